Background: an optimization exercise with open tools, aiming at small area, a short achievable clock period and few clock cycles per item. Do not read the settings as production practice.
RTL that was checked went through simulation tests only; none was proved equivalent to the original.
Runs are listed by start time; runs that overlapped did not see each other's results, and the first one shown may already differ from the original design.
Not every run is shown, and edits may drop behaviour that the tests do not exercise.
Only the layout flow was run in runs 2 to 15, 20 to 24, 26, 30, 34 and 38; the RTL was not checked for function there.
Power is estimated from default activity; no workload was simulated.

## design/flow/run.sh

```bash
#!/bin/bash
# synth_recipe.tcl (not shown) runs the flow's synth.tcl, then flattens the netlist and writes it again
# the make line also repeats each setting of config.mk as NAME=value (left out here)
make -C /OpenROAD-flow-scripts/flow DESIGN_CONFIG=/design/flow/config.mk WORK_HOME=/design/flow/orfs CLKGATE_MAP_FILE= SYNTH_SCRIPT=/design/flow/synth_recipe.tcl finish
```

## design/flow/config.mk

```make
export PLATFORM = sky130hd
export DESIGN_NAME = aes_top
export DESIGN_NICKNAME = aes_top
export VERILOG_FILES = /design/flow/design.v
export SDC_FILE = /design/flow/constraint.sdc
export NUM_CORES = 8
export LEC_CHECK = 0
export ABC_AREA = 1
export CAP_MARGIN = 20
export CORE_MARGIN = 2
export CORE_UTILIZATION = 40
export SLEW_MARGIN = 20
```

## design/flow/constraint.sdc

```tcl
create_clock -name core_clock -period 7.0 [get_ports {clk}]
set_input_delay 1.4000 -clock core_clock [delete_from_list [all_inputs] [get_ports {clk}]]
set_output_delay 1.4000 -clock core_clock [all_outputs]
set_load 0.01 [all_outputs]
```

## design/flow/design.v

```verilog
module aes_sbox(
    input [7:0]in_byte,
    output reg [7:0]out_byte
);
always@(*) begin
  case(in_byte)
          8'h00: out_byte = 8'h63;  8'h01: out_byte = 8'h7c;
        8'h02: out_byte = 8'h77;  8'h03: out_byte = 8'h7b;
        8'h04: out_byte = 8'hf2;  8'h05: out_byte = 8'h6b;
        8'h06: out_byte = 8'h6f;  8'h07: out_byte = 8'hc5;
        8'h08: out_byte = 8'h30;  8'h09: out_byte = 8'h01;
        8'h0a: out_byte = 8'h67;  8'h0b: out_byte = 8'h2b;
        8'h0c: out_byte = 8'hfe;  8'h0d: out_byte = 8'hd7;
        8'h0e: out_byte = 8'hab;  8'h0f: out_byte = 8'h76;
        8'h10: out_byte = 8'hca;  8'h11: out_byte = 8'h82;
        8'h12: out_byte = 8'hc9;  8'h13: out_byte = 8'h7d;
        8'h14: out_byte = 8'hfa;  8'h15: out_byte = 8'h59;
        8'h16: out_byte = 8'h47;  8'h17: out_byte = 8'hf0;
        8'h18: out_byte = 8'had;  8'h19: out_byte = 8'hd4;
        8'h1a: out_byte = 8'ha2;  8'h1b: out_byte = 8'haf;
        8'h1c: out_byte = 8'h9c;  8'h1d: out_byte = 8'ha4;
        8'h1e: out_byte = 8'h72;  8'h1f: out_byte = 8'hc0;
        8'h20: out_byte = 8'hb7;  8'h21: out_byte = 8'hfd;
        8'h22: out_byte = 8'h93;  8'h23: out_byte = 8'h26;
        8'h24: out_byte = 8'h36;  8'h25: out_byte = 8'h3f;
        8'h26: out_byte = 8'hf7;  8'h27: out_byte = 8'hcc;
        8'h28: out_byte = 8'h34;  8'h29: out_byte = 8'ha5;
        8'h2a: out_byte = 8'he5;  8'h2b: out_byte = 8'hf1;
        8'h2c: out_byte = 8'h71;  8'h2d: out_byte = 8'hd8;
        8'h2e: out_byte = 8'h31;  8'h2f: out_byte = 8'h15;
        8'h30: out_byte = 8'h04;  8'h31: out_byte = 8'hc7;
        8'h32: out_byte = 8'h23;  8'h33: out_byte = 8'hc3;
        8'h34: out_byte = 8'h18;  8'h35: out_byte = 8'h96;
        8'h36: out_byte = 8'h05;  8'h37: out_byte = 8'h9a;
        8'h38: out_byte = 8'h07;  8'h39: out_byte = 8'h12;
        8'h3a: out_byte = 8'h80;  8'h3b: out_byte = 8'he2;
        8'h3c: out_byte = 8'heb;  8'h3d: out_byte = 8'h27;
        8'h3e: out_byte = 8'hb2;  8'h3f: out_byte = 8'h75;
        8'h40: out_byte = 8'h09;  8'h41: out_byte = 8'h83;
        8'h42: out_byte = 8'h2c;  8'h43: out_byte = 8'h1a;
        8'h44: out_byte = 8'h1b;  8'h45: out_byte = 8'h6e;
        8'h46: out_byte = 8'h5a;  8'h47: out_byte = 8'ha0;
        8'h48: out_byte = 8'h52;  8'h49: out_byte = 8'h3b;
        8'h4a: out_byte = 8'hd6;  8'h4b: out_byte = 8'hb3;
        8'h4c: out_byte = 8'h29;  8'h4d: out_byte = 8'he3;
        8'h4e: out_byte = 8'h2f;  8'h4f: out_byte = 8'h84;
        8'h50: out_byte = 8'h53;  8'h51: out_byte = 8'hd1;
        8'h52: out_byte = 8'h00;  8'h53: out_byte = 8'hed;
        8'h54: out_byte = 8'h20;  8'h55: out_byte = 8'hfc;
        8'h56: out_byte = 8'hb1;  8'h57: out_byte = 8'h5b;
        8'h58: out_byte = 8'h6a;  8'h59: out_byte = 8'hcb;
        8'h5a: out_byte = 8'hbe;  8'h5b: out_byte = 8'h39;
        8'h5c: out_byte = 8'h4a;  8'h5d: out_byte = 8'h4c;
        8'h5e: out_byte = 8'h58;  8'h5f: out_byte = 8'hcf;
        8'h60: out_byte = 8'hd0;  8'h61: out_byte = 8'hef;
        8'h62: out_byte = 8'haa;  8'h63: out_byte = 8'hfb;
        8'h64: out_byte = 8'h43;  8'h65: out_byte = 8'h4d;
        8'h66: out_byte = 8'h33;  8'h67: out_byte = 8'h85;
        8'h68: out_byte = 8'h45;  8'h69: out_byte = 8'hf9;
        8'h6a: out_byte = 8'h02;  8'h6b: out_byte = 8'h7f;
        8'h6c: out_byte = 8'h50;  8'h6d: out_byte = 8'h3c;
        8'h6e: out_byte = 8'h9f;  8'h6f: out_byte = 8'ha8;
        8'h70: out_byte = 8'h51;  8'h71: out_byte = 8'ha3;
        8'h72: out_byte = 8'h40;  8'h73: out_byte = 8'h8f;
        8'h74: out_byte = 8'h92;  8'h75: out_byte = 8'h9d;
        8'h76: out_byte = 8'h38;  8'h77: out_byte = 8'hf5;
        8'h78: out_byte = 8'hbc;  8'h79: out_byte = 8'hb6;
        8'h7a: out_byte = 8'hda;  8'h7b: out_byte = 8'h21;
        8'h7c: out_byte = 8'h10;  8'h7d: out_byte = 8'hff;
        8'h7e: out_byte = 8'hf3;  8'h7f: out_byte = 8'hd2;
        8'h80: out_byte = 8'hcd;  8'h81: out_byte = 8'h0c;
        8'h82: out_byte = 8'h13;  8'h83: out_byte = 8'hec;
        8'h84: out_byte = 8'h5f;  8'h85: out_byte = 8'h97;
        8'h86: out_byte = 8'h44;  8'h87: out_byte = 8'h17;
        8'h88: out_byte = 8'hc4;  8'h89: out_byte = 8'ha7;
        8'h8a: out_byte = 8'h7e;  8'h8b: out_byte = 8'h3d;
        8'h8c: out_byte = 8'h64;  8'h8d: out_byte = 8'h5d;
        8'h8e: out_byte = 8'h19;  8'h8f: out_byte = 8'h73;
        8'h90: out_byte = 8'h60;  8'h91: out_byte = 8'h81;
        8'h92: out_byte = 8'h4f;  8'h93: out_byte = 8'hdc;
        8'h94: out_byte = 8'h22;  8'h95: out_byte = 8'h2a;
        8'h96: out_byte = 8'h90;  8'h97: out_byte = 8'h88;
        8'h98: out_byte = 8'h46;  8'h99: out_byte = 8'hee;
        8'h9a: out_byte = 8'hb8;  8'h9b: out_byte = 8'h14;
        8'h9c: out_byte = 8'hde;  8'h9d: out_byte = 8'h5e;
        8'h9e: out_byte = 8'h0b;  8'h9f: out_byte = 8'hdb;
        8'ha0: out_byte = 8'he0;  8'ha1: out_byte = 8'h32;
        8'ha2: out_byte = 8'h3a;  8'ha3: out_byte = 8'h0a;
        8'ha4: out_byte = 8'h49;  8'ha5: out_byte = 8'h06;
        8'ha6: out_byte = 8'h24;  8'ha7: out_byte = 8'h5c;
        8'ha8: out_byte = 8'hc2;  8'ha9: out_byte = 8'hd3;
        8'haa: out_byte = 8'hac;  8'hab: out_byte = 8'h62;
        8'hac: out_byte = 8'h91;  8'had: out_byte = 8'h95;
        8'hae: out_byte = 8'he4;  8'haf: out_byte = 8'h79;
        8'hb0: out_byte = 8'he7;  8'hb1: out_byte = 8'hc8;
        8'hb2: out_byte = 8'h37;  8'hb3: out_byte = 8'h6d;
        8'hb4: out_byte = 8'h8d;  8'hb5: out_byte = 8'hd5;
        8'hb6: out_byte = 8'h4e;  8'hb7: out_byte = 8'ha9;
        8'hb8: out_byte = 8'h6c;  8'hb9: out_byte = 8'h56;
        8'hba: out_byte = 8'hf4;  8'hbb: out_byte = 8'hea;
        8'hbc: out_byte = 8'h65;  8'hbd: out_byte = 8'h7a;
        8'hbe: out_byte = 8'hae;  8'hbf: out_byte = 8'h08;
        8'hc0: out_byte = 8'hba;  8'hc1: out_byte = 8'h78;
        8'hc2: out_byte = 8'h25;  8'hc3: out_byte = 8'h2e;
        8'hc4: out_byte = 8'h1c;  8'hc5: out_byte = 8'ha6;
        8'hc6: out_byte = 8'hb4;  8'hc7: out_byte = 8'hc6;
        8'hc8: out_byte = 8'he8;  8'hc9: out_byte = 8'hdd;
        8'hca: out_byte = 8'h74;  8'hcb: out_byte = 8'h1f;
        8'hcc: out_byte = 8'h4b;  8'hcd: out_byte = 8'hbd;
        8'hce: out_byte = 8'h8b;  8'hcf: out_byte = 8'h8a;
        8'hd0: out_byte = 8'h70;  8'hd1: out_byte = 8'h3e;
        8'hd2: out_byte = 8'hb5;  8'hd3: out_byte = 8'h66;
        8'hd4: out_byte = 8'h48;  8'hd5: out_byte = 8'h03;
        8'hd6: out_byte = 8'hf6;  8'hd7: out_byte = 8'h0e;
        8'hd8: out_byte = 8'h61;  8'hd9: out_byte = 8'h35;
        8'hda: out_byte = 8'h57;  8'hdb: out_byte = 8'hb9;
        8'hdc: out_byte = 8'h86;  8'hdd: out_byte = 8'hc1;
        8'hde: out_byte = 8'h1d;  8'hdf: out_byte = 8'h9e;
        8'he0: out_byte = 8'he1;  8'he1: out_byte = 8'hf8;
        8'he2: out_byte = 8'h98;  8'he3: out_byte = 8'h11;
        8'he4: out_byte = 8'h69;  8'he5: out_byte = 8'hd9;
        8'he6: out_byte = 8'h8e;  8'he7: out_byte = 8'h94;
        8'he8: out_byte = 8'h9b;  8'he9: out_byte = 8'h1e;
        8'hea: out_byte = 8'h87;  8'heb: out_byte = 8'he9;
        8'hec: out_byte = 8'hce;  8'hed: out_byte = 8'h55;
        8'hee: out_byte = 8'h28;  8'hef: out_byte = 8'hdf;
        8'hf0: out_byte = 8'h8c;  8'hf1: out_byte = 8'ha1;
        8'hf2: out_byte = 8'h89;  8'hf3: out_byte = 8'h0d;
        8'hf4: out_byte = 8'hbf;  8'hf5: out_byte = 8'he6;
        8'hf6: out_byte = 8'h42;  8'hf7: out_byte = 8'h68;
        8'hf8: out_byte = 8'h41;  8'hf9: out_byte = 8'h99;
        8'hfa: out_byte = 8'h2d;  8'hfb: out_byte = 8'h0f;
        8'hfc: out_byte = 8'hb0;  8'hfd: out_byte = 8'h54;
        8'hfe: out_byte = 8'hbb;  8'hff: out_byte = 8'h16;
        default: out_byte = 8'h00;
    endcase
end
endmodule
module subbytes(
    input [127:0]in_state,
    output [127:0]out_state
);
aes_sbox sbox0 (.in_byte(in_state[127:120]), .out_byte(out_state[127:120]));
aes_sbox sbox1 (.in_byte(in_state[119:112]), .out_byte(out_state[119:112]));
aes_sbox sbox2 (.in_byte(in_state[111:104]), .out_byte(out_state[111:104]));
aes_sbox sbox3 (.in_byte(in_state[103:96]), .out_byte(out_state[103:96]));
aes_sbox sbox4 (.in_byte(in_state[95:88]), .out_byte(out_state[95:88]));
aes_sbox sbox5 (.in_byte(in_state[87:80]), .out_byte(out_state[87:80]));
aes_sbox sbox6 (.in_byte(in_state[79:72]), .out_byte(out_state[79:72]));
aes_sbox sbox7 (.in_byte(in_state[71:64]), .out_byte(out_state[71:64]));
aes_sbox sbox8 (.in_byte(in_state[63:56]), .out_byte(out_state[63:56]));
aes_sbox sbox9 (.in_byte(in_state[55:48]), .out_byte(out_state[55:48]));
aes_sbox sbox10 (.in_byte(in_state[47:40]), .out_byte(out_state[47:40]));
aes_sbox sbox11 (.in_byte(in_state[39:32]), .out_byte(out_state[39:32]));
aes_sbox sbox12 (.in_byte(in_state[31:24]), .out_byte(out_state[31:24]));
aes_sbox sbox13 (.in_byte(in_state[23:16]), .out_byte(out_state[23:16]));
aes_sbox sbox14 (.in_byte(in_state[15:8]), .out_byte(out_state[15:8]));
aes_sbox sbox15 (.in_byte(in_state[7:0]), .out_byte(out_state[7:0]));
endmodule
module shiftrows(
    input [127:0]in_state,
    output [127:0]out_state
);
assign out_state[127:120] = in_state[127:120];
assign out_state[95:88]   = in_state[95:88];
assign out_state[63:56]   = in_state[63:56];
assign out_state[31:24]   = in_state[31:24];
assign out_state[119:112] = in_state[87:80];
assign out_state[87:80]   = in_state[55:48];   
assign out_state[55:48]   = in_state[23:16];  
assign out_state[23:16]   = in_state[119:112];
assign out_state[111:104] = in_state[47:40];
assign out_state[79:72]   = in_state[15:8];
assign out_state[47:40]   = in_state[111:104];
assign out_state[15:8]    = in_state[79:72];
assign out_state[103:96] = in_state[7:0];
assign out_state[71:64]   = in_state[103:96];
assign out_state[39:32]   = in_state[71:64];
assign out_state[7:0]     = in_state[39:32];
endmodule
module mixcolumns(
    input [127:0]in_state,
    output [127:0]out_state
);
function [7:0]xtime;
input [7:0]b;
begin
    xtime = (b[7] == 1'b0)? (b<<1) : ((b<<1)^8'h1b);
end
endfunction
genvar i;
generate
    for(i=0; i<4; i=i+1) begin : MC 
    wire [7:0]s0 = in_state[127 - i*32 -: 8];
    wire [7:0]s1 = in_state[119 - i*32 -: 8];
    wire [7:0]s2 = in_state[111 - i*32 -: 8];
    wire [7:0]s3 = in_state[103 - i*32 -: 8];
    wire [7:0]m0 = xtime(s0) ^ (xtime(s1)^s1) ^ s2 ^ s3;
    wire [7:0]m1 = s0 ^ xtime(s1) ^ (xtime(s2) ^ s2) ^ s3;
    wire [7:0]m2 = s0 ^ s1 ^ xtime(s2) ^ (xtime(s3) ^ s3);
    wire [7:0]m3 = (xtime(s0) ^ s0) ^ s1 ^ s2 ^ xtime(s3);
    assign out_state[127 - i*32 -: 8] = m0;
    assign out_state[119 - i*32 -: 8] = m1;
    assign out_state[111 - i*32 -: 8] = m2;
    assign out_state[103 - i*32 -: 8] = m3;
    end
endgenerate
endmodule
module addroundkey(
    input [127:0]in_state,
    input [127:0]round_key,
    output [127:0]out_state
);
assign out_state = in_state ^ round_key;
endmodule
module aes_datapath(
    input [127:0]state_in,
    input [127:0]round_key,
    input final_round,
    output [127:0]state_out
);
wire [127:0]subbytes_out;
wire [127:0]shiftrows_out;
wire [127:0]mixcolumns_out;
wire [127:0]addroundkey_in;
subbytes u_subbytes(
    .in_state(state_in),
    .out_state(subbytes_out)
);
shiftrows u_shiftrows(
    .in_state(subbytes_out),
    .out_state(shiftrows_out)
);
mixcolumns u_mixcolumns(
    .in_state(shiftrows_out),
    .out_state(mixcolumns_out)
);
assign addroundkey_in = final_round ? shiftrows_out : mixcolumns_out;
addroundkey u_addroundkey(
    .in_state(addroundkey_in),
    .round_key(round_key),
    .out_state(state_out)
);
endmodule
module key_expansion (
    input         clk,
    input         rst_n,
    input         en,
    input  [3:0]  round,
    input  [127:0] cipher_key,
    output [127:0] round_key
);
    reg [127:0] key_reg;
    wire [127:0] prev_key;
    assign prev_key = (round == 0) ? cipher_key : key_reg;
    wire [31:0] w0, w1, w2, w3;
    assign w0 = prev_key[127:96];
    assign w1 = prev_key[95:64];
    assign w2 = prev_key[63:32];
    assign w3 = prev_key[31:0];
    wire [31:0] rotword;
    assign rotword = {w3[23:0], w3[31:24]};
    wire [31:0] subword;
    wire [7:0] sb0, sb1, sb2, sb3;
    aes_sbox u_s0(.in_byte(rotword[31:24]), .out_byte(sb0));
    aes_sbox u_s1(.in_byte(rotword[23:16]), .out_byte(sb1));
    aes_sbox u_s2(.in_byte(rotword[15:8 ]), .out_byte(sb2));
    aes_sbox u_s3(.in_byte(rotword[7 :0 ]), .out_byte(sb3));
    assign subword = {sb0, sb1, sb2, sb3};
    function [7:0] get_rcon;
        input [3:0] r;
        case(r)
            0: get_rcon = 8'h01; 1: get_rcon = 8'h02; 2: get_rcon = 8'h04;
            3: get_rcon = 8'h08; 4: get_rcon = 8'h10; 5: get_rcon = 8'h20;
            6: get_rcon = 8'h40; 7: get_rcon = 8'h80; 8: get_rcon = 8'h1b;
            9: get_rcon = 8'h36; default: get_rcon = 8'h00;
        endcase
    endfunction
    wire [31:0] rcon_word;
    assign rcon_word = {get_rcon(round), 24'h0};
    wire [31:0] g_out;
    assign g_out = subword ^ rcon_word;
    wire [31:0] w4, w5, w6, w7;
    assign w4 = w0 ^ g_out;
    assign w5 = w1 ^ w4;
    assign w6 = w2 ^ w5;
    assign w7 = w3 ^ w6;
    wire [127:0] next_key;
    assign next_key = {w4, w5, w6, w7};
    assign round_key = key_reg; 
    always @(posedge clk or negedge rst_n) begin
        if (!rst_n) 
            key_reg <= 128'b0;
        else if (en) 
            key_reg <= next_key;
    end
endmodule
module state_reg (
    input         clk,         
    input         rst_n,       
    input         en,          
    input  [127:0] d,          
    output reg [127:0] q       
);
    always @(posedge clk or negedge rst_n) begin
        if (!rst_n)
            q <= 128'b0;       
        else if (en)
            q <= d;            
    end
endmodule
module aes_controller (
    input        clk,
    input        rst_n,
    input        start,
    output reg [3:0] round,
    output reg   state_en,
    output reg   final_round,
    output reg   done
);
    localparam IDLE   = 2'b00;
    localparam INIT   = 2'b01;
    localparam ROUND  = 2'b10;
    localparam FINISH = 2'b11;
    reg [1:0] state, next_state;
    always @(posedge clk or negedge rst_n) begin
        if (!rst_n) state <= IDLE;
        else        state <= next_state;
    end
    always @(posedge clk or negedge rst_n) begin
        if (!rst_n)
            round <= 4'd0;
        else begin
            if (state == INIT)
                round <= 4'd1;           
            else if (state == ROUND && round < 4'd10)
                round <= round + 1'b1;   
            else if (state == IDLE)
                round <= 4'd0;
        end
    end
    always @(*) begin
        next_state  = state;
        state_en    = 1'b0;
        final_round = 1'b0;
        done        = 1'b0;
        case (state)
            IDLE: begin
                if (start) next_state = INIT;
            end
            INIT: begin
                state_en   = 1'b1;
                next_state = ROUND;
            end
            ROUND: begin
                state_en = 1'b1;
                if (round == 4'd10) begin
                    final_round = 1'b1;    
                    next_state  = FINISH;  
                end
            end
            FINISH: begin
                done = 1'b1;
                next_state = IDLE;
            end
        endcase
    end
endmodule
module aes_top (
    input         clk,
    input         rst_n,
    input         start,
    input  [127:0] plaintext,
    input  [127:0] cipher_key,
    output [127:0] ciphertext,
    output        done
);
    wire [127:0] state_q;         
    wire [127:0] next_state;      
    wire [127:0] round_key;       
    wire [127:0] initial_state;   
    wire [3:0]   round;           
    wire         state_en;        
    wire         final_round;     
    assign initial_state = plaintext ^ cipher_key;
    state_reg u_state_reg (
        .clk   (clk),
        .rst_n (rst_n),
        .en    (state_en),
        .d     ( (round == 4'd0) ? initial_state : next_state ),
        .q     (state_q)
    );
    aes_datapath u_datapath (
        .state_in   (state_q),
        .round_key  (round_key),
        .final_round(final_round),
        .state_out  (next_state)
    );
    key_expansion u_key_expansion (
        .clk        (clk),
        .rst_n      (rst_n),
        .en         (state_en),      
        .round      (round),
        .cipher_key (cipher_key),
        .round_key  (round_key)
    );
    aes_controller u_controller (
        .clk        (clk),
        .rst_n      (rst_n),
        .start      (start),
        .round      (round),
        .state_en   (state_en),
        .final_round(final_round),
        .done       (done)
    );
    assign ciphertext = state_q;
endmodule
```

==> results.toml, run 1 <==
[sta]
setup_viol = 0
final-max-slew-violation-count = 0
max_freq_ghz = 0.179
layout_worst_path_cycle_share_pct = 79.7
hold_violations = 0
relSlewSlack_pct = 15.3
final.setup.tns_ns = 0
pin_slew_with_the_least_headroom_to_its_limit_ns = 1.27
layout_min_cycle_time_ns = 5.58
setup_repair_after_global_routing_missed_its_margin = "false"
timing.clock.skew_ns = 0.0394

[routing]
post_drt_wl_per_cell_um = 28.0
vias = 138000
drt-pass1-iter-count = 12
via_per_inst = 6.43
antenna_left = 0
finalWirelength_um = 603000
drt_iter0_drc = 26500
route.detailed.drc = 0

[yosys]
ys_seq_elements = 262
yosys-top-cells-area = "sky130_fd_sc_hd__nand2_1, sky130_fd_sc_hd__nand3_1, sky130_fd_sc_hd__dfrtp_1"
ys_async_sr_fraction_pct = 100
synthDistinctLibCells = 50
syn_area_per_cell_um2 = 4.81
synth_top_cell_by_area = "sky130_fd_sc_hd__nand2_1"
netlist_area_mm2 = 0.0908
number_of_enable_flip_flop_cells_after_synthesis = 0
synthCells = 18900
synthesis.yosys.warnings = 5
postSynth.topFlopCell = "sky130_fd_sc_hd__dfrtp_1"
synth_sequential_area_ratio_pct = 7.22
synth_top_area_share_pct = 32.1

[job]
drv.max_cap_violation_count = 0

[critical_path]
reg2reg_from = "u_state_reg.q[104]"
critPathLaunchType = "flop"
critPathArrivalTime_ns = 6.15
worst-setup-path-type = "reg -> reg"
setup.reg_to_reg.worst_slack_ns = 1.42
path_max_fanout = 11
rr_worst_depth = 21
worst_setup_path_startpoint = "u_state_reg.q[104]"
cp-end-kind = "flop"
critical_path_required_ns = 7.57

[clock_tree]
max-clock-path-buffers = 3
worst_skew_pair.late_latency_ns = 0.72
tritoncts.num_buffers = 45
cts_repair_resize_count = 0
clkTransAtPathRegs_ns = 0.06
tritoncts = "yes"
clock_sinks = 262
cts_hold_repair.buffers = 0
cts_root_buf = "sky130_fd_sc_hd__clkbuf_16"
htree_num_levels = 2
post-cts-setup-buffer-count = 0

[die]
start_util_pct = 40.3
die_height_um = 480
chipWidth_um = 480
number_of_top_level_pins = 388
floorplan.die_area_mm2 = 0.231
placement_rows = 174
design.core.area_mm2 = 0.225

[finish]
seq_area_mm2 = 0.00660
multi_input_comb_area_mm2 = 0.0747
total_of_fill_cells_in_the_finished_design = 26300
layout-drive-gt1-share_pct = 3.39
final_nets = 19000
signed_area_change_from_the_synthesized_netlist_to_the_final_layout_pct = 7.37
fin_util_pct = 43.3

[grt]
grt_first_pass_wirelength_um = 865000
antenna_found_initial = 40
gr-usage-all-layers_pct = 49.7
grt_max_degree = 131
overflow = 0
vias_in_the_first_global_route = 123000

[worst_hold_path]
holdCritStartpoint = "u_key_expansion.key_reg[70]"
worst_hold_path_type = "reg -> reg"
hold-path-cell-count = 2

[placement]
finalWeightedCongestion = 1.10
place_hpwl_um = 455000
numPortBuffers = 387

[outcome]
outcome = "timing/DRC/antenna clean"
area by class of cell:
cell class / count / area share [%]
clock inverter: 27 / 0.332
multi-input combinational: 16300 / 76.6
tap: 2992 / 3.84
antenna: 23 / 0.0591
inverter: 1168 / 4.51
sequential: 262 / 6.77
timing repair buffer: 708 / 6.62
clock buffer: 56 / 1.24
cells in the mapped netlist, drive strengths merged, types with 12 or more instances:
cell type / count
o21ai: 522
nand3: 5403
inv: 1132
o211ai: 186
clkbuf: 469
a31oi: 59
clkinv: 36
buf: 687
dfrtp: 262
nand3b: 40
xnor2: 16
or2: 17
nand4: 59
xor2: 151
nor3: 14
nand2: 7852
a21oi: 679
ha: 290
o22ai: 12
nor2: 986
metal layers:
| layer | global-route usage [%] | wire (um) | vias up |
|---|---|---|---|
| met5 | 0 | 279 | - |
| met1 | 61.9 | 220000 | 62800 |
| met3 | 14.6 | 84100 | 2816 |
| li1 | - | - | 61400 |
| met2 | 71.2 | 239000 | 11400 |
| met4 | 38.5 | 59300 | 40 |
path summary, 6_finish.rpt:
| path | to |
|---|---|
| max | u_state_reg.q[46] |
| min | u_key_expansion.key_reg[70] |
| max reg2reg | u_state_reg.q[46] |
| min reg2reg | u_key_expansion.key_reg[70] |
| max in group asynchronous | u_state_reg.q[92] |
| min in group asynchronous | u_state_reg.q[17] |
worst max-delay path, cell delays in order (launching register included):
cell	delay, ns
sky130_fd_sc_hd__dfrtp_1	0.79
sky130_fd_sc_hd__inv_1	0.37
sky130_fd_sc_hd__ha_1	0.44
sky130_fd_sc_hd__inv_1	0.08
sky130_fd_sc_hd__nand2_1	0.32
sky130_fd_sc_hd__nand2_1	0.33
sky130_fd_sc_hd__inv_1	0.25
sky130_fd_sc_hd__a21oi_1	0.09
sky130_fd_sc_hd__o21ai_0	0.15
sky130_fd_sc_hd__nand3_1	0.24
sky130_fd_sc_hd__inv_1	0.13
sky130_fd_sc_hd__nor2_1	0.05
sky130_fd_sc_hd__nor2_1	0.64
sky130_fd_sc_hd__nand2_1	0.16
sky130_fd_sc_hd__nand2_1	0.14
sky130_fd_sc_hd__nand3_1	0.11
sky130_fd_sc_hd__nand2_1	0.08
sky130_fd_sc_hd__nand2_1	0.05
sky130_fd_sc_hd__nand3_1	0.10
sky130_fd_sc_hd__nand3_1	0.65
sky130_fd_sc_hd__nand2_1	0.23
sky130_fd_sc_hd__inv_1	0.05
cell families after synthesis:
logic type               synth area share, %
flip-flops                              7.22
XOR/XNOR                                1.61
AND/OR/NAND/NOR                         67.8
adder cells (fa/ha/maj)                 4.00
buffers and inverters                   10.6
AO/OA/AOI/OAI                           8.80
cell usage in the layout, fill, tap and decap left out, types with 5 or more instances in the layout:
master,n
sky130_fd_sc_hd__clkinvlp_4,9
sky130_fd_sc_hd__diode_2,23
sky130_fd_sc_hd__nand2_4,13
sky130_fd_sc_hd__nor2_1,978
sky130_fd_sc_hd__inv_2,43
sky130_fd_sc_hd__clkinv_1,37
sky130_fd_sc_hd__o21ai_4,6
sky130_fd_sc_hd__nand4_1,59
sky130_fd_sc_hd__nand3_1,5379
sky130_fd_sc_hd__ha_1,288
sky130_fd_sc_hd__buf_4,306
sky130_fd_sc_hd__nor3_1,14
sky130_fd_sc_hd__clkbuf_1,8
sky130_fd_sc_hd__o211ai_1,186
sky130_fd_sc_hd__nand3b_1,39
sky130_fd_sc_hd__o21ai_1,47
sky130_fd_sc_hd__nand3_2,23
sky130_fd_sc_hd__o22ai_1,12
sky130_fd_sc_hd__xor2_1,151
sky130_fd_sc_hd__nor2_2,6
sky130_fd_sc_hd__nand2_1,7761
sky130_fd_sc_hd__clkinv_4,5
sky130_fd_sc_hd__clkdlybuf4s50_1,386
sky130_fd_sc_hd__clkbuf_16,46
sky130_fd_sc_hd__a21oi_1,676
sky130_fd_sc_hd__or2_2,17
sky130_fd_sc_hd__buf_12,13
sky130_fd_sc_hd__a31oi_1,59
sky130_fd_sc_hd__inv_1,1086
sky130_fd_sc_hd__nand2_2,77
sky130_fd_sc_hd__dfrtp_1,230
sky130_fd_sc_hd__xnor2_1,16
sky130_fd_sc_hd__dfrtp_2,31
sky130_fd_sc_hd__o21ai_0,468
sky130_fd_sc_hd__bufinv_16,5
metrics by stage:
step / setup slack [ns] / std cells / cell area [um2] / hold WS, ns
finish: 1.42 / 21500 / 97500 / 0.489
global route: 1.22 / 21500 / 97400 / 0.521
CTS: 1.82 / 21500 / 97400 / 0.495
detailed placement: 1.55 / 21400 / 95900 / 0.479
global placement: 1.51 / 21400 / 95900 / 0.473
floorplan: 3.52 / 18900 / 90800 / 0.449
Testbench counts, summed over its fixed seeds: cycles 6,656, blocks 512.
Power of run 1 is left out: the tool's default activity adds up to more than one toggle a clock period on the data nets, which glitch-free logic cannot reach.
--- run 2: outline of the changes from run 1 ---
design/flow/design.v: 417 -> 1663 lines; modules unchanged: 0
  aes_sbox: edited, 138 -> 141 lines, not shown
  aes_sbox_n: new, 141 lines, not shown
  subbytes: edited, 21 -> 18 lines, not shown
  shiftrows_addkey: new, 134 lines, not shown
  mixcolumns: edited, 28 -> 456 lines, not shown
  g_xor2: new, 1 line, not shown
  g_xnor2: new, 1 line, not shown
  g_nand2: new, 1 line, not shown
  g_nor2: new, 1 line, not shown
  g_nand2b: new, 1 line, not shown
  g_mux2i: new, 1 line, not shown
  mux128_n: new, 135 lines, not shown
  and 6 more new or edited modules, 0 of them shown
  removed: shiftrows, addroundkey, state_reg
--- a/design/flow/config.mk
+++ b/design/flow/config.mk
@@ -5,8 +5,10 @@
 export SDC_FILE = /design/flow/constraint.sdc
 export NUM_CORES = 8
 export LEC_CHECK = 0
-export ABC_AREA = 1
+export ABC_AREA = 0
 export CAP_MARGIN = 20
 export CORE_MARGIN = 2
 export CORE_UTILIZATION = 40
 export SLEW_MARGIN = 20
+export SYNTH_HIERARCHICAL = 1
+export SYNTH_MINIMUM_KEEP_SIZE = 0
==> run 2 against run 1 <==
  * Final area fell by 52%
  * Via count fell by 79%
  * Wire length fell by 78%
  * Hold slack improved by 0.14 ns
  * Area after synthesis fell by 60%
  * Clock skew fell by 0.010 ns
  * Critical path depth rose by 3
  * Non-clock buffer count fell by 36
  * Register-to-register slack got worse by 1.0 ns
  * Largest cell class unchanged
==> results.toml, run 2 <==
[outcome]
outcome = "timing/DRC/antenna clean"

[sta]
timing.clock.skew_ns = 0.0294
layout_worst_path_cycle_share_pct = 94.0
hold_violations = 0
hold_ws_ns = 0.625
setup_repair_after_global_routing_missed_its_margin = "true"
layout_min_cycle_time_ns = 6.58
max_freq_ghz = 0.152
layout_setup_ws_ns = 0.422
final-max-slew-violation-count = 0
relSlewSlack_pct = 34.2
pin_slew_with_the_least_headroom_to_its_limit_ns = 0.983
setup_viol = 0

[critical_path]
critPathLaunchType = "flop"
crit_top_cell = "sky130_fd_sc_hd__xor2_1"
path_max_fanout = 52
critical_path.slowest_cell = "sky130_fd_sc_hd__xor2_1"
critical_path_required_ns = 7.50
cp-end-kind = "flop"
setup.reg_to_reg.worst_slack_ns = 0.42
critPathArrivalTime_ns = 7.08
regToRegEndpoint = "r_q[116]"
reg2reg_from = "cnt[0]"
rr_worst_depth = 24
critical_path_cell_by_cell = "inv_2 > ha_4 > nand2b_4 > nor2_4 > buf_12 > mux2i_1 > xor2_1 > xor2_2 > xor2_2 > xor2_1 > nand2_1 > xor2_2 > xor2_1 > xor2_2 > xor2_1 > nand2b_1 > xnor2_2 > xor2_1 > nand2_1 > xor2_2 > xnor2_2 > xor2_1 > xor2_1 > buf_4"
worst_path_largest_cell_delay_ns = 0.45
worst-setup-path-type = "reg -> reg"
worst_setup_path_startpoint = "cnt[0]"

[yosys]
synthesis.yosys.warnings = 8
netlist_area_mm2 = 0.0362
synthCells = 4099
synthDistinctLibCells = 27
ys_seq_elements = 292
synth_top_area_share_pct = 54.0
syn_area_per_cell_um2 = 8.83
postSynth.topFlopCell = "sky130_fd_sc_hd__dfxtp_1"
ys_async_sr_fraction_pct = 1.37
yosys-top-cells-area = "sky130_fd_sc_hd__xor2_1, sky130_fd_sc_hd__dfxtp_1, sky130_fd_sc_hd__xnor2_1"
post_synth_most_frequent_cells = "sky130_fd_sc_hd__xor2_1, sky130_fd_sc_hd__nand2_1, sky130_fd_sc_hd__xnor2_1"
synth_most_common_cell = "sky130_fd_sc_hd__xor2_1"
synth_top_cell_by_area = "sky130_fd_sc_hd__xor2_1"
number_of_enable_flip_flop_cells_after_synthesis = 0
synth_sequential_area_ratio_pct = 16.2

[finish]
final_nets = 5077
antennaDiodeCount = 0
signed_area_change_from_the_synthesized_netlist_to_the_final_layout_pct = 29.9
mostFrequentLayoutCells = "sky130_fd_sc_hd__xor2_1, sky130_fd_sc_hd__nand2_1, sky130_fd_sc_hd__xnor2_1"
layoutNonFillerInstCount = 6018
layout-drive-gt1-share_pct = 12.7
total_of_fill_cells_in_the_finished_design = 8475
mostFrequentLayoutCell = "sky130_fd_sc_hd__xor2_1"

[routing]
drt_iter0_drc = 1754
route.detailed.drc = 0
vias = 28500
via_per_inst = 4.73
drt-pass1-iter-count = 6
finalWirelength_um = 135000
antenna_left = 0
post_drt_wl_per_cell_um = 22.5

[clock_tree]
worst_skew_pair.late_latency_ns = 0.59
clock_sinks = 292
max-clock-path-buffers = 3
cts_root_buf = "sky130_fd_sc_hd__clkbuf_16"
post-cts-setup-buffer-count = 0
cts_hold_repair.buffers = 0
htree_num_levels = 2
tritoncts.num_buffers = 41
cts_repair_resize_count = 0
clkTransAtPathRegs_ns = 0.06
tritoncts = "yes"

[grt]
vias_in_the_first_global_route = 29100
grt_max_degree = 53
overflow = 0
gr-usage-all-layers_pct = 28.5
antenna_found_initial = 3
grt_first_pass_wirelength_um = 195000

[die]
design.core.area_mm2 = 0.0899
start_util_pct = 40.3
floorplan.die_area_mm2 = 0.0929
number_of_top_level_pins = 388
placement_rows = 110
die_height_um = 305
chipWidth_um = 305

[placement]
placedCellCount = 5945
place_ws_ns = 0.209
finalWeightedCongestion = 0.982
numPortBuffers = 387
place_hpwl_um = 118000

[worst_hold_path]
holdPathEnd = "cnt[0]"
worst_hold_path_type = "reg -> reg"
holdCritStartpoint = "cnt[0]"
hold-path-cell-count = 1

[job]
drv.max_cap_violation_count = 0
==> run 2: cell count changes in the layout (fill, tap and decap cells not counted), sizes merged, moves of 677 or more <==
cell,before,now
nor2,986,8
nand3,5403,1
xor2,151,2232
inv,1134,5
a21oi,679,2
nand2,7852,633
==> run 2: area by class of cell <==
type	instances	area, um2	area share [%]
clock buffer	56	1180	2.52
multi-input combinational	3800	32200	68.4
tap	1176	1470	3.13
sequential	292	5870	12.5
inverter	5	21.3	0.0452
clock inverter	17	201	0.428
timing repair buffer	672	6110	13.0
==> run 2: routing by layer <==
metal | track usage [%] | share of wire [%] | up-vias
met3 | 3.05 | 4.6 | 160
met2 | 46.9 | 46 | 805
met1 | 38.9 | 46 | 13500
met5 | 0 | 0.0081 | -
li1 | - | - | 14000
met4 | 9.11 | 3.6 | 2
==> run 2: worst max-delay path: cells and delay by family, from the launching register on <==
family / cells / cell delay, ns
fa+ha+maj: 1 / 0.16
simple gates: 5 / 0.81
mux: 1 / 0.38
flops: 1 / 0.44
buf+inv: 3 / 0.66
xor+xnor: 14 / 4.01
==> run 2: metrics by stage <==
step | instance area, um2 | setup TNS, ns | util [%]
2_1_floorplan | 37900 | -645.36 | -
3_3_place_gp | 45500 | 0 | 50.6
3_5_place_dp | 45500 | 0 | 50.6
4_1_cts | 46900 | 0 | 52.2
5_1_grt | 47000 | -0.131 | 52.3
6_report | 47000 | 0 | 52.3
==> run 2: logic make-up after synthesis <==
family,Yosys count,share of synthesized area [%]
AO/OA/AOI/OAI,10,0.218
adder cells (fa/ha/maj),6,0.207
flip-flops,292,16.2
multiplexers,257,7.11
AND/OR/NAND/NOR,695,7.62
buffers and inverters,7,0.121
XOR/XNOR,2832,68.5
==> run 2: per-module statistics from Yosys, one instance, submodules excluded, excerpt <==
module	times used	flops+latches	cells	area [um2]
aes_top	1	292	292	5870
aes_controller	1	0	39	295
g_mux2i	256	0	1	10.0
g_xnor2	600	0	1	8.76
g_xor2	2232	0	1	8.76
g_nand2b	48	0	1	6.26
g_nand2	632	0	1	3.75
==> run 2: how the worst max path moves through the flow <==
stage / end / cells past startpoint
6_report: r_q[116] / 24
5_1_grt: r_q[27] / 25
4_1_cts: r_q[27] / 28
3_5_place_dp: r_q[50] / 19
3_3_place_gp: r_q[116] / 20
2_1_floorplan: r_q[10] / 22
Power of run 2 is left out for the same reason.
==> inputs of run 3 (changes only) <==
--- a/design/flow/design.v
+++ b/design/flow/design.v
@@ -1600,15 +1600,17 @@
 endmodule
 module aes_controller(
     input      [3:0] cnt,
+    input            idle,
+    input            done,
     input            start,
     output     [3:0] cnt_next,
-    output           idle,
-    output           done,
+    output           idle_next,
+    output           done_next,
     output reg [7:0] rc
 );
-    assign idle = (cnt == 4'd0);
-    assign done = (cnt == 4'd10);
-    assign cnt_next = idle ? {3'b000, start} : (done ? 4'd0 : cnt + 4'd1);
+    assign cnt_next  = idle ? {3'b000, start} : (done ? 4'd0 : cnt + 4'd1);
+    assign idle_next = (cnt_next == 4'd0);
+    assign done_next = (cnt_next == 4'd10);
     always @(*) begin
         case (cnt)
             4'd1:    rc = 8'h01;
@@ -1635,16 +1637,20 @@
     output         done
 );
     reg  [3:0]   cnt;
+    reg          idle;      
+    reg          done_q;    
     reg  [127:0] r_q;       
     reg  [127:0] kn_q;      
     reg  [31:0]  s_q;       
     wire [3:0]   cnt_next;
-    wire         idle;
+    wire         idle_next, done_next;
     wire [7:0]   rc;
     wire [127:0] k_next, kp_n, x, sb;
     wire [31:0]  s_d;
-    aes_controller u_ctrl (.cnt(cnt), .start(start), .cnt_next(cnt_next),
-                           .idle(idle), .done(done), .rc(rc));
+    aes_controller u_ctrl (.cnt(cnt), .idle(idle), .done(done_q), .start(start),
+                           .cnt_next(cnt_next), .idle_next(idle_next),
+                           .done_next(done_next), .rc(rc));
+    assign done = done_q;
     key_expansion u_kx (.k_n(kn_q), .s(s_q), .rc(rc), .k_next(k_next));
     mux128_n      u_km (.s(idle), .a(k_next), .b(cipher_key), .y_n(kp_n));
     key_sbox      u_ks (.w_n(kp_n[31:0]), .s(s_d));
@@ -1657,7 +1663,14 @@
         s_q  <= s_d;
     end
     always @(posedge clk or negedge rst_n) begin
-        if (!rst_n) cnt <= 4'd0;
-        else        cnt <= cnt_next;
+        if (!rst_n) begin
+            cnt    <= 4'd0;
+            idle   <= 1'b1;
+            done_q <= 1'b0;
+        end else begin
+            cnt    <= cnt_next;
+            idle   <= idle_next;
+            done_q <= done_next;
+        end
     end
 endmodule
--- a/design/flow/config.mk
+++ b/design/flow/config.mk
@@ -9,6 +9,7 @@
 export CAP_MARGIN = 20
 export CORE_MARGIN = 2
 export CORE_UTILIZATION = 40
+export SETUP_SLACK_MARGIN = 2.0
 export SLEW_MARGIN = 20
 export SYNTH_HIERARCHICAL = 1
 export SYNTH_MINIMUM_KEEP_SIZE = 0
==> run 3 against run 2 <==
  * Wire length grew 52%
  * Hold slack worse by 0.022 ns
  * Global-route usage up 7.3 points
  * Clock skew fell by 0.0048 ns
==> results.toml, run 3 <==
[clock_tree]
tritoncts.num_buffers = 41
tritoncts = "yes"
cts_hold_repair.buffers = 0
cts_root_buf = "sky130_fd_sc_hd__clkbuf_16"
clock_sinks = 294
htree_num_levels = 2
worst_skew_pair.late_latency_ns = 0.61
max-clock-path-buffers = 3
clkTransAtPathRegs_ns = 0.06

[finish]
mostFrequentLayoutCell = "sky130_fd_sc_hd__xor2_1"
fin_util_pct = 83.2
signed_area_change_from_the_synthesized_netlist_to_the_final_layout_pct = 107
total_of_fill_cells_in_the_finished_design = 4146
layout-drive-gt1-share_pct = 57.1
multi_input_comb_area_mm2 = 0.0491
mostFrequentLayoutCells = "sky130_fd_sc_hd__xor2_1, sky130_fd_sc_hd__buf_4, sky130_fd_sc_hd__xor2_2"
seq_area_mm2 = 0.00608
final_nets = 6196
layoutNonFillerInstCount = 7141

[die]
floorplan.die_area_mm2 = 0.0930
design.core.area_mm2 = 0.0899
placement_rows = 110
chipWidth_um = 305
start_util_pct = 40.3
number_of_top_level_pins = 388
die_height_um = 305

[sta]
layout_setup_ws_ns = 0.680
layout_worst_path_cycle_share_pct = 90.3
final-max-slew-violation-count = 0
timing.clock.skew_ns = 0.0245
setup_repair_after_global_routing_missed_its_margin = "true"
final.setup.tns_ns = 0
relSlewSlack_pct = 39.2
setup_viol = 0
layout_min_cycle_time_ns = 6.32
max_freq_ghz = 0.158
pin_slew_with_the_least_headroom_to_its_limit_ns = 0.906
hold_violations = 0

[grt]
grt_first_pass_wirelength_um = 244000
gr-usage-all-layers_pct = 35.8
grt_max_degree = 19
vias_in_the_first_global_route = 37300
overflow = 0
antenna_found_initial = 3

[yosys]
post_synth_most_frequent_cells = "sky130_fd_sc_hd__xor2_1, sky130_fd_sc_hd__nand2_1, sky130_fd_sc_hd__xnor2_1"
synthesis.yosys.warnings = 8
synth_most_common_cell = "sky130_fd_sc_hd__xor2_1"
synth_sequential_area_ratio_pct = 16.3
yosys-top-cells-area = "sky130_fd_sc_hd__xor2_1, sky130_fd_sc_hd__dfxtp_1, sky130_fd_sc_hd__xnor2_1"
synth_top_cell_by_area = "sky130_fd_sc_hd__xor2_1"
number_of_enable_flip_flop_cells_after_synthesis = 0
synthDistinctLibCells = 24
synth_top_area_share_pct = 54.0
ys_seq_elements = 294
synthCells = 4094
netlist_area_mm2 = 0.0362
postSynth.topFlopCell = "sky130_fd_sc_hd__dfxtp_1"
syn_area_per_cell_um2 = 8.85
ys_async_sr_fraction_pct = 2.04

[critical_path]
worst-setup-path-type = "reg -> reg"
critPathLaunchType = "flop"
cp-end-kind = "flop"
critical_path_required_ns = 7.55
critPathArrivalTime_ns = 6.87
path_max_fanout = 4

[placement]
placedCellCount = 5942
finalWeightedCongestion = 0.966
place_hpwl_um = 120000
numPortBuffers = 387
place_ws_ns = 0.224

[routing]
antenna_left = 0
post_drt_wl_per_cell_um = 28.8
drt-pass1-iter-count = 5
finalWirelength_um = 206000
vias = 37900
route.detailed.drc = 0
via_per_inst = 5.31
drt_iter0_drc = 3271

[outcome]
outcome = "timing/DRC/antenna clean"

[worst_hold_path]
worst_hold_path_type = "reg -> reg"

[job]
drv.max_cap_violation_count = 0
run 3: cell types whose count changed in the layout (fill, tap and decap cells not counted), sizes merged, moves of 3 or more:
cell	change
diode	+3
nor2	-6
bufinv	+3
clkdlybuf4s50	-100
dlygate4sd2	+100
clkbuf	-5
buf	+1120
run 3: path summary, 6_finish.rpt:
kind | startpoint | endpoint | slack [ns] | cells past startpoint
worst max-delay path | r_q[37] | r_q[1] | 0.68 | 23
worst min-delay path | done_q | cnt[2] | 0.60 | 1
worst max register to register | r_q[37] | r_q[1] | 0.68 | 23
worst min register to register | done_q | cnt[2] | 0.60 | 1
max in group asynchronous | rst_n | idle | 5.68 | 1
min in group asynchronous | rst_n | done_q | 1.05 | 1
run 3: critical path: stages, from the launching register on:
cell                      delay, ns
sky130_fd_sc_hd__dfxtp_1       0.63
sky130_fd_sc_hd__xor2_1        0.34
sky130_fd_sc_hd__xor2_1        0.45
sky130_fd_sc_hd__mux2i_1       0.25
sky130_fd_sc_hd__xor2_2        0.36
sky130_fd_sc_hd__xor2_2        0.28
sky130_fd_sc_hd__buf_6         0.18
sky130_fd_sc_hd__xor2_2        0.19
sky130_fd_sc_hd__xor2_1        0.24
sky130_fd_sc_hd__nand2_1       0.11
sky130_fd_sc_hd__xor2_1        0.27
sky130_fd_sc_hd__xor2_1        0.32
sky130_fd_sc_hd__xor2_2        0.25
sky130_fd_sc_hd__xor2_2        0.26
sky130_fd_sc_hd__xnor2_2       0.12
sky130_fd_sc_hd__xnor2_2       0.26
sky130_fd_sc_hd__xor2_2        0.22
sky130_fd_sc_hd__xor2_1        0.36
sky130_fd_sc_hd__nand2_2       0.19
sky130_fd_sc_hd__xor2_4        0.20
sky130_fd_sc_hd__buf_6         0.14
sky130_fd_sc_hd__xnor2_1       0.22
sky130_fd_sc_hd__xnor2_1       0.21
sky130_fd_sc_hd__buf_4         0.21
run 3: cells by family after synthesis:
| family | Yosys count | share of synthesized area, % |
|---|---|---|
| buf+inv | 4 | 0.0415 |
| fa+ha+maj | 6 | 0.207 |
| compound gates | 5 | 0.104 |
| flops | 294 | 16.3 |
| simple gates | 695 | 7.67 |
| mux | 258 | 7.15 |
| xor+xnor | 2832 | 68.5 |
run 3: per-layer routing:
layer	global-route usage [%]	vias to the layer above	wire length [um]
met3	5.53	921	16700
met1	44.0	19100	71500
met5	0	-	13
met2	58.6	2310	95700
li1	-	15600	-
met4	23.5	2	21900
run 3: what timing repair did:
action / CTS / global route
pin swaps: 722 / 654
setup endpoints to repair: 165 / 163
setup buffers: 827 / 284
gates cloned: 10 / 1
gates resized for setup: 1906 / 808
run 3: Yosys stat by module, one instance, submodules excluded, a selection:
module | flip-flops and latches | times used | area (um2)
g_nand2b | 0 | 48 | 6.26
aes_controller | 0 | 1 | 256
g_nand2 | 0 | 632 | 3.75
g_mux2i | 0 | 256 | 10.0
g_xnor2 | 0 | 600 | 8.76
g_xor2 | 0 | 2232 | 8.76
aes_top | 294 | 1 | 5920
run 3: layout make-up:
cell class	count	share of cell area, %
Antenna cell	3	0.0100
Clock buffer	50	1.50
Clock inverter	24	0.425
Inverter	4	0.0201
Multi-Input combinational cell	3796	65.7
Sequential cell	294	8.12
Tap cell	1176	1.97
Timing Repair Buffer	1794	22.3
run 3: through the flow:
| step | hold slack [ns] | area, um2 |
|---|---|---|
| finish | 0.603 | 74800 |
| global placement | 0.611 | 46400 |
| floorplan | 0.560 | 38800 |
| detailed placement | 0.603 | 46400 |
| CTS | 0.610 | 66700 |
| global route | 0.645 | 74800 |
Power of run 3 is left out for the same reason.
==> inputs of run 4 (changes only) <==
--- a/design/flow/config.mk
+++ b/design/flow/config.mk
@@ -9,7 +9,6 @@
 export CAP_MARGIN = 20
 export CORE_MARGIN = 2
 export CORE_UTILIZATION = 40
-export SETUP_SLACK_MARGIN = 2.0
 export SLEW_MARGIN = 20
 export SYNTH_HIERARCHICAL = 1
 export SYNTH_MINIMUM_KEEP_SIZE = 0
==> run 4 against run 3 <==
  * Wire length decreased by 34%
  * Critical endpoint is now s_q[2]
  * Via count shrank 24%
  * Area after synthesis is the same
  * Clock skew is 0.012 ns higher
  * First-iteration DRC count down 43%
==> results.toml, run 4 <==
[outcome]
outcome = "timing/DRC/antenna clean"

[critical_path]
worst_path_largest_cell_delay_ns = 0.43
critPathTopFamily = "XOR/XNOR gates"
critical_path_required_ns = 7.52
setup.reg_to_reg.worst_slack_ns = 0.42
path_max_fanout = 5
cp-end-kind = "flop"
critical_path.slowest_cell = "sky130_fd_sc_hd__dfrtp_1"
worst-path-buf-inv = 2
worst-setup-path-type = "reg -> reg"
critPathLaunchType = "flop"
crit_top_cell = "sky130_fd_sc_hd__xor2_1"
critical_path_cell_by_cell = "inv_1 > ha_1 > a22o_1 > xnor2_1 > xnor2_2 > xor2_1 > mux2i_1 > buf_4 > xor2_2 > xor2_2 > xor2_1 > nand2_1 > xor2_2 > xor2_1 > xor2_2 > xor2_1 > nand2b_1 > xnor2_2 > xor2_1 > xor2_1 > nand2_2 > xnor2_4 > xor2_1 > xor2_1"
critPathArrivalTime_ns = 7.10

[die]
chipWidth_um = 305
start_util_pct = 40.3
design.core.area_mm2 = 0.0899
floorplan.die_area_mm2 = 0.0930
die_height_um = 305
placement_rows = 110
number_of_top_level_pins = 388

[clock_tree]
htree_num_levels = 2
worst_skew_pair.late_latency_ns = 0.61
cts_repair_resize_count = 0
max-clock-path-buffers = 3
tritoncts = "yes"
cts_root_buf = "sky130_fd_sc_hd__clkbuf_16"
post-cts-setup-buffer-count = 0
clkTransAtPathRegs_ns = 0.07
clock_sinks = 294
cts_hold_repair.buffers = 0
tritoncts.num_buffers = 42

[yosys]
synthesis.yosys.warnings = 8
postSynth.topFlopCell = "sky130_fd_sc_hd__dfxtp_1"
syn_area_per_cell_um2 = 8.85
number_of_enable_flip_flop_cells_after_synthesis = 0
ys_seq_elements = 294
synthDistinctLibCells = 24
synth_sequential_area_ratio_pct = 16.3
post_synth_most_frequent_cells = "sky130_fd_sc_hd__xor2_1, sky130_fd_sc_hd__nand2_1, sky130_fd_sc_hd__xnor2_1"
yosys-top-cells-area = "sky130_fd_sc_hd__xor2_1, sky130_fd_sc_hd__dfxtp_1, sky130_fd_sc_hd__xnor2_1"
synth_most_common_cell = "sky130_fd_sc_hd__xor2_1"
synth_top_cell_by_area = "sky130_fd_sc_hd__xor2_1"
synth_top_area_share_pct = 54.0
ys_async_sr_fraction_pct = 2.04
netlist_area_mm2 = 0.0362
synthCells = 4094

[grt]
gr-usage-all-layers_pct = 28.7
antenna_found_initial = 1
grt_first_pass_wirelength_um = 196000
overflow = 0
grt_max_degree = 53
vias_in_the_first_global_route = 29500

[routing]
drt_iter0_drc = 1870
drt-pass1-iter-count = 5
antenna_left = 0
post_drt_wl_per_cell_um = 22.6
via_per_inst = 4.75
route.detailed.drc = 0
vias = 28600
finalWirelength_um = 136000

[sta]
relSlewSlack_pct = 36.6
setup_viol = 0
max_freq_ghz = 0.152
layout_min_cycle_time_ns = 6.58
hold_violations = 0
timing.clock.skew_ns = 0.0367
setup_repair_after_global_routing_missed_its_margin = "false"
layout_worst_path_cycle_share_pct = 94.0
pin_slew_with_the_least_headroom_to_its_limit_ns = 0.948
final-max-slew-violation-count = 0

[finish]
signed_area_change_from_the_synthesized_netlist_to_the_final_layout_pct = 31.5
final_nets = 5079
mostFrequentLayoutCells = "sky130_fd_sc_hd__xor2_1, sky130_fd_sc_hd__nand2_1, sky130_fd_sc_hd__xnor2_1"
total_of_fill_cells_in_the_finished_design = 8409
layout.cell_area.non_filler_mm2 = 0.0476
layout-drive-gt1-share_pct = 13.9
mostFrequentLayoutCell = "sky130_fd_sc_hd__xor2_1"

[placement]
numPortBuffers = 387
place_hpwl_um = 119000
place_area_mm2 = 0.0460
finalWeightedCongestion = 0.982

[worst_hold_path]
worst_hold_path_type = "reg -> reg"

[job]
drv.max_cap_violation_count = 0
## run 4: cell counts after synthesis
No cell type changed its count.
## run 4: per-module statistics from Yosys, one instance, submodules excluded, a selection
module,times used,area [um2],flip-flops and latches
g_nand2b,48,6.26,0
g_mux2i,256,10.0,0
g_xnor2,600,8.76,0
g_xor2,2232,8.76,0
g_nand2,632,3.75,0
aes_top,1,5920,294
aes_controller,1,256,0
## run 4: logic make-up (layout without fill, tap and decap cells)
group / count (synthesis) / after routing / synth area share (%)
mux: 258 / 258 / 7.15
other cells: 0 / 1 / 0
flops: 294 / 294 / 16.3
simple gates: 695 / 695 / 7.67
buf+inv: 4 / 757 / 0.0415
fa+ha+maj: 6 / 6 / 0.207
compound gates: 5 / 5 / 0.104
xor+xnor: 2832 / 2832 / 68.5
## run 4: path summary, 6_finish.rpt
kind	startpoint	end	cells after the start
setup / recovery	cnt[0]	s_q[2]	24
hold / removal	done_q	cnt[2]	1
setup reg to reg	cnt[0]	s_q[2]	24
hold reg to reg	done_q	cnt[2]	1
max in group asynchronous	rst_n	idle	1
min in group asynchronous	rst_n	cnt[2]	1
## run 4: layout make-up
type,count,area (um2),share of cell area (%)
Antenna cell,1,2.50,0.00526
Clock buffer,51,1130,2.38
Tap cell,1176,1470,3.09
Timing Repair Buffer,676,6120,12.9
Clock inverter,26,392,0.823
Sequential cell,294,5920,12.4
Inverter,4,15.0,0.0315
Multi-Input combinational cell,3796,32600,68.4
## run 4: metrics by stage
stage | cells | setup slack [ns] | hold slack (ns) | setup TNS, ns | utilization [%]
detailed placement | 5946 | 0.241 | 0.584 | 0 | 51.2
floorplan | 4094 | -0.439 | 0.560 | -18.66 | -
finish | 6024 | 0.422 | 0.598 | 0 | 53.0
global placement | 5946 | 0.160 | 0.599 | 0 | 51.2
global route | 6023 | 0.00160 | 0.618 | 0 | 53.0
CTS | 6023 | 0.308 | 0.596 | 0 | 52.9
## run 4: metal layers
layer  up-vias  GRT usage [%]  routed length (um)
met2       812           45.0               59700
met4         0           14.3                7690
li1      14000              -                   -
met5         -              0                   0
met3       189           2.79                5930
met1     13700           39.1               63000
## run 4: worst register-to-register path: stages, from the launching register on
cell	delay [ns]
sky130_fd_sc_hd__dfrtp_1	0.43
sky130_fd_sc_hd__inv_1	0.09
sky130_fd_sc_hd__ha_1	0.33
sky130_fd_sc_hd__a22o_1	0.23
sky130_fd_sc_hd__xnor2_1	0.40
sky130_fd_sc_hd__xnor2_2	0.24
sky130_fd_sc_hd__xor2_1	0.22
sky130_fd_sc_hd__mux2i_1	0.29
sky130_fd_sc_hd__buf_4	0.22
sky130_fd_sc_hd__xor2_2	0.37
sky130_fd_sc_hd__xor2_2	0.33
sky130_fd_sc_hd__xor2_1	0.35
sky130_fd_sc_hd__nand2_1	0.16
sky130_fd_sc_hd__xor2_2	0.22
sky130_fd_sc_hd__xor2_1	0.26
sky130_fd_sc_hd__xor2_2	0.35
sky130_fd_sc_hd__xor2_1	0.29
sky130_fd_sc_hd__nand2b_1	0.14
sky130_fd_sc_hd__xnor2_2	0.27
sky130_fd_sc_hd__xor2_1	0.29
sky130_fd_sc_hd__xor2_1	0.25
sky130_fd_sc_hd__nand2_2	0.16
sky130_fd_sc_hd__xnor2_4	0.28
sky130_fd_sc_hd__xor2_1	0.19
sky130_fd_sc_hd__xor2_1	0.15
Power of run 4 is left out for the same reason.
==> inputs of run 5 (changes only) <==
--- a/design/flow/design.v
+++ b/design/flow/design.v
@@ -1,3 +1,26 @@
+module gf16_inv(input [3:0] a, output reg [8:0] y);
+  always @(*) begin
+    case (a)
+      4'h0: y = 9'h000;
+      4'h1: y = 9'h03c;
+      4'h2: y = 9'h198;
+      4'h3: y = 9'h1a4;
+      4'h4: y = 9'h033;
+      4'h5: y = 9'h0ca;
+      4'h6: y = 9'h197;
+      4'h7: y = 9'h0f6;
+      4'h8: y = 9'h152;
+      4'h9: y = 9'h15d;
+      4'ha: y = 9'h0c5;
+      4'hb: y = 9'h16e;
+      4'hc: y = 9'h161;
+      4'hd: y = 9'h0f9;
+      4'he: y = 9'h1ab;
+      4'hf: y = 9'h00f;
+      default: y = 9'h000;
+    endcase
+  end
+endmodule
 module aes_sbox(
     input [7:0] a,
     output [7:0] y
@@ -8,8 +31,7 @@
   wire n49, n50, n51, n52, n53, n54, n55, n56, n57, n58, n59, n60, n61, n62, n63, n64;
   wire n65, n66, n67, n68, n69, n70, n71, n72, n73, n74, n75, n76, n77, n78, n79, n80;
   wire n81, n82, n83, n84, n85, n86, n87, n88, n89, n90, n91, n92, n93, n94, n95, n96;
-  wire n97, n98, n99, n100, n101, n102, n103, n104, n105, n106, n107, n108, n109, n110, n111, n112;
-  wire n113, n114, n115, n116, n117, n118, n119, n120;
+  wire n97, n98, n99, n100, n101, n102, n103, n104, n105, n106, n107;
   g_xor2 un1 (.a(a[7]), .b(a[4]), .y(n1));
   g_xor2 un2 (.a(a[7]), .b(a[2]), .y(n2));
   g_xor2 un3 (.a(a[7]), .b(a[1]), .y(n3));
@@ -60,84 +82,63 @@
   g_xor2 un48 (.a(n44), .b(n42), .y(n48));
   g_xor2 un49 (.a(n45), .b(n40), .y(n49));
   g_xor2 un50 (.a(n46), .b(n25), .y(n50));
-  g_xor2 un51 (.a(n49), .b(n50), .y(n51));
-  g_nand2 un52 (.a(n49), .b(n47), .y(n52));
-  g_xnor2 un53 (.a(n48), .b(n52), .y(n53));
-  g_xor2 un54 (.a(n47), .b(n48), .y(n54));
-  g_xnor2 un55 (.a(n50), .b(n52), .y(n55));
-  g_nand2 un56 (.a(n55), .b(n54), .y(n56));
-  g_nand2 un57 (.a(n53), .b(n51), .y(n57));
-  g_nand2 un58 (.a(n47), .b(n50), .y(n58));
-  g_nand2b un59 (.a(n54), .b(n58), .y(n59));
-  g_xnor2 un60 (.a(n54), .b(n52), .y(n60));
-  g_nand2 un61 (.a(n48), .b(n49), .y(n61));
-  g_nand2b un62 (.a(n51), .b(n61), .y(n62));
-  g_xnor2 un63 (.a(n51), .b(n52), .y(n63));
-  g_xnor2 un64 (.a(n48), .b(n56), .y(n64));
-  g_xnor2 un65 (.a(n59), .b(n60), .y(n65));
-  g_xnor2 un66 (.a(n50), .b(n57), .y(n66));
-  g_xnor2 un67 (.a(n62), .b(n63), .y(n67));
-  g_xor2 un68 (.a(n65), .b(n67), .y(n68));
-  g_xor2 un69 (.a(n64), .b(n66), .y(n69));
-  g_xor2 un70 (.a(n64), .b(n65), .y(n70));
-  g_xor2 un71 (.a(n66), .b(n67), .y(n71));
-  g_xor2 un72 (.a(n69), .b(n68), .y(n72));
-  g_nand2 un73 (.a(n71), .b(n6), .y(n73));
-  g_nand2 un74 (.a(n67), .b(n8), .y(n74));
-  g_nand2 un75 (.a(n66), .b(a[0]), .y(n75));
-  g_nand2 un76 (.a(n70), .b(n16), .y(n76));
-  g_nand2 un77 (.a(n65), .b(n9), .y(n77));
-  g_nand2 un78 (.a(n64), .b(n17), .y(n78));
-  g_nand2 un79 (.a(n69), .b(n15), .y(n79));
-  g_nand2 un80 (.a(n72), .b(n27), .y(n80));
-  g_nand2 un81 (.a(n68), .b(n10), .y(n81));
-  g_nand2 un82 (.a(n71), .b(n13), .y(n82));
-  g_nand2 un83 (.a(n67), .b(n23), .y(n83));
-  g_nand2 un84 (.a(n66), .b(n19), .y(n84));
-  g_nand2 un85 (.a(n70), .b(n3), .y(n85));
-  g_nand2 un86 (.a(n65), .b(n22), .y(n86));
-  g_nand2 un87 (.a(n64), .b(n20), .y(n87));
-  g_nand2 un88 (.a(n69), .b(n1), .y(n88));
-  g_nand2 un89 (.a(n72), .b(n4), .y(n89));
-  g_nand2 un90 (.a(n68), .b(n2), .y(n90));
-  g_xor2 un91 (.a(n88), .b(n89), .y(n91));
-  g_xor2 un92 (.a(n77), .b(n83), .y(n92));
-  g_xor2 un93 (.a(n73), .b(n75), .y(n93));
-  g_xor2 un94 (.a(n74), .b(n82), .y(n94));
-  g_xor2 un95 (.a(n81), .b(n85), .y(n95));
-  g_xor2 un96 (.a(n76), .b(n88), .y(n96));
-  g_xnor2 un97 (.a(n89), .b(n96), .y(n97));
-  g_xnor2 un98 (.a(n73), .b(n94), .y(n98));
-  g_xor2 un99 (.a(n78), .b(n86), .y(n99));
-  g_xor2 un100 (.a(n79), .b(n80), .y(n100));
-  g_xnor2 un101 (.a(n80), .b(n95), .y(n101));
-  g_xnor2 un102 (.a(n87), .b(n93), .y(n102));
-  g_xor2 un103 (.a(n75), .b(n78), .y(n103));
-  g_xnor2 un104 (.a(n77), .b(n91), .y(n104));
-  g_xor2 un105 (.a(n79), .b(n88), .y(n105));
-  g_xnor2 un106 (.a(n82), .b(n92), .y(n106));
-  g_xnor2 un107 (.a(n83), .b(n91), .y(n107));
-  g_xnor2 un108 (.a(n84), .b(n92), .y(n108));
-  g_xnor2 un109 (.a(n85), .b(n99), .y(n109));
-  g_xnor2 un110 (.a(n90), .b(n95), .y(n110));
-  g_xor2 un111 (.a(n91), .b(n92), .y(n111));
-  g_xor2 un112 (.a(n92), .b(n98), .y(n112));
-  g_xor2 un113 (.a(n94), .b(n103), .y(n113));
-  g_xor2 un114 (.a(n109), .b(n93), .y(n114));
-  g_xor2 un115 (.a(n106), .b(n100), .y(n115));
-  g_xor2 un116 (.a(n97), .b(n101), .y(n116));
-  g_xor2 un117 (.a(n98), .b(n100), .y(n117));
-  g_xor2 un118 (.a(n99), .b(n101), .y(n118));
-  g_xor2 un119 (.a(n102), .b(n105), .y(n119));
-  g_xor2 un120 (.a(n102), .b(n108), .y(n120));
-  g_xor2 un121 (.a(n97), .b(n115), .y(y[7]));
-  g_xnor2 un122 (.a(n107), .b(n117), .y(y[6]));
-  g_xnor2 un123 (.a(n110), .b(n119), .y(y[5]));
-  g_xor2 un124 (.a(n97), .b(n112), .y(y[4]));
-  g_xor2 un125 (.a(n111), .b(n113), .y(y[3]));
-  g_xor2 un126 (.a(n116), .b(n120), .y(y[2]));
-  g_xnor2 un127 (.a(n104), .b(n118), .y(y[1]));
-  g_xnor2 un128 (.a(n97), .b(n114), .y(y[0]));
+  gf16_inv un51 (.a({n47, n48, n49, n50}), .y({n59, n58, n57, n56, n55, n54, n53, n52, n51}));
+  g_nand2 un60 (.a(n58), .b(n6), .y(n60));
+  g_nand2 un61 (.a(n54), .b(n8), .y(n61));
+  g_nand2 un62 (.a(n53), .b(a[0]), .y(n62));
+  g_nand2 un63 (.a(n57), .b(n16), .y(n63));
+  g_nand2 un64 (.a(n52), .b(n9), .y(n64));
+  g_nand2 un65 (.a(n51), .b(n17), .y(n65));
+  g_nand2 un66 (.a(n56), .b(n15), .y(n66));
+  g_nand2 un67 (.a(n59), .b(n27), .y(n67));
+  g_nand2 un68 (.a(n55), .b(n10), .y(n68));
+  g_nand2 un69 (.a(n58), .b(n13), .y(n69));
+  g_nand2 un70 (.a(n54), .b(n23), .y(n70));
+  g_nand2 un71 (.a(n53), .b(n19), .y(n71));
+  g_nand2 un72 (.a(n57), .b(n3), .y(n72));
+  g_nand2 un73 (.a(n52), .b(n22), .y(n73));
+  g_nand2 un74 (.a(n51), .b(n20), .y(n74));
+  g_nand2 un75 (.a(n56), .b(n1), .y(n75));
+  g_nand2 un76 (.a(n59), .b(n4), .y(n76));
+  g_nand2 un77 (.a(n55), .b(n2), .y(n77));
+  g_xor2 un78 (.a(n75), .b(n76), .y(n78));
+  g_xor2 un79 (.a(n64), .b(n70), .y(n79));
+  g_xor2 un80 (.a(n60), .b(n62), .y(n80));
+  g_xor2 un81 (.a(n61), .b(n69), .y(n81));
+  g_xor2 un82 (.a(n68), .b(n72), .y(n82));
+  g_xor2 un83 (.a(n63), .b(n75), .y(n83));
+  g_xnor2 un84 (.a(n76), .b(n83), .y(n84));
+  g_xnor2 un85 (.a(n60), .b(n81), .y(n85));
+  g_xor2 un86 (.a(n65), .b(n73), .y(n86));
+  g_xor2 un87 (.a(n66), .b(n67), .y(n87));
+  g_xnor2 un88 (.a(n67), .b(n82), .y(n88));
+  g_xnor2 un89 (.a(n74), .b(n80), .y(n89));
+  g_xor2 un90 (.a(n62), .b(n65), .y(n90));
+  g_xnor2 un91 (.a(n64), .b(n78), .y(n91));
+  g_xor2 un92 (.a(n66), .b(n75), .y(n92));
+  g_xnor2 un93 (.a(n69), .b(n79), .y(n93));
+  g_xnor2 un94 (.a(n70), .b(n78), .y(n94));
+  g_xnor2 un95 (.a(n71), .b(n79), .y(n95));
+  g_xnor2 un96 (.a(n72), .b(n86), .y(n96));
+  g_xnor2 un97 (.a(n77), .b(n82), .y(n97));
+  g_xor2 un98 (.a(n78), .b(n79), .y(n98));
+  g_xor2 un99 (.a(n79), .b(n85), .y(n99));
+  g_xor2 un100 (.a(n81), .b(n90), .y(n100));
+  g_xor2 un101 (.a(n96), .b(n80), .y(n101));
+  g_xor2 un102 (.a(n93), .b(n87), .y(n102));
+  g_xor2 un103 (.a(n84), .b(n88), .y(n103));
+  g_xor2 un104 (.a(n85), .b(n87), .y(n104));
+  g_xor2 un105 (.a(n86), .b(n88), .y(n105));
+  g_xor2 un106 (.a(n89), .b(n92), .y(n106));
+  g_xor2 un107 (.a(n89), .b(n95), .y(n107));
+  g_xor2 un108 (.a(n84), .b(n102), .y(y[7]));
+  g_xnor2 un109 (.a(n94), .b(n104), .y(y[6]));
+  g_xnor2 un110 (.a(n97), .b(n106), .y(y[5]));
+  g_xor2 un111 (.a(n84), .b(n99), .y(y[4]));
+  g_xor2 un112 (.a(n98), .b(n100), .y(y[3]));
+  g_xor2 un113 (.a(n103), .b(n107), .y(y[2]));
+  g_xnor2 un114 (.a(n91), .b(n105), .y(y[1]));
+  g_xnor2 un115 (.a(n84), .b(n101), .y(y[0]));
 endmodule
 module aes_sbox_n(
     input [7:0] a,
@@ -149,8 +150,7 @@
   wire n49, n50, n51, n52, n53, n54, n55, n56, n57, n58, n59, n60, n61, n62, n63, n64;
   wire n65, n66, n67, n68, n69, n70, n71, n72, n73, n74, n75, n76, n77, n78, n79, n80;
   wire n81, n82, n83, n84, n85, n86, n87, n88, n89, n90, n91, n92, n93, n94, n95, n96;
-  wire n97, n98, n99, n100, n101, n102, n103, n104, n105, n106, n107, n108, n109, n110, n111, n112;
-  wire n113, n114, n115, n116, n117, n118, n119, n120;
+  wire n97, n98, n99, n100, n101, n102, n103, n104, n105, n106, n107;
   g_xor2 un1 (.a(a[7]), .b(a[4]), .y(n1));
   g_xor2 un2 (.a(a[7]), .b(a[2]), .y(n2));
   g_xor2 un3 (.a(a[7]), .b(a[1]), .y(n3));
@@ -201,84 +201,63 @@
   g_xor2 un48 (.a(n44), .b(n42), .y(n48));
   g_xor2 un49 (.a(n45), .b(n40), .y(n49));
   g_xor2 un50 (.a(n46), .b(n25), .y(n50));
-  g_xor2 un51 (.a(n49), .b(n50), .y(n51));
-  g_nand2 un52 (.a(n49), .b(n47), .y(n52));
-  g_xnor2 un53 (.a(n48), .b(n52), .y(n53));
-  g_xor2 un54 (.a(n47), .b(n48), .y(n54));
-  g_xnor2 un55 (.a(n50), .b(n52), .y(n55));
-  g_nand2 un56 (.a(n55), .b(n54), .y(n56));
-  g_nand2 un57 (.a(n53), .b(n51), .y(n57));
-  g_nand2 un58 (.a(n47), .b(n50), .y(n58));
-  g_nand2b un59 (.a(n54), .b(n58), .y(n59));
-  g_xnor2 un60 (.a(n54), .b(n52), .y(n60));
-  g_nand2 un61 (.a(n48), .b(n49), .y(n61));
-  g_nand2b un62 (.a(n51), .b(n61), .y(n62));
-  g_xnor2 un63 (.a(n51), .b(n52), .y(n63));
-  g_xnor2 un64 (.a(n48), .b(n56), .y(n64));
-  g_xnor2 un65 (.a(n59), .b(n60), .y(n65));
-  g_xnor2 un66 (.a(n50), .b(n57), .y(n66));
-  g_xnor2 un67 (.a(n62), .b(n63), .y(n67));
-  g_xor2 un68 (.a(n65), .b(n67), .y(n68));
-  g_xor2 un69 (.a(n64), .b(n66), .y(n69));
-  g_xor2 un70 (.a(n64), .b(n65), .y(n70));
-  g_xor2 un71 (.a(n66), .b(n67), .y(n71));
-  g_xor2 un72 (.a(n69), .b(n68), .y(n72));
-  g_nand2 un73 (.a(n71), .b(n6), .y(n73));
-  g_nand2 un74 (.a(n67), .b(n8), .y(n74));
-  g_nand2b un75 (.a(n66), .b(a[0]), .y(n75));
-  g_nand2 un76 (.a(n70), .b(n16), .y(n76));
-  g_nand2 un77 (.a(n65), .b(n9), .y(n77));
-  g_nand2 un78 (.a(n64), .b(n17), .y(n78));
-  g_nand2 un79 (.a(n69), .b(n15), .y(n79));
-  g_nand2 un80 (.a(n72), .b(n27), .y(n80));
-  g_nand2 un81 (.a(n68), .b(n10), .y(n81));
-  g_nand2 un82 (.a(n71), .b(n13), .y(n82));
-  g_nand2 un83 (.a(n67), .b(n23), .y(n83));
-  g_nand2 un84 (.a(n66), .b(n19), .y(n84));
-  g_nand2 un85 (.a(n70), .b(n3), .y(n85));
-  g_nand2 un86 (.a(n65), .b(n22), .y(n86));
-  g_nand2 un87 (.a(n64), .b(n20), .y(n87));
-  g_nand2 un88 (.a(n69), .b(n1), .y(n88));
-  g_nand2 un89 (.a(n72), .b(n4), .y(n89));
-  g_nand2 un90 (.a(n68), .b(n2), .y(n90));
-  g_xor2 un91 (.a(n88), .b(n89), .y(n91));
-  g_xor2 un92 (.a(n77), .b(n83), .y(n92));
-  g_xor2 un93 (.a(n73), .b(n75), .y(n93));
-  g_xor2 un94 (.a(n74), .b(n82), .y(n94));
-  g_xor2 un95 (.a(n81), .b(n85), .y(n95));
-  g_xor2 un96 (.a(n76), .b(n88), .y(n96));
-  g_xnor2 un97 (.a(n89), .b(n96), .y(n97));
-  g_xnor2 un98 (.a(n73), .b(n94), .y(n98));
-  g_xor2 un99 (.a(n78), .b(n86), .y(n99));
-  g_xor2 un100 (.a(n79), .b(n80), .y(n100));
-  g_xnor2 un101 (.a(n80), .b(n95), .y(n101));
-  g_xnor2 un102 (.a(n87), .b(n93), .y(n102));
-  g_xor2 un103 (.a(n75), .b(n78), .y(n103));
-  g_xnor2 un104 (.a(n77), .b(n91), .y(n104));
-  g_xor2 un105 (.a(n79), .b(n88), .y(n105));
-  g_xnor2 un106 (.a(n82), .b(n92), .y(n106));
-  g_xnor2 un107 (.a(n83), .b(n91), .y(n107));
-  g_xnor2 un108 (.a(n84), .b(n92), .y(n108));
-  g_xnor2 un109 (.a(n85), .b(n99), .y(n109));
-  g_xnor2 un110 (.a(n90), .b(n95), .y(n110));
-  g_xor2 un111 (.a(n91), .b(n92), .y(n111));
-  g_xor2 un112 (.a(n92), .b(n98), .y(n112));
-  g_xor2 un113 (.a(n94), .b(n103), .y(n113));
-  g_xor2 un114 (.a(n109), .b(n93), .y(n114));
-  g_xor2 un115 (.a(n106), .b(n100), .y(n115));
-  g_xor2 un116 (.a(n97), .b(n101), .y(n116));
-  g_xor2 un117 (.a(n98), .b(n100), .y(n117));
-  g_xor2 un118 (.a(n99), .b(n101), .y(n118));
-  g_xor2 un119 (.a(n102), .b(n105), .y(n119));
-  g_xor2 un120 (.a(n102), .b(n108), .y(n120));
-  g_xor2 un121 (.a(n97), .b(n115), .y(y[7]));
-  g_xnor2 un122 (.a(n107), .b(n117), .y(y[6]));
-  g_xnor2 un123 (.a(n110), .b(n119), .y(y[5]));
-  g_xor2 un124 (.a(n97), .b(n112), .y(y[4]));
-  g_xor2 un125 (.a(n111), .b(n113), .y(y[3]));
-  g_xor2 un126 (.a(n116), .b(n120), .y(y[2]));
-  g_xnor2 un127 (.a(n104), .b(n118), .y(y[1]));
-  g_xnor2 un128 (.a(n97), .b(n114), .y(y[0]));
+  gf16_inv un51 (.a({n47, n48, n49, n50}), .y({n59, n58, n57, n56, n55, n54, n53, n52, n51}));
+  g_nand2 un60 (.a(n58), .b(n6), .y(n60));
+  g_nand2 un61 (.a(n54), .b(n8), .y(n61));
+  g_nand2b un62 (.a(n53), .b(a[0]), .y(n62));
+  g_nand2 un63 (.a(n57), .b(n16), .y(n63));
+  g_nand2 un64 (.a(n52), .b(n9), .y(n64));
+  g_nand2 un65 (.a(n51), .b(n17), .y(n65));
+  g_nand2 un66 (.a(n56), .b(n15), .y(n66));
+  g_nand2 un67 (.a(n59), .b(n27), .y(n67));
+  g_nand2 un68 (.a(n55), .b(n10), .y(n68));
+  g_nand2 un69 (.a(n58), .b(n13), .y(n69));
+  g_nand2 un70 (.a(n54), .b(n23), .y(n70));
+  g_nand2 un71 (.a(n53), .b(n19), .y(n71));
+  g_nand2 un72 (.a(n57), .b(n3), .y(n72));
+  g_nand2 un73 (.a(n52), .b(n22), .y(n73));
+  g_nand2 un74 (.a(n51), .b(n20), .y(n74));
+  g_nand2 un75 (.a(n56), .b(n1), .y(n75));
+  g_nand2 un76 (.a(n59), .b(n4), .y(n76));
+  g_nand2 un77 (.a(n55), .b(n2), .y(n77));
+  g_xor2 un78 (.a(n75), .b(n76), .y(n78));
+  g_xor2 un79 (.a(n64), .b(n70), .y(n79));
+  g_xor2 un80 (.a(n60), .b(n62), .y(n80));
+  g_xor2 un81 (.a(n61), .b(n69), .y(n81));
+  g_xor2 un82 (.a(n68), .b(n72), .y(n82));
+  g_xor2 un83 (.a(n63), .b(n75), .y(n83));
+  g_xnor2 un84 (.a(n76), .b(n83), .y(n84));
+  g_xnor2 un85 (.a(n60), .b(n81), .y(n85));
+  g_xor2 un86 (.a(n65), .b(n73), .y(n86));
+  g_xor2 un87 (.a(n66), .b(n67), .y(n87));
+  g_xnor2 un88 (.a(n67), .b(n82), .y(n88));
+  g_xnor2 un89 (.a(n74), .b(n80), .y(n89));
+  g_xor2 un90 (.a(n62), .b(n65), .y(n90));
+  g_xnor2 un91 (.a(n64), .b(n78), .y(n91));
+  g_xor2 un92 (.a(n66), .b(n75), .y(n92));
+  g_xnor2 un93 (.a(n69), .b(n79), .y(n93));
+  g_xnor2 un94 (.a(n70), .b(n78), .y(n94));
+  g_xnor2 un95 (.a(n71), .b(n79), .y(n95));
+  g_xnor2 un96 (.a(n72), .b(n86), .y(n96));
+  g_xnor2 un97 (.a(n77), .b(n82), .y(n97));
+  g_xor2 un98 (.a(n78), .b(n79), .y(n98));
+  g_xor2 un99 (.a(n79), .b(n85), .y(n99));
+  g_xor2 un100 (.a(n81), .b(n90), .y(n100));
+  g_xor2 un101 (.a(n96), .b(n80), .y(n101));
+  g_xor2 un102 (.a(n93), .b(n87), .y(n102));
+  g_xor2 un103 (.a(n84), .b(n88), .y(n103));
+  g_xor2 un104 (.a(n85), .b(n87), .y(n104));
+  g_xor2 un105 (.a(n86), .b(n88), .y(n105));
+  g_xor2 un106 (.a(n89), .b(n92), .y(n106));
+  g_xor2 un107 (.a(n89), .b(n95), .y(n107));
+  g_xor2 un108 (.a(n84), .b(n102), .y(y[7]));
+  g_xnor2 un109 (.a(n94), .b(n104), .y(y[6]));
+  g_xnor2 un110 (.a(n97), .b(n106), .y(y[5]));
+  g_xor2 un111 (.a(n84), .b(n99), .y(y[4]));
+  g_xor2 un112 (.a(n98), .b(n100), .y(y[3]));
+  g_xor2 un113 (.a(n103), .b(n107), .y(y[2]));
+  g_xnor2 un114 (.a(n91), .b(n105), .y(y[1]));
+  g_xnor2 un115 (.a(n84), .b(n101), .y(y[0]));
 endmodule
 module subbytes(input [127:0] in_state, output [127:0] out_state);
   aes_sbox s0 (.a(in_state[127:120]), .y(out_state[127:120]));
@@ -1599,33 +1578,17 @@
     aes_sbox_n u3 (.a(w_n[31:24]), .y(s[7:0]));
 endmodule
 module aes_controller(
-    input      [3:0] cnt,
-    input            idle,
-    input            done,
-    input            start,
-    output     [3:0] cnt_next,
-    output           idle_next,
-    output           done_next,
-    output reg [7:0] rc
+    input        idle,
+    input        done,
+    input        start,
+    input  [7:0] rc,
+    output       idle_next,
+    output       done_next,
+    output [7:0] rc_next
 );
-    assign cnt_next  = idle ? {3'b000, start} : (done ? 4'd0 : cnt + 4'd1);
-    assign idle_next = (cnt_next == 4'd0);
-    assign done_next = (cnt_next == 4'd10);
-    always @(*) begin
-        case (cnt)
-            4'd1:    rc = 8'h01;
-            4'd2:    rc = 8'h02;
-            4'd3:    rc = 8'h04;
-            4'd4:    rc = 8'h08;
-            4'd5:    rc = 8'h10;
-            4'd6:    rc = 8'h20;
-            4'd7:    rc = 8'h40;
-            4'd8:    rc = 8'h80;
-            4'd9:    rc = 8'h1b;
-            4'd10:   rc = 8'h36;
-            default: rc = 8'h00;
-        endcase
-    end
+    assign idle_next = idle ? ~start : done;
+    assign done_next = ~idle & (rc == 8'h1b);
+    assign rc_next   = idle ? 8'h01 : {rc[6:0], 1'b0} ^ (rc[7] ? 8'h1b : 8'h00);
 endmodule
 module aes_top (
     input          clk,
@@ -1636,20 +1599,19 @@
     output [127:0] ciphertext,
     output         done
 );
-    reg  [3:0]   cnt;
     reg          idle;      
     reg          done_q;    
+    reg  [7:0]   rc;        
     reg  [127:0] r_q;       
     reg  [127:0] kn_q;      
     reg  [31:0]  s_q;       
-    wire [3:0]   cnt_next;
     wire         idle_next, done_next;
-    wire [7:0]   rc;
+    wire [7:0]   rc_next;
     wire [127:0] k_next, kp_n, x, sb;
     wire [31:0]  s_d;
-    aes_controller u_ctrl (.cnt(cnt), .idle(idle), .done(done_q), .start(start),
-                           .cnt_next(cnt_next), .idle_next(idle_next),
-                           .done_next(done_next), .rc(rc));
+    aes_controller u_ctrl (.idle(idle), .done(done_q), .start(start), .rc(rc),
+                           .idle_next(idle_next), .done_next(done_next),
+                           .rc_next(rc_next));
     assign done = done_q;
     key_expansion u_kx (.k_n(kn_q), .s(s_q), .rc(rc), .k_next(k_next));
     mux128_n      u_km (.s(idle), .a(k_next), .b(cipher_key), .y_n(kp_n));
@@ -1661,14 +1623,13 @@
         r_q  <= sb;
         kn_q <= kp_n;
         s_q  <= s_d;
+        rc   <= rc_next;
     end
     always @(posedge clk or negedge rst_n) begin
         if (!rst_n) begin
-            cnt    <= 4'd0;
             idle   <= 1'b1;
             done_q <= 1'b0;
         end else begin
-            cnt    <= cnt_next;
             idle   <= idle_next;
             done_q <= done_next;
         end
==> run 5 against run 4 <==
  * Clock skew is 0.0076 ns lower
  * Final area is 6.2% higher
  * Synthesized cell count is 3.6% higher
  * Utilization is 1.4 points lower
  * Area after synthesis is 8.7% higher
  * Worst setup slack better by 0.24 ns
  * First-iteration DRC count is 22% higher
  * Register-to-register slack better by 0.24 ns
  * Final cell count is 2.9% higher
  * Sequential share of layout area is 0.61 points lower
  * Still clean on timing, DRC and antenna
  * Global-route usage is 0.052 points higher
==> results.toml, run 5 <==
[sta]
timing.clock.skew_ns = 0.0291
relSlewSlack_pct = 31.0
layout_min_cycle_time_ns = 6.34
setup_viol = 0
setup_repair_after_global_routing_missed_its_margin = "false"
pin_slew_with_the_least_headroom_to_its_limit_ns = 1.03
final-max-slew-violation-count = 0
hold_violations = 0
max_freq_ghz = 0.158
layout_worst_path_cycle_share_pct = 90.5
final.setup.tns_ns = 0

[die]
number_of_top_level_pins = 388
placement_rows = 115
floorplan.die_area_mm2 = 0.101
die_height_um = 318
chipWidth_um = 318
start_util_pct = 40.2
design.core.area_mm2 = 0.0980

[yosys]
ys_async_sr_fraction_pct = 0.671
netlist_area_mm2 = 0.0394
synthDistinctLibCells = 24
post_synth_most_frequent_cells = "sky130_fd_sc_hd__xor2_1, sky130_fd_sc_hd__nand2_1, sky130_fd_sc_hd__xnor2_1"
postSynth.topFlopCell = "sky130_fd_sc_hd__dfxtp_1"
synthCells = 4243
syn_area_per_cell_um2 = 9.28
ys_seq_elements = 298
synth_top_area_share_pct = 46.5
number_of_enable_flip_flop_cells_after_synthesis = 0
synth_top_cell_by_area = "sky130_fd_sc_hd__xor2_1"
synth_sequential_area_ratio_pct = 15.2
synth_most_common_cell = "sky130_fd_sc_hd__xor2_1"
yosys-top-cells-area = "sky130_fd_sc_hd__xor2_1, sky130_fd_sc_hd__dfxtp_1, sky130_fd_sc_hd__xnor2_1"
synthesis.yosys.warnings = 8

[critical_path]
cp-end-kind = "flop"
reg2reg_from = "r_q[103]"
path_max_fanout = 6
rr_worst_depth = 21
critical_path_required_ns = 7.50
critPathArrivalTime_ns = 6.84
setup.reg_to_reg.worst_slack_ns = 0.66
worst-setup-path-type = "reg -> reg"
regToRegEndpoint = "r_q[68]"
critPathLaunchType = "flop"

[routing]
vias = 30300
route.detailed.drc = 0
finalWirelength_um = 148000
post_drt_wl_per_cell_um = 23.9
via_per_inst = 4.89
antenna_left = 0
drt_iter0_drc = 2288
drt-pass1-iter-count = 5

[grt]
gr-usage-all-layers_pct = 28.7
overflow = 0
antenna_found_initial = 4
grt_first_pass_wirelength_um = 212000
vias_in_the_first_global_route = 31000
grt_max_degree = 56

[finish]
mostFrequentLayoutCells = "sky130_fd_sc_hd__xor2_1, sky130_fd_sc_hd__nand2_1, sky130_fd_sc_hd__xnor2_1, sky130_fd_sc_hd__clkdlybuf4s50_1, sky130_fd_sc_hd__dfxtp_1"
antennaDiodeCount = 0
signed_area_change_from_the_synthesized_netlist_to_the_final_layout_pct = 28.4
layout-drive-gt1-share_pct = 17.5
layoutNonFillerInstCount = 6197
final_nets = 5276
multi_input_comb_area_mm2 = 0.0352
mostFrequentLayoutCell = "sky130_fd_sc_hd__xor2_1"
seq_area_mm2 = 0.00598
total_of_fill_cells_in_the_finished_design = 9161

[clock_tree]
post-cts-setup-buffer-count = 0
cts_root_buf = "sky130_fd_sc_hd__clkbuf_16"
clock_sinks = 298
tritoncts.num_buffers = 41
clkTransAtPathRegs_ns = 0.06
max-clock-path-buffers = 3
cts_hold_repair.buffers = 0
htree_num_levels = 2
tritoncts = "yes"
cts_repair_resize_count = 0
worst_skew_pair.late_latency_ns = 0.60

[worst_hold_path]
holdPathEnd = "idle"
hold-path-cell-count = 2
holdCritStartpoint = "done_q"
worst_hold_path_type = "reg -> reg"

[placement]
numPortBuffers = 387
placedCellCount = 6121
place_hpwl_um = 128000
finalWeightedCongestion = 0.984

[job]
drv.max_cap_violation_count = 0

[outcome]
outcome = "timing/DRC/antenna clean"
-- run 5: cell types whose count changed in the layout (fill, tap and decap cells not counted), moves of 32 or more --
cell	before	now
sky130_fd_sc_hd__xor2_1	2045	1864
sky130_fd_sc_hd__nand2_1	614	456
sky130_fd_sc_hd__inv_1	4	121
sky130_fd_sc_hd__xnor2_1	504	387
sky130_fd_sc_hd__ha_1	6	120
sky130_fd_sc_hd__mux4_2	0	100
sky130_fd_sc_hd__nand2_2	20	84
sky130_fd_sc_hd__a21oi_1	0	60
sky130_fd_sc_hd__buf_4	283	241
sky130_fd_sc_hd__nand2b_1	48	8
sky130_fd_sc_hd__xnor2_2	88	56
-- run 5: worst max-delay path by stage --
| stage | endpoint | depth (start not counted) | from | slack, ns |
|---|---|---|---|---|
| global route | r_q[34] | 20 | r_q[71] | 0.26 |
| global placement | r_q[68] | 18 | plaintext[66] | 0.40 |
| finish | r_q[68] | 21 | r_q[103] | 0.66 |
| detailed placement | r_q[68] | 18 | plaintext[66] | 0.41 |
| floorplan | r_q[10] | 18 | idle | -0.39 |
| CTS | r_q[68] | 21 | r_q[103] | 0.67 |
-- run 5: cells by family (layout without fill, tap and decap cells) --
kind of cell	after synthesis	count (layout)	synth area share, %
simple gates	591	591	5.87
fa+ha+maj	140	140	4.45
buf+inv	202	869	2.82
mux	377	377	13.8
xor+xnor	2535	2535	56.4
flops	298	298	15.2
compound gates	100	100	1.53
-- run 5: per-stage QoR --
stage | hold WS [ns] | area (um2) | setup slack, ns | util [%]
floorplan | 0.469 | 42300 | -0.391 | -
global placement | 0.471 | 49200 | 0.403 | 50.2
detailed placement | 0.475 | 49200 | 0.412 | 50.2
CTS | 0.484 | 50600 | 0.675 | 51.6
global route | 0.505 | 50600 | 0.258 | 51.6
finish | 0.479 | 50600 | 0.663 | 51.6
-- run 5: modules after synthesis (local to each module, per instance), a selection --
| module | flops+latches | copies in the design | cell area (um2) |
|---|---|---|---|
| aes_top | 298 | 1 | 5980 |
| gf16_inv | 0 | 20 | 325 |
| aes_controller | 0 | 1 | 111 |
| g_mux2i | 0 | 256 | 10.0 |
| g_xnor2 | 0 | 440 | 8.76 |
| g_xor2 | 0 | 2092 | 8.76 |
| g_nand2b | 0 | 8 | 6.26 |
| g_nand2 | 0 | 532 | 3.75 |
-- run 5: per-layer routing --
| layer | vias up | track usage [%] | routed length, um |
|---|---|---|---|
| met2 | 884 | 45.3 | 65600 |
| met1 | 14700 | 39.5 | 67600 |
| li1 | 14500 | - | - |
| met5 | - | 0 | 9 |
| met3 | 182 | 3.34 | 7200 |
| met4 | 2 | 12.5 | 7420 |
-- run 5: final cells by class --
class | instances | area share [%]
multi-input combinational | 3743 | 69.5
sequential | 298 | 11.8
timing repair buffer | 632 | 11.4
tap | 1287 | 3.18
clock buffer | 49 | 2.21
inverter | 161 | 1.29
clock inverter | 27 | 0.566
-- run 5: critical path: stages (launching register included) --
cell	delay [ns]
sky130_fd_sc_hd__dfxtp_1	0.65
sky130_fd_sc_hd__xor2_1	0.18
sky130_fd_sc_hd__buf_4	0.18
sky130_fd_sc_hd__xor2_1	0.17
sky130_fd_sc_hd__xor2_1	0.55
sky130_fd_sc_hd__mux2i_1	0.18
sky130_fd_sc_hd__xor2_1	0.45
sky130_fd_sc_hd__xor2_2	0.31
sky130_fd_sc_hd__xor2_1	0.41
sky130_fd_sc_hd__xor2_1	0.32
sky130_fd_sc_hd__nand2_1	0.11
sky130_fd_sc_hd__xor2_1	0.18
sky130_fd_sc_hd__xor2_1	0.24
sky130_fd_sc_hd__xor2_2	0.33
sky130_fd_sc_hd__inv_2	0.12
sky130_fd_sc_hd__ha_4	0.28
sky130_fd_sc_hd__mux4_2	0.52
sky130_fd_sc_hd__nand2_2	0.14
sky130_fd_sc_hd__xor2_2	0.21
sky130_fd_sc_hd__xnor2_1	0.22
sky130_fd_sc_hd__xor2_1	0.23
sky130_fd_sc_hd__xor2_1	0.25
Power of run 5 is left out for the same reason.
==> inputs of run 6 (changes only) <==
--- a/design/flow/design.v
+++ b/design/flow/design.v
@@ -1,26 +1,3 @@
-module gf16_inv(input [3:0] a, output reg [8:0] y);
-  always @(*) begin
-    case (a)
-      4'h0: y = 9'h000;
-      4'h1: y = 9'h03c;
-      4'h2: y = 9'h198;
-      4'h3: y = 9'h1a4;
-      4'h4: y = 9'h033;
-      4'h5: y = 9'h0ca;
-      4'h6: y = 9'h197;
-      4'h7: y = 9'h0f6;
-      4'h8: y = 9'h152;
-      4'h9: y = 9'h15d;
-      4'ha: y = 9'h0c5;
-      4'hb: y = 9'h16e;
-      4'hc: y = 9'h161;
-      4'hd: y = 9'h0f9;
-      4'he: y = 9'h1ab;
-      4'hf: y = 9'h00f;
-      default: y = 9'h000;
-    endcase
-  end
-endmodule
 module aes_sbox(
     input [7:0] a,
     output [7:0] y
@@ -31,7 +8,8 @@
   wire n49, n50, n51, n52, n53, n54, n55, n56, n57, n58, n59, n60, n61, n62, n63, n64;
   wire n65, n66, n67, n68, n69, n70, n71, n72, n73, n74, n75, n76, n77, n78, n79, n80;
   wire n81, n82, n83, n84, n85, n86, n87, n88, n89, n90, n91, n92, n93, n94, n95, n96;
-  wire n97, n98, n99, n100, n101, n102, n103, n104, n105, n106, n107;
+  wire n97, n98, n99, n100, n101, n102, n103, n104, n105, n106, n107, n108, n109, n110, n111, n112;
+  wire n113, n114, n115, n116, n117, n118, n119, n120;
   g_xor2 un1 (.a(a[7]), .b(a[4]), .y(n1));
   g_xor2 un2 (.a(a[7]), .b(a[2]), .y(n2));
   g_xor2 un3 (.a(a[7]), .b(a[1]), .y(n3));
@@ -82,63 +60,84 @@
   g_xor2 un48 (.a(n44), .b(n42), .y(n48));
   g_xor2 un49 (.a(n45), .b(n40), .y(n49));
   g_xor2 un50 (.a(n46), .b(n25), .y(n50));
-  gf16_inv un51 (.a({n47, n48, n49, n50}), .y({n59, n58, n57, n56, n55, n54, n53, n52, n51}));
-  g_nand2 un60 (.a(n58), .b(n6), .y(n60));
-  g_nand2 un61 (.a(n54), .b(n8), .y(n61));
-  g_nand2 un62 (.a(n53), .b(a[0]), .y(n62));
-  g_nand2 un63 (.a(n57), .b(n16), .y(n63));
-  g_nand2 un64 (.a(n52), .b(n9), .y(n64));
-  g_nand2 un65 (.a(n51), .b(n17), .y(n65));
-  g_nand2 un66 (.a(n56), .b(n15), .y(n66));
-  g_nand2 un67 (.a(n59), .b(n27), .y(n67));
-  g_nand2 un68 (.a(n55), .b(n10), .y(n68));
-  g_nand2 un69 (.a(n58), .b(n13), .y(n69));
-  g_nand2 un70 (.a(n54), .b(n23), .y(n70));
-  g_nand2 un71 (.a(n53), .b(n19), .y(n71));
-  g_nand2 un72 (.a(n57), .b(n3), .y(n72));
-  g_nand2 un73 (.a(n52), .b(n22), .y(n73));
-  g_nand2 un74 (.a(n51), .b(n20), .y(n74));
-  g_nand2 un75 (.a(n56), .b(n1), .y(n75));
-  g_nand2 un76 (.a(n59), .b(n4), .y(n76));
-  g_nand2 un77 (.a(n55), .b(n2), .y(n77));
-  g_xor2 un78 (.a(n75), .b(n76), .y(n78));
-  g_xor2 un79 (.a(n64), .b(n70), .y(n79));
-  g_xor2 un80 (.a(n60), .b(n62), .y(n80));
-  g_xor2 un81 (.a(n61), .b(n69), .y(n81));
-  g_xor2 un82 (.a(n68), .b(n72), .y(n82));
-  g_xor2 un83 (.a(n63), .b(n75), .y(n83));
-  g_xnor2 un84 (.a(n76), .b(n83), .y(n84));
-  g_xnor2 un85 (.a(n60), .b(n81), .y(n85));
-  g_xor2 un86 (.a(n65), .b(n73), .y(n86));
-  g_xor2 un87 (.a(n66), .b(n67), .y(n87));
-  g_xnor2 un88 (.a(n67), .b(n82), .y(n88));
-  g_xnor2 un89 (.a(n74), .b(n80), .y(n89));
-  g_xor2 un90 (.a(n62), .b(n65), .y(n90));
-  g_xnor2 un91 (.a(n64), .b(n78), .y(n91));
-  g_xor2 un92 (.a(n66), .b(n75), .y(n92));
-  g_xnor2 un93 (.a(n69), .b(n79), .y(n93));
-  g_xnor2 un94 (.a(n70), .b(n78), .y(n94));
-  g_xnor2 un95 (.a(n71), .b(n79), .y(n95));
-  g_xnor2 un96 (.a(n72), .b(n86), .y(n96));
-  g_xnor2 un97 (.a(n77), .b(n82), .y(n97));
-  g_xor2 un98 (.a(n78), .b(n79), .y(n98));
-  g_xor2 un99 (.a(n79), .b(n85), .y(n99));
-  g_xor2 un100 (.a(n81), .b(n90), .y(n100));
-  g_xor2 un101 (.a(n96), .b(n80), .y(n101));
-  g_xor2 un102 (.a(n93), .b(n87), .y(n102));
-  g_xor2 un103 (.a(n84), .b(n88), .y(n103));
-  g_xor2 un104 (.a(n85), .b(n87), .y(n104));
-  g_xor2 un105 (.a(n86), .b(n88), .y(n105));
-  g_xor2 un106 (.a(n89), .b(n92), .y(n106));
-  g_xor2 un107 (.a(n89), .b(n95), .y(n107));
-  g_xor2 un108 (.a(n84), .b(n102), .y(y[7]));
-  g_xnor2 un109 (.a(n94), .b(n104), .y(y[6]));
-  g_xnor2 un110 (.a(n97), .b(n106), .y(y[5]));
-  g_xor2 un111 (.a(n84), .b(n99), .y(y[4]));
-  g_xor2 un112 (.a(n98), .b(n100), .y(y[3]));
-  g_xor2 un113 (.a(n103), .b(n107), .y(y[2]));
-  g_xnor2 un114 (.a(n91), .b(n105), .y(y[1]));
-  g_xnor2 un115 (.a(n84), .b(n101), .y(y[0]));
+  g_xor2 un51 (.a(n49), .b(n50), .y(n51));
+  g_nand2 un52 (.a(n49), .b(n47), .y(n52));
+  g_xnor2 un53 (.a(n48), .b(n52), .y(n53));
+  g_xor2 un54 (.a(n47), .b(n48), .y(n54));
+  g_xnor2 un55 (.a(n50), .b(n52), .y(n55));
+  g_nand2 un56 (.a(n55), .b(n54), .y(n56));
+  g_nand2 un57 (.a(n53), .b(n51), .y(n57));
+  g_nand2 un58 (.a(n47), .b(n50), .y(n58));
+  g_nand2b un59 (.a(n54), .b(n58), .y(n59));
+  g_xnor2 un60 (.a(n54), .b(n52), .y(n60));
+  g_nand2 un61 (.a(n48), .b(n49), .y(n61));
+  g_nand2b un62 (.a(n51), .b(n61), .y(n62));
+  g_xnor2 un63 (.a(n51), .b(n52), .y(n63));
+  g_xnor2 un64 (.a(n48), .b(n56), .y(n64));
+  g_xnor2 un65 (.a(n59), .b(n60), .y(n65));
+  g_xnor2 un66 (.a(n50), .b(n57), .y(n66));
+  g_xnor2 un67 (.a(n62), .b(n63), .y(n67));
+  g_xor2 un68 (.a(n65), .b(n67), .y(n68));
+  g_xor2 un69 (.a(n64), .b(n66), .y(n69));
+  g_xor2 un70 (.a(n64), .b(n65), .y(n70));
+  g_xor2 un71 (.a(n66), .b(n67), .y(n71));
+  g_xor2 un72 (.a(n69), .b(n68), .y(n72));
+  g_nand2 un73 (.a(n71), .b(n6), .y(n73));
+  g_nand2 un74 (.a(n67), .b(n8), .y(n74));
+  g_nand2 un75 (.a(n66), .b(a[0]), .y(n75));
+  g_nand2 un76 (.a(n70), .b(n16), .y(n76));
+  g_nand2 un77 (.a(n65), .b(n9), .y(n77));
+  g_nand2 un78 (.a(n64), .b(n17), .y(n78));
+  g_nand2 un79 (.a(n69), .b(n15), .y(n79));
+  g_nand2 un80 (.a(n72), .b(n27), .y(n80));
+  g_nand2 un81 (.a(n68), .b(n10), .y(n81));
+  g_nand2 un82 (.a(n71), .b(n13), .y(n82));
+  g_nand2 un83 (.a(n67), .b(n23), .y(n83));
+  g_nand2 un84 (.a(n66), .b(n19), .y(n84));
+  g_nand2 un85 (.a(n70), .b(n3), .y(n85));
+  g_nand2 un86 (.a(n65), .b(n22), .y(n86));
+  g_nand2 un87 (.a(n64), .b(n20), .y(n87));
+  g_nand2 un88 (.a(n69), .b(n1), .y(n88));
+  g_nand2 un89 (.a(n72), .b(n4), .y(n89));
+  g_nand2 un90 (.a(n68), .b(n2), .y(n90));
+  g_xor2 un91 (.a(n88), .b(n89), .y(n91));
+  g_xor2 un92 (.a(n77), .b(n83), .y(n92));
+  g_xor2 un93 (.a(n73), .b(n75), .y(n93));
+  g_xor2 un94 (.a(n74), .b(n82), .y(n94));
+  g_xor2 un95 (.a(n81), .b(n85), .y(n95));
+  g_xor2 un96 (.a(n76), .b(n88), .y(n96));
+  g_xnor2 un97 (.a(n89), .b(n96), .y(n97));
+  g_xnor2 un98 (.a(n73), .b(n94), .y(n98));
+  g_xor2 un99 (.a(n78), .b(n86), .y(n99));
+  g_xor2 un100 (.a(n79), .b(n80), .y(n100));
+  g_xnor2 un101 (.a(n80), .b(n95), .y(n101));
+  g_xnor2 un102 (.a(n87), .b(n93), .y(n102));
+  g_xor2 un103 (.a(n75), .b(n78), .y(n103));
+  g_xnor2 un104 (.a(n77), .b(n91), .y(n104));
+  g_xor2 un105 (.a(n79), .b(n88), .y(n105));
+  g_xnor2 un106 (.a(n82), .b(n92), .y(n106));
+  g_xnor2 un107 (.a(n83), .b(n91), .y(n107));
+  g_xnor2 un108 (.a(n84), .b(n92), .y(n108));
+  g_xnor2 un109 (.a(n85), .b(n99), .y(n109));
+  g_xnor2 un110 (.a(n90), .b(n95), .y(n110));
+  g_xor2 un111 (.a(n91), .b(n92), .y(n111));
+  g_xor2 un112 (.a(n92), .b(n98), .y(n112));
+  g_xor2 un113 (.a(n94), .b(n103), .y(n113));
+  g_xor2 un114 (.a(n109), .b(n93), .y(n114));
+  g_xor2 un115 (.a(n106), .b(n100), .y(n115));
+  g_xor2 un116 (.a(n97), .b(n101), .y(n116));
+  g_xor2 un117 (.a(n98), .b(n100), .y(n117));
+  g_xor2 un118 (.a(n99), .b(n101), .y(n118));
+  g_xor2 un119 (.a(n102), .b(n105), .y(n119));
+  g_xor2 un120 (.a(n102), .b(n108), .y(n120));
+  g_xor2 un121 (.a(n97), .b(n115), .y(y[7]));
+  g_xnor2 un122 (.a(n107), .b(n117), .y(y[6]));
+  g_xnor2 un123 (.a(n110), .b(n119), .y(y[5]));
+  g_xor2 un124 (.a(n97), .b(n112), .y(y[4]));
+  g_xor2 un125 (.a(n111), .b(n113), .y(y[3]));
+  g_xor2 un126 (.a(n116), .b(n120), .y(y[2]));
+  g_xnor2 un127 (.a(n104), .b(n118), .y(y[1]));
+  g_xnor2 un128 (.a(n97), .b(n114), .y(y[0]));
 endmodule
 module aes_sbox_n(
     input [7:0] a,
@@ -150,7 +149,8 @@
   wire n49, n50, n51, n52, n53, n54, n55, n56, n57, n58, n59, n60, n61, n62, n63, n64;
   wire n65, n66, n67, n68, n69, n70, n71, n72, n73, n74, n75, n76, n77, n78, n79, n80;
   wire n81, n82, n83, n84, n85, n86, n87, n88, n89, n90, n91, n92, n93, n94, n95, n96;
-  wire n97, n98, n99, n100, n101, n102, n103, n104, n105, n106, n107;
+  wire n97, n98, n99, n100, n101, n102, n103, n104, n105, n106, n107, n108, n109, n110, n111, n112;
+  wire n113, n114, n115, n116, n117, n118, n119, n120;
   g_xor2 un1 (.a(a[7]), .b(a[4]), .y(n1));
   g_xor2 un2 (.a(a[7]), .b(a[2]), .y(n2));
   g_xor2 un3 (.a(a[7]), .b(a[1]), .y(n3));
@@ -201,63 +201,84 @@
   g_xor2 un48 (.a(n44), .b(n42), .y(n48));
   g_xor2 un49 (.a(n45), .b(n40), .y(n49));
   g_xor2 un50 (.a(n46), .b(n25), .y(n50));
-  gf16_inv un51 (.a({n47, n48, n49, n50}), .y({n59, n58, n57, n56, n55, n54, n53, n52, n51}));
-  g_nand2 un60 (.a(n58), .b(n6), .y(n60));
-  g_nand2 un61 (.a(n54), .b(n8), .y(n61));
-  g_nand2b un62 (.a(n53), .b(a[0]), .y(n62));
-  g_nand2 un63 (.a(n57), .b(n16), .y(n63));
-  g_nand2 un64 (.a(n52), .b(n9), .y(n64));
-  g_nand2 un65 (.a(n51), .b(n17), .y(n65));
-  g_nand2 un66 (.a(n56), .b(n15), .y(n66));
-  g_nand2 un67 (.a(n59), .b(n27), .y(n67));
-  g_nand2 un68 (.a(n55), .b(n10), .y(n68));
-  g_nand2 un69 (.a(n58), .b(n13), .y(n69));
-  g_nand2 un70 (.a(n54), .b(n23), .y(n70));
-  g_nand2 un71 (.a(n53), .b(n19), .y(n71));
-  g_nand2 un72 (.a(n57), .b(n3), .y(n72));
-  g_nand2 un73 (.a(n52), .b(n22), .y(n73));
-  g_nand2 un74 (.a(n51), .b(n20), .y(n74));
-  g_nand2 un75 (.a(n56), .b(n1), .y(n75));
-  g_nand2 un76 (.a(n59), .b(n4), .y(n76));
-  g_nand2 un77 (.a(n55), .b(n2), .y(n77));
-  g_xor2 un78 (.a(n75), .b(n76), .y(n78));
-  g_xor2 un79 (.a(n64), .b(n70), .y(n79));
-  g_xor2 un80 (.a(n60), .b(n62), .y(n80));
-  g_xor2 un81 (.a(n61), .b(n69), .y(n81));
-  g_xor2 un82 (.a(n68), .b(n72), .y(n82));
-  g_xor2 un83 (.a(n63), .b(n75), .y(n83));
-  g_xnor2 un84 (.a(n76), .b(n83), .y(n84));
-  g_xnor2 un85 (.a(n60), .b(n81), .y(n85));
-  g_xor2 un86 (.a(n65), .b(n73), .y(n86));
-  g_xor2 un87 (.a(n66), .b(n67), .y(n87));
-  g_xnor2 un88 (.a(n67), .b(n82), .y(n88));
-  g_xnor2 un89 (.a(n74), .b(n80), .y(n89));
-  g_xor2 un90 (.a(n62), .b(n65), .y(n90));
-  g_xnor2 un91 (.a(n64), .b(n78), .y(n91));
-  g_xor2 un92 (.a(n66), .b(n75), .y(n92));
-  g_xnor2 un93 (.a(n69), .b(n79), .y(n93));
-  g_xnor2 un94 (.a(n70), .b(n78), .y(n94));
-  g_xnor2 un95 (.a(n71), .b(n79), .y(n95));
-  g_xnor2 un96 (.a(n72), .b(n86), .y(n96));
-  g_xnor2 un97 (.a(n77), .b(n82), .y(n97));
-  g_xor2 un98 (.a(n78), .b(n79), .y(n98));
-  g_xor2 un99 (.a(n79), .b(n85), .y(n99));
-  g_xor2 un100 (.a(n81), .b(n90), .y(n100));
-  g_xor2 un101 (.a(n96), .b(n80), .y(n101));
-  g_xor2 un102 (.a(n93), .b(n87), .y(n102));
-  g_xor2 un103 (.a(n84), .b(n88), .y(n103));
-  g_xor2 un104 (.a(n85), .b(n87), .y(n104));
-  g_xor2 un105 (.a(n86), .b(n88), .y(n105));
-  g_xor2 un106 (.a(n89), .b(n92), .y(n106));
-  g_xor2 un107 (.a(n89), .b(n95), .y(n107));
-  g_xor2 un108 (.a(n84), .b(n102), .y(y[7]));
-  g_xnor2 un109 (.a(n94), .b(n104), .y(y[6]));
-  g_xnor2 un110 (.a(n97), .b(n106), .y(y[5]));
-  g_xor2 un111 (.a(n84), .b(n99), .y(y[4]));
-  g_xor2 un112 (.a(n98), .b(n100), .y(y[3]));
-  g_xor2 un113 (.a(n103), .b(n107), .y(y[2]));
-  g_xnor2 un114 (.a(n91), .b(n105), .y(y[1]));
-  g_xnor2 un115 (.a(n84), .b(n101), .y(y[0]));
+  g_xor2 un51 (.a(n49), .b(n50), .y(n51));
+  g_nand2 un52 (.a(n49), .b(n47), .y(n52));
+  g_xnor2 un53 (.a(n48), .b(n52), .y(n53));
+  g_xor2 un54 (.a(n47), .b(n48), .y(n54));
+  g_xnor2 un55 (.a(n50), .b(n52), .y(n55));
+  g_nand2 un56 (.a(n55), .b(n54), .y(n56));
+  g_nand2 un57 (.a(n53), .b(n51), .y(n57));
+  g_nand2 un58 (.a(n47), .b(n50), .y(n58));
+  g_nand2b un59 (.a(n54), .b(n58), .y(n59));
+  g_xnor2 un60 (.a(n54), .b(n52), .y(n60));
+  g_nand2 un61 (.a(n48), .b(n49), .y(n61));
+  g_nand2b un62 (.a(n51), .b(n61), .y(n62));
+  g_xnor2 un63 (.a(n51), .b(n52), .y(n63));
+  g_xnor2 un64 (.a(n48), .b(n56), .y(n64));
+  g_xnor2 un65 (.a(n59), .b(n60), .y(n65));
+  g_xnor2 un66 (.a(n50), .b(n57), .y(n66));
+  g_xnor2 un67 (.a(n62), .b(n63), .y(n67));
+  g_xor2 un68 (.a(n65), .b(n67), .y(n68));
+  g_xor2 un69 (.a(n64), .b(n66), .y(n69));
+  g_xor2 un70 (.a(n64), .b(n65), .y(n70));
+  g_xor2 un71 (.a(n66), .b(n67), .y(n71));
+  g_xor2 un72 (.a(n69), .b(n68), .y(n72));
+  g_nand2 un73 (.a(n71), .b(n6), .y(n73));
+  g_nand2 un74 (.a(n67), .b(n8), .y(n74));
+  g_nand2b un75 (.a(n66), .b(a[0]), .y(n75));
+  g_nand2 un76 (.a(n70), .b(n16), .y(n76));
+  g_nand2 un77 (.a(n65), .b(n9), .y(n77));
+  g_nand2 un78 (.a(n64), .b(n17), .y(n78));
+  g_nand2 un79 (.a(n69), .b(n15), .y(n79));
+  g_nand2 un80 (.a(n72), .b(n27), .y(n80));
+  g_nand2 un81 (.a(n68), .b(n10), .y(n81));
+  g_nand2 un82 (.a(n71), .b(n13), .y(n82));
+  g_nand2 un83 (.a(n67), .b(n23), .y(n83));
+  g_nand2 un84 (.a(n66), .b(n19), .y(n84));
+  g_nand2 un85 (.a(n70), .b(n3), .y(n85));
+  g_nand2 un86 (.a(n65), .b(n22), .y(n86));
+  g_nand2 un87 (.a(n64), .b(n20), .y(n87));
+  g_nand2 un88 (.a(n69), .b(n1), .y(n88));
+  g_nand2 un89 (.a(n72), .b(n4), .y(n89));
+  g_nand2 un90 (.a(n68), .b(n2), .y(n90));
+  g_xor2 un91 (.a(n88), .b(n89), .y(n91));
+  g_xor2 un92 (.a(n77), .b(n83), .y(n92));
+  g_xor2 un93 (.a(n73), .b(n75), .y(n93));
+  g_xor2 un94 (.a(n74), .b(n82), .y(n94));
+  g_xor2 un95 (.a(n81), .b(n85), .y(n95));
+  g_xor2 un96 (.a(n76), .b(n88), .y(n96));
+  g_xnor2 un97 (.a(n89), .b(n96), .y(n97));
+  g_xnor2 un98 (.a(n73), .b(n94), .y(n98));
+  g_xor2 un99 (.a(n78), .b(n86), .y(n99));
+  g_xor2 un100 (.a(n79), .b(n80), .y(n100));
+  g_xnor2 un101 (.a(n80), .b(n95), .y(n101));
+  g_xnor2 un102 (.a(n87), .b(n93), .y(n102));
+  g_xor2 un103 (.a(n75), .b(n78), .y(n103));
+  g_xnor2 un104 (.a(n77), .b(n91), .y(n104));
+  g_xor2 un105 (.a(n79), .b(n88), .y(n105));
+  g_xnor2 un106 (.a(n82), .b(n92), .y(n106));
+  g_xnor2 un107 (.a(n83), .b(n91), .y(n107));
+  g_xnor2 un108 (.a(n84), .b(n92), .y(n108));
+  g_xnor2 un109 (.a(n85), .b(n99), .y(n109));
+  g_xnor2 un110 (.a(n90), .b(n95), .y(n110));
+  g_xor2 un111 (.a(n91), .b(n92), .y(n111));
+  g_xor2 un112 (.a(n92), .b(n98), .y(n112));
+  g_xor2 un113 (.a(n94), .b(n103), .y(n113));
+  g_xor2 un114 (.a(n109), .b(n93), .y(n114));
+  g_xor2 un115 (.a(n106), .b(n100), .y(n115));
+  g_xor2 un116 (.a(n97), .b(n101), .y(n116));
+  g_xor2 un117 (.a(n98), .b(n100), .y(n117));
+  g_xor2 un118 (.a(n99), .b(n101), .y(n118));
+  g_xor2 un119 (.a(n102), .b(n105), .y(n119));
+  g_xor2 un120 (.a(n102), .b(n108), .y(n120));
+  g_xor2 un121 (.a(n97), .b(n115), .y(y[7]));
+  g_xnor2 un122 (.a(n107), .b(n117), .y(y[6]));
+  g_xnor2 un123 (.a(n110), .b(n119), .y(y[5]));
+  g_xor2 un124 (.a(n97), .b(n112), .y(y[4]));
+  g_xor2 un125 (.a(n111), .b(n113), .y(y[3]));
+  g_xor2 un126 (.a(n116), .b(n120), .y(y[2]));
+  g_xnor2 un127 (.a(n104), .b(n118), .y(y[1]));
+  g_xnor2 un128 (.a(n97), .b(n114), .y(y[0]));
 endmodule
 module subbytes(input [127:0] in_state, output [127:0] out_state);
   aes_sbox s0 (.a(in_state[127:120]), .y(out_state[127:120]));
==> run 6 against run 5 <==
  * Global-route usage shrank 0.69 points
  * Critical path type unchanged
  * Non-clock buffer count grew 45
  * First-iteration DRC count shrank 27%
  * Highest routed layer unchanged
  * Still clean
==> results.toml, run 6 <==
[sta]
setup_repair_after_global_routing_missed_its_margin = "false"
layout_setup_ws_ns = 0.412
max_freq_ghz = 0.152
final-max-slew-violation-count = 0
final.setup.tns_ns = 0
hold_violations = 0
pin_slew_with_the_least_headroom_to_its_limit_ns = 1.16
relSlewSlack_pct = 22.5
setup_viol = 0
timing.clock.skew_ns = 0.0231
layout_worst_path_cycle_share_pct = 94.1
layout_min_cycle_time_ns = 6.59

[critical_path]
setup.reg_to_reg.worst_slack_ns = 0.41
endpoint = "r_q[90]"
path_max_fanout = 5
critPathArrivalTime_ns = 7.07
cp-end-kind = "flop"
critPathLaunchType = "flop"
worst_setup_path_startpoint = "r_q[103]"
rr_worst_depth = 21
regToRegEndpoint = "r_q[90]"
reg2reg_from = "r_q[103]"
worst-setup-path-type = "reg -> reg"
critical_path_required_ns = 7.48

[clock_tree]
clock_sinks = 298
max-clock-path-buffers = 3
worst_skew_pair.late_latency_ns = 0.57
cts_root_buf = "sky130_fd_sc_hd__clkbuf_16"
tritoncts = "yes"
htree_num_levels = 2
clkTransAtPathRegs_ns = 0.06
post-cts-setup-buffer-count = 0
tritoncts.num_buffers = 39

[routing]
drt-pass1-iter-count = 7
drt_iter0_drc = 1670
via_per_inst = 4.71
post_drt_wl_per_cell_um = 22.2
route.detailed.drc = 0
antenna_left = 0
vias = 28300
finalWirelength_um = 133000

[yosys]
synth_most_common_cell = "sky130_fd_sc_hd__xor2_1"
ys_async_sr_fraction_pct = 0.671
synth_sequential_area_ratio_pct = 16.5
synth_top_cell_by_area = "sky130_fd_sc_hd__xor2_1"
netlist_area_mm2 = 0.0361
synthDistinctLibCells = 16
syn_area_per_cell_um2 = 8.85
postSynth.topFlopCell = "sky130_fd_sc_hd__dfxtp_1"
yosys-top-cells-area = "sky130_fd_sc_hd__xor2_1, sky130_fd_sc_hd__dfxtp_1, sky130_fd_sc_hd__xnor2_1"
synth_top_area_share_pct = 54.1
synthCells = 4083
number_of_enable_flip_flop_cells_after_synthesis = 0
post_synth_most_frequent_cells = "sky130_fd_sc_hd__xor2_1, sky130_fd_sc_hd__nand2_1, sky130_fd_sc_hd__xnor2_1"
synthesis.yosys.warnings = 7
ys_seq_elements = 298

[placement]
numPortBuffers = 387
finalWeightedCongestion = 0.975
place_area_mm2 = 0.0454
place_ws_ns = 0.218
place_hpwl_um = 116000

[die]
start_util_pct = 40.3
number_of_top_level_pins = 388
die_height_um = 305
chipWidth_um = 305
placement_rows = 110
floorplan.die_area_mm2 = 0.0927
design.core.area_mm2 = 0.0897

[finish]
layout.cell_area.non_filler_mm2 = 0.0467
mostFrequentLayoutCells = "sky130_fd_sc_hd__xor2_1, sky130_fd_sc_hd__nand2_1, sky130_fd_sc_hd__xnor2_1"
antennaDiodeCount = 0
layout-drive-gt1-share_pct = 12.2
final_nets = 5059
mostFrequentLayoutCell = "sky130_fd_sc_hd__xor2_1"
signed_area_change_from_the_synthesized_netlist_to_the_final_layout_pct = 29.4

[job]
drv.max_cap_violation_count = 0

[grt]
grt_first_pass_wirelength_um = 191000
gr-usage-all-layers_pct = 28.0
antenna_found_initial = 6
vias_in_the_first_global_route = 29100
overflow = 0
grt_max_degree = 38

[outcome]
outcome = "timing/DRC/antenna clean"

[worst_hold_path]
worst_hold_path_type = "reg -> reg"
-- run 6: cell types whose count changed after synthesis, moves of 40 or more --
cell and delta:
sky130_fd_sc_hd__ha_1 -140, sky130_fd_sc_hd__a21oi_1 -60, sky130_fd_sc_hd__inv_1 -140, sky130_fd_sc_hd__mux4_2 -80
sky130_fd_sc_hd__xnor2_1 +160, sky130_fd_sc_hd__buf_6 -40, sky130_fd_sc_hd__nand2_1 +80, sky130_fd_sc_hd__mux4_1 -40
sky130_fd_sc_hd__nand2b_1 +40, sky130_fd_sc_hd__xor2_1 +140
-- run 6: Yosys stat by module (local to each module, per instance), a selection --
module	cell area, um2	cells	flops+latches
aes_top	5980	298	298
aes_controller	111	17	0
g_mux2i	10.0	1	0
g_xnor2	8.76	1	0
g_xor2	8.76	1	0
g_nand2b	6.26	1	0
g_nand2	3.75	1	0
-- run 6: layout make-up --
type / count / area [um2]
timing repair buffer: 677 / 6100
fill: 8606 / 43000
clock inverter: 14 / 161
tap: 1176 / 1470
multi-input combinational: 3783 / 31800
inverter: 1 / 3.75
clock buffer: 56 / 1200
sequential: 298 / 5980
-- run 6: timing repair --
action / CTS / global route
hold buffers: 0 / 0
gates resized for setup: 0 / 1
endpoints found under the setup margin: 0 / 1
-- run 6: kinds of logic (layout without fill, tap and decap cells) --
family                 after synthesis  count (layout)  share of synthesized area (%)
AND/OR/NAND/NOR                    691             691                           7.58
XOR/XNOR                          2835            2835                           68.7
multiplexers                       257             257                           7.12
flip-flops                         298             298                           16.5
buffers and inverters                2             748                         0.0242
-- run 6: how the worst min path moves through the flow --
stage | endpoint | startpoint | slack [ns] | cells after the start
2_1_floorplan | rc[5] | rc[4] | 0.47 | 1
3_3_place_gp | idle | done_q | 0.48 | 2
3_5_place_dp | idle | done_q | 0.48 | 2
6_report | idle | done_q | 0.49 | 2
5_1_grt | rc[2] | rc[1] | 0.51 | 1
4_1_cts | idle | done_q | 0.49 | 2
-- run 6: worst max-delay path, cell delays in order (launching register included) --
cell and delay, ns:
sky130_fd_sc_hd__dfxtp_1 0.69, sky130_fd_sc_hd__xor2_1 0.58, sky130_fd_sc_hd__xor2_1 0.24, sky130_fd_sc_hd__xor2_1 0.32, sky130_fd_sc_hd__mux2i_1 0.18, sky130_fd_sc_hd__xor2_2 0.32
sky130_fd_sc_hd__xor2_2 0.40, sky130_fd_sc_hd__xor2_2 0.33, sky130_fd_sc_hd__xor2_1 0.35, sky130_fd_sc_hd__nand2_1 0.14, sky130_fd_sc_hd__xor2_2 0.21, sky130_fd_sc_hd__xor2_1 0.25
sky130_fd_sc_hd__xor2_2 0.32, sky130_fd_sc_hd__xor2_1 0.28, sky130_fd_sc_hd__nand2_1 0.13, sky130_fd_sc_hd__xnor2_2 0.28, sky130_fd_sc_hd__xor2_1 0.34, sky130_fd_sc_hd__nand2_1 0.22
sky130_fd_sc_hd__xor2_1 0.24, sky130_fd_sc_hd__xnor2_2 0.30, sky130_fd_sc_hd__xor2_1 0.21, sky130_fd_sc_hd__xor2_1 0.16
-- run 6: metal layers --
metal / routed length (um) / share of wire [%] / vias to the layer above / global-route usage [%]
li1: - / - / 13900 / -
met1: 61700 / 46 / 13400 / 38.0
met2: 58700 / 44 / 790 / 44.3
met3: 6340 / 4.8 / 173 / 3.91
met4: 6500 / 4.9 / 10 / 12.1
met5: 64 / 0.048 / - / 0
-- run 6: stage by stage --
step	hold WS [ns]	utilization, %	cells
5_1_grt	0.508	52.1	6005
4_1_cts	0.487	52.1	6005
3_3_place_gp	0.476	50.6	5935
3_5_place_dp	0.478	50.6	5935
2_1_floorplan	0.469	-	4083
6_report	0.489	52.1	6005
Power of run 6 is left out for the same reason.
==> inputs of run 7 (changes only) <==
--- a/design/flow/config.mk
+++ b/design/flow/config.mk
@@ -8,7 +8,7 @@
 export ABC_AREA = 0
 export CAP_MARGIN = 20
 export CORE_MARGIN = 2
-export CORE_UTILIZATION = 40
+export CORE_UTILIZATION = 65
 export SLEW_MARGIN = 20
 export SYNTH_HIERARCHICAL = 1
 export SYNTH_MINIMUM_KEEP_SIZE = 0
==> run 7 against run 6 <==
  * Synthesized cell count stayed put
  * Final cell count is 9.2% lower
  * Flip-flop and latch count stayed put
  * Die area is 38% lower
  * Largest cell class unchanged
  * Highest routed layer unchanged
  * Critical path depth stayed put
==> results.toml, run 7 <==
[finish]
layout-drive-gt1-share_pct = 9.82
antennaDiodeCount = 0
mostFrequentLayoutCells = "sky130_fd_sc_hd__xor2_1, sky130_fd_sc_hd__nand2_1, sky130_fd_sc_hd__xnor2_1"
final_nets = 4935
fin_util_pct = 82.3
mostFrequentLayoutCell = "sky130_fd_sc_hd__xor2_1"
signed_area_change_from_the_synthesized_netlist_to_the_final_layout_pct = 25.2

[clock_tree]
cts_hold_repair.buffers = 0
worst_skew_pair.late_latency_ns = 0.57
max-clock-path-buffers = 3
cts_root_buf = "sky130_fd_sc_hd__clkbuf_16"
tritoncts = "yes"
htree_num_levels = 2
tritoncts.num_buffers = 38
post-cts-setup-buffer-count = 0
cts_repair_resize_count = 0
clkTransAtPathRegs_ns = 0.06
clock_sinks = 298

[critical_path]
critPathLaunchType = "flop"
rr_worst_depth = 21
crit_top_cell = "sky130_fd_sc_hd__xor2_1"
worst-path-buf-inv = 0
worst_path_largest_cell_delay_ns = 0.66
path_max_fanout = 5
regToRegEndpoint = "r_q[106]"
critical_path_cell_by_cell = "xor2_1 > xor2_1 > xor2_1 > mux2i_1 > xor2_1 > xor2_2 > xor2_2 > xor2_1 > nand2_1 > xor2_2 > xor2_1 > xor2_2 > xor2_1 > nand2_1 > xnor2_2 > xor2_1 > nand2_1 > xor2_1 > xnor2_2 > xor2_1 > xor2_1"
critical_path_required_ns = 7.48
worst-setup-path-type = "reg -> reg"
reg2reg_from = "r_q[7]"
setup.reg_to_reg.worst_slack_ns = 0.25
critPathArrivalTime_ns = 7.23
critPathTopFamily = "XOR/XNOR gates"
critical_path.slowest_cell = "sky130_fd_sc_hd__xor2_1"
cp-end-kind = "flop"

[placement]
place_hpwl_um = 105000
numPortBuffers = 387
finalWeightedCongestion = 1.06

[yosys]
synth-compound-area-share_pct = 0
synthAdderAreaFrac_pct = 0
number_of_enable_flip_flop_cells_after_synthesis = 0
netlist_area_mm2 = 0.0361
postSynth.topFlopCell = "sky130_fd_sc_hd__dfxtp_1"
synth_top_area_share_pct = 54.1
ys_async_sr_fraction_pct = 0.671
synthCells = 4083
yosys.area_share.xor_xnor_pct = 68.7
syn_area_per_cell_um2 = 8.85
synth_sequential_area_ratio_pct = 16.5
yosys-top-cells-area = "sky130_fd_sc_hd__xor2_1, sky130_fd_sc_hd__dfxtp_1, sky130_fd_sc_hd__xnor2_1"
synth_most_common_cell = "sky130_fd_sc_hd__xor2_1"
synth_top_cell_by_area = "sky130_fd_sc_hd__xor2_1"
synthDistinctLibCells = 16
synth.mux.area_fraction_pct = 7.12
largest_family_of_logic_cells_by_synthesized_area = "XOR/XNOR gates"
synthesis.yosys.warnings = 7
post_synth_and_or_nand_nor_area_fraction_pct = 7.58
post_synth_most_frequent_cells = "sky130_fd_sc_hd__xor2_1, sky130_fd_sc_hd__nand2_1, sky130_fd_sc_hd__xnor2_1"
ys_seq_elements = 298

[grt]
antenna_found_initial = 3
grt_first_pass_wirelength_um = 182000
overflow = 0
gr-usage-all-layers_pct = 42.7
grt_max_degree = 51
vias_in_the_first_global_route = 30000

[routing]
post_drt_wl_per_cell_um = 23.0
vias = 29700
antenna_left = 0
drt_iter0_drc = 2718
drt-pass1-iter-count = 5
route.detailed.drc = 0
finalWirelength_um = 126000
via_per_inst = 5.44

[outcome]
outcome = "timing/DRC/antenna clean"

[sta]
setup_viol = 0
final-max-slew-violation-count = 0
layout_min_cycle_time_ns = 6.75
max_freq_ghz = 0.148
pin_slew_with_the_least_headroom_to_its_limit_ns = 1.08
timing.clock.skew_ns = 0.0228
layout_worst_path_cycle_share_pct = 96.5
hold_violations = 0
setup_repair_after_global_routing_missed_its_margin = "false"
relSlewSlack_pct = 27.7

[die]
floorplan.die_area_mm2 = 0.0575
number_of_top_level_pins = 388
start_util_pct = 65.7
die_height_um = 240
design.core.area_mm2 = 0.0550
placement_rows = 86
chipWidth_um = 240

[worst_hold_path]
hold-path-cell-count = 1
worst_hold_path_type = "reg -> reg"
holdCritStartpoint = "rc[1]"
holdPathEnd = "rc[2]"

[job]
drv.max_cap_violation_count = 0
-- run 7: cell counts after synthesis --
No cell type changed its count.
-- run 7: stage by stage --
step	hold slack, ns	area [um2]	std cells	setup slack (ns)	TNS [ns]
4_1_cts	0.505	45200	5452	0.472	0
6_report	0.509	45200	5452	0.246	0
3_3_place_gp	0.480	43900	5384	0.271	0
5_1_grt	0.518	45200	5452	0.0354	0
3_5_place_dp	0.489	43900	5384	0.260	0
2_1_floorplan	0.469	37800	4083	-0.436	-20.93
-- run 7: how the worst max path moves through the flow --
stage,endpoint,cells past startpoint,start
global route,r_q[31],21,rc[5]
floorplan,s_q[10],17,idle
finish,r_q[106],21,r_q[7]
global placement,r_q[65],20,plaintext[66]
detailed placement,r_q[27],19,cipher_key[30]
CTS,r_q[106],21,r_q[7]
-- run 7: layout make-up --
cell class,count,area (um2)
flip-flops and latches,298,5980
inverters,1,3.75
well taps,748,936
multi-input cells,3783,31800
fillers,3523,9740
clock inverters,18,254
repair buffers,554,5180
clock buffers,50,1080
-- run 7: routing by layer --
metal,wire (um),track usage (%),vias to the layer above
met4,9030,27.1,6
li1,-,-,13700
met3,10800,7.47,341
met1,51300,55.1,14200
met2,54400,66.0,1468
met5,39,0,-
-- run 7: worst register-to-register path: cells and delay by family, from the launching register on --
kind             cells  cell delay (ns)
XOR/XNOR            17             5.30
AND/OR/NAND/NOR      3             0.50
flip-flops           1             0.64
multiplexers         1             0.21
-- run 7: kinds of logic (layout without fill, tap and decap cells) --
family                    after synthesis  after routing
buffers and inverters                   2            623
xor gates and xnor gates             2835           2835
and+or+nand+nor                       691            691
muxes                                 257            257
DFF                                   298            298
-- run 7: per-module statistics from Yosys (local to each module, per instance), a selection --
module          cell area, um2  flops+latches
g_xor2                    8.76              0
g_nand2b                  6.26              0
g_mux2i                   10.0              0
g_xnor2                   8.76              0
aes_top                   5980            298
g_nand2                   3.75              0
aes_controller             111              0
Power of run 7 is left out for the same reason.
==> inputs of run 8 (changes only) <==
--- a/design/flow/config.mk
+++ b/design/flow/config.mk
@@ -6,9 +6,9 @@
 export NUM_CORES = 8
 export LEC_CHECK = 0
 export ABC_AREA = 0
-export CAP_MARGIN = 20
+export CAP_MARGIN = 5
 export CORE_MARGIN = 2
-export CORE_UTILIZATION = 65
-export SLEW_MARGIN = 20
+export CORE_UTILIZATION = 40
+export SLEW_MARGIN = 5
 export SYNTH_HIERARCHICAL = 1
 export SYNTH_MINIMUM_KEEP_SIZE = 0
==> run 8 against run 7 <==
  * Still clean
  * Critical path depth stayed put
  * Critical path type unchanged
  * Register-to-register slack improved by 0.17 ns
  * Non-clock buffer count grew 123
  * Final cell count grew 10%
  * Die area up 61%
  * Global-route usage decreased by 15 points
  * Highest routed layer unchanged
  * Fmax rose by 2.5%
  * Worst setup slack improved by 0.17 ns
==> results.toml, run 8 <==
[finish]
mostFrequentLayoutCells = "sky130_fd_sc_hd__xor2_1, sky130_fd_sc_hd__nand2_1, sky130_fd_sc_hd__xnor2_1"
mostFrequentLayoutCell = "sky130_fd_sc_hd__xor2_1"
layout-drive-gt1-share_pct = 12.2
antennaDiodeCount = 0
signed_area_change_from_the_synthesized_netlist_to_the_final_layout_pct = 29.4
final_nets = 5059

[clock_tree]
clkTransAtPathRegs_ns = 0.06
cts_root_buf = "sky130_fd_sc_hd__clkbuf_16"
tritoncts = "yes"
clock_sinks = 298
worst_skew_pair.late_latency_ns = 0.57
cts_hold_repair.buffers = 0
htree_num_levels = 2
tritoncts.num_buffers = 39
max-clock-path-buffers = 3

[critical_path]
endpoint = "r_q[90]"
critical_path.slowest_cell = "sky130_fd_sc_hd__dfxtp_1"
reg2reg_from = "r_q[103]"
critPathTopFamily = "XOR/XNOR gates"
path_max_fanout = 5
worst-setup-path-type = "reg -> reg"
setup.reg_to_reg.worst_slack_ns = 0.41
critical_path_cell_by_cell = "xor2_1 > xor2_1 > xor2_1 > mux2i_1 > xor2_2 > xor2_2 > xor2_2 > xor2_1 > nand2_1 > xor2_2 > xor2_1 > xor2_2 > xor2_1 > nand2_1 > xnor2_2 > xor2_1 > nand2_1 > xor2_1 > xnor2_2 > xor2_1 > xor2_1"
worst_setup_path_startpoint = "r_q[103]"
rr_worst_depth = 21
worst-path-buf-inv = 0
worst_path_largest_cell_delay_ns = 0.69
crit_top_cell = "sky130_fd_sc_hd__xor2_1"
regToRegEndpoint = "r_q[90]"
critPathArrivalTime_ns = 7.07
critical_path_required_ns = 7.48
critical_path_cell_count = 21
cp-end-kind = "flop"
critPathLaunchType = "flop"

[routing]
via_per_inst = 4.71
finalWirelength_um = 133000
vias = 28300
post_drt_wl_per_cell_um = 22.2
drt-pass1-iter-count = 7
antenna_left = 0
drt_iter0_drc = 1670
route.detailed.drc = 0

[sta]
final-max-slew-violation-count = 0
max_freq_ghz = 0.152
layout_setup_ws_ns = 0.412
pin_slew_with_the_least_headroom_to_its_limit_ns = 1.16
layout_min_cycle_time_ns = 6.59
layout_worst_path_cycle_share_pct = 94.1
timing.clock.skew_ns = 0.0231
relSlewSlack_pct = 22.5
setup_repair_after_global_routing_missed_its_margin = "false"
setup_viol = 0
hold_violations = 0

[die]
die_height_um = 305
number_of_top_level_pins = 388
placement_rows = 110
design.core.area_mm2 = 0.0897
chipWidth_um = 305
start_util_pct = 40.3
floorplan.die_area_mm2 = 0.0927

[worst_hold_path]
holdCritStartpoint = "done_q"
worst_hold_path_type = "reg -> reg"

[grt]
gr-usage-all-layers_pct = 28.0
globalRoute.busiestLayer = "met2"
grt_max_degree = 38
global_route.usage.met2_pct = 44.3
grt_util_met1_pct = 38.0
antenna_found_initial = 6
overflow = 0
gr-usage-met3_pct = 3.91
vias_in_the_first_global_route = 29100
grt_first_pass_wirelength_um = 191000

[placement]
place_hpwl_um = 116000
finalWeightedCongestion = 0.975
numPortBuffers = 387
place_ws_ns = 0.218

[yosys]
postSynth.topFlopCell = "sky130_fd_sc_hd__dfxtp_1"
synth_top_cell_by_area = "sky130_fd_sc_hd__xor2_1"
post_synth_most_frequent_cells = "sky130_fd_sc_hd__xor2_1, sky130_fd_sc_hd__nand2_1, sky130_fd_sc_hd__xnor2_1"
ys_seq_elements = 298
netlist_area_mm2 = 0.0361
synth_most_common_cell = "sky130_fd_sc_hd__xor2_1"
ys_async_sr_fraction_pct = 0.671
synthesis.yosys.warnings = 7
synth_top_area_share_pct = 54.1
synth_sequential_area_ratio_pct = 16.5
syn_area_per_cell_um2 = 8.85
synthCells = 4083
synthDistinctLibCells = 16
yosys-top-cells-area = "sky130_fd_sc_hd__xor2_1, sky130_fd_sc_hd__dfxtp_1, sky130_fd_sc_hd__xnor2_1"
number_of_enable_flip_flop_cells_after_synthesis = 0

[job]
drv.max_cap_violation_count = 0

[outcome]
outcome = "timing/DRC/antenna clean"
[run 8: worst min-delay path by stage]
stage	slack, ns	depth (start not counted)	end
3_3_place_gp	0.48	2	idle
6_report	0.49	2	idle
2_1_floorplan	0.47	1	rc[5]
3_5_place_dp	0.48	2	idle
5_1_grt	0.51	1	rc[2]
4_1_cts	0.49	2	idle
[run 8: modules after synthesis, one instance, submodules excluded, a selection]
module          copies in the design  area (um2)
aes_controller                     1         111
aes_top                            1        5980
g_xnor2                          600        8.76
g_nand2b                          48        6.26
g_xor2                          2232        8.76
g_mux2i                          256        10.0
g_nand2                          632        3.75
[run 8: layer usage]
metal  vias up  wire length (um)
met5         -                64
met4        10              6500
met3       173              6340
met2       790             58700
met1     13400             61700
li1      13900                 -
[run 8: cells by family after synthesis]
logic type,Yosys count,synth area share [%]
flops,298,16.5
xor+xnor,2835,68.7
buf+inv,2,0.0242
mux,257,7.12
simple gates,691,7.58
[run 8: timing repair]
item | 4_1_cts | 5_1_grt
endpoints found under the setup margin | 0 | 1
buffers inserted | 0 | 0
gates resized for setup | 0 | 1
[run 8: stage by stage]
stage | TNS [ns] | utilization (%) | instance area, um2 | hold WS [ns] | std cells
4_1_cts | 0 | 52.1 | 46700 | 0.487 | 6005
6_report | 0 | 52.1 | 46700 | 0.489 | 6005
3_5_place_dp | 0 | 50.6 | 45400 | 0.478 | 5935
2_1_floorplan | -20.93 | - | 37800 | 0.469 | 4083
5_1_grt | 0 | 52.1 | 46700 | 0.508 | 6005
3_3_place_gp | 0 | 50.6 | 45400 | 0.476 | 5935
[run 8: final cells by class]
cell class	instances	area, um2
clock buffer	56	1200
clock inverter	14	161
fill	8606	43000
inverter	1	3.75
multi-input combinational	3783	31800
sequential	298	5980
tap	1176	1470
timing repair buffer	677	6100
[run 8: worst reg2reg max path: stages (launching register included)]
cell and delay (ns):
sky130_fd_sc_hd__dfxtp_1 0.69, sky130_fd_sc_hd__xor2_1 0.58, sky130_fd_sc_hd__xor2_1 0.24, sky130_fd_sc_hd__xor2_1 0.32, sky130_fd_sc_hd__mux2i_1 0.18, sky130_fd_sc_hd__xor2_2 0.32
sky130_fd_sc_hd__xor2_2 0.40, sky130_fd_sc_hd__xor2_2 0.34, sky130_fd_sc_hd__xor2_1 0.35, sky130_fd_sc_hd__nand2_1 0.15, sky130_fd_sc_hd__xor2_2 0.21, sky130_fd_sc_hd__xor2_1 0.25
sky130_fd_sc_hd__xor2_2 0.32, sky130_fd_sc_hd__xor2_1 0.28, sky130_fd_sc_hd__nand2_1 0.13, sky130_fd_sc_hd__xnor2_2 0.28, sky130_fd_sc_hd__xor2_1 0.34, sky130_fd_sc_hd__nand2_1 0.22
sky130_fd_sc_hd__xor2_1 0.24, sky130_fd_sc_hd__xnor2_2 0.30, sky130_fd_sc_hd__xor2_1 0.21, sky130_fd_sc_hd__xor2_1 0.16
Power of run 8 is left out for the same reason.
==> inputs of run 9 (changes only) <==
--- a/design/flow/config.mk
+++ b/design/flow/config.mk
@@ -6,9 +6,10 @@
 export NUM_CORES = 8
 export LEC_CHECK = 0
 export ABC_AREA = 0
-export CAP_MARGIN = 5
+export CAP_MARGIN = 20
 export CORE_MARGIN = 2
 export CORE_UTILIZATION = 40
-export SLEW_MARGIN = 5
+export CTS_BUF_LIST = sky130_fd_sc_hd__clkbuf_4 sky130_fd_sc_hd__clkbuf_8
+export SLEW_MARGIN = 20
 export SYNTH_HIERARCHICAL = 1
 export SYNTH_MINIMUM_KEEP_SIZE = 0
==> run 9 against run 8 <==
  * Hold slack barely moved
  * Sequential share of layout area barely moved
  * Final area is 0.19% higher
  * Clock-buffer cell count is 32 higher
  * Wire length hardly changed
  * Utilization grew 0.098 points
  * First-iteration DRC count shrank 0.42%
  * Fmax fell by 0.25%
  * Clock skew rose by 0.019 ns
  * Critical path type unchanged
==> results.toml, run 9 <==
[critical_path]
critPathArrivalTime_ns = 7.18
critical_path_cell_by_cell = "xor2_1 > xor2_1 > xor2_1 > mux2i_1 > xor2_1 > xor2_2 > xor2_1 > xor2_1 > nand2_1 > xor2_1 > xor2_1 > xor2_2 > xor2_1 > nand2_1 > xnor2_2 > xor2_1 > nand2_1 > xor2_1 > xnor2_2 > xor2_1 > xor2_1"
worst_setup_path_startpoint = "r_q[103]"
critical_path_required_ns = 7.58
reg2reg_from = "r_q[103]"
regToRegEndpoint = "r_q[66]"
crit_top_cell = "sky130_fd_sc_hd__xor2_1"
worst-setup-path-type = "reg -> reg"
worst-path-buf-inv = 0
critical_path.slowest_cell = "sky130_fd_sc_hd__dfxtp_1"
setup.reg_to_reg.worst_slack_ns = 0.40
rr_worst_depth = 21
worst_path_largest_cell_delay_ns = 0.70
critPathTopFamily = "XOR/XNOR gates"
critPathLaunchType = "flop"
path_max_fanout = 5
cp-end-kind = "flop"

[yosys]
syn_area_per_cell_um2 = 8.85
synth_most_common_cell = "sky130_fd_sc_hd__xor2_1"
ys_async_sr_fraction_pct = 0.671
synth_top_cell_by_area = "sky130_fd_sc_hd__xor2_1"
postSynth.topFlopCell = "sky130_fd_sc_hd__dfxtp_1"
synthDistinctLibCells = 16
synthCells = 4083
ys_seq_elements = 298
post_synth_most_frequent_cells = "sky130_fd_sc_hd__xor2_1, sky130_fd_sc_hd__nand2_1, sky130_fd_sc_hd__xnor2_1"
number_of_enable_flip_flop_cells_after_synthesis = 0
synthesis.yosys.warnings = 7
synth_sequential_area_ratio_pct = 16.5
synth_top_area_share_pct = 54.1
yosys-top-cells-area = "sky130_fd_sc_hd__xor2_1, sky130_fd_sc_hd__dfxtp_1, sky130_fd_sc_hd__xnor2_1"
netlist_area_mm2 = 0.0361

[clock_tree]
clock_sinks = 298
tritoncts = "yes"
tritoncts.num_buffers = 58
worst_skew_pair.late_latency_ns = 0.68
htree_num_levels = 2
cts_repair_resize_count = 0
max-clock-path-buffers = 3
clkTransAtPathRegs_ns = 0.06
cts_root_buf = "sky130_fd_sc_hd__clkbuf_8"
cts_hold_repair.buffers = 0
post-cts-setup-buffer-count = 0

[sta]
setup_viol = 0
layout_setup_ws_ns = 0.396
layout_worst_path_cycle_share_pct = 94.3
max_freq_ghz = 0.151
pin_slew_with_the_least_headroom_to_its_limit_ns = 1.15
setup_repair_after_global_routing_missed_its_margin = "false"
relSlewSlack_pct = 22.8
hold_violations = 0
final-max-slew-violation-count = 0
timing.clock.skew_ns = 0.0426
layout_min_cycle_time_ns = 6.60

[grt]
antenna_found_initial = 7
vias_in_the_first_global_route = 29400
overflow = 0
grt_max_degree = 38
grt_first_pass_wirelength_um = 192000
gr-usage-all-layers_pct = 28.1

[finish]
signed_area_change_from_the_synthesized_netlist_to_the_final_layout_pct = 29.6
final_nets = 5078
mostFrequentLayoutCell = "sky130_fd_sc_hd__xor2_1"
total_of_fill_cells_in_the_finished_design = 8599
layout-drive-gt1-share_pct = 13.0
layoutNonFillerInstCount = 6044
mostFrequentLayoutCells = "sky130_fd_sc_hd__xor2_1, sky130_fd_sc_hd__nand2_1, sky130_fd_sc_hd__xnor2_1"

[placement]
place_ws_ns = 0.218
numPortBuffers = 387
placedCellCount = 5935
finalWeightedCongestion = 0.975
place_hpwl_um = 116000

[routing]
vias = 28200
drt_iter0_drc = 1663
via_per_inst = 4.67
drt-pass1-iter-count = 5
route.detailed.drc = 0
antenna_left = 0
post_drt_wl_per_cell_um = 22.0
finalWirelength_um = 133000

[die]
design.core.area_mm2 = 0.0897
placement_rows = 110
start_util_pct = 40.3
floorplan.die_area_mm2 = 0.0927
chipWidth_um = 305
number_of_top_level_pins = 388
die_height_um = 305

[worst_hold_path]
hold-path-cell-count = 2
holdPathEnd = "idle"
holdCritStartpoint = "done_q"
worst_hold_path_type = "reg -> reg"

[job]
drv.max_cap_violation_count = 0

[outcome]
outcome = "timing/DRC/antenna clean"
[run 9: cell count changes in the layout (fill, tap and decap cells not counted), sizes merged]
cell	before	now
clkinv	6	10
diode	0	1
clkinvlp	5	3
clkbuf	56	88
bufinv	3	7
[run 9: stage by stage]
step           area (um2)  hold slack, ns  utilization, %  setup TNS (ns)
2_1_floorplan       37800           0.469               -          -20.93
3_3_place_gp        45400           0.476            50.6               0
3_5_place_dp        45400           0.478            50.6               0
4_1_cts             46800           0.487            52.2               0
5_1_grt             46800           0.508            52.2               0
6_report            46800           0.489            52.2               0
[run 9: cells by family after synthesis]
family | after synthesis | share of synthesized area [%]
flops | 298 | 16.5
xor+xnor | 2835 | 68.7
buf+inv | 2 | 0.0242
mux | 257 | 7.12
simple gates | 691 | 7.58
[run 9: Yosys stat by module (local to each module, per instance), excerpt]
module	area [um2]	flops+latches	copies in the design	cells
aes_controller	111	0	1	17
aes_top	5980	298	1	298
g_mux2i	10.0	0	256	1
g_nand2	3.75	0	632	1
g_nand2b	6.26	0	48	1
g_xnor2	8.76	0	600	1
g_xor2	8.76	0	2232	1
[run 9: layout make-up]
class                      count  area (um2)  share of cell area (%)
antenna                        1        2.50                 0.00534
inverter                       1        3.75                 0.00801
clock buffer                  88        1150                    2.47
multi-input combinational   3783       31800                    68.0
clock inverter                20         294                   0.628
tap                         1176        1470                    3.14
sequential                   298        5980                    12.8
timing repair buffer         677        6100                    13.0
[run 9: worst max path at each step]
| stage | to | slack [ns] | cells after the start |
|---|---|---|---|
| 2_1_floorplan | s_q[10] | -0.44 | 17 |
| 3_3_place_gp | r_q[106] | 0.18 | 18 |
| 3_5_place_dp | r_q[42] | 0.22 | 19 |
| 4_1_cts | r_q[66] | 0.47 | 21 |
| 5_1_grt | r_q[118] | 0.04 | 20 |
| 6_report | r_q[66] | 0.40 | 21 |
[run 9: worst reg2reg max path: cells and delay by family (launching register included)]
family / cells / cell delay [ns]
XOR/XNOR: 17 / 4.97
flip-flops: 1 / 0.70
AND/OR/NAND/NOR: 3 / 0.47
multiplexers: 1 / 0.39
[run 9: layer usage]
layer / up-vias / global-route usage (%) / wire [um]
li1: 14000 / - / -
met1: 13300 / 37.8 / 61600
met2: 739 / 44.4 / 58600
met3: 191 / 4.23 / 6360
met4: 10 / 12.5 / 6550
met5: - / 0 / 64
Power of run 9 is left out for the same reason.
==> run 10: too many edits to list; what changed since run 9 <==
design/flow/design.v: 1658 -> 1657 lines; modules unchanged: 9
  gf16_inv: new, 23 lines, not shown
  aes_sbox_n: edited, 141 -> 119 lines, not shown
  subbytes: edited, 18 -> 18 lines, not shown
  mixcolumns_addkey: new, 593 lines, shown in part
  aes_inmux: new, 272 lines, not shown
  aes_datapath: edited, 11 -> 12 lines, not shown
  key_expansion: edited, 280 -> 280 lines, not shown
  aes_controller: edited, 13 -> 14 lines, not shown
  aes_top: edited, 45 -> 45 lines, not shown
  removed: aes_sbox, mixcolumns, aes_addkey
==> module mixcolumns_addkey as of run 10, first 6 of 593 lines <==
module mixcolumns_addkey(
    input [127:0] r,
    input [127:0] k,
    output [127:0] y
);
  wire m1, m2, m3, m4, m5, m6, m7, m8, m9, m10, m11, m12, m13, m14, m15, m16;
--- a/design/flow/config.mk
+++ b/design/flow/config.mk
@@ -9,7 +9,6 @@
 export CAP_MARGIN = 20
 export CORE_MARGIN = 2
 export CORE_UTILIZATION = 40
-export CTS_BUF_LIST = sky130_fd_sc_hd__clkbuf_4 sky130_fd_sc_hd__clkbuf_8
 export SLEW_MARGIN = 20
 export SYNTH_HIERARCHICAL = 1
 export SYNTH_MINIMUM_KEEP_SIZE = 0
==> run 10 against run 9 <==
  * Final area rose by 9.4%
  * First-iteration DRC count grew 38%
  * Still clean
  * Non-clock buffer count up 2
  * Clock skew down 0.016 ns
  * Final cell count increased by 4.8%
  * Critical endpoint is now r_q[107]
  * Clock-buffer cell count fell by 36
  * Global-route usage rose by 0.41 points
  * Utilization decreased by 0.26 points
==> results.toml, run 10 <==
[placement]
place_hpwl_um = 130000
finalWeightedCongestion = 0.975
placedCellCount = 6265
place_area_mm2 = 0.0498
numPortBuffers = 387
place_ws_ns = 0.236

[sta]
layout_min_cycle_time_ns = 6.41
setup_viol = 0
layout_worst_path_cycle_share_pct = 91.5
setup_repair_after_global_routing_missed_its_margin = "false"
hold_violations = 0
final-max-slew-violation-count = 0
relSlewSlack_pct = 18.4
timing.clock.skew_ns = 0.0271
final.setup.tns_ns = 0
max_freq_ghz = 0.156
pin_slew_with_the_least_headroom_to_its_limit_ns = 1.22
layout_setup_ws_ns = 0.592

[clock_tree]
clkTransAtPathRegs_ns = 0.06
cts_root_buf = "sky130_fd_sc_hd__clkbuf_16"
clock_sinks = 266
cts_hold_repair.buffers = 0
worst_skew_pair.late_latency_ns = 0.58
tritoncts.num_buffers = 38
tritoncts = "yes"
cts_repair_resize_count = 0
post-cts-setup-buffer-count = 0
htree_num_levels = 2
max-clock-path-buffers = 3

[critical_path]
regToRegEndpoint = "r_q[107]"
path_max_fanout = 32
worst_path_largest_cell_delay_ns = 1.04
worst-setup-path-type = "reg -> reg"
crit_top_cell = "sky130_fd_sc_hd__xor2_1"
worst-path-buf-inv = 4
critical_path.slowest_cell = "sky130_fd_sc_hd__dfstp_4"
rr_worst_depth = 18
setup.reg_to_reg.worst_slack_ns = 0.59
critPathTopFamily = "XOR/XNOR gates"
critPathArrivalTime_ns = 6.90
worst_setup_path_startpoint = "idle"
cp-end-kind = "flop"
reg2reg_from = "idle"
critical_path_required_ns = 7.49
critical_path_cell_count = 18
critPathLaunchType = "flop"
critical_path_cell_by_cell = "buf_12 > buf_4 > mux2i_1 > xor2_1 > xor2_1 > xor2_1 > nand2_1 > xor2_1 > xor2_1 > xor2_2 > inv_2 > ha_4 > inv_1 > mux4_2 > nand2_2 > xor2_1 > xor2_1 > xor2_1"

[routing]
via_per_inst = 4.94
post_drt_wl_per_cell_um = 23.6
route.detailed.drc = 0
drt_iter0_drc = 2298
antenna_left = 0
finalWirelength_um = 150000
drt-pass1-iter-count = 5
vias = 31300

[grt]
antenna_found_initial = 1
gr-usage-all-layers_pct = 28.5
grt_first_pass_wirelength_um = 215000
grt_max_degree = 37
vias_in_the_first_global_route = 32000
overflow = 0

[finish]
final_nets = 5417
antennaDiodeCount = 0
layout-drive-gt1-share_pct = 15.6
layout.cell_area.non_filler_mm2 = 0.0513
mostFrequentLayoutCells = "sky130_fd_sc_hd__xor2_1, sky130_fd_sc_hd__nand2_1, sky130_fd_sc_hd__xnor2_1"
layoutNonFillerInstCount = 6335
mostFrequentLayoutCell = "sky130_fd_sc_hd__xor2_1"
seq_area_mm2 = 0.00538
multi_input_comb_area_mm2 = 0.0361
signed_area_change_from_the_synthesized_netlist_to_the_final_layout_pct = 28.2
total_of_fill_cells_in_the_finished_design = 9230

[yosys]
ys_seq_elements = 266
ys_async_sr_fraction_pct = 3.76
number_of_enable_flip_flop_cells_after_synthesis = 0
synthDistinctLibCells = 27
synth_most_common_cell = "sky130_fd_sc_hd__xor2_1"
netlist_area_mm2 = 0.0400
postSynth.topFlopCell = "sky130_fd_sc_hd__dfxtp_1"
synth_top_cell_by_area = "sky130_fd_sc_hd__xor2_1"
synthCells = 4341
syn_area_per_cell_um2 = 9.21
synthesis.yosys.warnings = 8
synth_top_area_share_pct = 47.9
synth_sequential_area_ratio_pct = 13.5
post_synth_most_frequent_cells = "sky130_fd_sc_hd__xor2_1, sky130_fd_sc_hd__nand2_1, sky130_fd_sc_hd__xnor2_1"
yosys-top-cells-area = "sky130_fd_sc_hd__xor2_1, sky130_fd_sc_hd__dfxtp_1, sky130_fd_sc_hd__xnor2_1"

[worst_hold_path]
hold-path-cell-count = 1
worst_hold_path_type = "reg -> reg"
holdPathEnd = "rc[5]"
holdCritStartpoint = "rc[4]"

[die]
chipWidth_um = 320
design.core.area_mm2 = 0.0987
number_of_top_level_pins = 388
die_height_um = 320
floorplan.die_area_mm2 = 0.102
placement_rows = 115
start_util_pct = 40.5

[outcome]
outcome = "timing/DRC/antenna clean"

[job]
drv.max_cap_violation_count = 0
[run 10: logic make-up (layout without fill, tap and decap cells)]
| kind of cell | Yosys count | in the layout | synth area share (%) |
|---|---|---|---|
| AO/OA/AOI/OAI | 101 | 101 | 1.52 |
| XOR/XNOR | 2663 | 2663 | 58.4 |
| adder cells (fa/ha/maj) | 140 | 140 | 4.38 |
| buffers and inverters | 203 | 910 | 2.49 |
| flip-flops | 266 | 266 | 13.5 |
| multiplexers | 376 | 376 | 13.7 |
| AND/OR/NAND/NOR | 592 | 592 | 6.05 |
[run 10: Yosys stat by module, one instance, submodules excluded, excerpt]
module          cells  cell area (um2)  flops+latches
aes_controller     19              145              0
aes_top           266             5380            266
g_mux2i             1             10.0              0
g_nand2             1             3.75              0
g_nand2b            1             6.26              0
g_xnor2             1             8.76              0
g_xor2              1             8.76              0
gf16_inv           30              323              0
[run 10: worst reg2reg max path, cell delays in order (launching register included)]
cell                      delay (ns)
sky130_fd_sc_hd__dfstp_4        1.04
sky130_fd_sc_hd__buf_12         0.29
sky130_fd_sc_hd__buf_4          0.22
sky130_fd_sc_hd__mux2i_1        0.53
sky130_fd_sc_hd__xor2_1         0.49
sky130_fd_sc_hd__xor2_1         0.46
sky130_fd_sc_hd__xor2_1         0.37
sky130_fd_sc_hd__nand2_1        0.11
sky130_fd_sc_hd__xor2_1         0.18
sky130_fd_sc_hd__xor2_1         0.25
sky130_fd_sc_hd__xor2_2         0.43
sky130_fd_sc_hd__inv_2          0.14
sky130_fd_sc_hd__ha_4           0.32
sky130_fd_sc_hd__inv_1          0.04
sky130_fd_sc_hd__mux4_2         0.48
sky130_fd_sc_hd__nand2_2        0.15
sky130_fd_sc_hd__xor2_1         0.41
sky130_fd_sc_hd__xor2_1         0.23
sky130_fd_sc_hd__xor2_1         0.20
[run 10: layout make-up]
type                    instances  area share [%]
repair buffers                679            11.9
inverters                     161            1.28
clock buffers                  52            2.18
clock inverters                18           0.649
multi-input cells            3872            70.3
well taps                    1287            3.14
flip-flops and latches        266            10.5
[run 10: worst max path at each step]
| stage | slack, ns | to |
|---|---|---|
| after floorplan | -0.63 | k_q[34] |
| after global placement | 0.25 | r_q[108] |
| after detailed placement | 0.24 | k_q[101] |
| after CTS | 0.63 | r_q[107] |
| after global routing | 0.27 | r_q[106] |
| final | 0.59 | r_q[107] |
[run 10: layer usage]
layer / GRT usage, % / part of all wire, %
met1: 38.3 / 45
met2: 46.7 / 46
met3: 3.60 / 5.3
met4: 10.3 / 3.9
met5: 0 / 0.012
[run 10: through the flow]
step                hold slack [ns]  util [%]
finish                        0.582      51.9
global route                  0.606      51.9
CTS                           0.580      51.9
detailed placement            0.571      50.5
global placement              0.564      50.5
floorplan                     0.543         -
Power of run 10 is not shown: the default activity estimate is doubtful for this run.
==> inputs of run 11 (changes only) <==
--- a/design/flow/design.v
+++ b/design/flow/design.v
@@ -1,26 +1,3 @@
-module gf16_inv(input [3:0] a, output reg [8:0] y);
-  always @(*) begin
-    case (a)
-      4'h0: y = 9'h000;
-      4'h1: y = 9'h03c;
-      4'h2: y = 9'h198;
-      4'h3: y = 9'h1a4;
-      4'h4: y = 9'h033;
-      4'h5: y = 9'h0ca;
-      4'h6: y = 9'h197;
-      4'h7: y = 9'h0f6;
-      4'h8: y = 9'h152;
-      4'h9: y = 9'h15d;
-      4'ha: y = 9'h0c5;
-      4'hb: y = 9'h16e;
-      4'hc: y = 9'h161;
-      4'hd: y = 9'h0f9;
-      4'he: y = 9'h1ab;
-      4'hf: y = 9'h00f;
-      default: y = 9'h000;
-    endcase
-  end
-endmodule
 module aes_sbox_n(
     input [7:0] a,
     output [7:0] y
@@ -31,7 +8,8 @@
   wire n49, n50, n51, n52, n53, n54, n55, n56, n57, n58, n59, n60, n61, n62, n63, n64;
   wire n65, n66, n67, n68, n69, n70, n71, n72, n73, n74, n75, n76, n77, n78, n79, n80;
   wire n81, n82, n83, n84, n85, n86, n87, n88, n89, n90, n91, n92, n93, n94, n95, n96;
-  wire n97, n98, n99, n100, n101, n102, n103, n104, n105, n106, n107;
+  wire n97, n98, n99, n100, n101, n102, n103, n104, n105, n106, n107, n108, n109, n110, n111, n112;
+  wire n113, n114, n115, n116, n117, n118, n119, n120;
   g_xor2 un1 (.a(a[7]), .b(a[4]), .y(n1));
   g_xor2 un2 (.a(a[7]), .b(a[2]), .y(n2));
   g_xor2 un3 (.a(a[7]), .b(a[1]), .y(n3));
@@ -82,63 +60,84 @@
   g_xor2 un48 (.a(n44), .b(n42), .y(n48));
   g_xor2 un49 (.a(n45), .b(n40), .y(n49));
   g_xor2 un50 (.a(n46), .b(n25), .y(n50));
-  gf16_inv un51 (.a({n47, n48, n49, n50}), .y({n59, n58, n57, n56, n55, n54, n53, n52, n51}));
-  g_nand2 un60 (.a(n58), .b(n6), .y(n60));
-  g_nand2 un61 (.a(n54), .b(n8), .y(n61));
-  g_nand2b un62 (.a(n53), .b(a[0]), .y(n62));
-  g_nand2 un63 (.a(n57), .b(n16), .y(n63));
-  g_nand2 un64 (.a(n52), .b(n9), .y(n64));
-  g_nand2 un65 (.a(n51), .b(n17), .y(n65));
-  g_nand2 un66 (.a(n56), .b(n15), .y(n66));
-  g_nand2 un67 (.a(n59), .b(n27), .y(n67));
-  g_nand2 un68 (.a(n55), .b(n10), .y(n68));
-  g_nand2 un69 (.a(n58), .b(n13), .y(n69));
-  g_nand2 un70 (.a(n54), .b(n23), .y(n70));
-  g_nand2 un71 (.a(n53), .b(n19), .y(n71));
-  g_nand2 un72 (.a(n57), .b(n3), .y(n72));
-  g_nand2 un73 (.a(n52), .b(n22), .y(n73));
-  g_nand2 un74 (.a(n51), .b(n20), .y(n74));
-  g_nand2 un75 (.a(n56), .b(n1), .y(n75));
-  g_nand2 un76 (.a(n59), .b(n4), .y(n76));
-  g_nand2 un77 (.a(n55), .b(n2), .y(n77));
-  g_xor2 un78 (.a(n75), .b(n76), .y(n78));
-  g_xor2 un79 (.a(n64), .b(n70), .y(n79));
-  g_xor2 un80 (.a(n60), .b(n62), .y(n80));
-  g_xor2 un81 (.a(n61), .b(n69), .y(n81));
-  g_xor2 un82 (.a(n68), .b(n72), .y(n82));
-  g_xor2 un83 (.a(n63), .b(n75), .y(n83));
-  g_xnor2 un84 (.a(n76), .b(n83), .y(n84));
-  g_xnor2 un85 (.a(n60), .b(n81), .y(n85));
-  g_xor2 un86 (.a(n65), .b(n73), .y(n86));
-  g_xor2 un87 (.a(n66), .b(n67), .y(n87));
-  g_xnor2 un88 (.a(n67), .b(n82), .y(n88));
-  g_xnor2 un89 (.a(n74), .b(n80), .y(n89));
-  g_xor2 un90 (.a(n62), .b(n65), .y(n90));
-  g_xnor2 un91 (.a(n64), .b(n78), .y(n91));
-  g_xor2 un92 (.a(n66), .b(n75), .y(n92));
-  g_xnor2 un93 (.a(n69), .b(n79), .y(n93));
-  g_xnor2 un94 (.a(n70), .b(n78), .y(n94));
-  g_xnor2 un95 (.a(n71), .b(n79), .y(n95));
-  g_xnor2 un96 (.a(n72), .b(n86), .y(n96));
-  g_xnor2 un97 (.a(n77), .b(n82), .y(n97));
-  g_xor2 un98 (.a(n78), .b(n79), .y(n98));
-  g_xor2 un99 (.a(n79), .b(n85), .y(n99));
-  g_xor2 un100 (.a(n81), .b(n90), .y(n100));
-  g_xor2 un101 (.a(n96), .b(n80), .y(n101));
-  g_xor2 un102 (.a(n93), .b(n87), .y(n102));
-  g_xor2 un103 (.a(n84), .b(n88), .y(n103));
-  g_xor2 un104 (.a(n85), .b(n87), .y(n104));
-  g_xor2 un105 (.a(n86), .b(n88), .y(n105));
-  g_xor2 un106 (.a(n89), .b(n92), .y(n106));
-  g_xor2 un107 (.a(n89), .b(n95), .y(n107));
-  g_xor2 un108 (.a(n84), .b(n102), .y(y[7]));
-  g_xnor2 un109 (.a(n94), .b(n104), .y(y[6]));
-  g_xnor2 un110 (.a(n97), .b(n106), .y(y[5]));
-  g_xor2 un111 (.a(n84), .b(n99), .y(y[4]));
-  g_xor2 un112 (.a(n98), .b(n100), .y(y[3]));
-  g_xor2 un113 (.a(n103), .b(n107), .y(y[2]));
-  g_xnor2 un114 (.a(n91), .b(n105), .y(y[1]));
-  g_xnor2 un115 (.a(n84), .b(n101), .y(y[0]));
+  g_xor2 un51 (.a(n49), .b(n50), .y(n51));
+  g_nand2 un52 (.a(n49), .b(n47), .y(n52));
+  g_xnor2 un53 (.a(n48), .b(n52), .y(n53));
+  g_xor2 un54 (.a(n47), .b(n48), .y(n54));
+  g_xnor2 un55 (.a(n50), .b(n52), .y(n55));
+  g_nand2 un56 (.a(n55), .b(n54), .y(n56));
+  g_nand2 un57 (.a(n53), .b(n51), .y(n57));
+  g_nand2 un58 (.a(n47), .b(n50), .y(n58));
+  g_nand2b un59 (.a(n54), .b(n58), .y(n59));
+  g_xnor2 un60 (.a(n54), .b(n52), .y(n60));
+  g_nand2 un61 (.a(n48), .b(n49), .y(n61));
+  g_nand2b un62 (.a(n51), .b(n61), .y(n62));
+  g_xnor2 un63 (.a(n51), .b(n52), .y(n63));
+  g_xnor2 un64 (.a(n48), .b(n56), .y(n64));
+  g_xnor2 un65 (.a(n59), .b(n60), .y(n65));
+  g_xnor2 un66 (.a(n50), .b(n57), .y(n66));
+  g_xnor2 un67 (.a(n62), .b(n63), .y(n67));
+  g_xor2 un68 (.a(n65), .b(n67), .y(n68));
+  g_xor2 un69 (.a(n64), .b(n66), .y(n69));
+  g_xor2 un70 (.a(n64), .b(n65), .y(n70));
+  g_xor2 un71 (.a(n66), .b(n67), .y(n71));
+  g_xor2 un72 (.a(n69), .b(n68), .y(n72));
+  g_nand2 un73 (.a(n71), .b(n6), .y(n73));
+  g_nand2 un74 (.a(n67), .b(n8), .y(n74));
+  g_nand2b un75 (.a(n66), .b(a[0]), .y(n75));
+  g_nand2 un76 (.a(n70), .b(n16), .y(n76));
+  g_nand2 un77 (.a(n65), .b(n9), .y(n77));
+  g_nand2 un78 (.a(n64), .b(n17), .y(n78));
+  g_nand2 un79 (.a(n69), .b(n15), .y(n79));
+  g_nand2 un80 (.a(n72), .b(n27), .y(n80));
+  g_nand2 un81 (.a(n68), .b(n10), .y(n81));
+  g_nand2 un82 (.a(n71), .b(n13), .y(n82));
+  g_nand2 un83 (.a(n67), .b(n23), .y(n83));
+  g_nand2 un84 (.a(n66), .b(n19), .y(n84));
+  g_nand2 un85 (.a(n70), .b(n3), .y(n85));
+  g_nand2 un86 (.a(n65), .b(n22), .y(n86));
+  g_nand2 un87 (.a(n64), .b(n20), .y(n87));
+  g_nand2 un88 (.a(n69), .b(n1), .y(n88));
+  g_nand2 un89 (.a(n72), .b(n4), .y(n89));
+  g_nand2 un90 (.a(n68), .b(n2), .y(n90));
+  g_xor2 un91 (.a(n88), .b(n89), .y(n91));
+  g_xor2 un92 (.a(n77), .b(n83), .y(n92));
+  g_xor2 un93 (.a(n73), .b(n75), .y(n93));
+  g_xor2 un94 (.a(n74), .b(n82), .y(n94));
+  g_xor2 un95 (.a(n81), .b(n85), .y(n95));
+  g_xor2 un96 (.a(n76), .b(n88), .y(n96));
+  g_xnor2 un97 (.a(n89), .b(n96), .y(n97));
+  g_xnor2 un98 (.a(n73), .b(n94), .y(n98));
+  g_xor2 un99 (.a(n78), .b(n86), .y(n99));
+  g_xor2 un100 (.a(n79), .b(n80), .y(n100));
+  g_xnor2 un101 (.a(n80), .b(n95), .y(n101));
+  g_xnor2 un102 (.a(n87), .b(n93), .y(n102));
+  g_xor2 un103 (.a(n75), .b(n78), .y(n103));
+  g_xnor2 un104 (.a(n77), .b(n91), .y(n104));
+  g_xor2 un105 (.a(n79), .b(n88), .y(n105));
+  g_xnor2 un106 (.a(n82), .b(n92), .y(n106));
+  g_xnor2 un107 (.a(n83), .b(n91), .y(n107));
+  g_xnor2 un108 (.a(n84), .b(n92), .y(n108));
+  g_xnor2 un109 (.a(n85), .b(n99), .y(n109));
+  g_xnor2 un110 (.a(n90), .b(n95), .y(n110));
+  g_xor2 un111 (.a(n91), .b(n92), .y(n111));
+  g_xor2 un112 (.a(n92), .b(n98), .y(n112));
+  g_xor2 un113 (.a(n94), .b(n103), .y(n113));
+  g_xor2 un114 (.a(n109), .b(n93), .y(n114));
+  g_xor2 un115 (.a(n106), .b(n100), .y(n115));
+  g_xor2 un116 (.a(n97), .b(n101), .y(n116));
+  g_xor2 un117 (.a(n98), .b(n100), .y(n117));
+  g_xor2 un118 (.a(n99), .b(n101), .y(n118));
+  g_xor2 un119 (.a(n102), .b(n105), .y(n119));
+  g_xor2 un120 (.a(n102), .b(n108), .y(n120));
+  g_xor2 un121 (.a(n97), .b(n115), .y(y[7]));
+  g_xnor2 un122 (.a(n107), .b(n117), .y(y[6]));
+  g_xnor2 un123 (.a(n110), .b(n119), .y(y[5]));
+  g_xor2 un124 (.a(n97), .b(n112), .y(y[4]));
+  g_xor2 un125 (.a(n111), .b(n113), .y(y[3]));
+  g_xor2 un126 (.a(n116), .b(n120), .y(y[2]));
+  g_xnor2 un127 (.a(n104), .b(n118), .y(y[1]));
+  g_xnor2 un128 (.a(n97), .b(n114), .y(y[0]));
 endmodule
 module subbytes(input [127:0] x_n, output [127:0] y);
   aes_sbox_n s0 (.a(x_n[127:120]), .y(y[127:120]));
==> run 11 against run 10 <==
  * Still clean
  * Via count fell by 7.1%
  * Global-route usage decreased by 0.24 points
  * Wire length shrank 9.3%
  * Final area is 7.7% lower
  * Clock skew decreased by 0.0085 ns
  * Critical path type unchanged
  * Critical endpoint is now r_q[114]
  * Largest cell class unchanged
==> results.toml, run 11 <==
[outcome]
outcome = "timing/DRC/antenna clean"

[yosys]
postSynth.topFlopCell = "sky130_fd_sc_hd__dfxtp_1"
synthDistinctLibCells = 18
synth_top_cell_by_area = "sky130_fd_sc_hd__xor2_1"
ys_seq_elements = 266
post_synth_most_frequent_cells = "sky130_fd_sc_hd__xor2_1, sky130_fd_sc_hd__xnor2_1, sky130_fd_sc_hd__nand2_1"
ys_async_sr_fraction_pct = 3.76
number_of_enable_flip_flop_cells_after_synthesis = 0
synth_most_common_cell = "sky130_fd_sc_hd__xor2_1"
netlist_area_mm2 = 0.0368
synth_top_area_share_pct = 55.5
synthesis.yosys.warnings = 7
synth_sequential_area_ratio_pct = 14.6
syn_area_per_cell_um2 = 8.79
synthCells = 4181
yosys-top-cells-area = "sky130_fd_sc_hd__xor2_1, sky130_fd_sc_hd__xnor2_1, sky130_fd_sc_hd__dfxtp_1"

[critical_path]
endpoint = "r_q[114]"
rr_worst_depth = 21
worst-setup-path-type = "reg -> reg"
critical_path_required_ns = 7.49
regToRegEndpoint = "r_q[114]"
critPathLaunchType = "flop"
reg2reg_from = "r_q[47]"
critPathArrivalTime_ns = 6.97
path_max_fanout = 5
worst_setup_path_startpoint = "r_q[47]"
setup.reg_to_reg.worst_slack_ns = 0.52
cp-end-kind = "flop"

[routing]
route.detailed.drc = 0
antenna_left = 0
finalWirelength_um = 136000
drt-pass1-iter-count = 5
vias = 29100
drt_iter0_drc = 1743
post_drt_wl_per_cell_um = 22.2
via_per_inst = 4.75

[sta]
pin_slew_with_the_least_headroom_to_its_limit_ns = 1.08
max_freq_ghz = 0.154
timing.clock.skew_ns = 0.0186
setup_repair_after_global_routing_missed_its_margin = "false"
setup_viol = 0
layout_worst_path_cycle_share_pct = 92.6
hold_violations = 0
relSlewSlack_pct = 26.0
layout_min_cycle_time_ns = 6.48
final-max-slew-violation-count = 0

[finish]
seq_area_mm2 = 0.00538
signed_area_change_from_the_synthesized_netlist_to_the_final_layout_pct = 28.7
antennaDiodeCount = 0
multi_input_comb_area_mm2 = 0.0330
final_nets = 5164
total_of_fill_cells_in_the_finished_design = 8707
layoutNonFillerInstCount = 6116
layout-drive-gt1-share_pct = 11.7
mostFrequentLayoutCell = "sky130_fd_sc_hd__xor2_1"
mostFrequentLayoutCells = "sky130_fd_sc_hd__xor2_1, sky130_fd_sc_hd__nand2_1, sky130_fd_sc_hd__xnor2_1"

[grt]
overflow = 0
vias_in_the_first_global_route = 29900
grt_max_degree = 45
antenna_found_initial = 2
grt_first_pass_wirelength_um = 196000
gr-usage-all-layers_pct = 28.2

[placement]
finalWeightedCongestion = 1.01
place_hpwl_um = 119000
placedCellCount = 6053
numPortBuffers = 387

[clock_tree]
clock_sinks = 266
clkTransAtPathRegs_ns = 0.06
max-clock-path-buffers = 3
cts_root_buf = "sky130_fd_sc_hd__clkbuf_16"
worst_skew_pair.late_latency_ns = 0.57
tritoncts = "yes"
cts_repair_resize_count = 0
post-cts-setup-buffer-count = 0
tritoncts.num_buffers = 36
htree_num_levels = 2
cts_hold_repair.buffers = 0

[die]
floorplan.die_area_mm2 = 0.0943
chipWidth_um = 307
number_of_top_level_pins = 388
design.core.area_mm2 = 0.0914
placement_rows = 111
die_height_um = 307
start_util_pct = 40.2

[worst_hold_path]
hold-path-cell-count = 1
worst_hold_path_type = "reg -> reg"

[job]
drv.max_cap_violation_count = 0
## run 11: cell count changes after synthesis, moves of 80 or more
cell	delta
sky130_fd_sc_hd__xnor2_1	+160
sky130_fd_sc_hd__nand2_1	+80
sky130_fd_sc_hd__xor2_1	+140
sky130_fd_sc_hd__inv_1	-140
sky130_fd_sc_hd__ha_1	-140
## run 11: final cells by class
class	instances	area share, %
timing repair buffer	688	13.1
tap	1186	3.14
multi-input combinational	3912	69.8
clock inverter	15	0.381
clock buffer	48	2.20
inverter	1	0.00794
sequential	266	11.4
## run 11: worst max-delay path: stages, from the launching register on
cell and delay (ns):
sky130_fd_sc_hd__dfxtp_1 0.49, sky130_fd_sc_hd__xor2_1 0.57, sky130_fd_sc_hd__xor2_1 0.23, sky130_fd_sc_hd__xor2_1 0.41, sky130_fd_sc_hd__mux2i_1 0.14, sky130_fd_sc_hd__buf_4 0.19
sky130_fd_sc_hd__xor2_1 0.45, sky130_fd_sc_hd__xor2_1 0.47, sky130_fd_sc_hd__xor2_1 0.34, sky130_fd_sc_hd__nand2_1 0.11, sky130_fd_sc_hd__xor2_1 0.17, sky130_fd_sc_hd__xor2_1 0.26
sky130_fd_sc_hd__xor2_2 0.34, sky130_fd_sc_hd__xor2_1 0.30, sky130_fd_sc_hd__nand2b_1 0.14, sky130_fd_sc_hd__xnor2_2 0.29, sky130_fd_sc_hd__xor2_1 0.33, sky130_fd_sc_hd__xor2_1 0.22
sky130_fd_sc_hd__nand2_1 0.18, sky130_fd_sc_hd__xnor2_2 0.37, sky130_fd_sc_hd__xor2_1 0.21, sky130_fd_sc_hd__xor2_1 0.18
## run 11: cell families after synthesis
kind of cell / after synthesis / share of synthesized area, %
AND/OR/NAND/NOR: 692 / 7.74
XOR/XNOR: 2963 / 70.6
multiplexers: 256 / 6.97
buffers and inverters: 3 / 0.0510
AO/OA/AOI/OAI: 1 / 0.0204
flip-flops: 266 / 14.6
## run 11: per-module statistics from Yosys, one instance, submodules excluded, a selection
module / flops+latches / times used / cells inside
g_mux2i: 0 / 256 / 1
g_nand2: 0 / 600 / 1
g_nand2b: 0 / 80 / 1
aes_controller: 0 / 1 / 19
g_xnor2: 0 / 632 / 1
g_xor2: 0 / 2328 / 1
aes_top: 266 / 1 / 266
## run 11: worst min-delay path by stage
stage	from	endpoint	slack, ns
detailed placement	rc[4]	rc[5]	0.57
CTS	rc[4]	rc[5]	0.57
global route	rc[4]	rc[5]	0.58
global placement	rc[4]	rc[5]	0.57
finish	rc[4]	rc[5]	0.57
floorplan	rc[4]	rc[5]	0.54
## run 11: stage by stage
stage | cell area, um2 | utilization (%) | hold WS (ns) | TNS [ns] | setup slack, ns
detailed placement | 46100 | 50.4 | 0.573 | 0 | 0.0860
global route | 47300 | 51.8 | 0.582 | 0 | 0.0607
floorplan | 38400 | - | 0.543 | -55.08 | -0.601
CTS | 47300 | 51.8 | 0.573 | 0 | 0.586
global placement | 46100 | 50.4 | 0.574 | 0 | 0.170
finish | 47300 | 51.8 | 0.572 | 0 | 0.520
## run 11: metal layers
layer | vias to the layer above | share of wire [%] | track usage (%)
li1 | 14300 | - | -
met1 | 13900 | 45 | 37.5
met2 | 798 | 47 | 47.6
met3 | 149 | 5.0 | 3.32
met4 | 2 | 3.5 | 8.97
met5 | - | 0.0096 | 0
Power of run 11 is not shown: the default activity estimate is doubtful for this run.
==> inputs of run 12 (changes only) <==
--- a/design/flow/config.mk
+++ b/design/flow/config.mk
@@ -9,6 +9,7 @@
 export CAP_MARGIN = 20
 export CORE_MARGIN = 2
 export CORE_UTILIZATION = 40
+export SETUP_SLACK_MARGIN = 1.0
 export SLEW_MARGIN = 20
 export SYNTH_HIERARCHICAL = 1
 export SYNTH_MINIMUM_KEEP_SIZE = 0
==> run 12 against run 11 <==
  * Still clean
  * Sequential share of layout area decreased by 1.2 points
  * Global-route usage about the same
  * Wire length increased by 3.3%
  * Final cell count increased by 2.5%
  * Flip-flop and latch count unchanged
  * Clock skew about the same
  * Worst setup slack improved by 0.52 ns
  * Non-clock buffer count increased by 150
  * Critical path depth increased by 3
  * First-iteration DRC count increased by 5.4%
  * Synthesized cell count unchanged
  * Die area unchanged
  * Critical path type is now in -> reg
  * Highest routed layer is now met4
==> results.toml, run 12 <==
[outcome]
outcome = "timing/DRC/antenna clean"

[sta]
relSlewSlack_pct = 27.5
layout_min_cycle_time_ns = 5.96
pin_slew_with_the_least_headroom_to_its_limit_ns = 1.08
hold_ws_ns = 0.575
hold_violations = 0
max_freq_ghz = 0.168
layout_worst_path_cycle_share_pct = 85.1
timing.clock.skew_ns = 0.0185
final-max-slew-violation-count = 0
final.setup.tns_ns = 0
setup_repair_after_global_routing_missed_its_margin = "true"
setup_viol = 0

[critical_path]
path_max_fanout = 4
critPathTopFamily = "XOR/XNOR gates"
critical_path_required_ns = 7.43
reg2reg_from = "idle"
rr_worst_depth = 24
critPathArrivalTime_ns = 6.38
critical_path_cell_by_cell = "clkdlybuf4s50_1 > mux2i_2 > xor2_1 > buf_4 > xor2_1 > buf_4 > xor2_1 > xnor2_1 > xnor2_1 > xor2_1 > buf_4 > nand2_2 > buf_4 > xnor2_1 > xnor2_1 > buf_4 > xor2_4 > xor2_4 > nand2_2 > xor2_4 > xor2_2 > xnor2_2 > xor2_1 > xor2_1"
cp-end-kind = "flop"
worst_path_largest_cell_delay_ns = 0.50
worst-setup-path-type = "in -> reg"
critPathLaunchType = "primary input"
critical_path.slowest_cell = "sky130_fd_sc_hd__clkdlybuf4s50_1"
worst-path-buf-inv = 6
setup.reg_to_reg.worst_slack_ns = 1.22
regToRegEndpoint = "k_q[22]"
crit_top_cell = "sky130_fd_sc_hd__xor2_1"

[clock_tree]
clkTransAtPathRegs_ns = 0.06
cts_root_buf = "sky130_fd_sc_hd__clkbuf_16"
htree_num_levels = 2
max-clock-path-buffers = 3
cts_hold_repair.buffers = 0
clock_sinks = 266
worst_skew_pair.late_latency_ns = 0.57
tritoncts = "yes"
tritoncts.num_buffers = 36

[yosys]
synth_most_common_cell = "sky130_fd_sc_hd__xor2_1"
netlist_area_mm2 = 0.0368
synthAdderAreaFrac_pct = 0
synth_top_area_share_pct = 55.5
yosys.area_share.xor_xnor_pct = 70.6
largest_family_of_logic_cells_by_synthesized_area = "XOR/XNOR gates"
synth_top_cell_by_area = "sky130_fd_sc_hd__xor2_1"
post_synth_most_frequent_cells = "sky130_fd_sc_hd__xor2_1, sky130_fd_sc_hd__xnor2_1, sky130_fd_sc_hd__nand2_1"
ys_async_sr_fraction_pct = 3.76
yosys-top-cells-area = "sky130_fd_sc_hd__xor2_1, sky130_fd_sc_hd__xnor2_1, sky130_fd_sc_hd__dfxtp_1"
synthCells = 4181
number_of_enable_flip_flop_cells_after_synthesis = 0
post_synth_and_or_nand_nor_area_fraction_pct = 7.74
syn_area_per_cell_um2 = 8.79
synthesis.yosys.warnings = 7
synth_sequential_area_ratio_pct = 14.6
synthDistinctLibCells = 18
synth.mux.area_fraction_pct = 6.97
synth-compound-area-share_pct = 0.0204
ys_seq_elements = 266
postSynth.topFlopCell = "sky130_fd_sc_hd__dfxtp_1"

[placement]
place_hpwl_um = 119000
finalWeightedCongestion = 1.01
numPortBuffers = 387

[grt]
overflow = 0
antenna_found_initial = 1
vias_in_the_first_global_route = 30200
grt_max_degree = 51
gr-usage-all-layers_pct = 28.2
grt_first_pass_wirelength_um = 196000

[finish]
mostFrequentLayoutCell = "sky130_fd_sc_hd__xor2_1"
mostFrequentLayoutCells = "sky130_fd_sc_hd__xor2_1, sky130_fd_sc_hd__nand2_1, sky130_fd_sc_hd__xnor2_1"
signed_area_change_from_the_synthesized_netlist_to_the_final_layout_pct = 44.1
layout-drive-gt1-share_pct = 24.0
final_nets = 5314
fin_util_pct = 58.0

[worst_hold_path]
holdPathEnd = "rc[7]"
holdCritStartpoint = "rc[6]"
hold-path-cell-count = 1
worst_hold_path_type = "reg -> reg"

[die]
start_util_pct = 40.2
chipWidth_um = 307
design.core.area_mm2 = 0.0914
floorplan.die_area_mm2 = 0.0943
placement_rows = 111
number_of_top_level_pins = 388
die_height_um = 307

[routing]
finalWirelength_um = 140000
via_per_inst = 4.79
post_drt_wl_per_cell_um = 22.4
antenna_left = 0
route.detailed.drc = 0
drt-pass1-iter-count = 5
drt_iter0_drc = 1837
vias = 30100

[job]
drv.max_cap_violation_count = 0
==> run 12: changes by cell type in the layout (fill, tap and decap cells not counted), moves of 18 or more <==
cell,previous run,this run
sky130_fd_sc_hd__mux2i_1,256,167
sky130_fd_sc_hd__nand2_2,4,36
sky130_fd_sc_hd__mux2i_4,0,47
sky130_fd_sc_hd__dlymetal6s2s_1,0,18
sky130_fd_sc_hd__buf_4,295,434
sky130_fd_sc_hd__xor2_4,0,52
sky130_fd_sc_hd__mux2i_2,0,42
sky130_fd_sc_hd__xnor2_2,78,132
sky130_fd_sc_hd__xor2_1,2199,1915
sky130_fd_sc_hd__nand2_1,596,560
sky130_fd_sc_hd__clkdlybuf4s50_1,387,368
sky130_fd_sc_hd__xnor2_1,553,482
sky130_fd_sc_hd__xor2_2,129,361
==> run 12: worst max-delay path by stage <==
| stage | startpoint | to | cells after the start |
|---|---|---|---|
| finish | cipher_key[11] | k_q[22] | 24 |
| global route | cipher_key[1] | k_q[42] | 23 |
| CTS | idle | r_q[106] | 19 |
| detailed placement | cipher_key[2] | k_q[11] | 20 |
| global placement | cipher_key[105] | r_q[106] | 19 |
| floorplan | idle | k_q[31] | 19 |
==> run 12: per-module statistics from Yosys, one instance, submodules excluded, excerpt <==
| module | area [um2] | flops+latches | times used |
|---|---|---|---|
| g_nand2 | 3.75 | 0 | 600 |
| g_nand2b | 6.26 | 0 | 80 |
| aes_top | 5380 | 266 | 1 |
| g_xor2 | 8.76 | 0 | 2328 |
| aes_controller | 145 | 0 | 1 |
| g_mux2i | 10.0 | 0 | 256 |
| g_xnor2 | 8.76 | 0 | 632 |
==> run 12: timing repair <==
item,in CTS,in global routing
cloned,0,1
buffers inserted,13,133
setup endpoints to repair,127,252
resized for setup,79,504
pin swaps,10,144
==> run 12: per-layer routing <==
layer | part of all wire (%) | track usage (%)
met1 | 44 | 38.5
met2 | 47 | 46.8
met3 | 5.9 | 3.14
met4 | 3.2 | 7.95
met5 | 0 | 0
==> run 12: worst reg2reg max path, delay by kind of cell (launching register included) <==
kind	cells	cell delay (ns)
buffers and inverters	6	1.17
XOR/XNOR	15	3.18
flip-flops	1	0.69
multiplexers	1	0.39
AND/OR/NAND/NOR	2	0.22
==> run 12: layout make-up <==
class,count,area (um2)
diodes,1,2.50
clock buffers,42,985
clock inverters,24,322
fillers,8102,38400
inverters,1,3.75
multi-input cells,3912,37300
flip-flops and latches,266,5390
well taps,1186,1480
repair buffers,838,7470
==> run 12: kinds of logic (layout without fill, tap and decap cells) <==
kind of cell,count (synthesis),after routing
AND/OR/NAND/NOR,692,692
buffers and inverters,3,905
AO/OA/AOI/OAI,1,1
flip-flops,266,266
multiplexers,256,256
other,0,1
XOR/XNOR,2963,2963
==> run 12: stage by stage <==
stage	worst slack, ns	instance area [um2]	cells
3_5_place_dp	0.167	46400	6056
5_1_grt	0.811	53000	6269
4_1_cts	0.942	48300	6135
2_1_floorplan	-0.601	38700	4181
6_report	1.04	53000	6270
3_3_place_gp	0.268	46400	6056
Power of run 12 is not shown: the default activity estimate is doubtful for this run.
==> inputs of run 13 (changes only) <==
--- a/design/flow/config.mk
+++ b/design/flow/config.mk
@@ -9,7 +9,7 @@
 export CAP_MARGIN = 20
 export CORE_MARGIN = 2
 export CORE_UTILIZATION = 40
-export SETUP_SLACK_MARGIN = 1.0
+export SETUP_SLACK_MARGIN = 0.5
 export SLEW_MARGIN = 20
 export SYNTH_HIERARCHICAL = 1
 export SYNTH_MINIMUM_KEEP_SIZE = 0
==> run 13 against run 12 <==
  * Still clean
  * Wire length down 3.0%
  * Hold slack worse by 0.00079 ns
  * Utilization down 5.5 points
  * Largest cell class unchanged
  * Highest routed layer unchanged
==> results.toml, run 13 <==
[placement]
numPortBuffers = 387
finalWeightedCongestion = 1.01
place_hpwl_um = 119000
placedCellCount = 6056
place_area_mm2 = 0.0464

[worst_hold_path]
worst_hold_path_type = "reg -> reg"

[sta]
hold_violations = 0
layout_worst_path_cycle_share_pct = 89.6
pin_slew_with_the_least_headroom_to_its_limit_ns = 1.12
timing.clock.skew_ns = 0.0163
final-max-slew-violation-count = 0
hold_ws_ns = 0.575
setup_viol = 0
setup_repair_after_global_routing_missed_its_margin = "true"
max_freq_ghz = 0.159
relSlewSlack_pct = 24.8
layout_min_cycle_time_ns = 6.27

[yosys]
yosys-top-cells-area = "sky130_fd_sc_hd__xor2_1, sky130_fd_sc_hd__xnor2_1, sky130_fd_sc_hd__dfxtp_1"
postSynth.topFlopCell = "sky130_fd_sc_hd__dfxtp_1"
ys_async_sr_fraction_pct = 3.76
synth_top_cell_by_area = "sky130_fd_sc_hd__xor2_1"
synth_top_area_share_pct = 55.5
netlist_area_mm2 = 0.0368
post_synth_most_frequent_cells = "sky130_fd_sc_hd__xor2_1, sky130_fd_sc_hd__xnor2_1, sky130_fd_sc_hd__nand2_1"
synth_most_common_cell = "sky130_fd_sc_hd__xor2_1"
synthDistinctLibCells = 18
number_of_enable_flip_flop_cells_after_synthesis = 0
synthCells = 4181
synthesis.yosys.warnings = 7
synth_sequential_area_ratio_pct = 14.6
syn_area_per_cell_um2 = 8.79
ys_seq_elements = 266

[finish]
layout-drive-gt1-share_pct = 13.6
layoutNonFillerInstCount = 6125
mostFrequentLayoutCells = "sky130_fd_sc_hd__xor2_1, sky130_fd_sc_hd__nand2_1, sky130_fd_sc_hd__xnor2_1"
signed_area_change_from_the_synthesized_netlist_to_the_final_layout_pct = 30.5
fin_util_pct = 52.5
seq_area_mm2 = 0.00538
multi_input_comb_area_mm2 = 0.0335
layout.cell_area.non_filler_mm2 = 0.0480
final_nets = 5168
total_of_fill_cells_in_the_finished_design = 8667
mostFrequentLayoutCell = "sky130_fd_sc_hd__xor2_1"

[critical_path]
cp-end-kind = "flop"
critical_path_required_ns = 7.45
endpoint = "k_q[27]"
path_max_fanout = 4
rr_worst_depth = 21
worst_setup_path_startpoint = "cipher_key[21]"
regToRegEndpoint = "k_q[103]"
critPathArrivalTime_ns = 6.72
reg2reg_from = "idle"
worst-setup-path-type = "in -> reg"
setup.reg_to_reg.worst_slack_ns = 0.80
critPathLaunchType = "primary input"

[die]
design.core.area_mm2 = 0.0914
number_of_top_level_pins = 388
die_height_um = 307
chipWidth_um = 307
floorplan.die_area_mm2 = 0.0943
placement_rows = 111
start_util_pct = 40.2

[routing]
drt-pass1-iter-count = 5
antenna_left = 0
route.detailed.drc = 0
drt_iter0_drc = 1944
finalWirelength_um = 136000
post_drt_wl_per_cell_um = 22.2
vias = 29200
via_per_inst = 4.77

[grt]
grt_max_degree = 51
overflow = 0
antenna_found_initial = 2
vias_in_the_first_global_route = 30100
grt_first_pass_wirelength_um = 195000
gr-usage-all-layers_pct = 28.1

[clock_tree]
htree_num_levels = 2
max-clock-path-buffers = 3
cts_root_buf = "sky130_fd_sc_hd__clkbuf_16"
tritoncts = "yes"
clock_sinks = 266
clkTransAtPathRegs_ns = 0.06
tritoncts.num_buffers = 36
cts_hold_repair.buffers = 0
worst_skew_pair.late_latency_ns = 0.57

[outcome]
outcome = "timing/DRC/antenna clean"

[job]
drv.max_cap_violation_count = 0
[run 13: worst min path at each step]
stage           from     to  slack (ns)  depth (start not counted)
6_report       rc[1]  rc[2]        0.57                          1
5_1_grt        rc[6]  rc[7]        0.59                          1
4_1_cts        rc[6]  rc[7]        0.57                          1
3_5_place_dp   rc[6]  rc[7]        0.57                          1
3_3_place_gp   rc[6]  rc[7]        0.56                          1
2_1_floorplan  rc[4]  rc[5]        0.54                          1
[run 13: layout make-up]
class                           count  area share (%)
Antenna cell                        2          0.0104
Clock buffer                       42            2.05
Clock inverter                     24           0.670
Inverter                            1         0.00782
Multi-Input combinational cell   3912            69.9
Sequential cell                   266            11.2
Tap cell                         1186            3.09
Timing Repair Buffer              692            13.0
[run 13: logic make-up (layout without fill, tap and decap cells)]
family / Yosys count / after routing / share of synthesized area [%]
AOI/OAI and AO/OA: 1 / 1 / 0.0204
xor gates and xnor gates: 2963 / 2963 / 70.6
buffers and inverters: 3 / 759 / 0.0510
DFF: 266 / 266 / 14.6
muxes: 256 / 256 / 6.97
other: 0 / 2 / 0
and+or+nand+nor: 692 / 692 / 7.74
[run 13: through the flow]
step / setup slack, ns / TNS (ns)
finish: 0.730 / 0
global route: 0.445 / 0
CTS: 0.649 / 0
detailed placement: 0.167 / 0
global placement: 0.268 / 0
floorplan: -0.601 / -54.81
[run 13: per-layer routing]
metal | part of all wire [%] | up-vias | GRT usage, %
li1 | - | 14200 | -
met1 | 46 | 14100 | 38.5
met2 | 46 | 772 | 46.7
met3 | 5.0 | 150 | 3.11
met4 | 2.8 | 0 | 7.61
met5 | 0 | - | 0
[run 13: worst max-delay path: stages]
cell and delay [ns]:
sky130_fd_sc_hd__clkdlybuf4s50_1 0.55, sky130_fd_sc_hd__mux2i_1 0.22, sky130_fd_sc_hd__buf_4 0.18, sky130_fd_sc_hd__xor2_1 0.18
sky130_fd_sc_hd__buf_4 0.15, sky130_fd_sc_hd__xor2_1 0.21, sky130_fd_sc_hd__xor2_1 0.31, sky130_fd_sc_hd__nand2_1 0.12
sky130_fd_sc_hd__xnor2_1 0.25, sky130_fd_sc_hd__xor2_1 0.28, sky130_fd_sc_hd__nand2_1 0.22, sky130_fd_sc_hd__xnor2_1 0.22
sky130_fd_sc_hd__nand2_1 0.09, sky130_fd_sc_hd__xnor2_1 0.26, sky130_fd_sc_hd__xor2_1 0.35, sky130_fd_sc_hd__xor2_1 0.25
sky130_fd_sc_hd__nand2_2 0.15, sky130_fd_sc_hd__xor2_2 0.27, sky130_fd_sc_hd__xor2_1 0.26, sky130_fd_sc_hd__xor2_2 0.14
sky130_fd_sc_hd__buf_4 0.17, sky130_fd_sc_hd__xor2_1 0.18, sky130_fd_sc_hd__xor2_1 0.29
[run 13: per-module statistics from Yosys (local to each module, per instance), excerpt]
module / cells / flip-flops and latches
g_xnor2: 1 / 0
aes_controller: 19 / 0
g_nand2b: 1 / 0
g_mux2i: 1 / 0
g_xor2: 1 / 0
g_nand2: 1 / 0
aes_top: 266 / 266
[run 13: repair_timing]
action | 4_1_cts | 5_1_grt
endpoints found under the setup margin | 0 | 62
setup buffers | 0 | 1
gates resized for setup | 0 | 39
Power of run 13 is not shown: the default activity estimate is doubtful for this run.
==> inputs of run 14 (changes only) <==
--- a/design/flow/config.mk
+++ b/design/flow/config.mk
@@ -9,7 +9,7 @@
 export CAP_MARGIN = 20
 export CORE_MARGIN = 2
 export CORE_UTILIZATION = 40
-export SETUP_SLACK_MARGIN = 0.5
+export GPL_TIMING_DRIVEN = 0
 export SLEW_MARGIN = 20
 export SYNTH_HIERARCHICAL = 1
 export SYNTH_MINIMUM_KEEP_SIZE = 0
==> run 14 against run 13 <==
  * Wire length decreased by 2.3%
  * Sequential share of layout area up 0.34 points
  * Die area did not move
  * Global-route usage is 0.76 points lower
  * Still clean
  * Hold slack improved by 0.025 ns
  * Area after synthesis is the same
  * Flip-flop and latch count stayed put
  * Register-to-register slack worse by 0.63 ns
  * Largest cell class unchanged
==> results.toml, run 14 <==
[die]
floorplan.die_area_mm2 = 0.0943
die_height_um = 307
design.core.area_mm2 = 0.0914
start_util_pct = 40.2
placement_rows = 111
chipWidth_um = 307
number_of_top_level_pins = 388

[sta]
timing.clock.skew_ns = 0.0305
relSlewSlack_pct = 24.1
setup_viol = 0
pin_slew_with_the_least_headroom_to_its_limit_ns = 1.13
layout_min_cycle_time_ns = 6.83
max_freq_ghz = 0.146
setup_repair_after_global_routing_missed_its_margin = "true"
layout_worst_path_cycle_share_pct = 97.6
final-max-slew-violation-count = 0
hold_violations = 0
layout_setup_ws_ns = 0.169

[clock_tree]
max-clock-path-buffers = 3
worst_skew_pair.late_latency_ns = 0.56
tritoncts.num_buffers = 34
tritoncts = "yes"
clock_sinks = 266
clkTransAtPathRegs_ns = 0.07
cts_root_buf = "sky130_fd_sc_hd__clkbuf_16"
htree_num_levels = 2

[yosys]
post_synth_most_frequent_cells = "sky130_fd_sc_hd__xor2_1, sky130_fd_sc_hd__xnor2_1, sky130_fd_sc_hd__nand2_1"
synthDistinctLibCells = 18
synth_top_area_share_pct = 55.5
ys_async_sr_fraction_pct = 3.76
postSynth.topFlopCell = "sky130_fd_sc_hd__dfxtp_1"
ys_seq_elements = 266
synthCells = 4181
synth_top_cell_by_area = "sky130_fd_sc_hd__xor2_1"
synth_sequential_area_ratio_pct = 14.6
number_of_enable_flip_flop_cells_after_synthesis = 0
syn_area_per_cell_um2 = 8.79
netlist_area_mm2 = 0.0368
synth_most_common_cell = "sky130_fd_sc_hd__xor2_1"
yosys-top-cells-area = "sky130_fd_sc_hd__xor2_1, sky130_fd_sc_hd__xnor2_1, sky130_fd_sc_hd__dfxtp_1"
synthesis.yosys.warnings = 7

[grt]
grt_max_degree = 49
grt_first_pass_wirelength_um = 189000
overflow = 0
vias_in_the_first_global_route = 28600
antenna_found_initial = 1
gr-usage-all-layers_pct = 27.3

[placement]
place_ws_ns = -1.47
finalWeightedCongestion = 0.983
place_area_mm2 = 0.0439
place_hpwl_um = 114000
numPortBuffers = 387

[critical_path]
cp-end-kind = "flop"
regToRegEndpoint = "k_q[41]"
worst_setup_path_startpoint = "idle"
rr_worst_depth = 22
path_max_fanout = 25
critPathArrivalTime_ns = 7.22
critical_path_required_ns = 7.38
critPathLaunchType = "flop"
setup.reg_to_reg.worst_slack_ns = 0.17
reg2reg_from = "idle"
worst-setup-path-type = "reg -> reg"

[worst_hold_path]
holdPathEnd = "rc[2]"
worst_hold_path_type = "reg -> reg"
hold-path-cell-count = 1
holdCritStartpoint = "rc[1]"

[routing]
antenna_left = 0
drt_iter0_drc = 1690
route.detailed.drc = 0
vias = 28100
drt-pass1-iter-count = 5
finalWirelength_um = 133000
post_drt_wl_per_cell_um = 22.7
via_per_inst = 4.79

[finish]
signed_area_change_from_the_synthesized_netlist_to_the_final_layout_pct = 26.7
mostFrequentLayoutCells = "sky130_fd_sc_hd__xor2_1, sky130_fd_sc_hd__nand2_1, sky130_fd_sc_hd__xnor2_1"
final_nets = 4914
mostFrequentLayoutCell = "sky130_fd_sc_hd__xor2_1"
layout-drive-gt1-share_pct = 9.04
total_of_fill_cells_in_the_finished_design = 8638
layout.cell_area.non_filler_mm2 = 0.0466

[job]
drv.max_cap_violation_count = 0

[outcome]
outcome = "timing/DRC/antenna clean"
-- run 14: cell counts after synthesis --
Identical to the previous run, type by type.
-- run 14: timing repair --
item	4_1_cts	5_1_grt
endpoints found under the setup margin	129	95
buffers inserted	16	26
resized for setup	61	80
pin swaps	10	16
gates cloned	3	1
hold buffers	0	0
-- run 14: worst max-delay path by stage --
stage	cells past startpoint	end	slack, ns
after floorplan	19	k_q[31]	-0.60
after global placement	19	k_q[58]	-3.42
after detailed placement	21	k_q[56]	-1.47
after CTS	20	k_q[58]	0.02
after global routing	21	k_q[22]	-0.04
final	22	k_q[41]	0.17
-- run 14: layout make-up --
cell class / count / area (um2) / area share [%]
multi-input cells: 3912 / 34100 / 73.2
flip-flops and latches: 266 / 5380 / 11.6
repair buffers: 438 / 4480 / 9.62
well taps: 1186 / 1480 / 3.19
clock buffers: 45 / 996 / 2.14
clock inverters: 15 / 128 / 0.274
plain buffers: 2 / 15.0 / 0.0322
inverters: 1 / 3.75 / 0.00806
diodes: 1 / 2.50 / 0.00537
-- run 14: per-module statistics from Yosys (local to each module, per instance), excerpt --
module          cell area [um2]  flops+latches  copies in the design  cells
g_mux2i                    10.0              0                   256      1
g_nand2b                   6.26              0                    80      1
g_xor2                     8.76              0                  2328      1
g_nand2                    3.75              0                   600      1
aes_top                    5380            266                     1    266
aes_controller              145              0                     1     19
g_xnor2                    8.76              0                   632      1
-- run 14: cells by family (layout without fill, tap and decap cells) --
family	count (synthesis)	after routing	synth area share (%)
flops	266	266	14.6
simple gates	692	692	7.74
other cells	0	1	0
buf+inv	3	501	0.0510
xor+xnor	2963	2963	70.6
compound gates	1	1	0.0204
mux	256	256	6.97
-- run 14: per-layer routing --
layer	GRT usage (%)	wire (um)	up-vias	part of all wire, %
li1	-	-	13700	-
met3	3.25	6790	133	5.1
met5	0	0	-	0
met2	45.9	62200	796	47
met4	9.29	4750	0	3.6
met1	36.3	59100	13400	44
-- run 14: worst max-delay path: stages, from the launching register on --
cell	delay, ns
sky130_fd_sc_hd__dfstp_4	0.64
sky130_fd_sc_hd__buf_16	0.20
sky130_fd_sc_hd__buf_16	0.28
sky130_fd_sc_hd__buf_16	0.25
sky130_fd_sc_hd__mux2i_4	0.42
sky130_fd_sc_hd__xor2_4	0.33
sky130_fd_sc_hd__xor2_4	0.29
sky130_fd_sc_hd__xor2_2	0.27
sky130_fd_sc_hd__nand2_1	0.13
sky130_fd_sc_hd__xor2_2	0.26
sky130_fd_sc_hd__xor2_1	0.26
sky130_fd_sc_hd__xor2_2	0.32
sky130_fd_sc_hd__xor2_1	0.30
sky130_fd_sc_hd__nand2b_1	0.15
sky130_fd_sc_hd__xnor2_2	0.29
sky130_fd_sc_hd__xor2_1	0.31
sky130_fd_sc_hd__xor2_1	0.24
sky130_fd_sc_hd__nand2_1	0.18
sky130_fd_sc_hd__xnor2_2	0.30
sky130_fd_sc_hd__xor2_2	0.28
sky130_fd_sc_hd__xnor2_4	0.15
sky130_fd_sc_hd__xnor2_1	0.27
sky130_fd_sc_hd__xor2_2	0.42
-- run 14: metrics by stage --
stage	TNS, ns	std cells	hold WS [ns]	util (%)
floorplan	-55.08	4181	0.543	-
global placement	-565.00	5754	0.586	47.9
detailed placement	-85.38	5759	0.590	48.0
CTS	0	5838	0.598	50.0
global route	-0.0625	5865	0.617	51.0
finish	0	5866	0.599	51.0
Power of run 14 is not shown: the default activity estimate is doubtful for this run.
==> inputs of run 15 (changes only) <==
==> design/flow/flow/run.sh (new file) <==
#!/bin/bash
# The standard layout (standard.sh), with smaller port buffers: every input
# and output port still gets its own buffer, but a buf_1 instead of the
# default clkdlybuf4s50_1.
set -euo pipefail
bash standard.sh "BUFFER_PORTS_ARGS=-buffer_cell sky130_fd_sc_hd__buf_1" finish > layout.log 2>&1
==> design/flow/standard.sh (new file) <==
#!/bin/bash
# synth_recipe.tcl (not shown) runs the flow's synth.tcl, then flattens the netlist and writes it again
# the make line also repeats each setting of config.mk as NAME=value (left out here)
make -C /OpenROAD-flow-scripts/flow DESIGN_CONFIG=/design/flow/config.mk WORK_HOME=/design/flow/orfs CLKGATE_MAP_FILE= SYNTH_SCRIPT=/design/flow/synth_recipe.tcl "${@:-finish}"
--- a/design/flow/config.mk
+++ b/design/flow/config.mk
@@ -9,7 +9,7 @@
 export CAP_MARGIN = 20
 export CORE_MARGIN = 2
 export CORE_UTILIZATION = 40
-export GPL_TIMING_DRIVEN = 0
+export SETUP_SLACK_MARGIN = 0.5
 export SLEW_MARGIN = 20
 export SYNTH_HIERARCHICAL = 1
 export SYNTH_MINIMUM_KEEP_SIZE = 0
removed: design/flow/run.sh
==> run 15 against run 14 <==
  * Still clean on timing, DRC and antenna
  * Final cell count up 2.2%
  * Area after synthesis unchanged
  * First-iteration DRC count is 21% higher
  * Clock-buffer cell count fell by 3
  * Wire length up 2.2%
  * Sequential share of layout area increased by 0.47 points
  * Non-clock buffer count increased by 129
  * Critical path depth increased by 3
  * Die area unchanged
  * Fmax increased by 9.4%
  * Flip-flop and latch count unchanged
  * Utilization is 1.9 points lower
  * Critical endpoint is now k_q[121]
==> results.toml, run 15 <==
[outcome]
outcome = "timing/DRC/antenna clean"

[yosys]
synthesis.yosys.warnings = 7
synth_top_cell_by_area = "sky130_fd_sc_hd__xor2_1"
synthDistinctLibCells = 18
ys_async_sr_fraction_pct = 3.76
netlist_area_mm2 = 0.0368
synth_sequential_area_ratio_pct = 14.6
syn_area_per_cell_um2 = 8.79
post_synth_most_frequent_cells = "sky130_fd_sc_hd__xor2_1, sky130_fd_sc_hd__xnor2_1, sky130_fd_sc_hd__nand2_1"
synth_most_common_cell = "sky130_fd_sc_hd__xor2_1"
yosys-top-cells-area = "sky130_fd_sc_hd__xor2_1, sky130_fd_sc_hd__xnor2_1, sky130_fd_sc_hd__dfxtp_1"
synth_top_area_share_pct = 55.5
synthCells = 4181
number_of_enable_flip_flop_cells_after_synthesis = 0
ys_seq_elements = 266
postSynth.topFlopCell = "sky130_fd_sc_hd__dfxtp_1"

[die]
number_of_top_level_pins = 388
die_height_um = 307
floorplan.die_area_mm2 = 0.0943
start_util_pct = 40.2
design.core.area_mm2 = 0.0914
placement_rows = 111
chipWidth_um = 307

[finish]
final_nets = 5044
total_of_fill_cells_in_the_finished_design = 8959
fin_util_pct = 49.0
antennaDiodeCount = 0
layout-drive-gt1-share_pct = 12.1
mostFrequentLayoutCells = "sky130_fd_sc_hd__xor2_1, sky130_fd_sc_hd__nand2_1, sky130_fd_sc_hd__xnor2_1"
mostFrequentLayoutCell = "sky130_fd_sc_hd__xor2_1"
layoutNonFillerInstCount = 5996
layout.cell_area.non_filler_mm2 = 0.0448
signed_area_change_from_the_synthesized_netlist_to_the_final_layout_pct = 21.8

[sta]
final.setup.tns_ns = 0
relSlewSlack_pct = 26.7
max_freq_ghz = 0.160
final-max-slew-violation-count = 0
layout_min_cycle_time_ns = 6.24
layout_worst_path_cycle_share_pct = 89.2
hold_violations = 0
timing.clock.skew_ns = 0.0147
setup_repair_after_global_routing_missed_its_margin = "true"
setup_viol = 0
pin_slew_with_the_least_headroom_to_its_limit_ns = 1.09

[grt]
gr-usage-all-layers_pct = 28.2
vias_in_the_first_global_route = 29300
overflow = 0
antenna_found_initial = 1
grt_max_degree = 46
grt_first_pass_wirelength_um = 195000

[placement]
placedCellCount = 5925
finalWeightedCongestion = 1.02
place_hpwl_um = 119000
numPortBuffers = 387
place_area_mm2 = 0.0430

[clock_tree]
worst_skew_pair.late_latency_ns = 0.57
max-clock-path-buffers = 3
tritoncts = "yes"
clock_sinks = 266
tritoncts.num_buffers = 35
cts_hold_repair.buffers = 0
htree_num_levels = 2
clkTransAtPathRegs_ns = 0.07
cts_root_buf = "sky130_fd_sc_hd__clkbuf_16"

[routing]
antenna_left = 0
via_per_inst = 4.80
finalWirelength_um = 136000
vias = 28800
post_drt_wl_per_cell_um = 22.7
drt_iter0_drc = 2049
route.detailed.drc = 0
drt-pass1-iter-count = 5

[critical_path]
worst_setup_path_startpoint = "idle"
cp-end-kind = "flop"
critPathArrivalTime_ns = 6.68
regToRegEndpoint = "k_q[121]"
reg2reg_from = "idle"
critPathLaunchType = "flop"
endpoint = "k_q[121]"
rr_worst_depth = 25
critical_path.slowest_cell = "sky130_fd_sc_hd__dfstp_4"
critical_path_required_ns = 7.44
path_max_fanout = 45
crit_top_cell = "sky130_fd_sc_hd__xor2_1"
worst-setup-path-type = "reg -> reg"
worst_path_largest_cell_delay_ns = 0.81
setup.reg_to_reg.worst_slack_ns = 0.76

[worst_hold_path]
worst_hold_path_type = "reg -> reg"

[job]
drv.max_cap_violation_count = 0
==> run 15: worst min path at each step <==
stage                from     to  slack [ns]  depth (start not counted)
floorplan           rc[4]  rc[5]        0.54                          1
global placement    rc[1]  rc[2]        0.57                          1
detailed placement  rc[1]  rc[2]        0.58                          1
CTS                 rc[4]  rc[5]        0.59                          1
global route        rc[6]  rc[7]        0.60                          1
finish              rc[5]  rc[6]        0.59                          1
==> run 15: kinds of logic (layout without fill, tap and decap cells) <==
kind of cell | Yosys count | after routing | share of synthesized area [%]
AOI/OAI and AO/OA | 1 | 1 | 0.0204
buffers and inverters | 3 | 632 | 0.0510
muxes | 256 | 256 | 6.97
DFF | 266 | 266 | 14.6
xor gates and xnor gates | 2963 | 2963 | 70.6
and+or+nand+nor | 692 | 692 | 7.74
==> run 15: per-module statistics from Yosys (local to each module, per instance), excerpt <==
module,copies in the design,cells,flops+latches,cell area (um2)
g_nand2,600,1,0,3.75
g_nand2b,80,1,0,6.26
aes_top,1,266,266,5380
aes_controller,1,19,0,145
g_xor2,2328,1,0,8.76
g_mux2i,256,1,0,10.0
g_xnor2,632,1,0,8.76
==> run 15: critical path: cells and delay by family (launching register included) <==
family / cells / cell delay, ns
xor+xnor: 14 / 3.03
buf+inv: 7 / 1.36
flops: 1 / 0.81
simple gates: 3 / 0.44
mux: 1 / 0.38
==> run 15: layout make-up <==
cell class / count / area, um2 / share of cell area (%)
clock inverter: 20 / 282 / 0.628
clock buffer: 42 / 985 / 2.20
sequential: 266 / 5390 / 12.0
multi-input combinational: 3912 / 33800 / 75.4
timing repair buffer: 569 / 2890 / 6.46
tap: 1186 / 1480 / 3.31
inverter: 1 / 3.75 / 0.00838
==> run 15: stage by stage <==
| stage | worst slack [ns] | hold slack [ns] |
|---|---|---|
| floorplan | -0.601 | 0.543 |
| CTS | 0.564 | 0.594 |
| global route | 0.405 | 0.604 |
| global placement | 0.157 | 0.566 |
| finish | 0.759 | 0.591 |
| detailed placement | 0.0439 | 0.579 |
==> run 15: repair_timing <==
item,in CTS,in global routing
pin swaps,0,1
buffers inserted,0,9
resized for setup,2,77
endpoints found under the setup margin,17,162
==> run 15: per-layer routing <==
metal	part of all wire [%]	vias up	global-route usage, %	routed length, um
met3	6.1	166	3.94	8240
met1	45	13700	38.8	61600
met2	45	914	45.6	61300
met5	0	-	0	0
met4	3.4	0	8.41	4660
li1	-	14000	-	-
Power of run 15 is not shown: the default activity estimate is doubtful for this run.
==> run 16: too many edits to list; what changed since run 15 <==
design/flow/design.v: 1656 -> 1622 lines; modules unchanged: 16
  key_expansion: edited, 280 -> 246 lines, shown in part
==> module key_expansion as of run 16, first 15 of 246 lines <==
module key_expansion(
    input [127:0] kin_n,
    input [31:0] s,
    input [7:0] rc,
    output [127:0] k_next
);
  wire k1, k2, k3, k4, k5, k6, k7, k8, k9, k10, k11, k12, k13, k14, k15, k16;
  wire k17, k18, k19, k20, k21, k22, k23, k24, k25, k26, k27, k28, k29, k30, k31, k32;
  wire k33, k34, k35, k36, k37, k38, k39, k40, k41, k42, k43, k44, k45, k46, k47, k48;
  wire k49, k50, k51, k52, k53, k54, k55, k56, k57, k58, k59, k60, k61, k62, k63, k64;
  wire k65, k66, k67, k68, k69, k70, k71, k72, k73, k74, k75, k76, k77, k78, k79, k80;
  wire k81, k82, k83, k84, k85, k86, k87, k88, k89, k90, k91, k92, k93, k94, k95, k96;
  wire k97, k98, k99, k100, k101, k102, k103, k104;
  g_xnor2 uk1 (.a(kin_n[120]), .b(rc[0]), .y(k1));
  g_xnor2 uk2 (.a(kin_n[121]), .b(rc[1]), .y(k2));
==> run 16 against run 15 <==
  * Still clean
  * Critical path depth is 7 lower
  * First-iteration DRC count is 8.0% higher
  * Die area is 0.75% lower
  * Worst setup slack worse by 0.013 ns
  * Via count is 1.1% higher
  * Flip-flop and latch count stayed put
  * Highest routed layer unchanged
==> results.toml, run 16 <==
[routing]
drt-pass1-iter-count = 5
drt_iter0_drc = 2212
route.detailed.drc = 0
via_per_inst = 4.85
post_drt_wl_per_cell_um = 23.1
finalWirelength_um = 139000
vias = 29100
antenna_left = 0

[grt]
grt_first_pass_wirelength_um = 197000
overflow = 0
grt_max_degree = 40
antenna_found_initial = 3
gr-usage-all-layers_pct = 28.7
vias_in_the_first_global_route = 29400

[finish]
fin_util_pct = 49.6
signed_area_change_from_the_synthesized_netlist_to_the_final_layout_pct = 22.6
layout-drive-gt1-share_pct = 12.4
mostFrequentLayoutCells = "sky130_fd_sc_hd__xor2_1, sky130_fd_sc_hd__nand2_1, sky130_fd_sc_hd__xnor2_1"
total_of_fill_cells_in_the_finished_design = 8727
final_nets = 5054
layoutNonFillerInstCount = 6004
mostFrequentLayoutCell = "sky130_fd_sc_hd__xor2_1"
layout.cell_area.non_filler_mm2 = 0.0447

[clock_tree]
clock_sinks = 266
worst_skew_pair.late_latency_ns = 0.58
cts_hold_repair.buffers = 0
tritoncts.num_buffers = 36
cts_root_buf = "sky130_fd_sc_hd__clkbuf_16"
clkTransAtPathRegs_ns = 0.06
htree_num_levels = 2
tritoncts = "yes"
max-clock-path-buffers = 3

[yosys]
yosys.area_share.xor_xnor_pct = 70.4
number_of_enable_flip_flop_cells_after_synthesis = 0
synth_sequential_area_ratio_pct = 14.7
ys_async_sr_fraction_pct = 3.76
largest_family_of_logic_cells_by_synthesized_area = "XOR/XNOR gates"
post_synth_most_frequent_cells = "sky130_fd_sc_hd__xor2_1, sky130_fd_sc_hd__xnor2_1, sky130_fd_sc_hd__nand2_1"
netlist_area_mm2 = 0.0365
synth.mux.area_fraction_pct = 7.02
synth_top_area_share_pct = 54.4
synth_most_common_cell = "sky130_fd_sc_hd__xor2_1"
yosys-top-cells-area = "sky130_fd_sc_hd__xor2_1, sky130_fd_sc_hd__xnor2_1, sky130_fd_sc_hd__dfxtp_1"
postSynth.topFlopCell = "sky130_fd_sc_hd__dfxtp_1"
synthCells = 4149
synthDistinctLibCells = 18
synth-compound-area-share_pct = 0.0206
ys_seq_elements = 266
synthesis.yosys.warnings = 7
post_synth_and_or_nand_nor_area_fraction_pct = 7.80
synth_top_cell_by_area = "sky130_fd_sc_hd__xor2_1"
syn_area_per_cell_um2 = 8.79
synthAdderAreaFrac_pct = 0

[critical_path]
regToRegEndpoint = "r_q[76]"
critical_path_required_ns = 7.51
worst_path_largest_cell_delay_ns = 0.82
setup.reg_to_reg.worst_slack_ns = 0.75
reg2reg_from = "idle"
rr_worst_depth = 18
cp-end-kind = "flop"
critPathTopFamily = "XOR/XNOR gates"
worst_setup_path_startpoint = "idle"
critical_path_cell_by_cell = "buf_4 > buf_12 > mux2i_4 > xor2_4 > xor2_2 > xor2_1 > xor2_1 > xor2_1 > xor2_1 > xor2_1 > xnor2_1 > xnor2_1 > xor2_1 > xor2_1 > nand2_2 > xnor2_2 > xor2_1 > buf_4"
path_max_fanout = 39
worst-path-buf-inv = 3
worst-setup-path-type = "reg -> reg"
critical_path.slowest_cell = "sky130_fd_sc_hd__dfstp_4"
critPathArrivalTime_ns = 6.76
crit_top_cell = "sky130_fd_sc_hd__xor2_1"
critPathLaunchType = "flop"

[placement]
place_area_mm2 = 0.0429
place_hpwl_um = 120000
placedCellCount = 5923
numPortBuffers = 387
finalWeightedCongestion = 1.01

[die]
number_of_top_level_pins = 388
floorplan.die_area_mm2 = 0.0936
chipWidth_um = 306
start_util_pct = 40.5
design.core.area_mm2 = 0.0901
die_height_um = 306
placement_rows = 110

[power_and_ir_drop]
total_power_uw = 3750
powerDensity_mw_per_mm2 = 83.9
ir_worst_vdd_uv = 133
power.leakage_uw = 0.0184

[worst_hold_path]
hold-path-cell-count = 1
worst_hold_path_type = "reg -> reg"
holdCritStartpoint = "rc[4]"
holdPathEnd = "rc[5]"

[sta]
setup_viol = 0
hold_violations = 0
layout_min_cycle_time_ns = 6.25
hold_ws_ns = 0.579
relSlewSlack_pct = 31.6
final-max-slew-violation-count = 0
layout_worst_path_cycle_share_pct = 89.3
timing.clock.skew_ns = 0.0329
setup_repair_after_global_routing_missed_its_margin = "true"
max_freq_ghz = 0.160
pin_slew_with_the_least_headroom_to_its_limit_ns = 0.998

[job]
drv.max_cap_violation_count = 0

[outcome]
outcome = "timing/DRC/antenna clean"
[run 16: what timing repair did]
action | 4_1_cts | 5_1_grt
pin swaps | 0 | 6
buffers inserted | 0 | 10
cloned | 0 | 0
gates resized for setup | 6 | 65
endpoints found under the setup margin | 37 | 197
[run 16: report_power, final]
part | switching (uW) | total (uW) | internal [uW]
sequential | 0 | 1510 | 1510
combinational | 146 | 216 | 69.1
clock | 816 | 2020 | 1210
total | 963 | 3750 | 2790
[run 16: how the worst max path moves through the flow]
stage / to / slack [ns] / depth (start not counted)
floorplan: k_q[106] / -0.42 / 18
global placement: k_q[123] / 0.1 / 19
detailed placement: k_q[78] / 0.10 / 19
CTS: k_q[42] / 0.54 / 20
global route: r_q[122] / 0.47 / 21
finish: r_q[76] / 0.75 / 18
[run 16: cell type report]
class	instances	area (um2)	area share [%]
flip-flops and latches	266	5380	12.0
diodes	8	20.0	0.0448
multi-input cells	3880	33400	74.7
inverters	1	3.75	0.00839
well taps	1176	1470	3.29
clock inverters	15	235	0.526
clock buffers	48	1010	2.25
repair buffers	610	3190	7.13
[run 16: cells by family after synthesis]
family                 count (synthesis)
AND/OR/NAND/NOR                      692
AO/OA/AOI/OAI                          1
buffers and inverters                  3
multiplexers                         256
flip-flops                           266
XOR/XNOR                            2931
[run 16: Yosys stat by module, one instance, submodules excluded, a selection]
module	flip-flops and latches	cells inside	times used	cell area [um2]
g_nand2	0	1	600	3.75
aes_controller	0	19	1	145
g_xor2	0	1	2264	8.76
aes_top	266	266	1	5380
g_xnor2	0	1	664	8.76
g_mux2i	0	1	256	10.0
g_nand2b	0	1	80	6.26
[run 16: per-layer routing]
| layer | part of all wire [%] | GRT usage (%) | vias up |
|---|---|---|---|
| met5 | 0 | 0 | - |
| met4 | 3.6 | 9.21 | 0 |
| met3 | 6.7 | 3.70 | 162 |
| met2 | 44 | 45.8 | 1001 |
| met1 | 46 | 40.0 | 14000 |
| li1 | - | - | 14000 |
[run 16: metrics by stage]
step | setup slack [ns] | TNS (ns)
after floorplan | -0.422 | -44.62
after global placement | 0.0960 | 0
after detailed placement | 0.103 | 0
after CTS | 0.537 | 0
after global routing | 0.472 | 0
final | 0.746 | 0
Testbench counts for the RTL of run 16, summed over its fixed seeds: cycles 5,632, blocks 512.
==> inputs of run 17 (changes only) <==
==> design/flow/flow/run.sh (replaced) <==
#!/bin/bash
# The standard layout (standard.sh) with two changes:
#  - every input and output port gets a buf_1 as its port buffer instead of
#    the default clkdlybuf4s50_1;
#  - no timing repair at floorplan (REMOVE_ABC_BUFFERS=1): its wire-load
#    estimates are pessimistic; timing is repaired after placement instead.
set -euo pipefail
bash standard.sh "BUFFER_PORTS_ARGS=-buffer_cell sky130_fd_sc_hd__buf_1" \
  REMOVE_ABC_BUFFERS=1 finish > layout.log 2>&1
--- a/design/flow/config.mk
+++ b/design/flow/config.mk
@@ -9,7 +9,7 @@
 export CAP_MARGIN = 20
 export CORE_MARGIN = 2
 export CORE_UTILIZATION = 40
-export SETUP_SLACK_MARGIN = 0.5
+export SETUP_SLACK_MARGIN = 1.0
 export SLEW_MARGIN = 20
 export SYNTH_HIERARCHICAL = 1
 export SYNTH_MINIMUM_KEEP_SIZE = 0
==> run 17 against run 16 <==
  * Synthesized cell count did not move
  * Hold slack improved by 0.0073 ns
  * Via count rose by 2.2%
  * Critical path depth rose by 5
  * Die area did not move
  * Final area rose by 2.8%
  * Clock skew rose by 0.0010 ns
  * Still clean on timing, DRC and antenna
  * Critical path type unchanged
  * Global-route usage fell by 0.83 points
  * Fmax rose by 7.2%
  * Power fell by 2.8%
  * Sequential share of layout area fell by 0.26 points
  * Register-to-register slack improved by 0.42 ns
==> results.toml, run 17 <==
[power_and_ir_drop]
total_switching_power_uw = 947
p_comb_share_pct = 6.0
ir_worst_vdd_uv = 122
total_power_uw = 3650
p_seq_share_pct = 41.5
power.leakage_uw = 0.0188
share_of_total_power_in_the_clock_network_pct = 52.4
cellInternalPower_uw = 2700
switching_share_pct = 26.0
powerDensity_mw_per_mm2 = 79.4

[sta]
timing.clock.skew_ns = 0.0339
relSlewSlack_pct = 29.5
layout_worst_path_cycle_share_pct = 83.3
final-max-slew-violation-count = 0
setup_viol = 0
pin_slew_with_the_least_headroom_to_its_limit_ns = 1.05
layout_min_cycle_time_ns = 5.83
hold_violations = 0
setup_repair_after_global_routing_missed_its_margin = "true"
final.setup.tns_ns = 0
max_freq_ghz = 0.171

[grt]
overflow = 0
grt_first_pass_wirelength_um = 192000
gr-usage-all-layers_pct = 27.9
antenna_found_initial = 1
grt_max_degree = 53
vias_in_the_first_global_route = 29400

[clock_tree]
clkTransAtPathRegs_ns = 0.06
worst_skew_pair.late_latency_ns = 0.58
tritoncts.num_buffers = 36
clock_sinks = 266
max-clock-path-buffers = 3
cts_hold_repair.buffers = 0
tritoncts = "yes"
cts_root_buf = "sky130_fd_sc_hd__clkbuf_16"
htree_num_levels = 2

[critical_path]
reg2reg_from = "idle"
critical_path.slowest_cell = "sky130_fd_sc_hd__dfstp_4"
path_max_fanout = 12
cp-end-kind = "flop"
critPathLaunchType = "flop"
worst_path_largest_cell_delay_ns = 0.64
crit_top_cell = "sky130_fd_sc_hd__xor2_1"
critical_path_cell_by_cell = "buf_16 > clkbuf_16 > mux2i_4 > buf_4 > xor2_1 > xor2_1 > nand2_1 > xnor2_1 > xnor2_1 > xor2_1 > nand2_1 > xnor2_1 > nand2_1 > xnor2_1 > buf_4 > xor2_1 > nand2_1 > xor2_1 > xnor2_1 > xor2_1 > xnor2_2 > buf_4 > xor2_1"
regToRegEndpoint = "k_q[70]"
rr_worst_depth = 23
critical_path_required_ns = 7.41
worst-setup-path-type = "reg -> reg"
setup.reg_to_reg.worst_slack_ns = 1.17
critPathArrivalTime_ns = 6.24

[worst_hold_path]
worst_hold_path_type = "reg -> reg"
hold-path-cell-count = 1
holdPathEnd = "rc[2]"
holdCritStartpoint = "rc[1]"

[yosys]
postSynth.topFlopCell = "sky130_fd_sc_hd__dfxtp_1"
number_of_enable_flip_flop_cells_after_synthesis = 0
netlist_area_mm2 = 0.0365
synth_top_area_share_pct = 54.4
post_synth_most_frequent_cells = "sky130_fd_sc_hd__xor2_1, sky130_fd_sc_hd__xnor2_1, sky130_fd_sc_hd__nand2_1"
synth_most_common_cell = "sky130_fd_sc_hd__xor2_1"
ys_seq_elements = 266
synth_sequential_area_ratio_pct = 14.7
syn_area_per_cell_um2 = 8.79
synthDistinctLibCells = 18
ys_async_sr_fraction_pct = 3.76
yosys-top-cells-area = "sky130_fd_sc_hd__xor2_1, sky130_fd_sc_hd__xnor2_1, sky130_fd_sc_hd__dfxtp_1"
synthesis.yosys.warnings = 7
synthCells = 4149
synth_top_cell_by_area = "sky130_fd_sc_hd__xor2_1"

[finish]
layoutNonFillerInstCount = 6058
final_nets = 5112
layout.cell_area.non_filler_mm2 = 0.0460
mostFrequentLayoutCell = "sky130_fd_sc_hd__xor2_1"
layout-drive-gt1-share_pct = 15.0
fin_util_pct = 51.0
mostFrequentLayoutCells = "sky130_fd_sc_hd__xor2_1, sky130_fd_sc_hd__nand2_1, sky130_fd_sc_hd__xnor2_1"
signed_area_change_from_the_synthesized_netlist_to_the_final_layout_pct = 26.0

[die]
floorplan.die_area_mm2 = 0.0936
design.core.area_mm2 = 0.0901
start_util_pct = 40.5
placement_rows = 110
die_height_um = 306
chipWidth_um = 306
number_of_top_level_pins = 388

[routing]
post_drt_wl_per_cell_um = 22.8
vias = 29800
drt-pass1-iter-count = 7
drt_iter0_drc = 2226
antenna_left = 0
via_per_inst = 4.91
finalWirelength_um = 138000
route.detailed.drc = 0

[job]
drv.max_cap_violation_count = 0

[placement]
place_hpwl_um = 117000
finalWeightedCongestion = 1.00
numPortBuffers = 387
placedCellCount = 5931
place_area_mm2 = 0.0411

[outcome]
outcome = "timing/DRC/antenna clean"
run 17: cell types whose count changed in the layout (fill, tap and decap cells not counted), sizes merged:
cell	previous run	this run
buf	610	664
bufinv	5	2
clkbuf	48	50
clkinv	4	8
clkinvlp	2	6
diode	8	1
run 17: per-module statistics from Yosys, one instance, submodules excluded, excerpt:
module / flops+latches / times used / area [um2] / cells
g_nand2: 0 / 600 / 3.75 / 1
g_mux2i: 0 / 256 / 10.0 / 1
g_xnor2: 0 / 664 / 8.76 / 1
g_xor2: 0 / 2264 / 8.76 / 1
aes_top: 266 / 1 / 5380 / 266
aes_controller: 0 / 1 / 145 / 19
g_nand2b: 0 / 80 / 6.26 / 1
run 17: cells by family (layout without fill, tap and decap cells):
group	after synthesis	in the layout	synth area share, %
flip-flops	266	266	14.7
multiplexers	256	256	7.02
buffers and inverters	3	735	0.0514
XOR/XNOR	2931	2931	70.4
AND/OR/NAND/NOR	692	692	7.80
other	0	1	0
AO/OA/AOI/OAI	1	1	0.0206
run 17: worst max path at each step:
stage | end | from | slack [ns] | cells past startpoint
floorplan | k_q[106] | idle | -3.27 | 18
global placement | r_q[90] | cipher_key[92] | 0.23 | 20
detailed placement | r_q[90] | cipher_key[92] | 0.21 | 20
CTS | r_q[106] | r_q[7] | 1.0 | 20
global route | k_q[83] | idle | 0.89 | 23
finish | k_q[70] | idle | 1.17 | 23
run 17: layout make-up:
| cell class | instances | area, um2 |
|---|---|---|
| clock inverters | 20 | 184 |
| repair buffers | 668 | 3760 |
| flip-flops and latches | 266 | 5410 |
| clock buffers | 46 | 1020 |
| well taps | 1176 | 1470 |
| fillers | 8563 | 44200 |
| inverters | 1 | 3.75 |
| diodes | 1 | 2.50 |
| multi-input cells | 3880 | 34100 |
run 17: worst max-delay path, delay by kind of cell (launching register included):
kind	cells	cell delay (ns)
mux	1	0.35
flops	1	0.64
xor+xnor	13	3.05
buf+inv	5	1.00
simple gates	4	0.57
run 17: repair_timing:
| action | in CTS | in global routing |
|---|---|---|
| cloned | 0 | 4 |
| gates resized for setup | 87 | 375 |
| setup endpoints to repair | 159 | 251 |
| pin swaps | 4 | 55 |
| buffers inserted | 5 | 51 |
run 17: per-stage QoR:
step                      hold WS (ns)  setup slack (ns)
after floorplan                  0.546             -3.27
after global placement           0.574             0.231
after detailed placement         0.581             0.207
after CTS                        0.587             0.998
after global routing             0.599             0.890
final                            0.587              1.17
run 17: power groups by stage:
stage	Clock (uW)	Sequential (uW)	Combinational (uW)
final	1910	1510	220
after global routing	1990	1510	227
after CTS	1940	1510	204
after detailed placement	0	1550	200
after global placement	0	1550	202
after floorplan	0	1550	49.6
run 17: layer usage:
metal | vias up | part of all wire [%] | track usage, %
met2 | 1120 | 46 | 45.6
li1 | 14100 | - | -
met1 | 14400 | 43 | 37.4
met4 | 0 | 4.4 | 10.9
met3 | 204 | 6.8 | 3.11
met5 | - | 0 | 0
==> inputs of run 18 (changes only) <==
--- a/design/flow/config.mk
+++ b/design/flow/config.mk
@@ -9,7 +9,7 @@
 export CAP_MARGIN = 20
 export CORE_MARGIN = 2
 export CORE_UTILIZATION = 40
-export SETUP_SLACK_MARGIN = 1.0
+export SETUP_SLACK_MARGIN = 0.75
 export SLEW_MARGIN = 20
 export SYNTH_HIERARCHICAL = 1
 export SYNTH_MINIMUM_KEEP_SIZE = 0
==> run 18 against run 17 <==
  * Final area fell by 4.6%
  * Global-route usage is 0.088 points lower
  * Highest routed layer unchanged
  * Still clean
  * Non-clock buffer count shrank 47
==> results.toml, run 18 <==
[grt]
vias_in_the_first_global_route = 29300
grt_max_degree = 53
overflow = 0
antenna_found_initial = 1
gr-usage-all-layers_pct = 27.8
grt_first_pass_wirelength_um = 191000

[die]
chipWidth_um = 306
number_of_top_level_pins = 388
start_util_pct = 40.5
floorplan.die_area_mm2 = 0.0936
design.core.area_mm2 = 0.0901
die_height_um = 306
placement_rows = 110

[finish]
final_nets = 5065
total_of_fill_cells_in_the_finished_design = 8831
seq_area_mm2 = 0.00540
mostFrequentLayoutCell = "sky130_fd_sc_hd__xor2_1"
signed_area_change_from_the_synthesized_netlist_to_the_final_layout_pct = 20.2
layout-drive-gt1-share_pct = 10.2
multi_input_comb_area_mm2 = 0.0324
mostFrequentLayoutCells = "sky130_fd_sc_hd__xor2_1, sky130_fd_sc_hd__xnor2_1, sky130_fd_sc_hd__nand2_1"
layoutNonFillerInstCount = 6011

[placement]
numPortBuffers = 387
place_hpwl_um = 117000
placedCellCount = 5931
finalWeightedCongestion = 1.00

[sta]
pin_slew_with_the_least_headroom_to_its_limit_ns = 1.02
final-max-slew-violation-count = 0
max_freq_ghz = 0.166
timing.clock.skew_ns = 0.0326
hold_ws_ns = 0.591
relSlewSlack_pct = 30.3
setup_repair_after_global_routing_missed_its_margin = "true"
setup_viol = 0
layout_worst_path_cycle_share_pct = 86.0
layout_min_cycle_time_ns = 6.02
hold_violations = 0

[clock_tree]
clkTransAtPathRegs_ns = 0.06
htree_num_levels = 2
tritoncts = "yes"
max-clock-path-buffers = 3
clock_sinks = 266
tritoncts.num_buffers = 36
cts_root_buf = "sky130_fd_sc_hd__clkbuf_16"
worst_skew_pair.late_latency_ns = 0.57
cts_hold_repair.buffers = 0

[routing]
drt_iter0_drc = 2296
drt-pass1-iter-count = 6
antenna_left = 0
route.detailed.drc = 0
post_drt_wl_per_cell_um = 22.6
vias = 29400
finalWirelength_um = 136000
via_per_inst = 4.89

[yosys]
synth_most_common_cell = "sky130_fd_sc_hd__xor2_1"
post_synth_most_frequent_cells = "sky130_fd_sc_hd__xor2_1, sky130_fd_sc_hd__xnor2_1, sky130_fd_sc_hd__nand2_1"
syn_area_per_cell_um2 = 8.79
number_of_enable_flip_flop_cells_after_synthesis = 0
ys_seq_elements = 266
netlist_area_mm2 = 0.0365
synthCells = 4149
synth_top_cell_by_area = "sky130_fd_sc_hd__xor2_1"
postSynth.topFlopCell = "sky130_fd_sc_hd__dfxtp_1"
synthDistinctLibCells = 18
synth_top_area_share_pct = 54.4
yosys-top-cells-area = "sky130_fd_sc_hd__xor2_1, sky130_fd_sc_hd__xnor2_1, sky130_fd_sc_hd__dfxtp_1"
synthesis.yosys.warnings = 7
synth_sequential_area_ratio_pct = 14.7
ys_async_sr_fraction_pct = 3.76

[job]
drv.max_cap_violation_count = 0

[critical_path]
cp-end-kind = "flop"
critPathTopFamily = "XOR/XNOR gates"
worst-setup-path-type = "reg -> reg"
crit_top_cell = "sky130_fd_sc_hd__xor2_1"
critical_path_required_ns = 7.42
critical_path_cell_by_cell = "buf_12 > buf_6 > mux2i_2 > xor2_2 > xor2_1 > xor2_1 > nand2_1 > xor2_1 > xor2_1 > xor2_1 > buf_4 > xnor2_1 > nand2_1 > xnor2_1 > buf_4 > xor2_1 > nand2_1 > xor2_2 > xnor2_2 > xor2_1 > xnor2_1 > buf_4 > xnor2_1"
worst_path_largest_cell_delay_ns = 0.63
critPathArrivalTime_ns = 6.44
worst-path-buf-inv = 5
path_max_fanout = 16
critPathLaunchType = "flop"
critical_path.slowest_cell = "sky130_fd_sc_hd__dfstp_4"

[worst_hold_path]
worst_hold_path_type = "reg -> reg"

[outcome]
outcome = "timing/DRC/antenna clean"
## run 18: cell counts after synthesis
Identical to the previous run, type by type.
## run 18: per-module statistics from Yosys (local to each module, per instance), a selection
module	cells	copies in the design
g_nand2b	1	80
aes_controller	19	1
aes_top	266	1
g_xor2	1	2264
g_nand2	1	600
g_mux2i	1	256
g_xnor2	1	664
## run 18: metrics by stage
stage                     setup slack, ns  cell area, um2  TNS, ns  util [%]
after detailed placement            0.207           41100        0      45.6
final                               0.979           43900        0      48.7
after CTS                           0.711           42400        0      47.1
after global placement              0.231           41100        0      45.6
after global routing                0.655           43900        0      48.7
after floorplan                     -3.27           36500  -724.29         -
## run 18: metal layers
metal  routed length [um]  GRT usage (%)  vias up  part of all wire (%)
met4                 5770           10.9        0                   4.3
met5                    0              0        -                     0
li1                     -              -    14100                     -
met3                 8770           2.83      197                   6.5
met1                59300           37.4    14100                    44
met2                61800           45.4     1091                    46
## run 18: what timing repair did
action	4_1_cts	5_1_grt
cloned	0	2
pin swaps	0	8
gates resized for setup	20	198
buffers inserted	0	11
endpoints found under the setup margin	33	232
## run 18: kinds of logic after synthesis
logic type	Yosys count	synth area share (%)
buffers and inverters	3	0.0514
AO/OA/AOI/OAI	1	0.0206
XOR/XNOR	2931	70.4
flip-flops	266	14.7
AND/OR/NAND/NOR	692	7.80
multiplexers	256	7.02
## run 18: worst register-to-register path, cell delays in order, from the launching register on
cell and delay, ns:
sky130_fd_sc_hd__dfstp_4 0.63, sky130_fd_sc_hd__buf_12 0.20, sky130_fd_sc_hd__buf_6 0.32, sky130_fd_sc_hd__mux2i_2 0.40, sky130_fd_sc_hd__xor2_2 0.30, sky130_fd_sc_hd__xor2_1 0.27, sky130_fd_sc_hd__xor2_1 0.29, sky130_fd_sc_hd__nand2_1 0.11
sky130_fd_sc_hd__xor2_1 0.29, sky130_fd_sc_hd__xor2_1 0.21, sky130_fd_sc_hd__xor2_1 0.24, sky130_fd_sc_hd__buf_4 0.17, sky130_fd_sc_hd__xnor2_1 0.11, sky130_fd_sc_hd__nand2_1 0.09, sky130_fd_sc_hd__xnor2_1 0.26, sky130_fd_sc_hd__buf_4 0.17
sky130_fd_sc_hd__xor2_1 0.25, sky130_fd_sc_hd__nand2_1 0.18, sky130_fd_sc_hd__xor2_2 0.25, sky130_fd_sc_hd__xnor2_2 0.22, sky130_fd_sc_hd__xor2_1 0.26, sky130_fd_sc_hd__xnor2_1 0.13, sky130_fd_sc_hd__buf_4 0.19, sky130_fd_sc_hd__xnor2_1 0.34
## run 18: layout make-up
type / instances / share of cell area [%]
clock inverters: 20 / 0.419
well taps: 1176 / 3.35
multi-input cells: 3880 / 74.0
clock buffers: 46 / 2.33
flip-flops and latches: 266 / 12.3
inverters: 1 / 0.00856
diodes: 1 / 0.00571
repair buffers: 621 / 7.59
## run 18: path summary, 6_finish.rpt
kind | slack (ns) | endpoint | cells past startpoint | startpoint
max | 0.98 | k_q[105] | 23 | idle
min | 0.59 | rc[6] | 1 | rc[5]
max reg2reg | 0.98 | k_q[105] | 23 | idle
min reg2reg | 0.59 | rc[6] | 1 | rc[5]
max in group asynchronous | 5.80 | rc[5] | 1 | rst_n
min in group asynchronous | 0.82 | rc[1] | 1 | rst_n
Power of run 18 is not shown: the default activity estimate is doubtful for this run.
==> inputs of run 19 (changes only) <==
--- a/design/flow/config.mk
+++ b/design/flow/config.mk
@@ -9,7 +9,7 @@
 export CAP_MARGIN = 20
 export CORE_MARGIN = 2
 export CORE_UTILIZATION = 40
-export SETUP_SLACK_MARGIN = 0.75
+export SETUP_SLACK_MARGIN = 0.5
 export SLEW_MARGIN = 20
 export SYNTH_HIERARCHICAL = 1
 export SYNTH_MINIMUM_KEEP_SIZE = 0
==> run 19 against run 18 <==
  * Wire length fell by 0.93%
  * Non-clock buffer count down 10
  * Highest routed layer unchanged
  * Flip-flop and latch count is the same
  * Clock skew rose by 0.0029 ns
  * Utilization fell by 0.99 points
  * Largest cell class unchanged
  * Still clean
  * Global-route usage hardly changed
  * Final cell count fell by 0.17%
  * Sequential share of layout area increased by 0.22 points
  * Hold slack worse by 0.0027 ns
  * Fmax is 2.9% lower
==> results.toml, run 19 <==
[outcome]
outcome = "timing/DRC/antenna clean"

[yosys]
number_of_enable_flip_flop_cells_after_synthesis = 0
yosys-top-cells-area = "sky130_fd_sc_hd__xor2_1, sky130_fd_sc_hd__xnor2_1, sky130_fd_sc_hd__dfxtp_1"
synthCells = 4149
synthDistinctLibCells = 18
netlist_area_mm2 = 0.0365
post_synth_most_frequent_cells = "sky130_fd_sc_hd__xor2_1, sky130_fd_sc_hd__xnor2_1, sky130_fd_sc_hd__nand2_1"
synth_most_common_cell = "sky130_fd_sc_hd__xor2_1"
postSynth.topFlopCell = "sky130_fd_sc_hd__dfxtp_1"
ys_seq_elements = 266
synth_top_area_share_pct = 54.4
synthesis.yosys.warnings = 7
ys_async_sr_fraction_pct = 3.76
synth_sequential_area_ratio_pct = 14.7
synth_top_cell_by_area = "sky130_fd_sc_hd__xor2_1"
syn_area_per_cell_um2 = 8.79

[finish]
layoutNonFillerInstCount = 6001
mostFrequentLayoutCells = "sky130_fd_sc_hd__xor2_1, sky130_fd_sc_hd__xnor2_1, sky130_fd_sc_hd__nand2_1"
signed_area_change_from_the_synthesized_netlist_to_the_final_layout_pct = 17.8
final_nets = 5055
mostFrequentLayoutCell = "sky130_fd_sc_hd__xor2_1"
layout-drive-gt1-share_pct = 7.92
layout.cell_area.non_filler_mm2 = 0.0430
total_of_fill_cells_in_the_finished_design = 8949

[sta]
max_freq_ghz = 0.161
timing.clock.skew_ns = 0.0356
layout_min_cycle_time_ns = 6.20
setup_viol = 0
final-max-slew-violation-count = 0
hold_violations = 0
setup_repair_after_global_routing_missed_its_margin = "true"
relSlewSlack_pct = 31.1
final.setup.tns_ns = 0
pin_slew_with_the_least_headroom_to_its_limit_ns = 1.01
layout_worst_path_cycle_share_pct = 88.6

[worst_hold_path]
worst_hold_path_type = "reg -> reg"
holdCritStartpoint = "rc[1]"

[clock_tree]
worst_skew_pair.late_latency_ns = 0.58
tritoncts = "yes"
max-clock-path-buffers = 3
clock_sinks = 266
tritoncts.num_buffers = 36
htree_num_levels = 2
clkTransAtPathRegs_ns = 0.06
cts_hold_repair.buffers = 0
cts_root_buf = "sky130_fd_sc_hd__clkbuf_16"

[routing]
drt_iter0_drc = 2219
finalWirelength_um = 134000
antenna_left = 0
via_per_inst = 4.85
route.detailed.drc = 0
drt-pass1-iter-count = 7
vias = 29100
post_drt_wl_per_cell_um = 22.4

[critical_path]
worst_setup_path_startpoint = "idle"
reg2reg_from = "idle"
critPathLaunchType = "flop"
worst-setup-path-type = "reg -> reg"
path_max_fanout = 39
critical_path_cell_by_cell = "buf_12 > buf_16 > buf_4 > mux2i_1 > buf_4 > xor2_1 > xor2_1 > xor2_1 > nand2_1 > xor2_1 > xor2_1 > xor2_1 > buf_4 > nand2_1 > nand2b_1 > xnor2_1 > xor2_1 > xor2_1 > nand2_1 > xor2_1 > xor2_1 > xor2_1 > buf_4 > xor2_1"
worst_path_largest_cell_delay_ns = 0.63
crit_top_cell = "sky130_fd_sc_hd__xor2_1"
cp-end-kind = "flop"
critPathArrivalTime_ns = 6.64
critical_path.slowest_cell = "sky130_fd_sc_hd__dfstp_4"
critical_path_required_ns = 7.44

[placement]
place_area_mm2 = 0.0411
placedCellCount = 5931
place_hpwl_um = 117000
numPortBuffers = 387
finalWeightedCongestion = 1.00

[grt]
grt_max_degree = 53
overflow = 0
antenna_found_initial = 1
gr-usage-all-layers_pct = 27.8
vias_in_the_first_global_route = 29300
grt_first_pass_wirelength_um = 191000

[job]
drv.max_cap_violation_count = 0

[die]
die_height_um = 306
design.core.area_mm2 = 0.0901
start_util_pct = 40.5
placement_rows = 110
number_of_top_level_pins = 388
chipWidth_um = 306
floorplan.die_area_mm2 = 0.0936
run 19: cell counts after synthesis:
No cell type changed its count.
run 19: modules after synthesis, one instance, submodules excluded, excerpt:
module / cells / area, um2
g_xor2: 1 / 8.76
g_nand2b: 1 / 6.26
g_mux2i: 1 / 10.0
aes_controller: 19 / 145
aes_top: 266 / 5380
g_nand2: 1 / 3.75
g_xnor2: 1 / 8.76
run 19: layout make-up:
| type | instances | area [um2] | share of cell area (%) |
|---|---|---|---|
| antenna | 1 | 2.50 | 0.00582 |
| timing repair buffer | 611 | 3220 | 7.48 |
| multi-input combinational | 3880 | 31700 | 73.7 |
| inverter | 1 | 3.75 | 0.00874 |
| clock inverter | 20 | 184 | 0.428 |
| clock buffer | 46 | 1020 | 2.37 |
| tap | 1176 | 1470 | 3.42 |
| sequential | 266 | 5390 | 12.5 |
run 19: worst paths after layout:
kind | endpoint | cells after the start | slack (ns)
min in group asynchronous | rc[6] | 1 | 0.83
max reg2reg | k_q[95] | 24 | 0.80
min | rc[2] | 1 | 0.59
max in group asynchronous | rc[1] | 1 | 5.79
max | k_q[95] | 24 | 0.80
min reg2reg | rc[2] | 1 | 0.59
run 19: repair_timing:
item,4_1_cts,5_1_grt
hold endpoints to repair,0,0
setup endpoints to repair,0,149
buffers inserted,0,3
gates resized for setup,0,98
run 19: worst max-delay path, delay by kind of cell, from the launching register on:
| family | cells | cell delay, ns |
|---|---|---|
| XOR/XNOR | 13 | 3.42 |
| buffers and inverters | 6 | 1.36 |
| flip-flops | 1 | 0.63 |
| multiplexers | 1 | 0.20 |
| AND/OR/NAND/NOR | 4 | 0.42 |
run 19: cells by family after synthesis:
logic type                share of synthesized area, %
xor gates and xnor gates                          70.4
and+or+nand+nor                                   7.80
DFF                                               14.7
muxes                                             7.02
buffers and inverters                           0.0514
AOI/OAI and AO/OA                               0.0206
run 19: routing by layer:
metal / vias to the layer above / GRT usage (%) / wire [um]
met3: 182 / 2.81 / 8080
met1: 13800 / 37.4 / 59700
met4: 0 / 10.9 / 5570
met2: 997 / 45.4 / 61000
li1: 14100 / - / -
met5: - / 0 / 0
run 19: metrics by stage:
step	utilization (%)	hold WS, ns	setup WS (ns)
floorplan	-	0.546	-3.27
global placement	45.6	0.574	0.231
detailed placement	45.6	0.581	0.207
CTS	46.9	0.587	0.508
global route	47.7	0.599	0.396
finish	47.7	0.588	0.800
Power of run 19 is not shown: the default activity estimate is doubtful for this run.
==> inputs of run 20 (changes only) <==
--- a/design/flow/design.v
+++ b/design/flow/design.v
@@ -9,7 +9,8 @@
   wire n65, n66, n67, n68, n69, n70, n71, n72, n73, n74, n75, n76, n77, n78, n79, n80;
   wire n81, n82, n83, n84, n85, n86, n87, n88, n89, n90, n91, n92, n93, n94, n95, n96;
   wire n97, n98, n99, n100, n101, n102, n103, n104, n105, n106, n107, n108, n109, n110, n111, n112;
-  wire n113, n114, n115, n116, n117, n118, n119, n120;
+  wire n113, n114, n115, n116, n117, n118, n119, n120, n121, n122, n123, n124, n125, n126, n127, n128;
+  wire n129, n130, n131, n132, n133, n134, n135, n136, n137, n138, n139;
   g_xor2 un1 (.a(a[7]), .b(a[4]), .y(n1));
   g_xor2 un2 (.a(a[7]), .b(a[2]), .y(n2));
   g_xor2 un3 (.a(a[7]), .b(a[1]), .y(n3));
@@ -60,84 +61,103 @@
   g_xor2 un48 (.a(n44), .b(n42), .y(n48));
   g_xor2 un49 (.a(n45), .b(n40), .y(n49));
   g_xor2 un50 (.a(n46), .b(n25), .y(n50));
-  g_xor2 un51 (.a(n49), .b(n50), .y(n51));
-  g_nand2 un52 (.a(n49), .b(n47), .y(n52));
-  g_xnor2 un53 (.a(n48), .b(n52), .y(n53));
-  g_xor2 un54 (.a(n47), .b(n48), .y(n54));
-  g_xnor2 un55 (.a(n50), .b(n52), .y(n55));
-  g_nand2 un56 (.a(n55), .b(n54), .y(n56));
-  g_nand2 un57 (.a(n53), .b(n51), .y(n57));
-  g_nand2 un58 (.a(n47), .b(n50), .y(n58));
-  g_nand2b un59 (.a(n54), .b(n58), .y(n59));
-  g_xnor2 un60 (.a(n54), .b(n52), .y(n60));
-  g_nand2 un61 (.a(n48), .b(n49), .y(n61));
-  g_nand2b un62 (.a(n51), .b(n61), .y(n62));
-  g_xnor2 un63 (.a(n51), .b(n52), .y(n63));
-  g_xnor2 un64 (.a(n48), .b(n56), .y(n64));
-  g_xnor2 un65 (.a(n59), .b(n60), .y(n65));
-  g_xnor2 un66 (.a(n50), .b(n57), .y(n66));
-  g_xnor2 un67 (.a(n62), .b(n63), .y(n67));
-  g_xor2 un68 (.a(n65), .b(n67), .y(n68));
-  g_xor2 un69 (.a(n64), .b(n66), .y(n69));
-  g_xor2 un70 (.a(n64), .b(n65), .y(n70));
-  g_xor2 un71 (.a(n66), .b(n67), .y(n71));
-  g_xor2 un72 (.a(n69), .b(n68), .y(n72));
-  g_nand2 un73 (.a(n71), .b(n6), .y(n73));
-  g_nand2 un74 (.a(n67), .b(n8), .y(n74));
-  g_nand2b un75 (.a(n66), .b(a[0]), .y(n75));
-  g_nand2 un76 (.a(n70), .b(n16), .y(n76));
-  g_nand2 un77 (.a(n65), .b(n9), .y(n77));
-  g_nand2 un78 (.a(n64), .b(n17), .y(n78));
-  g_nand2 un79 (.a(n69), .b(n15), .y(n79));
-  g_nand2 un80 (.a(n72), .b(n27), .y(n80));
-  g_nand2 un81 (.a(n68), .b(n10), .y(n81));
-  g_nand2 un82 (.a(n71), .b(n13), .y(n82));
-  g_nand2 un83 (.a(n67), .b(n23), .y(n83));
-  g_nand2 un84 (.a(n66), .b(n19), .y(n84));
-  g_nand2 un85 (.a(n70), .b(n3), .y(n85));
-  g_nand2 un86 (.a(n65), .b(n22), .y(n86));
-  g_nand2 un87 (.a(n64), .b(n20), .y(n87));
-  g_nand2 un88 (.a(n69), .b(n1), .y(n88));
-  g_nand2 un89 (.a(n72), .b(n4), .y(n89));
-  g_nand2 un90 (.a(n68), .b(n2), .y(n90));
-  g_xor2 un91 (.a(n88), .b(n89), .y(n91));
-  g_xor2 un92 (.a(n77), .b(n83), .y(n92));
-  g_xor2 un93 (.a(n73), .b(n75), .y(n93));
-  g_xor2 un94 (.a(n74), .b(n82), .y(n94));
-  g_xor2 un95 (.a(n81), .b(n85), .y(n95));
-  g_xor2 un96 (.a(n76), .b(n88), .y(n96));
-  g_xnor2 un97 (.a(n89), .b(n96), .y(n97));
-  g_xnor2 un98 (.a(n73), .b(n94), .y(n98));
-  g_xor2 un99 (.a(n78), .b(n86), .y(n99));
-  g_xor2 un100 (.a(n79), .b(n80), .y(n100));
-  g_xnor2 un101 (.a(n80), .b(n95), .y(n101));
-  g_xnor2 un102 (.a(n87), .b(n93), .y(n102));
-  g_xor2 un103 (.a(n75), .b(n78), .y(n103));
-  g_xnor2 un104 (.a(n77), .b(n91), .y(n104));
-  g_xor2 un105 (.a(n79), .b(n88), .y(n105));
-  g_xnor2 un106 (.a(n82), .b(n92), .y(n106));
-  g_xnor2 un107 (.a(n83), .b(n91), .y(n107));
-  g_xnor2 un108 (.a(n84), .b(n92), .y(n108));
-  g_xnor2 un109 (.a(n85), .b(n99), .y(n109));
-  g_xnor2 un110 (.a(n90), .b(n95), .y(n110));
-  g_xor2 un111 (.a(n91), .b(n92), .y(n111));
-  g_xor2 un112 (.a(n92), .b(n98), .y(n112));
-  g_xor2 un113 (.a(n94), .b(n103), .y(n113));
-  g_xor2 un114 (.a(n109), .b(n93), .y(n114));
-  g_xor2 un115 (.a(n106), .b(n100), .y(n115));
-  g_xor2 un116 (.a(n97), .b(n101), .y(n116));
-  g_xor2 un117 (.a(n98), .b(n100), .y(n117));
-  g_xor2 un118 (.a(n99), .b(n101), .y(n118));
-  g_xor2 un119 (.a(n102), .b(n105), .y(n119));
-  g_xor2 un120 (.a(n102), .b(n108), .y(n120));
-  g_xor2 un121 (.a(n97), .b(n115), .y(y[7]));
-  g_xnor2 un122 (.a(n107), .b(n117), .y(y[6]));
-  g_xnor2 un123 (.a(n110), .b(n119), .y(y[5]));
-  g_xor2 un124 (.a(n97), .b(n112), .y(y[4]));
-  g_xor2 un125 (.a(n111), .b(n113), .y(y[3]));
-  g_xor2 un126 (.a(n116), .b(n120), .y(y[2]));
-  g_xnor2 un127 (.a(n104), .b(n118), .y(y[1]));
-  g_xnor2 un128 (.a(n97), .b(n114), .y(y[0]));
+  g_inv un51 (.a(n47), .y(n51));
+  g_inv un52 (.a(n48), .y(n52));
+  g_inv un53 (.a(n49), .y(n53));
+  g_inv un54 (.a(n50), .y(n54));
+  g_nand3 un55 (.a(n52), .b(n53), .c(n54), .y(n55));
+  g_nand3 un56 (.a(n52), .b(n49), .c(n50), .y(n56));
+  g_nand2 un57 (.a(n51), .b(n50), .y(n57));
+  g_nand2 un58 (.a(n51), .b(n52), .y(n58));
+  g_nand4 un59 (.a(n55), .b(n56), .c(n57), .d(n58), .y(n59));
+  g_nand3 un60 (.a(n52), .b(n49), .c(n54), .y(n60));
+  g_nand3 un61 (.a(n47), .b(n53), .c(n50), .y(n61));
+  g_nand3 un62 (.a(n47), .b(n48), .c(n53), .y(n62));
+  g_nand4 un63 (.a(n60), .b(n61), .c(n58), .d(n62), .y(n63));
+  g_nand2 un64 (.a(n53), .b(n54), .y(n64));
+  g_nand2 un65 (.a(n48), .b(n53), .y(n65));
+  g_nand3 un66 (.a(n51), .b(n52), .c(n54), .y(n66));
+  g_nand3 un67 (.a(n47), .b(n48), .c(n54), .y(n67));
+  g_nand4 un68 (.a(n64), .b(n65), .c(n66), .d(n67), .y(n68));
+  g_nand3 un69 (.a(n51), .b(n49), .c(n50), .y(n69));
+  g_nand3 un70 (.a(n47), .b(n52), .c(n54), .y(n70));
+  g_nand3 un71 (.a(n51), .b(n48), .c(n49), .y(n71));
+  g_nand4 un72 (.a(n64), .b(n69), .c(n70), .d(n71), .y(n72));
+  g_nand3 un73 (.a(n52), .b(n53), .c(n50), .y(n73));
+  g_nand3 un74 (.a(n51), .b(n49), .c(n54), .y(n74));
+  g_nand3 un75 (.a(n51), .b(n48), .c(n54), .y(n75));
+  g_nand3 un76 (.a(n47), .b(n52), .c(n53), .y(n76));
+  g_nand3 un77 (.a(n73), .b(n74), .c(n61), .y(n77));
+  g_nand3 un78 (.a(n75), .b(n71), .c(n76), .y(n78));
+  g_nor2 un79 (.a(n77), .b(n78), .y(n79));
+  g_nand3 un80 (.a(n48), .b(n53), .c(n54), .y(n80));
+  g_nand3 un81 (.a(n51), .b(n52), .c(n50), .y(n81));
+  g_nand3 un82 (.a(n56), .b(n80), .c(n69), .y(n82));
+  g_nand3 un83 (.a(n81), .b(n67), .c(n62), .y(n83));
+  g_nor2 un84 (.a(n82), .b(n83), .y(n84));
+  g_nand2 un85 (.a(n51), .b(n54), .y(n85));
+  g_nand3 un86 (.a(n47), .b(n48), .c(n49), .y(n86));
+  g_nand3 un87 (.a(n85), .b(n58), .c(n86), .y(n87));
+  g_nand2 un88 (.a(n52), .b(n53), .y(n88));
+  g_nand3 un89 (.a(n47), .b(n49), .c(n50), .y(n89));
+  g_nand3 un90 (.a(n64), .b(n88), .c(n89), .y(n90));
+  g_nand4 un91 (.a(n56), .b(n74), .c(n67), .d(n76), .y(n91));
+  g_nand2b un92 (.a(n6), .b(n90), .y(n92));
+  g_nand2b un93 (.a(n8), .b(n72), .y(n93));
+  g_nor2 un94 (.a(n68), .b(a[0]), .y(n94));
+  g_nand2b un95 (.a(n16), .b(n87), .y(n95));
+  g_nand2b un96 (.a(n9), .b(n63), .y(n96));
+  g_nand2b un97 (.a(n17), .b(n59), .y(n97));
+  g_nand2b un98 (.a(n15), .b(n84), .y(n98));
+  g_nand2 un99 (.a(n91), .b(n27), .y(n99));
+  g_nand2b un100 (.a(n10), .b(n79), .y(n100));
+  g_nand2b un101 (.a(n13), .b(n90), .y(n101));
+  g_nand2b un102 (.a(n23), .b(n72), .y(n102));
+  g_nand2b un103 (.a(n19), .b(n68), .y(n103));
+  g_nand2b un104 (.a(n3), .b(n87), .y(n104));
+  g_nand2b un105 (.a(n22), .b(n63), .y(n105));
+  g_nand2b un106 (.a(n20), .b(n59), .y(n106));
+  g_nand2b un107 (.a(n1), .b(n84), .y(n107));
+  g_nand2 un108 (.a(n91), .b(n4), .y(n108));
+  g_nand2b un109 (.a(n2), .b(n79), .y(n109));
+  g_xor2 un110 (.a(n107), .b(n108), .y(n110));
+  g_xor2 un111 (.a(n96), .b(n102), .y(n111));
+  g_xnor2 un112 (.a(n92), .b(n94), .y(n112));
+  g_xor2 un113 (.a(n93), .b(n101), .y(n113));
+  g_xor2 un114 (.a(n100), .b(n104), .y(n114));
+  g_xor2 un115 (.a(n95), .b(n107), .y(n115));
+  g_xnor2 un116 (.a(n108), .b(n115), .y(n116));
+  g_xnor2 un117 (.a(n92), .b(n113), .y(n117));
+  g_xor2 un118 (.a(n97), .b(n105), .y(n118));
+  g_xor2 un119 (.a(n98), .b(n99), .y(n119));
+  g_xnor2 un120 (.a(n99), .b(n114), .y(n120));
+  g_xnor2 un121 (.a(n106), .b(n112), .y(n121));
+  g_xnor2 un122 (.a(n94), .b(n97), .y(n122));
+  g_xnor2 un123 (.a(n96), .b(n110), .y(n123));
+  g_xor2 un124 (.a(n98), .b(n107), .y(n124));
+  g_xnor2 un125 (.a(n101), .b(n111), .y(n125));
+  g_xnor2 un126 (.a(n102), .b(n110), .y(n126));
+  g_xnor2 un127 (.a(n103), .b(n111), .y(n127));
+  g_xnor2 un128 (.a(n104), .b(n118), .y(n128));
+  g_xnor2 un129 (.a(n109), .b(n114), .y(n129));
+  g_xor2 un130 (.a(n110), .b(n111), .y(n130));
+  g_xor2 un131 (.a(n111), .b(n117), .y(n131));
+  g_xor2 un132 (.a(n113), .b(n122), .y(n132));
+  g_xor2 un133 (.a(n128), .b(n112), .y(n133));
+  g_xor2 un134 (.a(n125), .b(n119), .y(n134));
+  g_xor2 un135 (.a(n116), .b(n120), .y(n135));
+  g_xor2 un136 (.a(n117), .b(n119), .y(n136));
+  g_xor2 un137 (.a(n118), .b(n120), .y(n137));
+  g_xor2 un138 (.a(n121), .b(n124), .y(n138));
+  g_xor2 un139 (.a(n121), .b(n127), .y(n139));
+  g_xor2 un140 (.a(n116), .b(n134), .y(y[7]));
+  g_xnor2 un141 (.a(n126), .b(n136), .y(y[6]));
+  g_xnor2 un142 (.a(n129), .b(n138), .y(y[5]));
+  g_xor2 un143 (.a(n116), .b(n131), .y(y[4]));
+  g_xor2 un144 (.a(n130), .b(n132), .y(y[3]));
+  g_xor2 un145 (.a(n135), .b(n139), .y(y[2]));
+  g_xnor2 un146 (.a(n123), .b(n137), .y(y[1]));
+  g_xnor2 un147 (.a(n116), .b(n133), .y(y[0]));
 endmodule
 module subbytes(input [127:0] x_n, output [127:0] y);
   aes_sbox_n s0 (.a(x_n[127:120]), .y(y[127:120]));
@@ -890,6 +910,9 @@
 module g_nor2  (input a, input b, output y); assign y = ~(a | b);  endmodule
 module g_nand2b(input a, input b, output y); assign y = ~(a & ~b); endmodule
 module g_mux2i (input a, input b, input s, output y); assign y = ~(s ? b : a); endmodule
+module g_inv   (input a, output y);                   assign y = ~a;           endmodule
+module g_nand3 (input a, input b, input c, output y); assign y = ~(a & b & c); endmodule
+module g_nand4 (input a, input b, input c, input d, output y); assign y = ~(a & b & c & d); endmodule
 module mux128_n(
     input s,
     input [127:0] a,
--- a/design/flow/config.mk
+++ b/design/flow/config.mk
@@ -9,7 +9,7 @@
 export CAP_MARGIN = 20
 export CORE_MARGIN = 2
 export CORE_UTILIZATION = 40
-export SETUP_SLACK_MARGIN = 0.5
+export SETUP_SLACK_MARGIN = 0.75
 export SLEW_MARGIN = 20
 export SYNTH_HIERARCHICAL = 1
 export SYNTH_MINIMUM_KEEP_SIZE = 0
==> run 20 against run 19 <==
  * Still clean on timing, DRC and antenna
  * Final area increased by 1.7%
  * Wire length increased by 5.9%
  * Critical path depth decreased by 4
  * Sequential share of layout area decreased by 0.21 points
  * First-iteration DRC count increased by 41%
  * Final cell count increased by 6.6%
  * Fmax increased by 3.6%
  * Largest cell class unchanged
==> results.toml, run 20 <==
[outcome]
outcome = "timing/DRC/antenna clean"

[clock_tree]
cts_root_buf = "sky130_fd_sc_hd__clkbuf_16"
htree_num_levels = 2
worst_skew_pair.late_latency_ns = 0.58
max-clock-path-buffers = 3
tritoncts.num_buffers = 35
clock_sinks = 266
clkTransAtPathRegs_ns = 0.06
tritoncts = "yes"

[grt]
overflow = 0
grt_max_degree = 50
gr-usage-all-layers_pct = 28.0
antenna_found_initial = 5
grt_first_pass_wirelength_um = 205000
vias_in_the_first_global_route = 32200

[yosys]
yosys.area_share.xor_xnor_pct = 60.9
post_synth_and_or_nand_nor_area_fraction_pct = 17.3
synth-compound-area-share_pct = 0.0198
synth_sequential_area_ratio_pct = 14.2
synth_top_area_share_pct = 48.2
synthesis.yosys.warnings = 7
synth_most_common_cell = "sky130_fd_sc_hd__xor2_1"
ys_async_sr_fraction_pct = 3.76
post_synth_most_frequent_cells = "sky130_fd_sc_hd__xor2_1, sky130_fd_sc_hd__xnor2_1, sky130_fd_sc_hd__nand3_1"
netlist_area_mm2 = 0.0379
synth_top_cell_by_area = "sky130_fd_sc_hd__xor2_1"
synth.mux.area_fraction_pct = 6.77
ys_seq_elements = 266
number_of_enable_flip_flop_cells_after_synthesis = 0
yosys-top-cells-area = "sky130_fd_sc_hd__xor2_1, sky130_fd_sc_hd__dfxtp_1, sky130_fd_sc_hd__xnor2_1"
synthCells = 4529
postSynth.topFlopCell = "sky130_fd_sc_hd__dfxtp_1"
syn_area_per_cell_um2 = 8.36
synthDistinctLibCells = 21
synthAdderAreaFrac_pct = 0
largest_family_of_logic_cells_by_synthesized_area = "XOR/XNOR gates"

[routing]
vias = 33100
finalWirelength_um = 142000
drt-pass1-iter-count = 9
drt_iter0_drc = 3132
via_per_inst = 5.18
post_drt_wl_per_cell_um = 22.3
route.detailed.drc = 0
antenna_left = 0

[finish]
mostFrequentLayoutCells = "sky130_fd_sc_hd__xor2_1, sky130_fd_sc_hd__xnor2_1, sky130_fd_sc_hd__nand3_1"
fin_util_pct = 46.7
signed_area_change_from_the_synthesized_netlist_to_the_final_layout_pct = 15.4
layout.cell_area.non_filler_mm2 = 0.0437
final_nets = 5371
total_of_fill_cells_in_the_finished_design = 9441
mostFrequentLayoutCell = "sky130_fd_sc_hd__xor2_1"
layout-drive-gt1-share_pct = 5.16

[die]
floorplan.die_area_mm2 = 0.0971
chipWidth_um = 312
start_util_pct = 40.4
design.core.area_mm2 = 0.0936
die_height_um = 312
placement_rows = 112
number_of_top_level_pins = 388

[sta]
setup_viol = 0
timing.clock.skew_ns = 0.0386
layout_worst_path_cycle_share_pct = 85.5
setup_repair_after_global_routing_missed_its_margin = "false"
relSlewSlack_pct = 34.0
pin_slew_with_the_least_headroom_to_its_limit_ns = 0.962
max_freq_ghz = 0.167
final.setup.tns_ns = 0
final-max-slew-violation-count = 0
layout_min_cycle_time_ns = 5.98
hold_violations = 0

[worst_hold_path]
hold-path-cell-count = 1
worst_hold_path_type = "reg -> reg"

[placement]
place_area_mm2 = 0.0421
place_hpwl_um = 122000
numPortBuffers = 387
finalWeightedCongestion = 1.03

[critical_path]
cp-end-kind = "flop"
critPathLaunchType = "flop"
rr_worst_depth = 20
critical_path_required_ns = 7.49
critPathArrivalTime_ns = 6.47
path_max_fanout = 32
worst-setup-path-type = "reg -> reg"

[job]
drv.max_cap_violation_count = 0
==> run 20: changes by cell type after synthesis, moves of 80 or more <==
cell	delta
sky130_fd_sc_hd__inv_1	+80
sky130_fd_sc_hd__nand2_1	-280
sky130_fd_sc_hd__nand2b_1	+240
sky130_fd_sc_hd__nand3_1	+480
sky130_fd_sc_hd__nand4_1	+100
sky130_fd_sc_hd__xnor2_1	-120
sky130_fd_sc_hd__xor2_1	-180
==> run 20: per-module statistics from Yosys (local to each module, per instance), excerpt <==
module          times used  cell area (um2)  flops+latches
g_nand2b               320             6.26              0
g_nand3                480             5.00              0
g_inv                   80             3.75              0
aes_controller           1              145              0
g_xnor2                544             8.76              0
g_mux2i                256             10.0              0
g_nand4                100             6.26              0
g_nor2                  60             3.75              0
g_xor2                2084             8.76              0
==> run 20: worst max-delay path, cell delays in order, from the launching register on <==
cell                       delay, ns
sky130_fd_sc_hd__dfstp_4        0.90
sky130_fd_sc_hd__buf_12         0.31
sky130_fd_sc_hd__buf_4          0.25
sky130_fd_sc_hd__mux2i_1        0.63
sky130_fd_sc_hd__xor2_1         0.31
sky130_fd_sc_hd__xor2_1         0.44
sky130_fd_sc_hd__xor2_1         0.32
sky130_fd_sc_hd__nand2_1        0.11
sky130_fd_sc_hd__xor2_1         0.16
sky130_fd_sc_hd__xor2_1         0.15
sky130_fd_sc_hd__xor2_1         0.15
sky130_fd_sc_hd__buf_4          0.17
sky130_fd_sc_hd__inv_1          0.23
sky130_fd_sc_hd__nand3_1        0.20
sky130_fd_sc_hd__nand3_1        0.12
sky130_fd_sc_hd__nor2_1         0.07
sky130_fd_sc_hd__nand2b_1       0.21
sky130_fd_sc_hd__xor2_1         0.21
sky130_fd_sc_hd__xnor2_1        0.47
sky130_fd_sc_hd__xor2_1         0.22
sky130_fd_sc_hd__xor2_1         0.21
==> run 20: repair_timing <==
item | in CTS | in global routing
resized for setup | 2 | 35
hold buffers | 0 | 0
endpoints found under the setup margin | 3 | 97
buffers inserted | 0 | 1
endpoints found under the hold margin | 0 | 0
==> run 20: cell type report <==
type | instances | area [um2] | area share (%)
well taps | 1254 | 1570 | 3.59
flip-flops and latches | 266 | 5380 | 12.3
multi-input cells | 4180 | 32400 | 74.2
clock inverters | 24 | 332 | 0.759
clock buffers | 40 | 956 | 2.19
repair buffers | 548 | 2720 | 6.23
inverters | 81 | 304 | 0.696
diodes | 2 | 5.00 | 0.0115
==> run 20: final timing paths <==
check,startpoint,end,slack (ns)
setup / recovery,idle,r_q[66],1.02
hold / removal,rc[4],rc[5],0.57
setup reg to reg,idle,r_q[66],1.02
hold reg to reg,rc[4],rc[5],0.57
max in group asynchronous,rst_n,idle,5.85
min in group asynchronous,rst_n,rc[6],0.77
==> run 20: per-stage QoR <==
| stage | worst slack [ns] | hold WS [ns] | std cells |
|---|---|---|---|
| after CTS | 0.800 | 0.573 | 6392 |
| after global placement | 0.585 | 0.562 | 6328 |
| after global routing | 0.727 | 0.590 | 6395 |
| after floorplan | -2.84 | 0.546 | 4527 |
| final | 1.02 | 0.571 | 6395 |
| after detailed placement | 0.510 | 0.566 | 6328 |
==> run 20: kinds of logic (layout without fill, tap and decap cells) <==
kind of cell / Yosys count / after routing
AO/OA/AOI/OAI: 1 / 1
XOR/XNOR: 2631 / 2631
buffers and inverters: 83 / 693
flip-flops: 266 / 266
multiplexers: 256 / 256
other: 0 / 2
AND/OR/NAND/NOR: 1292 / 1292
==> run 20: routing by layer <==
| layer | GRT usage, % | vias up | wire length [um] |
|---|---|---|---|
| met5 | 0 | - | 30 |
| met4 | 12.6 | 4 | 7340 |
| met3 | 4.29 | 261 | 10400 |
| met2 | 45.1 | 1439 | 63500 |
| met1 | 36.9 | 15600 | 61100 |
| li1 | - | 15800 | - |
Power of run 20 is not shown: the default activity estimate is doubtful for this run.
--- run 21: outline of the changes from run 20 ---
design/flow/design.v: 1645 -> 1651 lines; modules unchanged: 15
  mux128_n: edited, 135 -> 135 lines, not shown
  aes_inmux: edited, 272 -> 272 lines, shown in part
  aes_datapath: edited, 12 -> 12 lines
  aes_controller: edited, 14 -> 19 lines, not shown
  aes_top: edited, 45 -> 46 lines, not shown
==> module aes_inmux, changes in run 21, first 12 of 395 lines <==
@@ -1,5 +1,5 @@
 module aes_inmux(
-    input idle,
+    input [15:0] idle,
     input [127:0] mck,
     input [127:0] plaintext,
     input [127:0] cipher_key,
@@ -14,259 +14,259 @@
   wire d193, d195, d197, d199, d201, d203, d205, d207, d209, d211, d213, d215, d217, d219, d221, d223;
   wire d225, d227, d229, d231, d233, d235, d237, d239, d241, d243, d245, d247, d249, d251, d253, d255;
   g_xor2 ud1 (.a(plaintext[0]), .b(cipher_key[0]), .y(d1));
-  g_mux2i ud2 (.a(mck[0]), .b(d1), .s(idle), .y(x_n[0]));
==> module aes_datapath, changes in run 21 <==
@@ -1,5 +1,5 @@
 module aes_datapath(
-    input          idle,
+    input  [15:0]  idle,
     input  [127:0] r,
     input  [127:0] k,
     input  [127:0] plaintext,
==> run 21 against run 20 <==
  * First-iteration DRC count rose by 9.6%
  * Die area rose by 1.4%
  * Area after synthesis rose by 1.4%
  * Worst setup slack improved by 0.012 ns
  * Register-to-register slack barely moved
  * Clock skew fell by 0.022 ns
  * Synthesized cell count rose by 0.71%
  * Wire length rose by 2.8%
  * Hold slack improved by 0.0041 ns
==> results.toml, run 21 <==
[sta]
final-max-slew-violation-count = 0
max_freq_ghz = 0.167
pin_slew_with_the_least_headroom_to_its_limit_ns = 1.00
setup_viol = 0
relSlewSlack_pct = 31.4
hold_violations = 0
timing.clock.skew_ns = 0.0169
setup_repair_after_global_routing_missed_its_margin = "false"
layout_min_cycle_time_ns = 5.97
layout_worst_path_cycle_share_pct = 85.3
layout_setup_ws_ns = 1.03
final.setup.tns_ns = 0

[die]
start_util_pct = 40.4
placement_rows = 113
die_height_um = 314
chipWidth_um = 314
floorplan.die_area_mm2 = 0.0985
design.core.area_mm2 = 0.0950
number_of_top_level_pins = 388

[critical_path]
worst_path_largest_cell_delay_ns = 0.58
critical_path_cell_by_cell = "xor2_2 > xor2_1 > xor2_1 > mux2i_1 > xor2_1 > xor2_2 > xor2_1 > nand2_1 > xor2_1 > xor2_1 > xor2_2 > inv_1 > nand3_1 > nand3_1 > nor2_1 > nand2b_1 > xor2_1 > xnor2_1 > xor2_1"
critical_path.slowest_cell = "sky130_fd_sc_hd__dfxtp_1"
critPathTopFamily = "XOR/XNOR gates"
critical_path_required_ns = 7.43
worst-path-buf-inv = 1
critPathArrivalTime_ns = 6.40
critPathLaunchType = "flop"
crit_top_cell = "sky130_fd_sc_hd__xor2_1"
cp-end-kind = "flop"
worst-setup-path-type = "reg -> reg"
path_max_fanout = 10

[grt]
overflow = 0
gr-usage-all-layers_pct = 28.3
grt_max_degree = 26
vias_in_the_first_global_route = 32000
antenna_found_initial = 6
grt_first_pass_wirelength_um = 208000

[yosys]
ys_async_sr_fraction_pct = 8.90
yosys-top-cells-area = "sky130_fd_sc_hd__xor2_1, sky130_fd_sc_hd__dfxtp_1, sky130_fd_sc_hd__xnor2_1"
synth.mux.area_fraction_pct = 7.06
post_synth_most_frequent_cells = "sky130_fd_sc_hd__xor2_1, sky130_fd_sc_hd__xnor2_1, sky130_fd_sc_hd__nand3_1"
ys_seq_elements = 281
number_of_enable_flip_flop_cells_after_synthesis = 0
synth-compound-area-share_pct = 0.0195
yosys.area_share.xor_xnor_pct = 60.0
postSynth.topFlopCell = "sky130_fd_sc_hd__dfxtp_1"
synthDistinctLibCells = 20
synthAdderAreaFrac_pct = 0
syn_area_per_cell_um2 = 8.42
synth_most_common_cell = "sky130_fd_sc_hd__xor2_1"
netlist_area_mm2 = 0.0384
synth_top_area_share_pct = 47.5
synth_top_cell_by_area = "sky130_fd_sc_hd__xor2_1"
synthesis.yosys.warnings = 7
post_synth_and_or_nand_nor_area_fraction_pct = 17.0
largest_family_of_logic_cells_by_synthesized_area = "XOR/XNOR gates"
synth_sequential_area_ratio_pct = 15.0
synthCells = 4561

[clock_tree]
cts_hold_repair.buffers = 0
clkTransAtPathRegs_ns = 0.06
post-cts-setup-buffer-count = 0
htree_num_levels = 2
worst_skew_pair.late_latency_ns = 0.56
clock_sinks = 281
tritoncts = "yes"
tritoncts.num_buffers = 36
max-clock-path-buffers = 3
cts_repair_resize_count = 0
cts_root_buf = "sky130_fd_sc_hd__clkbuf_16"

[routing]
finalWirelength_um = 146000
drt_iter0_drc = 3433
vias = 33300
drt-pass1-iter-count = 8
route.detailed.drc = 0
antenna_left = 0
via_per_inst = 5.18
post_drt_wl_per_cell_um = 22.8

[placement]
finalWeightedCongestion = 1.03
place_ws_ns = 0.494
place_hpwl_um = 125000
numPortBuffers = 387

[finish]
final_nets = 5393
mostFrequentLayoutCells = "sky130_fd_sc_hd__xor2_1, sky130_fd_sc_hd__xnor2_1, sky130_fd_sc_hd__nand3_1"
signed_area_change_from_the_synthesized_netlist_to_the_final_layout_pct = 14.7
layout-drive-gt1-share_pct = 5.10
total_of_fill_cells_in_the_finished_design = 9495
mostFrequentLayoutCell = "sky130_fd_sc_hd__xor2_1"

[job]
drv.max_cap_violation_count = 0

[outcome]
outcome = "timing/DRC/antenna clean"

[worst_hold_path]
worst_hold_path_type = "reg -> reg"
-- run 21: layer usage --
layer  vias up  wire length [um]  share of wire [%]  track usage [%]
li1      15800                 -                  -                -
met1     15800             64700                 44             39.1
met2      1464             64300                 44             45.1
met3       240             11500                7.9             4.16
met4         6              5790                4.0             9.47
met5         -                38              0.026                0
-- run 21: worst paths after layout --
check | from | endpoint | slack (ns) | depth (start not counted)
worst min register to register | rc[6] | rc[7] | 0.57 | 1
max in group asynchronous | rst_n | rc[5] | 5.39 | 1
worst max-delay path | r_q[103] | r_q[76] | 1.03 | 19
min in group asynchronous | rst_n | rc[3] | 1.00 | 1
worst min-delay path | rc[6] | rc[7] | 0.57 | 1
worst max register to register | r_q[103] | r_q[76] | 1.03 | 19
-- run 21: cells by family (layout without fill, tap and decap cells) --
family	after synthesis	in the layout
AO/OA/AOI/OAI	1	1
XOR/XNOR	2631	2631
buffers and inverters	85	684
flip-flops	281	281
multiplexers	271	271
other	0	4
AND/OR/NAND/NOR	1292	1292
-- run 21: final cells by class --
class / instances / area, um2 / share of cell area [%]
Antenna cell: 4 / 10.0 / 0.0227
Clock buffer: 46 / 1020 / 2.32
Clock inverter: 18 / 215 / 0.489
Inverter: 81 / 304 / 0.690
Multi-Input combinational cell: 4195 / 32500 / 73.9
Sequential cell: 281 / 5780 / 13.1
Tap cell: 1265 / 1580 / 3.59
Timing Repair Buffer: 539 / 2590 / 5.89
-- run 21: worst reg2reg max path: cells and delay by family (launching register included) --
kind,cells,cell delay [ns]
XOR/XNOR,12,3.80
AND/OR/NAND/NOR,5,0.81
flip-flops,1,0.58
multiplexers,1,0.41
buffers and inverters,1,0.25
-- run 21: stage by stage --
| step | instance area, um2 | util (%) | hold WS, ns | cells |
|---|---|---|---|---|
| 2_1_floorplan | 38400 | - | 0.546 | 4557 |
| 3_3_place_gp | 42600 | 44.8 | 0.561 | 6361 |
| 3_5_place_dp | 42600 | 44.8 | 0.565 | 6361 |
| 4_1_cts | 43800 | 46.1 | 0.569 | 6425 |
| 5_1_grt | 44000 | 46.3 | 0.587 | 6426 |
| 6_report | 44000 | 46.3 | 0.575 | 6429 |
-- run 21: Yosys stat by module, one instance, submodules excluded, excerpt --
module	times used	area, um2	flops+latches	cells inside
g_nand2b	320	6.26	0	1
g_mux2i	256	10.0	0	1
g_xnor2	544	8.76	0	1
g_nand3	480	5.00	0	1
aes_top	1	5770	281	281
g_nand4	100	6.26	0	1
Power of run 21 is not shown: default switching activity piles up to over one toggle a cycle in this logic, so the estimate is an artifact.
==> inputs of run 22 (changes only) <==
--- a/design/flow/config.mk
+++ b/design/flow/config.mk
@@ -9,7 +9,7 @@
 export CAP_MARGIN = 20
 export CORE_MARGIN = 2
 export CORE_UTILIZATION = 40
-export SETUP_SLACK_MARGIN = 0.75
+export SETUP_SLACK_MARGIN = 1.25
 export SLEW_MARGIN = 20
 export SYNTH_HIERARCHICAL = 1
 export SYNTH_MINIMUM_KEEP_SIZE = 0
==> run 22 against run 21 <==
  * Global-route usage is 0.063 points higher
  * Final cell count is 0.34% higher
  * Hold slack worse by 0.0020 ns
  * Still clean on timing, DRC and antenna
  * Critical path depth is 2 lower
  * Non-clock buffer count is 22 higher
  * Largest cell class unchanged
  * Utilization is 1.3 points higher
  * First-iteration DRC count is 1.9% lower
  * Clock skew is 0.0043 ns higher
  * Flip-flop and latch count stayed put
==> results.toml, run 22 <==
[outcome]
outcome = "timing/DRC/antenna clean"

[clock_tree]
cts_root_buf = "sky130_fd_sc_hd__clkbuf_16"
clkTransAtPathRegs_ns = 0.06
tritoncts.num_buffers = 36
clock_sinks = 281
htree_num_levels = 2
tritoncts = "yes"
worst_skew_pair.late_latency_ns = 0.57
max-clock-path-buffers = 3

[worst_hold_path]
worst_hold_path_type = "reg -> reg"
hold-path-cell-count = 1

[die]
number_of_top_level_pins = 388
floorplan.die_area_mm2 = 0.0985
die_height_um = 314
placement_rows = 113
start_util_pct = 40.4
chipWidth_um = 314
design.core.area_mm2 = 0.0950

[critical_path]
critical_path.slowest_cell = "sky130_fd_sc_hd__xor2_1"
worst-setup-path-type = "in -> reg"
critical_path_cell_by_cell = "buf_1 > xor2_1 > mux2i_2 > xor2_2 > xor2_1 > nand2_1 > xnor2_1 > xnor2_1 > xor2_1 > inv_1 > nand2_1 > nand3_1 > nand2b_1 > xor2_1 > xnor2_1 > xor2_1 > xor2_1"
worst_path_largest_cell_delay_ns = 0.54
crit_top_cell = "sky130_fd_sc_hd__xor2_1"
critPathArrivalTime_ns = 6.02
critPathLaunchType = "primary input"
rr_worst_depth = 18
cp-end-kind = "flop"
path_max_fanout = 9
critical_path_required_ns = 7.42

[yosys]
netlist_area_mm2 = 0.0384
post_synth_most_frequent_cells = "sky130_fd_sc_hd__xor2_1, sky130_fd_sc_hd__xnor2_1, sky130_fd_sc_hd__nand3_1"
syn_area_per_cell_um2 = 8.42
ys_async_sr_fraction_pct = 8.90
synth_top_cell_by_area = "sky130_fd_sc_hd__xor2_1"
synthCells = 4561
synthesis.yosys.warnings = 7
synth_sequential_area_ratio_pct = 15.0
postSynth.topFlopCell = "sky130_fd_sc_hd__dfxtp_1"
ys_seq_elements = 281
number_of_enable_flip_flop_cells_after_synthesis = 0
synthDistinctLibCells = 20
yosys-top-cells-area = "sky130_fd_sc_hd__xor2_1, sky130_fd_sc_hd__dfxtp_1, sky130_fd_sc_hd__xnor2_1"
synth_top_area_share_pct = 47.5
synth_most_common_cell = "sky130_fd_sc_hd__xor2_1"

[sta]
layout_min_cycle_time_ns = 5.60
relSlewSlack_pct = 30.4
setup_repair_after_global_routing_missed_its_margin = "true"
final.setup.tns_ns = 0
layout_setup_ws_ns = 1.40
setup_viol = 0
timing.clock.skew_ns = 0.0212
pin_slew_with_the_least_headroom_to_its_limit_ns = 1.01
hold_violations = 0
final-max-slew-violation-count = 0
layout_worst_path_cycle_share_pct = 80.0
max_freq_ghz = 0.179

[routing]
antenna_left = 0
drt-pass1-iter-count = 6
vias = 33600
route.detailed.drc = 0
via_per_inst = 5.20
post_drt_wl_per_cell_um = 22.9
drt_iter0_drc = 3367
finalWirelength_um = 148000

[placement]
place_ws_ns = 0.494
numPortBuffers = 387
place_hpwl_um = 125000
finalWeightedCongestion = 1.03

[grt]
gr-usage-all-layers_pct = 28.4
grt_first_pass_wirelength_um = 208000
overflow = 0
vias_in_the_first_global_route = 32000
antenna_found_initial = 10
grt_max_degree = 26

[finish]
final_nets = 5415
mostFrequentLayoutCell = "sky130_fd_sc_hd__xor2_1"
layout-drive-gt1-share_pct = 8.63
mostFrequentLayoutCells = "sky130_fd_sc_hd__xor2_1, sky130_fd_sc_hd__xnor2_1, sky130_fd_sc_hd__nand3_1"
signed_area_change_from_the_synthesized_netlist_to_the_final_layout_pct = 17.8

[job]
drv.max_cap_violation_count = 0
## run 22: cell types whose count changed in the layout (fill, tap and decap cells not counted), sizes merged
cell    delta
buf       +21
clkbuf     +1
## run 22: path summary, 6_finish.rpt
kind / start / slack, ns / to
worst max-delay path: cipher_key[73] / 1.40 / r_q[76]
worst min-delay path: rc[5] / 0.57 / rc[6]
worst max register to register: r_q[8] / 1.45 / r_q[76]
worst min register to register: rc[5] / 0.57 / rc[6]
max in group asynchronous: rst_n / 5.38 / rc[5]
min in group asynchronous: rst_n / 1.01 / rc[3]
## run 22: repair_timing
item                       in CTS  in global routing
setup buffers                   0                 22
hold buffers                    0                  0
resized for setup              33                178
pin swaps                       0                 10
setup endpoints to repair      72                234
## run 22: kinds of logic after synthesis
group,count (synthesis),share of synthesized area [%]
AO/OA/AOI/OAI,1,0.0196
multiplexers,271,7.06
AND/OR/NAND/NOR,1292,17.0
buffers and inverters,85,0.844
XOR/XNOR,2631,60.0
flip-flops,281,15.0
## run 22: per-layer routing
| layer | global-route usage (%) | routed length (um) |
|---|---|---|
| met2 | 45.2 | 65600 |
| met4 | 9.29 | 5560 |
| met1 | 39.1 | 64700 |
| met5 | 0 | 52 |
| met3 | 4.31 | 11800 |
## run 22: area by class of cell
cell class / count / area (um2)
Clock buffer: 46 / 1020
Inverter: 81 / 304
Sequential cell: 281 / 5810
Timing Repair Buffer: 561 / 2770
Clock inverter: 18 / 215
Fill cell: 9387 / 49800
Antenna cell: 4 / 10.0
Tap cell: 1265 / 1580
Multi-Input combinational cell: 4195 / 33500
## run 22: critical path, delay by kind of cell
family                 cells  cell delay, ns
XOR/XNOR                  10            3.01
buffers and inverters      2            0.52
AND/OR/NAND/NOR            4            0.71
multiplexers               1            0.39
## run 22: Yosys stat by module, one instance, submodules excluded, a selection
module          copies in the design  cell area (um2)  cells inside
g_nand4                          100             6.26             1
g_xor2                          2084             8.76             1
g_inv                             80             3.75             1
g_nand2b                         320             6.26             1
g_mux2i                          256             10.0             1
aes_controller                     1              293            36
## run 22: per-stage QoR
stage	hold WS, ns	cell area (um2)	utilization, %	cells
finish	0.573	45300	47.6	6451
global route	0.587	45200	47.6	6448
CTS	0.569	44000	46.3	6425
detailed placement	0.565	42600	44.8	6361
global placement	0.561	42600	44.8	6361
floorplan	0.546	38400	-	4557
Power of run 22 is left out for the same reason.
==> inputs of run 23 (changes only) <==
--- a/design/flow/config.mk
+++ b/design/flow/config.mk
@@ -9,7 +9,7 @@
 export CAP_MARGIN = 20
 export CORE_MARGIN = 2
 export CORE_UTILIZATION = 40
-export SETUP_SLACK_MARGIN = 1.25
+export SETUP_SLACK_MARGIN = 1.5
 export SLEW_MARGIN = 20
 export SYNTH_HIERARCHICAL = 1
 export SYNTH_MINIMUM_KEEP_SIZE = 0
==> run 23 against run 22 <==
  * Largest cell class unchanged
  * Still clean on timing, DRC and antenna
  * Highest routed layer unchanged
  * Final cell count rose by 1.0%
  * Clock skew is 0.0054 ns lower
  * Worst setup slack improved by 0.20 ns
  * Area after synthesis did not move
==> results.toml, run 23 <==
[die]
chipWidth_um = 314
start_util_pct = 40.4
design.core.area_mm2 = 0.0950
floorplan.die_area_mm2 = 0.0985
placement_rows = 113
die_height_um = 314
number_of_top_level_pins = 388

[yosys]
ys_seq_elements = 281
post_synth_most_frequent_cells = "sky130_fd_sc_hd__xor2_1, sky130_fd_sc_hd__xnor2_1, sky130_fd_sc_hd__nand3_1"
synth_most_common_cell = "sky130_fd_sc_hd__xor2_1"
yosys-top-cells-area = "sky130_fd_sc_hd__xor2_1, sky130_fd_sc_hd__dfxtp_1, sky130_fd_sc_hd__xnor2_1"
syn_area_per_cell_um2 = 8.42
ys_async_sr_fraction_pct = 8.90
synth_top_cell_by_area = "sky130_fd_sc_hd__xor2_1"
synth_sequential_area_ratio_pct = 15.0
synthDistinctLibCells = 20
netlist_area_mm2 = 0.0384
synth_top_area_share_pct = 47.5
synthesis.yosys.warnings = 7
postSynth.topFlopCell = "sky130_fd_sc_hd__dfxtp_1"
synthCells = 4561
number_of_enable_flip_flop_cells_after_synthesis = 0

[job]
drv.max_cap_violation_count = 0

[worst_hold_path]
holdPathEnd = "rc[6]"
hold-path-cell-count = 1
worst_hold_path_type = "reg -> reg"
holdCritStartpoint = "rc[5]"

[sta]
setup_repair_after_global_routing_missed_its_margin = "true"
max_freq_ghz = 0.185
hold_ws_ns = 0.571
hold_violations = 0
layout_worst_path_cycle_share_pct = 77.1
setup_viol = 0
final.setup.tns_ns = 0
timing.clock.skew_ns = 0.0158
relSlewSlack_pct = 32.4
pin_slew_with_the_least_headroom_to_its_limit_ns = 1.01
final-max-slew-violation-count = 0
layout_min_cycle_time_ns = 5.40

[placement]
numPortBuffers = 387
finalWeightedCongestion = 1.03
place_hpwl_um = 125000

[clock_tree]
clkTransAtPathRegs_ns = 0.06
cts_root_buf = "sky130_fd_sc_hd__clkbuf_16"
max-clock-path-buffers = 3
tritoncts.num_buffers = 36
worst_skew_pair.late_latency_ns = 0.56
tritoncts = "yes"
clock_sinks = 281
htree_num_levels = 2
cts_hold_repair.buffers = 0

[routing]
antenna_left = 0
drt_iter0_drc = 3487
finalWirelength_um = 150000
vias = 33900
drt-pass1-iter-count = 8
route.detailed.drc = 0
via_per_inst = 5.20
post_drt_wl_per_cell_um = 23.0

[finish]
fin_util_pct = 49.8
signed_area_change_from_the_synthesized_netlist_to_the_final_layout_pct = 23.3
mostFrequentLayoutCells = "sky130_fd_sc_hd__xor2_1, sky130_fd_sc_hd__xnor2_1, sky130_fd_sc_hd__nand3_1"
final_nets = 5480
layout-drive-gt1-share_pct = 13.1
mostFrequentLayoutCell = "sky130_fd_sc_hd__xor2_1"

[critical_path]
critPathLaunchType = "primary input"
critical_path_required_ns = 7.39
reg2reg_from = "k_q[73]"
cp-end-kind = "flop"
path_max_fanout = 10
regToRegEndpoint = "r_q[76]"
rr_worst_depth = 19
worst-setup-path-type = "in -> reg"
critPathArrivalTime_ns = 5.79
setup.reg_to_reg.worst_slack_ns = 1.65

[grt]
overflow = 0
grt_first_pass_wirelength_um = 209000
antenna_found_initial = 10
vias_in_the_first_global_route = 32200
grt_max_degree = 26
gr-usage-all-layers_pct = 28.5

[outcome]
outcome = "timing/DRC/antenna clean"
-- run 23: cell counts after synthesis --
No cell type changed its count.
-- run 23: critical path, cell delays in order --
cell and delay, ns:
sky130_fd_sc_hd__buf_1 0.28, sky130_fd_sc_hd__xor2_1 0.34, sky130_fd_sc_hd__mux2i_1 0.22, sky130_fd_sc_hd__xor2_2 0.32, sky130_fd_sc_hd__xor2_1 0.38, sky130_fd_sc_hd__xor2_1 0.32
sky130_fd_sc_hd__nand2_1 0.11, sky130_fd_sc_hd__xor2_1 0.16, sky130_fd_sc_hd__xor2_1 0.19, sky130_fd_sc_hd__xor2_1 0.20, sky130_fd_sc_hd__inv_1 0.18, sky130_fd_sc_hd__nand3_1 0.18
sky130_fd_sc_hd__nand4_1 0.15, sky130_fd_sc_hd__nor2_1 0.25, sky130_fd_sc_hd__xnor2_1 0.17, sky130_fd_sc_hd__xnor2_1 0.32, sky130_fd_sc_hd__xor2_1 0.13, sky130_fd_sc_hd__xnor2_1 0.48
-- run 23: how the worst max path moves through the flow --
stage | from | to | slack (ns) | cells past startpoint
6_report | cipher_key[70] | r_q[69] | 1.60 | 18
3_5_place_dp | cipher_key[119] | r_q[114] | 0.49 | 20
4_1_cts | r_q[31] | r_q[2] | 1.47 | 21
5_1_grt | r_q[97] | r_q[90] | 1.43 | 21
2_1_floorplan | cipher_key[4] | k_q[106] | 1.30 | 18
3_3_place_gp | cipher_key[76] | r_q[75] | 0.44 | 18
-- run 23: logic make-up (layout without fill, tap and decap cells) --
group / after synthesis / after routing / synth area share [%]
AOI/OAI and AO/OA: 1 / 1 / 0.0196
buffers and inverters: 85 / 771 / 0.844
DFF: 281 / 281 / 15.0
muxes: 271 / 271 / 7.06
other: 0 / 6 / 0
and+or+nand+nor: 1292 / 1292 / 17.0
xor gates and xnor gates: 2631 / 2631 / 60.0
-- run 23: layout make-up --
class / instances / area (um2)
fillers: 9073 / 47700
flip-flops and latches: 281 / 5840
repair buffers: 626 / 3260
clock buffers: 46 / 1020
inverters: 81 / 304
multi-input cells: 4195 / 35100
clock inverters: 18 / 215
well taps: 1265 / 1580
diodes: 6 / 15.0
-- run 23: repair_timing --
item / 4_1_cts / 5_1_grt
gates cloned: 0 / 0
setup buffers: 0 / 87
pin swaps: 2 / 52
endpoints found under the setup margin: 187 / 254
gates resized for setup: 107 / 341
hold endpoints to repair: 0 / 0
-- run 23: per-stage QoR --
| step | setup WS [ns] | instances | area, um2 |
|---|---|---|---|
| floorplan | 1.30 | 4557 | 38400 |
| global placement | 0.442 | 6361 | 42600 |
| detailed placement | 0.494 | 6361 | 42600 |
| CTS | 1.47 | 6425 | 44500 |
| global route | 1.43 | 6513 | 47300 |
| finish | 1.60 | 6518 | 47300 |
-- run 23: Yosys stat by module, one instance, submodules excluded, a selection --
| module | area [um2] | times used |
|---|---|---|
| g_xor2 | 8.76 | 2084 |
| g_nand3 | 5.00 | 480 |
| g_nand2 | 3.75 | 320 |
| g_nand4 | 6.26 | 100 |
| aes_top | 5770 | 1 |
| g_xnor2 | 8.76 | 544 |
| aes_controller | 293 | 1 |
| g_inv | 3.75 | 80 |
| g_mux2i | 10.0 | 256 |
| g_nand2b | 6.26 | 320 |
| g_nor2 | 3.75 | 60 |
-- run 23: layer usage --
| layer | vias up | wire [um] | part of all wire (%) | track usage (%) |
|---|---|---|---|---|
| li1 | 15900 | - | - | - |
| met1 | 16200 | 64100 | 43 | 39.0 |
| met2 | 1557 | 67100 | 45 | 45.6 |
| met3 | 259 | 12900 | 8.6 | 4.55 |
| met4 | 10 | 5750 | 3.8 | 9.25 |
| met5 | - | 68 | 0.045 | 0 |
Power of run 23 is left out for the same reason.
==> inputs of run 24 (changes only) <==
--- a/design/flow/config.mk
+++ b/design/flow/config.mk
@@ -9,7 +9,7 @@
 export CAP_MARGIN = 20
 export CORE_MARGIN = 2
 export CORE_UTILIZATION = 40
-export SETUP_SLACK_MARGIN = 1.5
+export SETUP_SLACK_MARGIN = 1.75
 export SLEW_MARGIN = 20
 export SYNTH_HIERARCHICAL = 1
 export SYNTH_MINIMUM_KEEP_SIZE = 0
==> run 24 against run 23 <==
  * First-iteration DRC count is 2.7% higher
  * Worst setup slack improved by 0.22 ns
  * Synthesized cell count is the same
  * Clock skew up 0.0075 ns
  * Hold slack lost 0.0013 ns
  * Flip-flop and latch count stayed put
  * Critical endpoint is now r_q[58]
==> results.toml, run 24 <==
[yosys]
ys_async_sr_fraction_pct = 8.90
post_synth_most_frequent_cells = "sky130_fd_sc_hd__xor2_1, sky130_fd_sc_hd__xnor2_1, sky130_fd_sc_hd__nand3_1"
synth_top_cell_by_area = "sky130_fd_sc_hd__xor2_1"
synth_sequential_area_ratio_pct = 15.0
synthCells = 4561
synthesis.yosys.warnings = 7
synth_most_common_cell = "sky130_fd_sc_hd__xor2_1"
syn_area_per_cell_um2 = 8.42
yosys-top-cells-area = "sky130_fd_sc_hd__xor2_1, sky130_fd_sc_hd__dfxtp_1, sky130_fd_sc_hd__xnor2_1"
ys_seq_elements = 281
netlist_area_mm2 = 0.0384
synthDistinctLibCells = 20
number_of_enable_flip_flop_cells_after_synthesis = 0
synth_top_area_share_pct = 47.5
postSynth.topFlopCell = "sky130_fd_sc_hd__dfxtp_1"

[sta]
relSlewSlack_pct = 31.7
final-max-slew-violation-count = 0
hold_ws_ns = 0.570
layout_worst_path_cycle_share_pct = 74.0
max_freq_ghz = 0.193
timing.clock.skew_ns = 0.0233
pin_slew_with_the_least_headroom_to_its_limit_ns = 1.02
layout_min_cycle_time_ns = 5.18
hold_violations = 0
setup_repair_after_global_routing_missed_its_margin = "true"
layout_setup_ws_ns = 1.82
final.setup.tns_ns = 0
setup_viol = 0

[job]
drv.max_cap_violation_count = 0

[finish]
multi_input_comb_area_mm2 = 0.0373
signed_area_change_from_the_synthesized_netlist_to_the_final_layout_pct = 30.5
mostFrequentLayoutCells = "sky130_fd_sc_hd__xor2_1, sky130_fd_sc_hd__xnor2_1, sky130_fd_sc_hd__nand3_1"
layout-drive-gt1-share_pct = 19.2
mostFrequentLayoutCell = "sky130_fd_sc_hd__xor2_1"
seq_area_mm2 = 0.00591
final_nets = 5550
total_of_fill_cells_in_the_finished_design = 8701
fin_util_pct = 52.7

[grt]
overflow = 0
grt_first_pass_wirelength_um = 211000
antenna_found_initial = 8
vias_in_the_first_global_route = 32500
grt_max_degree = 26
gr-usage-all-layers_pct = 28.7

[die]
number_of_top_level_pins = 388
floorplan.die_area_mm2 = 0.0985
placement_rows = 113
start_util_pct = 40.4
design.core.area_mm2 = 0.0950
chipWidth_um = 314
die_height_um = 314

[placement]
finalWeightedCongestion = 1.03
numPortBuffers = 387
place_hpwl_um = 125000
place_ws_ns = 0.494

[clock_tree]
cts_hold_repair.buffers = 0
tritoncts = "yes"
clkTransAtPathRegs_ns = 0.07
htree_num_levels = 2
cts_root_buf = "sky130_fd_sc_hd__clkbuf_16"
tritoncts.num_buffers = 36
max-clock-path-buffers = 3
clock_sinks = 281
worst_skew_pair.late_latency_ns = 0.57

[routing]
drt_iter0_drc = 3580
drt-pass1-iter-count = 6
vias = 34400
route.detailed.drc = 0
finalWirelength_um = 153000
via_per_inst = 5.23
antenna_left = 0
post_drt_wl_per_cell_um = 23.2

[critical_path]
critPathLaunchType = "flop"
critPathArrivalTime_ns = 5.66
setup.reg_to_reg.worst_slack_ns = 1.82
critical_path_required_ns = 7.49
worst-setup-path-type = "reg -> reg"
cp-end-kind = "flop"
path_max_fanout = 10

[outcome]
outcome = "timing/DRC/antenna clean"

[worst_hold_path]
worst_hold_path_type = "reg -> reg"
## run 24: cell counts after synthesis
No cell type changed its count.
## run 24: final timing paths
path,from,endpoint,cells after the start
min in group asynchronous,rst_n,rc[3],1
min reg2reg,rc[5],rc[6],1
max,r_q[59],r_q[58],23
min,rc[5],rc[6],1
max in group asynchronous,rst_n,rc[5],1
max reg2reg,r_q[59],r_q[58],23
## run 24: logic make-up after synthesis
kind of cell,synth area share (%)
DFF,15.0
AOI/OAI and AO/OA,0.0196
and+or+nand+nor,17.0
buffers and inverters,0.844
muxes,7.06
xor gates and xnor gates,60.0
## run 24: modules after synthesis, one instance, submodules excluded, excerpt
module    flip-flops and latches  times used  cells inside  area (um2)
aes_top                      281           1           281        5770
g_nand4                        0         100             1        6.26
g_inv                          0          80             1        3.75
g_xnor2                        0         544             1        8.76
g_nand3                        0         480             1        5.00
g_nand2                        0         320             1        3.75
g_xor2                         0        2084             1        8.76
g_nand2b                       0         320             1        6.26
## run 24: critical path, cell delays in order, from the launching register on
cell and delay (ns):
sky130_fd_sc_hd__dfxtp_1 0.53, sky130_fd_sc_hd__xor2_1 0.38, sky130_fd_sc_hd__xor2_1 0.27, sky130_fd_sc_hd__xor2_2 0.30, sky130_fd_sc_hd__mux2i_2 0.11, sky130_fd_sc_hd__buf_4 0.18, sky130_fd_sc_hd__xor2_4 0.29, sky130_fd_sc_hd__xor2_2 0.28
sky130_fd_sc_hd__xor2_2 0.24, sky130_fd_sc_hd__nand2_1 0.12, sky130_fd_sc_hd__xor2_2 0.23, sky130_fd_sc_hd__xor2_1 0.20, sky130_fd_sc_hd__xor2_1 0.16, sky130_fd_sc_hd__buf_4 0.17, sky130_fd_sc_hd__inv_1 0.15, sky130_fd_sc_hd__nand3_1 0.18
sky130_fd_sc_hd__nand3_1 0.09, sky130_fd_sc_hd__nor2_1 0.23, sky130_fd_sc_hd__nand2b_4 0.20, sky130_fd_sc_hd__xor2_1 0.17, sky130_fd_sc_hd__xnor2_1 0.14, sky130_fd_sc_hd__buf_4 0.17, sky130_fd_sc_hd__xor2_1 0.17, sky130_fd_sc_hd__xor2_1 0.16
## run 24: timing repair
action,CTS,global route
setup endpoints to repair,256,254
resized for setup,262,532
pin swaps,16,104
buffers inserted,21,136
## run 24: metrics by stage
| step | instances | area, um2 |
|---|---|---|
| 2_1_floorplan | 4557 | 38400 |
| 3_5_place_dp | 6361 | 42600 |
| 6_report | 6584 | 50100 |
| 3_3_place_gp | 6361 | 42600 |
| 5_1_grt | 6583 | 50100 |
| 4_1_cts | 6446 | 45500 |
## run 24: layout make-up
cell class | count | area share (%)
multi-input cells | 4195 | 74.3
flip-flops and latches | 281 | 11.8
repair buffers | 696 | 7.62
well taps | 1265 | 3.16
clock buffers | 46 | 2.03
inverters | 81 | 0.607
clock inverters | 18 | 0.429
diodes | 2 | 0.00999
## run 24: routing by layer
| layer | up-vias | share of wire, % | track usage (%) |
|---|---|---|---|
| met5 | - | 0.033 | 0 |
| met4 | 8 | 3.9 | 8.74 |
| met3 | 260 | 8.4 | 4.59 |
| met2 | 1576 | 45 | 46.4 |
| met1 | 16700 | 42 | 39.3 |
| li1 | 15900 | - | - |
Power of run 24 is left out for the same reason.
==> inputs of run 25 (changes only) <==
--- a/design/flow/design.v
+++ b/design/flow/design.v
@@ -11,51 +11,51 @@
   wire n97, n98, n99, n100, n101, n102, n103, n104, n105, n106, n107, n108, n109, n110, n111, n112;
   wire n113, n114, n115, n116, n117, n118, n119, n120, n121, n122, n123, n124, n125, n126, n127, n128;
   wire n129, n130, n131, n132, n133, n134, n135, n136, n137, n138, n139;
-  g_xor2 un1 (.a(a[7]), .b(a[4]), .y(n1));
-  g_xor2 un2 (.a(a[7]), .b(a[2]), .y(n2));
-  g_xor2 un3 (.a(a[7]), .b(a[1]), .y(n3));
+  g_xnor2 un1 (.a(a[7]), .b(a[4]), .y(n1));
+  g_xnor2 un2 (.a(a[7]), .b(a[2]), .y(n2));
+  g_xnor2 un3 (.a(a[7]), .b(a[1]), .y(n3));
   g_xor2 un4 (.a(a[4]), .b(a[2]), .y(n4));
   g_xor2 un5 (.a(a[3]), .b(a[1]), .y(n5));
   g_xor2 un6 (.a(n1), .b(n5), .y(n6));
   g_xor2 un7 (.a(a[6]), .b(a[5]), .y(n7));
   g_xnor2 un8 (.a(a[0]), .b(n6), .y(n8));
-  g_xnor2 un9 (.a(a[0]), .b(n7), .y(n9));
+  g_xor2 un9 (.a(a[0]), .b(n7), .y(n9));
   g_xor2 un10 (.a(n6), .b(n7), .y(n10));
   g_xor2 un11 (.a(a[6]), .b(a[2]), .y(n11));
   g_xor2 un12 (.a(a[5]), .b(a[2]), .y(n12));
   g_xor2 un13 (.a(n3), .b(n4), .y(n13));
-  g_xor2 un14 (.a(n6), .b(n11), .y(n14));
-  g_xor2 un15 (.a(n5), .b(n11), .y(n15));
-  g_xor2 un16 (.a(n5), .b(n12), .y(n16));
-  g_xor2 un17 (.a(n9), .b(n16), .y(n17));
+  g_xnor2 un14 (.a(n6), .b(n11), .y(n14));
+  g_xnor2 un15 (.a(n5), .b(n11), .y(n15));
+  g_xnor2 un16 (.a(n5), .b(n12), .y(n16));
+  g_xnor2 un17 (.a(n9), .b(n16), .y(n17));
   g_xor2 un18 (.a(a[4]), .b(a[0]), .y(n18));
-  g_xor2 un19 (.a(n7), .b(n18), .y(n19));
-  g_xor2 un20 (.a(n1), .b(n19), .y(n20));
+  g_xnor2 un19 (.a(n7), .b(n18), .y(n19));
+  g_xnor2 un20 (.a(n1), .b(n19), .y(n20));
   g_xor2 un21 (.a(a[1]), .b(a[0]), .y(n21));
-  g_xor2 un22 (.a(n7), .b(n21), .y(n22));
-  g_xor2 un23 (.a(n2), .b(n22), .y(n23));
+  g_xnor2 un22 (.a(n7), .b(n21), .y(n22));
+  g_xnor2 un23 (.a(n2), .b(n22), .y(n23));
   g_xor2 un24 (.a(n2), .b(n10), .y(n24));
   g_xor2 un25 (.a(n20), .b(n17), .y(n25));
   g_xor2 un26 (.a(n3), .b(n16), .y(n26));
-  g_xor2 un27 (.a(n1), .b(n12), .y(n27));
-  g_nand2 un28 (.a(n13), .b(n6), .y(n28));
-  g_nand2 un29 (.a(n23), .b(n8), .y(n29));
-  g_xnor2 un30 (.a(n14), .b(n28), .y(n30));
-  g_nand2b un31 (.a(n19), .b(a[0]), .y(n31));
+  g_xnor2 un27 (.a(n1), .b(n12), .y(n27));
+  g_nor2 un28 (.a(n13), .b(n6), .y(n28));
+  g_nor2 un29 (.a(n23), .b(n8), .y(n29));
+  g_xor2 un30 (.a(n14), .b(n28), .y(n30));
+  g_nor2 un31 (.a(n19), .b(a[0]), .y(n31));
   g_xor2 un32 (.a(n31), .b(n28), .y(n32));
-  g_nand2 un33 (.a(n3), .b(n16), .y(n33));
-  g_nand2 un34 (.a(n22), .b(n9), .y(n34));
-  g_xnor2 un35 (.a(n26), .b(n33), .y(n35));
-  g_nand2 un36 (.a(n20), .b(n17), .y(n36));
+  g_nor2 un33 (.a(n3), .b(n16), .y(n33));
+  g_nor2 un34 (.a(n22), .b(n9), .y(n34));
+  g_xor2 un35 (.a(n26), .b(n33), .y(n35));
+  g_nor2 un36 (.a(n20), .b(n17), .y(n36));
   g_xor2 un37 (.a(n36), .b(n33), .y(n37));
-  g_nand2 un38 (.a(n1), .b(n15), .y(n38));
+  g_nor2 un38 (.a(n1), .b(n15), .y(n38));
   g_nand2 un39 (.a(n4), .b(n27), .y(n39));
-  g_xor2 un40 (.a(n39), .b(n38), .y(n40));
-  g_nand2 un41 (.a(n2), .b(n10), .y(n41));
+  g_xnor2 un40 (.a(n39), .b(n38), .y(n40));
+  g_nor2 un41 (.a(n2), .b(n10), .y(n41));
   g_xor2 un42 (.a(n41), .b(n38), .y(n42));
-  g_xnor2 un43 (.a(n30), .b(n29), .y(n43));
+  g_xor2 un43 (.a(n30), .b(n29), .y(n43));
   g_xor2 un44 (.a(n32), .b(n24), .y(n44));
-  g_xnor2 un45 (.a(n35), .b(n34), .y(n45));
+  g_xor2 un45 (.a(n35), .b(n34), .y(n45));
   g_xor2 un46 (.a(n37), .b(n42), .y(n46));
   g_xor2 un47 (.a(n43), .b(n40), .y(n47));
   g_xor2 un48 (.a(n44), .b(n42), .y(n48));
@@ -102,44 +102,44 @@
   g_nand3 un89 (.a(n47), .b(n49), .c(n50), .y(n89));
   g_nand3 un90 (.a(n64), .b(n88), .c(n89), .y(n90));
   g_nand4 un91 (.a(n56), .b(n74), .c(n67), .d(n76), .y(n91));
-  g_nand2b un92 (.a(n6), .b(n90), .y(n92));
-  g_nand2b un93 (.a(n8), .b(n72), .y(n93));
+  g_nor2 un92 (.a(n90), .b(n6), .y(n92));
+  g_nor2 un93 (.a(n72), .b(n8), .y(n93));
   g_nor2 un94 (.a(n68), .b(a[0]), .y(n94));
-  g_nand2b un95 (.a(n16), .b(n87), .y(n95));
-  g_nand2b un96 (.a(n9), .b(n63), .y(n96));
-  g_nand2b un97 (.a(n17), .b(n59), .y(n97));
-  g_nand2b un98 (.a(n15), .b(n84), .y(n98));
+  g_nor2 un95 (.a(n87), .b(n16), .y(n95));
+  g_nor2 un96 (.a(n63), .b(n9), .y(n96));
+  g_nor2 un97 (.a(n59), .b(n17), .y(n97));
+  g_nor2 un98 (.a(n84), .b(n15), .y(n98));
   g_nand2 un99 (.a(n91), .b(n27), .y(n99));
-  g_nand2b un100 (.a(n10), .b(n79), .y(n100));
-  g_nand2b un101 (.a(n13), .b(n90), .y(n101));
-  g_nand2b un102 (.a(n23), .b(n72), .y(n102));
-  g_nand2b un103 (.a(n19), .b(n68), .y(n103));
-  g_nand2b un104 (.a(n3), .b(n87), .y(n104));
-  g_nand2b un105 (.a(n22), .b(n63), .y(n105));
-  g_nand2b un106 (.a(n20), .b(n59), .y(n106));
-  g_nand2b un107 (.a(n1), .b(n84), .y(n107));
+  g_nor2 un100 (.a(n79), .b(n10), .y(n100));
+  g_nor2 un101 (.a(n90), .b(n13), .y(n101));
+  g_nor2 un102 (.a(n72), .b(n23), .y(n102));
+  g_nor2 un103 (.a(n68), .b(n19), .y(n103));
+  g_nor2 un104 (.a(n87), .b(n3), .y(n104));
+  g_nor2 un105 (.a(n63), .b(n22), .y(n105));
+  g_nor2 un106 (.a(n59), .b(n20), .y(n106));
+  g_nor2 un107 (.a(n84), .b(n1), .y(n107));
   g_nand2 un108 (.a(n91), .b(n4), .y(n108));
-  g_nand2b un109 (.a(n2), .b(n79), .y(n109));
-  g_xor2 un110 (.a(n107), .b(n108), .y(n110));
+  g_nor2 un109 (.a(n79), .b(n2), .y(n109));
+  g_xnor2 un110 (.a(n107), .b(n108), .y(n110));
   g_xor2 un111 (.a(n96), .b(n102), .y(n111));
-  g_xnor2 un112 (.a(n92), .b(n94), .y(n112));
+  g_xor2 un112 (.a(n92), .b(n94), .y(n112));
   g_xor2 un113 (.a(n93), .b(n101), .y(n113));
   g_xor2 un114 (.a(n100), .b(n104), .y(n114));
   g_xor2 un115 (.a(n95), .b(n107), .y(n115));
   g_xnor2 un116 (.a(n108), .b(n115), .y(n116));
-  g_xnor2 un117 (.a(n92), .b(n113), .y(n117));
+  g_xor2 un117 (.a(n92), .b(n113), .y(n117));
   g_xor2 un118 (.a(n97), .b(n105), .y(n118));
-  g_xor2 un119 (.a(n98), .b(n99), .y(n119));
+  g_xnor2 un119 (.a(n98), .b(n99), .y(n119));
   g_xnor2 un120 (.a(n99), .b(n114), .y(n120));
-  g_xnor2 un121 (.a(n106), .b(n112), .y(n121));
-  g_xnor2 un122 (.a(n94), .b(n97), .y(n122));
-  g_xnor2 un123 (.a(n96), .b(n110), .y(n123));
+  g_xor2 un121 (.a(n106), .b(n112), .y(n121));
+  g_xor2 un122 (.a(n94), .b(n97), .y(n122));
+  g_xor2 un123 (.a(n96), .b(n110), .y(n123));
   g_xor2 un124 (.a(n98), .b(n107), .y(n124));
-  g_xnor2 un125 (.a(n101), .b(n111), .y(n125));
-  g_xnor2 un126 (.a(n102), .b(n110), .y(n126));
-  g_xnor2 un127 (.a(n103), .b(n111), .y(n127));
-  g_xnor2 un128 (.a(n104), .b(n118), .y(n128));
-  g_xnor2 un129 (.a(n109), .b(n114), .y(n129));
+  g_xor2 un125 (.a(n101), .b(n111), .y(n125));
+  g_xor2 un126 (.a(n102), .b(n110), .y(n126));
+  g_xor2 un127 (.a(n103), .b(n111), .y(n127));
+  g_xor2 un128 (.a(n104), .b(n118), .y(n128));
+  g_xor2 un129 (.a(n109), .b(n114), .y(n129));
   g_xor2 un130 (.a(n110), .b(n111), .y(n130));
   g_xor2 un131 (.a(n111), .b(n117), .y(n131));
   g_xor2 un132 (.a(n113), .b(n122), .y(n132));
--- a/design/flow/config.mk
+++ b/design/flow/config.mk
@@ -9,7 +9,7 @@
 export CAP_MARGIN = 20
 export CORE_MARGIN = 2
 export CORE_UTILIZATION = 40
-export SETUP_SLACK_MARGIN = 1.75
+export SETUP_SLACK_MARGIN = 1.25
 export SLEW_MARGIN = 20
 export SYNTH_HIERARCHICAL = 1
 export SYNTH_MINIMUM_KEEP_SIZE = 0
==> run 25 against run 24 <==
  * Register-to-register slack got worse by 0.41 ns
  * Final area decreased by 11%
  * Fmax decreased by 8.2%
  * Worst setup slack got worse by 0.46 ns
  * Hold slack improved by 0.011 ns
  * Utilization decreased by 5.1 points
  * Synthesized cell count unchanged
  * Clock skew increased by 0.0045 ns
  * Area after synthesis decreased by 2.1%
  * Critical path type is now in -> reg
  * Largest cell class unchanged
==> results.toml, run 25 <==
[yosys]
synthesis.yosys.warnings = 7
synth_top_area_share_pct = 48.5
post_synth_and_or_nand_nor_area_fraction_pct = 15.3
ys_seq_elements = 281
synth-compound-area-share_pct = 0.0200
synthDistinctLibCells = 19
synth_most_common_cell = "sky130_fd_sc_hd__xor2_1"
synth.mux.area_fraction_pct = 7.21
largest_family_of_logic_cells_by_synthesized_area = "XOR/XNOR gates"
number_of_enable_flip_flop_cells_after_synthesis = 0
postSynth.topFlopCell = "sky130_fd_sc_hd__dfxtp_1"
syn_area_per_cell_um2 = 8.24
netlist_area_mm2 = 0.0376
synth_sequential_area_ratio_pct = 15.4
ys_async_sr_fraction_pct = 8.90
synthCells = 4561
synth_top_cell_by_area = "sky130_fd_sc_hd__xor2_1"
post_synth_most_frequent_cells = "sky130_fd_sc_hd__xor2_1, sky130_fd_sc_hd__xnor2_1, sky130_fd_sc_hd__nor2_1"
yosys-top-cells-area = "sky130_fd_sc_hd__xor2_1, sky130_fd_sc_hd__dfxtp_1, sky130_fd_sc_hd__xnor2_1"
yosys.area_share.xor_xnor_pct = 61.3
synthAdderAreaFrac_pct = 0

[sta]
timing.clock.skew_ns = 0.0278
layout_worst_path_cycle_share_pct = 80.6
setup_viol = 0
max_freq_ghz = 0.177
final-max-slew-violation-count = 0
relSlewSlack_pct = 21.4
layout_min_cycle_time_ns = 5.64
pin_slew_with_the_least_headroom_to_its_limit_ns = 1.17
hold_violations = 0
setup_repair_after_global_routing_missed_its_margin = "true"
final.setup.tns_ns = 0

[clock_tree]
cts_root_buf = "sky130_fd_sc_hd__clkbuf_16"
tritoncts = "yes"
worst_skew_pair.late_latency_ns = 0.58
clkTransAtPathRegs_ns = 0.06
clock_sinks = 281
tritoncts.num_buffers = 38
max-clock-path-buffers = 3
htree_num_levels = 2

[job]
drv.max_cap_violation_count = 0

[finish]
mostFrequentLayoutCells = "sky130_fd_sc_hd__xor2_1, sky130_fd_sc_hd__nor2_1, sky130_fd_sc_hd__xnor2_1"
mostFrequentLayoutCell = "sky130_fd_sc_hd__xor2_1"
layout-drive-gt1-share_pct = 8.31
final_nets = 5404
signed_area_change_from_the_synthesized_netlist_to_the_final_layout_pct = 18.2
seq_area_mm2 = 0.00581
multi_input_comb_area_mm2 = 0.0327
total_of_fill_cells_in_the_finished_design = 9277

[critical_path]
cp-end-kind = "flop"
worst-setup-path-type = "in -> reg"
path_max_fanout = 10
critical_path_cell_by_cell = "buf_1 > mux2i_2 > xor2_2 > xor2_2 > xor2_1 > nor2_1 > xor2_1 > xor2_1 > xor2_1 > inv_1 > nand3_1 > nand4_1 > nor2_1 > xor2_2 > xor2_1 > xor2_1 > xor2_2 > xor2_1"
critPathLaunchType = "primary input"
reg2reg_from = "r_q[116]"
critPathArrivalTime_ns = 6.12
rr_worst_depth = 19
setup.reg_to_reg.worst_slack_ns = 1.41
critical_path_required_ns = 7.48
crit_top_cell = "sky130_fd_sc_hd__xor2_1"
regToRegEndpoint = "r_q[5]"
critical_path.slowest_cell = "sky130_fd_sc_hd__xor2_2"
worst_path_largest_cell_delay_ns = 0.46

[routing]
drt_iter0_drc = 3696
post_drt_wl_per_cell_um = 23.1
antenna_left = 0
finalWirelength_um = 148000
via_per_inst = 5.28
drt-pass1-iter-count = 7
route.detailed.drc = 0
vias = 33900

[grt]
grt_max_degree = 26
vias_in_the_first_global_route = 32600
gr-usage-all-layers_pct = 29.3
antenna_found_initial = 4
overflow = 0
grt_first_pass_wirelength_um = 212000

[die]
chipWidth_um = 311
design.core.area_mm2 = 0.0932
die_height_um = 311
floorplan.die_area_mm2 = 0.0965
start_util_pct = 40.3
number_of_top_level_pins = 388
placement_rows = 112

[outcome]
outcome = "timing/DRC/antenna clean"

[placement]
place_hpwl_um = 126000
finalWeightedCongestion = 1.03
numPortBuffers = 387

[worst_hold_path]
holdPathEnd = "rc[7]"
hold-path-cell-count = 1
holdCritStartpoint = "rc[6]"
worst_hold_path_type = "reg -> reg"
==> run 25: changes by cell type in the layout (fill, tap and decap cells not counted), moves of 13 or more <==
| cell | previous run | this run |
|---|---|---|
| sky130_fd_sc_hd__mux2i_4 | 85 | 2 |
| sky130_fd_sc_hd__dfxtp_2 | 59 | 21 |
| sky130_fd_sc_hd__mux2i_1 | 151 | 235 |
| sky130_fd_sc_hd__dfxtp_4 | 13 | 0 |
| sky130_fd_sc_hd__nor2_1 | 57 | 520 |
| sky130_fd_sc_hd__nand2_1 | 320 | 180 |
| sky130_fd_sc_hd__xor2_2 | 306 | 85 |
| sky130_fd_sc_hd__xor2_4 | 59 | 9 |
| sky130_fd_sc_hd__dfxtp_1 | 184 | 235 |
| sky130_fd_sc_hd__clkbuf_2 | 16 | 1 |
| sky130_fd_sc_hd__buf_1 | 370 | 386 |
| sky130_fd_sc_hd__xor2_1 | 1719 | 1990 |
| sky130_fd_sc_hd__nand2b_1 | 310 | 0 |
| sky130_fd_sc_hd__buf_4 | 307 | 161 |
==> run 25: cell families after synthesis <==
family          after synthesis
mux                         271
flops                       281
simple gates               1292
compound gates                1
xor+xnor                   2631
buf+inv                      85
==> run 25: layout make-up <==
| cell class | instances | area share (%) |
|---|---|---|
| Multi-Input combinational cell | 4195 | 73.7 |
| Timing Repair Buffer | 548 | 5.99 |
| Inverter | 81 | 0.684 |
| Sequential cell | 281 | 13.1 |
| Clock inverter | 21 | 0.617 |
| Clock buffer | 49 | 2.42 |
| Tap cell | 1254 | 3.53 |
| Antenna cell | 2 | 0.0113 |
==> run 25: metal layers <==
metal	routed length, um	GRT usage (%)	vias up
met3	12900	4.77	283
li1	-	-	15800
met5	21	0	-
met1	64300	40.6	16100
met2	65300	45.8	1755
met4	5960	9.98	4
==> run 25: critical path: cells and delay by family <==
kind	cells	cell delay, ns
simple gates	4	0.75
mux	1	0.45
buf+inv	2	0.32
xor+xnor	11	3.18
==> run 25: how the worst max path moves through the flow <==
stage,startpoint,endpoint,slack (ns),cells past startpoint
after floorplan,cipher_key[1],k_q[106],1.31,18
after global placement,cipher_key[31],k_q[7],0.44,18
after detailed placement,cipher_key[31],k_q[7],0.44,18
after CTS,r_q[23],r_q[37],1.22,21
after global routing,r_q[81],r_q[122],1.21,21
final,cipher_key[25],k_q[7],1.36,18
==> run 25: through the flow <==
stage / instances / setup WS (ns) / util (%) / instance area [um2] / hold WS [ns]
final: 6431 / 1.36 / 47.7 / 44400 / 0.581
after CTS: 6411 / 1.22 / 46.4 / 43200 / 0.578
after floorplan: 4557 / 1.31 / - / 37600 / 0.546
after detailed placement: 6341 / 0.435 / 44.7 / 41700 / 0.565
after global placement: 6341 / 0.441 / 44.7 / 41700 / 0.563
after global routing: 6429 / 1.21 / 47.7 / 44400 / 0.594
==> run 25: modules after synthesis (local to each module, per instance), excerpt <==
module	cells inside	copies in the design	area, um2
aes_top	281	1	5770
aes_controller	36	1	293
g_mux2i	1	256	10.0
g_xnor2	1	544	8.76
g_xor2	1	2084	8.76
g_nand4	1	100	6.26
g_nand3	1	480	5.00
g_inv	1	80	3.75
g_nand2	1	180	3.75
g_nor2	1	520	3.75
==> run 25: what timing repair did <==
| action | in CTS | in global routing |
|---|---|---|
| buffers inserted | 0 | 18 |
| gates resized for setup | 33 | 168 |
| setup endpoints to repair | 72 | 231 |
| pin swaps | 0 | 18 |
| hold buffers | 0 | 0 |
Testbench counts for the RTL of run 25, summed over its fixed seeds: cycles 5,632, blocks 512.
Power of run 25 is left out for the same reason.
## Run 26: large edit since run 25, in outline
design/flow/design.v: 1651 -> 1645 lines; modules unchanged: 15
  mux128_n: edited, 135 -> 135 lines, not shown
  aes_inmux: edited, 272 -> 272 lines, shown in part
  aes_datapath: edited, 12 -> 12 lines
  aes_controller: edited, 19 -> 14 lines, not shown
  aes_top: edited, 46 -> 45 lines, not shown
==> module aes_inmux, changes in run 26, first 12 of 395 lines <==
@@ -1,5 +1,5 @@
 module aes_inmux(
-    input [15:0] idle,
+    input idle,
     input [127:0] mck,
     input [127:0] plaintext,
     input [127:0] cipher_key,
@@ -14,259 +14,259 @@
   wire d193, d195, d197, d199, d201, d203, d205, d207, d209, d211, d213, d215, d217, d219, d221, d223;
   wire d225, d227, d229, d231, d233, d235, d237, d239, d241, d243, d245, d247, d249, d251, d253, d255;
   g_xor2 ud1 (.a(plaintext[0]), .b(cipher_key[0]), .y(d1));
-  g_mux2i ud2 (.a(mck[0]), .b(d1), .s(idle[0]), .y(x_n[0]));
==> module aes_datapath, changes in run 26 <==
@@ -1,5 +1,5 @@
 module aes_datapath(
-    input  [15:0]  idle,
+    input          idle,
     input  [127:0] r,
     input  [127:0] k,
     input  [127:0] plaintext,
==> run 26 against run 25 <==
  * Sequential share of layout area down 0.93 points
  * Global-route usage is 0.63 points lower
  * Fmax fell by 0.89%
  * Die area is 1.4% lower
  * Largest cell class unchanged
==> results.toml, run 26 <==
[finish]
final_nets = 5404
multi_input_comb_area_mm2 = 0.0329
mostFrequentLayoutCell = "sky130_fd_sc_hd__xor2_1"
total_of_fill_cells_in_the_finished_design = 9062
seq_area_mm2 = 0.00540
layoutNonFillerInstCount = 6418
mostFrequentLayoutCells = "sky130_fd_sc_hd__xor2_1, sky130_fd_sc_hd__nor2_1, sky130_fd_sc_hd__xnor2_1"
signed_area_change_from_the_synthesized_netlist_to_the_final_layout_pct = 19.8
layout-drive-gt1-share_pct = 9.03
layout.cell_area.non_filler_mm2 = 0.0444

[worst_hold_path]
worst_hold_path_type = "reg -> reg"
holdCritStartpoint = "rc[6]"
hold-path-cell-count = 1

[yosys]
synth_top_area_share_pct = 49.3
ys_async_sr_fraction_pct = 3.76
netlist_area_mm2 = 0.0371
synth_most_common_cell = "sky130_fd_sc_hd__xor2_1"
synthCells = 4529
syn_area_per_cell_um2 = 8.18
yosys-top-cells-area = "sky130_fd_sc_hd__xor2_1, sky130_fd_sc_hd__dfxtp_1, sky130_fd_sc_hd__xnor2_1"
synthesis.yosys.warnings = 7
post_synth_most_frequent_cells = "sky130_fd_sc_hd__xor2_1, sky130_fd_sc_hd__xnor2_1, sky130_fd_sc_hd__nor2_1"
number_of_enable_flip_flop_cells_after_synthesis = 0
synth_sequential_area_ratio_pct = 14.5
synth_top_cell_by_area = "sky130_fd_sc_hd__xor2_1"
synthDistinctLibCells = 20
ys_seq_elements = 266
postSynth.topFlopCell = "sky130_fd_sc_hd__dfxtp_1"

[routing]
vias = 33300
route.detailed.drc = 0
via_per_inst = 5.19
post_drt_wl_per_cell_um = 22.3
antenna_left = 0
drt-pass1-iter-count = 8
finalWirelength_um = 143000
drt_iter0_drc = 3537

[placement]
numPortBuffers = 387
place_hpwl_um = 120000
finalWeightedCongestion = 1.00
place_area_mm2 = 0.0413
placedCellCount = 6323
place_ws_ns = 0.377

[die]
die_height_um = 308
number_of_top_level_pins = 388
floorplan.die_area_mm2 = 0.0951
placement_rows = 111
chipWidth_um = 308
start_util_pct = 40.4
design.core.area_mm2 = 0.0918

[grt]
grt_max_degree = 42
antenna_found_initial = 5
gr-usage-all-layers_pct = 28.6
grt_first_pass_wirelength_um = 202000
overflow = 0
vias_in_the_first_global_route = 31300

[sta]
max_freq_ghz = 0.176
pin_slew_with_the_least_headroom_to_its_limit_ns = 1.05
layout_min_cycle_time_ns = 5.69
hold_ws_ns = 0.597
final-max-slew-violation-count = 0
hold_violations = 0
timing.clock.skew_ns = 0.0230
relSlewSlack_pct = 29.6
layout_worst_path_cycle_share_pct = 81.3
setup_viol = 0
setup_repair_after_global_routing_missed_its_margin = "true"
layout_setup_ws_ns = 1.31

[critical_path]
rr_worst_depth = 18
critPathLaunchType = "primary input"
worst-setup-path-type = "in -> reg"
reg2reg_from = "idle"
cp-end-kind = "flop"
critPathArrivalTime_ns = 6.19
critical_path_required_ns = 7.50
path_max_fanout = 9
worst_setup_path_startpoint = "cipher_key[69]"

[outcome]
outcome = "timing/DRC/antenna clean"

[clock_tree]
htree_num_levels = 2
clock_sinks = 266
tritoncts = "yes"
worst_skew_pair.late_latency_ns = 0.56
tritoncts.num_buffers = 36
max-clock-path-buffers = 3
cts_root_buf = "sky130_fd_sc_hd__clkbuf_16"
cts_hold_repair.buffers = 0
clkTransAtPathRegs_ns = 0.07

[job]
drv.max_cap_violation_count = 0
run 26: repair_timing:
action / in CTS / in global routing
cloned: 1 / 1
buffers inserted: 3 / 22
resized for setup: 56 / 197
pin swaps: 0 / 13
endpoints found under the setup margin: 140 / 236
run 26: layout make-up:
cell class | count | share of cell area [%]
repair buffers | 580 | 6.85
inverters | 81 | 0.685
clock buffers | 44 | 2.23
well taps | 1243 | 3.50
multi-input cells | 4180 | 74.1
flip-flops and latches | 266 | 12.2
diodes | 5 | 0.0282
clock inverters | 19 | 0.459
run 26: worst paths after layout:
check,end,slack (ns)
worst max register to register,r_q[65],1.32
worst min-delay path,rc[7],0.60
max in group asynchronous,idle,5.84
worst max-delay path,r_q[65],1.31
min in group asynchronous,rc[5],0.79
worst min register to register,rc[7],0.60
run 26: cell families (layout without fill, tap and decap cells):
| family | after synthesis | after routing | share of synthesized area (%) |
|---|---|---|---|
| other | 0 | 5 | 0 |
| buffers and inverters | 83 | 724 | 0.861 |
| muxes | 256 | 256 | 6.91 |
| xor gates and xnor gates | 2631 | 2631 | 62.2 |
| DFF | 266 | 266 | 14.5 |
| and+or+nand+nor | 1292 | 1292 | 15.5 |
| AOI/OAI and AO/OA | 1 | 1 | 0.0203 |
run 26: through the flow:
stage,util [%],TNS [ns]
global route,48.4,0
detailed placement,45.0,0
floorplan,-,-646.01
CTS,46.8,0
finish,48.4,0
global placement,45.0,0
run 26: per-layer routing:
layer | part of all wire, % | GRT usage [%] | wire length (um)
met5 | 0.014 | 0 | 20
met4 | 4.8 | 11.3 | 6900
met3 | 7.9 | 4.22 | 11400
met2 | 44 | 45.4 | 63100
met1 | 43 | 38.9 | 61700
run 26: critical path, stage by stage:
cell	delay, ns
sky130_fd_sc_hd__buf_1	0.25
sky130_fd_sc_hd__xor2_1	0.16
sky130_fd_sc_hd__mux2i_1	0.53
sky130_fd_sc_hd__xor2_1	0.22
sky130_fd_sc_hd__xnor2_1	0.53
sky130_fd_sc_hd__xor2_1	0.23
sky130_fd_sc_hd__xor2_1	0.19
sky130_fd_sc_hd__xor2_1	0.28
sky130_fd_sc_hd__xor2_2	0.38
sky130_fd_sc_hd__inv_1	0.25
sky130_fd_sc_hd__nand3_1	0.18
sky130_fd_sc_hd__nand3_1	0.09
sky130_fd_sc_hd__nor2_1	0.24
sky130_fd_sc_hd__nor2_1	0.09
sky130_fd_sc_hd__xor2_1	0.31
sky130_fd_sc_hd__xnor2_2	0.16
sky130_fd_sc_hd__xor2_1	0.20
sky130_fd_sc_hd__xnor2_1	0.28
sky130_fd_sc_hd__buf_4	0.21
run 26: Yosys stat by module, one instance, submodules excluded, a selection:
module          cells inside  area, um2  flops+latches
g_xor2                     1       8.76              0
g_inv                      1       3.75              0
g_nand4                    1       6.26              0
g_nor2                     1       3.75              0
g_nand3                    1       5.00              0
g_xnor2                    1       8.76              0
g_nand2                    1       3.75              0
aes_controller            19        145              0
g_mux2i                    1       10.0              0
aes_top                  266       5380            266
Power of run 26 is not shown: the default activity estimate is doubtful for this run.
==> inputs of run 27 (changes only) <==
==> design/flow/design.v: back to that of run 25 <==
--- a/design/flow/config.mk
+++ b/design/flow/config.mk
@@ -8,7 +8,8 @@
 export ABC_AREA = 0
 export CAP_MARGIN = 20
 export CORE_MARGIN = 2
-export CORE_UTILIZATION = 40
+export CORE_UTILIZATION = 55
+export PLACE_DENSITY = 0.75
 export SETUP_SLACK_MARGIN = 1.25
 export SLEW_MARGIN = 20
 export SYNTH_HIERARCHICAL = 1
==> run 27 against run 26 <==
  * Critical path depth is 1 higher
  * Sequential share of layout area is 1.2 points higher
  * Clock-buffer cell count is 3 higher
  * Clock skew is 0.00051 ns lower
  * Die area is 26% lower
  * Global-route usage is 9.0 points higher
  * First-iteration DRC count is 11% higher
  * Hold slack worse by 0.022 ns
  * Area after synthesis is 1.5% higher
  * Utilization is 16 points higher
  * Non-clock buffer count is 36 lower
  * Fmax is 0.97% higher
  * Critical endpoint is now r_q[74]
  * Largest cell class unchanged
==> results.toml, run 27 <==
[yosys]
synth_top_area_share_pct = 48.5
synth_top_cell_by_area = "sky130_fd_sc_hd__xor2_1"
synth_most_common_cell = "sky130_fd_sc_hd__xor2_1"
synthDistinctLibCells = 19
syn_area_per_cell_um2 = 8.24
number_of_enable_flip_flop_cells_after_synthesis = 0
ys_seq_elements = 281
yosys-top-cells-area = "sky130_fd_sc_hd__xor2_1, sky130_fd_sc_hd__dfxtp_1, sky130_fd_sc_hd__xnor2_1"
synth_sequential_area_ratio_pct = 15.4
netlist_area_mm2 = 0.0376
synthCells = 4561
postSynth.topFlopCell = "sky130_fd_sc_hd__dfxtp_1"
ys_async_sr_fraction_pct = 8.90
post_synth_most_frequent_cells = "sky130_fd_sc_hd__xor2_1, sky130_fd_sc_hd__xnor2_1, sky130_fd_sc_hd__nor2_1"
synthesis.yosys.warnings = 7

[clock_tree]
cts_root_buf = "sky130_fd_sc_hd__clkbuf_16"
htree_num_levels = 2
tritoncts.num_buffers = 35
tritoncts = "yes"
clkTransAtPathRegs_ns = 0.07
max-clock-path-buffers = 3
clock_sinks = 281
cts_hold_repair.buffers = 0
worst_skew_pair.late_latency_ns = 0.56

[die]
design.core.area_mm2 = 0.0674
floorplan.die_area_mm2 = 0.0705
placement_rows = 95
die_height_um = 265
number_of_top_level_pins = 388
start_util_pct = 55.8
chipWidth_um = 265

[grt]
vias_in_the_first_global_route = 32700
grt_first_pass_wirelength_um = 200000
antenna_found_initial = 5
grt_max_degree = 26
overflow = 0
gr-usage-all-layers_pct = 37.6

[routing]
drt-pass1-iter-count = 8
drt_iter0_drc = 3943
antenna_left = 0
vias = 34400
via_per_inst = 5.69
post_drt_wl_per_cell_um = 23.2
finalWirelength_um = 140000
route.detailed.drc = 0

[finish]
seq_area_mm2 = 0.00581
antennaDiodeCount = 0
mostFrequentLayoutCell = "sky130_fd_sc_hd__xor2_1"
layout-drive-gt1-share_pct = 7.36
fin_util_pct = 64.6
multi_input_comb_area_mm2 = 0.0325
total_of_fill_cells_in_the_finished_design = 6018
layout.cell_area.non_filler_mm2 = 0.0435
final_nets = 5397
mostFrequentLayoutCells = "sky130_fd_sc_hd__xor2_1, sky130_fd_sc_hd__nor2_1, sky130_fd_sc_hd__xnor2_1"
signed_area_change_from_the_synthesized_netlist_to_the_final_layout_pct = 15.8

[sta]
final-max-slew-violation-count = 0
relSlewSlack_pct = 30.9
hold_violations = 0
setup_repair_after_global_routing_missed_its_margin = "true"
layout_worst_path_cycle_share_pct = 80.6
hold_ws_ns = 0.574
max_freq_ghz = 0.177
setup_viol = 0
pin_slew_with_the_least_headroom_to_its_limit_ns = 1.03
layout_min_cycle_time_ns = 5.64
final.setup.tns_ns = 0
timing.clock.skew_ns = 0.0225

[worst_hold_path]
holdPathEnd = "rc[5]"
worst_hold_path_type = "reg -> reg"
hold-path-cell-count = 1
holdCritStartpoint = "rc[4]"

[critical_path]
setup.reg_to_reg.worst_slack_ns = 1.36
worst-setup-path-type = "reg -> reg"
regToRegEndpoint = "r_q[74]"
reg2reg_from = "r_q[98]"
rr_worst_depth = 20
critical_path_required_ns = 7.49
path_max_fanout = 10
critPathLaunchType = "flop"
cp-end-kind = "flop"
critPathArrivalTime_ns = 6.13

[placement]
finalWeightedCongestion = 1.11
place_area_mm2 = 0.0412
place_hpwl_um = 117000
numPortBuffers = 387

[outcome]
outcome = "timing/DRC/antenna clean"

[job]
drv.max_cap_violation_count = 0
run 27: cell types whose count changed after synthesis, sizes merged:
| cell | change |
|---|---|
| a21o | -1 |
| mux2i | +15 |
| clkbuf | -1 |
| buf | +3 |
| dfstp | +15 |
| o21bai | +1 |
run 27: cell type report:
cell class                      instances  share of cell area (%)
Sequential cell                       281                    13.3
Clock inverter                         16                   0.457
Multi-Input combinational cell       4195                    74.6
Inverter                               81                   0.698
Timing Repair Buffer                  544                    6.05
Clock buffer                           47                    2.40
Tap cell                              873                    2.51
run 27: modules after synthesis (local to each module, per instance), a selection:
module | flip-flops and latches | area (um2)
g_xor2 | 0 | 8.76
g_nand2 | 0 | 3.75
aes_controller | 0 | 293
g_xnor2 | 0 | 8.76
g_inv | 0 | 3.75
aes_top | 281 | 5770
g_mux2i | 0 | 10.0
g_nor2 | 0 | 3.75
g_nand3 | 0 | 5.00
g_nand4 | 0 | 6.26
run 27: cell families (layout without fill, tap and decap cells):
logic type | after synthesis | in the layout | synth area share [%]
xor gates and xnor gates | 2631 | 2631 | 61.3
and+or+nand+nor | 1292 | 1292 | 15.3
muxes | 271 | 271 | 7.21
buffers and inverters | 85 | 688 | 0.862
DFF | 281 | 281 | 15.4
AOI/OAI and AO/OA | 1 | 1 | 0.0200
run 27: per-layer routing:
layer | global-route usage [%] | share of wire [%] | up-vias
met5 | 0 | 0.050 | -
met3 | 6.68 | 9.4 | 372
met1 | 49.0 | 41 | 16100
li1 | - | - | 15800
met2 | 59.7 | 44 | 2046
met4 | 18.4 | 5.7 | 10
run 27: metrics by stage:
| step | cells | worst slack (ns) |
|---|---|---|
| 6_report | 6037 | 1.36 |
| 5_1_grt | 6037 | 1.16 |
| 3_5_place_dp | 5962 | 0.540 |
| 2_1_floorplan | 4557 | 1.31 |
| 3_3_place_gp | 5962 | 0.516 |
| 4_1_cts | 6025 | 1.25 |
run 27: how the worst max path moves through the flow:
stage | startpoint | to | slack [ns] | depth (start not counted)
finish | r_q[98] | r_q[74] | 1.36 | 20
detailed placement | cipher_key[9] | k_q[85] | 0.54 | 19
global route | r_q[55] | r_q[66] | 1.16 | 20
global placement | cipher_key[9] | k_q[117] | 0.52 | 19
CTS | r_q[39] | r_q[10] | 1.25 | 22
floorplan | cipher_key[1] | k_q[106] | 1.31 | 18
run 27: critical path, cell delays in order, from the launching register on:
cell	delay, ns
sky130_fd_sc_hd__dfxtp_1	0.54
sky130_fd_sc_hd__xor2_1	0.36
sky130_fd_sc_hd__xor2_1	0.23
sky130_fd_sc_hd__xor2_1	0.45
sky130_fd_sc_hd__mux2i_1	0.21
sky130_fd_sc_hd__xor2_2	0.35
sky130_fd_sc_hd__xor2_2	0.34
sky130_fd_sc_hd__xor2_1	0.34
sky130_fd_sc_hd__nor2_1	0.10
sky130_fd_sc_hd__xor2_1	0.34
sky130_fd_sc_hd__xor2_1	0.24
sky130_fd_sc_hd__xor2_1	0.17
sky130_fd_sc_hd__buf_4	0.18
sky130_fd_sc_hd__inv_1	0.16
sky130_fd_sc_hd__nand3_1	0.18
sky130_fd_sc_hd__nand4_1	0.16
sky130_fd_sc_hd__nor2_1	0.23
sky130_fd_sc_hd__xor2_1	0.28
sky130_fd_sc_hd__xor2_1	0.31
sky130_fd_sc_hd__xor2_1	0.22
sky130_fd_sc_hd__xor2_1	0.15
run 27: what timing repair did:
item,CTS,global route
pin swaps,0,15
buffers inserted,0,12
endpoints found under the hold margin,0,0
setup endpoints to repair,61,202
gates resized for setup,33,124
Testbench counts for the RTL of run 27, summed over its fixed seeds: cycles 5,632, blocks 512.
Power of run 27 is not shown: default switching activity piles up to over one toggle a cycle in this logic, so the estimate is an artifact.
==> inputs of run 28 (changes only) <==
--- a/design/flow/config.mk
+++ b/design/flow/config.mk
@@ -8,8 +8,8 @@
 export ABC_AREA = 0
 export CAP_MARGIN = 20
 export CORE_MARGIN = 2
-export CORE_UTILIZATION = 55
-export PLACE_DENSITY = 0.75
+export CORE_UTILIZATION = 40
+export PLACE_DENSITY = 0.8
 export SETUP_SLACK_MARGIN = 1.25
 export SLEW_MARGIN = 20
 export SYNTH_HIERARCHICAL = 1
==> run 28 against run 27 <==
  * Fmax down 1.2%
  * Still clean
  * Worst setup slack worse by 0.070 ns
  * Global-route usage down 9.2 points
  * Flip-flop and latch count unchanged
  * Sequential share of layout area down 0.19 points
  * Hold slack better by 0.0047 ns
  * Register-to-register slack better by 0.03 ns
  * Synthesized cell count unchanged
  * First-iteration DRC count down 8.2%
  * Clock-buffer cell count down 6
  * Critical path depth unchanged
==> results.toml, run 28 <==
[outcome]
outcome = "timing/DRC/antenna clean"

[worst_hold_path]
worst_hold_path_type = "reg -> reg"

[yosys]
number_of_enable_flip_flop_cells_after_synthesis = 0
synth-compound-area-share_pct = 0.0200
postSynth.topFlopCell = "sky130_fd_sc_hd__dfxtp_1"
ys_async_sr_fraction_pct = 8.90
synthesis.yosys.warnings = 7
netlist_area_mm2 = 0.0376
synth_sequential_area_ratio_pct = 15.4
syn_area_per_cell_um2 = 8.24
synth_top_cell_by_area = "sky130_fd_sc_hd__xor2_1"
synth_top_area_share_pct = 48.5
ys_seq_elements = 281
synthDistinctLibCells = 19
synthAdderAreaFrac_pct = 0
post_synth_and_or_nand_nor_area_fraction_pct = 15.3
synthCells = 4561
yosys.area_share.xor_xnor_pct = 61.3
synth_most_common_cell = "sky130_fd_sc_hd__xor2_1"
yosys-top-cells-area = "sky130_fd_sc_hd__xor2_1, sky130_fd_sc_hd__dfxtp_1, sky130_fd_sc_hd__xnor2_1"
synth.mux.area_fraction_pct = 7.21
largest_family_of_logic_cells_by_synthesized_area = "XOR/XNOR gates"
post_synth_most_frequent_cells = "sky130_fd_sc_hd__xor2_1, sky130_fd_sc_hd__xnor2_1, sky130_fd_sc_hd__nor2_1"

[sta]
setup_repair_after_global_routing_missed_its_margin = "true"
final-max-slew-violation-count = 0
max_freq_ghz = 0.175
pin_slew_with_the_least_headroom_to_its_limit_ns = 1.08
hold_violations = 0
layout_worst_path_cycle_share_pct = 81.5
hold_ws_ns = 0.579
timing.clock.skew_ns = 0.0315
final.setup.tns_ns = 0
layout_min_cycle_time_ns = 5.71
relSlewSlack_pct = 27.9
setup_viol = 0

[clock_tree]
clkTransAtPathRegs_ns = 0.06
htree_num_levels = 2
tritoncts.num_buffers = 35
cts_root_buf = "sky130_fd_sc_hd__clkbuf_16"
worst_skew_pair.late_latency_ns = 0.58
max-clock-path-buffers = 3
clock_sinks = 281
cts_hold_repair.buffers = 0
tritoncts = "yes"

[grt]
vias_in_the_first_global_route = 32600
gr-usage-all-layers_pct = 28.4
grt_max_degree = 26
overflow = 0
antenna_found_initial = 2
grt_first_pass_wirelength_um = 207000

[routing]
antenna_left = 0
post_drt_wl_per_cell_um = 22.7
drt_iter0_drc = 3620
via_per_inst = 5.35
route.detailed.drc = 0
vias = 34300
drt-pass1-iter-count = 10
finalWirelength_um = 146000

[die]
start_util_pct = 40.3
design.core.area_mm2 = 0.0932
chipWidth_um = 311
floorplan.die_area_mm2 = 0.0965
placement_rows = 112
number_of_top_level_pins = 388
die_height_um = 311

[finish]
layoutNonFillerInstCount = 6407
mostFrequentLayoutCells = "sky130_fd_sc_hd__xor2_1, sky130_fd_sc_hd__xnor2_1, sky130_fd_sc_hd__nor2_1"
mostFrequentLayoutCell = "sky130_fd_sc_hd__xor2_1"
final_nets = 5385
layout-drive-gt1-share_pct = 7.74
signed_area_change_from_the_synthesized_netlist_to_the_final_layout_pct = 17.4
total_of_fill_cells_in_the_finished_design = 8998

[job]
drv.max_cap_violation_count = 0

[critical_path]
critPathLaunchType = "primary input"
cp-end-kind = "flop"
path_max_fanout = 10
critPathArrivalTime_ns = 6.12
worst-setup-path-type = "in -> reg"
critical_path_required_ns = 7.41
setup.reg_to_reg.worst_slack_ns = 1.39

[placement]
place_hpwl_um = 122000
numPortBuffers = 387
finalWeightedCongestion = 1.01
placedCellCount = 6333
run 28: cells by family after synthesis:
family / after synthesis
muxes: 271
buffers and inverters: 85
AOI/OAI and AO/OA: 1
xor gates and xnor gates: 2631
DFF: 281
and+or+nand+nor: 1292
run 28: critical path, cell delays in order:
cell and delay, ns:
sky130_fd_sc_hd__buf_1 0.24, sky130_fd_sc_hd__xor2_1 0.47, sky130_fd_sc_hd__mux2i_1 0.32, sky130_fd_sc_hd__xor2_1 0.27, sky130_fd_sc_hd__xnor2_1 0.54, sky130_fd_sc_hd__xnor2_1 0.23
sky130_fd_sc_hd__nor2_1 0.17, sky130_fd_sc_hd__xor2_1 0.18, sky130_fd_sc_hd__xor2_1 0.20, sky130_fd_sc_hd__xor2_1 0.17, sky130_fd_sc_hd__buf_4 0.18, sky130_fd_sc_hd__inv_1 0.15
sky130_fd_sc_hd__nand3_1 0.15, sky130_fd_sc_hd__nand3_1 0.09, sky130_fd_sc_hd__nor2_1 0.14, sky130_fd_sc_hd__nor2_1 0.07, sky130_fd_sc_hd__xor2_1 0.18, sky130_fd_sc_hd__xnor2_1 0.36
sky130_fd_sc_hd__xor2_1 0.15, sky130_fd_sc_hd__xnor2_1 0.45
run 28: per-layer routing:
layer	part of all wire, %	global-route usage, %
met2	43	43.7
met1	42	38.1
met4	5.3	13.4
met3	9.7	5.50
met5	0.019	0
run 28: layout make-up:
class	count	area [um2]	area share, %
diodes	1	2.50	0.00567
multi-input cells	4195	32700	74.0
well taps	1254	1570	3.55
clock inverters	22	313	0.709
inverters	81	304	0.689
clock buffers	41	938	2.13
repair buffers	532	2550	5.79
flip-flops and latches	281	5800	13.1
run 28: Yosys stat by module, one instance, submodules excluded, a selection:
module	cells inside	copies in the design	area, um2	flops+latches
g_inv	1	80	3.75	0
g_mux2i	1	256	10.0	0
g_nor2	1	520	3.75	0
aes_top	281	1	5770	281
g_nand2	1	180	3.75	0
g_nand3	1	480	5.00	0
g_xor2	1	2084	8.76	0
run 28: worst paths after layout:
| path | cells after the start | startpoint | endpoint |
|---|---|---|---|
| max in group asynchronous | 1 | rst_n | rc[4] |
| max reg2reg | 21 | r_q[95] | r_q[65] |
| min | 1 | rc[5] | rc[6] |
| min reg2reg | 1 | rc[5] | rc[6] |
| min in group asynchronous | 1 | rst_n | rc[7] |
| max | 20 | cipher_key[66] | r_q[65] |
run 28: stage by stage:
| stage | util, % | setup slack (ns) | cell area [um2] |
|---|---|---|---|
| final | 47.4 | 1.29 | 44100 |
| after global routing | 47.4 | 1.17 | 44100 |
| after CTS | 46.2 | 1.11 | 43100 |
| after detailed placement | 44.7 | 0.626 | 41600 |
| after global placement | 44.7 | 0.615 | 41600 |
| after floorplan | - | 1.31 | 37600 |
run 28: what timing repair did:
action / in CTS / in global routing
gates resized for setup: 30 / 158
endpoints found under the setup margin: 62 / 223
pin swaps: 0 / 7
setup buffers: 0 / 10
Power of run 28 is left out for the same reason.
==> inputs of run 29 (changes only) <==
--- a/design/flow/config.mk
+++ b/design/flow/config.mk
@@ -9,6 +9,7 @@
 export CAP_MARGIN = 20
 export CORE_MARGIN = 2
 export CORE_UTILIZATION = 40
+export GPL_ROUTABILITY_DRIVEN = 0
 export PLACE_DENSITY = 0.8
 export SETUP_SLACK_MARGIN = 1.25
 export SLEW_MARGIN = 20
==> run 29 against run 28 <==
  * Die area did not move
  * Fmax fell by 3.2%
  * Wire length rose by 4.1%
  * Synthesized cell count did not move
  * Non-clock buffer count down 31
  * Clock-buffer cell count rose by 2
  * Critical endpoint is now k_q[1]
==> results.toml, run 29 <==
[critical_path]
worst_path_largest_cell_delay_ns = 0.65
worst-setup-path-type = "in -> reg"
path_max_fanout = 9
critical_path.slowest_cell = "sky130_fd_sc_hd__xnor2_2"
critPathLaunchType = "primary input"
cp-end-kind = "flop"
critical_path_cell_by_cell = "buf_1 > mux2i_2 > xor2_1 > xnor2_2 > nor2_1 > xor2_1 > xor2_1 > xor2_2 > inv_1 > nand3_1 > nand3_1 > nor2_1 > nor2_1 > xor2_1 > xnor2_1 > xor2_1 > xnor2_2 > xor2_1"
critPathTopFamily = "XOR/XNOR gates"
critPathArrivalTime_ns = 6.29
critical_path_cell_count = 18
worst-path-buf-inv = 2
crit_top_cell = "sky130_fd_sc_hd__xor2_1"
reg2reg_from = "idle[3]"
rr_worst_depth = 18
critical_path_required_ns = 7.39
worst_setup_path_startpoint = "cipher_key[29]"

[yosys]
number_of_enable_flip_flop_cells_after_synthesis = 0
ys_seq_elements = 281
ys_async_sr_fraction_pct = 8.90
post_synth_most_frequent_cells = "sky130_fd_sc_hd__xor2_1, sky130_fd_sc_hd__xnor2_1, sky130_fd_sc_hd__nor2_1"
synthCells = 4561
synth_sequential_area_ratio_pct = 15.4
netlist_area_mm2 = 0.0376
synthesis.yosys.warnings = 7
synth_top_area_share_pct = 48.5
syn_area_per_cell_um2 = 8.24
synth_most_common_cell = "sky130_fd_sc_hd__xor2_1"
postSynth.topFlopCell = "sky130_fd_sc_hd__dfxtp_1"
synthDistinctLibCells = 19
synth_top_cell_by_area = "sky130_fd_sc_hd__xor2_1"
yosys-top-cells-area = "sky130_fd_sc_hd__xor2_1, sky130_fd_sc_hd__dfxtp_1, sky130_fd_sc_hd__xnor2_1"

[finish]
layout-drive-gt1-share_pct = 8.50
final_nets = 5353
mostFrequentLayoutCells = "sky130_fd_sc_hd__xor2_1, sky130_fd_sc_hd__nor2_1, sky130_fd_sc_hd__xnor2_1"
signed_area_change_from_the_synthesized_netlist_to_the_final_layout_pct = 18.1
mostFrequentLayoutCell = "sky130_fd_sc_hd__xor2_1"
total_of_fill_cells_in_the_finished_design = 8288

[sta]
setup_repair_after_global_routing_missed_its_margin = "true"
final-max-slew-violation-count = 0
setup_viol = 0
relSlewSlack_pct = 23.3
layout_min_cycle_time_ns = 5.89
pin_slew_with_the_least_headroom_to_its_limit_ns = 1.15
layout_worst_path_cycle_share_pct = 84.2
final.setup.tns_ns = 0
hold_violations = 0
timing.clock.skew_ns = 0.0398
max_freq_ghz = 0.170

[grt]
grt_first_pass_wirelength_um = 207000
gr-usage-all-layers_pct = 28.3
overflow = 0
antenna_found_initial = 7
grt_max_degree = 26
vias_in_the_first_global_route = 33500

[clock_tree]
clkTransAtPathRegs_ns = 0.07
htree_num_levels = 2
cts_root_buf = "sky130_fd_sc_hd__clkbuf_16"
worst_skew_pair.late_latency_ns = 0.56
tritoncts = "yes"
cts_hold_repair.buffers = 0
clock_sinks = 281
max-clock-path-buffers = 3
tritoncts.num_buffers = 34

[die]
start_util_pct = 40.3
design.core.area_mm2 = 0.0932
placement_rows = 112
floorplan.die_area_mm2 = 0.0965
die_height_um = 311
chipWidth_um = 311
number_of_top_level_pins = 388

[routing]
drt_iter0_drc = 5567
drt-pass1-iter-count = 10
antenna_left = 0
vias = 36200
finalWirelength_um = 152000
post_drt_wl_per_cell_um = 23.8
via_per_inst = 5.67
route.detailed.drc = 0

[worst_hold_path]
worst_hold_path_type = "reg -> reg"
hold-path-cell-count = 1
holdCritStartpoint = "rc[5]"

[placement]
place_hpwl_um = 120000
numPortBuffers = 387

[job]
drv.max_cap_violation_count = 0

[outcome]
outcome = "timing/DRC/antenna clean"
==> run 29: cell counts after synthesis <==
Identical to the previous run, type by type.
==> run 29: per-module statistics from Yosys (local to each module, per instance), a selection <==
module          cell area, um2  flops+latches  times used
g_nand3                   5.00              0         480
g_nand4                   6.26              0         100
aes_top                   5770            281           1
aes_controller             293              0           1
g_xnor2                   8.76              0         544
g_xor2                    8.76              0        2084
g_inv                     3.75              0          80
g_mux2i                   10.0              0         256
g_nor2                    3.75              0         520
g_nand2                   3.75              0         180
==> run 29: logic make-up after synthesis <==
| logic type | share of synthesized area (%) |
|---|---|
| DFF | 15.4 |
| AOI/OAI and AO/OA | 0.0200 |
| buffers and inverters | 0.862 |
| muxes | 7.21 |
| xor gates and xnor gates | 61.3 |
| and+or+nand+nor | 15.3 |
==> run 29: area by class of cell <==
cell class              instances  area [um2]  area share (%)
clock buffers                  43         946            2.13
clock inverters                18         204           0.459
multi-input cells            4195       33200            74.9
well taps                    1254        1570            3.53
repair buffers                501        2310            5.21
diodes                          2        5.00          0.0113
flip-flops and latches        281        5810            13.1
inverters                      81         304           0.685
==> run 29: final timing paths <==
| kind | endpoint | slack, ns |
|---|---|---|
| max in group asynchronous | rc[6] | 5.28 |
| min in group asynchronous | rc[2] | 1.08 |
| worst max register to register | k_q[1] | 1.17 |
| worst min-delay path | rc[6] | 0.57 |
| worst max-delay path | k_q[1] | 1.11 |
| worst min register to register | rc[6] | 0.57 |
==> run 29: timing repair <==
item,in CTS,in global routing
gates resized for setup,54,221
setup buffers,0,27
cloned,0,0
pin swaps,0,19
endpoints found under the setup margin,129,252
==> run 29: per-stage QoR <==
stage,hold slack [ns],setup slack [ns],util [%],instances,instance area [um2]
floorplan,0.546,1.31,-,4557,37600
global placement,0.553,0.442,44.3,6285,41300
detailed placement,0.561,0.345,44.3,6285,41300
CTS,0.568,1.08,45.9,6346,42800
global route,0.587,0.872,47.6,6374,44400
finish,0.573,1.11,47.6,6375,44400
==> run 29: routing by layer <==
layer	wire [um]	global-route usage, %
met1	54200	35.3
met5	56	0
met3	22900	9.96
met2	62800	42.1
met4	11700	16.4
Power of run 29 is left out for the same reason.
==> inputs of run 30 (changes only) <==
--- a/design/flow/design.v
+++ b/design/flow/design.v
@@ -58,48 +58,48 @@
   g_xor2 un45 (.a(n35), .b(n34), .y(n45));
   g_xor2 un46 (.a(n37), .b(n42), .y(n46));
   g_xor2 un47 (.a(n43), .b(n40), .y(n47));
-  g_xor2 un48 (.a(n44), .b(n42), .y(n48));
-  g_xor2 un49 (.a(n45), .b(n40), .y(n49));
-  g_xor2 un50 (.a(n46), .b(n25), .y(n50));
-  g_inv un51 (.a(n47), .y(n51));
-  g_inv un52 (.a(n48), .y(n52));
-  g_inv un53 (.a(n49), .y(n53));
-  g_inv un54 (.a(n50), .y(n54));
-  g_nand3 un55 (.a(n52), .b(n53), .c(n54), .y(n55));
-  g_nand3 un56 (.a(n52), .b(n49), .c(n50), .y(n56));
-  g_nand2 un57 (.a(n51), .b(n50), .y(n57));
-  g_nand2 un58 (.a(n51), .b(n52), .y(n58));
+  g_xnor2 un48 (.a(n43), .b(n40), .y(n48));
+  g_xor2 un49 (.a(n44), .b(n42), .y(n49));
+  g_xnor2 un50 (.a(n44), .b(n42), .y(n50));
+  g_xor2 un51 (.a(n45), .b(n40), .y(n51));
+  g_xnor2 un52 (.a(n45), .b(n40), .y(n52));
+  g_xor2 un53 (.a(n46), .b(n25), .y(n53));
+  g_xnor2 un54 (.a(n46), .b(n25), .y(n54));
+  g_nand3 un55 (.a(n50), .b(n52), .c(n54), .y(n55));
+  g_nand3 un56 (.a(n50), .b(n51), .c(n53), .y(n56));
+  g_nand2 un57 (.a(n48), .b(n53), .y(n57));
+  g_nand2 un58 (.a(n48), .b(n50), .y(n58));
   g_nand4 un59 (.a(n55), .b(n56), .c(n57), .d(n58), .y(n59));
-  g_nand3 un60 (.a(n52), .b(n49), .c(n54), .y(n60));
-  g_nand3 un61 (.a(n47), .b(n53), .c(n50), .y(n61));
-  g_nand3 un62 (.a(n47), .b(n48), .c(n53), .y(n62));
+  g_nand3 un60 (.a(n50), .b(n51), .c(n54), .y(n60));
+  g_nand3 un61 (.a(n47), .b(n52), .c(n53), .y(n61));
+  g_nand3 un62 (.a(n47), .b(n49), .c(n52), .y(n62));
   g_nand4 un63 (.a(n60), .b(n61), .c(n58), .d(n62), .y(n63));
-  g_nand2 un64 (.a(n53), .b(n54), .y(n64));
-  g_nand2 un65 (.a(n48), .b(n53), .y(n65));
-  g_nand3 un66 (.a(n51), .b(n52), .c(n54), .y(n66));
-  g_nand3 un67 (.a(n47), .b(n48), .c(n54), .y(n67));
+  g_nand2 un64 (.a(n52), .b(n54), .y(n64));
+  g_nand2 un65 (.a(n49), .b(n52), .y(n65));
+  g_nand3 un66 (.a(n48), .b(n50), .c(n54), .y(n66));
+  g_nand3 un67 (.a(n47), .b(n49), .c(n54), .y(n67));
   g_nand4 un68 (.a(n64), .b(n65), .c(n66), .d(n67), .y(n68));
-  g_nand3 un69 (.a(n51), .b(n49), .c(n50), .y(n69));
-  g_nand3 un70 (.a(n47), .b(n52), .c(n54), .y(n70));
-  g_nand3 un71 (.a(n51), .b(n48), .c(n49), .y(n71));
+  g_nand3 un69 (.a(n48), .b(n51), .c(n53), .y(n69));
+  g_nand3 un70 (.a(n47), .b(n50), .c(n54), .y(n70));
+  g_nand3 un71 (.a(n48), .b(n49), .c(n51), .y(n71));
   g_nand4 un72 (.a(n64), .b(n69), .c(n70), .d(n71), .y(n72));
-  g_nand3 un73 (.a(n52), .b(n53), .c(n50), .y(n73));
-  g_nand3 un74 (.a(n51), .b(n49), .c(n54), .y(n74));
-  g_nand3 un75 (.a(n51), .b(n48), .c(n54), .y(n75));
-  g_nand3 un76 (.a(n47), .b(n52), .c(n53), .y(n76));
+  g_nand3 un73 (.a(n50), .b(n52), .c(n53), .y(n73));
+  g_nand3 un74 (.a(n48), .b(n51), .c(n54), .y(n74));
+  g_nand3 un75 (.a(n48), .b(n49), .c(n54), .y(n75));
+  g_nand3 un76 (.a(n47), .b(n50), .c(n52), .y(n76));
   g_nand3 un77 (.a(n73), .b(n74), .c(n61), .y(n77));
   g_nand3 un78 (.a(n75), .b(n71), .c(n76), .y(n78));
   g_nor2 un79 (.a(n77), .b(n78), .y(n79));
-  g_nand3 un80 (.a(n48), .b(n53), .c(n54), .y(n80));
-  g_nand3 un81 (.a(n51), .b(n52), .c(n50), .y(n81));
+  g_nand3 un80 (.a(n49), .b(n52), .c(n54), .y(n80));
+  g_nand3 un81 (.a(n48), .b(n50), .c(n53), .y(n81));
   g_nand3 un82 (.a(n56), .b(n80), .c(n69), .y(n82));
   g_nand3 un83 (.a(n81), .b(n67), .c(n62), .y(n83));
   g_nor2 un84 (.a(n82), .b(n83), .y(n84));
-  g_nand2 un85 (.a(n51), .b(n54), .y(n85));
-  g_nand3 un86 (.a(n47), .b(n48), .c(n49), .y(n86));
+  g_nand2 un85 (.a(n48), .b(n54), .y(n85));
+  g_nand3 un86 (.a(n47), .b(n49), .c(n51), .y(n86));
   g_nand3 un87 (.a(n85), .b(n58), .c(n86), .y(n87));
-  g_nand2 un88 (.a(n52), .b(n53), .y(n88));
-  g_nand3 un89 (.a(n47), .b(n49), .c(n50), .y(n89));
+  g_nand2 un88 (.a(n50), .b(n52), .y(n88));
+  g_nand3 un89 (.a(n47), .b(n51), .c(n53), .y(n89));
   g_nand3 un90 (.a(n64), .b(n88), .c(n89), .y(n90));
   g_nand4 un91 (.a(n56), .b(n74), .c(n67), .d(n76), .y(n91));
   g_nor2 un92 (.a(n90), .b(n6), .y(n92));
--- a/design/flow/config.mk
+++ b/design/flow/config.mk
@@ -9,7 +9,6 @@
 export CAP_MARGIN = 20
 export CORE_MARGIN = 2
 export CORE_UTILIZATION = 40
-export GPL_ROUTABILITY_DRIVEN = 0
 export PLACE_DENSITY = 0.8
 export SETUP_SLACK_MARGIN = 1.25
 export SLEW_MARGIN = 20
==> run 30 against run 29 <==
  * Still clean
  * Fmax rose by 5.0%
  * Hold slack barely moved
  * Global-route usage rose by 1.2 points
  * Sequential share of layout area fell by 0.12 points
  * Worst setup slack improved by 0.28 ns
  * Final cell count rose by 0.30%
  * Via count fell by 3.0%
  * Non-clock buffer count rose by 8
  * Flip-flop and latch count did not move
  * Clock-buffer cell count rose by 1
  * Area after synthesis rose by 1.1%
  * Critical endpoint is now r_q[79]
  * Highest routed layer unchanged
==> results.toml, run 30 <==
[yosys]
synth_sequential_area_ratio_pct = 15.2
synthesis.yosys.warnings = 7
synth_top_cell_by_area = "sky130_fd_sc_hd__xor2_1"
netlist_area_mm2 = 0.0380
ys_seq_elements = 281
synthCells = 4561
post_synth_most_frequent_cells = "sky130_fd_sc_hd__xor2_1, sky130_fd_sc_hd__xnor2_1, sky130_fd_sc_hd__nor2_1"
synth_top_area_share_pct = 48.0
syn_area_per_cell_um2 = 8.33
number_of_enable_flip_flop_cells_after_synthesis = 0
ys_async_sr_fraction_pct = 8.90
yosys-top-cells-area = "sky130_fd_sc_hd__xor2_1, sky130_fd_sc_hd__xnor2_1, sky130_fd_sc_hd__dfxtp_1"
synth_most_common_cell = "sky130_fd_sc_hd__xor2_1"
synthDistinctLibCells = 19
postSynth.topFlopCell = "sky130_fd_sc_hd__dfxtp_1"

[grt]
grt_first_pass_wirelength_um = 215000
overflow = 0
antenna_found_initial = 15
vias_in_the_first_global_route = 33200
gr-usage-all-layers_pct = 29.5
grt_max_degree = 26

[routing]
post_drt_wl_per_cell_um = 24.0
route.detailed.drc = 0
antenna_left = 0
finalWirelength_um = 153000
vias = 35100
drt-pass1-iter-count = 6
via_per_inst = 5.49
drt_iter0_drc = 4504

[critical_path]
cp-end-kind = "flop"
setup.reg_to_reg.worst_slack_ns = 1.38
critPathArrivalTime_ns = 6.02
regToRegEndpoint = "r_q[79]"
critical_path_required_ns = 7.40
worst_setup_path_startpoint = "r_q[95]"
path_max_fanout = 7
rr_worst_depth = 18
worst-setup-path-type = "reg -> reg"
critPathLaunchType = "flop"
reg2reg_from = "r_q[95]"

[sta]
timing.clock.skew_ns = 0.0270
pin_slew_with_the_least_headroom_to_its_limit_ns = 1.03
layout_min_cycle_time_ns = 5.62
final-max-slew-violation-count = 0
relSlewSlack_pct = 30.9
setup_viol = 0
setup_repair_after_global_routing_missed_its_margin = "true"
max_freq_ghz = 0.178
layout_worst_path_cycle_share_pct = 80.2
final.setup.tns_ns = 0
hold_violations = 0

[clock_tree]
clkTransAtPathRegs_ns = 0.06
cts_hold_repair.buffers = 0
tritoncts = "yes"
clock_sinks = 281
tritoncts.num_buffers = 35
htree_num_levels = 2
cts_root_buf = "sky130_fd_sc_hd__clkbuf_16"
max-clock-path-buffers = 3
worst_skew_pair.late_latency_ns = 0.57

[job]
drv.max_cap_violation_count = 0

[die]
placement_rows = 113
start_util_pct = 40.2
design.core.area_mm2 = 0.0946
floorplan.die_area_mm2 = 0.0975
die_height_um = 312
chipWidth_um = 312
number_of_top_level_pins = 388

[outcome]
outcome = "timing/DRC/antenna clean"

[worst_hold_path]
holdCritStartpoint = "rc[4]"
hold-path-cell-count = 1
worst_hold_path_type = "reg -> reg"
holdPathEnd = "rc[5]"

[finish]
mostFrequentLayoutCell = "sky130_fd_sc_hd__xor2_1"
layout-drive-gt1-share_pct = 8.01
final_nets = 5362
mostFrequentLayoutCells = "sky130_fd_sc_hd__xor2_1, sky130_fd_sc_hd__xnor2_1, sky130_fd_sc_hd__nor2_1"
signed_area_change_from_the_synthesized_netlist_to_the_final_layout_pct = 17.6

[placement]
place_hpwl_um = 129000
numPortBuffers = 387
finalWeightedCongestion = 1.04
run 30: changes by cell type after synthesis:
| cell | previous run | this run |
|---|---|---|
| sky130_fd_sc_hd__xnor2_1 | 547 | 627 |
| sky130_fd_sc_hd__inv_1 | 81 | 1 |
run 30: cell type report:
cell class | count | area, um2
Antenna cell | 1 | 2.50
Clock buffer | 44 | 950
Clock inverter | 18 | 188
Fill cell | 9049 | 49900
Inverter | 1 | 3.75
Multi-Input combinational cell | 4275 | 33800
Sequential cell | 281 | 5790
Tap cell | 1265 | 1580
Timing Repair Buffer | 509 | 2370
run 30: kinds of logic after synthesis:
logic type / after synthesis / share of synthesized area, %
AO/OA/AOI/OAI: 1 / 0.0198
XOR/XNOR: 2711 / 62.5
buffers and inverters: 5 / 0.0626
flip-flops: 281 / 15.2
multiplexers: 271 / 7.14
AND/OR/NAND/NOR: 1292 / 15.1
run 30: modules after synthesis (local to each module, per instance), excerpt:
module	cells inside	flops+latches	copies in the design
g_nand3	1	0	480
aes_controller	36	0	1
g_nor2	1	0	520
g_nand4	1	0	100
g_xnor2	1	0	624
aes_top	281	281	1
g_xor2	1	0	2084
g_nand2	1	0	180
g_mux2i	1	0	256
run 30: how the worst max path moves through the flow:
stage | end | slack, ns
6_report | r_q[79] | 1.38
5_1_grt | r_q[10] | 1.07
4_1_cts | r_q[10] | 1.14
3_5_place_dp | k_q[95] | 0.52
3_3_place_gp | k_q[73] | 0.55
2_1_floorplan | k_q[106] | 1.39
run 30: through the flow:
| stage | instance area, um2 | instances | hold WS [ns] | setup slack, ns | utilization (%) |
|---|---|---|---|---|---|
| CTS | 43300 | 6369 | 0.571 | 1.14 | 45.8 |
| finish | 44700 | 6394 | 0.572 | 1.38 | 47.2 |
| global route | 44700 | 6393 | 0.596 | 1.07 | 47.2 |
| detailed placement | 41800 | 6307 | 0.563 | 0.516 | 44.1 |
| floorplan | 38000 | 4557 | 0.546 | 1.39 | - |
| global placement | 41800 | 6307 | 0.559 | 0.554 | 44.1 |
run 30: routing by layer:
| layer | global-route usage [%] | vias up | wire length [um] |
|---|---|---|---|
| li1 | - | 15800 | - |
| met1 | 39.1 | 16700 | 61600 |
| met2 | 45.6 | 2246 | 66300 |
| met3 | 7.70 | 394 | 18200 |
| met4 | 11.4 | 26 | 7040 |
| met5 | 0 | - | 186 |
run 30: worst max-delay path: stages (launching register included):
cell and delay, ns:
sky130_fd_sc_hd__dfxtp_1 0.55, sky130_fd_sc_hd__xor2_2 0.38, sky130_fd_sc_hd__xor2_1 0.21, sky130_fd_sc_hd__xor2_1 0.08, sky130_fd_sc_hd__mux2i_1 0.64, sky130_fd_sc_hd__xnor2_2 0.24, sky130_fd_sc_hd__xor2_2 0.31, sky130_fd_sc_hd__xor2_1 0.30
sky130_fd_sc_hd__nor2_1 0.12, sky130_fd_sc_hd__xor2_2 0.29, sky130_fd_sc_hd__xor2_2 0.37, sky130_fd_sc_hd__xor2_2 0.21, sky130_fd_sc_hd__nand3_1 0.16, sky130_fd_sc_hd__nand4_1 0.13, sky130_fd_sc_hd__nor2_1 0.33, sky130_fd_sc_hd__xor2_2 0.32
sky130_fd_sc_hd__xor2_1 0.25, sky130_fd_sc_hd__xor2_1 0.19, sky130_fd_sc_hd__xor2_1 0.37
run 30: what timing repair did:
| action | CTS | global route |
|---|---|---|
| setup endpoints to repair | 108 | 237 |
| gates resized for setup | 60 | 176 |
| pin swaps | 0 | 23 |
| setup buffers | 0 | 24 |
Power of run 30 is left out for the same reason.
==> inputs of run 31 (changes only) <==
==> design/flow/design.v: back to that of run 25 <==
--- a/design/flow/config.mk
+++ b/design/flow/config.mk
@@ -8,7 +8,7 @@
 export ABC_AREA = 0
 export CAP_MARGIN = 20
 export CORE_MARGIN = 2
-export CORE_UTILIZATION = 40
+export CORE_UTILIZATION = 55
 export PLACE_DENSITY = 0.8
 export SETUP_SLACK_MARGIN = 1.25
 export SLEW_MARGIN = 20
==> run 31 against run 30 <==
  * Clock skew up 0.0012 ns
  * Highest routed layer unchanged
  * Largest cell class unchanged
  * Critical endpoint is now r_q[118]
  * Via count down 1.8%
  * Fmax down 0.89%
  * Synthesized cell count unchanged
  * Final cell count down 5.4%
  * First-iteration DRC count down 16%
==> results.toml, run 31 <==
[job]
drv.max_cap_violation_count = 0

[sta]
setup_viol = 0
relSlewSlack_pct = 28.8
hold_violations = 0
pin_slew_with_the_least_headroom_to_its_limit_ns = 1.06
timing.clock.skew_ns = 0.0282
max_freq_ghz = 0.176
layout_worst_path_cycle_share_pct = 80.9
final-max-slew-violation-count = 0
setup_repair_after_global_routing_missed_its_margin = "true"
hold_ws_ns = 0.577
layout_setup_ws_ns = 1.33
final.setup.tns_ns = 0
layout_min_cycle_time_ns = 5.67

[critical_path]
critical_path_required_ns = 7.44
cp-end-kind = "flop"
reg2reg_from = "r_q[83]"
worst-setup-path-type = "reg -> reg"
worst_setup_path_startpoint = "r_q[83]"
critical_path_cell_by_cell = "xor2_1 > xor2_1 > xor2_1 > mux2i_1 > xnor2_2 > buf_4 > xor2_4 > xor2_1 > nor2_1 > xor2_1 > xor2_1 > xor2_2 > inv_1 > nand2_1 > nand3_1 > nor2_1 > xor2_1 > xor2_1 > xor2_1 > xnor2_1"
critPathLaunchType = "flop"
critical_path.slowest_cell = "sky130_fd_sc_hd__dfxtp_1"
critPathArrivalTime_ns = 6.11
path_max_fanout = 10
crit_top_cell = "sky130_fd_sc_hd__xor2_1"
critPathTopFamily = "XOR/XNOR gates"
worst_path_largest_cell_delay_ns = 0.47
worst-path-buf-inv = 2

[grt]
grt_first_pass_wirelength_um = 199000
antenna_found_initial = 5
vias_in_the_first_global_route = 32600
overflow = 0
gr-usage-all-layers_pct = 37.5
grt_max_degree = 26

[yosys]
synth_top_area_share_pct = 48.5
synthDistinctLibCells = 19
synthCells = 4561
syn_area_per_cell_um2 = 8.24
synth_most_common_cell = "sky130_fd_sc_hd__xor2_1"
ys_seq_elements = 281
number_of_enable_flip_flop_cells_after_synthesis = 0
post_synth_most_frequent_cells = "sky130_fd_sc_hd__xor2_1, sky130_fd_sc_hd__xnor2_1, sky130_fd_sc_hd__nor2_1"
postSynth.topFlopCell = "sky130_fd_sc_hd__dfxtp_1"
synth_sequential_area_ratio_pct = 15.4
netlist_area_mm2 = 0.0376
synthesis.yosys.warnings = 7
ys_async_sr_fraction_pct = 8.90
synth_top_cell_by_area = "sky130_fd_sc_hd__xor2_1"
yosys-top-cells-area = "sky130_fd_sc_hd__xor2_1, sky130_fd_sc_hd__dfxtp_1, sky130_fd_sc_hd__xnor2_1"

[placement]
place_ws_ns = 0.592
finalWeightedCongestion = 1.04
numPortBuffers = 387
place_hpwl_um = 116000

[clock_tree]
tritoncts.num_buffers = 35
max-clock-path-buffers = 3
cts_hold_repair.buffers = 0
clock_sinks = 281
clkTransAtPathRegs_ns = 0.06
worst_skew_pair.late_latency_ns = 0.57
tritoncts = "yes"
htree_num_levels = 2
cts_root_buf = "sky130_fd_sc_hd__clkbuf_16"

[die]
floorplan.die_area_mm2 = 0.0705
placement_rows = 95
die_height_um = 265
design.core.area_mm2 = 0.0674
start_util_pct = 55.8
chipWidth_um = 265
number_of_top_level_pins = 388

[finish]
fin_util_pct = 64.7
signed_area_change_from_the_synthesized_netlist_to_the_final_layout_pct = 16.0
final_nets = 5405
mostFrequentLayoutCell = "sky130_fd_sc_hd__xor2_1"
mostFrequentLayoutCells = "sky130_fd_sc_hd__xor2_1, sky130_fd_sc_hd__xnor2_1, sky130_fd_sc_hd__nor2_1"
layout-drive-gt1-share_pct = 7.71

[routing]
drt-pass1-iter-count = 6
via_per_inst = 5.70
vias = 34500
route.detailed.drc = 0
post_drt_wl_per_cell_um = 23.0
drt_iter0_drc = 3777
antenna_left = 0
finalWirelength_um = 139000

[outcome]
outcome = "timing/DRC/antenna clean"

[worst_hold_path]
holdCritStartpoint = "rc[6]"
worst_hold_path_type = "reg -> reg"
==> run 31: changes by cell type in the layout (fill, tap and decap cells not counted), sizes merged <==
| cell | delta |
|---|---|
| buf | +46 |
| clkinvlp | -1 |
| diode | +1 |
| inv | +80 |
| xnor2 | -80 |
==> run 31: cell type report <==
cell class	instances	area, um2
well taps	873	1090
fillers	5830	23800
diodes	2	5.00
inverters	81	304
clock buffers	47	1020
flip-flops and latches	281	5800
repair buffers	552	2690
clock inverters	17	199
multi-input cells	4195	32500
==> run 31: path summary, 6_finish.rpt <==
| kind | slack (ns) | end | cells past startpoint |
|---|---|---|---|
| setup / recovery | 1.33 | r_q[118] | 20 |
| hold / removal | 0.58 | rc[7] | 1 |
| hold reg to reg | 0.58 | rc[7] | 1 |
| min in group asynchronous | 0.94 | rc[4] | 1 |
| max in group asynchronous | 5.57 | rc[7] | 1 |
| setup reg to reg | 1.33 | r_q[118] | 20 |
==> run 31: through the flow <==
stage / cell area (um2) / cells
floorplan: 37600 / 4557
global placement: 41200 / 5962
detailed placement: 41200 / 5962
CTS: 42700 / 6026
global route: 43600 / 6047
finish: 43600 / 6048
==> run 31: cells by family after synthesis <==
group / Yosys count / synth area share, %
AO/OA/AOI/OAI: 1 / 0.0200
buffers and inverters: 85 / 0.862
flip-flops: 281 / 15.4
multiplexers: 271 / 7.21
AND/OR/NAND/NOR: 1292 / 15.3
XOR/XNOR: 2631 / 61.3
==> run 31: per-module statistics from Yosys, one instance, submodules excluded, a selection <==
module          flops+latches  cell area, um2  cells inside
g_mux2i                     0            10.0             1
g_nand2                     0            3.75             1
g_nand3                     0            5.00             1
g_inv                       0            3.75             1
aes_controller              0             293            36
aes_top                   281            5770           281
g_xor2                      0            8.76             1
g_xnor2                     0            8.76             1
g_nand4                     0            6.26             1
==> run 31: repair_timing <==
action	in CTS	in global routing
gates resized for setup	33	132
pin swaps	0	14
setup endpoints to repair	58	225
buffers inserted	0	20
==> run 31: metal layers <==
metal	wire, um	track usage (%)	up-vias
met5	33	0	-
met4	8690	20.7	6
met3	13700	7.44	392
met2	60000	57.9	2021
met1	56600	48.9	16200
li1	-	-	15800
Testbench counts for the RTL of run 31, summed over its fixed seeds: cycles 5,632, blocks 512.
Power of run 31 is left out for the same reason.
==> inputs of run 32 (changes only) <==
--- a/design/flow/config.mk
+++ b/design/flow/config.mk
@@ -8,9 +8,9 @@
 export ABC_AREA = 0
 export CAP_MARGIN = 20
 export CORE_MARGIN = 2
-export CORE_UTILIZATION = 55
+export CORE_UTILIZATION = 40
 export PLACE_DENSITY = 0.8
-export SETUP_SLACK_MARGIN = 1.25
+export SETUP_SLACK_MARGIN = 1.4
 export SLEW_MARGIN = 20
 export SYNTH_HIERARCHICAL = 1
 export SYNTH_MINIMUM_KEEP_SIZE = 0
==> run 32 against run 31 <==
  * Still clean
  * Via count shrank 0.48%
  * First-iteration DRC count is 3.6% lower
  * Utilization decreased by 17 points
  * Hold slack got worse by 0.0061 ns
  * Critical path depth down 1
  * Clock-buffer cell count down 6
  * Synthesized cell count is the same
  * Die area rose by 37%
  * Final cell count increased by 6.3%
  * Global-route usage is 9.0 points lower
  * Worst setup slack got worse by 0.0022 ns
  * Critical path type is now in -> reg
  * Critical endpoint is now r_q[65]
==> results.toml, run 32 <==
[outcome]
outcome = "timing/DRC/antenna clean"

[finish]
mostFrequentLayoutCells = "sky130_fd_sc_hd__xor2_1, sky130_fd_sc_hd__xnor2_1, sky130_fd_sc_hd__nor2_1"
layoutNonFillerInstCount = 6430
final_nets = 5407
total_of_fill_cells_in_the_finished_design = 8905
mostFrequentLayoutCell = "sky130_fd_sc_hd__xor2_1"
layout-drive-gt1-share_pct = 9.57
signed_area_change_from_the_synthesized_netlist_to_the_final_layout_pct = 19.4

[die]
placement_rows = 112
design.core.area_mm2 = 0.0932
die_height_um = 311
start_util_pct = 40.3
chipWidth_um = 311
floorplan.die_area_mm2 = 0.0965
number_of_top_level_pins = 388

[clock_tree]
clkTransAtPathRegs_ns = 0.06
htree_num_levels = 2
cts_root_buf = "sky130_fd_sc_hd__clkbuf_16"
tritoncts = "yes"
clock_sinks = 281
worst_skew_pair.late_latency_ns = 0.58
max-clock-path-buffers = 3
tritoncts.num_buffers = 35

[routing]
via_per_inst = 5.33
post_drt_wl_per_cell_um = 22.8
finalWirelength_um = 146000
antenna_left = 0
drt_iter0_drc = 3640
vias = 34300
drt-pass1-iter-count = 6
route.detailed.drc = 0

[sta]
hold_violations = 0
layout_worst_path_cycle_share_pct = 81.0
timing.clock.skew_ns = 0.0329
setup_viol = 0
pin_slew_with_the_least_headroom_to_its_limit_ns = 1.10
hold_ws_ns = 0.571
relSlewSlack_pct = 26.7
max_freq_ghz = 0.176
layout_min_cycle_time_ns = 5.67
setup_repair_after_global_routing_missed_its_margin = "true"
final-max-slew-violation-count = 0
final.setup.tns_ns = 0

[critical_path]
critPathArrivalTime_ns = 6.09
critPathLaunchType = "primary input"
critical_path.slowest_cell = "sky130_fd_sc_hd__xnor2_1"
regToRegEndpoint = "r_q[65]"
reg2reg_from = "r_q[95]"
critical_path_cell_count = 19
critical_path_cell_by_cell = "buf_1 > xor2_1 > mux2i_1 > xor2_1 > xnor2_1 > xnor2_1 > nor2_1 > xor2_1 > xor2_1 > xor2_1 > buf_4 > inv_1 > nand3_1 > nand3_1 > nor2_1 > nor2_1 > xnor2_1 > xor2_1 > xnor2_1"
setup.reg_to_reg.worst_slack_ns = 1.48
rr_worst_depth = 20
worst_path_largest_cell_delay_ns = 0.53
path_max_fanout = 10
worst-path-buf-inv = 3
crit_top_cell = "sky130_fd_sc_hd__xor2_1"
critical_path_required_ns = 7.42
critPathTopFamily = "XOR/XNOR gates"
cp-end-kind = "flop"
worst-setup-path-type = "in -> reg"

[placement]
placedCellCount = 6333
finalWeightedCongestion = 1.01
numPortBuffers = 387
place_hpwl_um = 122000

[grt]
gr-usage-all-layers_pct = 28.5
grt_max_degree = 26
overflow = 0
grt_first_pass_wirelength_um = 207000
antenna_found_initial = 2
vias_in_the_first_global_route = 32600

[yosys]
yosys-top-cells-area = "sky130_fd_sc_hd__xor2_1, sky130_fd_sc_hd__dfxtp_1, sky130_fd_sc_hd__xnor2_1"
post_synth_most_frequent_cells = "sky130_fd_sc_hd__xor2_1, sky130_fd_sc_hd__xnor2_1, sky130_fd_sc_hd__nor2_1"
synthCells = 4561
synthesis.yosys.warnings = 7
postSynth.topFlopCell = "sky130_fd_sc_hd__dfxtp_1"
number_of_enable_flip_flop_cells_after_synthesis = 0
syn_area_per_cell_um2 = 8.24
synth_top_cell_by_area = "sky130_fd_sc_hd__xor2_1"
ys_async_sr_fraction_pct = 8.90
netlist_area_mm2 = 0.0376
ys_seq_elements = 281
synth_sequential_area_ratio_pct = 15.4
synth_most_common_cell = "sky130_fd_sc_hd__xor2_1"
synthDistinctLibCells = 19
synth_top_area_share_pct = 48.5

[job]
drv.max_cap_violation_count = 0

[worst_hold_path]
hold-path-cell-count = 1
worst_hold_path_type = "reg -> reg"
holdPathEnd = "rc[7]"
holdCritStartpoint = "rc[6]"
-- run 32: stage by stage --
step                      utilization (%)  area (um2)  setup slack [ns]
final                                48.2       44900              1.33
after global routing                 48.2       44900              1.16
after CTS                            46.5       43300              1.40
after detailed placement             44.7       41600             0.626
after global placement               44.7       41600             0.615
after floorplan                         -       37600              1.31
-- run 32: per-module statistics from Yosys, one instance, submodules excluded, excerpt --
module | flip-flops and latches | copies in the design
g_nand2 | 0 | 180
g_xor2 | 0 | 2084
g_nand4 | 0 | 100
g_xnor2 | 0 | 544
g_nand3 | 0 | 480
g_inv | 0 | 80
g_nor2 | 0 | 520
aes_controller | 0 | 1
aes_top | 281 | 1
g_mux2i | 0 | 256
-- run 32: cell families (layout without fill, tap and decap cells) --
kind of cell	after synthesis	count (layout)	share of synthesized area, %
flip-flops	281	281	15.4
AND/OR/NAND/NOR	1292	1292	15.3
buffers and inverters	85	698	0.862
multiplexers	271	271	7.21
AO/OA/AOI/OAI	1	1	0.0200
other	0	2	0
XOR/XNOR	2631	2631	61.3
-- run 32: routing by layer --
metal  track usage [%]  routed length (um)  vias up
li1                  -                   -    15800
met2              43.7               63300     1881
met3              5.55               13700      350
met5                 0                  25        -
met1              38.1               61200    16300
met4              13.9                8250        4
-- run 32: area by class of cell --
| class | count | area (um2) | area share (%) |
|---|---|---|---|
| clock inverters | 22 | 313 | 0.697 |
| flip-flops and latches | 281 | 5810 | 13.0 |
| multi-input cells | 4195 | 33200 | 74.0 |
| repair buffers | 554 | 2720 | 6.06 |
| well taps | 1254 | 1570 | 3.49 |
| diodes | 2 | 5.00 | 0.0111 |
| clock buffers | 41 | 938 | 2.09 |
| inverters | 81 | 304 | 0.677 |
-- run 32: how the worst max path moves through the flow --
stage | from | end
after floorplan | cipher_key[1] | k_q[106]
after global placement | cipher_key[4] | k_q[76]
after detailed placement | cipher_key[17] | k_q[90]
after CTS | r_q[86] | r_q[119]
after global routing | r_q[95] | r_q[66]
final | cipher_key[66] | r_q[65]
-- run 32: timing repair --
action / CTS / global route
gates resized for setup: 59 / 222
pin swaps: 0 / 26
hold buffers: 0 / 0
setup buffers: 0 / 32
endpoints found under the setup margin: 160 / 244
-- run 32: worst register-to-register path, cell delays in order, from the launching register on --
cell and delay, ns:
sky130_fd_sc_hd__dfxtp_1 0.54, sky130_fd_sc_hd__xor2_2 0.41, sky130_fd_sc_hd__xor2_1 0.23, sky130_fd_sc_hd__xor2_1 0.12, sky130_fd_sc_hd__mux2i_1 0.43, sky130_fd_sc_hd__xor2_2 0.34, sky130_fd_sc_hd__xor2_2 0.34, sky130_fd_sc_hd__xor2_1 0.35
sky130_fd_sc_hd__nor2_1 0.10, sky130_fd_sc_hd__xor2_1 0.25, sky130_fd_sc_hd__xor2_1 0.21, sky130_fd_sc_hd__xor2_1 0.16, sky130_fd_sc_hd__buf_4 0.18, sky130_fd_sc_hd__inv_1 0.15, sky130_fd_sc_hd__nand3_1 0.18, sky130_fd_sc_hd__nand3_1 0.08
sky130_fd_sc_hd__nor2_1 0.23, sky130_fd_sc_hd__nor2_1 0.15, sky130_fd_sc_hd__xnor2_1 0.41, sky130_fd_sc_hd__xor2_1 0.14, sky130_fd_sc_hd__xnor2_1 0.39
Power of run 32 is left out for the same reason.
==> inputs of run 33 (changes only) <==
--- a/design/flow/flow/run.sh
+++ b/design/flow/flow/run.sh
@@ -6,4 +6,4 @@
 #    estimates are pessimistic; timing is repaired after placement instead.
 set -euo pipefail
 bash standard.sh "BUFFER_PORTS_ARGS=-buffer_cell sky130_fd_sc_hd__buf_1" \
-  REMOVE_ABC_BUFFERS=1 finish > layout.log 2>&1
+  REMOVE_ABC_BUFFERS=1 RECOVER_POWER=100 finish > layout.log 2>&1
--- a/design/flow/config.mk
+++ b/design/flow/config.mk
@@ -10,7 +10,7 @@
 export CORE_MARGIN = 2
 export CORE_UTILIZATION = 40
 export PLACE_DENSITY = 0.8
-export SETUP_SLACK_MARGIN = 1.4
+export SETUP_SLACK_MARGIN = 1.25
 export SLEW_MARGIN = 20
 export SYNTH_HIERARCHICAL = 1
 export SYNTH_MINIMUM_KEEP_SIZE = 0
==> run 33 against run 32 <==
  * Fmax down 8.5%
  * Critical path depth increased by 2
  * Now fails the layout checks on capacitance limit, slew limit
  * Flip-flop and latch count unchanged
  * Clock skew increased by 0.0021 ns
  * Via count down 0.52%
  * Critical endpoint is now k_q[121]
  * Synthesized cell count unchanged
  * Critical path type unchanged
  * Die area unchanged
==> results.toml, run 33 <==
[finish]
signed_area_change_from_the_synthesized_netlist_to_the_final_layout_pct = 15.9
final_nets = 5385
layout-drive-gt1-share_pct = 5.75
multi_input_comb_area_mm2 = 0.0323
total_of_fill_cells_in_the_finished_design = 9113
seq_area_mm2 = 0.00579
mostFrequentLayoutCell = "sky130_fd_sc_hd__xor2_1"
mostFrequentLayoutCells = "sky130_fd_sc_hd__xor2_1, sky130_fd_sc_hd__xnor2_1, sky130_fd_sc_hd__nor2_1"

[yosys]
ys_seq_elements = 281
synth_most_common_cell = "sky130_fd_sc_hd__xor2_1"
synthCells = 4561
post_synth_most_frequent_cells = "sky130_fd_sc_hd__xor2_1, sky130_fd_sc_hd__xnor2_1, sky130_fd_sc_hd__nor2_1"
number_of_enable_flip_flop_cells_after_synthesis = 0
synth_sequential_area_ratio_pct = 15.4
ys_async_sr_fraction_pct = 8.90
netlist_area_mm2 = 0.0376
syn_area_per_cell_um2 = 8.24
postSynth.topFlopCell = "sky130_fd_sc_hd__dfxtp_1"
synthDistinctLibCells = 19
yosys-top-cells-area = "sky130_fd_sc_hd__xor2_1, sky130_fd_sc_hd__dfxtp_1, sky130_fd_sc_hd__xnor2_1"
synthesis.yosys.warnings = 7
synth_top_cell_by_area = "sky130_fd_sc_hd__xor2_1"
synth_top_area_share_pct = 48.5

[placement]
finalWeightedCongestion = 1.01
place_hpwl_um = 122000
numPortBuffers = 387

[routing]
route.detailed.drc = 0
finalWirelength_um = 146000
post_drt_wl_per_cell_um = 22.7
drt_iter0_drc = 3487
antenna_left = 0
via_per_inst = 5.32
vias = 34100
drt-pass1-iter-count = 6

[sta]
pin_slew_with_the_least_headroom_to_its_limit_ns = 2.24
setup_repair_after_global_routing_missed_its_margin = "true"
final.setup.tns_ns = 0
layout_worst_path_cycle_share_pct = 88.5
max_freq_ghz = 0.161
relSlewSlack_pct = -49.3
hold_violations = 0
final-max-slew-violation-count = 43
timing.clock.skew_ns = 0.0350
setup_viol = 0
layout_min_cycle_time_ns = 6.19

[clock_tree]
cts_hold_repair.buffers = 0
clkTransAtPathRegs_ns = 0.06
max-clock-path-buffers = 3
cts_root_buf = "sky130_fd_sc_hd__clkbuf_16"
tritoncts.num_buffers = 35
tritoncts = "yes"
clock_sinks = 281
htree_num_levels = 2
worst_skew_pair.late_latency_ns = 0.58

[worst_hold_path]
worst_hold_path_type = "reg -> reg"

[die]
floorplan.die_area_mm2 = 0.0965
placement_rows = 112
design.core.area_mm2 = 0.0932
chipWidth_um = 311
number_of_top_level_pins = 388
start_util_pct = 40.3
die_height_um = 311

[job]
drv.max_cap_violation_count = 2

[critical_path]
critPathArrivalTime_ns = 6.61
cp-end-kind = "flop"
critPathLaunchType = "primary input"
worst-setup-path-type = "in -> reg"
critical_path_required_ns = 7.42
path_max_fanout = 10

[grt]
antenna_found_initial = 2
grt_max_degree = 26
grt_first_pass_wirelength_um = 207000
gr-usage-all-layers_pct = 28.4
vias_in_the_first_global_route = 32600
overflow = 0

[outcome]
outcome = "complete, but fails checks"
failing_checks = "capacitance limit, slew limit"
==> run 33: worst max-delay path, cell delays in order <==
cell	delay [ns]
sky130_fd_sc_hd__buf_1	0.14
sky130_fd_sc_hd__mux2i_1	0.46
sky130_fd_sc_hd__xor2_1	0.47
sky130_fd_sc_hd__xor2_1	0.34
sky130_fd_sc_hd__xnor2_1	0.18
sky130_fd_sc_hd__nor2_1	0.19
sky130_fd_sc_hd__xor2_1	0.21
sky130_fd_sc_hd__xor2_1	0.19
sky130_fd_sc_hd__xor2_1	0.15
sky130_fd_sc_hd__clkbuf_1	0.30
sky130_fd_sc_hd__inv_1	0.24
sky130_fd_sc_hd__nand3_1	0.18
sky130_fd_sc_hd__nand3_1	0.09
sky130_fd_sc_hd__nor2_1	0.21
sky130_fd_sc_hd__nor2_1	0.10
sky130_fd_sc_hd__xor2_1	0.19
sky130_fd_sc_hd__xnor2_1	0.32
sky130_fd_sc_hd__xor2_1	0.21
sky130_fd_sc_hd__xnor2_1	0.14
sky130_fd_sc_hd__clkbuf_1	0.71
sky130_fd_sc_hd__xor2_1	0.19
==> run 33: cells by family (layout without fill, tap and decap cells) <==
group / count (synthesis) / count (layout) / synth area share [%]
compound gates: 1 / 1 / 0.0200
xor+xnor: 2631 / 2631 / 61.3
buf+inv: 85 / 676 / 0.862
flops: 281 / 281 / 15.4
mux: 271 / 271 / 7.21
other cells: 0 / 2 / 0
simple gates: 1292 / 1292 / 15.3
==> run 33: per-stage QoR <==
step	area (um2)	util (%)	instances	setup slack (ns)	hold WS, ns
3_3_place_gp	41600	44.7	6333	0.615	0.557
6_report	43600	46.8	6408	0.805	0.574
5_1_grt	43600	46.8	6406	0.580	0.594
3_5_place_dp	41600	44.7	6333	0.626	0.563
2_1_floorplan	37600	-	4557	1.31	0.546
4_1_cts	43100	46.2	6396	1.11	0.571
==> run 33: final timing paths <==
path                                 from  endpoint  slack (ns)  cells after the start
max                        cipher_key[22]  k_q[121]        0.81                     21
min                                 rc[6]     rc[7]        0.57                      1
max reg2reg                       idle[0]   k_q[15]        0.86                     19
min reg2reg                         rc[6]     rc[7]        0.57                      1
max in group asynchronous           rst_n     rc[4]        4.24                      1
min in group asynchronous           rst_n     rc[7]        1.48                      1
==> run 33: modules after synthesis, one instance, submodules excluded, excerpt <==
module | area [um2] | times used
aes_top | 5770 | 1
aes_controller | 293 | 1
g_inv | 3.75 | 80
g_xnor2 | 8.76 | 544
g_xor2 | 8.76 | 2084
g_nand3 | 5.00 | 480
g_nand2 | 3.75 | 180
g_mux2i | 10.0 | 256
g_nor2 | 3.75 | 520
g_nand4 | 6.26 | 100
==> run 33: per-layer routing <==
metal	vias to the layer above	share of wire (%)	GRT usage, %
met2	1885	43	43.7
met4	4	5.4	13.4
met1	16100	42	38.1
li1	15800	-	-
met3	328	9.4	5.50
met5	-	0.019	0
==> run 33: cell type report <==
| class | instances | area share, % |
|---|---|---|
| clock inverter | 22 | 0.718 |
| sequential | 281 | 13.3 |
| tap | 1254 | 3.60 |
| clock buffer | 41 | 2.15 |
| antenna | 2 | 0.0115 |
| timing repair buffer | 532 | 5.49 |
| multi-input combinational | 4195 | 74.0 |
| inverter | 81 | 0.698 |
==> run 33: repair_timing <==
action / 4_1_cts / 5_1_grt
resized for setup: 30 / 158
buffers inserted: 0 / 10
pin swaps: 0 / 7
endpoints found under the setup margin: 62 / 223
Power of run 33 is left out for the same reason.
==> inputs of run 34 (changes only) <==
--- a/design/flow/design.v
+++ b/design/flow/design.v
@@ -9,49 +9,48 @@
   wire n65, n66, n67, n68, n69, n70, n71, n72, n73, n74, n75, n76, n77, n78, n79, n80;
   wire n81, n82, n83, n84, n85, n86, n87, n88, n89, n90, n91, n92, n93, n94, n95, n96;
   wire n97, n98, n99, n100, n101, n102, n103, n104, n105, n106, n107, n108, n109, n110, n111, n112;
-  wire n113, n114, n115, n116, n117, n118, n119, n120, n121, n122, n123, n124, n125, n126, n127, n128;
-  wire n129, n130, n131, n132, n133, n134, n135, n136, n137, n138, n139;
-  g_xnor2 un1 (.a(a[7]), .b(a[4]), .y(n1));
-  g_xnor2 un2 (.a(a[7]), .b(a[2]), .y(n2));
-  g_xnor2 un3 (.a(a[7]), .b(a[1]), .y(n3));
+  wire n113, n114, n115, n116, n117, n118, n119, n120, n121, n122, n123, n124, n125, n126, n127;
+  g_xor2 un1 (.a(a[7]), .b(a[4]), .y(n1));
+  g_xor2 un2 (.a(a[7]), .b(a[2]), .y(n2));
+  g_xor2 un3 (.a(a[7]), .b(a[1]), .y(n3));
   g_xor2 un4 (.a(a[4]), .b(a[2]), .y(n4));
   g_xor2 un5 (.a(a[3]), .b(a[1]), .y(n5));
   g_xor2 un6 (.a(n1), .b(n5), .y(n6));
   g_xor2 un7 (.a(a[6]), .b(a[5]), .y(n7));
-  g_xnor2 un8 (.a(a[0]), .b(n6), .y(n8));
+  g_xor2 un8 (.a(a[0]), .b(n6), .y(n8));
   g_xor2 un9 (.a(a[0]), .b(n7), .y(n9));
   g_xor2 un10 (.a(n6), .b(n7), .y(n10));
   g_xor2 un11 (.a(a[6]), .b(a[2]), .y(n11));
   g_xor2 un12 (.a(a[5]), .b(a[2]), .y(n12));
   g_xor2 un13 (.a(n3), .b(n4), .y(n13));
-  g_xnor2 un14 (.a(n6), .b(n11), .y(n14));
-  g_xnor2 un15 (.a(n5), .b(n11), .y(n15));
-  g_xnor2 un16 (.a(n5), .b(n12), .y(n16));
-  g_xnor2 un17 (.a(n9), .b(n16), .y(n17));
+  g_xor2 un14 (.a(n6), .b(n11), .y(n14));
+  g_xor2 un15 (.a(n5), .b(n11), .y(n15));
+  g_xor2 un16 (.a(n5), .b(n12), .y(n16));
+  g_xor2 un17 (.a(n9), .b(n16), .y(n17));
   g_xor2 un18 (.a(a[4]), .b(a[0]), .y(n18));
   g_xnor2 un19 (.a(n7), .b(n18), .y(n19));
-  g_xnor2 un20 (.a(n1), .b(n19), .y(n20));
+  g_xor2 un20 (.a(n1), .b(n19), .y(n20));
   g_xor2 un21 (.a(a[1]), .b(a[0]), .y(n21));
   g_xnor2 un22 (.a(n7), .b(n21), .y(n22));
-  g_xnor2 un23 (.a(n2), .b(n22), .y(n23));
+  g_xor2 un23 (.a(n2), .b(n22), .y(n23));
   g_xor2 un24 (.a(n2), .b(n10), .y(n24));
   g_xor2 un25 (.a(n20), .b(n17), .y(n25));
   g_xor2 un26 (.a(n3), .b(n16), .y(n26));
-  g_xnor2 un27 (.a(n1), .b(n12), .y(n27));
-  g_nor2 un28 (.a(n13), .b(n6), .y(n28));
+  g_xor2 un27 (.a(n1), .b(n12), .y(n27));
+  g_nand2 un28 (.a(n13), .b(n6), .y(n28));
   g_nor2 un29 (.a(n23), .b(n8), .y(n29));
-  g_xor2 un30 (.a(n14), .b(n28), .y(n30));
+  g_xnor2 un30 (.a(n14), .b(n28), .y(n30));
   g_nor2 un31 (.a(n19), .b(a[0]), .y(n31));
-  g_xor2 un32 (.a(n31), .b(n28), .y(n32));
-  g_nor2 un33 (.a(n3), .b(n16), .y(n33));
+  g_xnor2 un32 (.a(n31), .b(n28), .y(n32));
+  g_nand2 un33 (.a(n3), .b(n16), .y(n33));
   g_nor2 un34 (.a(n22), .b(n9), .y(n34));
-  g_xor2 un35 (.a(n26), .b(n33), .y(n35));
+  g_xnor2 un35 (.a(n26), .b(n33), .y(n35));
   g_nor2 un36 (.a(n20), .b(n17), .y(n36));
-  g_xor2 un37 (.a(n36), .b(n33), .y(n37));
-  g_nor2 un38 (.a(n1), .b(n15), .y(n38));
+  g_xnor2 un37 (.a(n36), .b(n33), .y(n37));
+  g_nand2 un38 (.a(n1), .b(n15), .y(n38));
   g_nand2 un39 (.a(n4), .b(n27), .y(n39));
-  g_xnor2 un40 (.a(n39), .b(n38), .y(n40));
-  g_nor2 un41 (.a(n2), .b(n10), .y(n41));
+  g_xor2 un40 (.a(n39), .b(n38), .y(n40));
+  g_nand2 un41 (.a(n2), .b(n10), .y(n41));
   g_xor2 un42 (.a(n41), .b(n38), .y(n42));
   g_xor2 un43 (.a(n30), .b(n29), .y(n43));
   g_xor2 un44 (.a(n32), .b(n24), .y(n44));
@@ -70,8 +69,8 @@
   g_nand2 un57 (.a(n51), .b(n50), .y(n57));
   g_nand2 un58 (.a(n51), .b(n52), .y(n58));
   g_nand4 un59 (.a(n55), .b(n56), .c(n57), .d(n58), .y(n59));
-  g_nand3 un60 (.a(n52), .b(n49), .c(n54), .y(n60));
-  g_nand3 un61 (.a(n47), .b(n53), .c(n50), .y(n61));
+  g_nand3 un60 (.a(n52), .b(n53), .c(n50), .y(n60));
+  g_nand3 un61 (.a(n52), .b(n49), .c(n54), .y(n61));
   g_nand3 un62 (.a(n47), .b(n48), .c(n53), .y(n62));
   g_nand4 un63 (.a(n60), .b(n61), .c(n58), .d(n62), .y(n63));
   g_nand2 un64 (.a(n53), .b(n54), .y(n64));
@@ -83,81 +82,69 @@
   g_nand3 un70 (.a(n47), .b(n52), .c(n54), .y(n70));
   g_nand3 un71 (.a(n51), .b(n48), .c(n49), .y(n71));
   g_nand4 un72 (.a(n64), .b(n69), .c(n70), .d(n71), .y(n72));
-  g_nand3 un73 (.a(n52), .b(n53), .c(n50), .y(n73));
-  g_nand3 un74 (.a(n51), .b(n49), .c(n54), .y(n74));
-  g_nand3 un75 (.a(n51), .b(n48), .c(n54), .y(n75));
-  g_nand3 un76 (.a(n47), .b(n52), .c(n53), .y(n76));
-  g_nand3 un77 (.a(n73), .b(n74), .c(n61), .y(n77));
-  g_nand3 un78 (.a(n75), .b(n71), .c(n76), .y(n78));
-  g_nor2 un79 (.a(n77), .b(n78), .y(n79));
-  g_nand3 un80 (.a(n48), .b(n53), .c(n54), .y(n80));
-  g_nand3 un81 (.a(n51), .b(n52), .c(n50), .y(n81));
-  g_nand3 un82 (.a(n56), .b(n80), .c(n69), .y(n82));
-  g_nand3 un83 (.a(n81), .b(n67), .c(n62), .y(n83));
-  g_nor2 un84 (.a(n82), .b(n83), .y(n84));
-  g_nand2 un85 (.a(n51), .b(n54), .y(n85));
-  g_nand3 un86 (.a(n47), .b(n48), .c(n49), .y(n86));
-  g_nand3 un87 (.a(n85), .b(n58), .c(n86), .y(n87));
-  g_nand2 un88 (.a(n52), .b(n53), .y(n88));
-  g_nand3 un89 (.a(n47), .b(n49), .c(n50), .y(n89));
-  g_nand3 un90 (.a(n64), .b(n88), .c(n89), .y(n90));
-  g_nand4 un91 (.a(n56), .b(n74), .c(n67), .d(n76), .y(n91));
-  g_nor2 un92 (.a(n90), .b(n6), .y(n92));
-  g_nor2 un93 (.a(n72), .b(n8), .y(n93));
-  g_nor2 un94 (.a(n68), .b(a[0]), .y(n94));
-  g_nor2 un95 (.a(n87), .b(n16), .y(n95));
-  g_nor2 un96 (.a(n63), .b(n9), .y(n96));
-  g_nor2 un97 (.a(n59), .b(n17), .y(n97));
-  g_nor2 un98 (.a(n84), .b(n15), .y(n98));
-  g_nand2 un99 (.a(n91), .b(n27), .y(n99));
-  g_nor2 un100 (.a(n79), .b(n10), .y(n100));
-  g_nor2 un101 (.a(n90), .b(n13), .y(n101));
-  g_nor2 un102 (.a(n72), .b(n23), .y(n102));
-  g_nor2 un103 (.a(n68), .b(n19), .y(n103));
-  g_nor2 un104 (.a(n87), .b(n3), .y(n104));
-  g_nor2 un105 (.a(n63), .b(n22), .y(n105));
-  g_nor2 un106 (.a(n59), .b(n20), .y(n106));
-  g_nor2 un107 (.a(n84), .b(n1), .y(n107));
-  g_nand2 un108 (.a(n91), .b(n4), .y(n108));
-  g_nor2 un109 (.a(n79), .b(n2), .y(n109));
-  g_xnor2 un110 (.a(n107), .b(n108), .y(n110));
-  g_xor2 un111 (.a(n96), .b(n102), .y(n111));
-  g_xor2 un112 (.a(n92), .b(n94), .y(n112));
-  g_xor2 un113 (.a(n93), .b(n101), .y(n113));
-  g_xor2 un114 (.a(n100), .b(n104), .y(n114));
-  g_xor2 un115 (.a(n95), .b(n107), .y(n115));
-  g_xnor2 un116 (.a(n108), .b(n115), .y(n116));
-  g_xor2 un117 (.a(n92), .b(n113), .y(n117));
-  g_xor2 un118 (.a(n97), .b(n105), .y(n118));
-  g_xnor2 un119 (.a(n98), .b(n99), .y(n119));
-  g_xnor2 un120 (.a(n99), .b(n114), .y(n120));
-  g_xor2 un121 (.a(n106), .b(n112), .y(n121));
-  g_xor2 un122 (.a(n94), .b(n97), .y(n122));
-  g_xor2 un123 (.a(n96), .b(n110), .y(n123));
-  g_xor2 un124 (.a(n98), .b(n107), .y(n124));
-  g_xor2 un125 (.a(n101), .b(n111), .y(n125));
-  g_xor2 un126 (.a(n102), .b(n110), .y(n126));
-  g_xor2 un127 (.a(n103), .b(n111), .y(n127));
-  g_xor2 un128 (.a(n104), .b(n118), .y(n128));
-  g_xor2 un129 (.a(n109), .b(n114), .y(n129));
-  g_xor2 un130 (.a(n110), .b(n111), .y(n130));
-  g_xor2 un131 (.a(n111), .b(n117), .y(n131));
-  g_xor2 un132 (.a(n113), .b(n122), .y(n132));
-  g_xor2 un133 (.a(n128), .b(n112), .y(n133));
-  g_xor2 un134 (.a(n125), .b(n119), .y(n134));
-  g_xor2 un135 (.a(n116), .b(n120), .y(n135));
-  g_xor2 un136 (.a(n117), .b(n119), .y(n136));
-  g_xor2 un137 (.a(n118), .b(n120), .y(n137));
-  g_xor2 un138 (.a(n121), .b(n124), .y(n138));
-  g_xor2 un139 (.a(n121), .b(n127), .y(n139));
-  g_xor2 un140 (.a(n116), .b(n134), .y(y[7]));
-  g_xnor2 un141 (.a(n126), .b(n136), .y(y[6]));
-  g_xnor2 un142 (.a(n129), .b(n138), .y(y[5]));
-  g_xor2 un143 (.a(n116), .b(n131), .y(y[4]));
-  g_xor2 un144 (.a(n130), .b(n132), .y(y[3]));
-  g_xor2 un145 (.a(n135), .b(n139), .y(y[2]));
-  g_xnor2 un146 (.a(n123), .b(n137), .y(y[1]));
-  g_xnor2 un147 (.a(n116), .b(n133), .y(y[0]));
+  g_nand3 un73 (.a(n51), .b(n49), .c(n54), .y(n73));
+  g_nand3 un74 (.a(n47), .b(n52), .c(n53), .y(n74));
+  g_nand4 un75 (.a(n56), .b(n73), .c(n67), .d(n74), .y(n75));
+  g_xor2 un76 (.a(n63), .b(n72), .y(n76));
+  g_xor2 un77 (.a(n59), .b(n68), .y(n77));
+  g_xor2 un78 (.a(n59), .b(n63), .y(n78));
+  g_xor2 un79 (.a(n68), .b(n72), .y(n79));
+  g_nand2 un80 (.a(n79), .b(n6), .y(n80));
+  g_nor2 un81 (.a(n72), .b(n8), .y(n81));
+  g_nor2 un82 (.a(n68), .b(a[0]), .y(n82));
+  g_nand2 un83 (.a(n78), .b(n16), .y(n83));
+  g_nor2 un84 (.a(n63), .b(n9), .y(n84));
+  g_nor2 un85 (.a(n59), .b(n17), .y(n85));
+  g_nand2 un86 (.a(n77), .b(n15), .y(n86));
+  g_nand2 un87 (.a(n75), .b(n27), .y(n87));
+  g_nand2 un88 (.a(n76), .b(n10), .y(n88));
+  g_nand2 un89 (.a(n79), .b(n13), .y(n89));
+  g_nor2 un90 (.a(n72), .b(n23), .y(n90));
+  g_nor2 un91 (.a(n68), .b(n19), .y(n91));
+  g_nand2 un92 (.a(n78), .b(n3), .y(n92));
+  g_nor2 un93 (.a(n63), .b(n22), .y(n93));
+  g_nor2 un94 (.a(n59), .b(n20), .y(n94));
+  g_nand2 un95 (.a(n77), .b(n1), .y(n95));
+  g_nand2 un96 (.a(n75), .b(n4), .y(n96));
+  g_nand2 un97 (.a(n76), .b(n2), .y(n97));
+  g_xor2 un98 (.a(n95), .b(n96), .y(n98));
+  g_xor2 un99 (.a(n84), .b(n90), .y(n99));
+  g_xnor2 un100 (.a(n80), .b(n82), .y(n100));
+  g_xnor2 un101 (.a(n81), .b(n89), .y(n101));
+  g_xor2 un102 (.a(n88), .b(n92), .y(n102));
+  g_xor2 un103 (.a(n83), .b(n95), .y(n103));
+  g_xnor2 un104 (.a(n96), .b(n103), .y(n104));
+  g_xnor2 un105 (.a(n80), .b(n101), .y(n105));
+  g_xor2 un106 (.a(n85), .b(n93), .y(n106));
+  g_xor2 un107 (.a(n86), .b(n87), .y(n107));
+  g_xnor2 un108 (.a(n87), .b(n102), .y(n108));
+  g_xor2 un109 (.a(n94), .b(n100), .y(n109));
+  g_xor2 un110 (.a(n82), .b(n85), .y(n110));
+  g_xor2 un111 (.a(n84), .b(n98), .y(n111));
+  g_xor2 un112 (.a(n86), .b(n95), .y(n112));
+  g_xnor2 un113 (.a(n89), .b(n99), .y(n113));
+  g_xor2 un114 (.a(n90), .b(n98), .y(n114));
+  g_xor2 un115 (.a(n91), .b(n99), .y(n115));
+  g_xnor2 un116 (.a(n92), .b(n106), .y(n116));
+  g_xnor2 un117 (.a(n97), .b(n102), .y(n117));
+  g_xor2 un118 (.a(n98), .b(n99), .y(n118));
+  g_xor2 un119 (.a(n99), .b(n105), .y(n119));
+  g_xor2 un120 (.a(n101), .b(n110), .y(n120));
+  g_xor2 un121 (.a(n116), .b(n100), .y(n121));
+  g_xor2 un122 (.a(n113), .b(n107), .y(n122));
+  g_xor2 un123 (.a(n104), .b(n108), .y(n123));
+  g_xor2 un124 (.a(n105), .b(n107), .y(n124));
+  g_xor2 un125 (.a(n106), .b(n108), .y(n125));
+  g_xor2 un126 (.a(n109), .b(n112), .y(n126));
+  g_xor2 un127 (.a(n109), .b(n115), .y(n127));
+  g_xor2 un128 (.a(n104), .b(n122), .y(y[7]));
+  g_xnor2 un129 (.a(n114), .b(n124), .y(y[6]));
+  g_xnor2 un130 (.a(n117), .b(n126), .y(y[5]));
+  g_xor2 un131 (.a(n104), .b(n119), .y(y[4]));
+  g_xor2 un132 (.a(n118), .b(n120), .y(y[3]));
+  g_xor2 un133 (.a(n123), .b(n127), .y(y[2]));
+  g_xnor2 un134 (.a(n111), .b(n125), .y(y[1]));
+  g_xnor2 un135 (.a(n104), .b(n121), .y(y[0]));
 endmodule
 module subbytes(input [127:0] x_n, output [127:0] y);
   aes_sbox_n s0 (.a(x_n[127:120]), .y(y[127:120]));
--- a/design/flow/flow/run.sh
+++ b/design/flow/flow/run.sh
@@ -6,4 +6,4 @@
 #    estimates are pessimistic; timing is repaired after placement instead.
 set -euo pipefail
 bash standard.sh "BUFFER_PORTS_ARGS=-buffer_cell sky130_fd_sc_hd__buf_1" \
-  REMOVE_ABC_BUFFERS=1 RECOVER_POWER=100 finish > layout.log 2>&1
+  REMOVE_ABC_BUFFERS=1 finish > layout.log 2>&1
==> run 34 against run 33 <==
  * The run now finishes clean
  * Non-clock buffer count decreased by 2
  * Flip-flop and latch count did not move
  * Final cell count shrank 4.8%
  * Critical path depth fell by 1
  * Area after synthesis decreased by 2.1%
  * Hold slack gained 0.0031 ns
  * Critical path type unchanged
==> results.toml, run 34 <==
[sta]
pin_slew_with_the_least_headroom_to_its_limit_ns = 1.05
setup_repair_after_global_routing_missed_its_margin = "true"
relSlewSlack_pct = 30.1
layout_min_cycle_time_ns = 5.64
final.setup.tns_ns = 0
max_freq_ghz = 0.177
final-max-slew-violation-count = 0
hold_violations = 0
hold_ws_ns = 0.577
setup_viol = 0
layout_worst_path_cycle_share_pct = 80.6
timing.clock.skew_ns = 0.0448

[finish]
mostFrequentLayoutCells = "sky130_fd_sc_hd__xor2_1, sky130_fd_sc_hd__xnor2_1, sky130_fd_sc_hd__nand2_1"
layout.cell_area.non_filler_mm2 = 0.0452
final_nets = 5142
mostFrequentLayoutCell = "sky130_fd_sc_hd__xor2_1"
signed_area_change_from_the_synthesized_netlist_to_the_final_layout_pct = 22.9
layout-drive-gt1-share_pct = 13.1

[clock_tree]
max-clock-path-buffers = 3
tritoncts = "yes"
cts_root_buf = "sky130_fd_sc_hd__clkbuf_16"
htree_num_levels = 2
clkTransAtPathRegs_ns = 0.06
tritoncts.num_buffers = 34
worst_skew_pair.late_latency_ns = 0.59
clock_sinks = 281

[die]
floorplan.die_area_mm2 = 0.0944
design.core.area_mm2 = 0.0914
start_util_pct = 40.3
die_height_um = 307
number_of_top_level_pins = 388
chipWidth_um = 307
placement_rows = 111

[grt]
antenna_found_initial = 9
grt_first_pass_wirelength_um = 203000
gr-usage-all-layers_pct = 29.0
overflow = 0
vias_in_the_first_global_route = 31100
grt_max_degree = 26

[yosys]
yosys-top-cells-area = "sky130_fd_sc_hd__xor2_1, sky130_fd_sc_hd__dfxtp_1, sky130_fd_sc_hd__xnor2_1"
ys_seq_elements = 281
syn_area_per_cell_um2 = 8.52
netlist_area_mm2 = 0.0368
synth_most_common_cell = "sky130_fd_sc_hd__xor2_1"
synthCells = 4321
synth_top_area_share_pct = 53.4
ys_async_sr_fraction_pct = 8.90
post_synth_most_frequent_cells = "sky130_fd_sc_hd__xor2_1, sky130_fd_sc_hd__xnor2_1, sky130_fd_sc_hd__nand2_1"
synth_top_cell_by_area = "sky130_fd_sc_hd__xor2_1"
synth_sequential_area_ratio_pct = 15.7
synthesis.yosys.warnings = 7
number_of_enable_flip_flop_cells_after_synthesis = 0
postSynth.topFlopCell = "sky130_fd_sc_hd__dfxtp_1"
synthDistinctLibCells = 19

[routing]
post_drt_wl_per_cell_um = 24.0
drt_iter0_drc = 4087
finalWirelength_um = 147000
route.detailed.drc = 0
vias = 32700
antenna_left = 0
drt-pass1-iter-count = 6
via_per_inst = 5.37

[critical_path]
critPathLaunchType = "primary input"
worst-setup-path-type = "in -> reg"
setup.reg_to_reg.worst_slack_ns = 1.38
critPathArrivalTime_ns = 6.11
critical_path_required_ns = 7.47
path_max_fanout = 7
cp-end-kind = "flop"

[placement]
finalWeightedCongestion = 1.06
numPortBuffers = 387
place_area_mm2 = 0.0404
place_hpwl_um = 122000

[outcome]
outcome = "timing/DRC/antenna clean"

[worst_hold_path]
worst_hold_path_type = "reg -> reg"

[job]
drv.max_cap_violation_count = 0
-- run 34: area by class of cell --
cell class / instances / area (um2)
Antenna cell: 4 / 10.0
Inverter: 81 / 304
Multi-Input combinational cell: 3955 / 33800
Clock inverter: 10 / 110
Fill cell: 8350 / 46200
Timing Repair Buffer: 530 / 2560
Sequential cell: 281 / 5860
Tap cell: 1186 / 1480
Clock buffer: 51 / 1050
-- run 34: kinds of logic after synthesis --
group | synth area share, %
multiplexers | 7.37
AO/OA/AOI/OAI | 0.0204
flip-flops | 15.7
AND/OR/NAND/NOR | 11.5
buffers and inverters | 0.881
XOR/XNOR | 64.5
-- run 34: modules after synthesis (local to each module, per instance), a selection --
module          area (um2)  times used  flops+latches
aes_top               5770           1            281
aes_controller         293           1              0
g_mux2i               10.0         256              0
g_xnor2               8.76         464              0
g_nand4               6.26         100              0
g_nand3               5.00         240              0
g_nor2                3.75         240              0
g_nand2               3.75         380              0
g_inv                 3.75          80              0
-- run 34: final timing paths --
| path | start | end | cells past startpoint |
|---|---|---|---|
| min in group asynchronous | rst_n | rc[2] | 1 |
| setup / recovery | cipher_key[17] | r_q[17] | 20 |
| hold reg to reg | rc[1] | rc[2] | 1 |
| setup reg to reg | r_q[23] | r_q[37] | 19 |
| hold / removal | rc[1] | rc[2] | 1 |
| max in group asynchronous | rst_n | rc[5] | 1 |
-- run 34: critical path: stages --
cell and delay, ns:
sky130_fd_sc_hd__buf_1 0.31, sky130_fd_sc_hd__xor2_1 0.18, sky130_fd_sc_hd__mux2i_2 0.31, sky130_fd_sc_hd__xor2_2 0.32
sky130_fd_sc_hd__xor2_1 0.20, sky130_fd_sc_hd__buf_4 0.17, sky130_fd_sc_hd__xor2_1 0.30, sky130_fd_sc_hd__nand2_1 0.16
sky130_fd_sc_hd__xor2_2 0.29, sky130_fd_sc_hd__xor2_1 0.27, sky130_fd_sc_hd__xor2_2 0.26, sky130_fd_sc_hd__inv_1 0.18
sky130_fd_sc_hd__nand3_1 0.12, sky130_fd_sc_hd__nand4_1 0.22, sky130_fd_sc_hd__xor2_1 0.25, sky130_fd_sc_hd__nand2_1 0.13
sky130_fd_sc_hd__xor2_1 0.31, sky130_fd_sc_hd__xnor2_1 0.22, sky130_fd_sc_hd__xor2_1 0.32, sky130_fd_sc_hd__xnor2_2 0.21
-- run 34: repair_timing --
item                                    4_1_cts  5_1_grt
endpoints found under the setup margin      149      254
pin swaps                                     3       56
buffers inserted                              3       54
cloned                                        0        0
hold buffers                                  0        0
resized for setup                           104      406
-- run 34: through the flow --
| step | utilization [%] | setup slack (ns) | cells |
|---|---|---|---|
| finish | 49.5 | 1.36 | 6098 |
| global route | 49.5 | 1.15 | 6095 |
| CTS | 46.2 | 1.17 | 6040 |
| detailed placement | 44.2 | 0.143 | 5976 |
| global placement | 44.2 | 0.131 | 5976 |
| floorplan | - | 1.22 | 4317 |
-- run 34: routing by layer --
layer  vias up  track usage [%]  wire length [um]  share of wire (%)
met5         -                0                40              0.027
met1     15700             38.8             59200                 40
li1      14700                -                 -                  -
met2      2007             45.8             65300                 45
met4         6             9.65              5620                3.8
met3       305             6.52             16500                 11
Power of run 34 is left out for the same reason.
==> inputs of run 35 (changes only) <==
==> design/flow/design.v: back to that of run 25 <==
--- a/design/flow/config.mk
+++ b/design/flow/config.mk
@@ -9,6 +9,8 @@
 export CAP_MARGIN = 20
 export CORE_MARGIN = 2
 export CORE_UTILIZATION = 40
+export CTS_BUF_LIST = sky130_fd_sc_hd__clkbuf_8
+export CTS_CLUSTER_SIZE = 30
 export PLACE_DENSITY = 0.8
 export SETUP_SLACK_MARGIN = 1.25
 export SLEW_MARGIN = 20
==> run 35 against run 34 <==
  * Synthesized cell count grew 5.6%
  * Die area grew 2.1%
  * Utilization shrank 2.3 points
  * Register-to-register slack lost 0.04 ns
  * Via count grew 5.3%
==> results.toml, run 35 <==
[die]
design.core.area_mm2 = 0.0932
placement_rows = 112
die_height_um = 311
start_util_pct = 40.3
floorplan.die_area_mm2 = 0.0965
chipWidth_um = 311
number_of_top_level_pins = 388

[critical_path]
setup.reg_to_reg.worst_slack_ns = 1.34
regToRegEndpoint = "r_q[65]"
reg2reg_from = "r_q[95]"
rr_worst_depth = 21
crit_top_cell = "sky130_fd_sc_hd__xor2_1"
critical_path.slowest_cell = "sky130_fd_sc_hd__mux2i_1"
worst_setup_path_startpoint = "r_q[95]"
critical_path_cell_by_cell = "xor2_2 > xor2_1 > xor2_1 > mux2i_1 > xnor2_2 > xor2_2 > xor2_1 > nor2_1 > xor2_1 > xor2_1 > xor2_1 > buf_4 > inv_1 > nand3_1 > nand3_1 > nor2_1 > nor2_1 > xor2_1 > xnor2_1 > xor2_1 > xnor2_1"
path_max_fanout = 10
critical_path_required_ns = 7.50
cp-end-kind = "flop"
worst_path_largest_cell_delay_ns = 0.57
worst-setup-path-type = "reg -> reg"
critPathArrivalTime_ns = 6.16
critPathLaunchType = "flop"

[finish]
mostFrequentLayoutCells = "sky130_fd_sc_hd__xor2_1, sky130_fd_sc_hd__xnor2_1, sky130_fd_sc_hd__nor2_1"
final_nets = 5404
signed_area_change_from_the_synthesized_netlist_to_the_final_layout_pct = 16.9
layout-drive-gt1-share_pct = 7.77
mostFrequentLayoutCell = "sky130_fd_sc_hd__xor2_1"

[clock_tree]
max-clock-path-buffers = 3
worst_skew_pair.late_latency_ns = 0.70
clkTransAtPathRegs_ns = 0.07
cts_root_buf = "sky130_fd_sc_hd__clkbuf_8"
tritoncts = "yes"
cts_hold_repair.buffers = 0
clock_sinks = 281
htree_num_levels = 2
tritoncts.num_buffers = 52

[yosys]
postSynth.topFlopCell = "sky130_fd_sc_hd__dfxtp_1"
synthDistinctLibCells = 19
synth_most_common_cell = "sky130_fd_sc_hd__xor2_1"
synthCells = 4561
netlist_area_mm2 = 0.0376
post_synth_most_frequent_cells = "sky130_fd_sc_hd__xor2_1, sky130_fd_sc_hd__xnor2_1, sky130_fd_sc_hd__nor2_1"
ys_seq_elements = 281
number_of_enable_flip_flop_cells_after_synthesis = 0
syn_area_per_cell_um2 = 8.24
yosys-top-cells-area = "sky130_fd_sc_hd__xor2_1, sky130_fd_sc_hd__dfxtp_1, sky130_fd_sc_hd__xnor2_1"
synth_sequential_area_ratio_pct = 15.4
synth_top_cell_by_area = "sky130_fd_sc_hd__xor2_1"
synth_top_area_share_pct = 48.5
ys_async_sr_fraction_pct = 8.90
synthesis.yosys.warnings = 7

[outcome]
outcome = "timing/DRC/antenna clean"

[routing]
wl_met3_um = 13900
routed.top_layer = "met5"
via_per_inst = 5.35
finalWirelength_um = 146000
post_drt_wl_per_cell_um = 22.7
drt-pass1-iter-count = 6
antenna_left = 0
route.detailed.drc = 0
wl_met2_um = 63300
wirelength_met1_um = 61300
vias = 34500
drt_iter0_drc = 3620

[grt]
antenna_found_initial = 5
grt_first_pass_wirelength_um = 208000
overflow = 0
grt_max_degree = 26
vias_in_the_first_global_route = 32800
gr-usage-all-layers_pct = 28.5

[placement]
numPortBuffers = 387
finalWeightedCongestion = 1.01
place_hpwl_um = 122000

[worst_hold_path]
worst_hold_path_type = "reg -> reg"
hold-path-cell-count = 1
holdCritStartpoint = "rc[6]"
holdPathEnd = "rc[7]"

[sta]
final.setup.tns_ns = 0
hold_violations = 0
timing.clock.skew_ns = 0.0525
relSlewSlack_pct = 26.6
layout_min_cycle_time_ns = 5.66
setup_viol = 0
pin_slew_with_the_least_headroom_to_its_limit_ns = 1.10
layout_worst_path_cycle_share_pct = 80.8
max_freq_ghz = 0.177
setup_repair_after_global_routing_missed_its_margin = "true"
final-max-slew-violation-count = 0

[job]
drv.max_cap_violation_count = 0
[run 35: cell count changes after synthesis, sizes merged]
cell / previous run / this run
xor2: 2244 / 2084
xnor2: 467 / 547
nand2: 380 / 180
nor2: 240 / 520
nand3: 240 / 480
[run 35: how the worst max path moves through the flow]
stage               cells past startpoint  slack (ns)  endpoint
finish                                 21        1.34   r_q[65]
global route                           22        1.18   r_q[26]
CTS                                    20        1.21  r_q[119]
detailed placement                     21        0.63   k_q[90]
global placement                       21        0.61   k_q[76]
floorplan                              18        1.31  k_q[106]
[run 35: layer usage]
| metal | up-vias | GRT usage (%) |
|---|---|---|
| li1 | 15800 | - |
| met3 | 320 | 5.41 |
| met4 | 4 | 13.3 |
| met2 | 1982 | 43.9 |
| met5 | - | 0 |
| met1 | 16300 | 38.4 |
[run 35: area by class of cell]
cell class,count,area [um2]
fill,9075,49200
multi-input combinational,4195,32500
sequential,281,5800
timing repair buffer,534,2570
tap,1254,1570
clock buffer,62,853
clock inverter,36,368
inverter,81,304
antenna,2,5.00
[run 35: logic make-up after synthesis]
family	synth area share, %
xor gates and xnor gates	61.3
and+or+nand+nor	15.3
DFF	15.4
muxes	7.21
buffers and inverters	0.862
AOI/OAI and AO/OA	0.0200
[run 35: what timing repair did]
| item | in CTS | in global routing |
|---|---|---|
| resized for setup | 27 | 135 |
| pin swaps | 0 | 7 |
| setup endpoints to repair | 61 | 226 |
| setup buffers | 0 | 12 |
[run 35: per-module statistics from Yosys, one instance, submodules excluded, a selection]
module / area [um2] / flip-flops and latches
aes_top: 5770 / 281
aes_controller: 293 / 0
g_mux2i: 10.0 / 0
g_xnor2: 8.76 / 0
g_xor2: 8.76 / 0
g_nand4: 6.26 / 0
g_nand3: 5.00 / 0
g_inv: 3.75 / 0
g_nand2: 3.75 / 0
g_nor2: 3.75 / 0
[run 35: critical path, delay by kind of cell, from the launching register on]
kind                      cells  cell delay (ns)
xor gates and xnor gates     13             3.46
and+or+nand+nor               5             0.57
buffers and inverters         2             0.33
DFF                           1             0.54
muxes                         1             0.57
[run 35: stage by stage]
step                      std cells  area (um2)  utilization (%)  setup slack (ns)  hold slack, ns
after floorplan                4557       37600                -              1.31           0.546
final                          6445       44000             47.2              1.34           0.578
after detailed placement       6333       41600             44.7             0.626           0.563
after CTS                      6431       43000             46.2              1.21           0.573
after global routing           6445       44000             47.2              1.18           0.595
after global placement         6333       41600             44.7             0.615           0.557
Testbench counts for the RTL of run 35, summed over its fixed seeds: cycles 5,632, blocks 512.
Power of run 35 is left out for the same reason.
==> inputs of run 36 (changes only) <==
--- a/design/flow/config.mk
+++ b/design/flow/config.mk
@@ -9,10 +9,10 @@
 export CAP_MARGIN = 20
 export CORE_MARGIN = 2
 export CORE_UTILIZATION = 40
-export CTS_BUF_LIST = sky130_fd_sc_hd__clkbuf_8
-export CTS_CLUSTER_SIZE = 30
+export CTS_CLUSTER_DIAMETER = 80
+export CTS_CLUSTER_SIZE = 40
 export PLACE_DENSITY = 0.8
-export SETUP_SLACK_MARGIN = 1.25
+export SETUP_SLACK_MARGIN = 1.4
 export SLEW_MARGIN = 20
 export SYNTH_HIERARCHICAL = 1
 export SYNTH_MINIMUM_KEEP_SIZE = 0
==> run 36 against run 35 <==
  * Final area grew 1.2%
  * Die area did not move
  * Flip-flop and latch count unchanged
  * Utilization increased by 0.58 points
==> results.toml, run 36 <==
[outcome]
outcome = "timing/DRC/antenna clean"

[routing]
post_drt_wl_per_cell_um = 22.8
drt-pass1-iter-count = 6
route.detailed.drc = 0
finalWirelength_um = 146000
wl_met3_um = 14200
vias = 34500
wirelength_met1_um = 60700
antenna_left = 0
drt_iter0_drc = 3627
via_per_inst = 5.38
wl_met2_um = 63000
routed.top_layer = "met5"

[grt]
vias_in_the_first_global_route = 32500
antenna_found_initial = 3
overflow = 0
grt_max_degree = 26
gr-usage-all-layers_pct = 28.3
grt_first_pass_wirelength_um = 207000

[finish]
mostFrequentLayoutCell = "sky130_fd_sc_hd__xor2_1"
final_nets = 5403
layout-drive-gt1-share_pct = 9.32
signed_area_change_from_the_synthesized_netlist_to_the_final_layout_pct = 18.3
mostFrequentLayoutCells = "sky130_fd_sc_hd__xor2_1, sky130_fd_sc_hd__xnor2_1, sky130_fd_sc_hd__nor2_1"
total_of_fill_cells_in_the_finished_design = 8935

[sta]
setup_viol = 0
max_freq_ghz = 0.181
layout_worst_path_cycle_share_pct = 78.8
final-max-slew-violation-count = 0
hold_violations = 0
layout_min_cycle_time_ns = 5.51
pin_slew_with_the_least_headroom_to_its_limit_ns = 1.07
relSlewSlack_pct = 28.8
timing.clock.skew_ns = 0.0387
setup_repair_after_global_routing_missed_its_margin = "true"
final.setup.tns_ns = 0

[yosys]
synthDistinctLibCells = 19
ys_seq_elements = 281
post_synth_and_or_nand_nor_area_fraction_pct = 15.3
synth.mux.area_fraction_pct = 7.21
synth_top_area_share_pct = 48.5
synthesis.yosys.warnings = 7
post_synth_most_frequent_cells = "sky130_fd_sc_hd__xor2_1, sky130_fd_sc_hd__xnor2_1, sky130_fd_sc_hd__nor2_1"
ys_async_sr_fraction_pct = 8.90
yosys-top-cells-area = "sky130_fd_sc_hd__xor2_1, sky130_fd_sc_hd__dfxtp_1, sky130_fd_sc_hd__xnor2_1"
netlist_area_mm2 = 0.0376
synthCells = 4561
synthAdderAreaFrac_pct = 0
yosys.area_share.xor_xnor_pct = 61.3
syn_area_per_cell_um2 = 8.24
postSynth.topFlopCell = "sky130_fd_sc_hd__dfxtp_1"
synth_sequential_area_ratio_pct = 15.4
synth_top_cell_by_area = "sky130_fd_sc_hd__xor2_1"
number_of_enable_flip_flop_cells_after_synthesis = 0
synth-compound-area-share_pct = 0.0200
largest_family_of_logic_cells_by_synthesized_area = "XOR/XNOR gates"
synth_most_common_cell = "sky130_fd_sc_hd__xor2_1"

[critical_path]
cp-end-kind = "flop"
worst_setup_path_startpoint = "r_q[111]"
critical_path_required_ns = 7.50
rr_worst_depth = 19
critPathLaunchType = "flop"
reg2reg_from = "r_q[111]"
worst-setup-path-type = "reg -> reg"
critPathArrivalTime_ns = 6.02
path_max_fanout = 10

[clock_tree]
tritoncts.num_buffers = 24
htree_num_levels = 1
clock_sinks = 281
worst_skew_pair.late_latency_ns = 0.59
tritoncts = "yes"
max-clock-path-buffers = 3
cts_root_buf = "sky130_fd_sc_hd__clkbuf_16"
clkTransAtPathRegs_ns = 0.08

[die]
number_of_top_level_pins = 388
placement_rows = 112
design.core.area_mm2 = 0.0932
floorplan.die_area_mm2 = 0.0965
die_height_um = 311
chipWidth_um = 311
start_util_pct = 40.3

[job]
drv.max_cap_violation_count = 0

[worst_hold_path]
holdCritStartpoint = "rc[4]"
hold-path-cell-count = 1
worst_hold_path_type = "reg -> reg"

[placement]
finalWeightedCongestion = 1.01
place_hpwl_um = 122000
numPortBuffers = 387
-- run 36: final cells by class --
class	count	area, um2	share of cell area, %
Sequential cell	281	5820	13.1
Clock buffer	28	647	1.45
Clock inverter	16	236	0.531
Tap cell	1254	1570	3.53
Antenna cell	1	2.50	0.00562
Timing Repair Buffer	561	2780	6.24
Multi-Input combinational cell	4195	33100	74.5
Inverter	81	304	0.683
-- run 36: kinds of logic (layout without fill, tap and decap cells) --
| family | after synthesis | count (layout) |
|---|---|---|
| XOR/XNOR | 2631 | 2631 |
| AND/OR/NAND/NOR | 1292 | 1292 |
| flip-flops | 281 | 281 |
| multiplexers | 271 | 271 |
| buffers and inverters | 85 | 686 |
| AO/OA/AOI/OAI | 1 | 1 |
| other | 0 | 1 |
-- run 36: path summary, 6_finish.rpt --
kind	to	slack, ns
setup / recovery	r_q[53]	1.49
setup reg to reg	r_q[53]	1.49
hold / removal	rc[5]	0.58
min in group asynchronous	rc[1]	0.98
hold reg to reg	rc[5]	0.58
max in group asynchronous	rc[4]	5.37
-- run 36: through the flow --
| step | cell area (um2) | worst slack (ns) | utilization, % | cells | hold slack, ns |
|---|---|---|---|---|---|
| CTS | 42900 | 1.38 | 46.1 | 6377 | 0.575 |
| global placement | 41600 | 0.615 | 44.7 | 6333 | 0.557 |
| finish | 44500 | 1.49 | 47.7 | 6417 | 0.583 |
| detailed placement | 41600 | 0.626 | 44.7 | 6333 | 0.563 |
| global route | 44500 | 1.27 | 47.7 | 6416 | 0.597 |
| floorplan | 37600 | 1.31 | - | 4557 | 0.546 |
-- run 36: per-layer routing --
layer  up-vias  GRT usage (%)
met5         -              0
met4         4           13.5
met3       350           5.57
met2      2006           43.4
met1     16400           37.9
li1      15800              -
-- run 36: critical path: stages, from the launching register on --
cell	delay (ns)
sky130_fd_sc_hd__dfxtp_2	0.50
sky130_fd_sc_hd__xor2_2	0.42
sky130_fd_sc_hd__xor2_1	0.29
sky130_fd_sc_hd__xor2_1	0.49
sky130_fd_sc_hd__mux2i_1	0.38
sky130_fd_sc_hd__xor2_1	0.26
sky130_fd_sc_hd__xnor2_1	0.39
sky130_fd_sc_hd__xnor2_1	0.19
sky130_fd_sc_hd__nor2_1	0.15
sky130_fd_sc_hd__xor2_1	0.18
sky130_fd_sc_hd__xor2_1	0.19
sky130_fd_sc_hd__xor2_1	0.21
sky130_fd_sc_hd__inv_1	0.19
sky130_fd_sc_hd__nand3_1	0.18
sky130_fd_sc_hd__nand4_1	0.19
sky130_fd_sc_hd__nor2_1	0.25
sky130_fd_sc_hd__xor2_1	0.29
sky130_fd_sc_hd__xor2_1	0.30
sky130_fd_sc_hd__xor2_1	0.20
sky130_fd_sc_hd__xnor2_1	0.17
-- run 36: Yosys stat by module, one instance, submodules excluded, a selection --
module | cells inside | copies in the design
aes_top | 281 | 1
g_nor2 | 1 | 520
g_inv | 1 | 80
g_nand2 | 1 | 180
g_xor2 | 1 | 2084
g_xnor2 | 1 | 544
g_nand3 | 1 | 480
aes_controller | 36 | 1
g_nand4 | 1 | 100
g_mux2i | 1 | 256
-- run 36: repair_timing --
item                                    CTS  global route
endpoints found under the setup margin  155           241
pin swaps                                 0            23
resized for setup                        63           211
hold buffers                              0             0
setup buffers                             0            39
Power of run 36 is left out for the same reason.
==> inputs of run 37 (changes only) <==
--- a/design/flow/config.mk
+++ b/design/flow/config.mk
@@ -12,7 +12,7 @@
 export CTS_CLUSTER_DIAMETER = 80
 export CTS_CLUSTER_SIZE = 40
 export PLACE_DENSITY = 0.8
-export SETUP_SLACK_MARGIN = 1.4
+export SETUP_SLACK_MARGIN = 1.25
 export SLEW_MARGIN = 20
 export SYNTH_HIERARCHICAL = 1
 export SYNTH_MINIMUM_KEEP_SIZE = 0
==> run 37 against run 36 <==
  * Register-to-register slack lost 0.08 ns
  * Global-route usage fell by 0.062 points
  * Final cell count fell by 0.44%
  * Clock-buffer cell count unchanged
  * Flip-flop and latch count stayed put
  * Critical endpoint is now r_q[93]
==> results.toml, run 37 <==
[outcome]
outcome = "timing/DRC/antenna clean"

[yosys]
synth_most_common_cell = "sky130_fd_sc_hd__xor2_1"
number_of_enable_flip_flop_cells_after_synthesis = 0
post_synth_and_or_nand_nor_area_fraction_pct = 15.3
postSynth.topFlopCell = "sky130_fd_sc_hd__dfxtp_1"
synth_top_cell_by_area = "sky130_fd_sc_hd__xor2_1"
synthCells = 4561
synth-compound-area-share_pct = 0.0200
netlist_area_mm2 = 0.0376
yosys-top-cells-area = "sky130_fd_sc_hd__xor2_1, sky130_fd_sc_hd__dfxtp_1, sky130_fd_sc_hd__xnor2_1"
ys_seq_elements = 281
synthDistinctLibCells = 19
ys_async_sr_fraction_pct = 8.90
synth_top_area_share_pct = 48.5
synth_sequential_area_ratio_pct = 15.4
synthAdderAreaFrac_pct = 0
synthesis.yosys.warnings = 7
yosys.area_share.xor_xnor_pct = 61.3
syn_area_per_cell_um2 = 8.24
largest_family_of_logic_cells_by_synthesized_area = "XOR/XNOR gates"
post_synth_most_frequent_cells = "sky130_fd_sc_hd__xor2_1, sky130_fd_sc_hd__xnor2_1, sky130_fd_sc_hd__nor2_1"
synth.mux.area_fraction_pct = 7.21

[critical_path]
path_max_fanout = 10
reg2reg_from = "r_q[55]"
critical_path_required_ns = 7.51
setup.reg_to_reg.worst_slack_ns = 1.41
regToRegEndpoint = "r_q[93]"
cp-end-kind = "flop"
critPathArrivalTime_ns = 6.11
critPathLaunchType = "flop"
critical_path_cell_by_cell = "xor2_2 > xor2_1 > xor2_1 > mux2i_1 > xor2_1 > xor2_1 > buf_4 > xor2_1 > nor2_1 > xor2_1 > xor2_1 > xor2_1 > inv_1 > nand3_1 > nand4_1 > nor2_1 > xor2_1 > xor2_1 > xor2_1 > xnor2_1"
rr_worst_depth = 20
critical_path.slowest_cell = "sky130_fd_sc_hd__dfxtp_1"
endpoint = "r_q[93]"
worst-setup-path-type = "reg -> reg"
worst_path_largest_cell_delay_ns = 0.57
worst_setup_path_startpoint = "r_q[55]"
crit_top_cell = "sky130_fd_sc_hd__xor2_1"

[sta]
max_freq_ghz = 0.179
setup_viol = 0
final.setup.tns_ns = 0
layout_worst_path_cycle_share_pct = 79.9
layout_min_cycle_time_ns = 5.59
timing.clock.skew_ns = 0.0358
layout_setup_ws_ns = 1.41
relSlewSlack_pct = 30.0
final-max-slew-violation-count = 0
pin_slew_with_the_least_headroom_to_its_limit_ns = 1.05
hold_violations = 0
setup_repair_after_global_routing_missed_its_margin = "true"

[clock_tree]
tritoncts = "yes"
worst_skew_pair.late_latency_ns = 0.60
max-clock-path-buffers = 3
cts_root_buf = "sky130_fd_sc_hd__clkbuf_16"
tritoncts.num_buffers = 24
clkTransAtPathRegs_ns = 0.08
htree_num_levels = 1
clock_sinks = 281

[die]
start_util_pct = 40.3
floorplan.die_area_mm2 = 0.0965
chipWidth_um = 311
number_of_top_level_pins = 388
die_height_um = 311
design.core.area_mm2 = 0.0932
placement_rows = 112

[finish]
multi_input_comb_area_mm2 = 0.0326
total_of_fill_cells_in_the_finished_design = 9039
layout-drive-gt1-share_pct = 7.40
mostFrequentLayoutCell = "sky130_fd_sc_hd__xor2_1"
seq_area_mm2 = 0.00580
signed_area_change_from_the_synthesized_netlist_to_the_final_layout_pct = 16.4
layout.cell_area.non_filler_mm2 = 0.0438
mostFrequentLayoutCells = "sky130_fd_sc_hd__xor2_1, sky130_fd_sc_hd__xnor2_1, sky130_fd_sc_hd__nor2_1"
final_nets = 5375
fin_util_pct = 46.9

[routing]
vias = 34100
post_drt_wl_per_cell_um = 22.7
antenna_left = 0
drt_iter0_drc = 3612
via_per_inst = 5.34
drt-pass1-iter-count = 6
finalWirelength_um = 145000
route.detailed.drc = 0

[placement]
place_ws_ns = 0.626
place_area_mm2 = 0.0416
place_hpwl_um = 122000
finalWeightedCongestion = 1.01
numPortBuffers = 387

[worst_hold_path]
holdCritStartpoint = "rc[5]"
worst_hold_path_type = "reg -> reg"

[grt]
antenna_found_initial = 3
gr-usage-all-layers_pct = 28.2
grt_first_pass_wirelength_um = 206000
vias_in_the_first_global_route = 32600
grt_max_degree = 26
overflow = 0

[job]
drv.max_cap_violation_count = 0
[run 37: logic make-up after synthesis]
| group | count (synthesis) |
|---|---|
| AOI/OAI and AO/OA | 1 |
| and+or+nand+nor | 1292 |
| xor gates and xnor gates | 2631 |
| DFF | 281 |
| muxes | 271 |
| buffers and inverters | 85 |
[run 37: timing repair]
item	4_1_cts	5_1_grt
pin swaps	0	8
hold buffers	0	0
gates resized for setup	34	152
setup buffers	0	11
endpoints found under the setup margin	66	236
[run 37: worst max-delay path: cells and delay by family (launching register included)]
kind / cells / cell delay [ns]
xor gates and xnor gates: 13 / 3.43
buffers and inverters: 2 / 0.38
muxes: 1 / 0.39
DFF: 1 / 0.57
and+or+nand+nor: 4 / 0.73
[run 37: modules after synthesis, one instance, submodules excluded, excerpt]
module | flip-flops and latches | area (um2) | copies in the design
g_inv | 0 | 3.75 | 80
g_mux2i | 0 | 10.0 | 256
aes_controller | 0 | 293 | 1
aes_top | 281 | 5770 | 1
g_xnor2 | 0 | 8.76 | 544
g_nand4 | 0 | 6.26 | 100
g_nand2 | 0 | 3.75 | 180
g_nand3 | 0 | 5.00 | 480
g_xor2 | 0 | 8.76 | 2084
g_nor2 | 0 | 3.75 | 520
[run 37: worst min path at each step]
stage / slack (ns) / end / cells after the start
2_1_floorplan: 0.55 / rc[5] / 1
3_3_place_gp: 0.56 / rc[6] / 1
3_5_place_dp: 0.56 / rc[6] / 1
4_1_cts: 0.58 / rc[6] / 1
5_1_grt: 0.60 / rc[5] / 1
6_report: 0.58 / rc[6] / 1
[run 37: cell type report]
class / instances / area share (%)
inverters: 81 / 0.695
flip-flops and latches: 281 / 13.3
repair buffers: 533 / 5.86
diodes: 1 / 0.00572
clock inverters: 16 / 0.541
clock buffers: 28 / 1.48
well taps: 1254 / 3.59
multi-input cells: 4195 / 74.6
[run 37: layer usage]
| layer | global-route usage (%) | vias to the layer above | wire length, um |
|---|---|---|---|
| li1 | - | 15700 | - |
| met1 | 37.9 | 16200 | 60800 |
| met2 | 43.2 | 1921 | 62200 |
| met3 | 5.44 | 336 | 13800 |
| met4 | 13.7 | 2 | 8250 |
| met5 | 0 | - | 13 |
[run 37: through the flow]
stage | std cells | hold slack [ns]
after floorplan | 4557 | 0.546
after global placement | 6333 | 0.557
after detailed placement | 6333 | 0.563
after CTS | 6377 | 0.575
after global routing | 6389 | 0.597
final | 6389 | 0.579
Power of run 37 is left out for the same reason.
## Run 38: large edit since run 37, in outline
design/flow/design.v: 1651 -> 1949 lines; modules unchanged: 15
  aes_sbox_nn: new, 161 lines, not shown
  subbytes: edited, 18 -> 18 lines, not shown
  shiftrows_addkey: edited, 134 -> 134 lines, not shown
  mixcolumns_addkey: edited, 593 -> 730 lines, shown in part
  aes_inmux: edited, 272 -> 272 lines, not shown
  aes_datapath: edited, 12 -> 12 lines, not shown
==> module mixcolumns_addkey, changes in run 38, first 14 of 1319 lines <==
@@ -1,593 +1,730 @@
 module mixcolumns_addkey(
-    input [127:0] r,
-    input [127:0] k,
-    output [127:0] y
+    input [15:0] idle,
+    input [127:0] r_n,
+    input [127:0] kb_n,
+    output [127:0] x_n
 );
   wire m1, m2, m3, m4, m5, m6, m7, m8, m9, m10, m11, m12, m13, m14, m15, m16;
   wire m17, m18, m19, m20, m21, m22, m23, m24, m25, m26, m27, m28, m29, m30, m31, m32;
-  wire m33, m34, m36, m37, m38, m40, m41, m43, m44, m45, m47, m48, m49, m51, m52, m54;
-  wire m55, m57, m58, m60, m61, m63, m64, m65, m67, m68, m70, m71, m72, m74, m75, m76;
==> run 38 against run 37 <==
  * Final cell count up 4.9%
  * Sequential share of layout area down 0.89 points
  * Utilization up 2.7 points
  * Register-to-register slack worse by 0.03 ns
  * First-iteration DRC count up 21%
  * Critical path depth up 1
  * Fmax down 2.2%
  * Global-route usage up 1.6 points
  * Clock skew down 0.0021 ns
==> results.toml, run 38 <==
[yosys]
synthesis.yosys.warnings = 7
synth_most_common_cell = "sky130_fd_sc_hd__xor2_1"
synthCells = 4689
postSynth.topFlopCell = "sky130_fd_sc_hd__dfxtp_1"
netlist_area_mm2 = 0.0381
synth_top_area_share_pct = 39.1
synth_top_cell_by_area = "sky130_fd_sc_hd__xor2_1"
synthDistinctLibCells = 19
synth_sequential_area_ratio_pct = 15.2
ys_seq_elements = 281
yosys-top-cells-area = "sky130_fd_sc_hd__xor2_1, sky130_fd_sc_hd__xnor2_1, sky130_fd_sc_hd__dfxtp_1"
number_of_enable_flip_flop_cells_after_synthesis = 0
syn_area_per_cell_um2 = 8.12
post_synth_most_frequent_cells = "sky130_fd_sc_hd__xor2_1, sky130_fd_sc_hd__xnor2_1, sky130_fd_sc_hd__nor2_1"
ys_async_sr_fraction_pct = 8.90

[worst_hold_path]
holdCritStartpoint = "rc[6]"
hold-path-cell-count = 1
holdPathEnd = "rc[7]"
worst_hold_path_type = "reg -> reg"

[outcome]
outcome = "timing/DRC/antenna clean"

[finish]
signed_area_change_from_the_synthesized_netlist_to_the_final_layout_pct = 23.5
total_of_fill_cells_in_the_finished_design = 8914
fin_util_pct = 49.7
mostFrequentLayoutCell = "sky130_fd_sc_hd__xor2_1"
final_nets = 5672
mostFrequentLayoutCells = "sky130_fd_sc_hd__xor2_1, sky130_fd_sc_hd__xnor2_1, sky130_fd_sc_hd__nor2_1"
layout-drive-gt1-share_pct = 13.3

[routing]
post_drt_wl_per_cell_um = 23.4
route.detailed.drc = 0
drt-pass1-iter-count = 10
finalWirelength_um = 157000
drt_iter0_drc = 4359
wl_met2_um = 68000
antenna_left = 0
wl_met3_um = 16700
vias = 36100
via_per_inst = 5.40
routed.top_layer = "met5"
wirelength_met1_um = 62100

[critical_path]
cp-end-kind = "flop"
critPathArrivalTime_ns = 6.18
critical_path.slowest_cell = "sky130_fd_sc_hd__mux2i_1"
path_max_fanout = 10
worst_path_largest_cell_delay_ns = 0.58
critPathLaunchType = "primary input"
critical_path_required_ns = 7.46
regToRegEndpoint = "r_q[1]"
setup.reg_to_reg.worst_slack_ns = 1.38
worst-setup-path-type = "in -> reg"
reg2reg_from = "idle[1]"
rr_worst_depth = 20
critical_path_cell_by_cell = "buf_1 > xor2_1 > mux2i_1 > xnor2_1 > xnor2_1 > buf_4 > xor2_1 > xnor2_1 > xnor2_1 > nor2_1 > xor2_1 > xor2_1 > xor2_1 > inv_2 > nand3_1 > nand3_1 > nor2_1 > nor2_1 > xnor2_1 > xor2_1 > xor2_1"
crit_top_cell = "sky130_fd_sc_hd__xor2_1"

[sta]
setup_viol = 0
layout_min_cycle_time_ns = 5.72
timing.clock.skew_ns = 0.0337
final-max-slew-violation-count = 0
layout_setup_ws_ns = 1.28
final.setup.tns_ns = 0
layout_worst_path_cycle_share_pct = 81.7
relSlewSlack_pct = 24.3
max_freq_ghz = 0.175
setup_repair_after_global_routing_missed_its_margin = "true"
pin_slew_with_the_least_headroom_to_its_limit_ns = 1.13
hold_violations = 0

[placement]
numPortBuffers = 387
place_ws_ns = 0.170
place_hpwl_um = 131000
finalWeightedCongestion = 1.03

[die]
floorplan.die_area_mm2 = 0.0977
design.core.area_mm2 = 0.0947
start_util_pct = 40.2
number_of_top_level_pins = 388
chipWidth_um = 313
die_height_um = 313
placement_rows = 113

[clock_tree]
tritoncts.num_buffers = 24
max-clock-path-buffers = 3
cts_root_buf = "sky130_fd_sc_hd__clkbuf_16"
clock_sinks = 281
tritoncts = "yes"
worst_skew_pair.late_latency_ns = 0.60
clkTransAtPathRegs_ns = 0.09
htree_num_levels = 1

[grt]
gr-usage-all-layers_pct = 29.8
grt_max_degree = 28
vias_in_the_first_global_route = 34300
grt_first_pass_wirelength_um = 218000
overflow = 0
antenna_found_initial = 5

[job]
drv.max_cap_violation_count = 0
-- run 38: per-stage QoR --
stage / hold WS, ns / instance area (um2) / instances
after global routing: 0.592 / 47000 / 6696
after global placement: 0.554 / 43000 / 6585
after CTS: 0.577 / 44400 / 6630
after floorplan: 0.546 / 38100 / 4685
final: 0.581 / 47000 / 6699
after detailed placement: 0.567 / 43000 / 6585
-- run 38: routing by layer --
metal,track usage (%),up-vias
li1,-,16400
met1,38.6,17100
met2,46.3,2148
met3,7.06,462
met4,14.8,10
met5,0,-
-- run 38: kinds of logic (layout without fill, tap and decap cells) --
| group | after synthesis | after routing | synth area share (%) |
|---|---|---|---|
| AO/OA/AOI/OAI | 1 | 1 | 0.0197 |
| XOR/XNOR | 2631 | 2631 | 60.5 |
| buffers and inverters | 85 | 827 | 0.851 |
| flip-flops | 281 | 281 | 15.2 |
| multiplexers | 271 | 271 | 7.12 |
| other | 0 | 3 | 0 |
| AND/OR/NAND/NOR | 1420 | 1420 | 16.3 |
-- run 38: critical path: cells and delay by family --
kind,cells,cell delay [ns]
simple gates,5,0.79
buf+inv,3,0.61
xor+xnor,12,2.78
mux,1,0.58
-- run 38: worst max-delay path by stage --
| stage | slack (ns) | to | start | cells after the start |
|---|---|---|---|---|
| after floorplan | 1.19 | r_q[98] | cipher_key[97] | 21 |
| after global placement | 0.29 | r_q[73] | cipher_key[76] | 21 |
| after detailed placement | 0.17 | r_q[73] | cipher_key[76] | 21 |
| after CTS | 1.26 | r_q[29] | cipher_key[28] | 23 |
| after global routing | 1.14 | r_q[73] | cipher_key[76] | 22 |
| final | 1.28 | r_q[1] | cipher_key[0] | 21 |
-- run 38: layout make-up --
type / instances / area [um2] / area share [%]
Antenna cell: 3 / 7.51 / 0.0160
Clock buffer: 26 / 618 / 1.31
Clock inverter: 18 / 251 / 0.535
Inverter: 81 / 304 / 0.646
Multi-Input combinational cell: 4323 / 34600 / 73.5
Sequential cell: 281 / 5820 / 12.4
Tap cell: 1265 / 1580 / 3.36
Timing Repair Buffer: 702 / 3860 / 8.21
-- run 38: what timing repair did --
| item | CTS | global route |
|---|---|---|
| setup buffers | 1 | 66 |
| hold buffers | 0 | 0 |
| resized for setup | 80 | 319 |
| endpoints found under the setup margin | 124 | 233 |
| gates cloned | 0 | 0 |
| pin swaps | 1 | 83 |
-- run 38: Yosys stat by module, one instance, submodules excluded, excerpt --
| module | flops+latches | area [um2] | cells inside | times used |
|---|---|---|---|---|
| g_nor2 | 0 | 3.75 | 1 | 648 |
| g_mux2i | 0 | 10.0 | 1 | 256 |
| g_xor2 | 0 | 8.76 | 1 | 1700 |
| aes_top | 281 | 5770 | 281 | 1 |
| g_nand3 | 0 | 5.00 | 1 | 480 |
| g_xnor2 | 0 | 8.76 | 1 | 928 |
| g_inv | 0 | 3.75 | 1 | 80 |
| g_nand4 | 0 | 6.26 | 1 | 100 |
| aes_controller | 0 | 293 | 36 | 1 |
| g_nand2 | 0 | 3.75 | 1 | 180 |
Power of run 38 is left out for the same reason.
==> inputs of run 39 (changes only) <==
==> design/flow/design.v: back to that of run 25 <==
==> design/flow/flow/run.sh (replaced) <==
#!/bin/bash
# The standard layout (standard.sh) with three changes:
#  - every input and output port gets a buf_1 as its port buffer instead of
#    the default clkdlybuf4s50_1;
#  - no timing repair at floorplan (REMOVE_ABC_BUFFERS=1): its wire-load
#    estimates are pessimistic; timing is repaired after placement instead;
#  - clock tree synthesis without dummy loads.
set -euo pipefail
bash standard.sh "BUFFER_PORTS_ARGS=-buffer_cell sky130_fd_sc_hd__buf_1" \
  REMOVE_ABC_BUFFERS=1 \
  "CTS_ARGS=-sink_clustering_enable -repair_clock_nets -sink_clustering_size 40 -sink_clustering_max_diameter 80 -dont_use_dummy_load" \
  finish > layout.log 2>&1
--- a/design/flow/config.mk
+++ b/design/flow/config.mk
@@ -12,7 +12,7 @@
 export CTS_CLUSTER_DIAMETER = 80
 export CTS_CLUSTER_SIZE = 40
 export PLACE_DENSITY = 0.8
-export SETUP_SLACK_MARGIN = 1.25
+export SETUP_SLACK_MARGIN = 1.5
 export SLEW_MARGIN = 20
 export SYNTH_HIERARCHICAL = 1
 export SYNTH_MINIMUM_KEEP_SIZE = 0
==> run 39 against run 38 <==
  * Still clean
  * Area after synthesis decreased by 1.3%
  * Final cell count decreased by 4.0%
  * Wire length decreased by 5.9%
  * Clock-buffer cell count decreased by 2
  * Flip-flop and latch count unchanged
  * Critical path type is now reg -> reg
  * Critical endpoint is now r_q[7]
  * Highest routed layer unchanged
==> results.toml, run 39 <==
[routing]
drt_iter0_drc = 3660
drt-pass1-iter-count = 5
via_per_inst = 5.40
finalWirelength_um = 147000
antenna_left = 0
post_drt_wl_per_cell_um = 22.9
vias = 34700
route.detailed.drc = 0

[sta]
setup_viol = 0
layout_setup_ws_ns = 1.49
hold_violations = 0
final-max-slew-violation-count = 0
max_freq_ghz = 0.182
pin_slew_with_the_least_headroom_to_its_limit_ns = 1.05
final.setup.tns_ns = 0
layout_worst_path_cycle_share_pct = 78.7
timing.clock.skew_ns = 0.0823
layout_min_cycle_time_ns = 5.51
hold_ws_ns = 0.577
setup_repair_after_global_routing_missed_its_margin = "true"
relSlewSlack_pct = 30.3

[yosys]
synthCells = 4561
synth_most_common_cell = "sky130_fd_sc_hd__xor2_1"
synthesis.yosys.warnings = 7
syn_area_per_cell_um2 = 8.24
synth_top_area_share_pct = 48.5
postSynth.topFlopCell = "sky130_fd_sc_hd__dfxtp_1"
synth_sequential_area_ratio_pct = 15.4
post_synth_most_frequent_cells = "sky130_fd_sc_hd__xor2_1, sky130_fd_sc_hd__xnor2_1, sky130_fd_sc_hd__nor2_1"
netlist_area_mm2 = 0.0376
synth_top_cell_by_area = "sky130_fd_sc_hd__xor2_1"
ys_async_sr_fraction_pct = 8.90
number_of_enable_flip_flop_cells_after_synthesis = 0
yosys-top-cells-area = "sky130_fd_sc_hd__xor2_1, sky130_fd_sc_hd__dfxtp_1, sky130_fd_sc_hd__xnor2_1"
synthDistinctLibCells = 19
ys_seq_elements = 281

[critical_path]
worst_setup_path_startpoint = "r_q[115]"
crit_top_cell = "sky130_fd_sc_hd__xor2_1"
worst-path-buf-inv = 3
critical_path.slowest_cell = "sky130_fd_sc_hd__dfxtp_1"
setup.reg_to_reg.worst_slack_ns = 1.49
path_max_fanout = 9
endpoint = "r_q[7]"
critPathTopFamily = "XOR/XNOR gates"
rr_worst_depth = 20
critical_path_cell_count = 20
cp-end-kind = "flop"
worst_path_largest_cell_delay_ns = 0.57
critPathLaunchType = "flop"
critical_path_required_ns = 7.52
critical_path_cell_by_cell = "xor2_1 > xor2_1 > xor2_1 > mux2i_1 > xor2_2 > buf_4 > buf_4 > xnor2_2 > xor2_1 > xor2_1 > xor2_1 > xor2_2 > inv_1 > nand2_1 > nand4_1 > nor2_1 > xor2_2 > xor2_1 > xor2_1 > xor2_1"
critPathArrivalTime_ns = 6.02
worst-setup-path-type = "reg -> reg"
regToRegEndpoint = "r_q[7]"
reg2reg_from = "r_q[115]"

[placement]
numPortBuffers = 387
finalWeightedCongestion = 1.01
place_hpwl_um = 122000
place_area_mm2 = 0.0416
place_ws_ns = 0.626

[finish]
total_of_fill_cells_in_the_finished_design = 8847
layout-drive-gt1-share_pct = 10.9
final_nets = 5435
layout.cell_area.non_filler_mm2 = 0.0451
seq_area_mm2 = 0.00584
antennaDiodeCount = 0
multi_input_comb_area_mm2 = 0.0338
signed_area_change_from_the_synthesized_netlist_to_the_final_layout_pct = 20.1
mostFrequentLayoutCells = "sky130_fd_sc_hd__xor2_1, sky130_fd_sc_hd__nor2_1, sky130_fd_sc_hd__xnor2_1"
mostFrequentLayoutCell = "sky130_fd_sc_hd__xor2_1"

[clock_tree]
tritoncts = "yes"
worst_skew_pair.late_latency_ns = 0.60
htree_num_levels = 1
cts_root_buf = "sky130_fd_sc_hd__clkbuf_16"
max-clock-path-buffers = 3
clkTransAtPathRegs_ns = 0.09
clock_sinks = 281
tritoncts.num_buffers = 24

[outcome]
outcome = "timing/DRC/antenna clean"

[die]
start_util_pct = 40.3
chipWidth_um = 311
number_of_top_level_pins = 388
design.core.area_mm2 = 0.0932
floorplan.die_area_mm2 = 0.0965
placement_rows = 112
die_height_um = 311

[job]
drv.max_cap_violation_count = 0

[grt]
grt_first_pass_wirelength_um = 207000
vias_in_the_first_global_route = 32500
overflow = 0
gr-usage-all-layers_pct = 28.3
grt_max_degree = 26
antenna_found_initial = 2

[worst_hold_path]
worst_hold_path_type = "reg -> reg"
[run 39: cell types whose count changed after synthesis, sizes merged]
cell   change
nor2     -128
xor2     +384
xnor2    -384
[run 39: cell families (layout without fill, tap and decap cells)]
logic type | after synthesis | count (layout) | share of synthesized area, %
flip-flops | 281 | 281 | 15.4
AND/OR/NAND/NOR | 1292 | 1292 | 15.3
AO/OA/AOI/OAI | 1 | 1 | 0.0200
XOR/XNOR | 2631 | 2631 | 61.3
multiplexers | 271 | 271 | 7.21
buffers and inverters | 85 | 698 | 0.862
[run 39: layout make-up]
type	instances	share of cell area, %
multi-input combinational	4195	74.9
clock buffer	24	1.33
sequential	281	12.9
inverter	81	0.673
tap	1254	3.48
timing repair buffer	593	6.68
[run 39: stage by stage]
| stage | utilization, % | std cells |
|---|---|---|
| final | 48.4 | 6428 |
| after global routing | 48.4 | 6428 |
| after CTS | 46.0 | 6357 |
| after detailed placement | 44.7 | 6333 |
| after global placement | 44.7 | 6333 |
| after floorplan | - | 4557 |
[run 39: worst min path at each step]
stage          start  endpoint  slack [ns]  cells past startpoint
6_report       rc[5]     rc[6]        0.58                      1
3_5_place_dp   rc[5]     rc[6]        0.56                      1
2_1_floorplan  rc[4]     rc[5]        0.55                      1
3_3_place_gp   rc[5]     rc[6]        0.56                      1
5_1_grt        rc[4]     rc[5]        0.60                      1
4_1_cts        rc[5]     rc[6]        0.57                      1
[run 39: routing by layer]
layer	track usage (%)	share of wire [%]
met1	38.2	42
met2	43.4	43
met3	5.09	9.3
met4	13.5	5.9
met5	0	0.0088
[run 39: per-module statistics from Yosys, one instance, submodules excluded, a selection]
module          flip-flops and latches  area, um2  cells  times used
aes_top                            281       5770    281           1
aes_controller                       0        293     36           1
g_mux2i                              0       10.0      1         256
g_xnor2                              0       8.76      1         544
g_xor2                               0       8.76      1        2084
g_nand4                              0       6.26      1         100
g_nand3                              0       5.00      1         480
g_inv                                0       3.75      1          80
g_nand2                              0       3.75      1         180
g_nor2                               0       3.75      1         520
[run 39: what timing repair did]
| action | in CTS | in global routing |
|---|---|---|
| gates cloned | 0 | 0 |
| hold buffers | 0 | 0 |
| endpoints found under the setup margin | 218 | 255 |
| pin swaps | 0 | 43 |
| gates resized for setup | 101 | 280 |
| setup buffers | 0 | 71 |
Testbench counts for the RTL of run 39, summed over its fixed seeds: cycles 5,632, blocks 512.
Power of run 39 is left out for the same reason.
==> inputs of run 40 (changes only) <==
--- a/design/flow/config.mk
+++ b/design/flow/config.mk
@@ -12,7 +12,7 @@
 export CTS_CLUSTER_DIAMETER = 80
 export CTS_CLUSTER_SIZE = 40
 export PLACE_DENSITY = 0.8
-export SETUP_SLACK_MARGIN = 1.5
+export SETUP_SLACK_MARGIN = 1.0
 export SLEW_MARGIN = 20
 export SYNTH_HIERARCHICAL = 1
 export SYNTH_MINIMUM_KEEP_SIZE = 0
==> run 40 against run 39 <==
  * Fmax fell by 4.7%
  * Wire length fell by 2.6%
  * Register-to-register slack got worse by 0.27 ns
  * Die area stayed put
  * Flip-flop and latch count stayed put
  * Area after synthesis unchanged
  * Non-clock buffer count down 71
  * Clock-buffer cell count did not move
  * Final area down 5.4%
  * Synthesized cell count unchanged
  * Hold slack better by 0.0028 ns
  * Clock skew decreased by 0.0063 ns
  * Highest routed layer unchanged
==> results.toml, run 40 <==
[die]
design.core.area_mm2 = 0.0932
chipWidth_um = 311
number_of_top_level_pins = 388
placement_rows = 112
die_height_um = 311
start_util_pct = 40.3
floorplan.die_area_mm2 = 0.0965

[finish]
signed_area_change_from_the_synthesized_netlist_to_the_final_layout_pct = 13.6
layout-drive-gt1-share_pct = 4.88
seq_area_mm2 = 0.00578
final_nets = 5364
fin_util_pct = 45.9
mostFrequentLayoutCells = "sky130_fd_sc_hd__xor2_1, sky130_fd_sc_hd__xnor2_1, sky130_fd_sc_hd__nor2_1"
layoutNonFillerInstCount = 6358
mostFrequentLayoutCell = "sky130_fd_sc_hd__xor2_1"
multi_input_comb_area_mm2 = 0.0320
total_of_fill_cells_in_the_finished_design = 9188

[critical_path]
regToRegEndpoint = "r_q[63]"
critical_path_cell_by_cell = "xor2_2 > xor2_1 > xor2_1 > mux2i_1 > xnor2_2 > xor2_1 > xor2_1 > nor2_1 > xor2_1 > xor2_1 > xor2_1 > buf_4 > inv_1 > nand2_1 > nand4_1 > nor2_1 > xor2_1 > xor2_1 > xor2_1 > xor2_1"
critical_path.slowest_cell = "sky130_fd_sc_hd__dfxtp_1"
critPathLaunchType = "flop"
crit_top_cell = "sky130_fd_sc_hd__xor2_1"
rr_worst_depth = 20
worst-setup-path-type = "reg -> reg"
cp-end-kind = "flop"
worst_path_largest_cell_delay_ns = 0.63
worst_setup_path_startpoint = "r_q[71]"
critical_path_required_ns = 7.45
reg2reg_from = "r_q[71]"
setup.reg_to_reg.worst_slack_ns = 1.22
path_max_fanout = 10
critPathArrivalTime_ns = 6.22

[routing]
finalWirelength_um = 144000
vias = 34000
via_per_inst = 5.34
route.detailed.drc = 0
drt_iter0_drc = 3487
post_drt_wl_per_cell_um = 22.6
antenna_left = 0
drt-pass1-iter-count = 6

[worst_hold_path]
worst_hold_path_type = "reg -> reg"
holdCritStartpoint = "rc[5]"
holdPathEnd = "rc[6]"
hold-path-cell-count = 1

[sta]
setup_viol = 0
final.setup.tns_ns = 0
max_freq_ghz = 0.173
hold_violations = 0
final-max-slew-violation-count = 0
layout_min_cycle_time_ns = 5.78
layout_worst_path_cycle_share_pct = 82.5
pin_slew_with_the_least_headroom_to_its_limit_ns = 1.07
relSlewSlack_pct = 28.4
setup_repair_after_global_routing_missed_its_margin = "true"
timing.clock.skew_ns = 0.0760

[yosys]
synthDistinctLibCells = 19
ys_async_sr_fraction_pct = 8.90
synthCells = 4561
netlist_area_mm2 = 0.0376
yosys-top-cells-area = "sky130_fd_sc_hd__xor2_1, sky130_fd_sc_hd__dfxtp_1, sky130_fd_sc_hd__xnor2_1"
synthesis.yosys.warnings = 7
postSynth.topFlopCell = "sky130_fd_sc_hd__dfxtp_1"
post_synth_most_frequent_cells = "sky130_fd_sc_hd__xor2_1, sky130_fd_sc_hd__xnor2_1, sky130_fd_sc_hd__nor2_1"
ys_seq_elements = 281
synth_sequential_area_ratio_pct = 15.4
synth_top_cell_by_area = "sky130_fd_sc_hd__xor2_1"
synth_top_area_share_pct = 48.5
syn_area_per_cell_um2 = 8.24
number_of_enable_flip_flop_cells_after_synthesis = 0
synth_most_common_cell = "sky130_fd_sc_hd__xor2_1"

[outcome]
outcome = "timing/DRC/antenna clean"

[grt]
grt_max_degree = 26
gr-usage-all-layers_pct = 28.1
antenna_found_initial = 3
overflow = 0
grt_first_pass_wirelength_um = 205000
vias_in_the_first_global_route = 32300

[clock_tree]
tritoncts = "yes"
clock_sinks = 281
cts_hold_repair.buffers = 0
worst_skew_pair.late_latency_ns = 0.59
tritoncts.num_buffers = 24
clkTransAtPathRegs_ns = 0.07
htree_num_levels = 1
max-clock-path-buffers = 3
cts_root_buf = "sky130_fd_sc_hd__clkbuf_16"

[placement]
place_hpwl_um = 122000
finalWeightedCongestion = 1.01
numPortBuffers = 387
placedCellCount = 6333

[job]
drv.max_cap_violation_count = 0
run 40: cell counts after synthesis:
Identical to the previous run, type by type.
run 40: how the worst max path moves through the flow:
stage / slack [ns] / endpoint
2_1_floorplan: 1.31 / k_q[106]
3_3_place_gp: 0.61 / k_q[76]
3_5_place_dp: 0.63 / k_q[90]
4_1_cts: 1.00 / r_q[74]
5_1_grt: 0.91 / r_q[10]
6_report: 1.22 / r_q[63]
run 40: per-layer routing:
metal / share of wire (%) / GRT usage, %
met1: 43 / 38.1
met2: 43 / 43.3
met3: 9.2 / 5.02
met5: 0.0090 / 0
met4: 5.5 / 12.8
run 40: cells by family (layout without fill, tap and decap cells):
| kind of cell | count (synthesis) | in the layout | synth area share (%) |
|---|---|---|---|
| xor gates and xnor gates | 2631 | 2631 | 61.3 |
| and+or+nand+nor | 1292 | 1292 | 15.3 |
| DFF | 281 | 281 | 15.4 |
| muxes | 271 | 271 | 7.21 |
| buffers and inverters | 85 | 627 | 0.862 |
| AOI/OAI and AO/OA | 1 | 1 | 0.0200 |
| other | 0 | 1 | 0 |
run 40: cell type report:
type | count | area share (%)
multi-input cells | 4195 | 74.9
flip-flops and latches | 281 | 13.5
repair buffers | 522 | 5.80
well taps | 1254 | 3.67
clock buffers | 24 | 1.41
inverters | 81 | 0.712
diodes | 1 | 0.00586
run 40: metrics by stage:
step	hold WS (ns)	worst slack (ns)	cell area, um2
2_1_floorplan	0.546	1.31	37600
3_3_place_gp	0.557	0.615	41600
3_5_place_dp	0.563	0.626	41600
4_1_cts	0.574	1.00	42300
5_1_grt	0.596	0.908	42700
6_report	0.580	1.22	42700
run 40: what timing repair did:
item                                    4_1_cts  5_1_grt
endpoints found under the setup margin        4      172
resized for setup                             3       70
buffers inserted                              0        0
cloned                                        0        0
run 40: worst max-delay path, delay by kind of cell (launching register included):
family / cells / cell delay (ns)
flip-flops: 1 / 0.63
multiplexers: 1 / 0.24
XOR/XNOR: 13 / 3.77
buffers and inverters: 2 / 0.33
AND/OR/NAND/NOR: 4 / 0.68
run 40: modules after synthesis (local to each module, per instance), a selection:
module / times used / cell area (um2) / cells
g_xnor2: 544 / 8.76 / 1
g_xor2: 2084 / 8.76 / 1
g_nand4: 100 / 6.26 / 1
g_nand2: 180 / 3.75 / 1
g_inv: 80 / 3.75 / 1
g_nor2: 520 / 3.75 / 1
Power of run 40 is left out for the same reason.
==> inputs of run 41 (changes only) <==
--- a/design/flow/config.mk
+++ b/design/flow/config.mk
@@ -12,7 +12,7 @@
 export CTS_CLUSTER_DIAMETER = 80
 export CTS_CLUSTER_SIZE = 40
 export PLACE_DENSITY = 0.8
-export SETUP_SLACK_MARGIN = 1.0
+export SETUP_SLACK_MARGIN = 1.25
 export SLEW_MARGIN = 20
 export SYNTH_HIERARCHICAL = 1
 export SYNTH_MINIMUM_KEEP_SIZE = 0
==> run 41 against run 40 <==
  * Still clean
  * Critical endpoint is now r_q[7]
  * Fmax is 3.9% higher
  * Global-route usage is 0.051 points higher
  * Sequential share of layout area is 0.17 points lower
  * Hold slack hardly changed
  * Final cell count is 0.22% higher
  * Register-to-register slack better by 0.22 ns
  * Synthesized cell count stayed put
  * Utilization is 0.80 points higher
==> results.toml, run 41 <==
[grt]
grt_util_met1_pct = 38.2
gr-usage-all-layers_pct = 28.2
global_route.usage.met2_pct = 43.2
gr-usage-met3_pct = 5.03
grt_max_degree = 26
grt_first_pass_wirelength_um = 206000
globalRoute.busiestLayer = "met2"
vias_in_the_first_global_route = 32400
antenna_found_initial = 3
overflow = 0

[die]
start_util_pct = 40.3
die_height_um = 311
number_of_top_level_pins = 388
floorplan.die_area_mm2 = 0.0965
design.core.area_mm2 = 0.0932
placement_rows = 112
chipWidth_um = 311

[sta]
layout_worst_path_cycle_share_pct = 79.4
layout_min_cycle_time_ns = 5.56
setup_repair_after_global_routing_missed_its_margin = "true"
pin_slew_with_the_least_headroom_to_its_limit_ns = 1.06
final-max-slew-violation-count = 0
hold_violations = 0
final.setup.tns_ns = 0
setup_viol = 0
max_freq_ghz = 0.180
relSlewSlack_pct = 29.2
timing.clock.skew_ns = 0.0754

[yosys]
number_of_enable_flip_flop_cells_after_synthesis = 0
netlist_area_mm2 = 0.0376
post_synth_most_frequent_cells = "sky130_fd_sc_hd__xor2_1, sky130_fd_sc_hd__xnor2_1, sky130_fd_sc_hd__nor2_1"
yosys-top-cells-area = "sky130_fd_sc_hd__xor2_1, sky130_fd_sc_hd__dfxtp_1, sky130_fd_sc_hd__xnor2_1"
ys_seq_elements = 281
postSynth.topFlopCell = "sky130_fd_sc_hd__dfxtp_1"
synth_most_common_cell = "sky130_fd_sc_hd__xor2_1"
synth_top_area_share_pct = 48.5
synth_top_cell_by_area = "sky130_fd_sc_hd__xor2_1"
synth_sequential_area_ratio_pct = 15.4
synthCells = 4561
syn_area_per_cell_um2 = 8.24
synthesis.yosys.warnings = 7
synthDistinctLibCells = 19
ys_async_sr_fraction_pct = 8.90

[clock_tree]
max-clock-path-buffers = 3
tritoncts.num_buffers = 24
worst_skew_pair.late_latency_ns = 0.59
tritoncts = "yes"
cts_hold_repair.buffers = 0
htree_num_levels = 1
clock_sinks = 281
cts_root_buf = "sky130_fd_sc_hd__clkbuf_16"
clkTransAtPathRegs_ns = 0.08

[routing]
route.detailed.drc = 0
finalWirelength_um = 145000
post_drt_wl_per_cell_um = 22.7
vias = 34000
antenna_left = 0
via_per_inst = 5.34
drt-pass1-iter-count = 6
drt_iter0_drc = 3651

[critical_path]
path_max_fanout = 9
cp-end-kind = "flop"
critical_path_required_ns = 7.51
setup.reg_to_reg.worst_slack_ns = 1.44
worst-setup-path-type = "reg -> reg"
critical_path.slowest_cell = "sky130_fd_sc_hd__dfxtp_1"
critPathLaunchType = "flop"
critPathArrivalTime_ns = 6.07
rr_worst_depth = 18
worst_path_largest_cell_delay_ns = 0.60
critical_path_cell_by_cell = "xor2_1 > xor2_1 > xor2_1 > mux2i_1 > xor2_1 > xnor2_2 > nor2_1 > xor2_1 > xor2_1 > xor2_2 > inv_1 > nand2_1 > nand4_1 > nor2_1 > xor2_2 > xor2_1 > xor2_1 > xor2_1"
crit_top_cell = "sky130_fd_sc_hd__xor2_1"

[finish]
mostFrequentLayoutCells = "sky130_fd_sc_hd__xor2_1, sky130_fd_sc_hd__xnor2_1, sky130_fd_sc_hd__nor2_1"
fin_util_pct = 46.6
final_nets = 5377
signed_area_change_from_the_synthesized_netlist_to_the_final_layout_pct = 15.6
layout-drive-gt1-share_pct = 7.04
total_of_fill_cells_in_the_finished_design = 9075
mostFrequentLayoutCell = "sky130_fd_sc_hd__xor2_1"

[worst_hold_path]
hold-path-cell-count = 1
worst_hold_path_type = "reg -> reg"

[placement]
place_hpwl_um = 122000
numPortBuffers = 387
finalWeightedCongestion = 1.01

[job]
drv.max_cap_violation_count = 0

[outcome]
outcome = "timing/DRC/antenna clean"
==> run 41: cell counts after synthesis <==
No cell type changed its count.
==> run 41: final timing paths <==
kind                            startpoint  endpoint
worst max-delay path               r_q[74]    r_q[7]
worst min-delay path                 rc[5]     rc[6]
worst max register to register     r_q[74]    r_q[7]
worst min register to register       rc[5]     rc[6]
max in group asynchronous            rst_n     rc[7]
min in group asynchronous            rst_n     rc[1]
==> run 41: worst max-delay path, delay by kind of cell, from the launching register on <==
kind | cells | cell delay [ns]
xor gates and xnor gates | 12 | 3.45
and+or+nand+nor | 4 | 0.86
DFF | 1 | 0.60
muxes | 1 | 0.33
buffers and inverters | 1 | 0.25
==> run 41: area by class of cell <==
cell class / count / area [um2] / area share [%]
diodes: 2 / 5.00 / 0.0115
repair buffers: 535 / 2580 / 5.93
flip-flops and latches: 281 / 5800 / 13.3
well taps: 1254 / 1570 / 3.61
inverters: 81 / 304 / 0.699
multi-input cells: 4195 / 32600 / 75.0
clock buffers: 24 / 601 / 1.38
==> run 41: what timing repair did <==
item                       4_1_cts  5_1_grt
gates resized for setup         33      150
setup buffers                    0       13
setup endpoints to repair       70      240
pin swaps                        0        7
==> run 41: per-module statistics from Yosys (local to each module, per instance), excerpt <==
| module | flops+latches | copies in the design | cells |
|---|---|---|---|
| g_inv | 0 | 80 | 1 |
| g_xnor2 | 0 | 544 | 1 |
| g_nand2 | 0 | 180 | 1 |
| aes_top | 281 | 1 | 281 |
| g_nor2 | 0 | 520 | 1 |
| g_mux2i | 0 | 256 | 1 |
| g_nand3 | 0 | 480 | 1 |
| g_xor2 | 0 | 2084 | 1 |
| g_nand4 | 0 | 100 | 1 |
| aes_controller | 0 | 1 | 36 |
==> run 41: per-layer routing <==
metal	routed length, um	share of wire, %
met1	61100	42
met2	61800	43
met3	13300	9.2
met5	13	0.0090
met4	8520	5.9
==> run 41: cell families after synthesis <==
| group | synth area share, % |
|---|---|
| xor gates and xnor gates | 61.3 |
| AOI/OAI and AO/OA | 0.0200 |
| and+or+nand+nor | 15.3 |
| muxes | 7.21 |
| buffers and inverters | 0.862 |
| DFF | 15.4 |
==> run 41: metrics by stage <==
step	instances	hold WS (ns)	setup WS [ns]	instance area (um2)
after floorplan	4557	0.546	1.31	37600
after global placement	6333	0.557	0.615	41600
after detailed placement	6333	0.563	0.626	41600
after CTS	6357	0.574	1.24	42500
after global routing	6371	0.596	1.20	43500
final	6372	0.579	1.44	43500
Power of run 41 is left out for the same reason.
==> inputs of run 42 (changes only) <==
--- a/design/flow/config.mk
+++ b/design/flow/config.mk
@@ -11,6 +11,7 @@
 export CORE_UTILIZATION = 40
 export CTS_CLUSTER_DIAMETER = 80
 export CTS_CLUSTER_SIZE = 40
+export GPL_TIMING_DRIVEN = 0
 export PLACE_DENSITY = 0.8
 export SETUP_SLACK_MARGIN = 1.25
 export SLEW_MARGIN = 20
==> run 42 against run 41 <==
  * Utilization rose by 2.0 points
  * Sequential share of layout area is 0.54 points lower
  * Synthesized cell count is the same
  * Critical path depth up 1
  * Non-clock buffer count fell by 30
  * Clock skew is 0.014 ns lower
  * Final cell count is 0.46% lower
  * Final area grew 4.4%
  * Flip-flop and latch count stayed put
  * Hold slack got worse by 0.0032 ns
  * Largest cell class unchanged
==> results.toml, run 42 <==
[placement]
finalWeightedCongestion = 1.01
place_ws_ns = -0.557
placedCellCount = 6199
numPortBuffers = 387
place_hpwl_um = 119000

[yosys]
synthDistinctLibCells = 19
synthCells = 4561
netlist_area_mm2 = 0.0376
synthesis.yosys.warnings = 7
yosys-top-cells-area = "sky130_fd_sc_hd__xor2_1, sky130_fd_sc_hd__dfxtp_1, sky130_fd_sc_hd__xnor2_1"
synth_most_common_cell = "sky130_fd_sc_hd__xor2_1"
post_synth_most_frequent_cells = "sky130_fd_sc_hd__xor2_1, sky130_fd_sc_hd__xnor2_1, sky130_fd_sc_hd__nor2_1"
synth_sequential_area_ratio_pct = 15.4
ys_async_sr_fraction_pct = 8.90
synth_top_area_share_pct = 48.5
syn_area_per_cell_um2 = 8.24
postSynth.topFlopCell = "sky130_fd_sc_hd__dfxtp_1"
synth_top_cell_by_area = "sky130_fd_sc_hd__xor2_1"
ys_seq_elements = 281
number_of_enable_flip_flop_cells_after_synthesis = 0

[finish]
signed_area_change_from_the_synthesized_netlist_to_the_final_layout_pct = 20.6
layout-drive-gt1-share_pct = 11.0
final_nets = 5347
mostFrequentLayoutCells = "sky130_fd_sc_hd__xor2_1, sky130_fd_sc_hd__nor2_1, sky130_fd_sc_hd__nand3_1"
mostFrequentLayoutCell = "sky130_fd_sc_hd__xor2_1"
layoutNonFillerInstCount = 6343

[sta]
layout_worst_path_cycle_share_pct = 81.9
hold_violations = 0
layout_setup_ws_ns = 1.27
setup_repair_after_global_routing_missed_its_margin = "true"
setup_viol = 0
relSlewSlack_pct = 31.6
max_freq_ghz = 0.174
timing.clock.skew_ns = 0.0609
layout_min_cycle_time_ns = 5.73
final-max-slew-violation-count = 0
pin_slew_with_the_least_headroom_to_its_limit_ns = 1.03

[grt]
vias_in_the_first_global_route = 32300
antenna_found_initial = 6
grt_max_degree = 25
grt_first_pass_wirelength_um = 204000
overflow = 0
gr-usage-all-layers_pct = 28.0

[clock_tree]
tritoncts = "yes"
clkTransAtPathRegs_ns = 0.09
htree_num_levels = 1
max-clock-path-buffers = 3
cts_hold_repair.buffers = 0
worst_skew_pair.late_latency_ns = 0.59
tritoncts.num_buffers = 24
clock_sinks = 281
cts_root_buf = "sky130_fd_sc_hd__clkbuf_16"

[worst_hold_path]
worst_hold_path_type = "reg -> reg"

[outcome]
outcome = "timing/DRC/antenna clean"

[critical_path]
cp-end-kind = "flop"
worst-path-buf-inv = 2
critical_path_cell_by_cell = "buf_1 > xor2_2 > mux2i_4 > xor2_4 > xor2_4 > xor2_1 > nor2_1 > xor2_2 > xor2_1 > xor2_2 > inv_1 > nand3_1 > nand3_1 > nor2_1 > nor2_1 > xor2_1 > xnor2_2 > xor2_1 > xor2_1"
worst-setup-path-type = "in -> reg"
critPathArrivalTime_ns = 6.20
path_max_fanout = 10
worst_path_largest_cell_delay_ns = 0.41
critPathLaunchType = "primary input"
critical_path.slowest_cell = "sky130_fd_sc_hd__xor2_2"
crit_top_cell = "sky130_fd_sc_hd__xor2_1"
critical_path_required_ns = 7.47
critPathTopFamily = "XOR/XNOR gates"

[job]
drv.max_cap_violation_count = 0

[routing]
vias = 34400
route.detailed.drc = 0
drt_iter0_drc = 4097
post_drt_wl_per_cell_um = 23.0
antenna_left = 0
drt-pass1-iter-count = 6
via_per_inst = 5.43
finalWirelength_um = 146000

[die]
die_height_um = 311
placement_rows = 112
start_util_pct = 40.3
design.core.area_mm2 = 0.0932
number_of_top_level_pins = 388
chipWidth_um = 311
floorplan.die_area_mm2 = 0.0965
-- run 42: changes by cell type in the layout (fill, tap and decap cells not counted), moves of 6 or more --
cell and change:
sky130_fd_sc_hd__mux2i_2 +21, sky130_fd_sc_hd__buf_4 -32, sky130_fd_sc_hd__nor2_1 -6, sky130_fd_sc_hd__xnor2_4 +10, sky130_fd_sc_hd__xor2_2 +100, sky130_fd_sc_hd__xor2_1 -125
sky130_fd_sc_hd__nor2_2 +6, sky130_fd_sc_hd__xnor2_2 +33, sky130_fd_sc_hd__xnor2_1 -43, sky130_fd_sc_hd__xor2_4 +25, sky130_fd_sc_hd__mux2i_1 -47, sky130_fd_sc_hd__mux2i_4 +26
-- run 42: path summary, 6_finish.rpt --
kind	startpoint	endpoint	slack (ns)	depth (start not counted)
setup reg to reg	r_q[80]	r_q[116]	1.39	19
setup / recovery	cipher_key[65]	r_q[66]	1.27	19
min in group asynchronous	rst_n	rc[1]	0.72	1
hold / removal	rc[1]	rc[2]	0.58	1
max in group asynchronous	rst_n	idle[6]	5.71	2
hold reg to reg	rc[1]	rc[2]	0.58	1
-- run 42: logic make-up after synthesis --
logic type | count (synthesis) | share of synthesized area (%)
xor gates and xnor gates | 2631 | 61.3
buffers and inverters | 85 | 0.862
muxes | 271 | 7.21
and+or+nand+nor | 1292 | 15.3
AOI/OAI and AO/OA | 1 | 0.0200
DFF | 281 | 15.4
-- run 42: area by class of cell --
cell class | count | area (um2)
Inverter | 81 | 304
Fill cell | 8771 | 47800
Antenna cell | 3 | 7.51
Multi-Input combinational cell | 4195 | 34700
Sequential cell | 281 | 5810
Clock buffer | 24 | 601
Timing Repair Buffer | 505 | 2380
Tap cell | 1254 | 1570
-- run 42: Yosys stat by module (local to each module, per instance), excerpt --
| module | area (um2) | flip-flops and latches | copies in the design |
|---|---|---|---|
| aes_controller | 293 | 0 | 1 |
| g_inv | 3.75 | 0 | 80 |
| g_mux2i | 10.0 | 0 | 256 |
| g_nand2 | 3.75 | 0 | 180 |
| g_nand3 | 5.00 | 0 | 480 |
| g_nand4 | 6.26 | 0 | 100 |
| g_nor2 | 3.75 | 0 | 520 |
| g_xnor2 | 8.76 | 0 | 544 |
| g_xor2 | 8.76 | 0 | 2084 |
-- run 42: routing by layer --
layer	wire (um)	global-route usage, %	part of all wire (%)
met1	58400	37.6	40
met2	63600	43.6	44
met3	16400	5.99	11
met4	7340	11.1	5.0
met5	26	0	0.018
-- run 42: repair_timing --
item / CTS / global route
endpoints found under the setup margin: 252 / 254
gates resized for setup: 193 / 278
endpoints found under the hold margin: 0 / 0
buffers inserted: 23 / 94
gates cloned: 0 / 0
pin swaps: 16 / 49
-- run 42: worst reg2reg max path, delay by kind of cell (launching register included) --
| family | cells | cell delay, ns |
|---|---|---|
| flops | 1 | 0.58 |
| buf+inv | 1 | 0.24 |
| simple gates | 4 | 0.79 |
| xor+xnor | 13 | 3.71 |
| mux | 1 | 0.18 |
-- run 42: stage by stage --
step	utilization, %	area, um2	hold WS [ns]	TNS [ns]
2_1_floorplan	-	37600	0.546	0
3_3_place_gp	43.6	40600	0.560	-8.08
3_5_place_dp	43.6	40700	0.568	-8.82
4_1_cts	45.9	42800	0.565	0
5_1_grt	48.7	45400	0.580	0
6_report	48.7	45400	0.576	0
Power of run 42 is left out for the same reason.

what the ideal ports hide:
No port has a modelled driver above. Below, the same layouts with a new extraction and two added sets of constraints.
Step 1 assumes that a clkbuf_16 drives the clock port and a buf_2 every other input.
Step 2 times the ports against the registers' clock, not the clock port: input delays grow and output delays shrink by t, the midpoint of the rising clock arrivals with the driver on.
a / b / c = no drivers / after step 1 / after step 2; a / b = the first two.
run	t (ns)	slack for setup (ns)	latest minus earliest clock arrival (ns)	worst register clock-pin slew, ns	worst slew at a driven data input, ns
run 1	0.800	1.420 / 1.420 / 1.306	0.041 / 0.041	0.07 / 0.07	0.23
run 2	0.641	0.422 / 0.422 / 0.120	0.029 / 0.029	0.06 / 0.06	0.10
run 3	0.675	0.680 / 0.680 / 0.194	0.025 / 0.025	0.07 / 0.07	0.12
run 4	0.660	0.422 / 0.422 / 0.082	0.037 / 0.038	0.07 / 0.07	0.08
run 5	0.659	0.663 / 0.663 / 0.218	0.029 / 0.029	0.07 / 0.07	0.18
run 6	0.627	0.412 / 0.412 / 0.108	0.023 / 0.023	0.07 / 0.07	0.11
run 7	0.615	0.246 / 0.246 / 0.056	0.023 / 0.023	0.06 / 0.06	0.14
run 8	0.627	0.412 / 0.412 / 0.108	0.023 / 0.023	0.07 / 0.07	0.11
run 9	0.726	0.396 / 0.396 / 0.103	0.043 / 0.044	0.07 / 0.07	0.10
run 10	0.633	0.592 / 0.592 / 0.103	0.027 / 0.027	0.07 / 0.07	0.09
run 11	0.625	0.520 / 0.520 / -0.044	0.019 / 0.019	0.06 / 0.06	0.09
run 12	0.629	1.042 / 1.089 / 0.460	0.019 / 0.019	0.06 / 0.06	0.16
run 13	0.635	0.730 / 0.780 / 0.145	0.016 / 0.017	0.06 / 0.06	0.16
run 14	0.607	0.169 / 0.169 / -0.399	0.031 / 0.030	0.07 / 0.07	0.06
run 15	0.635	0.759 / 0.759 / 0.233	0.016 / 0.015	0.07 / 0.07	0.15
run 16	0.627	0.746 / 0.746 / 0.288	0.033 / 0.033	0.06 / 0.06	0.07
run 17	0.631	1.168 / 1.168 / 0.628	0.034 / 0.034	0.07 / 0.07	0.14
run 18	0.628	0.979 / 0.979 / 0.471	0.034 / 0.034	0.06 / 0.06	0.14
run 19	0.630	0.800 / 0.800 / 0.306	0.037 / 0.036	0.07 / 0.07	0.14
run 20	0.629	1.017 / 1.017 / 0.661	0.038 / 0.039	0.07 / 0.07	0.12
run 21	0.617	1.029 / 1.029 / 0.484	0.020 / 0.019	0.07 / 0.07	0.17
run 22	0.617	1.399 / 1.438 / 0.821	0.025 / 0.024	0.07 / 0.07	0.15
run 23	0.620	1.602 / 1.639 / 1.019	0.020 / 0.020	0.07 / 0.07	0.16
run 24	0.618	1.822 / 1.822 / 1.270	0.025 / 0.026	0.07 / 0.07	0.15
run 25	0.633	1.357 / 1.401 / 0.768	0.028 / 0.028	0.06 / 0.06	0.13
run 26	0.617	1.306 / 1.317 / 0.727	0.026 / 0.026	0.07 / 0.07	0.15
run 27	0.611	1.361 / 1.361 / 0.837	0.023 / 0.023	0.07 / 0.07	0.09
run 28	0.629	1.292 / 1.329 / 0.699	0.033 / 0.033	0.07 / 0.07	0.12
run 29	0.599	1.105 / 1.147 / 0.548	0.041 / 0.041	0.07 / 0.07	0.13
run 30	0.619	1.384 / 1.384 / 0.823	0.027 / 0.027	0.07 / 0.07	0.17
run 31	0.615	1.334 / 1.334 / 0.801	0.029 / 0.029	0.07 / 0.07	0.15
run 32	0.629	1.332 / 1.369 / 0.741	0.033 / 0.033	0.06 / 0.06	0.12
run 33	0.630	0.805 / 0.850 / 0.220	0.036 / 0.036	0.06 / 0.06	0.13
run 34	0.631	1.355 / 1.383 / 0.759	0.045 / 0.045	0.07 / 0.07	0.16
run 35	0.744	1.343 / 1.343 / 0.654	0.053 / 0.053	0.07 / 0.07	0.13
run 36	0.649	1.486 / 1.486 / 0.905	0.041 / 0.041	0.09 / 0.09	0.12
run 37	0.649	1.407 / 1.407 / 0.808	0.041 / 0.041	0.09 / 0.09	0.12
run 38	0.654	1.278 / 1.322 / 0.668	0.034 / 0.034	0.11 / 0.11	0.10
run 39	0.627	1.493 / 1.493 / 1.007	0.083 / 0.083	0.09 / 0.09	0.12
run 40	0.620	1.223 / 1.223 / 0.712	0.076 / 0.076	0.09 / 0.09	0.12
run 41	0.621	1.439 / 1.439 / 0.870	0.077 / 0.077	0.09 / 0.09	0.12
run 42	0.631	1.268 / 1.315 / 0.684	0.063 / 0.064	0.09 / 0.09	0.13
With both steps, setup timing fails in run 11 and run 14, where it was met with ideal ports. For run 35, which loses most, drivers alone change the setup slack by 0.000 ns; drivers and shift together by -0.689 ns.
